From an optimization exercise on the open Yosys and OpenROAD flow, aimed at small area, a short achievable clock period and few clock cycles; shortcuts taken in it are not production practice.
The RTL was checked by simulation tests, not by an equivalence proof against the original design.
Runs are listed by start time; runs that overlapped did not see each other's results, and the first one shown may already differ from the original design.
Some runs may be left out. An edit can pass the tests and still lose a function that they never use.
Power is estimated from default activity; no workload was simulated.

**flow/design.v**
```verilog
`timescale 1ns / 1ps
module Multiplier #(parameter BITS = 16) (
    input   [BITS-1:0]  A,
    input   [BITS-1:0]  B,
    output  [BITS-1:0]  AB
);
wire signed [(2*BITS)-1:0] mult;
assign mult = $signed(A) * $signed(B);
assign AB = mult[(2*BITS)-(BITS/2)-1:(BITS/2)];
endmodule  
`timescale 1ns / 1ps
module Adder #(parameter BITS = 16) (
	input	[BITS-1:0]	A,
	input	[BITS-1:0]	B,
	output	[BITS-1:0]	C
);
assign C = A + B;
endmodule  
`timescale 1ns / 1ps
module ReLU #(parameter BITS = 16) (
	input	[BITS-1:0]	x,
	output	[BITS-1:0]	z
);
assign z = x[BITS-1] ? 0 : x;
endmodule  
`timescale 1ns / 1ps
module Sigmoid_16(
	input	[15:0]	x,
	output	[15:0]	z
);
reg [3:0] addr;
reg [15:0] m, c;
wire [15:0]	xa, mx, y;
wire neg;
assign neg = x[15];
assign xa = neg ? (~x)+1 : x;
always @ (*)
begin
	casez(xa)
	16'b0000_0000_0???_???? : addr = 0;
	16'b0000_0000_1???_???? : addr = 1;
	16'b0000_0001_0???_???? : addr = 2;
	16'b0000_0001_1???_???? : addr = 3;
	16'b0000_0010_0???_???? : addr = 4;
	16'b0000_0010_1???_???? : addr = 5;
	16'b0000_0011_0???_???? : addr = 6;
	16'b0000_0011_1???_???? : addr = 7;
	16'b0000_0100_0???_???? : addr = 8;
	16'b0000_0100_1???_???? : addr = 9;
	16'b0000_0101_0???_???? : addr = 10;
	16'b0000_0101_1???_???? : addr = 11;
	default : addr = 12;
	endcase
end
always @ (*)
begin
	case (addr)
	4'd0:  begin m = 16'h003f; c = 16'h0080; end
	4'd1:  begin m = 16'h0038; c = 16'h0084; end
	4'd2:  begin m = 16'h002c; c = 16'h008f; end
	4'd3:  begin m = 16'h0020; c = 16'h00a1; end
	4'd4:  begin m = 16'h0016; c = 16'h00b5; end
	4'd5:  begin m = 16'h000f; c = 16'h00c8; end
	4'd6:  begin m = 16'h0009; c = 16'h00d8; end
	4'd7:  begin m = 16'h0006; c = 16'h00e4; end
	4'd8:  begin m = 16'h0004; c = 16'h00ed; end
	4'd9:  begin m = 16'h0002; c = 16'h00f3; end
	4'd10: begin m = 16'h0001; c = 16'h00f8; end
	4'd11: begin m = 16'h0001; c = 16'h00fa; end
	default: begin m = 16'h0000; c = 16'h0100; end
	endcase
end
Multiplier #(.BITS(16)) MX(
	.A(xa),
	.B(m),
	.AB(mx)
);
assign y = mx + c;
assign z = neg ? 16'h0100 - y : y;
endmodule  
`timescale 1ns / 1ps
module Neuron_ReLU #(parameter N = 6, parameter BITS = 16) (
	input						clk,		 
	input						FP,			 
	input						BP,			 
	input	[N-1:0][BITS-1:0]	x,			 
	input	[N-1:0][BITS-1:0]	w,			 
	input	[BITS-1:0]			b,			 
	input	[BITS-1:0]			dZ_in,		 
	input	[BITS-1:0]			W_in,		 
	input	[BITS-1:0]			lr,			 
	output	[BITS-1:0]			y,			 
	output	[N:0][BITS-1:0]		W_out		 
);
reg [4:0] itr1, itr2, itr3;		 
reg INC;						 
reg [4:0] itr1_n, itr2_n;		 
reg INC_n;
reg [BITS-1:0] ACT, OUT, dz;
reg [BITS-1:0] dz_n;
reg [N:0][BITS-1:0] WL;
wire [BITS-1:0] val;
wire [BITS-1:0] AB1, AB2, S1, S2;	 
reg [BITS-1:0] A1, B1, A2, B2;		 
reg [BITS-1:0] R1, R2, R3, R4;		 
Multiplier M1(
	.A(A1),
	.B(B1),
	.AB(AB1)
);
Multiplier M2(
	.A(A2),
	.B(B2),
	.AB(AB2)
);
Adder AD1(
	.A(R1),
	.B(R2),
	.C(S1)
);
Adder AD2(
	.A(R3),
	.B(R4),
	.C(S2)
);
ReLU reluActFunc(
	.x(S2),
	.z(val)
);
assign W_out = WL;	 
assign y = OUT;		 
always @ (*) begin
	itr1_n = (INC) ? itr1 + 5'b00010 : 5'b00000;
	itr2_n = (INC) ? itr1_n + 5'b00001 : 5'b00000;
	INC_n = (itr1_n == N) ? 1'b0 : INC;
	dz_n = (itr1 == 5'b00000) ? ((ACT[BITS-1]) ? {BITS{1'b0}} : AB2) : dz;
end
always @ (posedge clk) begin
	if ({FP,BP} == 2'b00) begin					 
		itr1 <= 5'b00000;
		itr2 <= 5'b00001;
		itr3 <= 5'b00000;
		INC <= 1'b1;
		A1 <= x[0];		 
		B1 <= w[0];
		A2 <= x[1];
		B2 <= w[1];
		R1 <= 16'h00_00;
		R2 <= 16'h00_00;
		R3 <= 16'h00_00;
		R4 <= b;
	end
	else if ({FP,BP} == 2'b10) begin			 
		itr1 <= itr1_n;
		itr2 <= itr2_n;
		INC <= INC_n;
		A1 <= INC_n ? x[itr1_n] : 0;		 
		B1 <= INC_n ? w[itr1_n] : 0;
		A2 <= INC_n ? x[itr2_n] : 0;
		B2 <= INC_n ? w[itr2_n] : 0;
		R1 <= AB1;						 
		R2 <= AB2;
		R3 <= S1;
		R4 <= S2;
		ACT <= S2;		 
		OUT <= val;		 
	end
	else if ({FP,BP} == 2'b01) begin			 
		dz <= dz_n;
		itr1 <= itr1 + 5'b00001;
		itr2 <= itr1;
		itr3 <= itr2;
		A1 <= (itr1 == 5'b00000) ? dz_n : AB2;	 
		B1 <= lr;
		A2 <= dz_n;			 
		B2 <= (itr1 < N) ? x[itr1] : 0;
		R1 <= (itr2 <= N) ? WL[itr2] : 0;		 
		R2 <= AB1;
		if (itr3 <= N)
			WL[itr3] <= S1;		 
	end
	else if ({FP,BP} == 2'b11) begin			 
		itr1 <= 5'b00000;
		itr2 <= 5'b00000;
		itr3 <= 5'b00000;
		INC <= 1'b1;
		A1 <= 16'h00_00;
		B1 <= 16'h00_00;
		A2 <= W_in;			 
		B2 <= dZ_in;
		R1 <= b;
		R2 <= 16'h00_00;
		R3 <= 16'h00_00;
		R4 <= 16'h00_00;
		WL <= {w, b};
	end
end
endmodule  
`timescale 1ns / 1ps
module Neuron_Sigmoid #(parameter N = 30, parameter BITS = 16) (
	input						clk,		 
	input						FP,			 
	input						BP,			 
	input	[N-1:0][BITS-1:0]	x,			 
	input	[N-1:0][BITS-1:0]	w,			 
	input	[BITS-1:0]			b,			 
	input	[BITS-1:0]			y_true,		 
	input	[BITS-1:0]			lr,			 
	output	[BITS-1:0]			y,			 
	output	[BITS-1:0]			yhat,		 
	output	[BITS-1:0]			dZ_out,		 
	output	[N:0][BITS-1:0]		W_out		 
);
reg [4:0] itr1, itr2, itr3;		 
reg INC;						 
reg [4:0] itr1_n, itr2_n;		 
reg INC_n;
reg [BITS-1:0] ACT, OUT, dz;
reg [BITS-1:0] dz_n;
reg [N:0][BITS-1:0] WL;
wire [BITS-1:0] val;
wire [BITS-1:0] AB1, AB2, S1, S2;	 
reg [BITS-1:0] A1, B1, A2, B2;		 
reg [BITS-1:0] R1, R2, R3, R4;		 
Multiplier M1(
	.A(A1),
	.B(B1),
	.AB(AB1)
);
Multiplier M2(
	.A(A2),
	.B(B2),
	.AB(AB2)
);
Adder AD1(
	.A(R1),
	.B(R2),
	.C(S1)
);
Adder AD2(
	.A(R3),
	.B(R4),
	.C(S2)
);
Sigmoid_16 sigmoidActFunc(
	.x(S2),
	.z(val)
);
assign dZ_out = dz;							 
assign W_out = WL;							 
assign yhat = ACT[15] ? 0 : 16'h0100;		 
assign y = OUT;								 
always @ (*) begin
	itr1_n = (INC) ? itr1 + 5'b00010 : 5'b00000;
	itr2_n = (INC) ? itr1_n + 5'b00001 : 5'b00000;
	INC_n = (itr1_n == N) ? 1'b0 : INC;
	dz_n = (itr1 == 5'b00000) ? S2 : dz;
end
always @ (posedge clk) begin
	if ({FP,BP} == 2'b00) begin						 
		itr1 <= 5'b00000;
		itr2 <= 5'b00001;
		INC <= 1'b1;
		A1 <= x[0];		 
		B1 <= w[0];
		A2 <= x[1];
		B2 <= w[1];
		R1 <= 16'h00_00;
		R2 <= 16'h00_00;
		R3 <= 16'h00_00;
		R4 <= b;
	end
	else if ({FP,BP} == 2'b10) begin				 
		itr1 <= itr1_n;
		itr2 <= itr2_n;
		INC <= INC_n;
		A1 <= INC_n ? x[itr1_n] : 0;			 
		B1 <= INC_n ? w[itr1_n] : 0;
		A2 <= INC_n ? x[itr2_n] : 0;
		B2 <= INC_n ? w[itr2_n] : 0;
		R1 <= AB1;							 
		R2 <= AB2;
		R3 <= S1;
		R4 <= S2;
		ACT <= S2;			 
		OUT <= val;			 
	end
	else if ({FP,BP} == 2'b01) begin				 
		dz <= dz_n;
		itr1 <= itr1 + 5'b00001;
		itr2 <= itr1;
		itr3 <= itr2;
		A1 <= (itr1 == 5'b00000) ? S2 : AB2;	 
		B1 <= lr;
		A2 <= dz_n;								 
		B2 <= (itr1 < N) ? x[itr1] : 0;
		R1 <= (itr2 <= N) ? WL[itr2] : 0;		 
		R2 <= AB1;
		if (itr3 <= N)
			WL[itr3] <= S1;		 
	end
	else if ({FP,BP} == 2'b11) begin				 
		itr1 <= 5'b00000;
		itr2 <= 5'b00000;
		itr3 <= 5'b00000;
		INC <= 1'b1;
		A1 <= 16'h00_00;
		B1 <= 16'h00_00;
		A2 <= 16'h00_00;
		B2 <= 16'h00_00;
		R1 <= b; 
		R2 <= 16'h00_00;
		R3 <= OUT;					 
		R4 <= (~y_true) + 1;
		WL <= {w, b};
	end
end
endmodule
`timescale 1ns / 1ps
module ArchCTRL #(parameter NX = 6, parameter NH = 30) (
	input	clk,
	input	rst,
	input	TR,
	input	VL,
	output	FPH,
	output	FPO,
	output	BPH,
	output	BPO,
	output	S_Train,
	output	S_Error
);
localparam [5:0] HF_END = NX/2 + 2;				 
localparam [5:0] OS     = HF_END + 1;			 
localparam [5:0] OF_END = OS + NH/2 + 2;		 
localparam [5:0] OBS    = OF_END + 1;			 
localparam [5:0] OB_END = OBS + NH + 3;			 
localparam [5:0] HBS    = OBS + 2;				 
localparam [5:0] HB_END = HBS + NX + 3;			 
localparam [5:0] T_DONE = ((OB_END > HB_END) ? OB_END : HB_END) + 1;
localparam [5:0] V_DONE = OF_END + 1;
reg [5:0] count;
reg [3:0] Signal;
reg [1:0] TV;
reg ST, SE;
reg [5:0] count_n;
reg [1:0] TV_n;
reg [3:0] Signal_n;
assign {FPH, FPO, BPH, BPO} = Signal;
assign S_Train = ST;
assign S_Error = SE;
always @ (*) begin
	if (TR) begin
		TV_n = 2'b10;
		count_n = 6'd1;
	end
	else if (VL) begin
		TV_n = 2'b01;
		count_n = 6'd1;
	end
	else if ((TV == 2'b10 && count == T_DONE) || (TV == 2'b01 && count == V_DONE) || TV == 2'b00) begin
		TV_n = 2'b00;
		count_n = 6'd0;
	end
	else begin
		TV_n = TV;
		count_n = count + 6'd1;
	end
	Signal_n = 4'b0000;
	if (TV_n != 2'b00) begin
		if (count_n <= HF_END)
			Signal_n[3] = 1'b1;
		if (count_n > OS && count_n <= OF_END)
			Signal_n[2] = 1'b1;
	end
	if (TV_n == 2'b10) begin
		if (count_n == OBS)
			Signal_n[2] = 1'b1;
		if (count_n >= OBS && count_n <= OB_END)
			Signal_n[0] = 1'b1;
		if (count_n == HBS)
			Signal_n[3] = 1'b1;
		if (count_n >= HBS && count_n <= HB_END)
			Signal_n[1] = 1'b1;
	end
end
always @ (posedge clk) begin
	if (rst) begin
		TV <= 2'b00;
		count <= 6'd0;
		Signal <= 4'b0000;
		ST <= 1'b0;
		SE <= 1'b0;
	end
	else begin
		TV <= TV_n;
		count <= count_n;
		Signal <= Signal_n;
		ST <= (TV_n == 2'b10) && (count_n == T_DONE);	 
		SE <= (TV_n == 2'b01) && (count_n == V_DONE);	 
	end
end
endmodule  
`timescale 1ns / 1ps
module Architecture #(parameter NX = 6, parameter NH = 4, parameter BITS = 16) (
	input								clk,		 
	input								rst,		 
	input								TR,			 
	input								VL,			 
	input	[NX-1:0][BITS-1:0]			x,			 
	input	[BITS-1:0]					y,			 
	input	[BITS-1:0]					lr,			 
	output	[BITS-1:0]					yhat,
	output	[BITS-1:0]					Error,
	output								S_Train,	 
	output								S_Error,	 
	output	[NH-1:0][NX:0][BITS-1:0]	WH,
	output	[NH:0][BITS-1:0]			WO
);
wire FPH, FPO, BPH, BPO;	 
wire [BITS-1:0] dz2;		 
reg [NH-1:0][NX:0][BITS-1:0] W1;
reg [NH:0][BITS-1:0] W2;
wire [NH-1:0][BITS-1:0] a1;		 
wire [BITS-1:0] a2;				 
ArchCTRL #(.NX(NX), .NH(NH)) archControl(
	.clk(clk),
	.rst(rst),
	.TR(TR),
	.VL(VL),
	.FPH(FPH),
	.FPO(FPO),
	.BPH(BPH),
	.BPO(BPO),
	.S_Train(S_Train),
	.S_Error(S_Error)
);
assign Error = (y == yhat) ? 0 : 1;
always @ (posedge clk) begin
	if (rst) begin
		W1 <= {
			112'h0072_fff0_0021_fff7_ff60_ffd8_ffb6,
			112'h000c_011c_ff4d_003a_0116_ffe9_ffc3,
			112'h00ae_0087_fed4_0011_ff5d_ffd9_002d,
			112'hffc9_ff96_001d_0037_00d5_ff7c_ff9a
		};
		W2 <= 80'hffca_006f_0047_0008__0000;
	end
	else if (S_Train) begin
		W2 <= WO;		 
		W1 <= WH;		 
	end
end
genvar i;
generate
	for (i = 0; i < NH; i = i+1) begin : hidden
		Neuron_ReLU #(.N(NX), .BITS(BITS)) HiddenUnit (
			.clk(clk),
			.FP(FPH),
			.BP(BPH),
			.x(x),
			.w(W1[i][NX:1]),
			.b(W1[i][0]),
			.dZ_in(dz2),
			.W_in(W2[i+1]),
			.lr(lr),
			.y(a1[i]),
			.W_out(WH[i])
		);
	end
endgenerate
Neuron_Sigmoid #(.N(NH), .BITS(BITS)) OutputUnit (
			.clk(clk),
			.FP(FPO),
			.BP(BPO),
			.x(a1),
			.w(W2[NH:1]),
			.b(W2[0]),
			.y_true(y),
			.lr(lr),
			.y(a2),
			.yhat(yhat),
			.dZ_out(dz2),
			.W_out(WO)
);
endmodule  
```
**flow/run.sh**
```bash
#!/bin/bash
# synth_recipe.tcl (not shown) runs the flow's synth.tcl, then flattens the netlist and writes it again
# the make line also repeats each setting of config.mk as NAME=value (left out here)
make -C /OpenROAD-flow-scripts/flow DESIGN_CONFIG=/design/flow/config.mk WORK_HOME=/design/flow/orfs CLKGATE_MAP_FILE= SYNTH_SCRIPT=/design/flow/synth_recipe.tcl finish
```
**flow/config.mk**
```make
export PLATFORM = sky130hd
export DESIGN_NAME = Architecture
export DESIGN_NICKNAME = Architecture
export VERILOG_FILES = /design/flow/design.v
export SDC_FILE = /design/flow/constraint.sdc
export NUM_CORES = 4
export LEC_CHECK = 0
export CAP_MARGIN = 20
export CELL_PAD_IN_SITES_DETAIL_PLACEMENT = 1
export CELL_PAD_IN_SITES_GLOBAL_PLACEMENT = 2
export CORE_MARGIN = 2
export CORE_UTILIZATION = 30
export PLACE_DENSITY = 0.5
export SLEW_MARGIN = 20
```
**flow/constraint.sdc**
```tcl
create_clock -name core_clock -period 12.0 [get_ports {clk}]
set_input_delay 2.4000 -clock core_clock [delete_from_list [all_inputs] [get_ports {clk}]]
set_output_delay 2.4000 -clock core_clock [all_outputs]
set_load 0.01 [all_outputs]
```
==> insert_results.sql, run 1 <==
INSERT INTO impl_metrics (metric_group, metric, value, unit) VALUES
('outcome', 'run_status', 'finished clean', ''),
('synth', 'synth_top_area_share', '20.55', '%'),
('critical_path', 'critical_path_peak_fanout', '6', ''),
('final_layout', 'final.fill_count', '71590', ''),
('placed_design', 'hpwlAfterDp', '766.7', 'mm'),
('detailed_routing', 'final_wl', '1013', 'mm'),
('global_route', 'grt_max_degree', '175', ''),
('flow_run', 'max-cap-violations', '0', ''),
('timing', 'finalHoldViolations', '0', ''),
('clock_network', 'clock_latency', '1010', 'ps'),
('timing', 'slew_at_the_pin_with_the_worst_max_slew_slack', '1431', 'ps'),
('synth', 'synthesis_stage_register_bit_count', '1951', ''),
('critical_path', 'timing.critical_path.from_type', 'flop', ''),
('synth', 'ys_async_sr_fraction', '0', '%'),
('detailed_routing', 'drc', '0', ''),
('timing', 'hold_ws', '472.0', 'ps'),
('critical_path', 'r2r_start', 'OutputUnit.R4[0]', ''),
('critical_path', 'timing.critical_path.slowest_cell_delay', '560', 'ps'),
('global_route', 'number_of_antenna_violations_at_the_first_check_in_global_routing', '205', ''),
('min_path', 'worst_hold_path_type', 'flop to flop', ''),
('synth', 'synth_area_per_cell', '9.194', 'um2'),
('synth', 'synth.yosys.warnings', '5', ''),
('synth', 'netlist.top_cell.by_area', 'sky130_fd_sc_hd__fa_1', ''),
('final_layout', 'final_layout_size_suffix_gt1_share', '7.373', '%'),
('detailed_routing', 'drtPass1Iterations', '8', ''),
('floorplanning', 'fp.dieW', '797.4', 'um'),
('clock_network', 'cts_made_buffers', '275', ''),
('timing', 'final-setup-viol-count', '0', ''),
('critical_path', 'timing.critical_path.required', '12730', 'ps'),
('critical_path', 'timing.critical_path.slowest_stage_cell', 'sky130_fd_sc_hd__or4_1', ''),
('critical_path', 'data_arrival_time_of_the_worst_path', '12170', 'ps'),
('floorplanning', 'start_util', '30.08', '%'),
('timing', 'rsz_0062_raised_after_global_routing', 'no', ''),
('synth', 'synth_seq_area_share', '26.48', '%'),
('global_route', 'grt_pass1_vias', '164300', ''),
('final_layout', 'finish.net_count', '24130', ''),
('timing', 'period_needed', '11440', 'ps'),
('synth', 'distinct_cell_type_count_of_the_synthesized_netlist', '105', ''),
('floorplanning', 'core_area', '0.6277', 'mm2'),
('synth', 'post_synth_inst_count', '20540', ''),
('synth', 'synth.top_cells.by_count', 'sky130_fd_sc_hd__nand2_1 (3123), sky130_fd_sc_hd__inv_1 (2499), sky130_fd_sc_hd__fa_1 (1938), sky130_fd_sc_hd__clkbuf_1 (1289), sky130_fd_sc_hd__o21ai_0 (1271)', ''),
('synth', 'synth_ff_type', 'sky130_fd_sc_hd__edfxtp_1', ''),
('min_path', 'hold_path_end', 'OutputUnit.R3[0]', ''),
('timing', 'final_min_period_over_clock_period', '95.33', '%'),
('detailed_routing', 'drt_iter0_drc', '12640', ''),
('final_layout', 'layout.area.seq', '0.05006', 'mm2'),
('global_route', 'sum_of_overflow_across_all_layers_after_global_routing', '0', ''),
('detailed_routing', 'dr_total_vias', '159500', ''),
('timing', 'final_max_slew_viol_count', '0', ''),
('placed_design', 'placement.io_buffers', '663', ''),
('synth', 'synthesis.area', '0.1888', 'mm2'),
('critical_path', 'crit_path_frequent_cell', 'sky130_fd_sc_hd__ha_1', ''),
('critical_path', 'worstRegToRegCells', '47', ''),
('detailed_routing', 'avgRoutedWirePerCell', '34.05', 'um'),
('floorplanning', 'chipHeight', '797.4', 'um'),
('final_layout', 'multi_input_logic_area', '0.1262', 'mm2'),
('placed_design', 'routability_driven_placement_congestion_ratio', '0.8987', ''),
('critical_path', 'setup.worst_path.end_class', 'flop', ''),
('detailed_routing', 'vias_per_cell', '5.361', ''),
('detailed_routing', 'antenna_violating_nets_post_route', '0', ''),
('floorplanning', 'io-pin-count', '694', ''),
('clock_network', 'clk_pin_slew_worst_paths', '60', 'ps'),
('global_route', 'overall_fraction_of_global_route_tracks_in_use', '31.21', '%'),
('floorplanning', 'die_area', '0.6358', 'mm2'),
('timing', 'fin_tns_setup', '0', 'ps'),
('final_layout', 'layout-area-overhead-vs-synth', '14.98', '%'),
('timing', 'final_skew', '94.48', 'ps'),
('critical_path', 'reg2reg_setup_slack', '560', 'ps'),
('clock_network', 'clock_tree.htree_level_count', '5', ''),
('min_path', 'worstHoldStart', 'OutputUnit.R3[0]', ''),
('clock_network', 'clock-root-buffer', 'sky130_fd_sc_hd__clkbuf_16', '');
[layout make-up]
| cell class | instances | area share [%] |
|---|---|---|
| diodes | 117 | 0.1349 |
| clock buffers | 396 | 3.653 |
| clock inverters | 107 | 0.5187 |
| inverters | 2512 | 4.353 |
| multi-input cells | 15020 | 58.11 |
| flip-flops and latches | 1951 | 23.06 |
| well taps | 8350 | 4.812 |
| repair buffers | 1311 | 5.356 |
[state kept, by name, summed over array words and instances, names as in the netlist, 64 cells and up]
| name | cells |
|---|---|
| OutputUnit.WL | 80 |
| hidden.HiddenUnit.dz | 64 |
| W1 | 448 |
| W2 | 80 |
| hidden.HiddenUnit.WL | 448 |
| hidden.HiddenUnit.R2 | 64 |
| hidden.HiddenUnit.B2 | 64 |
| hidden.HiddenUnit.A2 | 64 |
| hidden.HiddenUnit.R4 | 64 |
| hidden.HiddenUnit.R3 | 64 |
| hidden.HiddenUnit.A1 | 64 |
| hidden.HiddenUnit.R1 | 64 |
| hidden.HiddenUnit.B1 | 64 |
[cell usage in the layout (no fill, tap or decap), drive strengths merged, types with 126 or more instances in the layout]
cell | Yosys | layout
a211oi | 144 | 144
ha | 989 | 989
mux4 | 142 | 142
conb | 2 | 398
clkbuf | 1289 | 396
nand3 | 261 | 261
nor3 | 127 | 127
a21oi | 677 | 677
edfxtp | 1094 | 1094
o21bai | 126 | 126
xor2 | 154 | 154
nand2 | 3123 | 3123
o22ai | 240 | 240
inv | 2500 | 2519
buf | 165 | 656
and2 | 933 | 933
xnor2 | 448 | 448
o21ai | 1282 | 1282
fa | 1938 | 1938
clkdlybuf4s50 | 0 | 655
nor2b | 426 | 426
a22o | 170 | 170
dfxtp | 857 | 857
mux2i | 1250 | 1250
nor2 | 756 | 756
a211o | 262 | 262
[routing by layer]
layer	part of all wire [%]	GRT usage, %
met3	6.0	5.340
met2	46	50.56
met4	3.4	9.492
met1	45	42.56
met5	0.046	0
[critical path, delay by kind of cell, from the launching register on]
kind / cells / cell delay, ps
xor gates and xnor gates: 4 / 630
and+or+nand+nor: 15 / 3330
DFF: 1 / 380
adders and majority gates: 11 / 3640
buffers and inverters: 4 / 340
AOI/OAI and AO/OA: 13 / 2840
[logic make-up (layout without fill, tap and decap cells)]
| group | count (synthesis) | count (layout) | share of synthesized area [%] |
|---|---|---|---|
| fa+ha+maj | 2928 | 2928 | 27.11 |
| mux | 1506 | 1506 | 9.000 |
| other cells | 2 | 515 | 0.003977 |
| flops | 1951 | 1951 | 26.48 |
| simple gates | 5969 | 5969 | 14.46 |
| xor+xnor | 603 | 603 | 2.812 |
| compound gates | 3612 | 3612 | 12.18 |
| buf+inv | 3966 | 4326 | 7.950 |
[through the flow]
| step | instance area (um2) | utilization (%) | cells | setup WS [ps] |
|---|---|---|---|---|
| floorplan | 190300 | - | 20930 | 1158 |
| global placement | 207500 | 33.05 | 29130 | 120.8 |
| detailed placement | 207600 | 33.07 | 29140 | 201.3 |
| CTS | 216600 | 34.51 | 29640 | 130.2 |
| global route | 216900 | 34.55 | 29670 | 10.93 |
| finish | 217100 | 34.59 | 29760 | 559.8 |
[how the worst max path moves through the flow]
stage                startpoint                 end  slack, ps  cells after the start
2_1_floorplan  OutputUnit.R4[0]  OutputUnit.OUT[15]       1160                     50
3_3_place_gp   OutputUnit.R4[0]  OutputUnit.OUT[15]        120                     50
3_5_place_dp   OutputUnit.R4[0]  OutputUnit.OUT[15]        200                     50
4_1_cts        OutputUnit.R4[0]  OutputUnit.OUT[15]        130                     50
5_1_grt        OutputUnit.R4[0]  OutputUnit.OUT[14]         10                     47
6_report       OutputUnit.R4[0]  OutputUnit.OUT[14]        560                     47
[repair_timing]
item | 4_1_cts | 5_1_grt
resized for setup | 0 | 21
hold buffers | 0 | 0
setup endpoints to repair | 0 | 7
setup buffers | 0 | 2
Testbench counts, summed over its fixed seeds: cycles 32,328.
Power of run 1 is not shown: default switching activity piles up to over one toggle a cycle in this logic, so the estimate is an artifact.
==> inputs of run 2 (changes only) <==
--- a/flow/design.v
+++ b/flow/design.v
@@ -403,83 +403,213 @@
 `timescale 1ns / 1ps
 module Architecture #(parameter NX = 6, parameter NH = 4, parameter BITS = 16) (
-	input								clk,		 
-	input								rst,		 
-	input								TR,			 
-	input								VL,			 
-	input	[NX-1:0][BITS-1:0]			x,			 
-	input	[BITS-1:0]					y,			 
-	input	[BITS-1:0]					lr,			 
+	input								clk,
+	input								rst,
+	input								TR,
+	input								VL,
+	input	[NX-1:0][BITS-1:0]			x,
+	input	[BITS-1:0]					y,
+	input	[BITS-1:0]					lr,
 	output	[BITS-1:0]					yhat,
 	output	[BITS-1:0]					Error,
-	output								S_Train,	 
-	output								S_Error,	 
+	output								S_Train,
+	output								S_Error,
 	output	[NH-1:0][NX:0][BITS-1:0]	WH,
 	output	[NH:0][BITS-1:0]			WO
 );
-wire FPH, FPO, BPH, BPO;	 
-wire [BITS-1:0] dz2;		 
-reg [NH-1:0][NX:0][BITS-1:0] W1;
-reg [NH:0][BITS-1:0] W2;
-wire [NH-1:0][BITS-1:0] a1;		 
-wire [BITS-1:0] a2;				 
-ArchCTRL #(.NX(NX), .NH(NH)) archControl(
-	.clk(clk),
-	.rst(rst),
-	.TR(TR),
-	.VL(VL),
-	.FPH(FPH),
-	.FPO(FPO),
-	.BPH(BPH),
-	.BPO(BPO),
-	.S_Train(S_Train),
-	.S_Error(S_Error)
-);
-assign Error = (y == yhat) ? 0 : 1;
-always @ (posedge clk) begin
+localparam [NH*(NX+1)*BITS-1:0] WH_INIT = {
+	112'h0072_fff0_0021_fff7_ff60_ffd8_ffb6,
+	112'h000c_011c_ff4d_003a_0116_ffe9_ffc3,
+	112'h00ae_0087_fed4_0011_ff5d_ffd9_002d,
+	112'hffc9_ff96_001d_0037_00d5_ff7c_ff9a
+};
+localparam [(NH+1)*BITS-1:0] WO_INIT = 80'hffca_006f_0047_0008_0000;
+reg [3:0] cnt;			 
+reg       mode_tr;		 
+reg       ST, SE;
+wire start = TR | VL;
+always @(posedge clk) begin
 	if (rst) begin
-		W1 <= {
-			112'h0072_fff0_0021_fff7_ff60_ffd8_ffb6,
-			112'h000c_011c_ff4d_003a_0116_ffe9_ffc3,
-			112'h00ae_0087_fed4_0011_ff5d_ffd9_002d,
-			112'hffc9_ff96_001d_0037_00d5_ff7c_ff9a
-		};
-		W2 <= 80'hffca_006f_0047_0008__0000;
+		cnt <= 4'd0;
+		mode_tr <= 1'b0;
+		ST <= 1'b0;
+		SE <= 1'b0;
+	end
+	else begin
+		if (start) begin
+			cnt <= 4'd1;
+			mode_tr <= TR;
+		end
+		else if (cnt == 4'd5 && !mode_tr)
+			cnt <= 4'd0;
+		else if (cnt == 4'd14)
+			cnt <= 4'd0;
+		else if (cnt != 4'd0)
+			cnt <= cnt + 4'd1;
+		SE <= !start && cnt == 4'd4 && !mode_tr;
+		ST <= !start && cnt == 4'd13 && mode_tr;
 	end
-	else if (S_Train) begin
-		W2 <= WO;		 
-		W1 <= WH;		 
+end
+assign S_Train = ST;
+assign S_Error = SE;
+wire c1 = (cnt == 4'd1);
+wire c2 = (cnt == 4'd2);
+wire c3 = (cnt == 4'd3);
+wire c4 = (cnt == 4'd4);
+wire c5 = (cnt == 4'd5);
+wire c6 = (cnt == 4'd6);
+wire c13 = (cnt == 4'd13);
+wire fwd = c1 | c2 | c3;
+wire bwd = mode_tr && (cnt >= 4'd7) && (cnt <= 4'd13);
+reg [NX-1:0][BITS-1:0] xr;
+reg [BITS-1:0] yr, lrr;
+always @(posedge clk) begin
+	xr <= x;
+	yr <= y;
+	lrr <= lr;
+end
+reg [BITS-1:0] xa_bus, xb_bus;
+always @(*) begin
+	case (cnt)
+	4'd1:    xa_bus = xr[0];
+	4'd2:    xa_bus = xr[2];
+	4'd3:    xa_bus = xr[4];
+	4'd7:    xa_bus = xr[0];
+	4'd8:    xa_bus = xr[1];
+	4'd9:    xa_bus = xr[2];
+	4'd10:   xa_bus = xr[3];
+	4'd11:   xa_bus = xr[4];
+	default: xa_bus = xr[5];
+	endcase
+	case (cnt)
+	4'd1:    xb_bus = xr[1];
+	4'd2:    xb_bus = xr[3];
+	default: xb_bus = xr[5];
+	endcase
+end
+reg [BITS-1:0] WO0;
+reg [BITS-1:0] zo, d;
+reg            yneg;
+wire [NH-1:0][BITS-1:0] pa_all;
+wire [BITS-1:0] zsum = WO0 + pa_all[0] + pa_all[1] + pa_all[2] + pa_all[3];
+wire y_is0   = (yr == 16'h0000);
+wire y_is100 = (yr == 16'h0100);
+always @(posedge clk) begin
+	if (c4) begin
+		zo <= zsum;
+		yneg <= zsum[BITS-1];
 	end
 end
+assign yhat  = yneg ? 16'h0000 : 16'h0100;
+assign Error = {15'd0, yneg ? !y_is0 : !y_is100};
+wire        zneg = zo[BITS-1];
+wire [15:0] zabs = zneg ? (~zo + 16'd1) : zo;
+reg  [3:0]  seg;
+reg  [5:0]  sm;
+reg  [8:0]  sc;
+always @(*) begin
+	seg = (zabs < 16'h0600) ? zabs[10:7] : 4'd12;
+	case (seg)
+	4'd0:    begin sm = 6'h3f; sc = 9'h080; end
+	4'd1:    begin sm = 6'h38; sc = 9'h084; end
+	4'd2:    begin sm = 6'h2c; sc = 9'h08f; end
+	4'd3:    begin sm = 6'h20; sc = 9'h0a1; end
+	4'd4:    begin sm = 6'h16; sc = 9'h0b5; end
+	4'd5:    begin sm = 6'h0f; sc = 9'h0c8; end
+	4'd6:    begin sm = 6'h09; sc = 9'h0d8; end
+	4'd7:    begin sm = 6'h06; sc = 9'h0e4; end
+	4'd8:    begin sm = 6'h04; sc = 9'h0ed; end
+	4'd9:    begin sm = 6'h02; sc = 9'h0f3; end
+	4'd10:   begin sm = 6'h01; sc = 9'h0f8; end
+	4'd11:   begin sm = 6'h01; sc = 9'h0fa; end
+	default: begin sm = 6'h00; sc = 9'h100; end
+	endcase
+end
+wire [16:0] smx = zabs[10:0] * sm;				 
+wire [15:0] st  = {7'd0, sc} + {7'd0, smx[16:8]};
+wire [15:0] sv  = zneg ? (16'h0100 - st) : st;
+always @(posedge clk)
+	if (c5)
+		d <= sv - yr;
+wire [23:0] dlr = $signed(d) * $signed(lrr);
+always @(posedge clk) begin
+	if (rst)
+		WO0 <= WO_INIT[BITS-1:0];
+	else if (c6 && mode_tr)
+		WO0 <= WO0 + dlr[23:8];
+end
+assign WO[0] = WO0;
+reg [NH-1:0][NX:0][BITS-1:0] Wh;
+reg [NH-1:0][BITS-1:0] Vo, accr, dhr, m1r, pr;
 genvar i;
 generate
-	for (i = 0; i < NH; i = i+1) begin : hidden
-		Neuron_ReLU #(.N(NX), .BITS(BITS)) HiddenUnit (
-			.clk(clk),
-			.FP(FPH),
-			.BP(BPH),
-			.x(x),
-			.w(W1[i][NX:1]),
-			.b(W1[i][0]),
-			.dZ_in(dz2),
-			.W_in(W2[i+1]),
-			.lr(lr),
-			.y(a1[i]),
-			.W_out(WH[i])
-		);
+	for (i = 0; i < NH; i = i + 1) begin : lane
+		wire [BITS-1:0] a  = accr[i][BITS-1] ? 16'h0000 : accr[i];
+		reg [BITS-1:0] ma_a, ma_b;
+		always @(*) begin
+			if (c4 | c6)      ma_a = a;
+			else if (c13)     ma_a = m1r[i];
+			else              ma_a = xa_bus;
+			case (cnt)
+			4'd1:    ma_b = Wh[i][1];
+			4'd2:    ma_b = Wh[i][3];
+			4'd3:    ma_b = Wh[i][5];
+			4'd4:    ma_b = Vo[i];
+			4'd6:    ma_b = d;
+			4'd13:   ma_b = lrr;
+			default: ma_b = dhr[i];
+			endcase
+		end
+		reg [BITS-1:0] mb_a, mb_b;
+		always @(*) begin
+			if (fwd)          mb_a = xb_bus;
+			else if (c6)      mb_a = Vo[i];
+			else              mb_a = pr[i];
+			case (cnt)
+			4'd1:    mb_b = Wh[i][2];
+			4'd2:    mb_b = Wh[i][4];
+			4'd3:    mb_b = Wh[i][6];
+			4'd6:    mb_b = d;
+			default: mb_b = lrr;
+			endcase
+		end
+		wire [23:0] pa_full = $signed(ma_a) * $signed(ma_b);
+		wire [23:0] pb_full = $signed(mb_a) * $signed(mb_b);
+		wire [BITS-1:0] pa = pa_full[23:8];
+		wire [BITS-1:0] pb = pb_full[23:8];
+		assign pa_all[i] = pa;
+		wire [BITS-1:0] s_x = (c1 | bwd) ? Wh[i][0] : accr[i];
+		wire [BITS-1:0] s_a = fwd ? pa : 16'h0000;
+		wire [BITS-1:0] sum3 = s_x + s_a + pb;
+		always @(posedge clk) begin
+			if (fwd)
+				accr[i] <= sum3;
+			if (c6) begin
+				m1r[i] <= pa;
+				dhr[i] <= accr[i][BITS-1] ? 16'h0000 : pb;
+				pr[i]  <= accr[i][BITS-1] ? 16'h0000 : pb;
+			end
+			else if (bwd)
+				pr[i] <= pa;
+		end
+		integer k;
+		always @(posedge clk) begin
+			if (rst) begin
+				for (k = 0; k <= NX; k = k + 1)
+					Wh[i][k] <= WH_INIT[(i*(NX+1)+k)*BITS +: BITS];
+				Vo[i] <= WO_INIT[(i+1)*BITS +: BITS];
+			end
+			else begin
+				if (bwd) begin
+					for (k = 0; k < NX; k = k + 1)
+						Wh[i][k] <= Wh[i][k+1];
+					Wh[i][NX] <= sum3;
+				end
+				if (c13 && mode_tr)
+					Vo[i] <= Vo[i] + pa;
+			end
+		end
+		assign WH[i] = Wh[i];
+		assign WO[i+1] = Vo[i];
 	end
 endgenerate
-Neuron_Sigmoid #(.N(NH), .BITS(BITS)) OutputUnit (
-			.clk(clk),
-			.FP(FPO),
-			.BP(BPO),
-			.x(a1),
-			.w(W2[NH:1]),
-			.b(W2[0]),
-			.y_true(y),
-			.lr(lr),
-			.y(a2),
-			.yhat(yhat),
-			.dZ_out(dz2),
-			.W_out(WO)
-);
 endmodule  
==> insert_results.sql, run 2 <==
INSERT INTO impl_metrics (metric_group, metric, value, unit) VALUES
('timing', 'final_max_slew_viol_count', '0', ''),
('synth', 'synth.top_cells.by_count', 'sky130_fd_sc_hd__nand2_1 (2347), sky130_fd_sc_hd__inv_1 (1997), sky130_fd_sc_hd__fa_1 (1825), sky130_fd_sc_hd__nor2_1 (1023), sky130_fd_sc_hd__ha_1 (837)', ''),
('timing', 'achievable-frequency', '84.55', 'MHz'),
('global_route', 'grtUsageMet2', '51.12', '%'),
('critical_path', 'critical_path_peak_fanout', '14', ''),
('timing', 'finalHoldViolations', '0', ''),
('global_route', 'sum_of_overflow_across_all_layers_after_global_routing', '0', ''),
('placed_design', 'routability_driven_placement_congestion_ratio', '0.9460', ''),
('floorplanning', 'io-pin-count', '694', ''),
('critical_path', 'data_arrival_time_of_the_worst_path', '12400', 'ps'),
('global_route', 'grt_util_met1', '47.05', '%'),
('global_route', 'grt_pass1_vias', '106800', ''),
('critical_path', 'timing.critical_path.slowest_cell_delay', '690', 'ps'),
('critical_path', 'worst_path_dominant_cell_family', 'adder cells', ''),
('final_layout', 'layout-area-overhead-vs-synth', '22.73', '%'),
('clock_network', 'cts_tree', 'built', ''),
('critical_path', 'reg2reg_to', 'yneg', ''),
('critical_path', 'crit_path_frequent_cell', 'sky130_fd_sc_hd__fa_1', ''),
('detailed_routing', 'final_wl', '637.1', 'mm'),
('critical_path', 'crit_path_start', 'cnt[1]', ''),
('synth', 'synthesis.area', '0.1141', 'mm2'),
('clock_network', 'cts_made_buffers', '139', ''),
('synth', 'synthesis_stage_register_bit_count', '951', ''),
('critical_path', 'timing.critical_path.to', 'yneg', ''),
('clock_network', 'buffer_depth_of_the_longest_clock_path', '4', ''),
('clock_network', 'clock_latency', '890', 'ps'),
('final_layout', 'final_common_cell', 'sky130_fd_sc_hd__nand2_1', ''),
('flow_run', 'max-cap-violations', '0', ''),
('timing', 'slew_at_the_pin_with_the_worst_max_slew_slack', '1409', 'ps'),
('synth', 'synth_edf_count', '288', ''),
('detailed_routing', 'drt_iter0_drc', '9135', ''),
('critical_path', 'path_buf_inv', '16', ''),
('global_route', 'overall_fraction_of_global_route_tracks_in_use', '32.74', '%'),
('global_route', 'routing_layer_with_the_top_usage_in_global_route', 'met2', ''),
('clock_network', 'clock_tree.htree_level_count', '4', ''),
('synth', 'netlist.top_cell.by_area', 'sky130_fd_sc_hd__fa_1', ''),
('clock_network', 'clk_pin_slew_worst_paths', '70', 'ps'),
('synth', 'ys_async_sr_fraction', '0', '%'),
('timing', 'period_needed', '11830', 'ps'),
('synth', 'synth.yosys.warnings', '1', ''),
('floorplanning', 'floorplan.rows', '226', ''),
('synth', 'synth_top_area_share', '32.01', '%'),
('critical_path', 'setup.worst_path.end_class', 'flop', ''),
('placed_design', 'placement.io_buffers', '663', ''),
('final_layout', 'registers.top_by_ff_count', 'Wh', ''),
('clock_network', 'postCtsHoldBufs', '0', ''),
('critical_path', 'worstRegToRegCells', '43', ''),
('floorplanning', 'start_util', '30.12', '%'),
('detailed_routing', 'vias_per_cell', '5.188', ''),
('clock_network', 'clock-root-buffer', 'sky130_fd_sc_hd__clkbuf_16', ''),
('clock_network', 'clock_sinks', '951', ''),
('critical_path', 'path_class', 'flop to flop', ''),
('synth', 'count_leader_synth', 'sky130_fd_sc_hd__nand2_1', ''),
('critical_path', 'timing.critical_path.required', '12580', 'ps'),
('global_route', 'global_route.usage.met3', '3.514', '%'),
('critical_path', 'timing.critical_path.from_type', 'flop', ''),
('synth', 'synth_ff_type', 'sky130_fd_sc_hd__dfxtp_1', ''),
('critical_path', 'reg2reg_setup_slack', '170', 'ps'),
('final_layout', 'most-common-layout-cells', 'sky130_fd_sc_hd__nand2_1 (2344), sky130_fd_sc_hd__inv_1 (1991), sky130_fd_sc_hd__fa_1 (1825), sky130_fd_sc_hd__buf_4 (1142), sky130_fd_sc_hd__nor2_1 (1017)', ''),
('detailed_routing', 'avgRoutedWirePerCell', '32.87', 'um'),
('final_layout', 'largest_reg_flops', '448', ''),
('synth', 'post_synth_inst_count', '12780', ''),
('detailed_routing', 'drtPass1Iterations', '8', ''),
('global_route', 'number_of_antenna_violations_at_the_first_check_in_global_routing', '60', ''),
('final_layout', 'top_regs', 'Wh (448), xr (96)', ''),
('detailed_routing', 'antenna_violating_nets_post_route', '0', ''),
('placed_design', 'hpwlAfterDp', '537.7', 'mm'),
('timing', 'final-setup-viol-count', '0', ''),
('synth', 'distinct_cell_type_count_of_the_synthesized_netlist', '103', ''),
('floorplanning', 'fp.dieW', '620.8', 'um'),
('final_layout', 'finish.net_count', '17030', ''),
('floorplanning', 'core_area', '0.3789', 'mm2'),
('synth', 'synth.top_cells.by_area', 'sky130_fd_sc_hd__fa_1 (32%), sky130_fd_sc_hd__dfxtp_1 (12%), sky130_fd_sc_hd__ha_1 (9.2%)', ''),
('final_layout', 'final_layout_size_suffix_gt1_share', '12.18', '%'),
('timing', 'relSlewSlack', '6.045', '%'),
('critical_path', 'cp_num_cells', '43', ''),
('synth', 'synth_area_per_cell', '8.932', 'um2'),
('timing', 'final_skew', '50.44', 'ps'),
('floorplanning', 'die_area', '0.3854', 'mm2'),
('timing', 'fin_tns_setup', '0', 'ps'),
('synth', 'synth_seq_area_share', '19.21', '%'),
('global_route', 'grt_max_degree', '197', ''),
('timing', 'final_min_period_over_clock_period', '98.56', '%'),
('detailed_routing', 'drc', '0', ''),
('min_path', 'worst_hold_path_type', 'flop to flop', ''),
('critical_path', 'timing.critical_path.slowest_stage_cell', 'sky130_fd_sc_hd__a222oi_1', ''),
('detailed_routing', 'dr_total_vias', '100600', ''),
('floorplanning', 'chipHeight', '620.8', 'um'),
('critical_path', 'r2r_start', 'cnt[1]', ''),
('global_route', 'grt_first_pass_wirelength', '877.1', 'mm'),
('outcome', 'run_status', 'finished clean', '');
run 2: cell count changes in the layout (fill, tap and decap cells not counted), moves of 153 or more:
cell,change
sky130_fd_sc_hd__dfxtp_1,-175
sky130_fd_sc_hd__o21ai_0,-1114
sky130_fd_sc_hd__nor2_1,+276
sky130_fd_sc_hd__buf_4,+507
sky130_fd_sc_hd__o22ai_1,-230
sky130_fd_sc_hd__mux2i_1,-1192
sky130_fd_sc_hd__nor2b_1,-312
sky130_fd_sc_hd__and2_1,-695
sky130_fd_sc_hd__inv_1,-502
sky130_fd_sc_hd__conb_1,-364
sky130_fd_sc_hd__edfxtp_1,-806
sky130_fd_sc_hd__nand2_1,-761
sky130_fd_sc_hd__a211o_1,-255
sky130_fd_sc_hd__ha_1,-153
run 2: worst register-to-register path, delay by kind of cell, from the launching register on:
kind	cells	cell delay [ps]
xor gates and xnor gates	4	830
DFF	1	380
adders and majority gates	12	5380
and+or+nand+nor	3	670
AOI/OAI and AO/OA	8	1830
buffers and inverters	16	2430
run 2: layout make-up:
type | instances | area, um2
antenna | 26 | 65.06
clock buffer | 183 | 3841
clock inverter | 63 | 734.5
fill | 43660 | 238800
inverter | 1999 | 7525
multi-input combinational | 9268 | 83030
sequential | 951 | 21930
tap | 5016 | 6276
timing repair buffer | 1880 | 16670
run 2: repair_timing:
| action | 4_1_cts | 5_1_grt |
|---|---|---|
| pin swaps | 1 | 10 |
| gates resized for setup | 5 | 73 |
| buffers inserted | 0 | 12 |
| setup endpoints to repair | 1 | 22 |
run 2: per-layer routing:
metal  vias up  part of all wire [%]
li1      43220                     -
met1     53650                    46
met2      3088                    44
met3       618                   5.4
met4         2                   4.1
met5         -                0.0020
run 2: stage by stage:
step | util [%] | hold slack [ps] | area [um2] | setup WS [ps] | instances
2_1_floorplan | - | 490.2 | 114300 | 814.6 | 12810
3_3_place_gp | 35.60 | 455.8 | 134900 | -147.1 | 19100
3_5_place_dp | 35.62 | 480.0 | 135000 | -212.1 | 19100
4_1_cts | 36.84 | 488.3 | 139600 | 18.08 | 19350
5_1_grt | 36.95 | 513.1 | 140000 | -44.79 | 19370
6_report | 36.97 | 476.8 | 140100 | 173.0 | 19390
run 2: cells by family after synthesis:
group           Yosys count  synth area share (%)
buf+inv                2590                 8.820
fa+ha+maj              2662                 41.19
compound gates         1543                 9.048
flops                   951                 19.21
mux                     153                 1.449
other cells               2              0.006580
xor+xnor                517                 4.102
simple gates           4359                 16.18
run 2: worst min-delay path by stage:
stage	start	endpoint	slack, ps	cells after the start
finish	Wh[139]	Wh[139]	480	2
global route	Wh[90]	Wh[74]	510	2
CTS	Wh[139]	Wh[139]	490	2
detailed placement	Wh[139]	Wh[139]	480	2
global placement	Wh[139]	Wh[139]	460	2
floorplan	Wh[113]	Wh[113]	490	2
Testbench counts for the RTL of run 2, summed over its fixed seeds: cycles 19,446.
Power of run 2 is left out for the same reason.
==> inputs of run 3 (changes only) <==
--- a/flow/design.v
+++ b/flow/design.v
@@ -402,4 +402,229 @@
 endmodule  
 `timescale 1ns / 1ps
+module mul_cs (
+	input  [15:0] a,		 
+	input  [23:0] enc,	 
+	output [15:0] s,
+	output [15:0] c,
+	output        cy
+);
+wire [16:0] ax = {a[15], a};
+wire [16:0] r0 = (({17{enc[0]}} & ax) | ({17{enc[1]}} & {ax[15:0], 1'b0})) ^ {17{enc[2]}};
+wire [16:0] r1 = (({17{enc[3]}} & ax) | ({17{enc[4]}} & {ax[15:0], 1'b0})) ^ {17{enc[5]}};
+wire [16:0] r2 = (({17{enc[6]}} & ax) | ({17{enc[7]}} & {ax[15:0], 1'b0})) ^ {17{enc[8]}};
+wire [16:0] r3 = (({17{enc[9]}} & ax) | ({17{enc[10]}} & {ax[15:0], 1'b0})) ^ {17{enc[11]}};
+wire [16:0] r4 = (({17{enc[12]}} & ax) | ({17{enc[13]}} & {ax[15:0], 1'b0})) ^ {17{enc[14]}};
+wire [16:0] r5 = (({17{enc[15]}} & ax) | ({17{enc[16]}} & {ax[15:0], 1'b0})) ^ {17{enc[17]}};
+wire [16:0] r6 = (({17{enc[18]}} & ax) | ({17{enc[19]}} & {ax[15:0], 1'b0})) ^ {17{enc[20]}};
+wire [16:0] r7 = (({17{enc[21]}} & ax) | ({17{enc[22]}} & {ax[15:0], 1'b0})) ^ {17{enc[23]}};
+wire t_s0 = enc[17] ^ r0[10];
+wire t_c0 = enc[17] & r0[10];
+wire t_s1 = r0[11] ^ r1[9];
+wire t_c1 = r0[11] & r1[9];
+wire t_s2 = enc[20] ^ r0[12] ^ r1[10];
+wire t_c2 = (enc[20] & r0[12]) | (r1[10] & (enc[20] ^ r0[12]));
+wire t_s3 = r2[8] ^ r3[6];
+wire t_c3 = r2[8] & r3[6];
+wire t_s4 = r0[13] ^ r1[11] ^ r2[9];
+wire t_c4 = (r0[13] & r1[11]) | (r2[9] & (r0[13] ^ r1[11]));
+wire t_s5 = r3[7] ^ r4[5];
+wire t_c5 = r3[7] & r4[5];
+wire t_s6 = enc[23] ^ r0[14] ^ r1[12];
+wire t_c6 = (enc[23] & r0[14]) | (r1[12] & (enc[23] ^ r0[14]));
+wire t_s7 = r2[10] ^ r3[8] ^ r4[6];
+wire t_c7 = (r2[10] & r3[8]) | (r4[6] & (r2[10] ^ r3[8]));
+wire t_s8 = r5[4] ^ r6[2];
+wire t_c8 = r5[4] & r6[2];
+wire t_s9 = r0[15] ^ r1[13] ^ r2[11];
+wire t_c9 = (r0[15] & r1[13]) | (r2[11] & (r0[15] ^ r1[13]));
+wire t_s10 = r3[9] ^ r4[7] ^ r5[5];
+wire t_c10 = (r3[9] & r4[7]) | (r5[5] & (r3[9] ^ r4[7]));
+wire t_s11 = r6[3] ^ r7[1];
+wire t_c11 = r6[3] & r7[1];
+wire t_s12 = r0[16] ^ r1[14] ^ r2[12];
+wire t_c12 = (r0[16] & r1[14]) | (r2[12] & (r0[16] ^ r1[14]));
+wire t_s13 = r3[10] ^ r4[8] ^ r5[6];
+wire t_c13 = (r3[10] & r4[8]) | (r5[6] & (r3[10] ^ r4[8]));
+wire t_s14 = r6[4] ^ r7[2];
+wire t_c14 = r6[4] & r7[2];
+wire t_s15 = r0[16] ^ r1[15] ^ r2[13];
+wire t_c15 = (r0[16] & r1[15]) | (r2[13] & (r0[16] ^ r1[15]));
+wire t_s16 = r3[11] ^ r4[9] ^ r5[7];
+wire t_c16 = (r3[11] & r4[9]) | (r5[7] & (r3[11] ^ r4[9]));
+wire t_s17 = r6[5] ^ r7[3];
+wire t_c17 = r6[5] & r7[3];
+wire t_s18 = ~r0[16] ^ ~r1[16] ^ r2[14];
+wire t_c18 = (~r0[16] & ~r1[16]) | (r2[14] & (~r0[16] ^ ~r1[16]));
+wire t_s19 = r3[12] ^ r4[10] ^ r5[8];
+wire t_c19 = (r3[12] & r4[10]) | (r5[8] & (r3[12] ^ r4[10]));
+wire t_s20 = r6[6] ^ r7[4];
+wire t_c20 = r6[6] & r7[4];
+wire t_s21 = 1'b1 ^ r2[15] ^ r3[13];
+wire t_c21 = (1'b1 & r2[15]) | (r3[13] & (1'b1 ^ r2[15]));
+wire t_s22 = r4[11] ^ r5[9] ^ r6[7];
+wire t_c22 = (r4[11] & r5[9]) | (r6[7] & (r4[11] ^ r5[9]));
+wire t_s23 = ~r2[16] ^ r3[14] ^ r4[12];
+wire t_c23 = (~r2[16] & r3[14]) | (r4[12] & (~r2[16] ^ r3[14]));
+wire t_s24 = 1'b1 ^ r3[15];
+wire t_c24 = 1'b1 & r3[15];
+wire t_s25 = enc[11] ^ r0[6];
+wire t_c25 = enc[11] & r0[6];
+wire t_s26 = r0[7] ^ r1[5];
+wire t_c26 = r0[7] & r1[5];
+wire t_s27 = enc[14] ^ r0[8] ^ r1[6];
+wire t_c27 = (enc[14] & r0[8]) | (r1[6] & (enc[14] ^ r0[8]));
+wire t_s28 = r2[4] ^ r3[2];
+wire t_c28 = r2[4] & r3[2];
+wire t_s29 = r0[9] ^ r1[7] ^ r2[5];
+wire t_c29 = (r0[9] & r1[7]) | (r2[5] & (r0[9] ^ r1[7]));
+wire t_s30 = r3[3] ^ r4[1];
+wire t_c30 = r3[3] & r4[1];
+wire t_s31 = r1[8] ^ r2[6] ^ r3[4];
+wire t_c31 = (r1[8] & r2[6]) | (r3[4] & (r1[8] ^ r2[6]));
+wire t_s32 = r4[2] ^ r5[0] ^ t_s0;
+wire t_c32 = (r4[2] & r5[0]) | (t_s0 & (r4[2] ^ r5[0]));
+wire t_s33 = r2[7] ^ r3[5] ^ r4[3];
+wire t_c33 = (r2[7] & r3[5]) | (r4[3] & (r2[7] ^ r3[5]));
+wire t_s34 = r5[1] ^ t_c0 ^ t_s1;
+wire t_c34 = (r5[1] & t_c0) | (t_s1 & (r5[1] ^ t_c0));
+wire t_s35 = r4[4] ^ r5[2] ^ r6[0];
+wire t_c35 = (r4[4] & r5[2]) | (r6[0] & (r4[4] ^ r5[2]));
+wire t_s36 = t_c1 ^ t_s3 ^ t_s2;
+wire t_c36 = (t_c1 & t_s3) | (t_s2 & (t_c1 ^ t_s3));
+wire t_s37 = r5[3] ^ r6[1] ^ t_c3;
+wire t_c37 = (r5[3] & r6[1]) | (t_c3 & (r5[3] ^ r6[1]));
+wire t_s38 = t_s5 ^ t_c2 ^ t_s4;
+wire t_c38 = (t_s5 & t_c2) | (t_s4 & (t_s5 ^ t_c2));
+wire t_s39 = r7[0] ^ t_c5 ^ t_s8;
+wire t_c39 = (r7[0] & t_c5) | (t_s8 & (r7[0] ^ t_c5));
+wire t_s40 = t_c4 ^ t_s6 ^ t_s7;
+wire t_c40 = (t_c4 & t_s6) | (t_s7 & (t_c4 ^ t_s6));
+wire t_s41 = t_c8 ^ t_s11 ^ t_c6;
+wire t_c41 = (t_c8 & t_s11) | (t_c6 & (t_c8 ^ t_s11));
+wire t_s42 = t_c7 ^ t_s9 ^ t_s10;
+wire t_c42 = (t_c7 & t_s9) | (t_s10 & (t_c7 ^ t_s9));
+wire t_s43 = t_c11 ^ t_s14 ^ t_c9;
+wire t_c43 = (t_c11 & t_s14) | (t_c9 & (t_c11 ^ t_s14));
+wire t_s44 = t_c10 ^ t_s12 ^ t_s13;
+wire t_c44 = (t_c10 & t_s12) | (t_s13 & (t_c10 ^ t_s12));
+wire t_s45 = t_c14 ^ t_s17 ^ t_c12;
+wire t_c45 = (t_c14 & t_s17) | (t_c12 & (t_c14 ^ t_s17));
+wire t_s46 = t_c13 ^ t_s15 ^ t_s16;
+wire t_c46 = (t_c13 & t_s15) | (t_s16 & (t_c13 ^ t_s15));
+wire t_s47 = t_c17 ^ t_s20 ^ t_c15;
+wire t_c47 = (t_c17 & t_s20) | (t_c15 & (t_c17 ^ t_s20));
+wire t_s48 = t_c16 ^ t_s18 ^ t_s19;
+wire t_c48 = (t_c16 & t_s18) | (t_s19 & (t_c16 ^ t_s18));
+wire t_s49 = r7[5] ^ t_c20 ^ t_c18;
+wire t_c49 = (r7[5] & t_c20) | (t_c18 & (r7[5] ^ t_c20));
+wire t_s50 = t_c19 ^ t_s21 ^ t_s22;
+wire t_c50 = (t_c19 & t_s21) | (t_s22 & (t_c19 ^ t_s21));
+wire t_s51 = r5[10] ^ r6[8] ^ r7[6];
+wire t_c51 = (r5[10] & r6[8]) | (r7[6] & (r5[10] ^ r6[8]));
+wire t_s52 = t_c21 ^ t_c22 ^ t_s23;
+wire t_c52 = (t_c21 & t_c22) | (t_s23 & (t_c21 ^ t_c22));
+wire t_s53 = r4[13] ^ r5[11] ^ r6[9];
+wire t_c53 = (r4[13] & r5[11]) | (r6[9] & (r4[13] ^ r5[11]));
+wire t_s54 = r7[7] ^ t_s24 ^ t_c23;
+wire t_c54 = (r7[7] & t_s24) | (t_c23 & (r7[7] ^ t_s24));
+wire t_s55 = ~r3[16] ^ r4[14] ^ r5[12];
+wire t_c55 = (~r3[16] & r4[14]) | (r5[12] & (~r3[16] ^ r4[14]));
+wire t_s56 = r6[10] ^ r7[8] ^ t_c24;
+wire t_c56 = (r6[10] & r7[8]) | (t_c24 & (r6[10] ^ r7[8]));
+wire t_s57 = 1'b1 ^ r4[15] ^ r5[13];
+wire t_c57 = (1'b1 & r4[15]) | (r5[13] & (1'b1 ^ r4[15]));
+wire t_s58 = r6[11] ^ r7[9];
+wire t_c58 = r6[11] & r7[9];
+wire t_s59 = enc[8] ^ r0[4];
+wire t_c59 = enc[8] & r0[4];
+wire t_s60 = r0[5] ^ r1[3];
+wire t_c60 = r0[5] & r1[3];
+wire t_s61 = r1[4] ^ r2[2] ^ r3[0];
+wire t_c61 = (r1[4] & r2[2]) | (r3[0] & (r1[4] ^ r2[2]));
+wire t_s62 = r2[3] ^ r3[1] ^ t_c25;
+wire t_c62 = (r2[3] & r3[1]) | (t_c25 & (r2[3] ^ r3[1]));
+wire t_s63 = r4[0] ^ t_c26 ^ t_s28;
+wire t_c63 = (r4[0] & t_c26) | (t_s28 & (r4[0] ^ t_c26));
+wire t_s64 = t_c28 ^ t_s30 ^ t_c27;
+wire t_c64 = (t_c28 & t_s30) | (t_c27 & (t_c28 ^ t_s30));
+wire t_s65 = t_c30 ^ t_c29 ^ t_s31;
+wire t_c65 = (t_c30 & t_c29) | (t_s31 & (t_c30 ^ t_c29));
+wire t_s66 = t_c31 ^ t_s33 ^ t_c32;
+wire t_c66 = (t_c31 & t_s33) | (t_c32 & (t_c31 ^ t_s33));
+wire t_s67 = t_c33 ^ t_s35 ^ t_c34;
+wire t_c67 = (t_c33 & t_s35) | (t_c34 & (t_c33 ^ t_s35));
+wire t_s68 = t_c35 ^ t_s37 ^ t_c36;
+wire t_c68 = (t_c35 & t_s37) | (t_c36 & (t_c35 ^ t_s37));
+wire t_s69 = t_c37 ^ t_s39 ^ t_c38;
+wire t_c69 = (t_c37 & t_s39) | (t_c38 & (t_c37 ^ t_s39));
+wire t_s70 = t_c39 ^ t_s41 ^ t_c40;
+wire t_c70 = (t_c39 & t_s41) | (t_c40 & (t_c39 ^ t_s41));
+wire t_s71 = t_c41 ^ t_s43 ^ t_c42;
+wire t_c71 = (t_c41 & t_s43) | (t_c42 & (t_c41 ^ t_s43));
+wire t_s72 = t_c43 ^ t_s45 ^ t_c44;
+wire t_c72 = (t_c43 & t_s45) | (t_c44 & (t_c43 ^ t_s45));
+wire t_s73 = t_c45 ^ t_s47 ^ t_c46;
+wire t_c73 = (t_c45 & t_s47) | (t_c46 & (t_c45 ^ t_s47));
+wire t_s74 = t_c47 ^ t_s49 ^ t_c48;
+wire t_c74 = (t_c47 & t_s49) | (t_c48 & (t_c47 ^ t_s49));
+wire t_s75 = t_s51 ^ t_c49 ^ t_c50;
+wire t_c75 = (t_s51 & t_c49) | (t_c50 & (t_s51 ^ t_c49));
+wire t_s76 = t_c51 ^ t_s53 ^ t_s54;
+wire t_c76 = (t_c51 & t_s53) | (t_s54 & (t_c51 ^ t_s53));
+wire t_s77 = t_c53 ^ t_s55 ^ t_s56;
+wire t_c77 = (t_c53 & t_s55) | (t_s56 & (t_c53 ^ t_s55));
+wire t_s78 = t_s58 ^ t_c55 ^ t_s57;
+wire t_c78 = (t_s58 & t_c55) | (t_s57 & (t_s58 ^ t_c55));
+wire t_s79 = enc[5] ^ r0[2];
+wire t_c79 = enc[5] & r0[2];
+wire t_s80 = r0[3] ^ r1[1];
+wire t_c80 = r0[3] & r1[1];
+wire t_s81 = r1[2] ^ r2[0] ^ t_s59;
+wire t_c81 = (r1[2] & r2[0]) | (t_s59 & (r1[2] ^ r2[0]));
+wire t_s82 = r2[1] ^ t_c59 ^ t_s60;
+wire t_c82 = (r2[1] & t_c59) | (t_s60 & (r2[1] ^ t_c59));
+wire t_s83 = t_c60 ^ t_s25 ^ t_s61;
+wire t_c83 = (t_c60 & t_s25) | (t_s61 & (t_c60 ^ t_s25));
+wire t_s84 = t_s26 ^ t_c61 ^ t_s62;
+wire t_c84 = (t_s26 & t_c61) | (t_s62 & (t_s26 ^ t_c61));
+wire t_s85 = t_s27 ^ t_c62 ^ t_s63;
+wire t_c85 = (t_s27 & t_c62) | (t_s63 & (t_s27 ^ t_c62));
+wire t_s86 = t_s29 ^ t_c63 ^ t_s64;
+wire t_c86 = (t_s29 & t_c63) | (t_s64 & (t_s29 ^ t_c63));
+wire t_s87 = t_s32 ^ t_c64 ^ t_s65;
+wire t_c87 = (t_s32 & t_c64) | (t_s65 & (t_s32 ^ t_c64));
+wire t_s88 = t_s34 ^ t_c65 ^ t_s66;
+wire t_c88 = (t_s34 & t_c65) | (t_s66 & (t_s34 ^ t_c65));
+wire t_s89 = t_s36 ^ t_c66 ^ t_s67;
+wire t_c89 = (t_s36 & t_c66) | (t_s67 & (t_s36 ^ t_c66));
+wire t_s90 = t_s38 ^ t_c67 ^ t_s68;
+wire t_c90 = (t_s38 & t_c67) | (t_s68 & (t_s38 ^ t_c67));
+wire t_s91 = t_s40 ^ t_c68 ^ t_s69;
+wire t_c91 = (t_s40 & t_c68) | (t_s69 & (t_s40 ^ t_c68));
+wire t_s92 = t_s42 ^ t_c69 ^ t_s70;
+wire t_c92 = (t_s42 & t_c69) | (t_s70 & (t_s42 ^ t_c69));
+wire t_s93 = t_s44 ^ t_c70 ^ t_s71;
+wire t_c93 = (t_s44 & t_c70) | (t_s71 & (t_s44 ^ t_c70));
+wire t_s94 = t_s46 ^ t_c71 ^ t_s72;
+wire t_c94 = (t_s46 & t_c71) | (t_s72 & (t_s46 ^ t_c71));
+wire t_s95 = t_s48 ^ t_c72 ^ t_s73;
+wire t_c95 = (t_s48 & t_c72) | (t_s73 & (t_s48 ^ t_c72));
+wire t_s96 = t_s50 ^ t_c73 ^ t_s74;
+wire t_c96 = (t_s50 & t_c73) | (t_s74 & (t_s50 ^ t_c73));
+wire t_s97 = t_s52 ^ t_c74 ^ t_s75;
+wire t_c97 = (t_s52 & t_c74) | (t_s75 & (t_s52 ^ t_c74));
+wire t_s98 = t_c52 ^ t_c75 ^ t_s76;
+wire t_c98 = (t_c52 & t_c75) | (t_s76 & (t_c52 ^ t_c75));
+wire t_s99 = t_c54 ^ t_s77 ^ t_c76;
+wire t_c99 = (t_c54 & t_s77) | (t_c76 & (t_c54 ^ t_s77));
+wire t_s100 = t_c56 ^ t_s78 ^ t_c77;
+wire t_c100 = (t_c56 & t_s78) | (t_c77 & (t_c56 ^ t_s78));
+wire [23:0] q0 = {t_s100, t_s99, t_s98, t_s97, t_s96, t_s95, t_s94, t_s93, t_s92, t_s91, t_s90, t_s89, t_s88, t_s87, t_s86, t_s85, t_s84, t_s83, t_s82, t_s81, t_s80, r1[0], r0[1], enc[2]};
+wire [23:0] q1 = {t_c99, t_c98, t_c97, t_c96, t_c95, t_c94, t_c93, t_c92, t_c91, t_c90, t_c89, t_c88, t_c87, t_c86, t_c85, t_c84, t_c83, t_c82, t_c81, t_c80, t_c79, t_s79, 1'b0, r0[0]};
+wire [8:0] lo = {1'b0, q0[7:0]} + {1'b0, q1[7:0]};
+assign cy = lo[8];
+assign s = q0[23:8];
+assign c = q1[23:8];
+endmodule
 module Architecture #(parameter NX = 6, parameter NH = 4, parameter BITS = 16) (
 	input								clk,
@@ -424,82 +649,312 @@
 };
 localparam [(NH+1)*BITS-1:0] WO_INIT = 80'hffca_006f_0047_0008_0000;
-reg [3:0] cnt;			 
-reg       mode_tr;		 
-reg       ST, SE;
+function [23:0] benc;
+	input [15:0] b;
+	integer k;
+	reg b0, b1, b2;
+	begin
+		for (k = 0; k < 8; k = k + 1) begin
+			b0 = (k == 0) ? 1'b0 : b[2*k-1];
+			b1 = b[2*k];
+			b2 = b[2*k+1];
+			benc[3*k]   = b1 ^ b0;
+			benc[3*k+1] = (b2 & ~b1 & ~b0) | (~b2 & b1 & b0);
+			benc[3*k+2] = b2 & ~(b1 & b0);
+		end
+	end
+endfunction
+reg [14:0] s;			 
+reg        mode_tr;		 
+reg        fwd, bwd, bwdA;	 
 wire start = TR | VL;
 always @(posedge clk) begin
 	if (rst) begin
-		cnt <= 4'd0;
+		s <= 15'd1;
 		mode_tr <= 1'b0;
-		ST <= 1'b0;
-		SE <= 1'b0;
+		fwd <= 1'b0;
+		bwd <= 1'b0;
+		bwdA <= 1'b0;
 	end
 	else begin
-		if (start) begin
-			cnt <= 4'd1;
+		s[0]  <= !start && (s[0] || s[14] || (s[5] && !mode_tr));
+		s[1]  <= start;
+		s[2]  <= !start && s[1];
+		s[3]  <= !start && s[2];
+		s[4]  <= !start && s[3];
+		s[5]  <= !start && s[4];
+		s[6]  <= !start && s[5] && mode_tr;
+		s[7]  <= !start && s[6];
+		s[8]  <= !start && s[7];
+		s[9]  <= !start && s[8];
+		s[10] <= !start && s[9];
+		s[11] <= !start && s[10];
+		s[12] <= !start && s[11];
+		s[13] <= !start && s[12];
+		s[14] <= !start && s[13];
+		if (start)
 			mode_tr <= TR;
-		end
-		else if (cnt == 4'd5 && !mode_tr)
-			cnt <= 4'd0;
-		else if (cnt == 4'd14)
-			cnt <= 4'd0;
-		else if (cnt != 4'd0)
-			cnt <= cnt + 4'd1;
-		SE <= !start && cnt == 4'd4 && !mode_tr;
-		ST <= !start && cnt == 4'd13 && mode_tr;
+		fwd  <= start || (!start && (s[1] || s[2]));
+		bwd  <= !start && (s[6] || s[7] || s[8] || s[9] || s[10] || s[11] || s[12]);
+		bwdA <= !start && (s[6] || s[7] || s[8] || s[9] || s[10] || s[11]);
 	end
 end
-assign S_Train = ST;
-assign S_Error = SE;
-wire c1 = (cnt == 4'd1);
-wire c2 = (cnt == 4'd2);
-wire c3 = (cnt == 4'd3);
-wire c4 = (cnt == 4'd4);
-wire c5 = (cnt == 4'd5);
-wire c6 = (cnt == 4'd6);
-wire c13 = (cnt == 4'd13);
-wire fwd = c1 | c2 | c3;
-wire bwd = mode_tr && (cnt >= 4'd7) && (cnt <= 4'd13);
-reg [NX-1:0][BITS-1:0] xr;
-reg [BITS-1:0] yr, lrr;
-always @(posedge clk) begin
-	xr <= x;
-	yr <= y;
-	lrr <= lr;
-end
-reg [BITS-1:0] xa_bus, xb_bus;
-always @(*) begin
-	case (cnt)
-	4'd1:    xa_bus = xr[0];
-	4'd2:    xa_bus = xr[2];
-	4'd3:    xa_bus = xr[4];
-	4'd7:    xa_bus = xr[0];
-	4'd8:    xa_bus = xr[1];
-	4'd9:    xa_bus = xr[2];
-	4'd10:   xa_bus = xr[3];
-	4'd11:   xa_bus = xr[4];
-	default: xa_bus = xr[5];
-	endcase
-	case (cnt)
-	4'd1:    xb_bus = xr[1];
-	4'd2:    xb_bus = xr[3];
-	default: xb_bus = xr[5];
-	endcase
-end
+assign S_Train = s[14];
+assign S_Error = s[5] && !mode_tr;
+wire [BITS-1:0] x_ma_next =
+	({BITS{s[0] | s[6]}} & x[0]) |
+	({BITS{s[7]}}        & x[1]) |
+	({BITS{s[1] | s[8]}} & x[2]) |
+	({BITS{s[9]}}        & x[3]) |
+	({BITS{s[2] | s[10]}} & x[4]) |
+	({BITS{s[11]}}       & x[5]);
+wire x_ma_sel = s[0] | s[1] | s[2] | s[6] | s[7] | s[8] | s[9] | s[10] | s[11];
+wire [BITS-1:0] x_mb_next =
+	({BITS{s[0]}} & x[1]) |
+	({BITS{s[1]}} & x[3]) |
+	({BITS{s[2]}} & x[5]);
+wire x_mb_sel = s[0] | s[1] | s[2];
+wire [23:0] enc_xa = benc(x_ma_next);
+wire [23:0] enc_xb = benc(x_mb_next);
+wire [23:0] enc_lr = benc(lr);
 reg [BITS-1:0] WO0;
 reg [BITS-1:0] zo, d;
-reg            yneg;
-wire [NH-1:0][BITS-1:0] pa_all;
-wire [BITS-1:0] zsum = WO0 + pa_all[0] + pa_all[1] + pa_all[2] + pa_all[3];
-wire y_is0   = (yr == 16'h0000);
-wire y_is100 = (yr == 16'h0100);
+reg            yneg, err;
+reg [23:0]     enc_o;
+wire [NH-1:0][BITS-1:0] sa_all, ca_all;
+wire [NH-1:0]           cya_all;
+	wire fs_s0 = WO0[0] ^ sa_all[0][0] ^ ca_all[0][0];
+	wire fs_c0 = (WO0[0] & sa_all[0][0]) | (ca_all[0][0] & (WO0[0] ^ sa_all[0][0]));
+	wire fs_s1 = sa_all[1][0] ^ ca_all[1][0] ^ sa_all[2][0];
+	wire fs_c1 = (sa_all[1][0] & ca_all[1][0]) | (sa_all[2][0] & (sa_all[1][0] ^ ca_all[1][0]));
+	wire fs_s2 = ca_all[2][0] ^ sa_all[3][0] ^ ca_all[3][0];
+	wire fs_c2 = (ca_all[2][0] & sa_all[3][0]) | (ca_all[3][0] & (ca_all[2][0] ^ sa_all[3][0]));
+	wire fs_s3 = cya_all[0] ^ cya_all[1] ^ cya_all[2];
+	wire fs_c3 = (cya_all[0] & cya_all[1]) | (cya_all[2] & (cya_all[0] ^ cya_all[1]));
+	wire fs_s4 = cya_all[3] ^ fs_s0 ^ fs_s1;
+	wire fs_c4 = (cya_all[3] & fs_s0) | (fs_s1 & (cya_all[3] ^ fs_s0));
+	wire fs_s5 = fs_s2 ^ fs_s3 ^ fs_s4;
+	wire fs_c5 = (fs_s2 & fs_s3) | (fs_s4 & (fs_s2 ^ fs_s3));
+	wire fs_s6 = WO0[1] ^ sa_all[0][1] ^ ca_all[0][1];
+	wire fs_c6 = (WO0[1] & sa_all[0][1]) | (ca_all[0][1] & (WO0[1] ^ sa_all[0][1]));
+	wire fs_s7 = sa_all[1][1] ^ ca_all[1][1] ^ sa_all[2][1];
+	wire fs_c7 = (sa_all[1][1] & ca_all[1][1]) | (sa_all[2][1] & (sa_all[1][1] ^ ca_all[1][1]));
+	wire fs_s8 = ca_all[2][1] ^ sa_all[3][1] ^ ca_all[3][1];
+	wire fs_c8 = (ca_all[2][1] & sa_all[3][1]) | (ca_all[3][1] & (ca_all[2][1] ^ sa_all[3][1]));
+	wire fs_s9 = fs_c0 ^ fs_c1 ^ fs_c2;
+	wire fs_c9 = (fs_c0 & fs_c1) | (fs_c2 & (fs_c0 ^ fs_c1));
+	wire fs_s10 = fs_s6 ^ fs_s7 ^ fs_s8;
+	wire fs_c10 = (fs_s6 & fs_s7) | (fs_s8 & (fs_s6 ^ fs_s7));
+	wire fs_s11 = fs_c3 ^ fs_c4 ^ fs_s9;
+	wire fs_c11 = (fs_c3 & fs_c4) | (fs_s9 & (fs_c3 ^ fs_c4));
+	wire fs_s12 = fs_s10 ^ fs_c5 ^ fs_s11;
+	wire fs_c12 = (fs_s10 & fs_c5) | (fs_s11 & (fs_s10 ^ fs_c5));
+	wire fs_s13 = WO0[2] ^ sa_all[0][2] ^ ca_all[0][2];
+	wire fs_c13 = (WO0[2] & sa_all[0][2]) | (ca_all[0][2] & (WO0[2] ^ sa_all[0][2]));
+	wire fs_s14 = sa_all[1][2] ^ ca_all[1][2] ^ sa_all[2][2];
+	wire fs_c14 = (sa_all[1][2] & ca_all[1][2]) | (sa_all[2][2] & (sa_all[1][2] ^ ca_all[1][2]));
+	wire fs_s15 = ca_all[2][2] ^ sa_all[3][2] ^ ca_all[3][2];
+	wire fs_c15 = (ca_all[2][2] & sa_all[3][2]) | (ca_all[3][2] & (ca_all[2][2] ^ sa_all[3][2]));
+	wire fs_s16 = fs_c6 ^ fs_c7 ^ fs_c8;
+	wire fs_c16 = (fs_c6 & fs_c7) | (fs_c8 & (fs_c6 ^ fs_c7));
+	wire fs_s17 = fs_s13 ^ fs_s14 ^ fs_s15;
+	wire fs_c17 = (fs_s13 & fs_s14) | (fs_s15 & (fs_s13 ^ fs_s14));
+	wire fs_s18 = fs_c9 ^ fs_s16 ^ fs_c10;
+	wire fs_c18 = (fs_c9 & fs_s16) | (fs_c10 & (fs_c9 ^ fs_s16));
+	wire fs_s19 = fs_s17 ^ fs_c11 ^ fs_s18;
+	wire fs_c19 = (fs_s17 & fs_c11) | (fs_s18 & (fs_s17 ^ fs_c11));
+	wire fs_s20 = WO0[3] ^ sa_all[0][3] ^ ca_all[0][3];
+	wire fs_c20 = (WO0[3] & sa_all[0][3]) | (ca_all[0][3] & (WO0[3] ^ sa_all[0][3]));
+	wire fs_s21 = sa_all[1][3] ^ ca_all[1][3] ^ sa_all[2][3];
+	wire fs_c21 = (sa_all[1][3] & ca_all[1][3]) | (sa_all[2][3] & (sa_all[1][3] ^ ca_all[1][3]));
+	wire fs_s22 = ca_all[2][3] ^ sa_all[3][3] ^ ca_all[3][3];
+	wire fs_c22 = (ca_all[2][3] & sa_all[3][3]) | (ca_all[3][3] & (ca_all[2][3] ^ sa_all[3][3]));
+	wire fs_s23 = fs_c13 ^ fs_c14 ^ fs_c15;
+	wire fs_c23 = (fs_c13 & fs_c14) | (fs_c15 & (fs_c13 ^ fs_c14));
+	wire fs_s24 = fs_s20 ^ fs_s21 ^ fs_s22;
+	wire fs_c24 = (fs_s20 & fs_s21) | (fs_s22 & (fs_s20 ^ fs_s21));
+	wire fs_s25 = fs_c16 ^ fs_c17 ^ fs_s23;
+	wire fs_c25 = (fs_c16 & fs_c17) | (fs_s23 & (fs_c16 ^ fs_c17));
+	wire fs_s26 = fs_s24 ^ fs_c18 ^ fs_s25;
+	wire fs_c26 = (fs_s24 & fs_c18) | (fs_s25 & (fs_s24 ^ fs_c18));
+	wire fs_s27 = WO0[4] ^ sa_all[0][4] ^ ca_all[0][4];
+	wire fs_c27 = (WO0[4] & sa_all[0][4]) | (ca_all[0][4] & (WO0[4] ^ sa_all[0][4]));
+	wire fs_s28 = sa_all[1][4] ^ ca_all[1][4] ^ sa_all[2][4];
+	wire fs_c28 = (sa_all[1][4] & ca_all[1][4]) | (sa_all[2][4] & (sa_all[1][4] ^ ca_all[1][4]));
+	wire fs_s29 = ca_all[2][4] ^ sa_all[3][4] ^ ca_all[3][4];
+	wire fs_c29 = (ca_all[2][4] & sa_all[3][4]) | (ca_all[3][4] & (ca_all[2][4] ^ sa_all[3][4]));
+	wire fs_s30 = fs_c20 ^ fs_c21 ^ fs_c22;
+	wire fs_c30 = (fs_c20 & fs_c21) | (fs_c22 & (fs_c20 ^ fs_c21));
+	wire fs_s31 = fs_s27 ^ fs_s28 ^ fs_s29;
+	wire fs_c31 = (fs_s27 & fs_s28) | (fs_s29 & (fs_s27 ^ fs_s28));
+	wire fs_s32 = fs_c23 ^ fs_c24 ^ fs_s30;
+	wire fs_c32 = (fs_c23 & fs_c24) | (fs_s30 & (fs_c23 ^ fs_c24));
+	wire fs_s33 = fs_s31 ^ fs_c25 ^ fs_s32;
+	wire fs_c33 = (fs_s31 & fs_c25) | (fs_s32 & (fs_s31 ^ fs_c25));
+	wire fs_s34 = WO0[5] ^ sa_all[0][5] ^ ca_all[0][5];
+	wire fs_c34 = (WO0[5] & sa_all[0][5]) | (ca_all[0][5] & (WO0[5] ^ sa_all[0][5]));
+	wire fs_s35 = sa_all[1][5] ^ ca_all[1][5] ^ sa_all[2][5];
+	wire fs_c35 = (sa_all[1][5] & ca_all[1][5]) | (sa_all[2][5] & (sa_all[1][5] ^ ca_all[1][5]));
+	wire fs_s36 = ca_all[2][5] ^ sa_all[3][5] ^ ca_all[3][5];
+	wire fs_c36 = (ca_all[2][5] & sa_all[3][5]) | (ca_all[3][5] & (ca_all[2][5] ^ sa_all[3][5]));
+	wire fs_s37 = fs_c27 ^ fs_c28 ^ fs_c29;
+	wire fs_c37 = (fs_c27 & fs_c28) | (fs_c29 & (fs_c27 ^ fs_c28));
+	wire fs_s38 = fs_s34 ^ fs_s35 ^ fs_s36;
+	wire fs_c38 = (fs_s34 & fs_s35) | (fs_s36 & (fs_s34 ^ fs_s35));
+	wire fs_s39 = fs_c30 ^ fs_c31 ^ fs_s37;
+	wire fs_c39 = (fs_c30 & fs_c31) | (fs_s37 & (fs_c30 ^ fs_c31));
+	wire fs_s40 = fs_s38 ^ fs_c32 ^ fs_s39;
+	wire fs_c40 = (fs_s38 & fs_c32) | (fs_s39 & (fs_s38 ^ fs_c32));
+	wire fs_s41 = WO0[6] ^ sa_all[0][6] ^ ca_all[0][6];
+	wire fs_c41 = (WO0[6] & sa_all[0][6]) | (ca_all[0][6] & (WO0[6] ^ sa_all[0][6]));
+	wire fs_s42 = sa_all[1][6] ^ ca_all[1][6] ^ sa_all[2][6];
+	wire fs_c42 = (sa_all[1][6] & ca_all[1][6]) | (sa_all[2][6] & (sa_all[1][6] ^ ca_all[1][6]));
+	wire fs_s43 = ca_all[2][6] ^ sa_all[3][6] ^ ca_all[3][6];
+	wire fs_c43 = (ca_all[2][6] & sa_all[3][6]) | (ca_all[3][6] & (ca_all[2][6] ^ sa_all[3][6]));
+	wire fs_s44 = fs_c34 ^ fs_c35 ^ fs_c36;
+	wire fs_c44 = (fs_c34 & fs_c35) | (fs_c36 & (fs_c34 ^ fs_c35));
+	wire fs_s45 = fs_s41 ^ fs_s42 ^ fs_s43;
+	wire fs_c45 = (fs_s41 & fs_s42) | (fs_s43 & (fs_s41 ^ fs_s42));
+	wire fs_s46 = fs_c37 ^ fs_c38 ^ fs_s44;
+	wire fs_c46 = (fs_c37 & fs_c38) | (fs_s44 & (fs_c37 ^ fs_c38));
+	wire fs_s47 = fs_s45 ^ fs_c39 ^ fs_s46;
+	wire fs_c47 = (fs_s45 & fs_c39) | (fs_s46 & (fs_s45 ^ fs_c39));
+	wire fs_s48 = WO0[7] ^ sa_all[0][7] ^ ca_all[0][7];
+	wire fs_c48 = (WO0[7] & sa_all[0][7]) | (ca_all[0][7] & (WO0[7] ^ sa_all[0][7]));
+	wire fs_s49 = sa_all[1][7] ^ ca_all[1][7] ^ sa_all[2][7];
+	wire fs_c49 = (sa_all[1][7] & ca_all[1][7]) | (sa_all[2][7] & (sa_all[1][7] ^ ca_all[1][7]));
+	wire fs_s50 = ca_all[2][7] ^ sa_all[3][7] ^ ca_all[3][7];
+	wire fs_c50 = (ca_all[2][7] & sa_all[3][7]) | (ca_all[3][7] & (ca_all[2][7] ^ sa_all[3][7]));
+	wire fs_s51 = fs_c41 ^ fs_c42 ^ fs_c43;
+	wire fs_c51 = (fs_c41 & fs_c42) | (fs_c43 & (fs_c41 ^ fs_c42));
+	wire fs_s52 = fs_s48 ^ fs_s49 ^ fs_s50;
+	wire fs_c52 = (fs_s48 & fs_s49) | (fs_s50 & (fs_s48 ^ fs_s49));
+	wire fs_s53 = fs_c44 ^ fs_c45 ^ fs_s51;
+	wire fs_c53 = (fs_c44 & fs_c45) | (fs_s51 & (fs_c44 ^ fs_c45));
+	wire fs_s54 = fs_s52 ^ fs_c46 ^ fs_s53;
+	wire fs_c54 = (fs_s52 & fs_c46) | (fs_s53 & (fs_s52 ^ fs_c46));
+	wire fs_s55 = WO0[8] ^ sa_all[0][8] ^ ca_all[0][8];
+	wire fs_c55 = (WO0[8] & sa_all[0][8]) | (ca_all[0][8] & (WO0[8] ^ sa_all[0][8]));
+	wire fs_s56 = sa_all[1][8] ^ ca_all[1][8] ^ sa_all[2][8];
+	wire fs_c56 = (sa_all[1][8] & ca_all[1][8]) | (sa_all[2][8] & (sa_all[1][8] ^ ca_all[1][8]));
+	wire fs_s57 = ca_all[2][8] ^ sa_all[3][8] ^ ca_all[3][8];
+	wire fs_c57 = (ca_all[2][8] & sa_all[3][8]) | (ca_all[3][8] & (ca_all[2][8] ^ sa_all[3][8]));
+	wire fs_s58 = fs_c48 ^ fs_c49 ^ fs_c50;
+	wire fs_c58 = (fs_c48 & fs_c49) | (fs_c50 & (fs_c48 ^ fs_c49));
+	wire fs_s59 = fs_s55 ^ fs_s56 ^ fs_s57;
+	wire fs_c59 = (fs_s55 & fs_s56) | (fs_s57 & (fs_s55 ^ fs_s56));
+	wire fs_s60 = fs_c51 ^ fs_c52 ^ fs_s58;
+	wire fs_c60 = (fs_c51 & fs_c52) | (fs_s58 & (fs_c51 ^ fs_c52));
+	wire fs_s61 = fs_s59 ^ fs_c53 ^ fs_s60;
+	wire fs_c61 = (fs_s59 & fs_c53) | (fs_s60 & (fs_s59 ^ fs_c53));
+	wire fs_s62 = WO0[9] ^ sa_all[0][9] ^ ca_all[0][9];
+	wire fs_c62 = (WO0[9] & sa_all[0][9]) | (ca_all[0][9] & (WO0[9] ^ sa_all[0][9]));
+	wire fs_s63 = sa_all[1][9] ^ ca_all[1][9] ^ sa_all[2][9];
+	wire fs_c63 = (sa_all[1][9] & ca_all[1][9]) | (sa_all[2][9] & (sa_all[1][9] ^ ca_all[1][9]));
+	wire fs_s64 = ca_all[2][9] ^ sa_all[3][9] ^ ca_all[3][9];
+	wire fs_c64 = (ca_all[2][9] & sa_all[3][9]) | (ca_all[3][9] & (ca_all[2][9] ^ sa_all[3][9]));
+	wire fs_s65 = fs_c55 ^ fs_c56 ^ fs_c57;
+	wire fs_c65 = (fs_c55 & fs_c56) | (fs_c57 & (fs_c55 ^ fs_c56));
+	wire fs_s66 = fs_s62 ^ fs_s63 ^ fs_s64;
+	wire fs_c66 = (fs_s62 & fs_s63) | (fs_s64 & (fs_s62 ^ fs_s63));
+	wire fs_s67 = fs_c58 ^ fs_c59 ^ fs_s65;
+	wire fs_c67 = (fs_c58 & fs_c59) | (fs_s65 & (fs_c58 ^ fs_c59));
+	wire fs_s68 = fs_s66 ^ fs_c60 ^ fs_s67;
+	wire fs_c68 = (fs_s66 & fs_c60) | (fs_s67 & (fs_s66 ^ fs_c60));
+	wire fs_s69 = WO0[10] ^ sa_all[0][10] ^ ca_all[0][10];
+	wire fs_c69 = (WO0[10] & sa_all[0][10]) | (ca_all[0][10] & (WO0[10] ^ sa_all[0][10]));
+	wire fs_s70 = sa_all[1][10] ^ ca_all[1][10] ^ sa_all[2][10];
+	wire fs_c70 = (sa_all[1][10] & ca_all[1][10]) | (sa_all[2][10] & (sa_all[1][10] ^ ca_all[1][10]));
+	wire fs_s71 = ca_all[2][10] ^ sa_all[3][10] ^ ca_all[3][10];
+	wire fs_c71 = (ca_all[2][10] & sa_all[3][10]) | (ca_all[3][10] & (ca_all[2][10] ^ sa_all[3][10]));
+	wire fs_s72 = fs_c62 ^ fs_c63 ^ fs_c64;
+	wire fs_c72 = (fs_c62 & fs_c63) | (fs_c64 & (fs_c62 ^ fs_c63));
+	wire fs_s73 = fs_s69 ^ fs_s70 ^ fs_s71;
+	wire fs_c73 = (fs_s69 & fs_s70) | (fs_s71 & (fs_s69 ^ fs_s70));
+	wire fs_s74 = fs_c65 ^ fs_c66 ^ fs_s72;
+	wire fs_c74 = (fs_c65 & fs_c66) | (fs_s72 & (fs_c65 ^ fs_c66));
+	wire fs_s75 = fs_s73 ^ fs_c67 ^ fs_s74;
+	wire fs_c75 = (fs_s73 & fs_c67) | (fs_s74 & (fs_s73 ^ fs_c67));
+	wire fs_s76 = WO0[11] ^ sa_all[0][11] ^ ca_all[0][11];
+	wire fs_c76 = (WO0[11] & sa_all[0][11]) | (ca_all[0][11] & (WO0[11] ^ sa_all[0][11]));
+	wire fs_s77 = sa_all[1][11] ^ ca_all[1][11] ^ sa_all[2][11];
+	wire fs_c77 = (sa_all[1][11] & ca_all[1][11]) | (sa_all[2][11] & (sa_all[1][11] ^ ca_all[1][11]));
+	wire fs_s78 = ca_all[2][11] ^ sa_all[3][11] ^ ca_all[3][11];
+	wire fs_c78 = (ca_all[2][11] & sa_all[3][11]) | (ca_all[3][11] & (ca_all[2][11] ^ sa_all[3][11]));
+	wire fs_s79 = fs_c69 ^ fs_c70 ^ fs_c71;
+	wire fs_c79 = (fs_c69 & fs_c70) | (fs_c71 & (fs_c69 ^ fs_c70));
+	wire fs_s80 = fs_s76 ^ fs_s77 ^ fs_s78;
+	wire fs_c80 = (fs_s76 & fs_s77) | (fs_s78 & (fs_s76 ^ fs_s77));
+	wire fs_s81 = fs_c72 ^ fs_c73 ^ fs_s79;
+	wire fs_c81 = (fs_c72 & fs_c73) | (fs_s79 & (fs_c72 ^ fs_c73));
+	wire fs_s82 = fs_s80 ^ fs_c74 ^ fs_s81;
+	wire fs_c82 = (fs_s80 & fs_c74) | (fs_s81 & (fs_s80 ^ fs_c74));
+	wire fs_s83 = WO0[12] ^ sa_all[0][12] ^ ca_all[0][12];
+	wire fs_c83 = (WO0[12] & sa_all[0][12]) | (ca_all[0][12] & (WO0[12] ^ sa_all[0][12]));
+	wire fs_s84 = sa_all[1][12] ^ ca_all[1][12] ^ sa_all[2][12];
+	wire fs_c84 = (sa_all[1][12] & ca_all[1][12]) | (sa_all[2][12] & (sa_all[1][12] ^ ca_all[1][12]));
+	wire fs_s85 = ca_all[2][12] ^ sa_all[3][12] ^ ca_all[3][12];
+	wire fs_c85 = (ca_all[2][12] & sa_all[3][12]) | (ca_all[3][12] & (ca_all[2][12] ^ sa_all[3][12]));
+	wire fs_s86 = fs_c76 ^ fs_c77 ^ fs_c78;
+	wire fs_c86 = (fs_c76 & fs_c77) | (fs_c78 & (fs_c76 ^ fs_c77));
+	wire fs_s87 = fs_s83 ^ fs_s84 ^ fs_s85;
+	wire fs_c87 = (fs_s83 & fs_s84) | (fs_s85 & (fs_s83 ^ fs_s84));
+	wire fs_s88 = fs_c79 ^ fs_c80 ^ fs_s86;
+	wire fs_c88 = (fs_c79 & fs_c80) | (fs_s86 & (fs_c79 ^ fs_c80));
+	wire fs_s89 = fs_s87 ^ fs_c81 ^ fs_s88;
+	wire fs_c89 = (fs_s87 & fs_c81) | (fs_s88 & (fs_s87 ^ fs_c81));
+	wire fs_s90 = WO0[13] ^ sa_all[0][13] ^ ca_all[0][13];
+	wire fs_c90 = (WO0[13] & sa_all[0][13]) | (ca_all[0][13] & (WO0[13] ^ sa_all[0][13]));
+	wire fs_s91 = sa_all[1][13] ^ ca_all[1][13] ^ sa_all[2][13];
+	wire fs_c91 = (sa_all[1][13] & ca_all[1][13]) | (sa_all[2][13] & (sa_all[1][13] ^ ca_all[1][13]));
+	wire fs_s92 = ca_all[2][13] ^ sa_all[3][13] ^ ca_all[3][13];
+	wire fs_c92 = (ca_all[2][13] & sa_all[3][13]) | (ca_all[3][13] & (ca_all[2][13] ^ sa_all[3][13]));
+	wire fs_s93 = fs_c83 ^ fs_c84 ^ fs_c85;
+	wire fs_c93 = (fs_c83 & fs_c84) | (fs_c85 & (fs_c83 ^ fs_c84));
+	wire fs_s94 = fs_s90 ^ fs_s91 ^ fs_s92;
+	wire fs_c94 = (fs_s90 & fs_s91) | (fs_s92 & (fs_s90 ^ fs_s91));
+	wire fs_s95 = fs_c86 ^ fs_c87 ^ fs_s93;
+	wire fs_c95 = (fs_c86 & fs_c87) | (fs_s93 & (fs_c86 ^ fs_c87));
+	wire fs_s96 = fs_s94 ^ fs_c88 ^ fs_s95;
+	wire fs_c96 = (fs_s94 & fs_c88) | (fs_s95 & (fs_s94 ^ fs_c88));
+	wire fs_s97 = WO0[14] ^ sa_all[0][14] ^ ca_all[0][14];
+	wire fs_c97 = (WO0[14] & sa_all[0][14]) | (ca_all[0][14] & (WO0[14] ^ sa_all[0][14]));
+	wire fs_s98 = sa_all[1][14] ^ ca_all[1][14] ^ sa_all[2][14];
+	wire fs_c98 = (sa_all[1][14] & ca_all[1][14]) | (sa_all[2][14] & (sa_all[1][14] ^ ca_all[1][14]));
+	wire fs_s99 = ca_all[2][14] ^ sa_all[3][14] ^ ca_all[3][14];
+	wire fs_c99 = (ca_all[2][14] & sa_all[3][14]) | (ca_all[3][14] & (ca_all[2][14] ^ sa_all[3][14]));
+	wire fs_s100 = fs_s97 ^ fs_s98 ^ fs_s99;
+	wire fs_c100 = (fs_s97 & fs_s98) | (fs_s99 & (fs_s97 ^ fs_s98));
+	wire fs_s101 = fs_c90 ^ fs_c91 ^ fs_c92;
+	wire fs_c101 = (fs_c90 & fs_c91) | (fs_c92 & (fs_c90 ^ fs_c91));
+	wire fs_s102 = fs_c93 ^ fs_s100 ^ fs_c94;
+	wire fs_c102 = (fs_c93 & fs_s100) | (fs_c94 & (fs_c93 ^ fs_s100));
+	wire fs_s103 = fs_s101 ^ fs_c95 ^ fs_s102;
+	wire fs_c103 = (fs_s101 & fs_c95) | (fs_s102 & (fs_s101 ^ fs_c95));
+	wire fs_s104 = WO0[15] ^ sa_all[0][15] ^ ca_all[0][15];
+	wire fs_c104 = (WO0[15] & sa_all[0][15]) | (ca_all[0][15] & (WO0[15] ^ sa_all[0][15]));
+	wire fs_s105 = sa_all[1][15] ^ ca_all[1][15] ^ sa_all[2][15];
+	wire fs_c105 = (sa_all[1][15] & ca_all[1][15]) | (sa_all[2][15] & (sa_all[1][15] ^ ca_all[1][15]));
+	wire fs_s106 = ca_all[2][15] ^ sa_all[3][15] ^ ca_all[3][15];
+	wire fs_c106 = (ca_all[2][15] & sa_all[3][15]) | (ca_all[3][15] & (ca_all[2][15] ^ sa_all[3][15]));
+	wire fs_s107 = fs_c97 ^ fs_c98 ^ fs_c99;
+	wire fs_c107 = (fs_c97 & fs_c98) | (fs_c99 & (fs_c97 ^ fs_c98));
+	wire fs_s108 = fs_s104 ^ fs_s105 ^ fs_s106;
+	wire fs_c108 = (fs_s104 & fs_s105) | (fs_s106 & (fs_s104 ^ fs_s105));
+	wire fs_s109 = fs_c100 ^ fs_s107 ^ fs_s108;
+	wire fs_c109 = (fs_c100 & fs_s107) | (fs_s108 & (fs_c100 ^ fs_s107));
+	wire fs_s110 = fs_c101 ^ fs_s109 ^ fs_c102;
+	wire fs_c110 = (fs_c101 & fs_s109) | (fs_c102 & (fs_c101 ^ fs_s109));
+	wire [15:0] fs_r0 = {fs_c103, fs_c96, fs_c89, fs_c82, fs_c75, fs_c68, fs_c61, fs_c54, fs_c47, fs_c40, fs_c33, fs_c26, fs_c19, fs_c12, fs_s12, fs_s5};
+	wire [15:0] fs_r1 = {fs_s110, fs_s103, fs_s96, fs_s89, fs_s82, fs_s75, fs_s68, fs_s61, fs_s54, fs_s47, fs_s40, fs_s33, fs_s26, fs_s19, 1'b0, 1'b0};
+	wire [15:0] zsum = fs_r0 + fs_r1;
 always @(posedge clk) begin
-	if (c4) begin
+	if (s[4]) begin
 		zo <= zsum;
 		yneg <= zsum[BITS-1];
+		err <= zsum[BITS-1] ? (y != 16'h0000) : (y != 16'h0100);
 	end
 end
 assign yhat  = yneg ? 16'h0000 : 16'h0100;
-assign Error = {15'd0, yneg ? !y_is0 : !y_is100};
+assign Error = {15'd0, err};
 wire        zneg = zo[BITS-1];
 wire [15:0] zabs = zneg ? (~zo + 16'd1) : zo;
@@ -528,66 +983,239 @@
 wire [15:0] st  = {7'd0, sc} + {7'd0, smx[16:8]};
 wire [15:0] sv  = zneg ? (16'h0100 - st) : st;
-always @(posedge clk)
-	if (c5)
-		d <= sv - yr;
-wire [23:0] dlr = $signed(d) * $signed(lrr);
+always @(posedge clk) begin
+	if (s[5])
+		d <= sv - y;
+	enc_o <= enc_lr;
+end
+wire [15:0] so, co;
+wire        cyo;
+mul_cs mul_o (.a(d), .enc(enc_o), .s(so), .c(co), .cy(cyo));
+	wire ws_s0 = WO0[0] ^ so[0] ^ co[0];
+	wire ws_c0 = (WO0[0] & so[0]) | (co[0] & (WO0[0] ^ so[0]));
+	wire ws_s1 = WO0[1] ^ so[1] ^ co[1];
+	wire ws_c1 = (WO0[1] & so[1]) | (co[1] & (WO0[1] ^ so[1]));
+	wire ws_s2 = WO0[2] ^ so[2] ^ co[2];
+	wire ws_c2 = (WO0[2] & so[2]) | (co[2] & (WO0[2] ^ so[2]));
+	wire ws_s3 = WO0[3] ^ so[3] ^ co[3];
+	wire ws_c3 = (WO0[3] & so[3]) | (co[3] & (WO0[3] ^ so[3]));
+	wire ws_s4 = WO0[4] ^ so[4] ^ co[4];
+	wire ws_c4 = (WO0[4] & so[4]) | (co[4] & (WO0[4] ^ so[4]));
+	wire ws_s5 = WO0[5] ^ so[5] ^ co[5];
+	wire ws_c5 = (WO0[5] & so[5]) | (co[5] & (WO0[5] ^ so[5]));
+	wire ws_s6 = WO0[6] ^ so[6] ^ co[6];
+	wire ws_c6 = (WO0[6] & so[6]) | (co[6] & (WO0[6] ^ so[6]));
+	wire ws_s7 = WO0[7] ^ so[7] ^ co[7];
+	wire ws_c7 = (WO0[7] & so[7]) | (co[7] & (WO0[7] ^ so[7]));
+	wire ws_s8 = WO0[8] ^ so[8] ^ co[8];
+	wire ws_c8 = (WO0[8] & so[8]) | (co[8] & (WO0[8] ^ so[8]));
+	wire ws_s9 = WO0[9] ^ so[9] ^ co[9];
+	wire ws_c9 = (WO0[9] & so[9]) | (co[9] & (WO0[9] ^ so[9]));
+	wire ws_s10 = WO0[10] ^ so[10] ^ co[10];
+	wire ws_c10 = (WO0[10] & so[10]) | (co[10] & (WO0[10] ^ so[10]));
+	wire ws_s11 = WO0[11] ^ so[11] ^ co[11];
+	wire ws_c11 = (WO0[11] & so[11]) | (co[11] & (WO0[11] ^ so[11]));
+	wire ws_s12 = WO0[12] ^ so[12] ^ co[12];
+	wire ws_c12 = (WO0[12] & so[12]) | (co[12] & (WO0[12] ^ so[12]));
+	wire ws_s13 = WO0[13] ^ so[13] ^ co[13];
+	wire ws_c13 = (WO0[13] & so[13]) | (co[13] & (WO0[13] ^ so[13]));
+	wire ws_s14 = WO0[14] ^ so[14] ^ co[14];
+	wire ws_c14 = (WO0[14] & so[14]) | (co[14] & (WO0[14] ^ so[14]));
+	wire ws_s15 = WO0[15] ^ so[15] ^ co[15];
+	wire ws_c15 = (WO0[15] & so[15]) | (co[15] & (WO0[15] ^ so[15]));
+	wire [15:0] ws_r0 = {ws_c14, ws_c13, ws_c12, ws_c11, ws_c10, ws_c9, ws_c8, ws_c7, ws_c6, ws_c5, ws_c4, ws_c3, ws_c2, ws_c1, ws_c0, cyo};
+	wire [15:0] ws_r1 = {ws_s15, ws_s14, ws_s13, ws_s12, ws_s11, ws_s10, ws_s9, ws_s8, ws_s7, ws_s6, ws_s5, ws_s4, ws_s3, ws_s2, ws_s1, ws_s0};
+	wire [15:0] wo0_new = ws_r0 + ws_r1;
 always @(posedge clk) begin
 	if (rst)
 		WO0 <= WO_INIT[BITS-1:0];
-	else if (c6 && mode_tr)
-		WO0 <= WO0 + dlr[23:8];
+	else if (s[6])
+		WO0 <= wo0_new;
 end
 assign WO[0] = WO0;
 reg [NH-1:0][NX:0][BITS-1:0] Wh;
 reg [NH-1:0][BITS-1:0] Vo, accr, dhr, m1r, pr;
+reg [NH-1:0][23:0] enc_a, enc_b;
 genvar i;
 generate
 	for (i = 0; i < NH; i = i + 1) begin : lane
-		wire [BITS-1:0] a  = accr[i][BITS-1] ? 16'h0000 : accr[i];
-		reg [BITS-1:0] ma_a, ma_b;
-		always @(*) begin
-			if (c4 | c6)      ma_a = a;
-			else if (c13)     ma_a = m1r[i];
-			else              ma_a = xa_bus;
-			case (cnt)
-			4'd1:    ma_b = Wh[i][1];
-			4'd2:    ma_b = Wh[i][3];
-			4'd3:    ma_b = Wh[i][5];
-			4'd4:    ma_b = Vo[i];
-			4'd6:    ma_b = d;
-			4'd13:   ma_b = lrr;
-			default: ma_b = dhr[i];
-			endcase
-		end
-		reg [BITS-1:0] mb_a, mb_b;
-		always @(*) begin
-			if (fwd)          mb_a = xb_bus;
-			else if (c6)      mb_a = Vo[i];
-			else              mb_a = pr[i];
-			case (cnt)
-			4'd1:    mb_b = Wh[i][2];
-			4'd2:    mb_b = Wh[i][4];
-			4'd3:    mb_b = Wh[i][6];
-			4'd6:    mb_b = d;
-			default: mb_b = lrr;
-			endcase
+		wire [BITS-1:0] a = accr[i][BITS-1] ? 16'h0000 : accr[i];
+		always @(posedge clk) begin
+			enc_a[i] <= ({24{x_ma_sel}} & enc_xa) |
+			            ({24{s[3]}}     & benc(Vo[i])) |
+			            ({24{s[5]}}     & benc(a)) |
+			            ({24{s[12]}}    & enc_lr);
+			enc_b[i] <= ({24{x_mb_sel}} & enc_xb) |
+			            ({24{s[5]}}     & benc(Vo[i])) |
+			            ({24{s[6] | s[7] | s[8] | s[9] | s[10] | s[11] | s[12]}} & enc_lr);
 		end
-		wire [23:0] pa_full = $signed(ma_a) * $signed(ma_b);
-		wire [23:0] pb_full = $signed(mb_a) * $signed(mb_b);
-		wire [BITS-1:0] pa = pa_full[23:8];
-		wire [BITS-1:0] pb = pb_full[23:8];
-		assign pa_all[i] = pa;
-		wire [BITS-1:0] s_x = (c1 | bwd) ? Wh[i][0] : accr[i];
-		wire [BITS-1:0] s_a = fwd ? pa : 16'h0000;
-		wire [BITS-1:0] sum3 = s_x + s_a + pb;
+		wire [BITS-1:0] ma_a =
+			({BITS{s[1]}}  & Wh[i][1]) |
+			({BITS{s[2]}}  & Wh[i][3]) |
+			({BITS{s[3]}}  & Wh[i][5]) |
+			({BITS{s[4]}}  & a) |
+			({BITS{s[6]}}  & d) |
+			({BITS{bwdA}}  & dhr[i]) |
+			({BITS{s[13]}} & m1r[i]);
+		wire [BITS-1:0] mb_a =
+			({BITS{s[1]}}  & Wh[i][2]) |
+			({BITS{s[2]}}  & Wh[i][4]) |
+			({BITS{s[3]}}  & Wh[i][6]) |
+			({BITS{s[6]}}  & d) |
+			({BITS{bwd}}   & pr[i]);
+		wire [15:0] sa, ca, sb, cb;
+		wire        cya, cyb;
+		mul_cs mul_a (.a(ma_a), .enc(enc_a[i]), .s(sa), .c(ca), .cy(cya));
+		mul_cs mul_b (.a(mb_a), .enc(enc_b[i]), .s(sb), .c(cb), .cy(cyb));
+		assign sa_all[i] = sa;
+		assign ca_all[i] = ca;
+		assign cya_all[i] = cya;
+		wire [BITS-1:0] s_x = ({BITS{s[1] | bwd}} & Wh[i][0]) | ({BITS{s[2] | s[3]}} & accr[i]);
+		wire [BITS-1:0] sa_g = {BITS{fwd}} & sa;
+		wire [BITS-1:0] ca_g = {BITS{fwd}} & ca;
+		wire            cya_g = fwd & cya;
+		wire ls_s0 = s_x[0] ^ sa_g[0] ^ ca_g[0];
+		wire ls_c0 = (s_x[0] & sa_g[0]) | (ca_g[0] & (s_x[0] ^ sa_g[0]));
+		wire ls_s1 = sb[0] ^ cb[0] ^ cya_g;
+		wire ls_c1 = (sb[0] & cb[0]) | (cya_g & (sb[0] ^ cb[0]));
+		wire ls_s2 = cyb ^ ls_s0;
+		wire ls_c2 = cyb & ls_s0;
+		wire ls_s3 = s_x[1] ^ sa_g[1] ^ ca_g[1];
+		wire ls_c3 = (s_x[1] & sa_g[1]) | (ca_g[1] & (s_x[1] ^ sa_g[1]));
+		wire ls_s4 = sb[1] ^ cb[1] ^ ls_c0;
+		wire ls_c4 = (sb[1] & cb[1]) | (ls_c0 & (sb[1] ^ cb[1]));
+		wire ls_s5 = ls_s3 ^ ls_c2 ^ ls_c1;
+		wire ls_c5 = (ls_s3 & ls_c2) | (ls_c1 & (ls_s3 ^ ls_c2));
+		wire ls_s6 = s_x[2] ^ sa_g[2] ^ ca_g[2];
+		wire ls_c6 = (s_x[2] & sa_g[2]) | (ca_g[2] & (s_x[2] ^ sa_g[2]));
+		wire ls_s7 = sb[2] ^ cb[2] ^ ls_c3;
+		wire ls_c7 = (sb[2] & cb[2]) | (ls_c3 & (sb[2] ^ cb[2]));
+		wire ls_s8 = ls_s6 ^ ls_c4 ^ ls_s7;
+		wire ls_c8 = (ls_s6 & ls_c4) | (ls_s7 & (ls_s6 ^ ls_c4));
+		wire ls_s9 = s_x[3] ^ sa_g[3] ^ ca_g[3];
+		wire ls_c9 = (s_x[3] & sa_g[3]) | (ca_g[3] & (s_x[3] ^ sa_g[3]));
+		wire ls_s10 = sb[3] ^ cb[3] ^ ls_c6;
+		wire ls_c10 = (sb[3] & cb[3]) | (ls_c6 & (sb[3] ^ cb[3]));
+		wire ls_s11 = ls_s9 ^ ls_c7 ^ ls_s10;
+		wire ls_c11 = (ls_s9 & ls_c7) | (ls_s10 & (ls_s9 ^ ls_c7));
+		wire ls_s12 = s_x[4] ^ sa_g[4] ^ ca_g[4];
+		wire ls_c12 = (s_x[4] & sa_g[4]) | (ca_g[4] & (s_x[4] ^ sa_g[4]));
+		wire ls_s13 = sb[4] ^ cb[4] ^ ls_c9;
+		wire ls_c13 = (sb[4] & cb[4]) | (ls_c9 & (sb[4] ^ cb[4]));
+		wire ls_s14 = ls_s12 ^ ls_c10 ^ ls_s13;
+		wire ls_c14 = (ls_s12 & ls_c10) | (ls_s13 & (ls_s12 ^ ls_c10));
+		wire ls_s15 = s_x[5] ^ sa_g[5] ^ ca_g[5];
+		wire ls_c15 = (s_x[5] & sa_g[5]) | (ca_g[5] & (s_x[5] ^ sa_g[5]));
+		wire ls_s16 = sb[5] ^ cb[5] ^ ls_c12;
+		wire ls_c16 = (sb[5] & cb[5]) | (ls_c12 & (sb[5] ^ cb[5]));
+		wire ls_s17 = ls_s15 ^ ls_c13 ^ ls_s16;
+		wire ls_c17 = (ls_s15 & ls_c13) | (ls_s16 & (ls_s15 ^ ls_c13));
+		wire ls_s18 = s_x[6] ^ sa_g[6] ^ ca_g[6];
+		wire ls_c18 = (s_x[6] & sa_g[6]) | (ca_g[6] & (s_x[6] ^ sa_g[6]));
+		wire ls_s19 = sb[6] ^ cb[6] ^ ls_c15;
+		wire ls_c19 = (sb[6] & cb[6]) | (ls_c15 & (sb[6] ^ cb[6]));
+		wire ls_s20 = ls_s18 ^ ls_c16 ^ ls_s19;
+		wire ls_c20 = (ls_s18 & ls_c16) | (ls_s19 & (ls_s18 ^ ls_c16));
+		wire ls_s21 = s_x[7] ^ sa_g[7] ^ ca_g[7];
+		wire ls_c21 = (s_x[7] & sa_g[7]) | (ca_g[7] & (s_x[7] ^ sa_g[7]));
+		wire ls_s22 = sb[7] ^ cb[7] ^ ls_c18;
+		wire ls_c22 = (sb[7] & cb[7]) | (ls_c18 & (sb[7] ^ cb[7]));
+		wire ls_s23 = ls_s21 ^ ls_c19 ^ ls_s22;
+		wire ls_c23 = (ls_s21 & ls_c19) | (ls_s22 & (ls_s21 ^ ls_c19));
+		wire ls_s24 = s_x[8] ^ sa_g[8] ^ ca_g[8];
+		wire ls_c24 = (s_x[8] & sa_g[8]) | (ca_g[8] & (s_x[8] ^ sa_g[8]));
+		wire ls_s25 = sb[8] ^ cb[8] ^ ls_c21;
+		wire ls_c25 = (sb[8] & cb[8]) | (ls_c21 & (sb[8] ^ cb[8]));
+		wire ls_s26 = ls_s24 ^ ls_c22 ^ ls_s25;
+		wire ls_c26 = (ls_s24 & ls_c22) | (ls_s25 & (ls_s24 ^ ls_c22));
+		wire ls_s27 = s_x[9] ^ sa_g[9] ^ ca_g[9];
+		wire ls_c27 = (s_x[9] & sa_g[9]) | (ca_g[9] & (s_x[9] ^ sa_g[9]));
+		wire ls_s28 = sb[9] ^ cb[9] ^ ls_c24;
+		wire ls_c28 = (sb[9] & cb[9]) | (ls_c24 & (sb[9] ^ cb[9]));
+		wire ls_s29 = ls_s27 ^ ls_c25 ^ ls_s28;
+		wire ls_c29 = (ls_s27 & ls_c25) | (ls_s28 & (ls_s27 ^ ls_c25));
+		wire ls_s30 = s_x[10] ^ sa_g[10] ^ ca_g[10];
+		wire ls_c30 = (s_x[10] & sa_g[10]) | (ca_g[10] & (s_x[10] ^ sa_g[10]));
+		wire ls_s31 = sb[10] ^ cb[10] ^ ls_c27;
+		wire ls_c31 = (sb[10] & cb[10]) | (ls_c27 & (sb[10] ^ cb[10]));
+		wire ls_s32 = ls_s30 ^ ls_c28 ^ ls_s31;
+		wire ls_c32 = (ls_s30 & ls_c28) | (ls_s31 & (ls_s30 ^ ls_c28));
+		wire ls_s33 = s_x[11] ^ sa_g[11] ^ ca_g[11];
+		wire ls_c33 = (s_x[11] & sa_g[11]) | (ca_g[11] & (s_x[11] ^ sa_g[11]));
+		wire ls_s34 = sb[11] ^ cb[11] ^ ls_c30;
+		wire ls_c34 = (sb[11] & cb[11]) | (ls_c30 & (sb[11] ^ cb[11]));
+		wire ls_s35 = ls_s33 ^ ls_c31 ^ ls_s34;
+		wire ls_c35 = (ls_s33 & ls_c31) | (ls_s34 & (ls_s33 ^ ls_c31));
+		wire ls_s36 = s_x[12] ^ sa_g[12] ^ ca_g[12];
+		wire ls_c36 = (s_x[12] & sa_g[12]) | (ca_g[12] & (s_x[12] ^ sa_g[12]));
+		wire ls_s37 = sb[12] ^ cb[12] ^ ls_c33;
+		wire ls_c37 = (sb[12] & cb[12]) | (ls_c33 & (sb[12] ^ cb[12]));
+		wire ls_s38 = ls_s36 ^ ls_c34 ^ ls_s37;
+		wire ls_c38 = (ls_s36 & ls_c34) | (ls_s37 & (ls_s36 ^ ls_c34));
+		wire ls_s39 = s_x[13] ^ sa_g[13] ^ ca_g[13];
+		wire ls_c39 = (s_x[13] & sa_g[13]) | (ca_g[13] & (s_x[13] ^ sa_g[13]));
+		wire ls_s40 = sb[13] ^ cb[13] ^ ls_c36;
+		wire ls_c40 = (sb[13] & cb[13]) | (ls_c36 & (sb[13] ^ cb[13]));
+		wire ls_s41 = ls_s39 ^ ls_c37 ^ ls_s40;
+		wire ls_c41 = (ls_s39 & ls_c37) | (ls_s40 & (ls_s39 ^ ls_c37));
+		wire ls_s42 = s_x[14] ^ sa_g[14] ^ ca_g[14];
+		wire ls_c42 = (s_x[14] & sa_g[14]) | (ca_g[14] & (s_x[14] ^ sa_g[14]));
+		wire ls_s43 = sb[14] ^ cb[14] ^ ls_s42;
+		wire ls_c43 = (sb[14] & cb[14]) | (ls_s42 & (sb[14] ^ cb[14]));
+		wire ls_s44 = ls_c39 ^ ls_c40 ^ ls_s43;
+		wire ls_c44 = (ls_c39 & ls_c40) | (ls_s43 & (ls_c39 ^ ls_c40));
+		wire ls_s45 = s_x[15] ^ sa_g[15] ^ ca_g[15];
+		wire ls_c45 = (s_x[15] & sa_g[15]) | (ca_g[15] & (s_x[15] ^ sa_g[15]));
+		wire ls_s46 = sb[15] ^ cb[15] ^ ls_c42;
+		wire ls_c46 = (sb[15] & cb[15]) | (ls_c42 & (sb[15] ^ cb[15]));
+		wire ls_s47 = ls_s45 ^ ls_c43 ^ ls_s46;
+		wire ls_c47 = (ls_s45 & ls_c43) | (ls_s46 & (ls_s45 ^ ls_c43));
+		wire [15:0] ls_r0 = {ls_c44, ls_c41, ls_c38, ls_c35, ls_c32, ls_c29, ls_c26, ls_c23, ls_c20, ls_c17, ls_c14, ls_c11, ls_c8, ls_c5, ls_s4, ls_s1};
+		wire [15:0] ls_r1 = {ls_s47, ls_s44, ls_s41, ls_s38, ls_s35, ls_s32, ls_s29, ls_s26, ls_s23, ls_s20, ls_s17, ls_s14, ls_s11, ls_s8, ls_s5, ls_s2};
+		wire [15:0] sum3 = ls_r0 + ls_r1;
+		wire [BITS-1:0] v_g = {BITS{s[13]}} & Vo[i];
+		wire lp_s0 = v_g[0] ^ sa[0] ^ ca[0];
+		wire lp_c0 = (v_g[0] & sa[0]) | (ca[0] & (v_g[0] ^ sa[0]));
+		wire lp_s1 = v_g[1] ^ sa[1] ^ ca[1];
+		wire lp_c1 = (v_g[1] & sa[1]) | (ca[1] & (v_g[1] ^ sa[1]));
+		wire lp_s2 = v_g[2] ^ sa[2] ^ ca[2];
+		wire lp_c2 = (v_g[2] & sa[2]) | (ca[2] & (v_g[2] ^ sa[2]));
+		wire lp_s3 = v_g[3] ^ sa[3] ^ ca[3];
+		wire lp_c3 = (v_g[3] & sa[3]) | (ca[3] & (v_g[3] ^ sa[3]));
+		wire lp_s4 = v_g[4] ^ sa[4] ^ ca[4];
+		wire lp_c4 = (v_g[4] & sa[4]) | (ca[4] & (v_g[4] ^ sa[4]));
+		wire lp_s5 = v_g[5] ^ sa[5] ^ ca[5];
+		wire lp_c5 = (v_g[5] & sa[5]) | (ca[5] & (v_g[5] ^ sa[5]));
+		wire lp_s6 = v_g[6] ^ sa[6] ^ ca[6];
+		wire lp_c6 = (v_g[6] & sa[6]) | (ca[6] & (v_g[6] ^ sa[6]));
+		wire lp_s7 = v_g[7] ^ sa[7] ^ ca[7];
+		wire lp_c7 = (v_g[7] & sa[7]) | (ca[7] & (v_g[7] ^ sa[7]));
+		wire lp_s8 = v_g[8] ^ sa[8] ^ ca[8];
+		wire lp_c8 = (v_g[8] & sa[8]) | (ca[8] & (v_g[8] ^ sa[8]));
+		wire lp_s9 = v_g[9] ^ sa[9] ^ ca[9];
+		wire lp_c9 = (v_g[9] & sa[9]) | (ca[9] & (v_g[9] ^ sa[9]));
+		wire lp_s10 = v_g[10] ^ sa[10] ^ ca[10];
+		wire lp_c10 = (v_g[10] & sa[10]) | (ca[10] & (v_g[10] ^ sa[10]));
+		wire lp_s11 = v_g[11] ^ sa[11] ^ ca[11];
+		wire lp_c11 = (v_g[11] & sa[11]) | (ca[11] & (v_g[11] ^ sa[11]));
+		wire lp_s12 = v_g[12] ^ sa[12] ^ ca[12];
+		wire lp_c12 = (v_g[12] & sa[12]) | (ca[12] & (v_g[12] ^ sa[12]));
+		wire lp_s13 = v_g[13] ^ sa[13] ^ ca[13];
+		wire lp_c13 = (v_g[13] & sa[13]) | (ca[13] & (v_g[13] ^ sa[13]));
+		wire lp_s14 = v_g[14] ^ sa[14] ^ ca[14];
+		wire lp_c14 = (v_g[14] & sa[14]) | (ca[14] & (v_g[14] ^ sa[14]));
+		wire lp_s15 = v_g[15] ^ sa[15] ^ ca[15];
+		wire lp_c15 = (v_g[15] & sa[15]) | (ca[15] & (v_g[15] ^ sa[15]));
+		wire [15:0] lp_r0 = {lp_c14, lp_c13, lp_c12, lp_c11, lp_c10, lp_c9, lp_c8, lp_c7, lp_c6, lp_c5, lp_c4, lp_c3, lp_c2, lp_c1, lp_c0, cya};
+		wire [15:0] lp_r1 = {lp_s15, lp_s14, lp_s13, lp_s12, lp_s11, lp_s10, lp_s9, lp_s8, lp_s7, lp_s6, lp_s5, lp_s4, lp_s3, lp_s2, lp_s1, lp_s0};
+		wire [15:0] pa = lp_r0 + lp_r1;
 		always @(posedge clk) begin
 			if (fwd)
 				accr[i] <= sum3;
-			if (c6) begin
+			if (s[6]) begin
 				m1r[i] <= pa;
-				dhr[i] <= accr[i][BITS-1] ? 16'h0000 : pb;
-				pr[i]  <= accr[i][BITS-1] ? 16'h0000 : pb;
+				dhr[i] <= accr[i][BITS-1] ? 16'h0000 : sum3;
+				pr[i]  <= accr[i][BITS-1] ? 16'h0000 : sum3;
 			end
-			else if (bwd)
+			else if (bwdA)
 				pr[i] <= pa;
 		end
@@ -605,6 +1233,6 @@
 					Wh[i][NX] <= sum3;
 				end
-				if (c13 && mode_tr)
-					Vo[i] <= Vo[i] + pa;
+				if (s[13])
+					Vo[i] <= pa;
 			end
 		end
==> insert_results.sql, run 3 <==
INSERT INTO impl_metrics (metric_group, metric, value, unit) VALUES
('outcome', 'run_status', 'finished clean', ''),
('floorplanning', 'chipHeight', '587.6', 'um'),
('global_route', 'grt_pass1_vias', '90430', ''),
('synth', 'post_synth_inst_count', '10730', ''),
('critical_path', 'path_class', 'flop to flop', ''),
('timing', 'final_min_period_over_clock_period', '93.04', '%'),
('critical_path', 'data_arrival_time_of_the_worst_path', '11730', 'ps'),
('detailed_routing', 'dr_total_vias', '86180', ''),
('synth', 'netlist.top_cell.by_area', 'sky130_fd_sc_hd__fa_1', ''),
('clock_network', 'clock_latency', '910', 'ps'),
('detailed_routing', 'final_wl', '536.3', 'mm'),
('clock_network', 'clock-root-buffer', 'sky130_fd_sc_hd__clkbuf_16', ''),
('placed_design', 'hpwlAfterDp', '414.8', 'mm'),
('clock_network', 'clock_tree.htree_level_count', '4', ''),
('floorplanning', 'core_area', '0.3392', 'mm2'),
('detailed_routing', 'vias_per_cell', '5.446', ''),
('synth', 'synthesis.area', '0.1022', 'mm2'),
('global_route', 'number_of_antenna_violations_at_the_first_check_in_global_routing', '48', ''),
('synth', 'synth_top_family_by_area', 'adder cells', ''),
('detailed_routing', 'avgRoutedWirePerCell', '33.89', 'um'),
('synth', 'synth_top_area_share', '21.65', '%'),
('critical_path', 'timing.critical_path.slowest_cell_delay', '610', 'ps'),
('final_layout', 'top_regs', 'Wh (448), enc_a (96), enc_b (96)', ''),
('clock_network', 'clock_sinks', '1052', ''),
('flow_run', 'max-cap-violations', '0', ''),
('global_route', 'grt_first_pass_wirelength', '749.4', 'mm'),
('detailed_routing', 'drtPass1Iterations', '10', ''),
('timing', 'slew_at_the_pin_with_the_worst_max_slew_slack', '1265', 'ps'),
('floorplanning', 'start_util', '30.12', '%'),
('synth', 'synth.top_cells.by_count', 'sky130_fd_sc_hd__inv_1 (1264), sky130_fd_sc_hd__a22oi_1 (1236), sky130_fd_sc_hd__fa_1 (1105), sky130_fd_sc_hd__nand2_1 (844), sky130_fd_sc_hd__xnor2_1 (783)', ''),
('timing', 'finalHoldViolations', '0', ''),
('timing', 'final_max_slew_viol_count', '0', ''),
('synth', 'synth.top_cells.by_area', 'sky130_fd_sc_hd__fa_1 (22%), sky130_fd_sc_hd__dfxtp_1 (15%), sky130_fd_sc_hd__a22oi_1 (9.1%)', ''),
('placed_design', 'routability_driven_placement_congestion_ratio', '0.8974', ''),
('global_route', 'overall_fraction_of_global_route_tracks_in_use', '30.46', '%'),
('detailed_routing', 'antenna_violating_nets_post_route', '0', ''),
('synth', 'count_leader_synth', 'sky130_fd_sc_hd__inv_1', ''),
('timing', 'final-setup-viol-count', '0', ''),
('placed_design', 'placement.io_buffers', '663', ''),
('critical_path', 'timing.critical_path.required', '12560', 'ps'),
('timing', 'achievable-frequency', '89.57', 'MHz'),
('synth', 'synthesis_stage_register_bit_count', '1052', ''),
('placed_design', 'post_dp_cell_area', '0.1146', 'mm2'),
('final_layout', 'most-common-layout-cells', 'sky130_fd_sc_hd__inv_1 (1262), sky130_fd_sc_hd__a22oi_1 (1236), sky130_fd_sc_hd__fa_1 (1105), sky130_fd_sc_hd__nand2_1 (838), sky130_fd_sc_hd__xnor2_1 (781)', ''),
('synth', 'synth_edf_count', '289', ''),
('synth', 'synth_seq_area_share', '23.45', '%'),
('detailed_routing', 'drt_iter0_drc', '7408', ''),
('synth', 'synth-compound-area-share', '15.31', '%'),
('final_layout', 'largest_reg_flops', '448', ''),
('final_layout', 'finish.net_count', '12870', ''),
('synth', 'synth-simple-area-share', '8.792', '%'),
('clock_network', 'clk_pin_slew_worst_paths', '50', 'ps'),
('floorplanning', 'fp.dieW', '587.6', 'um'),
('floorplanning', 'io-pin-count', '694', ''),
('synth', 'synth.yosys.warnings', '1', ''),
('timing', 'period_needed', '11160', 'ps'),
('floorplanning', 'die_area', '0.3452', 'mm2'),
('critical_path', 'timing.critical_path.slowest_stage_cell', 'sky130_fd_sc_hd__or4_1', ''),
('final_layout', 'layout-area-overhead-vs-synth', '17.15', '%'),
('final_layout', 'final_common_cell', 'sky130_fd_sc_hd__inv_1', ''),
('timing', 'relSlewSlack', '15.04', '%'),
('min_path', 'worst_hold_path_type', 'flop to flop', ''),
('floorplanning', 'floorplan.rows', '214', ''),
('detailed_routing', 'drc', '0', ''),
('final_layout', 'registers.top_by_ff_count', 'Wh', ''),
('final_layout', 'post-route-cell-area', '0.1197', 'mm2'),
('synth', 'yosys.area_share.adder', '27.78', '%'),
('final_layout', 'final_layout_size_suffix_gt1_share', '6.744', '%'),
('critical_path', 'timing.critical_path.from_type', 'flop', ''),
('synth', 'synth_xor_area_share', '11.38', '%'),
('critical_path', 'setup.worst_path.end_class', 'flop', ''),
('synth', 'synth_ff_type', 'sky130_fd_sc_hd__dfxtp_1', ''),
('synth', 'synth_area_per_cell', '9.526', 'um2'),
('global_route', 'sum_of_overflow_across_all_layers_after_global_routing', '0', ''),
('global_route', 'grt_max_degree', '84', ''),
('clock_network', 'cts_made_buffers', '151', ''),
('synth', 'synth_mux_area_share', '5.490', '%'),
('critical_path', 'critical_path_peak_fanout', '5', ''),
('clock_network', 'buffer_depth_of_the_longest_clock_path', '4', ''),
('timing', 'final_skew', '119.0', 'ps'),
('synth', 'distinct_cell_type_count_of_the_synthesized_netlist', '75', ''),
('clock_network', 'cts_tree', 'built', ''),
('synth', 'ys_async_sr_fraction', '0', '%');
run 3: changes by cell type in the layout (fill, tap and decap cells not counted), moves of 523 or more:
cell | previous run | this run
sky130_fd_sc_hd__nand2_1 | 2344 | 838
sky130_fd_sc_hd__fa_1 | 1825 | 1105
sky130_fd_sc_hd__nor2_1 | 1017 | 494
sky130_fd_sc_hd__a22oi_1 | 104 | 1236
sky130_fd_sc_hd__inv_1 | 1991 | 1262
sky130_fd_sc_hd__buf_4 | 1142 | 367
run 3: stage by stage:
step	util, %	setup WS (ps)	instances	setup TNS, ps	hold WS [ps]
floorplan	-	764.0	10760	0	444.9
global placement	33.76	471.9	15510	0	497.9
detailed placement	33.79	500.0	15510	0	495.0
CTS	35.23	393.5	15790	0	502.4
global route	35.26	-1.916	15790	-1.916	515.3
finish	35.28	835.2	15820	0	495.4
run 3: worst max-delay path, delay by kind of cell, from the launching register on:
kind,cells,cell delay [ps]
AND/OR/NAND/NOR,10,3150
flip-flops,1,460
buffers and inverters,4,370
XOR/XNOR,3,310
AO/OA/AOI/OAI,20,3900
adder cells (fa/ha/maj),7,2720
run 3: routing by layer:
| metal | GRT usage, % | vias to the layer above | part of all wire [%] |
|---|---|---|---|
| met1 | 43.06 | 45580 | 46 |
| met5 | 0 | - | 0.057 |
| li1 | - | 37050 | - |
| met2 | 45.30 | 2978 | 43 |
| met3 | 5.913 | 560 | 6.7 |
| met4 | 12.31 | 14 | 4.6 |
run 3: layout make-up:
type                       count  area [um2]
antenna                       34       85.08
clock buffer                 230        4400
clock inverter                44       480.5
fill                       38200      219600
inverter                    1268        4767
multi-input combinational   7615       70600
sequential                  1052       24000
tap                         4536        5675
timing repair buffer        1045        9686
run 3: logic make-up after synthesis:
group / after synthesis
compound gates: 2113
other cells: 2
xor+xnor: 1315
mux: 554
simple gates: 1994
flops: 1052
buf+inv: 2090
fa+ha+maj: 1605
run 3: what timing repair did:
| action | in CTS | in global routing |
|---|---|---|
| buffers inserted | 0 | 3 |
| hold buffers | 0 | 0 |
| hold endpoints to repair | 0 | 0 |
| endpoints found under the setup margin | 0 | 8 |
| gates resized for setup | 0 | 11 |
run 3: worst paths after layout:
path | from | endpoint | slack [ps] | cells past startpoint
worst max-delay path | zo[3] | d[14] | 840 | 44
worst min-delay path | s[8] | s[9] | 500 | 1
worst max register to register | zo[3] | d[14] | 840 | 44
worst min register to register | s[8] | s[9] | 500 | 1
Testbench counts for the RTL of run 3, summed over its fixed seeds: cycles 19,446.
Power of run 3 is left out for the same reason.
==> inputs of run 4 (changes only) <==
--- a/flow/config.mk
+++ b/flow/config.mk
@@ -12,3 +12,4 @@
 export CORE_UTILIZATION = 30
 export PLACE_DENSITY = 0.5
+export SETUP_SLACK_MARGIN = 5
 export SLEW_MARGIN = 20
==> insert_results.sql, run 4 <==
INSERT INTO impl_metrics (metric_group, metric, value, unit) VALUES
('critical_path', 'r2r_start', 'zo[3]', ''),
('clock_network', 'postCtsHoldBufs', '0', ''),
('synth', 'synthesis_stage_register_bit_count', '1052', ''),
('timing', 'final_skew', '100.3', 'ps'),
('synth', 'synth.top_cells.by_area', 'sky130_fd_sc_hd__fa_1 (22%), sky130_fd_sc_hd__dfxtp_1 (15%), sky130_fd_sc_hd__a22oi_1 (9.1%)', ''),
('global_route', 'sum_of_overflow_across_all_layers_after_global_routing', '0', ''),
('placed_design', 'routability_driven_placement_congestion_ratio', '0.8787', ''),
('clock_network', 'clock_sinks', '1052', ''),
('floorplanning', 'die_area', '0.3452', 'mm2'),
('critical_path', 'reg2reg_setup_slack', '1520', 'ps'),
('detailed_routing', 'vias_per_cell', '5.436', ''),
('global_route', 'grt_max_degree', '77', ''),
('clock_network', 'clock_tree.htree_level_count', '4', ''),
('clock_network', 'cts_made_buffers', '148', ''),
('critical_path', 'crit_path_start', 'zo[3]', ''),
('timing', 'slew_at_the_pin_with_the_worst_max_slew_slack', '1238', 'ps'),
('floorplanning', 'fp.dieW', '587.6', 'um'),
('synth', 'synth_top_area_share', '21.65', '%'),
('detailed_routing', 'final_wl', '563.3', 'mm'),
('min_path', 'worst_hold_path_type', 'flop to flop', ''),
('synth', 'synth.top_cells.by_count', 'sky130_fd_sc_hd__inv_1 (1264), sky130_fd_sc_hd__a22oi_1 (1236), sky130_fd_sc_hd__fa_1 (1105), sky130_fd_sc_hd__nand2_1 (844), sky130_fd_sc_hd__xnor2_1 (783)', ''),
('timing', 'relSlewSlack', '17.33', '%'),
('outcome', 'run_status', 'finished clean', ''),
('floorplanning', 'chipHeight', '587.6', 'um'),
('placed_design', 'post_dp_cell_area', '0.1157', 'mm2'),
('synth', 'synth_area_per_cell', '9.526', 'um2'),
('timing', 'achievable-frequency', '95.45', 'MHz'),
('min_path', 'instance_count_along_the_most_critical_hold_path', '1', ''),
('min_path', 'hold_path_end', 's[9]', ''),
('detailed_routing', 'antenna_violating_nets_post_route', '0', ''),
('floorplanning', 'start_util', '30.12', '%'),
('floorplanning', 'io-pin-count', '694', ''),
('placed_design', 'placement.io_buffers', '663', ''),
('synth', 'synthesis.area', '0.1022', 'mm2'),
('final_layout', 'largest_reg_flops', '448', ''),
('synth', 'post_synth_inst_count', '10730', ''),
('synth', 'netlist.top_cell.by_area', 'sky130_fd_sc_hd__fa_1', ''),
('clock_network', 'clock_latency', '900', 'ps'),
('critical_path', 'critical_path_peak_fanout', '3', ''),
('final_layout', 'finish.net_count', '13540', ''),
('timing', 'final_min_period_over_clock_period', '87.30', '%'),
('final_layout', 'final_common_cell', 'sky130_fd_sc_hd__inv_1', ''),
('critical_path', 'crit_path_frequent_cell', 'sky130_fd_sc_hd__buf_4', ''),
('min_path', 'worstHoldStart', 's[8]', ''),
('timing', 'period_needed', '10480', 'ps'),
('global_route', 'overall_fraction_of_global_route_tracks_in_use', '31.79', '%'),
('final_layout', 'most-common-layout-cells', 'sky130_fd_sc_hd__inv_1 (1113), sky130_fd_sc_hd__a22oi_1 (1096), sky130_fd_sc_hd__fa_1 (899), sky130_fd_sc_hd__nand2_1 (759), sky130_fd_sc_hd__dfxtp_1 (751)', ''),
('critical_path', 'timing.critical_path.required', '12570', 'ps'),
('final_layout', 'final_layout_size_suffix_gt1_share', '21.52', '%'),
('critical_path', 'path_class', 'flop to flop', ''),
('critical_path', 'timing.critical_path.slowest_cell_delay', '590', 'ps'),
('synth', 'count_leader_synth', 'sky130_fd_sc_hd__inv_1', ''),
('synth', 'synth_ff_type', 'sky130_fd_sc_hd__dfxtp_1', ''),
('timing', 'final-setup-viol-count', '0', ''),
('synth', 'synth_seq_area_share', '23.45', '%'),
('final_layout', 'top_regs', 'Wh (448), enc_a (96), enc_b (96)', ''),
('clock_network', 'clk_pin_slew_worst_paths', '50', 'ps'),
('final_layout', 'layout-area-overhead-vs-synth', '31.08', '%'),
('timing', 'final_max_slew_viol_count', '0', ''),
('critical_path', 'worstRegToRegCells', '69', ''),
('critical_path', 'setup.worst_path.end_class', 'flop', ''),
('synth', 'distinct_cell_type_count_of_the_synthesized_netlist', '75', ''),
('timing', 'hold_ws', '476.0', 'ps'),
('synth', 'ys_async_sr_fraction', '0', '%'),
('clock_network', 'clock-root-buffer', 'sky130_fd_sc_hd__clkbuf_16', ''),
('clock_network', 'buffer_depth_of_the_longest_clock_path', '4', ''),
('critical_path', 'reg2reg_to', 'd[13]', ''),
('critical_path', 'timing.critical_path.from_type', 'flop', ''),
('floorplanning', 'floorplan.rows', '214', ''),
('synth', 'synth_edf_count', '289', ''),
('detailed_routing', 'dr_total_vias', '89590', ''),
('floorplanning', 'core_area', '0.3392', 'mm2'),
('critical_path', 'data_arrival_time_of_the_worst_path', '11040', 'ps'),
('global_route', 'grt_pass1_vias', '93790', ''),
('timing', 'fin_tns_setup', '0', 'ps'),
('detailed_routing', 'drt_iter0_drc', '7739', ''),
('clock_network', 'cts_tree', 'built', ''),
('final_layout', 'registers.top_by_ff_count', 'Wh', ''),
('critical_path', 'timing.critical_path.slowest_stage_cell', 'sky130_fd_sc_hd__or4_4', ''),
('flow_run', 'max-cap-violations', '0', ''),
('detailed_routing', 'drtPass1Iterations', '8', ''),
('synth', 'synth.yosys.warnings', '1', ''),
('detailed_routing', 'drc', '0', ''),
('final_layout', 'post-route-cell-area', '0.1339', 'mm2'),
('timing', 'finalHoldViolations', '0', ''),
('detailed_routing', 'avgRoutedWirePerCell', '34.18', 'um'),
('global_route', 'grt_first_pass_wirelength', '779.6', 'mm'),
('global_route', 'number_of_antenna_violations_at_the_first_check_in_global_routing', '35', ''),
('timing', 'rsz_0062_raised_after_global_routing', 'yes', ''),
('placed_design', 'hpwlAfterDp', '410.0', 'mm');
## run 4: cell counts after synthesis
Identical to the previous run, type by type.
## run 4: repair_timing
item | CTS | global route
buffers inserted | 538 | 183
pin swaps | 491 | 318
endpoints found under the setup margin | 355 | 279
gates resized for setup | 1068 | 429
cloned | 21 | 2
## run 4: worst max-delay path by stage
stage / end
CTS: d[15]
global placement: d[15]
floorplan: d[15]
global route: d[15]
finish: d[13]
detailed placement: d[15]
## run 4: metrics by stage
step	utilization, %	cells	worst slack (ps)
2_1_floorplan	-	10760	2023
3_3_place_gp	34.09	15440	675.9
3_5_place_dp	34.11	15440	713.8
4_1_cts	38.41	16260	1723
5_1_grt	39.46	16460	1232
6_report	39.47	16480	1524
## run 4: cells by family (layout without fill, tap and decap cells)
family / after synthesis / after routing / synth area share [%]
mux: 554 / 554 / 5.490
simple gates: 1994 / 1996 / 8.792
compound gates: 2113 / 2113 / 15.31
fa+ha+maj: 1605 / 1605 / 27.78
other cells: 2 / 67 / 0.007351
buf+inv: 2090 / 3243 / 7.800
flops: 1052 / 1052 / 23.45
xor+xnor: 1315 / 1315 / 11.38
## run 4: layer usage
metal | wire (um) | vias to the layer above | part of all wire [%] | GRT usage [%]
met2 | 240900 | 2987 | 43 | 47.06
met5 | 49 | - | 0.0087 | 0
li1 | - | 38350 | - | -
met4 | 24560 | 8 | 4.4 | 12.66
met1 | 259800 | 47690 | 46 | 45.04
met3 | 38060 | 555 | 6.8 | 6.441
## run 4: layout make-up
type / count / area, um2
diodes: 33 / 82.58
clock buffers: 213 / 4169
clock inverters: 51 / 623.1
fillers: 37320 / 205300
inverters: 1268 / 4951
multi-input cells: 7617 / 77250
flip-flops and latches: 1052 / 23990
well taps: 4536 / 5675
repair buffers: 1711 / 17170
## run 4: critical path, delay by kind of cell (launching register included)
family | cells | cell delay, ps
adder cells (fa/ha/maj) | 2 | 510
buffers and inverters | 53 | 6410
AND/OR/NAND/NOR | 6 | 1490
AO/OA/AOI/OAI | 5 | 930
flip-flops | 1 | 410
XOR/XNOR | 3 | 460
Power of run 4 is left out for the same reason.
==> inputs of run 5 (changes only) <==
--- a/flow/design.v
+++ b/flow/design.v
@@ -958,32 +958,220 @@
 assign Error = {15'd0, err};
 wire        zneg = zo[BITS-1];
-wire [15:0] zabs = zneg ? (~zo + 16'd1) : zo;
-reg  [3:0]  seg;
+wire [15:0] xo = zo ^ {16{zneg}};
+wire [8:0]  xh = xo[15:7] + {8'd0, zneg & (&xo[6:0])};	 
+wire        big = (|xh[8:4]) | (xh[3] & xh[2]);				 
 reg  [5:0]  sm;
 reg  [8:0]  sc;
 always @(*) begin
-	seg = (zabs < 16'h0600) ? zabs[10:7] : 4'd12;
-	case (seg)
-	4'd0:    begin sm = 6'h3f; sc = 9'h080; end
-	4'd1:    begin sm = 6'h38; sc = 9'h084; end
-	4'd2:    begin sm = 6'h2c; sc = 9'h08f; end
-	4'd3:    begin sm = 6'h20; sc = 9'h0a1; end
-	4'd4:    begin sm = 6'h16; sc = 9'h0b5; end
-	4'd5:    begin sm = 6'h0f; sc = 9'h0c8; end
-	4'd6:    begin sm = 6'h09; sc = 9'h0d8; end
-	4'd7:    begin sm = 6'h06; sc = 9'h0e4; end
-	4'd8:    begin sm = 6'h04; sc = 9'h0ed; end
-	4'd9:    begin sm = 6'h02; sc = 9'h0f3; end
-	4'd10:   begin sm = 6'h01; sc = 9'h0f8; end
-	4'd11:   begin sm = 6'h01; sc = 9'h0fa; end
-	default: begin sm = 6'h00; sc = 9'h100; end
-	endcase
+	if (big) begin
+		sm = 6'h00; sc = 9'h100;
+	end
+	else begin
+		case (xh[3:0])
+		4'd0:    begin sm = 6'h3f; sc = 9'h080; end
+		4'd1:    begin sm = 6'h38; sc = 9'h084; end
+		4'd2:    begin sm = 6'h2c; sc = 9'h08f; end
+		4'd3:    begin sm = 6'h20; sc = 9'h0a1; end
+		4'd4:    begin sm = 6'h16; sc = 9'h0b5; end
+		4'd5:    begin sm = 6'h0f; sc = 9'h0c8; end
+		4'd6:    begin sm = 6'h09; sc = 9'h0d8; end
+		4'd7:    begin sm = 6'h06; sc = 9'h0e4; end
+		4'd8:    begin sm = 6'h04; sc = 9'h0ed; end
+		4'd9:    begin sm = 6'h02; sc = 9'h0f3; end
+		4'd10:   begin sm = 6'h01; sc = 9'h0f8; end
+		default: begin sm = 6'h01; sc = 9'h0fa; end
+		endcase
+	end
 end
-wire [16:0] smx = zabs[10:0] * sm;				 
-wire [15:0] st  = {7'd0, sc} + {7'd0, smx[16:8]};
-wire [15:0] sv  = zneg ? (16'h0100 - st) : st;
+wire [10:0] xs = xo[10:0];
+wire [5:0]  smn = sm & {6{zneg}};
+wire sg_s0 = smn[5] ^ (xs[5] & sm[0]);
+wire sg_c0 = smn[5] & (xs[5] & sm[0]);
+wire sg_s1 = (xs[6] & sm[0]) ^ (xs[5] & sm[1]);
+wire sg_c1 = (xs[6] & sm[0]) & (xs[5] & sm[1]);
+wire sg_s2 = (xs[7] & sm[0]) ^ (xs[6] & sm[1]);
+wire sg_c2 = (xs[7] & sm[0]) & (xs[6] & sm[1]);
+wire sg_s3 = sc[0] ^ (xs[8] & sm[0]) ^ (xs[7] & sm[1]);
+wire sg_c3 = (sc[0] & (xs[8] & sm[0])) | ((xs[7] & sm[1]) & (sc[0] ^ (xs[8] & sm[0])));
+wire sg_s4 = sc[1] ^ (xs[9] & sm[0]) ^ (xs[8] & sm[1]);
+wire sg_c4 = (sc[1] & (xs[9] & sm[0])) | ((xs[8] & sm[1]) & (sc[1] ^ (xs[9] & sm[0])));
+wire sg_s5 = sc[2] ^ (xs[10] & sm[0]) ^ (xs[9] & sm[1]);
+wire sg_c5 = (sc[2] & (xs[10] & sm[0])) | ((xs[9] & sm[1]) & (sc[2] ^ (xs[10] & sm[0])));
+wire sg_s6 = sc[3] ^ (xs[10] & sm[1]);
+wire sg_c6 = sc[3] & (xs[10] & sm[1]);
+wire sg_s7 = smn[3] ^ (xs[3] & sm[0]);
+wire sg_c7 = smn[3] & (xs[3] & sm[0]);
+wire sg_s8 = smn[4] ^ (xs[4] & sm[0]) ^ (xs[3] & sm[1]);
+wire sg_c8 = (smn[4] & (xs[4] & sm[0])) | ((xs[3] & sm[1]) & (smn[4] ^ (xs[4] & sm[0])));
+wire sg_s9 = (xs[2] & sm[2]) ^ (xs[1] & sm[3]);
+wire sg_c9 = (xs[2] & sm[2]) & (xs[1] & sm[3]);
+wire sg_s10 = (xs[4] & sm[1]) ^ (xs[3] & sm[2]) ^ (xs[2] & sm[3]);
+wire sg_c10 = ((xs[4] & sm[1]) & (xs[3] & sm[2])) | ((xs[2] & sm[3]) & ((xs[4] & sm[1]) ^ (xs[3] & sm[2])));
+wire sg_s11 = (xs[1] & sm[4]) ^ (xs[0] & sm[5]) ^ sg_s0;
+wire sg_c11 = ((xs[1] & sm[4]) & (xs[0] & sm[5])) | (sg_s0 & ((xs[1] & sm[4]) ^ (xs[0] & sm[5])));
+wire sg_s12 = (xs[4] & sm[2]) ^ (xs[3] & sm[3]) ^ (xs[2] & sm[4]);
+wire sg_c12 = ((xs[4] & sm[2]) & (xs[3] & sm[3])) | ((xs[2] & sm[4]) & ((xs[4] & sm[2]) ^ (xs[3] & sm[3])));
+wire sg_s13 = (xs[1] & sm[5]) ^ sg_c0 ^ sg_s1;
+wire sg_c13 = ((xs[1] & sm[5]) & sg_c0) | (sg_s1 & ((xs[1] & sm[5]) ^ sg_c0));
+wire sg_s14 = (xs[5] & sm[2]) ^ (xs[4] & sm[3]) ^ (xs[3] & sm[4]);
+wire sg_c14 = ((xs[5] & sm[2]) & (xs[4] & sm[3])) | ((xs[3] & sm[4]) & ((xs[5] & sm[2]) ^ (xs[4] & sm[3])));
+wire sg_s15 = (xs[2] & sm[5]) ^ sg_c1 ^ sg_s2;
+wire sg_c15 = ((xs[2] & sm[5]) & sg_c1) | (sg_s2 & ((xs[2] & sm[5]) ^ sg_c1));
+wire sg_s16 = (xs[6] & sm[2]) ^ (xs[5] & sm[3]) ^ (xs[4] & sm[4]);
+wire sg_c16 = ((xs[6] & sm[2]) & (xs[5] & sm[3])) | ((xs[4] & sm[4]) & ((xs[6] & sm[2]) ^ (xs[5] & sm[3])));
+wire sg_s17 = (xs[3] & sm[5]) ^ sg_c2 ^ sg_s3;
+wire sg_c17 = ((xs[3] & sm[5]) & sg_c2) | (sg_s3 & ((xs[3] & sm[5]) ^ sg_c2));
+wire sg_s18 = (xs[7] & sm[2]) ^ (xs[6] & sm[3]) ^ (xs[5] & sm[4]);
+wire sg_c18 = ((xs[7] & sm[2]) & (xs[6] & sm[3])) | ((xs[5] & sm[4]) & ((xs[7] & sm[2]) ^ (xs[6] & sm[3])));
+wire sg_s19 = (xs[4] & sm[5]) ^ sg_c3 ^ sg_s4;
+wire sg_c19 = ((xs[4] & sm[5]) & sg_c3) | (sg_s4 & ((xs[4] & sm[5]) ^ sg_c3));
+wire sg_s20 = (xs[8] & sm[2]) ^ (xs[7] & sm[3]) ^ (xs[6] & sm[4]);
+wire sg_c20 = ((xs[8] & sm[2]) & (xs[7] & sm[3])) | ((xs[6] & sm[4]) & ((xs[8] & sm[2]) ^ (xs[7] & sm[3])));
+wire sg_s21 = (xs[5] & sm[5]) ^ sg_c4 ^ sg_s5;
+wire sg_c21 = ((xs[5] & sm[5]) & sg_c4) | (sg_s5 & ((xs[5] & sm[5]) ^ sg_c4));
+wire sg_s22 = (xs[9] & sm[2]) ^ (xs[8] & sm[3]) ^ (xs[7] & sm[4]);
+wire sg_c22 = ((xs[9] & sm[2]) & (xs[8] & sm[3])) | ((xs[7] & sm[4]) & ((xs[9] & sm[2]) ^ (xs[8] & sm[3])));
+wire sg_s23 = (xs[6] & sm[5]) ^ sg_s6 ^ sg_c5;
+wire sg_c23 = ((xs[6] & sm[5]) & sg_s6) | (sg_c5 & ((xs[6] & sm[5]) ^ sg_s6));
+wire sg_s24 = sc[4] ^ (xs[10] & sm[2]) ^ (xs[9] & sm[3]);
+wire sg_c24 = (sc[4] & (xs[10] & sm[2])) | ((xs[9] & sm[3]) & (sc[4] ^ (xs[10] & sm[2])));
+wire sg_s25 = (xs[8] & sm[4]) ^ (xs[7] & sm[5]) ^ sg_c6;
+wire sg_c25 = ((xs[8] & sm[4]) & (xs[7] & sm[5])) | (sg_c6 & ((xs[8] & sm[4]) ^ (xs[7] & sm[5])));
+wire sg_s26 = sc[5] ^ (xs[10] & sm[3]) ^ (xs[9] & sm[4]);
+wire sg_c26 = (sc[5] & (xs[10] & sm[3])) | ((xs[9] & sm[4]) & (sc[5] ^ (xs[10] & sm[3])));
+wire sg_s27 = smn[2] ^ (xs[2] & sm[0]);
+wire sg_c27 = smn[2] & (xs[2] & sm[0]);
+wire sg_s28 = (xs[2] & sm[1]) ^ (xs[1] & sm[2]) ^ (xs[0] & sm[3]);
+wire sg_c28 = ((xs[2] & sm[1]) & (xs[1] & sm[2])) | ((xs[0] & sm[3]) & ((xs[2] & sm[1]) ^ (xs[1] & sm[2])));
+wire sg_s29 = (xs[0] & sm[4]) ^ sg_c7 ^ sg_s9;
+wire sg_c29 = ((xs[0] & sm[4]) & sg_c7) | (sg_s9 & ((xs[0] & sm[4]) ^ sg_c7));
+wire sg_s30 = sg_c9 ^ sg_c8 ^ sg_s10;
+wire sg_c30 = (sg_c9 & sg_c8) | (sg_s10 & (sg_c9 ^ sg_c8));
+wire sg_s31 = sg_c10 ^ sg_s12 ^ sg_c11;
+wire sg_c31 = (sg_c10 & sg_s12) | (sg_c11 & (sg_c10 ^ sg_s12));
+wire sg_s32 = sg_c12 ^ sg_s14 ^ sg_c13;
+wire sg_c32 = (sg_c12 & sg_s14) | (sg_c13 & (sg_c12 ^ sg_s14));
+wire sg_s33 = sg_c14 ^ sg_s16 ^ sg_c15;
+wire sg_c33 = (sg_c14 & sg_s16) | (sg_c15 & (sg_c14 ^ sg_s16));
+wire sg_s34 = sg_c16 ^ sg_s18 ^ sg_c17;
+wire sg_c34 = (sg_c16 & sg_s18) | (sg_c17 & (sg_c16 ^ sg_s18));
+wire sg_s35 = sg_c18 ^ sg_s20 ^ sg_c19;
+wire sg_c35 = (sg_c18 & sg_s20) | (sg_c19 & (sg_c18 ^ sg_s20));
+wire sg_s36 = sg_c20 ^ sg_s22 ^ sg_s23;
+wire sg_c36 = (sg_c20 & sg_s22) | (sg_s23 & (sg_c20 ^ sg_s22));
+wire sg_s37 = sg_c22 ^ sg_s24 ^ sg_s25;
+wire sg_c37 = (sg_c22 & sg_s24) | (sg_s25 & (sg_c22 ^ sg_s24));
+wire sg_s38 = (xs[8] & sm[5]) ^ sg_c24 ^ sg_s26;
+wire sg_c38 = ((xs[8] & sm[5]) & sg_c24) | (sg_s26 & ((xs[8] & sm[5]) ^ sg_c24));
+wire sg_s39 = sc[6] ^ (xs[10] & sm[4]) ^ (xs[9] & sm[5]);
+wire sg_c39 = (sc[6] & (xs[10] & sm[4])) | ((xs[9] & sm[5]) & (sc[6] ^ (xs[10] & sm[4])));
+wire sg_s40 = smn[1] ^ (xs[1] & sm[0]);
+wire sg_c40 = smn[1] & (xs[1] & sm[0]);
+wire sg_s41 = (xs[1] & sm[1]) ^ (xs[0] & sm[2]) ^ sg_s27;
+wire sg_c41 = ((xs[1] & sm[1]) & (xs[0] & sm[2])) | (sg_s27 & ((xs[1] & sm[1]) ^ (xs[0] & sm[2])));
+wire sg_s42 = sg_c27 ^ sg_s7 ^ sg_s28;
+wire sg_c42 = (sg_c27 & sg_s7) | (sg_s28 & (sg_c27 ^ sg_s7));
+wire sg_s43 = sg_c28 ^ sg_s8 ^ sg_s29;
+wire sg_c43 = (sg_c28 & sg_s8) | (sg_s29 & (sg_c28 ^ sg_s8));
+wire sg_s44 = sg_c29 ^ sg_s11 ^ sg_s30;
+wire sg_c44 = (sg_c29 & sg_s11) | (sg_s30 & (sg_c29 ^ sg_s11));
+wire sg_s45 = sg_s13 ^ sg_c30 ^ sg_s31;
+wire sg_c45 = (sg_s13 & sg_c30) | (sg_s31 & (sg_s13 ^ sg_c30));
+wire sg_s46 = sg_s15 ^ sg_c31 ^ sg_s32;
+wire sg_c46 = (sg_s15 & sg_c31) | (sg_s32 & (sg_s15 ^ sg_c31));
+wire sg_s47 = sg_s17 ^ sg_c32 ^ sg_s33;
+wire sg_c47 = (sg_s17 & sg_c32) | (sg_s33 & (sg_s17 ^ sg_c32));
+wire sg_s48 = sg_s19 ^ sg_c33 ^ sg_s34;
+wire sg_c48 = (sg_s19 & sg_c33) | (sg_s34 & (sg_s19 ^ sg_c33));
+wire sg_s49 = sg_s21 ^ sg_c34 ^ sg_s35;
+wire sg_c49 = (sg_s21 & sg_c34) | (sg_s35 & (sg_s21 ^ sg_c34));
+wire sg_s50 = sg_c21 ^ sg_c35 ^ sg_s36;
+wire sg_c50 = (sg_c21 & sg_c35) | (sg_s36 & (sg_c21 ^ sg_c35));
+wire sg_s51 = sg_c23 ^ sg_s37 ^ sg_c36;
+wire sg_c51 = (sg_c23 & sg_s37) | (sg_c36 & (sg_c23 ^ sg_s37));
+wire sg_s52 = sg_c25 ^ sg_s38 ^ sg_c37;
+wire sg_c52 = (sg_c25 & sg_s38) | (sg_c37 & (sg_c25 ^ sg_s38));
+wire sg_s53 = sg_c26 ^ sg_s39 ^ sg_c38;
+wire sg_c53 = (sg_c26 & sg_s39) | (sg_c38 & (sg_c26 ^ sg_s39));
+wire sg_s54 = sc[7] ^ (xs[10] & sm[5]) ^ sg_c39;
+wire sg_c54 = (sc[7] & (xs[10] & sm[5])) | (sg_c39 & (sc[7] ^ (xs[10] & sm[5])));
+wire [16:0] sg_r0 = {sc[8], sg_s54, sg_s53, sg_s52, sg_s51, sg_s50, sg_s49, sg_s48, sg_s47, sg_s46, sg_s45, sg_s44, sg_s43, sg_s42, sg_s41, (xs[0] & sm[1]), smn[0]};
+wire [16:0] sg_r1 = {sg_c54, sg_c53, sg_c52, sg_c51, sg_c50, sg_c49, sg_c48, sg_c47, sg_c46, sg_c45, sg_c44, sg_c43, sg_c42, sg_c41, sg_c40, sg_s40, (xs[0] & sm[0])};
+wire [8:0] sg_lo = {1'b0, sg_r0[7:0]} + {1'b0, sg_r1[7:0]};
+wire [15:0] t0n = {16{zneg}} ^ {7'd0, sg_r0[16:8]};
+wire [15:0] t1n = {16{zneg}} ^ {7'd0, sg_r1[16:8]};
+wire        tcy = sg_lo[8] ^ zneg;
+wire [15:0] yn = ~y;
+wire [15:0] kd = zneg ? 16'h0102 : 16'h0001;
+wire sd_s0 = yn[0] ^ kd[0] ^ t0n[0];
+wire sd_c0 = (yn[0] & kd[0]) | (t0n[0] & (yn[0] ^ kd[0]));
+wire sd_s1 = t1n[0] ^ tcy ^ sd_s0;
+wire sd_c1 = (t1n[0] & tcy) | (sd_s0 & (t1n[0] ^ tcy));
+wire sd_s2 = yn[1] ^ kd[1] ^ t0n[1];
+wire sd_c2 = (yn[1] & kd[1]) | (t0n[1] & (yn[1] ^ kd[1]));
+wire sd_s3 = t1n[1] ^ sd_c0 ^ sd_s2;
+wire sd_c3 = (t1n[1] & sd_c0) | (sd_s2 & (t1n[1] ^ sd_c0));
+wire sd_s4 = yn[2] ^ kd[2] ^ t0n[2];
+wire sd_c4 = (yn[2] & kd[2]) | (t0n[2] & (yn[2] ^ kd[2]));
+wire sd_s5 = t1n[2] ^ sd_c2 ^ sd_s4;
+wire sd_c5 = (t1n[2] & sd_c2) | (sd_s4 & (t1n[2] ^ sd_c2));
+wire sd_s6 = yn[3] ^ kd[3] ^ t0n[3];
+wire sd_c6 = (yn[3] & kd[3]) | (t0n[3] & (yn[3] ^ kd[3]));
+wire sd_s7 = t1n[3] ^ sd_c4 ^ sd_s6;
+wire sd_c7 = (t1n[3] & sd_c4) | (sd_s6 & (t1n[3] ^ sd_c4));
+wire sd_s8 = yn[4] ^ kd[4] ^ t0n[4];
+wire sd_c8 = (yn[4] & kd[4]) | (t0n[4] & (yn[4] ^ kd[4]));
+wire sd_s9 = t1n[4] ^ sd_c6 ^ sd_s8;
+wire sd_c9 = (t1n[4] & sd_c6) | (sd_s8 & (t1n[4] ^ sd_c6));
+wire sd_s10 = yn[5] ^ kd[5] ^ t0n[5];
+wire sd_c10 = (yn[5] & kd[5]) | (t0n[5] & (yn[5] ^ kd[5]));
+wire sd_s11 = t1n[5] ^ sd_c8 ^ sd_s10;
+wire sd_c11 = (t1n[5] & sd_c8) | (sd_s10 & (t1n[5] ^ sd_c8));
+wire sd_s12 = yn[6] ^ kd[6] ^ t0n[6];
+wire sd_c12 = (yn[6] & kd[6]) | (t0n[6] & (yn[6] ^ kd[6]));
+wire sd_s13 = t1n[6] ^ sd_c10 ^ sd_s12;
+wire sd_c13 = (t1n[6] & sd_c10) | (sd_s12 & (t1n[6] ^ sd_c10));
+wire sd_s14 = yn[7] ^ kd[7] ^ t0n[7];
+wire sd_c14 = (yn[7] & kd[7]) | (t0n[7] & (yn[7] ^ kd[7]));
+wire sd_s15 = t1n[7] ^ sd_c12 ^ sd_s14;
+wire sd_c15 = (t1n[7] & sd_c12) | (sd_s14 & (t1n[7] ^ sd_c12));
+wire sd_s16 = yn[8] ^ kd[8] ^ t0n[8];
+wire sd_c16 = (yn[8] & kd[8]) | (t0n[8] & (yn[8] ^ kd[8]));
+wire sd_s17 = t1n[8] ^ sd_c14 ^ sd_s16;
+wire sd_c17 = (t1n[8] & sd_c14) | (sd_s16 & (t1n[8] ^ sd_c14));
+wire sd_s18 = yn[9] ^ kd[9] ^ t0n[9];
+wire sd_c18 = (yn[9] & kd[9]) | (t0n[9] & (yn[9] ^ kd[9]));
+wire sd_s19 = t1n[9] ^ sd_c16 ^ sd_s18;
+wire sd_c19 = (t1n[9] & sd_c16) | (sd_s18 & (t1n[9] ^ sd_c16));
+wire sd_s20 = yn[10] ^ kd[10] ^ t0n[10];
+wire sd_c20 = (yn[10] & kd[10]) | (t0n[10] & (yn[10] ^ kd[10]));
+wire sd_s21 = t1n[10] ^ sd_c18 ^ sd_s20;
+wire sd_c21 = (t1n[10] & sd_c18) | (sd_s20 & (t1n[10] ^ sd_c18));
+wire sd_s22 = yn[11] ^ kd[11] ^ t0n[11];
+wire sd_c22 = (yn[11] & kd[11]) | (t0n[11] & (yn[11] ^ kd[11]));
+wire sd_s23 = t1n[11] ^ sd_c20 ^ sd_s22;
+wire sd_c23 = (t1n[11] & sd_c20) | (sd_s22 & (t1n[11] ^ sd_c20));
+wire sd_s24 = yn[12] ^ kd[12] ^ t0n[12];
+wire sd_c24 = (yn[12] & kd[12]) | (t0n[12] & (yn[12] ^ kd[12]));
+wire sd_s25 = t1n[12] ^ sd_c22 ^ sd_s24;
+wire sd_c25 = (t1n[12] & sd_c22) | (sd_s24 & (t1n[12] ^ sd_c22));
+wire sd_s26 = yn[13] ^ kd[13] ^ t0n[13];
+wire sd_c26 = (yn[13] & kd[13]) | (t0n[13] & (yn[13] ^ kd[13]));
+wire sd_s27 = t1n[13] ^ sd_c24 ^ sd_s26;
+wire sd_c27 = (t1n[13] & sd_c24) | (sd_s26 & (t1n[13] ^ sd_c24));
+wire sd_s28 = yn[14] ^ kd[14] ^ t0n[14];
+wire sd_c28 = (yn[14] & kd[14]) | (t0n[14] & (yn[14] ^ kd[14]));
+wire sd_s29 = t1n[14] ^ sd_c26 ^ sd_s28;
+wire sd_c29 = (t1n[14] & sd_c26) | (sd_s28 & (t1n[14] ^ sd_c26));
+wire sd_s30 = yn[15] ^ kd[15] ^ t0n[15];
+wire sd_c30 = (yn[15] & kd[15]) | (t0n[15] & (yn[15] ^ kd[15]));
+wire sd_s31 = t1n[15] ^ sd_c28 ^ sd_s30;
+wire sd_c31 = (t1n[15] & sd_c28) | (sd_s30 & (t1n[15] ^ sd_c28));
+wire [15:0] sd_r0 = {sd_c29, sd_c27, sd_c25, sd_c23, sd_c21, sd_c19, sd_c17, sd_c15, sd_c13, sd_c11, sd_c9, sd_c7, sd_c5, sd_c3, sd_c1, sd_s1};
+wire [15:0] sd_r1 = {sd_s31, sd_s29, sd_s27, sd_s25, sd_s23, sd_s21, sd_s19, sd_s17, sd_s15, sd_s13, sd_s11, sd_s9, sd_s7, sd_s5, sd_s3, 1'b0};
+wire [15:0] dnew = sd_r0 + sd_r1;
 always @(posedge clk) begin
 	if (s[5])
-		d <= sv - y;
+		d <= dnew;
 	enc_o <= enc_lr;
 end
==> insert_results.sql, run 5 <==
INSERT INTO impl_metrics (metric_group, metric, value, unit) VALUES
('timing', 'period_needed', '8515', 'ps'),
('final_layout', 'layout-area-overhead-vs-synth', '29.88', '%'),
('final_layout', 'final.fill_count', '37230', ''),
('synth', 'count_leader_synth', 'sky130_fd_sc_hd__inv_1', ''),
('timing', 'relSlewSlack', '15.66', '%'),
('placed_design', 'routability_driven_placement_congestion_ratio', '0.9480', ''),
('synth', 'synth_top_area_share', '21.98', '%'),
('detailed_routing', 'avgRoutedWirePerCell', '37.52', 'um'),
('final_layout', 'final_layout_size_suffix_gt1_share', '20.24', '%'),
('critical_path', 'timing.critical_path.from_type', 'flop', ''),
('clock_network', 'clock_latency', '880', 'ps'),
('final_layout', 'finish.net_count', '13470', ''),
('synth', 'synth_seq_area_share', '23.40', '%'),
('detailed_routing', 'drt_iter0_drc', '9622', ''),
('critical_path', 'critical_path_peak_fanout', '8', ''),
('synth', 'synthesis_stage_register_bit_count', '1052', ''),
('detailed_routing', 'vias_per_cell', '5.617', ''),
('detailed_routing', 'final_wl', '615.7', 'mm'),
('placed_design', 'hpwlAfterDp', '448.8', 'mm'),
('timing', 'achievable-frequency', '117.4', 'MHz'),
('global_route', 'grt_max_degree', '137', ''),
('outcome', 'run_status', 'finished clean', ''),
('global_route', 'sum_of_overflow_across_all_layers_after_global_routing', '0', ''),
('critical_path', 'timing.critical_path.required', '12500', 'ps'),
('clock_network', 'cts_tree', 'built', ''),
('detailed_routing', 'dr_total_vias', '92170', ''),
('detailed_routing', 'drc', '0', ''),
('synth', 'synth.yosys.warnings', '1', ''),
('floorplanning', 'start_util', '30.13', '%'),
('clock_network', 'postCtsHoldBufs', '0', ''),
('global_route', 'overall_fraction_of_global_route_tracks_in_use', '34.76', '%'),
('final_layout', 'post-route-cell-area', '0.1330', 'mm2'),
('critical_path', 'timing.critical_path.slowest_stage_cell', 'sky130_fd_sc_hd__fa_1', ''),
('clock_network', 'clk_pin_slew_worst_paths', '70', 'ps'),
('global_route', 'grt_first_pass_wirelength', '835.7', 'mm'),
('timing', 'final_skew', '97.90', 'ps'),
('synth', 'distinct_cell_type_count_of_the_synthesized_netlist', '83', ''),
('synth', 'netlist.top_cell.by_area', 'sky130_fd_sc_hd__fa_1', ''),
('detailed_routing', 'drtPass1Iterations', '9', ''),
('final_layout', 'utilization', '39.13', '%'),
('timing', 'final-setup-viol-count', '0', ''),
('placed_design', 'dp_worst_setup_slack', '2095', 'ps'),
('final_layout', 'final_common_cell', 'sky130_fd_sc_hd__inv_1', ''),
('synth', 'ys_async_sr_fraction', '0', '%'),
('floorplanning', 'die_area', '0.3459', 'mm2'),
('synth', 'synth_area_per_cell', '9.600', 'um2'),
('timing', 'final_max_slew_viol_count', '0', ''),
('floorplanning', 'chipHeight', '588.2', 'um'),
('synth', 'post_synth_inst_count', '10660', ''),
('critical_path', 'path_class', 'flop to flop', ''),
('timing', 'finalHoldViolations', '0', ''),
('global_route', 'grt_pass1_vias', '95410', ''),
('timing', 'layout_setup_ws', '3485', 'ps'),
('synth', 'synth.top_cells.by_area', 'sky130_fd_sc_hd__fa_1 (22%), sky130_fd_sc_hd__dfxtp_1 (15%), sky130_fd_sc_hd__a22oi_1 (9.0%)', ''),
('clock_network', 'clock-root-buffer', 'sky130_fd_sc_hd__clkbuf_16', ''),
('synth', 'synthesis.area', '0.1024', 'mm2'),
('timing', 'fin_tns_setup', '0', 'ps'),
('placed_design', 'post_dp_cell_area', '0.1160', 'mm2'),
('detailed_routing', 'antenna_violating_nets_post_route', '0', ''),
('placed_design', 'placement.io_buffers', '663', ''),
('synth', 'synth_ff_type', 'sky130_fd_sc_hd__dfxtp_1', ''),
('timing', 'slew_at_the_pin_with_the_worst_max_slew_slack', '1256', 'ps'),
('critical_path', 'timing.critical_path.slowest_cell_delay', '540', 'ps'),
('final_layout', 'top_regs', 'Wh (448), enc_a (96), enc_b (96)', ''),
('final_layout', 'largest_reg_flops', '448', ''),
('final_layout', 'most-common-layout-cells', 'sky130_fd_sc_hd__inv_1 (1138), sky130_fd_sc_hd__a22oi_1 (1114), sky130_fd_sc_hd__fa_1 (936), sky130_fd_sc_hd__dfxtp_1 (752), sky130_fd_sc_hd__nand2_1 (735)', ''),
('flow_run', 'max-cap-violations', '0', ''),
('timing', 'rsz_0062_raised_after_global_routing', 'yes', ''),
('synth', 'synth_edf_count', '289', ''),
('min_path', 'worst_hold_path_type', 'flop to flop', ''),
('clock_network', 'clock_sinks', '1052', ''),
('floorplanning', 'core_area', '0.3398', 'mm2'),
('final_layout', 'layout.area.seq', '0.02399', 'mm2'),
('clock_network', 'buffer_depth_of_the_longest_clock_path', '4', ''),
('final_layout', 'multi_input_logic_area', '0.07651', 'mm2'),
('critical_path', 'setup.worst_path.end_class', 'flop', ''),
('final_layout', 'registers.top_by_ff_count', 'Wh', ''),
('synth', 'synth.top_cells.by_count', 'sky130_fd_sc_hd__inv_1 (1267), sky130_fd_sc_hd__a22oi_1 (1223), sky130_fd_sc_hd__fa_1 (1124), sky130_fd_sc_hd__xnor2_1 (800), sky130_fd_sc_hd__nand2_1 (786)', ''),
('floorplanning', 'io-pin-count', '694', ''),
('critical_path', 'crit_path_frequent_cell', 'sky130_fd_sc_hd__fa_1', ''),
('clock_network', 'clock_tree.htree_level_count', '4', ''),
('timing', 'final_min_period_over_clock_period', '70.96', '%'),
('floorplanning', 'fp.dieW', '588.2', 'um'),
('critical_path', 'data_arrival_time_of_the_worst_path', '9010', 'ps'),
('floorplanning', 'floorplan.rows', '214', ''),
('global_route', 'number_of_antenna_violations_at_the_first_check_in_global_routing', '92', ''),
('clock_network', 'cts_made_buffers', '148', '');
[run 5: cell count changes after synthesis, sizes merged, moves of 18 or more]
cell	delta
nand2	-58
and2	+52
clkbuf	-24
a21oi	-25
fa	+19
a22o	+25
xnor2	+18
[run 5: what timing repair did]
action / in CTS / in global routing
pin swaps: 357 / 218
cloned: 19 / 2
endpoints found under the setup margin: 384 / 276
setup buffers: 557 / 116
resized for setup: 950 / 340
[run 5: final cells by class]
type	count	share of cell area [%]
multi-input cells	7557	57.55
flip-flops and latches	1052	18.04
repair buffers	1687	12.75
well taps	4536	4.269
inverters	1270	3.636
clock buffers	208	3.254
clock inverters	61	0.4225
diodes	40	0.07528
[run 5: routing by layer]
layer  up-vias  track usage [%]  wire [um]
li1      38110                -          -
met1     49100            47.57     268500
met2      4111            53.00     269500
met3       817            8.508      53010
met4        38            12.48      24410
met5         -                0        274
[run 5: cell families (layout without fill, tap and decap cells)]
family                     count (synthesis)  count (layout)  share of synthesized area, %
AOI/OAI and AO/OA                       2114            2114                         15.36
adders and majority gates               1623            1623                         28.08
buffers and inverters                   2083            3226                         7.814
and+or+nand+nor                         1917            1917                         8.486
DFF                                     1052            1052                         23.40
xor gates and xnor gates                1329            1329                         11.47
other                                      2              71                      0.007336
muxes                                    543             543                         5.379
[run 5: per-stage QoR]
step | std cells | hold WS (ps)
2_1_floorplan | 10690 | 445.4
3_3_place_gp | 15400 | 462.2
3_5_place_dp | 15410 | 476.9
4_1_cts | 16250 | 491.5
5_1_grt | 16380 | 511.8
6_report | 16410 | 491.2
[run 5: path summary, 6_finish.rpt]
check | from | slack (ps) | to | depth (start not counted)
worst max-delay path | s[4] | 3490 | err | 28
worst min-delay path | s[8] | 490 | s[9] | 1
worst max register to register | s[4] | 3490 | err | 28
worst min register to register | s[8] | 490 | s[9] | 1
[run 5: worst max-delay path, delay by kind of cell, from the launching register on]
family	cells	cell delay [ps]
AND/OR/NAND/NOR	4	570
adder cells (fa/ha/maj)	9	4160
buffers and inverters	7	830
flip-flops	1	470
AO/OA/AOI/OAI	5	1240
XOR/XNOR	3	790
Testbench counts for the RTL of run 5, summed over its fixed seeds: cycles 19,446.
Power of run 5 is left out for the same reason.
==> inputs of run 6 (changes only) <==
--- a/flow/design.v
+++ b/flow/design.v
@@ -664,49 +664,50 @@
 	end
 endfunction
-reg [14:0] s;			 
+reg [20:0] s;			 
 reg        mode_tr;		 
-reg        fwd, bwd, bwdA;	 
+reg        fwd2;		 
+reg        dhA;			 
+reg        pB;			 
+reg        rot;			 
+reg        pW;			 
+reg        lrB;			 
 wire start = TR | VL;
+integer n;
 always @(posedge clk) begin
 	if (rst) begin
-		s <= 15'd1;
+		s <= 21'd1;
 		mode_tr <= 1'b0;
-		fwd <= 1'b0;
-		bwd <= 1'b0;
-		bwdA <= 1'b0;
+		fwd2 <= 1'b0;
+		dhA <= 1'b0;
+		pB <= 1'b0;
+		rot <= 1'b0;
+		pW <= 1'b0;
+		lrB <= 1'b0;
 	end
 	else begin
-		s[0]  <= !start && (s[0] || s[14] || (s[5] && !mode_tr));
-		s[1]  <= start;
-		s[2]  <= !start && s[1];
-		s[3]  <= !start && s[2];
-		s[4]  <= !start && s[3];
-		s[5]  <= !start && s[4];
-		s[6]  <= !start && s[5] && mode_tr;
-		s[7]  <= !start && s[6];
-		s[8]  <= !start && s[7];
-		s[9]  <= !start && s[8];
-		s[10] <= !start && s[9];
-		s[11] <= !start && s[10];
-		s[12] <= !start && s[11];
-		s[13] <= !start && s[12];
-		s[14] <= !start && s[13];
+		s[0] <= !start && (s[0] || s[20] || (s[7] && !mode_tr));
+		s[1] <= start;
+		for (n = 1; n < 20; n = n + 1)
+			s[n+1] <= !start && s[n] && (n != 7 || mode_tr);
 		if (start)
 			mode_tr <= TR;
-		fwd  <= start || (!start && (s[1] || s[2]));
-		bwd  <= !start && (s[6] || s[7] || s[8] || s[9] || s[10] || s[11] || s[12]);
-		bwdA <= !start && (s[6] || s[7] || s[8] || s[9] || s[10] || s[11]);
+		fwd2 <= !start && (s[1] || s[2] || s[3]);
+		dhA  <= !start && (s[10] || s[11] || s[12] || s[13] || s[14] || s[15]);
+		pB   <= !start && (s[10] || s[12] || s[13] || s[14] || s[15] || s[16] || s[17]);
+		rot  <= !start && (s[11] || s[13] || s[14] || s[15] || s[16] || s[17] || s[18]);
+		pW   <= !start && (s[11] || s[12] || s[13] || s[14] || s[15] || s[16]);
+		lrB  <= !start && (s[9] || s[11] || s[12] || s[13] || s[14] || s[15] || s[16]);
 	end
 end
-assign S_Train = s[14];
-assign S_Error = s[5] && !mode_tr;
+assign S_Train = s[20];
+assign S_Error = s[7] && !mode_tr;
 wire [BITS-1:0] x_ma_next =
-	({BITS{s[0] | s[6]}} & x[0]) |
-	({BITS{s[7]}}        & x[1]) |
-	({BITS{s[1] | s[8]}} & x[2]) |
-	({BITS{s[9]}}        & x[3]) |
-	({BITS{s[2] | s[10]}} & x[4]) |
-	({BITS{s[11]}}       & x[5]);
-wire x_ma_sel = s[0] | s[1] | s[2] | s[6] | s[7] | s[8] | s[9] | s[10] | s[11];
+	({BITS{s[0] | s[10]}} & x[0]) |
+	({BITS{s[11]}}        & x[1]) |
+	({BITS{s[1] | s[12]}} & x[2]) |
+	({BITS{s[13]}}        & x[3]) |
+	({BITS{s[2] | s[14]}} & x[4]) |
+	({BITS{s[15]}}        & x[5]);
+wire x_ma_sel = s[0] | s[1] | s[2] | s[10] | s[11] | s[12] | s[13] | s[14] | s[15];
 wire [BITS-1:0] x_mb_next =
 	({BITS{s[0]}} & x[1]) |
@@ -733,6 +734,6 @@
 	wire fs_s4 = cya_all[3] ^ fs_s0 ^ fs_s1;
 	wire fs_c4 = (cya_all[3] & fs_s0) | (fs_s1 & (cya_all[3] ^ fs_s0));
-	wire fs_s5 = fs_s2 ^ fs_s3 ^ fs_s4;
-	wire fs_c5 = (fs_s2 & fs_s3) | (fs_s4 & (fs_s2 ^ fs_s3));
+	wire fs_s5 = fs_s2 ^ fs_s3;
+	wire fs_c5 = fs_s2 & fs_s3;
 	wire fs_s6 = WO0[1] ^ sa_all[0][1] ^ ca_all[0][1];
 	wire fs_c6 = (WO0[1] & sa_all[0][1]) | (ca_all[0][1] & (WO0[1] ^ sa_all[0][1]));
@@ -743,10 +744,10 @@
 	wire fs_s9 = fs_c0 ^ fs_c1 ^ fs_c2;
 	wire fs_c9 = (fs_c0 & fs_c1) | (fs_c2 & (fs_c0 ^ fs_c1));
-	wire fs_s10 = fs_s6 ^ fs_s7 ^ fs_s8;
-	wire fs_c10 = (fs_s6 & fs_s7) | (fs_s8 & (fs_s6 ^ fs_s7));
-	wire fs_s11 = fs_c3 ^ fs_c4 ^ fs_s9;
-	wire fs_c11 = (fs_c3 & fs_c4) | (fs_s9 & (fs_c3 ^ fs_c4));
-	wire fs_s12 = fs_s10 ^ fs_c5 ^ fs_s11;
-	wire fs_c12 = (fs_s10 & fs_c5) | (fs_s11 & (fs_s10 ^ fs_c5));
+	wire fs_s10 = fs_c3 ^ fs_s6 ^ fs_s7;
+	wire fs_c10 = (fs_c3 & fs_s6) | (fs_s7 & (fs_c3 ^ fs_s6));
+	wire fs_s11 = fs_s8 ^ fs_c5 ^ fs_c4;
+	wire fs_c11 = (fs_s8 & fs_c5) | (fs_c4 & (fs_s8 ^ fs_c5));
+	wire fs_s12 = fs_s9 ^ fs_s10;
+	wire fs_c12 = fs_s9 & fs_s10;
 	wire fs_s13 = WO0[2] ^ sa_all[0][2] ^ ca_all[0][2];
 	wire fs_c13 = (WO0[2] & sa_all[0][2]) | (ca_all[0][2] & (WO0[2] ^ sa_all[0][2]));
@@ -759,8 +760,8 @@
 	wire fs_s17 = fs_s13 ^ fs_s14 ^ fs_s15;
 	wire fs_c17 = (fs_s13 & fs_s14) | (fs_s15 & (fs_s13 ^ fs_s14));
-	wire fs_s18 = fs_c9 ^ fs_s16 ^ fs_c10;
-	wire fs_c18 = (fs_c9 & fs_s16) | (fs_c10 & (fs_c9 ^ fs_s16));
-	wire fs_s19 = fs_s17 ^ fs_c11 ^ fs_s18;
-	wire fs_c19 = (fs_s17 & fs_c11) | (fs_s18 & (fs_s17 ^ fs_c11));
+	wire fs_s18 = fs_c9 ^ fs_c10 ^ fs_s16;
+	wire fs_c18 = (fs_c9 & fs_c10) | (fs_s16 & (fs_c9 ^ fs_c10));
+	wire fs_s19 = fs_s17 ^ fs_c12 ^ fs_c11;
+	wire fs_c19 = (fs_s17 & fs_c12) | (fs_c11 & (fs_s17 ^ fs_c12));
 	wire fs_s20 = WO0[3] ^ sa_all[0][3] ^ ca_all[0][3];
 	wire fs_c20 = (WO0[3] & sa_all[0][3]) | (ca_all[0][3] & (WO0[3] ^ sa_all[0][3]));
@@ -923,10 +924,10 @@
 	wire fs_s99 = ca_all[2][14] ^ sa_all[3][14] ^ ca_all[3][14];
 	wire fs_c99 = (ca_all[2][14] & sa_all[3][14]) | (ca_all[3][14] & (ca_all[2][14] ^ sa_all[3][14]));
-	wire fs_s100 = fs_s97 ^ fs_s98 ^ fs_s99;
-	wire fs_c100 = (fs_s97 & fs_s98) | (fs_s99 & (fs_s97 ^ fs_s98));
-	wire fs_s101 = fs_c90 ^ fs_c91 ^ fs_c92;
-	wire fs_c101 = (fs_c90 & fs_c91) | (fs_c92 & (fs_c90 ^ fs_c91));
-	wire fs_s102 = fs_c93 ^ fs_s100 ^ fs_c94;
-	wire fs_c102 = (fs_c93 & fs_s100) | (fs_c94 & (fs_c93 ^ fs_s100));
+	wire fs_s100 = fs_c90 ^ fs_c91 ^ fs_c92;
+	wire fs_c100 = (fs_c90 & fs_c91) | (fs_c92 & (fs_c90 ^ fs_c91));
+	wire fs_s101 = fs_s97 ^ fs_s98 ^ fs_s99;
+	wire fs_c101 = (fs_s97 & fs_s98) | (fs_s99 & (fs_s97 ^ fs_s98));
+	wire fs_s102 = fs_c93 ^ fs_c94 ^ fs_s100;
+	wire fs_c102 = (fs_c93 & fs_c94) | (fs_s100 & (fs_c93 ^ fs_c94));
 	wire fs_s103 = fs_s101 ^ fs_c95 ^ fs_s102;
 	wire fs_c103 = (fs_s101 & fs_c95) | (fs_s102 & (fs_s101 ^ fs_c95));
@@ -941,13 +942,13 @@
 	wire fs_s108 = fs_s104 ^ fs_s105 ^ fs_s106;
 	wire fs_c108 = (fs_s104 & fs_s105) | (fs_s106 & (fs_s104 ^ fs_s105));
-	wire fs_s109 = fs_c100 ^ fs_s107 ^ fs_s108;
-	wire fs_c109 = (fs_c100 & fs_s107) | (fs_s108 & (fs_c100 ^ fs_s107));
-	wire fs_s110 = fs_c101 ^ fs_s109 ^ fs_c102;
-	wire fs_c110 = (fs_c101 & fs_s109) | (fs_c102 & (fs_c101 ^ fs_s109));
-	wire [15:0] fs_r0 = {fs_c103, fs_c96, fs_c89, fs_c82, fs_c75, fs_c68, fs_c61, fs_c54, fs_c47, fs_c40, fs_c33, fs_c26, fs_c19, fs_c12, fs_s12, fs_s5};
-	wire [15:0] fs_r1 = {fs_s110, fs_s103, fs_s96, fs_s89, fs_s82, fs_s75, fs_s68, fs_s61, fs_s54, fs_s47, fs_s40, fs_s33, fs_s26, fs_s19, 1'b0, 1'b0};
+	wire fs_s109 = fs_c100 ^ fs_c101 ^ fs_s107;
+	wire fs_c109 = (fs_c100 & fs_c101) | (fs_s107 & (fs_c100 ^ fs_c101));
+	wire fs_s110 = fs_s108 ^ fs_c102 ^ fs_s109;
+	wire fs_c110 = (fs_s108 & fs_c102) | (fs_s109 & (fs_s108 ^ fs_c102));
+	wire [15:0] fs_r0 = {fs_c103, fs_c96, fs_c89, fs_c82, fs_c75, fs_c68, fs_c61, fs_c54, fs_c47, fs_c40, fs_c33, fs_c26, fs_c19, fs_s18, fs_s11, fs_s4};
+	wire [15:0] fs_r1 = {fs_s110, fs_s103, fs_s96, fs_s89, fs_s82, fs_s75, fs_s68, fs_s61, fs_s54, fs_s47, fs_s40, fs_s33, fs_s26, fs_s19, fs_s12, fs_s5};
 	wire [15:0] zsum = fs_r0 + fs_r1;
 always @(posedge clk) begin
-	if (s[4]) begin
+	if (s[6]) begin
 		zo <= zsum;
 		yneg <= zsum[BITS-1];
@@ -1098,7 +1099,8 @@
 wire [16:0] sg_r0 = {sc[8], sg_s54, sg_s53, sg_s52, sg_s51, sg_s50, sg_s49, sg_s48, sg_s47, sg_s46, sg_s45, sg_s44, sg_s43, sg_s42, sg_s41, (xs[0] & sm[1]), smn[0]};
 wire [16:0] sg_r1 = {sg_c54, sg_c53, sg_c52, sg_c51, sg_c50, sg_c49, sg_c48, sg_c47, sg_c46, sg_c45, sg_c44, sg_c43, sg_c42, sg_c41, sg_c40, sg_s40, (xs[0] & sm[0])};
-wire [8:0] sg_lo = {1'b0, sg_r0[7:0]} + {1'b0, sg_r1[7:0]};
-wire [15:0] t0n = {16{zneg}} ^ {7'd0, sg_r0[16:8]};
-wire [15:0] t1n = {16{zneg}} ^ {7'd0, sg_r1[16:8]};
+reg [16:0] sgr0, sgr1;
+wire [8:0] sg_lo = {1'b0, sgr0[7:0]} + {1'b0, sgr1[7:0]};
+wire [15:0] t0n = {16{zneg}} ^ {7'd0, sgr0[16:8]};
+wire [15:0] t1n = {16{zneg}} ^ {7'd0, sgr1[16:8]};
 wire        tcy = sg_lo[8] ^ zneg;
 wire [15:0] yn = ~y;
@@ -1172,11 +1174,22 @@
 wire [15:0] dnew = sd_r0 + sd_r1;
 always @(posedge clk) begin
-	if (s[5])
+	if (s[7]) begin
+		sgr0 <= sg_r0;
+		sgr1 <= sg_r1;
+	end
+	if (s[8])
 		d <= dnew;
 	enc_o <= enc_lr;
 end
-wire [15:0] so, co;
-wire        cyo;
-mul_cs mul_o (.a(d), .enc(enc_o), .s(so), .c(co), .cy(cyo));
+wire [15:0] so_c, co_c;
+wire        cyo_c;
+mul_cs mul_o (.a(d), .enc(enc_o), .s(so_c), .c(co_c), .cy(cyo_c));
+reg  [15:0] so, co;
+reg         cyo;
+always @(posedge clk) begin
+	so <= so_c;
+	co <= co_c;
+	cyo <= cyo_c;
+end
 	wire ws_s0 = WO0[0] ^ so[0] ^ co[0];
 	wire ws_c0 = (WO0[0] & so[0]) | (co[0] & (WO0[0] ^ so[0]));
@@ -1217,5 +1230,5 @@
 	if (rst)
 		WO0 <= WO_INIT[BITS-1:0];
-	else if (s[6])
+	else if (s[10])
 		WO0 <= wo0_new;
 end
@@ -1224,4 +1237,6 @@
 reg [NH-1:0][BITS-1:0] Vo, accr, dhr, m1r, pr;
 reg [NH-1:0][23:0] enc_a, enc_b;
+reg [NH-1:0][BITS-1:0] sar, car, sbr, cbr;		 
+reg [NH-1:0] cyar, cybr;
 genvar i;
 generate
@@ -1230,10 +1245,9 @@
 		always @(posedge clk) begin
 			enc_a[i] <= ({24{x_ma_sel}} & enc_xa) |
-			            ({24{s[3]}}     & benc(Vo[i])) |
-			            ({24{s[5]}}     & benc(a)) |
-			            ({24{s[12]}}    & enc_lr);
+			            ({24{s[4] | s[8]}} & benc(s[4] ? Vo[i] : a)) |
+			            ({24{s[16]}}    & enc_lr);
 			enc_b[i] <= ({24{x_mb_sel}} & enc_xb) |
-			            ({24{s[5]}}     & benc(Vo[i])) |
-			            ({24{s[6] | s[7] | s[8] | s[9] | s[10] | s[11] | s[12]}} & enc_lr);
+			            ({24{s[8]}}     & benc(Vo[i])) |
+			            ({24{lrB}}      & enc_lr);
 		end
 		wire [BITS-1:0] ma_a =
@@ -1241,169 +1255,179 @@
 			({BITS{s[2]}}  & Wh[i][3]) |
 			({BITS{s[3]}}  & Wh[i][5]) |
-			({BITS{s[4]}}  & a) |
-			({BITS{s[6]}}  & d) |
-			({BITS{bwdA}}  & dhr[i]) |
-			({BITS{s[13]}} & m1r[i]);
+			({BITS{s[5]}}  & a) |
+			({BITS{s[9]}}  & d) |
+			({BITS{dhA}}   & dhr[i]) |
+			({BITS{s[17]}} & m1r[i]);
 		wire [BITS-1:0] mb_a =
 			({BITS{s[1]}}  & Wh[i][2]) |
 			({BITS{s[2]}}  & Wh[i][4]) |
 			({BITS{s[3]}}  & Wh[i][6]) |
-			({BITS{s[6]}}  & d) |
-			({BITS{bwd}}   & pr[i]);
-		wire [15:0] sa, ca, sb, cb;
-		wire        cya, cyb;
-		mul_cs mul_a (.a(ma_a), .enc(enc_a[i]), .s(sa), .c(ca), .cy(cya));
-		mul_cs mul_b (.a(mb_a), .enc(enc_b[i]), .s(sb), .c(cb), .cy(cyb));
+			({BITS{s[9]}}  & d) |
+			({BITS{pB}}    & pr[i]);
+		wire [15:0] sa_c, ca_c, sb_c, cb_c;
+		wire        cya_c, cyb_c;
+		mul_cs mul_a (.a(ma_a), .enc(enc_a[i]), .s(sa_c), .c(ca_c), .cy(cya_c));
+		mul_cs mul_b (.a(mb_a), .enc(enc_b[i]), .s(sb_c), .c(cb_c), .cy(cyb_c));
+		always @(posedge clk) begin
+			sar[i] <= sa_c;
+			car[i] <= ca_c;
+			cyar[i] <= cya_c;
+			sbr[i] <= sb_c;
+			cbr[i] <= cb_c;
+			cybr[i] <= cyb_c;
+		end
+		wire [15:0] sa = sar[i], ca = car[i], sb = sbr[i], cb = cbr[i];
+		wire        cya = cyar[i], cyb = cybr[i];
 		assign sa_all[i] = sa;
 		assign ca_all[i] = ca;
 		assign cya_all[i] = cya;
-		wire [BITS-1:0] s_x = ({BITS{s[1] | bwd}} & Wh[i][0]) | ({BITS{s[2] | s[3]}} & accr[i]);
-		wire [BITS-1:0] sa_g = {BITS{fwd}} & sa;
-		wire [BITS-1:0] ca_g = {BITS{fwd}} & ca;
-		wire            cya_g = fwd & cya;
-		wire ls_s0 = s_x[0] ^ sa_g[0] ^ ca_g[0];
-		wire ls_c0 = (s_x[0] & sa_g[0]) | (ca_g[0] & (s_x[0] ^ sa_g[0]));
-		wire ls_s1 = sb[0] ^ cb[0] ^ cya_g;
-		wire ls_c1 = (sb[0] & cb[0]) | (cya_g & (sb[0] ^ cb[0]));
-		wire ls_s2 = cyb ^ ls_s0;
-		wire ls_c2 = cyb & ls_s0;
-		wire ls_s3 = s_x[1] ^ sa_g[1] ^ ca_g[1];
-		wire ls_c3 = (s_x[1] & sa_g[1]) | (ca_g[1] & (s_x[1] ^ sa_g[1]));
-		wire ls_s4 = sb[1] ^ cb[1] ^ ls_c0;
-		wire ls_c4 = (sb[1] & cb[1]) | (ls_c0 & (sb[1] ^ cb[1]));
-		wire ls_s5 = ls_s3 ^ ls_c2 ^ ls_c1;
-		wire ls_c5 = (ls_s3 & ls_c2) | (ls_c1 & (ls_s3 ^ ls_c2));
-		wire ls_s6 = s_x[2] ^ sa_g[2] ^ ca_g[2];
-		wire ls_c6 = (s_x[2] & sa_g[2]) | (ca_g[2] & (s_x[2] ^ sa_g[2]));
-		wire ls_s7 = sb[2] ^ cb[2] ^ ls_c3;
-		wire ls_c7 = (sb[2] & cb[2]) | (ls_c3 & (sb[2] ^ cb[2]));
+		wire [BITS-1:0] s_x = ({BITS{s[2] | rot}} & Wh[i][0]) | ({BITS{s[3] | s[4]}} & accr[i]);
+		wire [BITS-1:0] sa_g = {BITS{fwd2}} & sa;
+		wire [BITS-1:0] ca_g = {BITS{fwd2}} & ca;
+		wire            cya_g = fwd2 & cya;
+		wire ls_s0 = sa_g[0] ^ ca_g[0] ^ sb[0];
+		wire ls_c0 = (sa_g[0] & ca_g[0]) | (sb[0] & (sa_g[0] ^ ca_g[0]));
+		wire ls_s1 = cb[0] ^ cya_g ^ cyb;
+		wire ls_c1 = (cb[0] & cya_g) | (cyb & (cb[0] ^ cya_g));
+		wire ls_s2 = s_x[0] ^ ls_s0 ^ ls_s1;
+		wire ls_c2 = (s_x[0] & ls_s0) | (ls_s1 & (s_x[0] ^ ls_s0));
+		wire ls_s3 = sa_g[1] ^ ca_g[1] ^ sb[1];
+		wire ls_c3 = (sa_g[1] & ca_g[1]) | (sb[1] & (sa_g[1] ^ ca_g[1]));
+		wire ls_s4 = cb[1] ^ s_x[1] ^ ls_c0;
+		wire ls_c4 = (cb[1] & s_x[1]) | (ls_c0 & (cb[1] ^ s_x[1]));
+		wire ls_s5 = ls_c1 ^ ls_s3 ^ ls_c2;
+		wire ls_c5 = (ls_c1 & ls_s3) | (ls_c2 & (ls_c1 ^ ls_s3));
+		wire ls_s6 = sa_g[2] ^ ca_g[2] ^ sb[2];
+		wire ls_c6 = (sa_g[2] & ca_g[2]) | (sb[2] & (sa_g[2] ^ ca_g[2]));
+		wire ls_s7 = cb[2] ^ s_x[2] ^ ls_c3;
+		wire ls_c7 = (cb[2] & s_x[2]) | (ls_c3 & (cb[2] ^ s_x[2]));
 		wire ls_s8 = ls_s6 ^ ls_c4 ^ ls_s7;
 		wire ls_c8 = (ls_s6 & ls_c4) | (ls_s7 & (ls_s6 ^ ls_c4));
-		wire ls_s9 = s_x[3] ^ sa_g[3] ^ ca_g[3];
-		wire ls_c9 = (s_x[3] & sa_g[3]) | (ca_g[3] & (s_x[3] ^ sa_g[3]));
-		wire ls_s10 = sb[3] ^ cb[3] ^ ls_c6;
-		wire ls_c10 = (sb[3] & cb[3]) | (ls_c6 & (sb[3] ^ cb[3]));
+		wire ls_s9 = sa_g[3] ^ ca_g[3] ^ sb[3];
+		wire ls_c9 = (sa_g[3] & ca_g[3]) | (sb[3] & (sa_g[3] ^ ca_g[3]));
+		wire ls_s10 = cb[3] ^ s_x[3] ^ ls_c6;
+		wire ls_c10 = (cb[3] & s_x[3]) | (ls_c6 & (cb[3] ^ s_x[3]));
 		wire ls_s11 = ls_s9 ^ ls_c7 ^ ls_s10;
 		wire ls_c11 = (ls_s9 & ls_c7) | (ls_s10 & (ls_s9 ^ ls_c7));
-		wire ls_s12 = s_x[4] ^ sa_g[4] ^ ca_g[4];
-		wire ls_c12 = (s_x[4] & sa_g[4]) | (ca_g[4] & (s_x[4] ^ sa_g[4]));
-		wire ls_s13 = sb[4] ^ cb[4] ^ ls_c9;
-		wire ls_c13 = (sb[4] & cb[4]) | (ls_c9 & (sb[4] ^ cb[4]));
+		wire ls_s12 = sa_g[4] ^ ca_g[4] ^ sb[4];
+		wire ls_c12 = (sa_g[4] & ca_g[4]) | (sb[4] & (sa_g[4] ^ ca_g[4]));
+		wire ls_s13 = cb[4] ^ s_x[4] ^ ls_c9;
+		wire ls_c13 = (cb[4] & s_x[4]) | (ls_c9 & (cb[4] ^ s_x[4]));
 		wire ls_s14 = ls_s12 ^ ls_c10 ^ ls_s13;
 		wire ls_c14 = (ls_s12 & ls_c10) | (ls_s13 & (ls_s12 ^ ls_c10));
-		wire ls_s15 = s_x[5] ^ sa_g[5] ^ ca_g[5];
-		wire ls_c15 = (s_x[5] & sa_g[5]) | (ca_g[5] & (s_x[5] ^ sa_g[5]));
-		wire ls_s16 = sb[5] ^ cb[5] ^ ls_c12;
-		wire ls_c16 = (sb[5] & cb[5]) | (ls_c12 & (sb[5] ^ cb[5]));
+		wire ls_s15 = sa_g[5] ^ ca_g[5] ^ sb[5];
+		wire ls_c15 = (sa_g[5] & ca_g[5]) | (sb[5] & (sa_g[5] ^ ca_g[5]));
+		wire ls_s16 = cb[5] ^ s_x[5] ^ ls_c12;
+		wire ls_c16 = (cb[5] & s_x[5]) | (ls_c12 & (cb[5] ^ s_x[5]));
 		wire ls_s17 = ls_s15 ^ ls_c13 ^ ls_s16;
 		wire ls_c17 = (ls_s15 & ls_c13) | (ls_s16 & (ls_s15 ^ ls_c13));
-		wire ls_s18 = s_x[6] ^ sa_g[6] ^ ca_g[6];
-		wire ls_c18 = (s_x[6] & sa_g[6]) | (ca_g[6] & (s_x[6] ^ sa_g[6]));
-		wire ls_s19 = sb[6] ^ cb[6] ^ ls_c15;
-		wire ls_c19 = (sb[6] & cb[6]) | (ls_c15 & (sb[6] ^ cb[6]));
+		wire ls_s18 = sa_g[6] ^ ca_g[6] ^ sb[6];
+		wire ls_c18 = (sa_g[6] & ca_g[6]) | (sb[6] & (sa_g[6] ^ ca_g[6]));
+		wire ls_s19 = cb[6] ^ s_x[6] ^ ls_c15;
+		wire ls_c19 = (cb[6] & s_x[6]) | (ls_c15 & (cb[6] ^ s_x[6]));
 		wire ls_s20 = ls_s18 ^ ls_c16 ^ ls_s19;
 		wire ls_c20 = (ls_s18 & ls_c16) | (ls_s19 & (ls_s18 ^ ls_c16));
-		wire ls_s21 = s_x[7] ^ sa_g[7] ^ ca_g[7];
-		wire ls_c21 = (s_x[7] & sa_g[7]) | (ca_g[7] & (s_x[7] ^ sa_g[7]));
-		wire ls_s22 = sb[7] ^ cb[7] ^ ls_c18;
-		wire ls_c22 = (sb[7] & cb[7]) | (ls_c18 & (sb[7] ^ cb[7]));
+		wire ls_s21 = sa_g[7] ^ ca_g[7] ^ sb[7];
+		wire ls_c21 = (sa_g[7] & ca_g[7]) | (sb[7] & (sa_g[7] ^ ca_g[7]));
+		wire ls_s22 = cb[7] ^ s_x[7] ^ ls_c18;
+		wire ls_c22 = (cb[7] & s_x[7]) | (ls_c18 & (cb[7] ^ s_x[7]));
 		wire ls_s23 = ls_s21 ^ ls_c19 ^ ls_s22;
 		wire ls_c23 = (ls_s21 & ls_c19) | (ls_s22 & (ls_s21 ^ ls_c19));
-		wire ls_s24 = s_x[8] ^ sa_g[8] ^ ca_g[8];
-		wire ls_c24 = (s_x[8] & sa_g[8]) | (ca_g[8] & (s_x[8] ^ sa_g[8]));
-		wire ls_s25 = sb[8] ^ cb[8] ^ ls_c21;
-		wire ls_c25 = (sb[8] & cb[8]) | (ls_c21 & (sb[8] ^ cb[8]));
+		wire ls_s24 = sa_g[8] ^ ca_g[8] ^ sb[8];
+		wire ls_c24 = (sa_g[8] & ca_g[8]) | (sb[8] & (sa_g[8] ^ ca_g[8]));
+		wire ls_s25 = cb[8] ^ s_x[8] ^ ls_c21;
+		wire ls_c25 = (cb[8] & s_x[8]) | (ls_c21 & (cb[8] ^ s_x[8]));
 		wire ls_s26 = ls_s24 ^ ls_c22 ^ ls_s25;
 		wire ls_c26 = (ls_s24 & ls_c22) | (ls_s25 & (ls_s24 ^ ls_c22));
-		wire ls_s27 = s_x[9] ^ sa_g[9] ^ ca_g[9];
-		wire ls_c27 = (s_x[9] & sa_g[9]) | (ca_g[9] & (s_x[9] ^ sa_g[9]));
-		wire ls_s28 = sb[9] ^ cb[9] ^ ls_c24;
-		wire ls_c28 = (sb[9] & cb[9]) | (ls_c24 & (sb[9] ^ cb[9]));
+		wire ls_s27 = sa_g[9] ^ ca_g[9] ^ sb[9];
+		wire ls_c27 = (sa_g[9] & ca_g[9]) | (sb[9] & (sa_g[9] ^ ca_g[9]));
+		wire ls_s28 = cb[9] ^ s_x[9] ^ ls_c24;
+		wire ls_c28 = (cb[9] & s_x[9]) | (ls_c24 & (cb[9] ^ s_x[9]));
 		wire ls_s29 = ls_s27 ^ ls_c25 ^ ls_s28;
 		wire ls_c29 = (ls_s27 & ls_c25) | (ls_s28 & (ls_s27 ^ ls_c25));
-		wire ls_s30 = s_x[10] ^ sa_g[10] ^ ca_g[10];
-		wire ls_c30 = (s_x[10] & sa_g[10]) | (ca_g[10] & (s_x[10] ^ sa_g[10]));
-		wire ls_s31 = sb[10] ^ cb[10] ^ ls_c27;
-		wire ls_c31 = (sb[10] & cb[10]) | (ls_c27 & (sb[10] ^ cb[10]));
+		wire ls_s30 = sa_g[10] ^ ca_g[10] ^ sb[10];
+		wire ls_c30 = (sa_g[10] & ca_g[10]) | (sb[10] & (sa_g[10] ^ ca_g[10]));
+		wire ls_s31 = cb[10] ^ s_x[10] ^ ls_c27;
+		wire ls_c31 = (cb[10] & s_x[10]) | (ls_c27 & (cb[10] ^ s_x[10]));
 		wire ls_s32 = ls_s30 ^ ls_c28 ^ ls_s31;
 		wire ls_c32 = (ls_s30 & ls_c28) | (ls_s31 & (ls_s30 ^ ls_c28));
-		wire ls_s33 = s_x[11] ^ sa_g[11] ^ ca_g[11];
-		wire ls_c33 = (s_x[11] & sa_g[11]) | (ca_g[11] & (s_x[11] ^ sa_g[11]));
-		wire ls_s34 = sb[11] ^ cb[11] ^ ls_c30;
-		wire ls_c34 = (sb[11] & cb[11]) | (ls_c30 & (sb[11] ^ cb[11]));
+		wire ls_s33 = sa_g[11] ^ ca_g[11] ^ sb[11];
+		wire ls_c33 = (sa_g[11] & ca_g[11]) | (sb[11] & (sa_g[11] ^ ca_g[11]));
+		wire ls_s34 = cb[11] ^ s_x[11] ^ ls_c30;
+		wire ls_c34 = (cb[11] & s_x[11]) | (ls_c30 & (cb[11] ^ s_x[11]));
 		wire ls_s35 = ls_s33 ^ ls_c31 ^ ls_s34;
 		wire ls_c35 = (ls_s33 & ls_c31) | (ls_s34 & (ls_s33 ^ ls_c31));
-		wire ls_s36 = s_x[12] ^ sa_g[12] ^ ca_g[12];
-		wire ls_c36 = (s_x[12] & sa_g[12]) | (ca_g[12] & (s_x[12] ^ sa_g[12]));
-		wire ls_s37 = sb[12] ^ cb[12] ^ ls_c33;
-		wire ls_c37 = (sb[12] & cb[12]) | (ls_c33 & (sb[12] ^ cb[12]));
+		wire ls_s36 = sa_g[12] ^ ca_g[12] ^ sb[12];
+		wire ls_c36 = (sa_g[12] & ca_g[12]) | (sb[12] & (sa_g[12] ^ ca_g[12]));
+		wire ls_s37 = cb[12] ^ s_x[12] ^ ls_c33;
+		wire ls_c37 = (cb[12] & s_x[12]) | (ls_c33 & (cb[12] ^ s_x[12]));
 		wire ls_s38 = ls_s36 ^ ls_c34 ^ ls_s37;
 		wire ls_c38 = (ls_s36 & ls_c34) | (ls_s37 & (ls_s36 ^ ls_c34));
-		wire ls_s39 = s_x[13] ^ sa_g[13] ^ ca_g[13];
-		wire ls_c39 = (s_x[13] & sa_g[13]) | (ca_g[13] & (s_x[13] ^ sa_g[13]));
-		wire ls_s40 = sb[13] ^ cb[13] ^ ls_c36;
-		wire ls_c40 = (sb[13] & cb[13]) | (ls_c36 & (sb[13] ^ cb[13]));
+		wire ls_s39 = sa_g[13] ^ ca_g[13] ^ sb[13];
+		wire ls_c39 = (sa_g[13] & ca_g[13]) | (sb[13] & (sa_g[13] ^ ca_g[13]));
+		wire ls_s40 = cb[13] ^ s_x[13] ^ ls_c36;
+		wire ls_c40 = (cb[13] & s_x[13]) | (ls_c36 & (cb[13] ^ s_x[13]));
 		wire ls_s41 = ls_s39 ^ ls_c37 ^ ls_s40;
 		wire ls_c41 = (ls_s39 & ls_c37) | (ls_s40 & (ls_s39 ^ ls_c37));
-		wire ls_s42 = s_x[14] ^ sa_g[14] ^ ca_g[14];
-		wire ls_c42 = (s_x[14] & sa_g[14]) | (ca_g[14] & (s_x[14] ^ sa_g[14]));
-		wire ls_s43 = sb[14] ^ cb[14] ^ ls_s42;
-		wire ls_c43 = (sb[14] & cb[14]) | (ls_s42 & (sb[14] ^ cb[14]));
-		wire ls_s44 = ls_c39 ^ ls_c40 ^ ls_s43;
-		wire ls_c44 = (ls_c39 & ls_c40) | (ls_s43 & (ls_c39 ^ ls_c40));
-		wire ls_s45 = s_x[15] ^ sa_g[15] ^ ca_g[15];
-		wire ls_c45 = (s_x[15] & sa_g[15]) | (ca_g[15] & (s_x[15] ^ sa_g[15]));
-		wire ls_s46 = sb[15] ^ cb[15] ^ ls_c42;
-		wire ls_c46 = (sb[15] & cb[15]) | (ls_c42 & (sb[15] ^ cb[15]));
+		wire ls_s42 = sa_g[14] ^ ca_g[14] ^ sb[14];
+		wire ls_c42 = (sa_g[14] & ca_g[14]) | (sb[14] & (sa_g[14] ^ ca_g[14]));
+		wire ls_s43 = cb[14] ^ s_x[14] ^ ls_c39;
+		wire ls_c43 = (cb[14] & s_x[14]) | (ls_c39 & (cb[14] ^ s_x[14]));
+		wire ls_s44 = ls_s42 ^ ls_c40 ^ ls_s43;
+		wire ls_c44 = (ls_s42 & ls_c40) | (ls_s43 & (ls_s42 ^ ls_c40));
+		wire ls_s45 = sa_g[15] ^ ca_g[15] ^ sb[15];
+		wire ls_c45 = (sa_g[15] & ca_g[15]) | (sb[15] & (sa_g[15] ^ ca_g[15]));
+		wire ls_s46 = cb[15] ^ s_x[15] ^ ls_c42;
+		wire ls_c46 = (cb[15] & s_x[15]) | (ls_c42 & (cb[15] ^ s_x[15]));
 		wire ls_s47 = ls_s45 ^ ls_c43 ^ ls_s46;
 		wire ls_c47 = (ls_s45 & ls_c43) | (ls_s46 & (ls_s45 ^ ls_c43));
-		wire [15:0] ls_r0 = {ls_c44, ls_c41, ls_c38, ls_c35, ls_c32, ls_c29, ls_c26, ls_c23, ls_c20, ls_c17, ls_c14, ls_c11, ls_c8, ls_c5, ls_s4, ls_s1};
-		wire [15:0] ls_r1 = {ls_s47, ls_s44, ls_s41, ls_s38, ls_s35, ls_s32, ls_s29, ls_s26, ls_s23, ls_s20, ls_s17, ls_s14, ls_s11, ls_s8, ls_s5, ls_s2};
+		wire [15:0] ls_r0 = {ls_c44, ls_c41, ls_c38, ls_c35, ls_c32, ls_c29, ls_c26, ls_c23, ls_c20, ls_c17, ls_c14, ls_c11, ls_c8, ls_c5, ls_s4, ls_s2};
+		wire [15:0] ls_r1 = {ls_s47, ls_s44, ls_s41, ls_s38, ls_s35, ls_s32, ls_s29, ls_s26, ls_s23, ls_s20, ls_s17, ls_s14, ls_s11, ls_s8, ls_s5, 1'b0};
 		wire [15:0] sum3 = ls_r0 + ls_r1;
-		wire [BITS-1:0] v_g = {BITS{s[13]}} & Vo[i];
-		wire lp_s0 = v_g[0] ^ sa[0] ^ ca[0];
-		wire lp_c0 = (v_g[0] & sa[0]) | (ca[0] & (v_g[0] ^ sa[0]));
-		wire lp_s1 = v_g[1] ^ sa[1] ^ ca[1];
-		wire lp_c1 = (v_g[1] & sa[1]) | (ca[1] & (v_g[1] ^ sa[1]));
-		wire lp_s2 = v_g[2] ^ sa[2] ^ ca[2];
-		wire lp_c2 = (v_g[2] & sa[2]) | (ca[2] & (v_g[2] ^ sa[2]));
-		wire lp_s3 = v_g[3] ^ sa[3] ^ ca[3];
-		wire lp_c3 = (v_g[3] & sa[3]) | (ca[3] & (v_g[3] ^ sa[3]));
-		wire lp_s4 = v_g[4] ^ sa[4] ^ ca[4];
-		wire lp_c4 = (v_g[4] & sa[4]) | (ca[4] & (v_g[4] ^ sa[4]));
-		wire lp_s5 = v_g[5] ^ sa[5] ^ ca[5];
-		wire lp_c5 = (v_g[5] & sa[5]) | (ca[5] & (v_g[5] ^ sa[5]));
-		wire lp_s6 = v_g[6] ^ sa[6] ^ ca[6];
-		wire lp_c6 = (v_g[6] & sa[6]) | (ca[6] & (v_g[6] ^ sa[6]));
-		wire lp_s7 = v_g[7] ^ sa[7] ^ ca[7];
-		wire lp_c7 = (v_g[7] & sa[7]) | (ca[7] & (v_g[7] ^ sa[7]));
-		wire lp_s8 = v_g[8] ^ sa[8] ^ ca[8];
-		wire lp_c8 = (v_g[8] & sa[8]) | (ca[8] & (v_g[8] ^ sa[8]));
-		wire lp_s9 = v_g[9] ^ sa[9] ^ ca[9];
-		wire lp_c9 = (v_g[9] & sa[9]) | (ca[9] & (v_g[9] ^ sa[9]));
-		wire lp_s10 = v_g[10] ^ sa[10] ^ ca[10];
-		wire lp_c10 = (v_g[10] & sa[10]) | (ca[10] & (v_g[10] ^ sa[10]));
-		wire lp_s11 = v_g[11] ^ sa[11] ^ ca[11];
-		wire lp_c11 = (v_g[11] & sa[11]) | (ca[11] & (v_g[11] ^ sa[11]));
-		wire lp_s12 = v_g[12] ^ sa[12] ^ ca[12];
-		wire lp_c12 = (v_g[12] & sa[12]) | (ca[12] & (v_g[12] ^ sa[12]));
-		wire lp_s13 = v_g[13] ^ sa[13] ^ ca[13];
-		wire lp_c13 = (v_g[13] & sa[13]) | (ca[13] & (v_g[13] ^ sa[13]));
-		wire lp_s14 = v_g[14] ^ sa[14] ^ ca[14];
-		wire lp_c14 = (v_g[14] & sa[14]) | (ca[14] & (v_g[14] ^ sa[14]));
-		wire lp_s15 = v_g[15] ^ sa[15] ^ ca[15];
-		wire lp_c15 = (v_g[15] & sa[15]) | (ca[15] & (v_g[15] ^ sa[15]));
-		wire [15:0] lp_r0 = {lp_c14, lp_c13, lp_c12, lp_c11, lp_c10, lp_c9, lp_c8, lp_c7, lp_c6, lp_c5, lp_c4, lp_c3, lp_c2, lp_c1, lp_c0, cya};
+		wire [BITS-1:0] v_g = {BITS{s[18]}} & Vo[i];
+		wire lp_s0 = sa[0] ^ ca[0] ^ cya;
+		wire lp_c0 = (sa[0] & ca[0]) | (cya & (sa[0] ^ ca[0]));
+		wire lp_s1 = sa[1] ^ ca[1] ^ v_g[1];
+		wire lp_c1 = (sa[1] & ca[1]) | (v_g[1] & (sa[1] ^ ca[1]));
+		wire lp_s2 = sa[2] ^ ca[2] ^ v_g[2];
+		wire lp_c2 = (sa[2] & ca[2]) | (v_g[2] & (sa[2] ^ ca[2]));
+		wire lp_s3 = sa[3] ^ ca[3] ^ v_g[3];
+		wire lp_c3 = (sa[3] & ca[3]) | (v_g[3] & (sa[3] ^ ca[3]));
+		wire lp_s4 = sa[4] ^ ca[4] ^ v_g[4];
+		wire lp_c4 = (sa[4] & ca[4]) | (v_g[4] & (sa[4] ^ ca[4]));
+		wire lp_s5 = sa[5] ^ ca[5] ^ v_g[5];
+		wire lp_c5 = (sa[5] & ca[5]) | (v_g[5] & (sa[5] ^ ca[5]));
+		wire lp_s6 = sa[6] ^ ca[6] ^ v_g[6];
+		wire lp_c6 = (sa[6] & ca[6]) | (v_g[6] & (sa[6] ^ ca[6]));
+		wire lp_s7 = sa[7] ^ ca[7] ^ v_g[7];
+		wire lp_c7 = (sa[7] & ca[7]) | (v_g[7] & (sa[7] ^ ca[7]));
+		wire lp_s8 = sa[8] ^ ca[8] ^ v_g[8];
+		wire lp_c8 = (sa[8] & ca[8]) | (v_g[8] & (sa[8] ^ ca[8]));
+		wire lp_s9 = sa[9] ^ ca[9] ^ v_g[9];
+		wire lp_c9 = (sa[9] & ca[9]) | (v_g[9] & (sa[9] ^ ca[9]));
+		wire lp_s10 = sa[10] ^ ca[10] ^ v_g[10];
+		wire lp_c10 = (sa[10] & ca[10]) | (v_g[10] & (sa[10] ^ ca[10]));
+		wire lp_s11 = sa[11] ^ ca[11] ^ v_g[11];
+		wire lp_c11 = (sa[11] & ca[11]) | (v_g[11] & (sa[11] ^ ca[11]));
+		wire lp_s12 = sa[12] ^ ca[12] ^ v_g[12];
+		wire lp_c12 = (sa[12] & ca[12]) | (v_g[12] & (sa[12] ^ ca[12]));
+		wire lp_s13 = sa[13] ^ ca[13] ^ v_g[13];
+		wire lp_c13 = (sa[13] & ca[13]) | (v_g[13] & (sa[13] ^ ca[13]));
+		wire lp_s14 = sa[14] ^ ca[14] ^ v_g[14];
+		wire lp_c14 = (sa[14] & ca[14]) | (v_g[14] & (sa[14] ^ ca[14]));
+		wire lp_s15 = sa[15] ^ ca[15] ^ v_g[15];
+		wire lp_c15 = (sa[15] & ca[15]) | (v_g[15] & (sa[15] ^ ca[15]));
+		wire [15:0] lp_r0 = {lp_c14, lp_c13, lp_c12, lp_c11, lp_c10, lp_c9, lp_c8, lp_c7, lp_c6, lp_c5, lp_c4, lp_c3, lp_c2, lp_c1, lp_c0, v_g[0]};
 		wire [15:0] lp_r1 = {lp_s15, lp_s14, lp_s13, lp_s12, lp_s11, lp_s10, lp_s9, lp_s8, lp_s7, lp_s6, lp_s5, lp_s4, lp_s3, lp_s2, lp_s1, lp_s0};
 		wire [15:0] pa = lp_r0 + lp_r1;
 		always @(posedge clk) begin
-			if (fwd)
+			if (fwd2)
 				accr[i] <= sum3;
-			if (s[6]) begin
+			if (s[10]) begin
 				m1r[i] <= pa;
 				dhr[i] <= accr[i][BITS-1] ? 16'h0000 : sum3;
 				pr[i]  <= accr[i][BITS-1] ? 16'h0000 : sum3;
 			end
-			else if (bwdA)
+			else if (pW)
 				pr[i] <= pa;
 		end
@@ -1416,10 +1440,10 @@
 			end
 			else begin
-				if (bwd) begin
+				if (rot) begin
 					for (k = 0; k < NX; k = k + 1)
 						Wh[i][k] <= Wh[i][k+1];
 					Wh[i][NX] <= sum3;
 				end
-				if (s[13])
+				if (s[18])
 					Vo[i] <= pa;
 			end
==> insert_results.sql, run 6 <==
INSERT INTO impl_metrics (metric_group, metric, value, unit) VALUES
('critical_path', 'timing.critical_path.required', '12620', 'ps'),
('clock_network', 'cts_setup_buffers', '0', ''),
('clock_network', 'cts_tree', 'built', ''),
('min_path', 'worst_hold_path_type', 'flop to flop', ''),
('clock_network', 'cts_made_buffers', '190', ''),
('synth', 'distinct_cell_type_count_of_the_synthesized_netlist', '90', ''),
('floorplanning', 'core_area', '0.3689', 'mm2'),
('critical_path', 'reg2reg_setup_slack', '5590', 'ps'),
('final_layout', 'final.fill_count', '41220', ''),
('synth', 'synthesis.area', '0.1111', 'mm2'),
('timing', 'final_skew', '54.27', 'ps'),
('synth', 'count_leader_synth', 'sky130_fd_sc_hd__inv_1', ''),
('timing', 'final-setup-viol-count', '0', ''),
('synth', 'synth.top_cells.by_area', 'sky130_fd_sc_hd__fa_1 (20%), sky130_fd_sc_hd__dfxtp_1 (19%), sky130_fd_sc_hd__edfxtp_1 (8.7%)', ''),
('synth', 'synth_top_area_share', '20.28', '%'),
('power_and_ir_drop', 'pwr_density_cell', '322.8', 'mW/mm2'),
('clock_network', 'clk_pin_slew_worst_paths', '60', 'ps'),
('clock_network', 'clock_latency', '930', 'ps'),
('detailed_routing', 'drtPass1Iterations', '8', ''),
('timing', 'final_max_slew_viol_count', '0', ''),
('detailed_routing', 'drc', '0', ''),
('global_route', 'sum_of_overflow_across_all_layers_after_global_routing', '0', ''),
('global_route', 'overall_fraction_of_global_route_tracks_in_use', '30.77', '%'),
('final_layout', 'final_layout_size_suffix_gt1_share', '6.420', '%'),
('timing', 'fin_tns_setup', '0', 'ps'),
('final_layout', 'registers.top_by_ff_count', 'Wh', ''),
('detailed_routing', 'final_wl', '587.1', 'mm'),
('clock_network', 'postCtsHoldBufs', '0', ''),
('placed_design', 'routability_driven_placement_congestion_ratio', '0.8920', ''),
('detailed_routing', 'antenna_violating_nets_post_route', '0', ''),
('critical_path', 'timing.critical_path.from_type', 'flop', ''),
('timing', 'relSlewSlack', '18.10', '%'),
('timing', 'final_min_period_over_clock_period', '53.38', '%'),
('floorplanning', 'fp.dieW', '612.7', 'um'),
('final_layout', 'most-common-layout-cells', 'sky130_fd_sc_hd__inv_1 (1387), sky130_fd_sc_hd__a22oi_1 (1186), sky130_fd_sc_hd__fa_1 (1126), sky130_fd_sc_hd__dfxtp_1 (1053), sky130_fd_sc_hd__xnor2_1 (817)', ''),
('outcome', 'run_status', 'finished clean', ''),
('clock_network', 'number_of_gates_resized_after_cts', '0', ''),
('power_and_ir_drop', 'power_leakage', '51.74', 'nW'),
('timing', 'period_needed', '6406', 'ps'),
('timing', 'achievable-frequency', '156.1', 'MHz'),
('global_route', 'grt_first_pass_wirelength', '807.1', 'mm'),
('clock_network', 'clock_tree.htree_level_count', '4', ''),
('power_and_ir_drop', 'total_power', '41.86', 'mW'),
('final_layout', 'multi_input_logic_area', '0.07169', 'mm2'),
('final_layout', 'final_common_cell', 'sky130_fd_sc_hd__inv_1', ''),
('final_layout', 'layout-area-overhead-vs-synth', '16.71', '%'),
('synth', 'synth_ff_type', 'sky130_fd_sc_hd__dfxtp_1', ''),
('placed_design', 'hpwlAfterDp', '448.6', 'mm'),
('synth', 'ys_async_sr_fraction', '0', '%'),
('floorplanning', 'die_area', '0.3753', 'mm2'),
('critical_path', 'setup.worst_path.end_class', 'flop', ''),
('critical_path', 'data_arrival_time_of_the_worst_path', '7030', 'ps'),
('timing', 'finalHoldViolations', '0', ''),
('power_and_ir_drop', 'pwr-share-comb', '65.7', '%'),
('critical_path', 'critical_path_peak_fanout', '49', ''),
('detailed_routing', 'avgRoutedWirePerCell', '34.91', 'um'),
('placed_design', 'placement.io_buffers', '663', ''),
('floorplanning', 'start_util', '30.13', '%'),
('synth', 'synth_edf_count', '323', ''),
('synth', 'synth_area_per_cell', '9.813', 'um2'),
('power_and_ir_drop', 'intPower', '20.04', 'mW'),
('power_and_ir_drop', 'power.switching', '21.83', 'mW'),
('synth', 'synth.top_cells.by_count', 'sky130_fd_sc_hd__inv_1 (1387), sky130_fd_sc_hd__a22oi_1 (1186), sky130_fd_sc_hd__fa_1 (1126), sky130_fd_sc_hd__dfxtp_1 (1069), sky130_fd_sc_hd__xnor2_1 (818)', ''),
('synth', 'netlist.top_cell.by_area', 'sky130_fd_sc_hd__fa_1', ''),
('clock_network', 'clock-root-buffer', 'sky130_fd_sc_hd__clkbuf_16', ''),
('synth', 'synthesis_stage_register_bit_count', '1392', ''),
('clock_network', 'buffer_depth_of_the_longest_clock_path', '4', ''),
('synth', 'synth.yosys.warnings', '1', ''),
('critical_path', 'path_class', 'flop to flop', ''),
('floorplanning', 'chipHeight', '612.7', 'um'),
('detailed_routing', 'vias_per_cell', '5.394', ''),
('floorplanning', 'io-pin-count', '694', ''),
('clock_network', 'clock_sinks', '1392', ''),
('final_layout', 'finish.net_count', '13400', ''),
('power_and_ir_drop', 'power_frac_clock', '14.2', '%'),
('global_route', 'number_of_antenna_violations_at_the_first_check_in_global_routing', '72', ''),
('final_layout', 'top_regs', 'Wh (448), enc_a (96), enc_b (96)', ''),
('power_and_ir_drop', 'seq_power_share', '20.1', '%'),
('final_layout', 'layout.area.seq', '0.03115', 'mm2'),
('global_route', 'grt_pass1_vias', '95370', ''),
('timing', 'slew_at_the_pin_with_the_worst_max_slew_slack', '1229', 'ps'),
('floorplanning', 'floorplan.rows', '223', ''),
('synth', 'post_synth_inst_count', '11330', ''),
('timing', 'rsz_0062_raised_after_global_routing', 'no', ''),
('flow_run', 'max-cap-violations', '0', ''),
('detailed_routing', 'drt_iter0_drc', '8064', ''),
('power_and_ir_drop', 'swShare', '52.13', '%'),
('power_and_ir_drop', 'max-vdd-ir-drop', '857.8', 'uV'),
('detailed_routing', 'dr_total_vias', '90720', ''),
('final_layout', 'largest_reg_flops', '448', ''),
('synth', 'synth_seq_area_share', '27.98', '%'),
('global_route', 'grt_max_degree', '176', '');
==> run 6: cell types whose count changed in the layout (fill, tap and decap cells not counted), sizes merged, moves of 73 or more <==
cell	before	now
dfxtp	763	1069
inv	1273	1393
buf	1006	300
mux2i	486	246
a211o	4	261
nor2b	180	327
nand2	786	546
clkbuf	210	283
==> run 6: final cells by class <==
cell class / count / share of cell area (%)
clock buffers: 283 / 4.313
well taps: 4950 / 4.775
diodes: 62 / 0.1196
inverters: 1388 / 4.017
flip-flops and latches: 1392 / 24.02
repair buffers: 962 / 6.920
multi-input cells: 7714 / 55.27
clock inverters: 67 / 0.5672
==> run 6: logic make-up (layout without fill, tap and decap cells) <==
| kind of cell | Yosys count | in the layout | synth area share [%] |
|---|---|---|---|
| xor+xnor | 1337 | 1337 | 10.57 |
| other cells | 1 | 93 | 0.003374 |
| simple gates | 2023 | 2023 | 8.968 |
| compound gates | 2399 | 2399 | 16.00 |
| buf+inv | 2250 | 2700 | 7.829 |
| flops | 1392 | 1392 | 27.98 |
| mux | 303 | 303 | 2.793 |
| fa+ha+maj | 1621 | 1621 | 25.86 |
==> run 6: final timing paths <==
check,depth (start not counted),to,from
max,17,pr[31],fwd2
min,1,s[20],s[19]
max reg2reg,17,pr[31],fwd2
min reg2reg,1,s[20],s[19]
==> run 6: power groups by stage <==
stage / logic (mW) / clock network [mW] / registers, mW
detailed placement: 27.6 / 0 / 8.52
CTS: 27.8 / 6.09 / 8.43
floorplan: 16.9 / 0 / 7.27
global placement: 27.1 / 0 / 8.53
finish: 27.5 / 5.96 / 8.42
global route: 30.4 / 6.26 / 8.44
==> run 6: stage by stage <==
| stage | utilization (%) | hold slack [ps] | worst slack (ps) | cells | instance area (um2) |
|---|---|---|---|---|---|
| floorplan | - | 405.7 | 5343 | 11360 | 111200 |
| global placement | 33.39 | 472.8 | 5651 | 16400 | 123200 |
| detailed placement | 33.41 | 470.5 | 5597 | 16410 | 123200 |
| CTS | 35.12 | 484.1 | 5586 | 16760 | 129500 |
| global route | 35.14 | 520.4 | 5264 | 16780 | 129600 |
| finish | 35.16 | 486.1 | 5594 | 16820 | 129700 |
==> run 6: routing by layer <==
metal,global-route usage [%],wire length (um),vias up,part of all wire (%)
li1,-,-,38860,-
met1,40.13,253200,48390,43
met2,51.08,279300,2808,48
met3,4.837,31730,656,5.4
met4,11.59,22750,4,3.9
met5,0,21,-,0.0036
==> run 6: worst max-delay path, stage by stage (launching register included) <==
cell and delay [ps]:
sky130_fd_sc_hd__dfxtp_4 540, sky130_fd_sc_hd__buf_4 550, sky130_fd_sc_hd__buf_4 590, sky130_fd_sc_hd__nand2_1 160
sky130_fd_sc_hd__fa_1 520, sky130_fd_sc_hd__fa_1 430, sky130_fd_sc_hd__fa_1 550, sky130_fd_sc_hd__inv_1 40
sky130_fd_sc_hd__ha_1 220, sky130_fd_sc_hd__fa_1 480, sky130_fd_sc_hd__a211oi_1 240, sky130_fd_sc_hd__nor2_1 130
sky130_fd_sc_hd__o31ai_1 340, sky130_fd_sc_hd__a211oi_1 150, sky130_fd_sc_hd__or2_2 390, sky130_fd_sc_hd__o41a_1 440
sky130_fd_sc_hd__nand4b_1 100, sky130_fd_sc_hd__o21ai_0 100
Testbench counts for the RTL of run 6, summed over its fixed seeds: cycles 27,022.
==> inputs of run 7 (changes only) <==
--- a/flow/design.v
+++ b/flow/design.v
@@ -664,64 +664,57 @@
 	end
 endfunction
-reg [20:0] s;			 
+reg [19:0] s;			 
 reg        mode_tr;		 
+reg        frot;		 
 reg        fwd2;		 
-reg        dhA;			 
-reg        pB;			 
 reg        rot;			 
 reg        pW;			 
-reg        lrB;			 
 wire start = TR | VL;
 integer n;
 always @(posedge clk) begin
 	if (rst) begin
-		s <= 21'd1;
+		s <= 20'd1;
 		mode_tr <= 1'b0;
+		frot <= 1'b0;
 		fwd2 <= 1'b0;
-		dhA <= 1'b0;
-		pB <= 1'b0;
 		rot <= 1'b0;
 		pW <= 1'b0;
-		lrB <= 1'b0;
 	end
 	else begin
-		s[0] <= !start && (s[0] || s[20] || (s[7] && !mode_tr));
+		s[0] <= !start && (s[0] || s[19] || (s[7] && !mode_tr));
 		s[1] <= start;
-		for (n = 1; n < 20; n = n + 1)
+		for (n = 1; n < 19; n = n + 1)
 			s[n+1] <= !start && s[n] && (n != 7 || mode_tr);
 		if (start)
 			mode_tr <= TR;
+		frot <= start || (!start && (s[1] || s[2] || s[3]));
 		fwd2 <= !start && (s[1] || s[2] || s[3]);
-		dhA  <= !start && (s[10] || s[11] || s[12] || s[13] || s[14] || s[15]);
-		pB   <= !start && (s[10] || s[12] || s[13] || s[14] || s[15] || s[16] || s[17]);
-		rot  <= !start && (s[11] || s[13] || s[14] || s[15] || s[16] || s[17] || s[18]);
-		pW   <= !start && (s[11] || s[12] || s[13] || s[14] || s[15] || s[16]);
-		lrB  <= !start && (s[9] || s[11] || s[12] || s[13] || s[14] || s[15] || s[16]);
+		rot  <= !start && (s[13] || s[15] || s[16] || s[17]);
+		pW   <= !start && (s[11] || s[12] || s[14]);
 	end
 end
-assign S_Train = s[20];
+assign S_Train = s[19];
 assign S_Error = s[7] && !mode_tr;
 wire [BITS-1:0] x_ma_next =
 	({BITS{s[0] | s[10]}} & x[0]) |
-	({BITS{s[11]}}        & x[1]) |
-	({BITS{s[1] | s[12]}} & x[2]) |
-	({BITS{s[13]}}        & x[3]) |
-	({BITS{s[2] | s[14]}} & x[4]) |
-	({BITS{s[15]}}        & x[5]);
-wire x_ma_sel = s[0] | s[1] | s[2] | s[10] | s[11] | s[12] | s[13] | s[14] | s[15];
+	({BITS{s[1] | s[11]}} & x[2]) |
+	({BITS{s[2] | s[13]}} & x[4]);
 wire [BITS-1:0] x_mb_next =
-	({BITS{s[0]}} & x[1]) |
-	({BITS{s[1]}} & x[3]) |
-	({BITS{s[2]}} & x[5]);
-wire x_mb_sel = s[0] | s[1] | s[2];
+	({BITS{s[0] | s[10]}} & x[1]) |
+	({BITS{s[1] | s[11]}} & x[3]) |
+	({BITS{s[2] | s[13]}} & x[5]);
+wire x_sel = s[0] | s[1] | s[2] | s[10] | s[11] | s[13];
 wire [23:0] enc_xa = benc(x_ma_next);
 wire [23:0] enc_xb = benc(x_mb_next);
 wire [23:0] enc_lr = benc(lr);
+wire [23:0] enc_ga = x_sel ? enc_xa : enc_lr;
+wire [23:0] enc_gb = x_sel ? enc_xb : enc_lr;
 reg [BITS-1:0] WO0;
 reg [BITS-1:0] zo, d;
 reg            yneg, err;
-reg [23:0]     enc_o;
 wire [NH-1:0][BITS-1:0] sa_all, ca_all;
 wire [NH-1:0]           cya_all;
+wire [NH-1:0][BITS-1:0] sb_all, cb_all;
+wire [NH-1:0]           cyb_all;
 	wire fs_s0 = WO0[0] ^ sa_all[0][0] ^ ca_all[0][0];
 	wire fs_c0 = (WO0[0] & sa_all[0][0]) | (ca_all[0][0] & (WO0[0] ^ sa_all[0][0]));
@@ -949,9 +942,12 @@
 	wire [15:0] fs_r1 = {fs_s110, fs_s103, fs_s96, fs_s89, fs_s82, fs_s75, fs_s68, fs_s61, fs_s54, fs_s47, fs_s40, fs_s33, fs_s26, fs_s19, fs_s12, fs_s5};
 	wire [15:0] zsum = fs_r0 + fs_r1;
+reg [BITS-1:0] yr;
+always @(posedge clk)
+	yr <= y;
 always @(posedge clk) begin
 	if (s[6]) begin
 		zo <= zsum;
 		yneg <= zsum[BITS-1];
-		err <= zsum[BITS-1] ? (y != 16'h0000) : (y != 16'h0100);
+		err <= zsum[BITS-1] ? (yr != 16'h0000) : (yr != 16'h0100);
 	end
 end
@@ -960,27 +956,39 @@
 wire        zneg = zo[BITS-1];
 wire [15:0] xo = zo ^ {16{zneg}};
-wire [8:0]  xh = xo[15:7] + {8'd0, zneg & (&xo[6:0])};	 
-wire        big = (|xh[8:4]) | (xh[3] & xh[2]);				 
-reg  [5:0]  sm;
-reg  [8:0]  sc;
+wire        c7 = zneg & (&xo[6:0]);			 
+wire        hi_nz = |xo[15:11];
+reg  [5:0]  sm0, sm1, sm;
+reg  [8:0]  sc0, sc1, sc;
+function [14:0] segtab;
+	input [4:0] k;
+	begin
+		case (k)
+		5'd0:    segtab = {6'h3f, 9'h080};
+		5'd1:    segtab = {6'h38, 9'h084};
+		5'd2:    segtab = {6'h2c, 9'h08f};
+		5'd3:    segtab = {6'h20, 9'h0a1};
+		5'd4:    segtab = {6'h16, 9'h0b5};
+		5'd5:    segtab = {6'h0f, 9'h0c8};
+		5'd6:    segtab = {6'h09, 9'h0d8};
+		5'd7:    segtab = {6'h06, 9'h0e4};
+		5'd8:    segtab = {6'h04, 9'h0ed};
+		5'd9:    segtab = {6'h02, 9'h0f3};
+		5'd10:   segtab = {6'h01, 9'h0f8};
+		5'd11:   segtab = {6'h01, 9'h0fa};
+		default: segtab = {6'h00, 9'h100};
+		endcase
+	end
+endfunction
 always @(*) begin
-	if (big) begin
+	{sm0, sc0} = segtab({1'b0, xo[10:7]});
+	{sm1, sc1} = segtab({1'b0, xo[10:7]} + 5'd1);
+	if (hi_nz) begin
 		sm = 6'h00; sc = 9'h100;
 	end
+	else if (c7) begin
+		sm = sm1; sc = sc1;
+	end
 	else begin
-		case (xh[3:0])
-		4'd0:    begin sm = 6'h3f; sc = 9'h080; end
-		4'd1:    begin sm = 6'h38; sc = 9'h084; end
-		4'd2:    begin sm = 6'h2c; sc = 9'h08f; end
-		4'd3:    begin sm = 6'h20; sc = 9'h0a1; end
-		4'd4:    begin sm = 6'h16; sc = 9'h0b5; end
-		4'd5:    begin sm = 6'h0f; sc = 9'h0c8; end
-		4'd6:    begin sm = 6'h09; sc = 9'h0d8; end
-		4'd7:    begin sm = 6'h06; sc = 9'h0e4; end
-		4'd8:    begin sm = 6'h04; sc = 9'h0ed; end
-		4'd9:    begin sm = 6'h02; sc = 9'h0f3; end
-		4'd10:   begin sm = 6'h01; sc = 9'h0f8; end
-		default: begin sm = 6'h01; sc = 9'h0fa; end
-		endcase
+		sm = sm0; sc = sc0;
 	end
 end
@@ -1104,5 +1112,5 @@
 wire [15:0] t1n = {16{zneg}} ^ {7'd0, sgr1[16:8]};
 wire        tcy = sg_lo[8] ^ zneg;
-wire [15:0] yn = ~y;
+wire [15:0] yn = ~yr;
 wire [15:0] kd = zneg ? 16'h0102 : 16'h0001;
 wire sd_s0 = yn[0] ^ kd[0] ^ t0n[0];
@@ -1180,49 +1188,38 @@
 	if (s[8])
 		d <= dnew;
-	enc_o <= enc_lr;
 end
-wire [15:0] so_c, co_c;
-wire        cyo_c;
-mul_cs mul_o (.a(d), .enc(enc_o), .s(so_c), .c(co_c), .cy(cyo_c));
-reg  [15:0] so, co;
-reg         cyo;
-always @(posedge clk) begin
-	so <= so_c;
-	co <= co_c;
-	cyo <= cyo_c;
-end
-	wire ws_s0 = WO0[0] ^ so[0] ^ co[0];
-	wire ws_c0 = (WO0[0] & so[0]) | (co[0] & (WO0[0] ^ so[0]));
-	wire ws_s1 = WO0[1] ^ so[1] ^ co[1];
-	wire ws_c1 = (WO0[1] & so[1]) | (co[1] & (WO0[1] ^ so[1]));
-	wire ws_s2 = WO0[2] ^ so[2] ^ co[2];
-	wire ws_c2 = (WO0[2] & so[2]) | (co[2] & (WO0[2] ^ so[2]));
-	wire ws_s3 = WO0[3] ^ so[3] ^ co[3];
-	wire ws_c3 = (WO0[3] & so[3]) | (co[3] & (WO0[3] ^ so[3]));
-	wire ws_s4 = WO0[4] ^ so[4] ^ co[4];
-	wire ws_c4 = (WO0[4] & so[4]) | (co[4] & (WO0[4] ^ so[4]));
-	wire ws_s5 = WO0[5] ^ so[5] ^ co[5];
-	wire ws_c5 = (WO0[5] & so[5]) | (co[5] & (WO0[5] ^ so[5]));
-	wire ws_s6 = WO0[6] ^ so[6] ^ co[6];
-	wire ws_c6 = (WO0[6] & so[6]) | (co[6] & (WO0[6] ^ so[6]));
-	wire ws_s7 = WO0[7] ^ so[7] ^ co[7];
-	wire ws_c7 = (WO0[7] & so[7]) | (co[7] & (WO0[7] ^ so[7]));
-	wire ws_s8 = WO0[8] ^ so[8] ^ co[8];
-	wire ws_c8 = (WO0[8] & so[8]) | (co[8] & (WO0[8] ^ so[8]));
-	wire ws_s9 = WO0[9] ^ so[9] ^ co[9];
-	wire ws_c9 = (WO0[9] & so[9]) | (co[9] & (WO0[9] ^ so[9]));
-	wire ws_s10 = WO0[10] ^ so[10] ^ co[10];
-	wire ws_c10 = (WO0[10] & so[10]) | (co[10] & (WO0[10] ^ so[10]));
-	wire ws_s11 = WO0[11] ^ so[11] ^ co[11];
-	wire ws_c11 = (WO0[11] & so[11]) | (co[11] & (WO0[11] ^ so[11]));
-	wire ws_s12 = WO0[12] ^ so[12] ^ co[12];
-	wire ws_c12 = (WO0[12] & so[12]) | (co[12] & (WO0[12] ^ so[12]));
-	wire ws_s13 = WO0[13] ^ so[13] ^ co[13];
-	wire ws_c13 = (WO0[13] & so[13]) | (co[13] & (WO0[13] ^ so[13]));
-	wire ws_s14 = WO0[14] ^ so[14] ^ co[14];
-	wire ws_c14 = (WO0[14] & so[14]) | (co[14] & (WO0[14] ^ so[14]));
-	wire ws_s15 = WO0[15] ^ so[15] ^ co[15];
-	wire ws_c15 = (WO0[15] & so[15]) | (co[15] & (WO0[15] ^ so[15]));
-	wire [15:0] ws_r0 = {ws_c14, ws_c13, ws_c12, ws_c11, ws_c10, ws_c9, ws_c8, ws_c7, ws_c6, ws_c5, ws_c4, ws_c3, ws_c2, ws_c1, ws_c0, cyo};
+	wire ws_s0 = WO0[0] ^ sb_all[0][0] ^ cb_all[0][0];
+	wire ws_c0 = (WO0[0] & sb_all[0][0]) | (cb_all[0][0] & (WO0[0] ^ sb_all[0][0]));
+	wire ws_s1 = WO0[1] ^ sb_all[0][1] ^ cb_all[0][1];
+	wire ws_c1 = (WO0[1] & sb_all[0][1]) | (cb_all[0][1] & (WO0[1] ^ sb_all[0][1]));
+	wire ws_s2 = WO0[2] ^ sb_all[0][2] ^ cb_all[0][2];
+	wire ws_c2 = (WO0[2] & sb_all[0][2]) | (cb_all[0][2] & (WO0[2] ^ sb_all[0][2]));
+	wire ws_s3 = WO0[3] ^ sb_all[0][3] ^ cb_all[0][3];
+	wire ws_c3 = (WO0[3] & sb_all[0][3]) | (cb_all[0][3] & (WO0[3] ^ sb_all[0][3]));
+	wire ws_s4 = WO0[4] ^ sb_all[0][4] ^ cb_all[0][4];
+	wire ws_c4 = (WO0[4] & sb_all[0][4]) | (cb_all[0][4] & (WO0[4] ^ sb_all[0][4]));
+	wire ws_s5 = WO0[5] ^ sb_all[0][5] ^ cb_all[0][5];
+	wire ws_c5 = (WO0[5] & sb_all[0][5]) | (cb_all[0][5] & (WO0[5] ^ sb_all[0][5]));
+	wire ws_s6 = WO0[6] ^ sb_all[0][6] ^ cb_all[0][6];
+	wire ws_c6 = (WO0[6] & sb_all[0][6]) | (cb_all[0][6] & (WO0[6] ^ sb_all[0][6]));
+	wire ws_s7 = WO0[7] ^ sb_all[0][7] ^ cb_all[0][7];
+	wire ws_c7 = (WO0[7] & sb_all[0][7]) | (cb_all[0][7] & (WO0[7] ^ sb_all[0][7]));
+	wire ws_s8 = WO0[8] ^ sb_all[0][8] ^ cb_all[0][8];
+	wire ws_c8 = (WO0[8] & sb_all[0][8]) | (cb_all[0][8] & (WO0[8] ^ sb_all[0][8]));
+	wire ws_s9 = WO0[9] ^ sb_all[0][9] ^ cb_all[0][9];
+	wire ws_c9 = (WO0[9] & sb_all[0][9]) | (cb_all[0][9] & (WO0[9] ^ sb_all[0][9]));
+	wire ws_s10 = WO0[10] ^ sb_all[0][10] ^ cb_all[0][10];
+	wire ws_c10 = (WO0[10] & sb_all[0][10]) | (cb_all[0][10] & (WO0[10] ^ sb_all[0][10]));
+	wire ws_s11 = WO0[11] ^ sb_all[0][11] ^ cb_all[0][11];
+	wire ws_c11 = (WO0[11] & sb_all[0][11]) | (cb_all[0][11] & (WO0[11] ^ sb_all[0][11]));
+	wire ws_s12 = WO0[12] ^ sb_all[0][12] ^ cb_all[0][12];
+	wire ws_c12 = (WO0[12] & sb_all[0][12]) | (cb_all[0][12] & (WO0[12] ^ sb_all[0][12]));
+	wire ws_s13 = WO0[13] ^ sb_all[0][13] ^ cb_all[0][13];
+	wire ws_c13 = (WO0[13] & sb_all[0][13]) | (cb_all[0][13] & (WO0[13] ^ sb_all[0][13]));
+	wire ws_s14 = WO0[14] ^ sb_all[0][14] ^ cb_all[0][14];
+	wire ws_c14 = (WO0[14] & sb_all[0][14]) | (cb_all[0][14] & (WO0[14] ^ sb_all[0][14]));
+	wire ws_s15 = WO0[15] ^ sb_all[0][15] ^ cb_all[0][15];
+	wire ws_c15 = (WO0[15] & sb_all[0][15]) | (cb_all[0][15] & (WO0[15] ^ sb_all[0][15]));
+	wire [15:0] ws_r0 = {ws_c14, ws_c13, ws_c12, ws_c11, ws_c10, ws_c9, ws_c8, ws_c7, ws_c6, ws_c5, ws_c4, ws_c3, ws_c2, ws_c1, ws_c0, cyb_all[0]};
 	wire [15:0] ws_r1 = {ws_s15, ws_s14, ws_s13, ws_s12, ws_s11, ws_s10, ws_s9, ws_s8, ws_s7, ws_s6, ws_s5, ws_s4, ws_s3, ws_s2, ws_s1, ws_s0};
 	wire [15:0] wo0_new = ws_r0 + ws_r1;
@@ -1230,10 +1227,11 @@
 	if (rst)
 		WO0 <= WO_INIT[BITS-1:0];
-	else if (s[10])
+	else if (s[11])
 		WO0 <= wo0_new;
 end
 assign WO[0] = WO0;
-reg [NH-1:0][NX:0][BITS-1:0] Wh;
-reg [NH-1:0][BITS-1:0] Vo, accr, dhr, m1r, pr;
+reg [NH-1:0][7:0][BITS-1:0] R;
+reg [NH-1:0][BITS-1:0] accr, dhr, m1r, par, pbr;
+reg [NH-1:0][BITS-1:0] MAr, MBr;				 
 reg [NH-1:0][23:0] enc_a, enc_b;
 reg [NH-1:0][BITS-1:0] sar, car, sbr, cbr;		 
@@ -1244,25 +1242,9 @@
 		wire [BITS-1:0] a = accr[i][BITS-1] ? 16'h0000 : accr[i];
 		always @(posedge clk) begin
-			enc_a[i] <= ({24{x_ma_sel}} & enc_xa) |
-			            ({24{s[4] | s[8]}} & benc(s[4] ? Vo[i] : a)) |
-			            ({24{s[16]}}    & enc_lr);
-			enc_b[i] <= ({24{x_mb_sel}} & enc_xb) |
-			            ({24{s[8]}}     & benc(Vo[i])) |
-			            ({24{lrB}}      & enc_lr);
+			enc_a[i] <= (s[4] | s[8]) ? benc(s[4] ? R[i][1] : a) : enc_ga;
+			enc_b[i] <= s[8] ? benc(R[i][7]) : enc_gb;
 		end
-		wire [BITS-1:0] ma_a =
-			({BITS{s[1]}}  & Wh[i][1]) |
-			({BITS{s[2]}}  & Wh[i][3]) |
-			({BITS{s[3]}}  & Wh[i][5]) |
-			({BITS{s[5]}}  & a) |
-			({BITS{s[9]}}  & d) |
-			({BITS{dhA}}   & dhr[i]) |
-			({BITS{s[17]}} & m1r[i]);
-		wire [BITS-1:0] mb_a =
-			({BITS{s[1]}}  & Wh[i][2]) |
-			({BITS{s[2]}}  & Wh[i][4]) |
-			({BITS{s[3]}}  & Wh[i][6]) |
-			({BITS{s[9]}}  & d) |
-			({BITS{pB}}    & pr[i]);
+		wire [BITS-1:0] ma_a = MAr[i];
+		wire [BITS-1:0] mb_a = MBr[i];
 		wire [15:0] sa_c, ca_c, sb_c, cb_c;
 		wire        cya_c, cyb_c;
@@ -1282,108 +1264,144 @@
 		assign ca_all[i] = ca;
 		assign cya_all[i] = cya;
-		wire [BITS-1:0] s_x = ({BITS{s[2] | rot}} & Wh[i][0]) | ({BITS{s[3] | s[4]}} & accr[i]);
-		wire [BITS-1:0] sa_g = {BITS{fwd2}} & sa;
-		wire [BITS-1:0] ca_g = {BITS{fwd2}} & ca;
-		wire            cya_g = fwd2 & cya;
-		wire ls_s0 = sa_g[0] ^ ca_g[0] ^ sb[0];
-		wire ls_c0 = (sa_g[0] & ca_g[0]) | (sb[0] & (sa_g[0] ^ ca_g[0]));
-		wire ls_s1 = cb[0] ^ cya_g ^ cyb;
-		wire ls_c1 = (cb[0] & cya_g) | (cyb & (cb[0] ^ cya_g));
-		wire ls_s2 = s_x[0] ^ ls_s0 ^ ls_s1;
-		wire ls_c2 = (s_x[0] & ls_s0) | (ls_s1 & (s_x[0] ^ ls_s0));
-		wire ls_s3 = sa_g[1] ^ ca_g[1] ^ sb[1];
-		wire ls_c3 = (sa_g[1] & ca_g[1]) | (sb[1] & (sa_g[1] ^ ca_g[1]));
-		wire ls_s4 = cb[1] ^ s_x[1] ^ ls_c0;
-		wire ls_c4 = (cb[1] & s_x[1]) | (ls_c0 & (cb[1] ^ s_x[1]));
-		wire ls_s5 = ls_c1 ^ ls_s3 ^ ls_c2;
-		wire ls_c5 = (ls_c1 & ls_s3) | (ls_c2 & (ls_c1 ^ ls_s3));
-		wire ls_s6 = sa_g[2] ^ ca_g[2] ^ sb[2];
-		wire ls_c6 = (sa_g[2] & ca_g[2]) | (sb[2] & (sa_g[2] ^ ca_g[2]));
-		wire ls_s7 = cb[2] ^ s_x[2] ^ ls_c3;
-		wire ls_c7 = (cb[2] & s_x[2]) | (ls_c3 & (cb[2] ^ s_x[2]));
-		wire ls_s8 = ls_s6 ^ ls_c4 ^ ls_s7;
-		wire ls_c8 = (ls_s6 & ls_c4) | (ls_s7 & (ls_s6 ^ ls_c4));
-		wire ls_s9 = sa_g[3] ^ ca_g[3] ^ sb[3];
-		wire ls_c9 = (sa_g[3] & ca_g[3]) | (sb[3] & (sa_g[3] ^ ca_g[3]));
-		wire ls_s10 = cb[3] ^ s_x[3] ^ ls_c6;
-		wire ls_c10 = (cb[3] & s_x[3]) | (ls_c6 & (cb[3] ^ s_x[3]));
-		wire ls_s11 = ls_s9 ^ ls_c7 ^ ls_s10;
-		wire ls_c11 = (ls_s9 & ls_c7) | (ls_s10 & (ls_s9 ^ ls_c7));
-		wire ls_s12 = sa_g[4] ^ ca_g[4] ^ sb[4];
-		wire ls_c12 = (sa_g[4] & ca_g[4]) | (sb[4] & (sa_g[4] ^ ca_g[4]));
-		wire ls_s13 = cb[4] ^ s_x[4] ^ ls_c9;
-		wire ls_c13 = (cb[4] & s_x[4]) | (ls_c9 & (cb[4] ^ s_x[4]));
-		wire ls_s14 = ls_s12 ^ ls_c10 ^ ls_s13;
-		wire ls_c14 = (ls_s12 & ls_c10) | (ls_s13 & (ls_s12 ^ ls_c10));
-		wire ls_s15 = sa_g[5] ^ ca_g[5] ^ sb[5];
-		wire ls_c15 = (sa_g[5] & ca_g[5]) | (sb[5] & (sa_g[5] ^ ca_g[5]));
-		wire ls_s16 = cb[5] ^ s_x[5] ^ ls_c12;
-		wire ls_c16 = (cb[5] & s_x[5]) | (ls_c12 & (cb[5] ^ s_x[5]));
-		wire ls_s17 = ls_s15 ^ ls_c13 ^ ls_s16;
-		wire ls_c17 = (ls_s15 & ls_c13) | (ls_s16 & (ls_s15 ^ ls_c13));
-		wire ls_s18 = sa_g[6] ^ ca_g[6] ^ sb[6];
-		wire ls_c18 = (sa_g[6] & ca_g[6]) | (sb[6] & (sa_g[6] ^ ca_g[6]));
-		wire ls_s19 = cb[6] ^ s_x[6] ^ ls_c15;
-		wire ls_c19 = (cb[6] & s_x[6]) | (ls_c15 & (cb[6] ^ s_x[6]));
-		wire ls_s20 = ls_s18 ^ ls_c16 ^ ls_s19;
-		wire ls_c20 = (ls_s18 & ls_c16) | (ls_s19 & (ls_s18 ^ ls_c16));
-		wire ls_s21 = sa_g[7] ^ ca_g[7] ^ sb[7];
-		wire ls_c21 = (sa_g[7] & ca_g[7]) | (sb[7] & (sa_g[7] ^ ca_g[7]));
-		wire ls_s22 = cb[7] ^ s_x[7] ^ ls_c18;
-		wire ls_c22 = (cb[7] & s_x[7]) | (ls_c18 & (cb[7] ^ s_x[7]));
-		wire ls_s23 = ls_s21 ^ ls_c19 ^ ls_s22;
-		wire ls_c23 = (ls_s21 & ls_c19) | (ls_s22 & (ls_s21 ^ ls_c19));
-		wire ls_s24 = sa_g[8] ^ ca_g[8] ^ sb[8];
-		wire ls_c24 = (sa_g[8] & ca_g[8]) | (sb[8] & (sa_g[8] ^ ca_g[8]));
-		wire ls_s25 = cb[8] ^ s_x[8] ^ ls_c21;
-		wire ls_c25 = (cb[8] & s_x[8]) | (ls_c21 & (cb[8] ^ s_x[8]));
-		wire ls_s26 = ls_s24 ^ ls_c22 ^ ls_s25;
-		wire ls_c26 = (ls_s24 & ls_c22) | (ls_s25 & (ls_s24 ^ ls_c22));
-		wire ls_s27 = sa_g[9] ^ ca_g[9] ^ sb[9];
-		wire ls_c27 = (sa_g[9] & ca_g[9]) | (sb[9] & (sa_g[9] ^ ca_g[9]));
-		wire ls_s28 = cb[9] ^ s_x[9] ^ ls_c24;
-		wire ls_c28 = (cb[9] & s_x[9]) | (ls_c24 & (cb[9] ^ s_x[9]));
-		wire ls_s29 = ls_s27 ^ ls_c25 ^ ls_s28;
-		wire ls_c29 = (ls_s27 & ls_c25) | (ls_s28 & (ls_s27 ^ ls_c25));
-		wire ls_s30 = sa_g[10] ^ ca_g[10] ^ sb[10];
-		wire ls_c30 = (sa_g[10] & ca_g[10]) | (sb[10] & (sa_g[10] ^ ca_g[10]));
-		wire ls_s31 = cb[10] ^ s_x[10] ^ ls_c27;
-		wire ls_c31 = (cb[10] & s_x[10]) | (ls_c27 & (cb[10] ^ s_x[10]));
-		wire ls_s32 = ls_s30 ^ ls_c28 ^ ls_s31;
-		wire ls_c32 = (ls_s30 & ls_c28) | (ls_s31 & (ls_s30 ^ ls_c28));
-		wire ls_s33 = sa_g[11] ^ ca_g[11] ^ sb[11];
-		wire ls_c33 = (sa_g[11] & ca_g[11]) | (sb[11] & (sa_g[11] ^ ca_g[11]));
-		wire ls_s34 = cb[11] ^ s_x[11] ^ ls_c30;
-		wire ls_c34 = (cb[11] & s_x[11]) | (ls_c30 & (cb[11] ^ s_x[11]));
-		wire ls_s35 = ls_s33 ^ ls_c31 ^ ls_s34;
-		wire ls_c35 = (ls_s33 & ls_c31) | (ls_s34 & (ls_s33 ^ ls_c31));
-		wire ls_s36 = sa_g[12] ^ ca_g[12] ^ sb[12];
-		wire ls_c36 = (sa_g[12] & ca_g[12]) | (sb[12] & (sa_g[12] ^ ca_g[12]));
-		wire ls_s37 = cb[12] ^ s_x[12] ^ ls_c33;
-		wire ls_c37 = (cb[12] & s_x[12]) | (ls_c33 & (cb[12] ^ s_x[12]));
-		wire ls_s38 = ls_s36 ^ ls_c34 ^ ls_s37;
-		wire ls_c38 = (ls_s36 & ls_c34) | (ls_s37 & (ls_s36 ^ ls_c34));
-		wire ls_s39 = sa_g[13] ^ ca_g[13] ^ sb[13];
-		wire ls_c39 = (sa_g[13] & ca_g[13]) | (sb[13] & (sa_g[13] ^ ca_g[13]));
-		wire ls_s40 = cb[13] ^ s_x[13] ^ ls_c36;
-		wire ls_c40 = (cb[13] & s_x[13]) | (ls_c36 & (cb[13] ^ s_x[13]));
-		wire ls_s41 = ls_s39 ^ ls_c37 ^ ls_s40;
-		wire ls_c41 = (ls_s39 & ls_c37) | (ls_s40 & (ls_s39 ^ ls_c37));
-		wire ls_s42 = sa_g[14] ^ ca_g[14] ^ sb[14];
-		wire ls_c42 = (sa_g[14] & ca_g[14]) | (sb[14] & (sa_g[14] ^ ca_g[14]));
-		wire ls_s43 = cb[14] ^ s_x[14] ^ ls_c39;
-		wire ls_c43 = (cb[14] & s_x[14]) | (ls_c39 & (cb[14] ^ s_x[14]));
-		wire ls_s44 = ls_s42 ^ ls_c40 ^ ls_s43;
-		wire ls_c44 = (ls_s42 & ls_c40) | (ls_s43 & (ls_s42 ^ ls_c40));
-		wire ls_s45 = sa_g[15] ^ ca_g[15] ^ sb[15];
-		wire ls_c45 = (sa_g[15] & ca_g[15]) | (sb[15] & (sa_g[15] ^ ca_g[15]));
-		wire ls_s46 = cb[15] ^ s_x[15] ^ ls_c42;
-		wire ls_c46 = (cb[15] & s_x[15]) | (ls_c42 & (cb[15] ^ s_x[15]));
-		wire ls_s47 = ls_s45 ^ ls_c43 ^ ls_s46;
-		wire ls_c47 = (ls_s45 & ls_c43) | (ls_s46 & (ls_s45 ^ ls_c43));
-		wire [15:0] ls_r0 = {ls_c44, ls_c41, ls_c38, ls_c35, ls_c32, ls_c29, ls_c26, ls_c23, ls_c20, ls_c17, ls_c14, ls_c11, ls_c8, ls_c5, ls_s4, ls_s2};
-		wire [15:0] ls_r1 = {ls_s47, ls_s44, ls_s41, ls_s38, ls_s35, ls_s32, ls_s29, ls_s26, ls_s23, ls_s20, ls_s17, ls_s14, ls_s11, ls_s8, ls_s5, 1'b0};
+		assign sb_all[i] = sb;
+		assign cb_all[i] = cb;
+		assign cyb_all[i] = cyb;
+		wire [BITS-1:0] f_x = s[2] ? R[i][4] : accr[i];
+		wire lf_s0 = sa[0] ^ ca[0] ^ sb[0];
+		wire lf_c0 = (sa[0] & ca[0]) | (sb[0] & (sa[0] ^ ca[0]));
+		wire lf_s1 = cb[0] ^ cya ^ cyb;
+		wire lf_c1 = (cb[0] & cya) | (cyb & (cb[0] ^ cya));
+		wire lf_s2 = f_x[0] ^ lf_s0 ^ lf_s1;
+		wire lf_c2 = (f_x[0] & lf_s0) | (lf_s1 & (f_x[0] ^ lf_s0));
+		wire lf_s3 = sa[1] ^ ca[1] ^ sb[1];
+		wire lf_c3 = (sa[1] & ca[1]) | (sb[1] & (sa[1] ^ ca[1]));
+		wire lf_s4 = cb[1] ^ lf_c0 ^ lf_c1;
+		wire lf_c4 = (cb[1] & lf_c0) | (lf_c1 & (cb[1] ^ lf_c0));
+		wire lf_s5 = f_x[1] ^ lf_s3 ^ lf_c2;
+		wire lf_c5 = (f_x[1] & lf_s3) | (lf_c2 & (f_x[1] ^ lf_s3));
+		wire lf_s6 = sa[2] ^ ca[2] ^ sb[2];
+		wire lf_c6 = (sa[2] & ca[2]) | (sb[2] & (sa[2] ^ ca[2]));
+		wire lf_s7 = cb[2] ^ lf_c3 ^ f_x[2];
+		wire lf_c7 = (cb[2] & lf_c3) | (f_x[2] & (cb[2] ^ lf_c3));
+		wire lf_s8 = lf_s6 ^ lf_c4 ^ lf_s7;
+		wire lf_c8 = (lf_s6 & lf_c4) | (lf_s7 & (lf_s6 ^ lf_c4));
+		wire lf_s9 = sa[3] ^ ca[3] ^ sb[3];
+		wire lf_c9 = (sa[3] & ca[3]) | (sb[3] & (sa[3] ^ ca[3]));
+		wire lf_s10 = cb[3] ^ lf_c6 ^ f_x[3];
+		wire lf_c10 = (cb[3] & lf_c6) | (f_x[3] & (cb[3] ^ lf_c6));
+		wire lf_s11 = lf_s9 ^ lf_c7 ^ lf_s10;
+		wire lf_c11 = (lf_s9 & lf_c7) | (lf_s10 & (lf_s9 ^ lf_c7));
+		wire lf_s12 = sa[4] ^ ca[4] ^ sb[4];
+		wire lf_c12 = (sa[4] & ca[4]) | (sb[4] & (sa[4] ^ ca[4]));
+		wire lf_s13 = cb[4] ^ lf_c9 ^ f_x[4];
+		wire lf_c13 = (cb[4] & lf_c9) | (f_x[4] & (cb[4] ^ lf_c9));
+		wire lf_s14 = lf_s12 ^ lf_c10 ^ lf_s13;
+		wire lf_c14 = (lf_s12 & lf_c10) | (lf_s13 & (lf_s12 ^ lf_c10));
+		wire lf_s15 = sa[5] ^ ca[5] ^ sb[5];
+		wire lf_c15 = (sa[5] & ca[5]) | (sb[5] & (sa[5] ^ ca[5]));
+		wire lf_s16 = cb[5] ^ lf_c12 ^ f_x[5];
+		wire lf_c16 = (cb[5] & lf_c12) | (f_x[5] & (cb[5] ^ lf_c12));
+		wire lf_s17 = lf_s15 ^ lf_c13 ^ lf_s16;
+		wire lf_c17 = (lf_s15 & lf_c13) | (lf_s16 & (lf_s15 ^ lf_c13));
+		wire lf_s18 = sa[6] ^ ca[6] ^ sb[6];
+		wire lf_c18 = (sa[6] & ca[6]) | (sb[6] & (sa[6] ^ ca[6]));
+		wire lf_s19 = cb[6] ^ lf_c15 ^ f_x[6];
+		wire lf_c19 = (cb[6] & lf_c15) | (f_x[6] & (cb[6] ^ lf_c15));
+		wire lf_s20 = lf_s18 ^ lf_c16 ^ lf_s19;
+		wire lf_c20 = (lf_s18 & lf_c16) | (lf_s19 & (lf_s18 ^ lf_c16));
+		wire lf_s21 = sa[7] ^ ca[7] ^ sb[7];
+		wire lf_c21 = (sa[7] & ca[7]) | (sb[7] & (sa[7] ^ ca[7]));
+		wire lf_s22 = cb[7] ^ lf_c18 ^ f_x[7];
+		wire lf_c22 = (cb[7] & lf_c18) | (f_x[7] & (cb[7] ^ lf_c18));
+		wire lf_s23 = lf_s21 ^ lf_c19 ^ lf_s22;
+		wire lf_c23 = (lf_s21 & lf_c19) | (lf_s22 & (lf_s21 ^ lf_c19));
+		wire lf_s24 = sa[8] ^ ca[8] ^ sb[8];
+		wire lf_c24 = (sa[8] & ca[8]) | (sb[8] & (sa[8] ^ ca[8]));
+		wire lf_s25 = cb[8] ^ lf_c21 ^ f_x[8];
+		wire lf_c25 = (cb[8] & lf_c21) | (f_x[8] & (cb[8] ^ lf_c21));
+		wire lf_s26 = lf_s24 ^ lf_c22 ^ lf_s25;
+		wire lf_c26 = (lf_s24 & lf_c22) | (lf_s25 & (lf_s24 ^ lf_c22));
+		wire lf_s27 = sa[9] ^ ca[9] ^ sb[9];
+		wire lf_c27 = (sa[9] & ca[9]) | (sb[9] & (sa[9] ^ ca[9]));
+		wire lf_s28 = cb[9] ^ lf_c24 ^ f_x[9];
+		wire lf_c28 = (cb[9] & lf_c24) | (f_x[9] & (cb[9] ^ lf_c24));
+		wire lf_s29 = lf_s27 ^ lf_c25 ^ lf_s28;
+		wire lf_c29 = (lf_s27 & lf_c25) | (lf_s28 & (lf_s27 ^ lf_c25));
+		wire lf_s30 = sa[10] ^ ca[10] ^ sb[10];
+		wire lf_c30 = (sa[10] & ca[10]) | (sb[10] & (sa[10] ^ ca[10]));
+		wire lf_s31 = cb[10] ^ lf_c27 ^ f_x[10];
+		wire lf_c31 = (cb[10] & lf_c27) | (f_x[10] & (cb[10] ^ lf_c27));
+		wire lf_s32 = lf_s30 ^ lf_c28 ^ lf_s31;
+		wire lf_c32 = (lf_s30 & lf_c28) | (lf_s31 & (lf_s30 ^ lf_c28));
+		wire lf_s33 = sa[11] ^ ca[11] ^ sb[11];
+		wire lf_c33 = (sa[11] & ca[11]) | (sb[11] & (sa[11] ^ ca[11]));
+		wire lf_s34 = cb[11] ^ lf_c30 ^ f_x[11];
+		wire lf_c34 = (cb[11] & lf_c30) | (f_x[11] & (cb[11] ^ lf_c30));
+		wire lf_s35 = lf_s33 ^ lf_c31 ^ lf_s34;
+		wire lf_c35 = (lf_s33 & lf_c31) | (lf_s34 & (lf_s33 ^ lf_c31));
+		wire lf_s36 = sa[12] ^ ca[12] ^ sb[12];
+		wire lf_c36 = (sa[12] & ca[12]) | (sb[12] & (sa[12] ^ ca[12]));
+		wire lf_s37 = cb[12] ^ lf_c33 ^ f_x[12];
+		wire lf_c37 = (cb[12] & lf_c33) | (f_x[12] & (cb[12] ^ lf_c33));
+		wire lf_s38 = lf_s36 ^ lf_c34 ^ lf_s37;
+		wire lf_c38 = (lf_s36 & lf_c34) | (lf_s37 & (lf_s36 ^ lf_c34));
+		wire lf_s39 = sa[13] ^ ca[13] ^ sb[13];
+		wire lf_c39 = (sa[13] & ca[13]) | (sb[13] & (sa[13] ^ ca[13]));
+		wire lf_s40 = cb[13] ^ lf_c36 ^ f_x[13];
+		wire lf_c40 = (cb[13] & lf_c36) | (f_x[13] & (cb[13] ^ lf_c36));
+		wire lf_s41 = lf_s39 ^ lf_c37 ^ lf_s40;
+		wire lf_c41 = (lf_s39 & lf_c37) | (lf_s40 & (lf_s39 ^ lf_c37));
+		wire lf_s42 = sa[14] ^ ca[14] ^ sb[14];
+		wire lf_c42 = (sa[14] & ca[14]) | (sb[14] & (sa[14] ^ ca[14]));
+		wire lf_s43 = cb[14] ^ lf_c39 ^ f_x[14];
+		wire lf_c43 = (cb[14] & lf_c39) | (f_x[14] & (cb[14] ^ lf_c39));
+		wire lf_s44 = lf_s42 ^ lf_c40 ^ lf_s43;
+		wire lf_c44 = (lf_s42 & lf_c40) | (lf_s43 & (lf_s42 ^ lf_c40));
+		wire lf_s45 = sa[15] ^ ca[15] ^ sb[15];
+		wire lf_c45 = (sa[15] & ca[15]) | (sb[15] & (sa[15] ^ ca[15]));
+		wire lf_s46 = cb[15] ^ lf_c42 ^ f_x[15];
+		wire lf_c46 = (cb[15] & lf_c42) | (f_x[15] & (cb[15] ^ lf_c42));
+		wire lf_s47 = lf_s45 ^ lf_c43 ^ lf_s46;
+		wire lf_c47 = (lf_s45 & lf_c43) | (lf_s46 & (lf_s45 ^ lf_c43));
+		wire [15:0] lf_r0 = {lf_c44, lf_c41, lf_c38, lf_c35, lf_c32, lf_c29, lf_c26, lf_c23, lf_c20, lf_c17, lf_c14, lf_c11, lf_c8, lf_c5, lf_s4, lf_s2};
+		wire [15:0] lf_r1 = {lf_s47, lf_s44, lf_s41, lf_s38, lf_s35, lf_s32, lf_s29, lf_s26, lf_s23, lf_s20, lf_s17, lf_s14, lf_s11, lf_s8, lf_s5, 1'b0};
+		wire [15:0] sumf = lf_r0 + lf_r1;
+		wire [BITS-1:0] s_x = {BITS{rot}} & R[i][1];
+		wire ls_s0 = sb[0] ^ cb[0] ^ cyb;
+		wire ls_c0 = (sb[0] & cb[0]) | (cyb & (sb[0] ^ cb[0]));
+		wire ls_s1 = sb[1] ^ cb[1] ^ ls_c0;
+		wire ls_c1 = (sb[1] & cb[1]) | (ls_c0 & (sb[1] ^ cb[1]));
+		wire ls_s2 = sb[2] ^ cb[2] ^ s_x[2];
+		wire ls_c2 = (sb[2] & cb[2]) | (s_x[2] & (sb[2] ^ cb[2]));
+		wire ls_s3 = sb[3] ^ cb[3] ^ s_x[3];
+		wire ls_c3 = (sb[3] & cb[3]) | (s_x[3] & (sb[3] ^ cb[3]));
+		wire ls_s4 = sb[4] ^ cb[4] ^ s_x[4];
+		wire ls_c4 = (sb[4] & cb[4]) | (s_x[4] & (sb[4] ^ cb[4]));
+		wire ls_s5 = sb[5] ^ cb[5] ^ s_x[5];
+		wire ls_c5 = (sb[5] & cb[5]) | (s_x[5] & (sb[5] ^ cb[5]));
+		wire ls_s6 = sb[6] ^ cb[6] ^ s_x[6];
+		wire ls_c6 = (sb[6] & cb[6]) | (s_x[6] & (sb[6] ^ cb[6]));
+		wire ls_s7 = sb[7] ^ cb[7] ^ s_x[7];
+		wire ls_c7 = (sb[7] & cb[7]) | (s_x[7] & (sb[7] ^ cb[7]));
+		wire ls_s8 = sb[8] ^ cb[8] ^ s_x[8];
+		wire ls_c8 = (sb[8] & cb[8]) | (s_x[8] & (sb[8] ^ cb[8]));
+		wire ls_s9 = sb[9] ^ cb[9] ^ s_x[9];
+		wire ls_c9 = (sb[9] & cb[9]) | (s_x[9] & (sb[9] ^ cb[9]));
+		wire ls_s10 = sb[10] ^ cb[10] ^ s_x[10];
+		wire ls_c10 = (sb[10] & cb[10]) | (s_x[10] & (sb[10] ^ cb[10]));
+		wire ls_s11 = sb[11] ^ cb[11] ^ s_x[11];
+		wire ls_c11 = (sb[11] & cb[11]) | (s_x[11] & (sb[11] ^ cb[11]));
+		wire ls_s12 = sb[12] ^ cb[12] ^ s_x[12];
+		wire ls_c12 = (sb[12] & cb[12]) | (s_x[12] & (sb[12] ^ cb[12]));
+		wire ls_s13 = sb[13] ^ cb[13] ^ s_x[13];
+		wire ls_c13 = (sb[13] & cb[13]) | (s_x[13] & (sb[13] ^ cb[13]));
+		wire ls_s14 = sb[14] ^ cb[14] ^ s_x[14];
+		wire ls_c14 = (sb[14] & cb[14]) | (s_x[14] & (sb[14] ^ cb[14]));
+		wire ls_s15 = sb[15] ^ cb[15] ^ s_x[15];
+		wire ls_c15 = (sb[15] & cb[15]) | (s_x[15] & (sb[15] ^ cb[15]));
+		wire [15:0] ls_r0 = {ls_c14, ls_c13, ls_c12, ls_c11, ls_c10, ls_c9, ls_c8, ls_c7, ls_c6, ls_c5, ls_c4, ls_c3, ls_c2, ls_c1, s_x[1], s_x[0]};
+		wire [15:0] ls_r1 = {ls_s15, ls_s14, ls_s13, ls_s12, ls_s11, ls_s10, ls_s9, ls_s8, ls_s7, ls_s6, ls_s5, ls_s4, ls_s3, ls_s2, ls_s1, ls_s0};
 		wire [15:0] sum3 = ls_r0 + ls_r1;
-		wire [BITS-1:0] v_g = {BITS{s[18]}} & Vo[i];
+		wire [BITS-1:0] v_g = {BITS{rot}} & R[i][0];
 		wire lp_s0 = sa[0] ^ ca[0] ^ cya;
 		wire lp_c0 = (sa[0] & ca[0]) | (cya & (sa[0] ^ ca[0]));
@@ -1421,34 +1439,54 @@
 		wire [15:0] lp_r1 = {lp_s15, lp_s14, lp_s13, lp_s12, lp_s11, lp_s10, lp_s9, lp_s8, lp_s7, lp_s6, lp_s5, lp_s4, lp_s3, lp_s2, lp_s1, lp_s0};
 		wire [15:0] pa = lp_r0 + lp_r1;
+		wire [BITS-1:0] a_next  = sumf[BITS-1] ? 16'h0000 : sumf;
+		wire [BITS-1:0] dh_next = accr[i][BITS-1] ? 16'h0000 : sum3;
+		always @(posedge clk) begin
+			MAr[i] <= ({BITS{s[0]}}                & R[i][0]) |
+			          ({BITS{s[1] | s[2]}}         & R[i][2]) |
+			          ({BITS{s[4]}}                & a_next) |
+			          ({BITS{s[8]}}                & dnew) |
+			          ({BITS{s[10]}}               & dh_next) |
+			          ({BITS{s[11] | s[13] | s[16]}} & dhr[i]) |
+			          ({BITS{s[12] | s[15]}}       & pa) |
+			          ({BITS{s[14]}}               & par[i]);
+			MBr[i] <= ({BITS{s[0]}}                & R[i][1]) |
+			          ({BITS{s[1] | s[2]}}         & R[i][3]) |
+			          ({BITS{s[8]}}                & dnew) |
+			          ({BITS{(i == 0) && s[9]}}    & d) |
+			          ({BITS{s[10]}}               & dh_next) |
+			          ({BITS{s[11] | s[13]}}       & dhr[i]) |
+			          ({BITS{s[12] | s[15]}}       & sum3) |
+			          ({BITS{s[14]}}               & pbr[i]) |
+			          ({BITS{s[16]}}               & m1r[i]);
+		end
 		always @(posedge clk) begin
 			if (fwd2)
-				accr[i] <= sum3;
+				accr[i] <= sumf;
 			if (s[10]) begin
 				m1r[i] <= pa;
 				dhr[i] <= accr[i][BITS-1] ? 16'h0000 : sum3;
-				pr[i]  <= accr[i][BITS-1] ? 16'h0000 : sum3;
 			end
-			else if (pW)
-				pr[i] <= pa;
+			if (pW) begin
+				par[i] <= pa;
+				pbr[i] <= sum3;
+			end
 		end
 		integer k;
 		always @(posedge clk) begin
 			if (rst) begin
-				for (k = 0; k <= NX; k = k + 1)
-					Wh[i][k] <= WH_INIT[(i*(NX+1)+k)*BITS +: BITS];
-				Vo[i] <= WO_INIT[(i+1)*BITS +: BITS];
+				for (k = 0; k < NX; k = k + 1)
+					R[i][k] <= WH_INIT[(i*(NX+1)+k+1)*BITS +: BITS];
+				R[i][6] <= WH_INIT[(i*(NX+1))*BITS +: BITS];
+				R[i][7] <= WO_INIT[(i+1)*BITS +: BITS];
 			end
-			else begin
-				if (rot) begin
-					for (k = 0; k < NX; k = k + 1)
-						Wh[i][k] <= Wh[i][k+1];
-					Wh[i][NX] <= sum3;
-				end
-				if (s[18])
-					Vo[i] <= pa;
+			else if (rot | frot) begin
+				for (k = 0; k < 6; k = k + 1)
+					R[i][k] <= R[i][k+2];
+				R[i][6] <= frot ? R[i][0] : pa;
+				R[i][7] <= frot ? R[i][1] : sum3;
 			end
 		end
-		assign WH[i] = Wh[i];
-		assign WO[i+1] = Vo[i];
+		assign WH[i] = {R[i][5:0], R[i][6]};
+		assign WO[i+1] = R[i][7];
 	end
 endgenerate
--- a/flow/config.mk
+++ b/flow/config.mk
@@ -6,5 +6,5 @@
 export NUM_CORES = 4
 export LEC_CHECK = 0
-export CAP_MARGIN = 20
+export CAP_MARGIN = 40
 export CELL_PAD_IN_SITES_DETAIL_PLACEMENT = 1
 export CELL_PAD_IN_SITES_GLOBAL_PLACEMENT = 2
@@ -12,4 +12,3 @@
 export CORE_UTILIZATION = 30
 export PLACE_DENSITY = 0.5
-export SETUP_SLACK_MARGIN = 5
-export SLEW_MARGIN = 20
+export SLEW_MARGIN = 60
==> insert_results.sql, run 7 <==
INSERT INTO impl_metrics (metric_group, metric, value, unit) VALUES
('outcome', 'run_status', 'finished clean', ''),
('timing', 'achievable-frequency', '181.7', 'MHz'),
('final_layout', 'registers.top_by_ff_count', 'R', ''),
('final_layout', 'final_common_cell', 'sky130_fd_sc_hd__nand2_1', ''),
('synth', 'synth.yosys.warnings', '1', ''),
('floorplanning', 'chipHeight', '623', 'um'),
('global_route', 'grt_util_met1', '41.77', '%'),
('clock_network', 'cts_tree', 'built', ''),
('clock_network', 'clock_tree.htree_level_count', '4', ''),
('detailed_routing', 'final_wl', '655.9', 'mm'),
('critical_path', 'crit_path_start', 'sgr0[1]', ''),
('detailed_routing', 'drc', '0', ''),
('detailed_routing', 'vias_per_cell', '5.520', ''),
('synth', 'count_leader_synth', 'sky130_fd_sc_hd__nand2_1', ''),
('flow_run', 'max-cap-violations', '0', ''),
('timing', 'period_needed', '5504', 'ps'),
('synth', 'post_synth_inst_count', '12110', ''),
('floorplanning', 'core_area', '0.3820', 'mm2'),
('timing', 'fin_tns_setup', '0', 'ps'),
('timing', 'final_min_period_over_clock_period', '45.86', '%'),
('floorplanning', 'fp.dieW', '623', 'um'),
('timing', 'slew_at_the_pin_with_the_worst_max_slew_slack', '667.0', 'ps'),
('global_route', 'routing_layer_with_the_top_usage_in_global_route', 'met2', ''),
('synth', 'synth.top_cells.by_area', 'sky130_fd_sc_hd__dfxtp_1 (20%), sky130_fd_sc_hd__fa_1 (19%), sky130_fd_sc_hd__edfxtp_1 (10%)', ''),
('timing', 'layout_setup_ws', '6496', 'ps'),
('floorplanning', 'die_area', '0.3881', 'mm2'),
('clock_network', 'number_of_gates_resized_after_cts', '0', ''),
('final_layout', 'final_layout_size_suffix_gt1_share', '10.66', '%'),
('placed_design', 'hpwlAfterDp', '510.6', 'mm'),
('critical_path', 'timing.critical_path.required', '12820', 'ps'),
('clock_network', 'buffer_depth_of_the_longest_clock_path', '4', ''),
('synth', 'synth_edf_count', '387', ''),
('clock_network', 'clock_latency', '960', 'ps'),
('clock_network', 'cts_made_buffers', '203', ''),
('synth', 'netlist.top_cell.by_area', 'sky130_fd_sc_hd__dfxtp_1', ''),
('floorplanning', 'floorplan.rows', '227', ''),
('critical_path', 'timing.critical_path.from_type', 'flop', ''),
('placed_design', 'dp_worst_setup_slack', '6187', 'ps'),
('final_layout', 'layout-area-overhead-vs-synth', '19.41', '%'),
('final_layout', 'top_regs', 'R (512), enc_a (96), enc_b (96)', ''),
('critical_path', 'path_class', 'flop to flop', ''),
('placed_design', 'placement.io_buffers', '663', ''),
('critical_path', 'setup.worst_path.end_class', 'flop', ''),
('clock_network', 'cts_setup_buffers', '0', ''),
('final_layout', 'most-common-layout-cells', 'sky130_fd_sc_hd__nand2_1 (1380), sky130_fd_sc_hd__inv_1 (1247), sky130_fd_sc_hd__fa_1 (1112), sky130_fd_sc_hd__a22oi_1 (953), sky130_fd_sc_hd__dfxtp_1 (860)', ''),
('final_layout', 'final.fill_count', '42710', ''),
('timing', 'final-setup-viol-count', '0', ''),
('global_route', 'grtUsageMet2', '54.38', '%'),
('synth', 'ys_async_sr_fraction', '0', '%'),
('global_route', 'grt_max_degree', '74', ''),
('synth', 'synthesis_stage_register_bit_count', '1540', ''),
('clock_network', 'clk_pin_slew_worst_paths', '60', 'ps'),
('clock_network', 'postCtsHoldBufs', '0', ''),
('synth', 'synthesis.area', '0.1149', 'mm2'),
('clock_network', 'clock-root-buffer', 'sky130_fd_sc_hd__clkbuf_16', ''),
('critical_path', 'reg2reg_to', 'MAr[59]', ''),
('global_route', 'overall_fraction_of_global_route_tracks_in_use', '33.07', '%'),
('global_route', 'number_of_antenna_violations_at_the_first_check_in_global_routing', '75', ''),
('synth', 'synth_top_area_share', '20.08', '%'),
('placed_design', 'routability_driven_placement_congestion_ratio', '0.9177', ''),
('final_layout', 'finish.net_count', '14310', ''),
('critical_path', 'timing.critical_path.to', 'MAr[59]', ''),
('synth', 'synth_area_per_cell', '9.495', 'um2'),
('floorplanning', 'start_util', '30.09', '%'),
('timing', 'finalHoldViolations', '0', ''),
('synth', 'synth_ff_type', 'sky130_fd_sc_hd__dfxtp_1', ''),
('critical_path', 'r2r_start', 'sgr0[1]', ''),
('global_route', 'global_route.usage.met3', '5.246', '%'),
('timing', 'final_skew', '72.32', 'ps'),
('synth', 'distinct_cell_type_count_of_the_synthesized_netlist', '95', ''),
('timing', 'rsz_0062_raised_after_global_routing', 'no', ''),
('clock_network', 'clock_sinks', '1540', ''),
('global_route', 'grt_first_pass_wirelength', '891.6', 'mm'),
('detailed_routing', 'avgRoutedWirePerCell', '36.83', 'um'),
('timing', 'relSlewSlack', '55.53', '%'),
('critical_path', 'data_arrival_time_of_the_worst_path', '6330', 'ps'),
('global_route', 'grt_pass1_vias', '101700', ''),
('critical_path', 'reg2reg_setup_slack', '6500', 'ps'),
('floorplanning', 'io-pin-count', '694', ''),
('detailed_routing', 'antenna_violating_nets_post_route', '0', ''),
('synth', 'synth_seq_area_share', '30.19', '%'),
('synth', 'synth.top_cells.by_count', 'sky130_fd_sc_hd__nand2_1 (1402), sky130_fd_sc_hd__inv_1 (1257), sky130_fd_sc_hd__dfxtp_1 (1153), sky130_fd_sc_hd__fa_1 (1112), sky130_fd_sc_hd__a22oi_1 (953)', ''),
('timing', 'final_max_slew_viol_count', '0', ''),
('global_route', 'sum_of_overflow_across_all_layers_after_global_routing', '0', ''),
('final_layout', 'utilization', '35.93', '%'),
('critical_path', 'critical_path_peak_fanout', '3', ''),
('detailed_routing', 'drt_iter0_drc', '9061', ''),
('final_layout', 'largest_reg_flops', '512', ''),
('detailed_routing', 'drtPass1Iterations', '9', ''),
('critical_path', 'worstRegToRegCells', '22', ''),
('detailed_routing', 'dr_total_vias', '98310', ''),
('min_path', 'worst_hold_path_type', 'flop to flop', '');
run 7: cell types whose count changed after synthesis, moves of 59 or more:
cell                       before   now
sky130_fd_sc_hd__a211o_1      260    21
sky130_fd_sc_hd__inv_1       1387  1257
sky130_fd_sc_hd__clkbuf_1     619   764
sky130_fd_sc_hd__mux2i_1      246    89
sky130_fd_sc_hd__buf_2         96    16
sky130_fd_sc_hd__a21oi_1      150   485
sky130_fd_sc_hd__edfxtp_1     323   387
sky130_fd_sc_hd__and2_1       207   148
sky130_fd_sc_hd__a22oi_1     1186   953
sky130_fd_sc_hd__nand3_1      101   299
sky130_fd_sc_hd__dfxtp_1     1069  1153
sky130_fd_sc_hd__nand2_1      546  1402
sky130_fd_sc_hd__o21a_1        46   105
sky130_fd_sc_hd__nor2b_1      327    84
run 7: kinds of logic (layout without fill, tap and decap cells):
group / count (synthesis) / after routing / share of synthesized area (%)
other: 1 / 92 / 0.003262
muxes: 151 / 151 / 1.385
buffers and inverters: 2169 / 2743 / 7.221
adders and majority gates: 1645 / 1645 / 25.17
and+or+nand+nor: 2773 / 2773 / 10.72
DFF: 1540 / 1540 / 30.19
xor gates and xnor gates: 1248 / 1248 / 9.573
AOI/OAI and AO/OA: 2579 / 2579 / 15.74
run 7: per-stage QoR:
stage               cell area (um2)  std cells  hold slack [ps]
CTS                          136900      17740            427.8
global placement             127400      17270            408.3
detailed placement           130100      17360            413.6
global route                 137100      17770            452.9
finish                       137300      17810            423.9
floorplan                    115100      12140            405.7
run 7: cell type report:
cell class,count,area [um2],share of cell area [%]
antenna,62,155.1,0.1130
clock buffer,301,6045,4.404
clock inverter,78,753.2,0.5488
inverter,1263,4758,3.467
multi-input combinational,8426,73370,53.46
sequential,1540,35140,25.60
tap,5038,6304,4.592
timing repair buffer,1101,10730,7.819
run 7: critical path, cell delays in order, from the launching register on:
cell and delay (ps):
sky130_fd_sc_hd__edfxtp_1 370, sky130_fd_sc_hd__ha_1 300, sky130_fd_sc_hd__a31o_2 250, sky130_fd_sc_hd__a21oi_1 160, sky130_fd_sc_hd__nor2b_1 60, sky130_fd_sc_hd__o21ai_0 150
sky130_fd_sc_hd__nand2b_1 70, sky130_fd_sc_hd__a21oi_1 160, sky130_fd_sc_hd__o21ai_0 260, sky130_fd_sc_hd__xnor2_1 220, sky130_fd_sc_hd__fa_1 410, sky130_fd_sc_hd__inv_1 80
sky130_fd_sc_hd__ha_1 210, sky130_fd_sc_hd__inv_1 80, sky130_fd_sc_hd__fa_1 460, sky130_fd_sc_hd__nor2b_1 140, sky130_fd_sc_hd__o21a_1 200, sky130_fd_sc_hd__o21ai_1 120
sky130_fd_sc_hd__a21oi_2 350, sky130_fd_sc_hd__a31oi_2 240, sky130_fd_sc_hd__mux2_2 520, sky130_fd_sc_hd__a211o_1 340, sky130_fd_sc_hd__a221o_1 250
run 7: worst min-delay path by stage:
stage / from / end / cells past startpoint
after floorplan: s[18] / s[19] / 1
after global placement: s[5] / s[6] / 1
after detailed placement: s[5] / s[6] / 1
after CTS: s[5] / s[6] / 1
after global routing: s[5] / s[6] / 1
final: s[5] / s[6] / 1
run 7: per-layer routing:
| metal | share of wire (%) | up-vias |
|---|---|---|
| met4 | 6.0 | 30 |
| met1 | 41 | 52020 |
| met3 | 6.1 | 934 |
| met2 | 47 | 3542 |
| met5 | 0.028 | - |
| li1 | - | 41790 |
Testbench counts for the RTL of run 7, summed over its fixed seeds: cycles 25,928.
Power of run 7 is left out: the tool's default activity adds up to more than one toggle a clock period on the data nets, which glitch-free logic cannot reach.
==> inputs of run 8 (changes only) <==
--- a/flow/config.mk
+++ b/flow/config.mk
@@ -10,5 +10,5 @@
 export CELL_PAD_IN_SITES_GLOBAL_PLACEMENT = 2
 export CORE_MARGIN = 2
-export CORE_UTILIZATION = 30
-export PLACE_DENSITY = 0.5
+export CORE_UTILIZATION = 50
+export PLACE_DENSITY = 0.65
 export SLEW_MARGIN = 60
==> insert_results.sql, run 8 <==
INSERT INTO impl_metrics (metric_group, metric, value, unit) VALUES
('placed_design', 'dp_worst_setup_slack', '6456', 'ps'),
('critical_path', 'worstRegToRegCells', '14', ''),
('timing', 'final_skew', '39.00', 'ps'),
('critical_path', 'timing.critical_path.required', '12760', 'ps'),
('floorplanning', 'chipHeight', '483.5', 'um'),
('timing', 'relSlewSlack', '52.96', '%'),
('final_layout', 'post-route-cell-area', '0.1326', 'mm2'),
('synth', 'ys_async_sr_fraction', '0', '%'),
('floorplanning', 'start_util', '50.14', '%'),
('detailed_routing', 'drtPass1Iterations', '14', ''),
('final_layout', 'final_common_cell', 'sky130_fd_sc_hd__nand2_1', ''),
('detailed_routing', 'dr_total_vias', '103600', ''),
('final_layout', 'finish.net_count', '14150', ''),
('timing', 'layout_setup_ws', '6426', 'ps'),
('global_route', 'grt_first_pass_wirelength', '785.6', 'mm'),
('timing', 'rsz_0062_raised_after_global_routing', 'no', ''),
('min_path', 'worstHoldStart', 'R[346]', ''),
('final_layout', 'largest_reg_flops', '512', ''),
('global_route', 'grt_pass1_vias', '104700', ''),
('critical_path', 'r2r_start', 's[2]', ''),
('timing', 'final_max_slew_viol_count', '0', ''),
('timing', 'final_min_period_over_clock_period', '46.45', '%'),
('clock_network', 'number_of_gates_resized_after_cts', '0', ''),
('final_layout', 'registers.top_by_ff_count', 'R', ''),
('synth', 'synth_seq_area_share', '30.19', '%'),
('outcome', 'run_status', 'finished clean', ''),
('final_layout', 'top_regs', 'R (512), enc_a (96), enc_b (96)', ''),
('critical_path', 'crit_path_start', 's[2]', ''),
('detailed_routing', 'avgRoutedWirePerCell', '35.89', 'um'),
('synth', 'synth_area_per_cell', '9.495', 'um2'),
('placed_design', 'hpwlAfterDp', '422.2', 'mm'),
('global_route', 'number_of_antenna_violations_at_the_first_check_in_global_routing', '75', ''),
('synth', 'synth.top_cells.by_count', 'sky130_fd_sc_hd__nand2_1 (1402), sky130_fd_sc_hd__inv_1 (1257), sky130_fd_sc_hd__dfxtp_1 (1153), sky130_fd_sc_hd__fa_1 (1112), sky130_fd_sc_hd__a22oi_1 (953)', ''),
('clock_network', 'cts_tree', 'built', ''),
('placed_design', 'placement.io_buffers', '663', ''),
('final_layout', 'final_layout_size_suffix_gt1_share', '9.231', '%'),
('clock_network', 'buffer_depth_of_the_longest_clock_path', '3', ''),
('synth', 'synth.top_cells.by_area', 'sky130_fd_sc_hd__dfxtp_1 (20%), sky130_fd_sc_hd__fa_1 (19%), sky130_fd_sc_hd__edfxtp_1 (10%)', ''),
('timing', 'achievable-frequency', '179.4', 'MHz'),
('floorplanning', 'floorplan.rows', '176', ''),
('critical_path', 'reg2reg_setup_slack', '6430', 'ps'),
('detailed_routing', 'drt_iter0_drc', '13910', ''),
('critical_path', 'setup.worst_path.end_class', 'flop', ''),
('synth', 'distinct_cell_type_count_of_the_synthesized_netlist', '95', ''),
('clock_network', 'cts_made_buffers', '178', ''),
('min_path', 'instance_count_along_the_most_critical_hold_path', '2', ''),
('final_layout', 'layout-area-overhead-vs-synth', '15.34', '%'),
('global_route', 'overall_fraction_of_global_route_tracks_in_use', '46.88', '%'),
('timing', 'period_needed', '5574', 'ps'),
('floorplanning', 'core_area', '0.2292', 'mm2'),
('detailed_routing', 'antenna_violating_nets_post_route', '0', ''),
('critical_path', 'data_arrival_time_of_the_worst_path', '6340', 'ps'),
('synth', 'count_leader_synth', 'sky130_fd_sc_hd__nand2_1', ''),
('placed_design', 'routability_driven_placement_congestion_ratio', '1.036', ''),
('global_route', 'grt_max_degree', '83', ''),
('detailed_routing', 'final_wl', '561.0', 'mm'),
('synth', 'synth_top_area_share', '20.08', '%'),
('timing', 'slew_at_the_pin_with_the_worst_max_slew_slack', '705.7', 'ps'),
('detailed_routing', 'vias_per_cell', '6.631', ''),
('synth', 'synth_ff_type', 'sky130_fd_sc_hd__dfxtp_1', ''),
('placed_design', 'post_dp_cell_area', '0.1258', 'mm2'),
('min_path', 'worst_hold_path_type', 'flop to flop', ''),
('critical_path', 'critical_path_peak_fanout', '35', ''),
('final_layout', 'most-common-layout-cells', 'sky130_fd_sc_hd__nand2_1 (1383), sky130_fd_sc_hd__inv_1 (1246), sky130_fd_sc_hd__fa_1 (1111), sky130_fd_sc_hd__a22oi_1 (953), sky130_fd_sc_hd__dfxtp_1 (869)', ''),
('floorplanning', 'die_area', '0.2337', 'mm2'),
('flow_run', 'max-cap-violations', '0', ''),
('floorplanning', 'io-pin-count', '694', ''),
('floorplanning', 'fp.dieW', '483.5', 'um'),
('timing', 'finalHoldViolations', '0', ''),
('clock_network', 'clock_latency', '860', 'ps'),
('synth', 'netlist.top_cell.by_area', 'sky130_fd_sc_hd__dfxtp_1', ''),
('clock_network', 'postCtsHoldBufs', '0', ''),
('critical_path', 'timing.critical_path.from_type', 'flop', ''),
('synth', 'synthesis.area', '0.1149', 'mm2'),
('clock_network', 'clock-root-buffer', 'sky130_fd_sc_hd__clkbuf_16', ''),
('critical_path', 'path_class', 'flop to flop', ''),
('detailed_routing', 'drc', '0', ''),
('clock_network', 'cts_setup_buffers', '0', ''),
('synth', 'synth_edf_count', '387', ''),
('synth', 'synthesis_stage_register_bit_count', '1540', ''),
('synth', 'post_synth_inst_count', '12110', ''),
('timing', 'final-setup-viol-count', '0', ''),
('clock_network', 'clock_tree.htree_level_count', '4', ''),
('global_route', 'sum_of_overflow_across_all_layers_after_global_routing', '0', ''),
('synth', 'synth.yosys.warnings', '1', ''),
('timing', 'fin_tns_setup', '0', 'ps'),
('clock_network', 'clock_sinks', '1540', ''),
('clock_network', 'clk_pin_slew_worst_paths', '60', 'ps');
==> run 8: cell counts after synthesis <==
Identical to the previous run, type by type.
==> run 8: final timing paths <==
check | to
max | MAr[17]
min | R[346]
max reg2reg | MAr[17]
min reg2reg | R[346]
==> run 8: cell families (layout without fill, tap and decap cells) <==
group	Yosys count	count (layout)	synth area share (%)
AO/OA/AOI/OAI	2579	2579	15.74
XOR/XNOR	1248	1248	9.573
adder cells (fa/ha/maj)	1645	1645	25.17
buffers and inverters	2169	2557	7.221
flip-flops	1540	1540	30.19
multiplexers	151	151	1.385
other	1	111	0.003262
AND/OR/NAND/NOR	2773	2773	10.72
==> run 8: metal layers <==
metal	share of wire, %	wire (um)	GRT usage, %
met5	0.043	243	0
met2	43	240100	68.71
met1	36	200400	57.11
met3	11	64130	13.15
met4	10	56100	39.61
==> run 8: worst max-delay path, stage by stage, from the launching register on <==
cell and delay [ps]:
sky130_fd_sc_hd__dfxtp_4 530, sky130_fd_sc_hd__buf_12 240, sky130_fd_sc_hd__buf_6 380, sky130_fd_sc_hd__mux2_2 410, sky130_fd_sc_hd__fa_1 500, sky130_fd_sc_hd__fa_1 550, sky130_fd_sc_hd__fa_1 430, sky130_fd_sc_hd__a21o_1 220
sky130_fd_sc_hd__a221o_1 350, sky130_fd_sc_hd__o211ai_1 160, sky130_fd_sc_hd__and2_1 210, sky130_fd_sc_hd__o21ai_1 130, sky130_fd_sc_hd__a31oi_1 410, sky130_fd_sc_hd__mux2_2 560, sky130_fd_sc_hd__o2111ai_1 260
==> run 8: layout make-up <==
type | count | area, um2
well taps | 3026 | 3786
clock buffers | 246 | 5160
repair buffers | 962 | 9370
multi-input cells | 8426 | 73250
diodes | 81 | 202.7
inverters | 1263 | 4753
fillers | 25160 | 96650
clock inverters | 86 | 964.7
flip-flops and latches | 1540 | 35100
==> run 8: through the flow <==
stage,utilization (%),hold slack [ps],std cells
detailed placement,54.87,439.8,15210
global route,57.76,494.1,15560
CTS,57.54,469.2,15540
floorplan,-,405.7,12140
finish,57.84,469.6,15630
global placement,54.05,414.9,15160
Power of run 8 is left out for the same reason.
==> inputs of run 9 (changes only) <==
--- a/flow/design.v
+++ b/flow/design.v
@@ -696,13 +696,26 @@
 assign S_Train = s[19];
 assign S_Error = s[7] && !mode_tr;
+reg xs0, xs1, xs2;
+always @(posedge clk) begin
+	if (rst) begin
+		xs0 <= 1'b1;
+		xs1 <= 1'b0;
+		xs2 <= 1'b0;
+	end
+	else begin
+		xs0 <= (!start && (s[0] || s[19] || (s[7] && !mode_tr))) || (!start && s[9]);
+		xs1 <= start || (!start && s[10]);
+		xs2 <= !start && (s[1] || s[12]);
+	end
+end
 wire [BITS-1:0] x_ma_next =
-	({BITS{s[0] | s[10]}} & x[0]) |
-	({BITS{s[1] | s[11]}} & x[2]) |
-	({BITS{s[2] | s[13]}} & x[4]);
+	({BITS{xs0}} & x[0]) |
+	({BITS{xs1}} & x[2]) |
+	({BITS{xs2}} & x[4]);
 wire [BITS-1:0] x_mb_next =
-	({BITS{s[0] | s[10]}} & x[1]) |
-	({BITS{s[1] | s[11]}} & x[3]) |
-	({BITS{s[2] | s[13]}} & x[5]);
-wire x_sel = s[0] | s[1] | s[2] | s[10] | s[11] | s[13];
+	({BITS{xs0}} & x[1]) |
+	({BITS{xs1}} & x[3]) |
+	({BITS{xs2}} & x[5]);
+wire x_sel = xs0 | xs1 | xs2;
 wire [23:0] enc_xa = benc(x_ma_next);
 wire [23:0] enc_xb = benc(x_mb_next);
@@ -711,5 +724,5 @@
 wire [23:0] enc_gb = x_sel ? enc_xb : enc_lr;
 reg [BITS-1:0] WO0;
-reg [BITS-1:0] zo, d;
+reg [BITS-1:0] xor_z, d;		 
 reg            yneg, err;
 wire [NH-1:0][BITS-1:0] sa_all, ca_all;
@@ -947,5 +960,5 @@
 always @(posedge clk) begin
 	if (s[6]) begin
-		zo <= zsum;
+		xor_z <= zsum ^ {16{zsum[BITS-1]}};
 		yneg <= zsum[BITS-1];
 		err <= zsum[BITS-1] ? (yr != 16'h0000) : (yr != 16'h0100);
@@ -954,6 +967,6 @@
 assign yhat  = yneg ? 16'h0000 : 16'h0100;
 assign Error = {15'd0, err};
-wire        zneg = zo[BITS-1];
-wire [15:0] xo = zo ^ {16{zneg}};
+wire        zneg = yneg;
+wire [15:0] xo = xor_z;
 wire        c7 = zneg & (&xo[6:0]);			 
 wire        hi_nz = |xo[15:11];
@@ -963,19 +976,17 @@
 	input [4:0] k;
 	begin
-		case (k)
-		5'd0:    segtab = {6'h3f, 9'h080};
-		5'd1:    segtab = {6'h38, 9'h084};
-		5'd2:    segtab = {6'h2c, 9'h08f};
-		5'd3:    segtab = {6'h20, 9'h0a1};
-		5'd4:    segtab = {6'h16, 9'h0b5};
-		5'd5:    segtab = {6'h0f, 9'h0c8};
-		5'd6:    segtab = {6'h09, 9'h0d8};
-		5'd7:    segtab = {6'h06, 9'h0e4};
-		5'd8:    segtab = {6'h04, 9'h0ed};
-		5'd9:    segtab = {6'h02, 9'h0f3};
-		5'd10:   segtab = {6'h01, 9'h0f8};
-		5'd11:   segtab = {6'h01, 9'h0fa};
-		default: segtab = {6'h00, 9'h100};
-		endcase
+		if (k == 5'd0) segtab = {6'h3f, 9'h080};
+		else if (k == 5'd1) segtab = {6'h38, 9'h084};
+		else if (k == 5'd2) segtab = {6'h2c, 9'h08f};
+		else if (k == 5'd3) segtab = {6'h20, 9'h0a1};
+		else if (k == 5'd4) segtab = {6'h16, 9'h0b5};
+		else if (k == 5'd5) segtab = {6'h0f, 9'h0c8};
+		else if (k == 5'd6) segtab = {6'h09, 9'h0d8};
+		else if (k == 5'd7) segtab = {6'h06, 9'h0e4};
+		else if (k == 5'd8) segtab = {6'h04, 9'h0ed};
+		else if (k == 5'd9) segtab = {6'h02, 9'h0f3};
+		else if (k == 5'd10) segtab = {6'h01, 9'h0f8};
+		else if (k == 5'd11) segtab = {6'h01, 9'h0fa};
+		else         segtab = {6'h00, 9'h100};
 	end
 endfunction
@@ -1107,19 +1118,20 @@
 wire [16:0] sg_r0 = {sc[8], sg_s54, sg_s53, sg_s52, sg_s51, sg_s50, sg_s49, sg_s48, sg_s47, sg_s46, sg_s45, sg_s44, sg_s43, sg_s42, sg_s41, (xs[0] & sm[1]), smn[0]};
 wire [16:0] sg_r1 = {sg_c54, sg_c53, sg_c52, sg_c51, sg_c50, sg_c49, sg_c48, sg_c47, sg_c46, sg_c45, sg_c44, sg_c43, sg_c42, sg_c41, sg_c40, sg_s40, (xs[0] & sm[0])};
+wire [8:0] sg_lo = {1'b0, sg_r0[7:0]} + {1'b0, sg_r1[7:0]};
 reg [16:0] sgr0, sgr1;
-wire [8:0] sg_lo = {1'b0, sgr0[7:0]} + {1'b0, sgr1[7:0]};
+reg        sgc;			 
 wire [15:0] t0n = {16{zneg}} ^ {7'd0, sgr0[16:8]};
 wire [15:0] t1n = {16{zneg}} ^ {7'd0, sgr1[16:8]};
-wire        tcy = sg_lo[8] ^ zneg;
+wire        tcy = sgc ^ zneg;
 wire [15:0] yn = ~yr;
 wire [15:0] kd = zneg ? 16'h0102 : 16'h0001;
 wire sd_s0 = yn[0] ^ kd[0] ^ t0n[0];
 wire sd_c0 = (yn[0] & kd[0]) | (t0n[0] & (yn[0] ^ kd[0]));
-wire sd_s1 = t1n[0] ^ tcy ^ sd_s0;
-wire sd_c1 = (t1n[0] & tcy) | (sd_s0 & (t1n[0] ^ tcy));
+wire sd_s1 = t1n[0] ^ tcy;
+wire sd_c1 = t1n[0] & tcy;
 wire sd_s2 = yn[1] ^ kd[1] ^ t0n[1];
 wire sd_c2 = (yn[1] & kd[1]) | (t0n[1] & (yn[1] ^ kd[1]));
-wire sd_s3 = t1n[1] ^ sd_c0 ^ sd_s2;
-wire sd_c3 = (t1n[1] & sd_c0) | (sd_s2 & (t1n[1] ^ sd_c0));
+wire sd_s3 = t1n[1] ^ sd_c1 ^ sd_c0;
+wire sd_c3 = (t1n[1] & sd_c1) | (sd_c0 & (t1n[1] ^ sd_c1));
 wire sd_s4 = yn[2] ^ kd[2] ^ t0n[2];
 wire sd_c4 = (yn[2] & kd[2]) | (t0n[2] & (yn[2] ^ kd[2]));
@@ -1178,6 +1190,6 @@
 wire sd_s31 = t1n[15] ^ sd_c28 ^ sd_s30;
 wire sd_c31 = (t1n[15] & sd_c28) | (sd_s30 & (t1n[15] ^ sd_c28));
-wire [15:0] sd_r0 = {sd_c29, sd_c27, sd_c25, sd_c23, sd_c21, sd_c19, sd_c17, sd_c15, sd_c13, sd_c11, sd_c9, sd_c7, sd_c5, sd_c3, sd_c1, sd_s1};
-wire [15:0] sd_r1 = {sd_s31, sd_s29, sd_s27, sd_s25, sd_s23, sd_s21, sd_s19, sd_s17, sd_s15, sd_s13, sd_s11, sd_s9, sd_s7, sd_s5, sd_s3, 1'b0};
+wire [15:0] sd_r0 = {sd_c29, sd_c27, sd_c25, sd_c23, sd_c21, sd_c19, sd_c17, sd_c15, sd_c13, sd_c11, sd_c9, sd_c7, sd_c5, sd_c3, sd_s2, sd_s0};
+wire [15:0] sd_r1 = {sd_s31, sd_s29, sd_s27, sd_s25, sd_s23, sd_s21, sd_s19, sd_s17, sd_s15, sd_s13, sd_s11, sd_s9, sd_s7, sd_s5, sd_s3, sd_s1};
 wire [15:0] dnew = sd_r0 + sd_r1;
 always @(posedge clk) begin
@@ -1185,4 +1197,5 @@
 		sgr0 <= sg_r0;
 		sgr1 <= sg_r1;
+		sgc <= sg_lo[8];
 	end
 	if (s[8])
--- a/flow/config.mk
+++ b/flow/config.mk
@@ -10,5 +10,5 @@
 export CELL_PAD_IN_SITES_GLOBAL_PLACEMENT = 2
 export CORE_MARGIN = 2
-export CORE_UTILIZATION = 50
-export PLACE_DENSITY = 0.65
+export CORE_UTILIZATION = 30
+export PLACE_DENSITY = 0.5
 export SLEW_MARGIN = 60
==> insert_results.sql, run 9 <==
INSERT INTO impl_metrics (metric_group, metric, value, unit) VALUES
('global_route', 'number_of_antenna_violations_at_the_first_check_in_global_routing', '91', ''),
('floorplanning', 'start_util', '30.13', '%'),
('timing', 'final_min_period_over_clock_period', '49.00', '%'),
('final_layout', 'layout.area.seq', '0.03475', 'mm2'),
('floorplanning', 'floorplan.rows', '226', ''),
('critical_path', 'timing.critical_path.from_type', 'flop', ''),
('synth', 'synthesis_stage_register_bit_count', '1528', ''),
('global_route', 'routing_layer_with_the_top_usage_in_global_route', 'met2', ''),
('clock_network', 'clock_latency', '960', 'ps'),
('synth', 'post_synth_inst_count', '12150', ''),
('clock_network', 'clock-root-buffer', 'sky130_fd_sc_hd__clkbuf_16', ''),
('clock_network', 'cts_setup_buffers', '0', ''),
('synth', 'distinct_cell_type_count_of_the_synthesized_netlist', '76', ''),
('floorplanning', 'core_area', '0.3789', 'mm2'),
('timing', 'final-setup-viol-count', '0', ''),
('synth', 'synth_edf_count', '372', ''),
('synth', 'ys_async_sr_fraction', '0', '%'),
('critical_path', 'data_arrival_time_of_the_worst_path', '6550', 'ps'),
('final_layout', 'finish.net_count', '14320', ''),
('detailed_routing', 'final_wl', '643.7', 'mm'),
('placed_design', 'dp_worst_setup_slack', '6126', 'ps'),
('clock_network', 'cts_made_buffers', '203', ''),
('outcome', 'run_status', 'finished clean', ''),
('final_layout', 'largest_reg_flops', '512', ''),
('timing', 'relSlewSlack', '54.84', '%'),
('timing', 'period_needed', '5880', 'ps'),
('final_layout', 'final_common_cell', 'sky130_fd_sc_hd__nand2_1', ''),
('final_layout', 'most-common-layout-cells', 'sky130_fd_sc_hd__nand2_1 (1409), sky130_fd_sc_hd__inv_1 (1397), sky130_fd_sc_hd__fa_1 (1110), sky130_fd_sc_hd__a22oi_1 (961), sky130_fd_sc_hd__dfxtp_1 (842)', ''),
('floorplanning', 'io-pin-count', '694', ''),
('synth', 'netlist.top_cell.by_area', 'sky130_fd_sc_hd__dfxtp_1', ''),
('placed_design', 'placement.io_buffers', '663', ''),
('global_route', 'grt_pass1_vias', '100300', ''),
('synth', 'synth_area_per_cell', '9.394', 'um2'),
('timing', 'slew_at_the_pin_with_the_worst_max_slew_slack', '676.5', 'ps'),
('final_layout', 'final_layout_size_suffix_gt1_share', '9.994', '%'),
('final_layout', 'multi_input_logic_area', '0.07230', 'mm2'),
('clock_network', 'buffer_depth_of_the_longest_clock_path', '4', ''),
('critical_path', 'path_class', 'flop to flop', ''),
('global_route', 'grt_first_pass_wirelength', '875.0', 'mm'),
('synth', 'synth.top_cells.by_area', 'sky130_fd_sc_hd__dfxtp_1 (20%), sky130_fd_sc_hd__fa_1 (19%), sky130_fd_sc_hd__edfxtp_1 (9.8%)', ''),
('floorplanning', 'fp.dieW', '620.9', 'um'),
('clock_network', 'postCtsHoldBufs', '0', ''),
('global_route', 'overall_fraction_of_global_route_tracks_in_use', '32.84', '%'),
('detailed_routing', 'drtPass1Iterations', '9', ''),
('global_route', 'grtUsageMet2', '52.76', '%'),
('clock_network', 'cts_tree', 'built', ''),
('floorplanning', 'chipHeight', '620.9', 'um'),
('timing', 'layout_setup_ws', '6120', 'ps'),
('timing', 'rsz_0062_raised_after_global_routing', 'no', ''),
('min_path', 'worst_hold_path_type', 'flop to flop', ''),
('floorplanning', 'die_area', '0.3855', 'mm2'),
('global_route', 'grt_max_degree', '81', ''),
('global_route', 'global_route.usage.met3', '4.522', '%'),
('timing', 'fin_tns_setup', '0', 'ps'),
('detailed_routing', 'antenna_violating_nets_post_route', '0', ''),
('critical_path', 'timing.critical_path.required', '12670', 'ps'),
('timing', 'achievable-frequency', '170.1', 'MHz'),
('placed_design', 'placed_cell_count', '17360', ''),
('synth', 'synth.top_cells.by_count', 'sky130_fd_sc_hd__nand2_1 (1418), sky130_fd_sc_hd__inv_1 (1408), sky130_fd_sc_hd__dfxtp_1 (1156), sky130_fd_sc_hd__fa_1 (1111), sky130_fd_sc_hd__a22oi_1 (961)', ''),
('timing', 'hold_ws', '431.5', 'ps'),
('critical_path', 'crit_path_start', 'car[34]', ''),
('timing', 'final_max_slew_viol_count', '0', ''),
('detailed_routing', 'vias_per_cell', '5.442', ''),
('timing', 'final_skew', '74.06', 'ps'),
('critical_path', 'critical_path_peak_fanout', '10', ''),
('clock_network', 'clock_sinks', '1528', ''),
('placed_design', 'routability_driven_placement_congestion_ratio', '0.9132', ''),
('flow_run', 'max-cap-violations', '0', ''),
('detailed_routing', 'drc', '0', ''),
('placed_design', 'hpwlAfterDp', '496.1', 'mm'),
('global_route', 'grt_util_met1', '44.12', '%'),
('final_layout', 'registers.top_by_ff_count', 'R', ''),
('synth', 'synth_seq_area_share', '30.06', '%'),
('final_layout', 'top_regs', 'R (512), enc_a (96), enc_b (96)', ''),
('synth', 'synthesis.area', '0.1142', 'mm2'),
('final_layout', 'final.fill_count', '42570', ''),
('synth', 'synth_ff_type', 'sky130_fd_sc_hd__dfxtp_1', ''),
('critical_path', 'r2r_start', 'car[34]', ''),
('final_layout', 'finish.cell_count_without_fillers', '17790', ''),
('detailed_routing', 'avgRoutedWirePerCell', '36.18', 'um'),
('clock_network', 'clk_pin_slew_worst_paths', '60', 'ps'),
('synth', 'synth.yosys.warnings', '1', ''),
('final_layout', 'layout-area-overhead-vs-synth', '19.28', '%'),
('detailed_routing', 'dr_total_vias', '96830', ''),
('clock_network', 'number_of_gates_resized_after_cts', '0', ''),
('critical_path', 'setup.worst_path.end_class', 'flop', ''),
('synth', 'synth_top_area_share', '20.27', '%'),
('global_route', 'sum_of_overflow_across_all_layers_after_global_routing', '0', ''),
('detailed_routing', 'drt_iter0_drc', '9377', ''),
('clock_network', 'clock_tree.htree_level_count', '4', ''),
('timing', 'finalHoldViolations', '0', ''),
('synth', 'count_leader_synth', 'sky130_fd_sc_hd__nand2_1', ''),
('min_path', 'worstHoldStart', 'R[483]', '');
-- run 9: final timing paths --
path | slack (ps) | depth (start not counted) | to
min | 430 | 2 | R[451]
max reg2reg | 6120 | 18 | xor_z[1]
max | 6120 | 18 | xor_z[1]
min reg2reg | 430 | 2 | R[451]
-- run 9: stage by stage --
stage	area, um2	utilization [%]
2_1_floorplan	114300	-
3_3_place_gp	126200	33.31
3_5_place_dp	128900	34.01
4_1_cts	135800	35.84
5_1_grt	136100	35.91
6_report	136200	35.94
-- run 9: cell families after synthesis --
kind of cell | after synthesis | synth area share (%)
flops | 1528 | 30.06
xor+xnor | 1280 | 9.892
buf+inv | 2314 | 7.734
simple gates | 2747 | 10.72
compound gates | 2499 | 15.06
fa+ha+maj | 1636 | 25.24
mux | 147 | 1.303
other cells | 2 | 0.006578
-- run 9: layer usage --
layer  vias to the layer above  wire length [um]
met5                         -                82
met4                        12             30180
met3                       696             36860
met2                      3266            296200
met1                     51410            280400
li1                      41440                 -
-- run 9: layout make-up --
class,instances,share of cell area [%]
repair buffers,1069,7.690
clock buffers,290,4.289
flip-flops and latches,1528,25.52
inverters,1409,3.900
clock inverters,89,0.8086
diodes,49,0.09005
multi-input cells,8343,53.09
well taps,5016,4.609
-- run 9: critical path, stage by stage (launching register included) --
cell	delay [ps]
sky130_fd_sc_hd__dfxtp_1	420
sky130_fd_sc_hd__inv_1	130
sky130_fd_sc_hd__fa_1	490
sky130_fd_sc_hd__fa_1	560
sky130_fd_sc_hd__inv_1	60
sky130_fd_sc_hd__fa_1	500
sky130_fd_sc_hd__fa_1	500
sky130_fd_sc_hd__ha_1	370
sky130_fd_sc_hd__a21oi_1	180
sky130_fd_sc_hd__o22ai_1	150
sky130_fd_sc_hd__or4_4	460
sky130_fd_sc_hd__a31oi_2	340
sky130_fd_sc_hd__o21ai_2	140
sky130_fd_sc_hd__a211o_1	310
sky130_fd_sc_hd__a21oi_4	230
sky130_fd_sc_hd__xor2_4	230
sky130_fd_sc_hd__buf_6	190
sky130_fd_sc_hd__buf_4	220
sky130_fd_sc_hd__xnor2_1	100
Testbench counts for the RTL of run 9, summed over its fixed seeds: cycles 25,928.
Power of run 9 is left out for the same reason.
==> inputs of run 10 (changes only) <==
==> flow/flow/run.sh (new file) <==
#!/bin/bash
# The standard layout, with timing repair asked for 7 ns of setup slack
# (the clock and the constraints are the design's; only the repair effort differs).
set -euo pipefail
bash standard.sh SETUP_SLACK_MARGIN=7.0 finish > standard_flow.log 2>&1
==> flow/standard.sh (new file) <==
#!/bin/bash
# synth_recipe.tcl (not shown) runs the flow's synth.tcl, then flattens the netlist and writes it again
# the make line also repeats each setting of config.mk as NAME=value (left out here)
make -C /OpenROAD-flow-scripts/flow DESIGN_CONFIG=/design/flow/config.mk WORK_HOME=/design/flow/orfs CLKGATE_MAP_FILE= SYNTH_SCRIPT=/design/flow/synth_recipe.tcl "${@:-finish}"
removed: flow/run.sh
==> insert_results.sql, run 10 <==
INSERT INTO impl_metrics (metric_group, metric, value, unit) VALUES
('critical_path', 'reg2reg_setup_slack', '6820', 'ps'),
('global_route', 'grt_first_pass_wirelength', '867.8', 'mm'),
('detailed_routing', 'vias_per_cell', '5.442', ''),
('global_route', 'sum_of_overflow_across_all_layers_after_global_routing', '0', ''),
('critical_path', 'critical_path_peak_fanout', '4', ''),
('final_layout', 'most-common-layout-cells', 'sky130_fd_sc_hd__nand2_1 (1406), sky130_fd_sc_hd__inv_1 (1385), sky130_fd_sc_hd__fa_1 (1092), sky130_fd_sc_hd__a22oi_1 (961), sky130_fd_sc_hd__dfxtp_1 (829)', ''),
('floorplanning', 'chipHeight', '620.9', 'um'),
('critical_path', 'timing.critical_path.required', '12640', 'ps'),
('critical_path', 'path_class', 'flop to flop', ''),
('critical_path', 'r2r_start', 'sar[52]', ''),
('final_layout', 'top_regs', 'R (512), enc_a (96), enc_b (96)', ''),
('min_path', 'worstHoldStart', 's[18]', ''),
('critical_path', 'reg2reg_to', 'err', ''),
('clock_network', 'buffer_depth_of_the_longest_clock_path', '4', ''),
('floorplanning', 'core_area', '0.3789', 'mm2'),
('timing', 'final_skew', '62.82', 'ps'),
('synth', 'synth_edf_count', '372', ''),
('global_route', 'grt_max_degree', '83', ''),
('timing', 'rsz_0062_raised_after_global_routing', 'yes', ''),
('floorplanning', 'fp.dieW', '620.9', 'um'),
('final_layout', 'layout-area-overhead-vs-synth', '19.90', '%'),
('global_route', 'overall_fraction_of_global_route_tracks_in_use', '32.35', '%'),
('final_layout', 'finish.cell_count_without_fillers', '17840', ''),
('timing', 'period_needed', '5183', 'ps'),
('placed_design', 'placement.io_buffers', '663', ''),
('final_layout', 'largest_reg_flops', '512', ''),
('detailed_routing', 'drtPass1Iterations', '9', ''),
('synth', 'count_leader_synth', 'sky130_fd_sc_hd__nand2_1', ''),
('timing', 'fin_tns_setup', '0', 'ps'),
('critical_path', 'timing.critical_path.from_type', 'flop', ''),
('synth', 'netlist.top_cell.by_area', 'sky130_fd_sc_hd__dfxtp_1', ''),
('timing', 'achievable-frequency', '192.9', 'MHz'),
('synth', 'synthesis_stage_register_bit_count', '1528', ''),
('timing', 'layout_setup_ws', '6817', 'ps'),
('floorplanning', 'floorplan.rows', '226', ''),
('clock_network', 'postCtsHoldBufs', '0', ''),
('timing', 'relSlewSlack', '56.79', '%'),
('global_route', 'number_of_antenna_violations_at_the_first_check_in_global_routing', '67', ''),
('synth', 'synth_area_per_cell', '9.394', 'um2'),
('clock_network', 'clock_latency', '980', 'ps'),
('critical_path', 'setup.worst_path.end_class', 'flop', ''),
('placed_design', 'placed_cell_count', '17370', ''),
('clock_network', 'cts_made_buffers', '207', ''),
('timing', 'final-setup-viol-count', '0', ''),
('synth', 'synth.top_cells.by_count', 'sky130_fd_sc_hd__nand2_1 (1418), sky130_fd_sc_hd__inv_1 (1408), sky130_fd_sc_hd__dfxtp_1 (1156), sky130_fd_sc_hd__fa_1 (1111), sky130_fd_sc_hd__a22oi_1 (961)', ''),
('min_path', 'instance_count_along_the_most_critical_hold_path', '1', ''),
('clock_network', 'clk_pin_slew_worst_paths', '60', 'ps'),
('detailed_routing', 'antenna_violating_nets_post_route', '0', ''),
('placed_design', 'dp_worst_setup_slack', '6033', 'ps'),
('final_layout', 'final_common_cell', 'sky130_fd_sc_hd__nand2_1', ''),
('flow_run', 'max-cap-violations', '0', ''),
('detailed_routing', 'drt_iter0_drc', '9097', ''),
('detailed_routing', 'avgRoutedWirePerCell', '35.52', 'um'),
('timing', 'final_min_period_over_clock_period', '43.20', '%'),
('final_layout', 'registers.top_by_ff_count', 'R', ''),
('floorplanning', 'die_area', '0.3855', 'mm2'),
('synth', 'synth.top_cells.by_area', 'sky130_fd_sc_hd__dfxtp_1 (20%), sky130_fd_sc_hd__fa_1 (19%), sky130_fd_sc_hd__edfxtp_1 (9.8%)', ''),
('clock_network', 'clock_sinks', '1528', ''),
('floorplanning', 'start_util', '30.13', '%'),
('detailed_routing', 'dr_total_vias', '97070', ''),
('synth', 'synth_top_area_share', '20.27', '%'),
('synth', 'ys_async_sr_fraction', '0', '%'),
('clock_network', 'cts_tree', 'built', ''),
('synth', 'synth.yosys.warnings', '1', ''),
('clock_network', 'clock-root-buffer', 'sky130_fd_sc_hd__clkbuf_16', ''),
('outcome', 'run_status', 'finished clean', ''),
('critical_path', 'worstRegToRegCells', '14', ''),
('timing', 'finalHoldViolations', '0', ''),
('synth', 'post_synth_inst_count', '12150', ''),
('synth', 'synth_ff_type', 'sky130_fd_sc_hd__dfxtp_1', ''),
('min_path', 'worst_hold_path_type', 'flop to flop', ''),
('synth', 'synthesis.area', '0.1142', 'mm2'),
('critical_path', 'data_arrival_time_of_the_worst_path', '5820', 'ps'),
('global_route', 'grt_pass1_vias', '101200', ''),
('floorplanning', 'io-pin-count', '694', ''),
('timing', 'final_max_slew_viol_count', '0', ''),
('detailed_routing', 'final_wl', '633.5', 'mm'),
('final_layout', 'finish.net_count', '14370', ''),
('final_layout', 'final_layout_size_suffix_gt1_share', '10.90', '%'),
('synth', 'distinct_cell_type_count_of_the_synthesized_netlist', '76', ''),
('detailed_routing', 'drc', '0', ''),
('min_path', 'hold_path_end', 's[19]', ''),
('timing', 'slew_at_the_pin_with_the_worst_max_slew_slack', '641.3', 'ps'),
('placed_design', 'hpwlAfterDp', '488.0', 'mm'),
('placed_design', 'routability_driven_placement_congestion_ratio', '0.8973', ''),
('clock_network', 'clock_tree.htree_level_count', '4', ''),
('synth', 'synth_seq_area_share', '30.06', '%');
[run 10: routing by layer]
metal / share of wire, % / up-vias / global-route usage [%]
met5: 0.011 / - / 0
met3: 6.0 / 758 / 4.770
met1: 42 / 51400 / 42.44
met4: 4.9 / 10 / 13.97
li1: - / 41550 / -
met2: 47 / 3351 / 52.85
[run 10: what timing repair did]
action                                  CTS  global route
setup buffers                            21            17
endpoints found under the setup margin  105            85
gates resized for setup                 117            57
pin swaps                                32            25
cloned                                    1             1
[run 10: worst max-delay path by stage]
stage,end,startpoint,depth (start not counted)
after floorplan,xor_z[10],car[34],17
after global placement,MAr[13],s[2],16
after detailed placement,err,car[34],16
after CTS,err,car[34],16
after global routing,err,car[34],16
final,err,sar[52],14
[run 10: worst max-delay path, cell delays in order (launching register included)]
cell and delay [ps]:
sky130_fd_sc_hd__dfxtp_1 530, sky130_fd_sc_hd__fa_1 270, sky130_fd_sc_hd__inv_1 130, sky130_fd_sc_hd__fa_1 560
sky130_fd_sc_hd__inv_1 60, sky130_fd_sc_hd__fa_1 500, sky130_fd_sc_hd__fa_1 540, sky130_fd_sc_hd__ha_4 210
sky130_fd_sc_hd__or4_4 560, sky130_fd_sc_hd__a31oi_4 250, sky130_fd_sc_hd__o21ai_2 100, sky130_fd_sc_hd__a211o_1 300
sky130_fd_sc_hd__a21oi_4 250, sky130_fd_sc_hd__xnor3_2 360, sky130_fd_sc_hd__nand4_1 250
[run 10: area by class of cell]
cell class | count | area (um2)
Antenna cell | 37 | 92.59
Sequential cell | 1528 | 34790
Tap cell | 5016 | 6276
Timing Repair Buffer | 1116 | 10770
Fill cell | 42340 | 242000
Multi-Input combinational cell | 8343 | 72580
Clock inverter | 95 | 1117
Clock buffer | 292 | 5937
Inverter | 1409 | 5316
[run 10: cell families after synthesis]
family                   share of synthesized area [%]
adder cells (fa/ha/maj)                          25.24
multiplexers                                     1.303
buffers and inverters                            7.734
XOR/XNOR                                         9.892
AO/OA/AOI/OAI                                    15.06
flip-flops                                       30.06
other                                         0.006578
AND/OR/NAND/NOR                                  10.72
[run 10: per-stage QoR]
stage | hold WS [ps] | utilization, % | area [um2]
global placement | 417.8 | 33.37 | 126400
CTS | 453.1 | 35.96 | 136200
floorplan | 405.7 | - | 114300
finish | 454.4 | 36.13 | 136900
detailed placement | 438.9 | 33.94 | 128600
global route | 468.6 | 36.11 | 136800
Power of run 10 is left out for the same reason.
==> inputs of run 11 (changes only) <==
--- a/flow/design.v
+++ b/flow/design.v
@@ -669,5 +669,4 @@
 reg        fwd2;		 
 reg        rot;			 
-reg        pW;			 
 wire start = TR | VL;
 integer n;
@@ -679,5 +678,4 @@
 		fwd2 <= 1'b0;
 		rot <= 1'b0;
-		pW <= 1'b0;
 	end
 	else begin
@@ -690,6 +688,5 @@
 		frot <= start || (!start && (s[1] || s[2] || s[3]));
 		fwd2 <= !start && (s[1] || s[2] || s[3]);
-		rot  <= !start && (s[13] || s[15] || s[16] || s[17]);
-		pW   <= !start && (s[11] || s[12] || s[14]);
+		rot  <= !start && (s[13] || s[14] || s[16] || s[17]);
 	end
 end
@@ -706,5 +703,5 @@
 		xs0 <= (!start && (s[0] || s[19] || (s[7] && !mode_tr))) || (!start && s[9]);
 		xs1 <= start || (!start && s[10]);
-		xs2 <= !start && (s[1] || s[12]);
+		xs2 <= !start && (s[1] || s[13]);
 	end
 end
@@ -718,11 +715,8 @@
 	({BITS{xs2}} & x[5]);
 wire x_sel = xs0 | xs1 | xs2;
-wire [23:0] enc_xa = benc(x_ma_next);
-wire [23:0] enc_xb = benc(x_mb_next);
-wire [23:0] enc_lr = benc(lr);
-wire [23:0] enc_ga = x_sel ? enc_xa : enc_lr;
-wire [23:0] enc_gb = x_sel ? enc_xb : enc_lr;
+wire [BITS-1:0] b_ga = x_sel ? x_ma_next : lr;
+wire [BITS-1:0] b_gb = x_sel ? x_mb_next : lr;
 reg [BITS-1:0] WO0;
-reg [BITS-1:0] xor_z, d;		 
+reg [BITS-1:0] zo, d;
 reg            yneg, err;
 wire [NH-1:0][BITS-1:0] sa_all, ca_all;
@@ -960,5 +954,5 @@
 always @(posedge clk) begin
 	if (s[6]) begin
-		xor_z <= zsum ^ {16{zsum[BITS-1]}};
+		zo <= zsum;
 		yneg <= zsum[BITS-1];
 		err <= zsum[BITS-1] ? (yr != 16'h0000) : (yr != 16'h0100);
@@ -967,6 +961,6 @@
 assign yhat  = yneg ? 16'h0000 : 16'h0100;
 assign Error = {15'd0, err};
-wire        zneg = yneg;
-wire [15:0] xo = xor_z;
+wire        zneg = zo[BITS-1];
+wire [15:0] xo = zo ^ {16{zneg}};
 wire        c7 = zneg & (&xo[6:0]);			 
 wire        hi_nz = |xo[15:11];
@@ -1245,7 +1239,7 @@
 assign WO[0] = WO0;
 reg [NH-1:0][7:0][BITS-1:0] R;
-reg [NH-1:0][BITS-1:0] accr, dhr, m1r, par, pbr;
+reg [NH-1:0][BITS-1:0] accr, dhr, m1r;
 reg [NH-1:0][BITS-1:0] MAr, MBr;				 
-reg [NH-1:0][23:0] enc_a, enc_b;
+reg [NH-1:0][BITS-1:0] MAb, MBb;				 
 reg [NH-1:0][BITS-1:0] sar, car, sbr, cbr;		 
 reg [NH-1:0] cyar, cybr;
@@ -1255,6 +1249,6 @@
 		wire [BITS-1:0] a = accr[i][BITS-1] ? 16'h0000 : accr[i];
 		always @(posedge clk) begin
-			enc_a[i] <= (s[4] | s[8]) ? benc(s[4] ? R[i][1] : a) : enc_ga;
-			enc_b[i] <= s[8] ? benc(R[i][7]) : enc_gb;
+			MAb[i] <= s[4] ? R[i][7] : s[8] ? a : b_ga;
+			MBb[i] <= s[8] ? R[i][5] : b_gb;
 		end
 		wire [BITS-1:0] ma_a = MAr[i];
@@ -1262,6 +1256,8 @@
 		wire [15:0] sa_c, ca_c, sb_c, cb_c;
 		wire        cya_c, cyb_c;
-		mul_cs mul_a (.a(ma_a), .enc(enc_a[i]), .s(sa_c), .c(ca_c), .cy(cya_c));
-		mul_cs mul_b (.a(mb_a), .enc(enc_b[i]), .s(sb_c), .c(cb_c), .cy(cyb_c));
+		wire [23:0] enc_a = benc(MAb[i]);
+		wire [23:0] enc_b = benc(MBb[i]);
+		mul_cs mul_a (.a(ma_a), .enc(enc_a), .s(sa_c), .c(ca_c), .cy(cya_c));
+		mul_cs mul_b (.a(mb_a), .enc(enc_b), .s(sb_c), .c(cb_c), .cy(cyb_c));
 		always @(posedge clk) begin
 			sar[i] <= sa_c;
@@ -1280,99 +1276,99 @@
 		assign cb_all[i] = cb;
 		assign cyb_all[i] = cyb;
-		wire [BITS-1:0] f_x = s[2] ? R[i][4] : accr[i];
-		wire lf_s0 = sa[0] ^ ca[0] ^ sb[0];
-		wire lf_c0 = (sa[0] & ca[0]) | (sb[0] & (sa[0] ^ ca[0]));
-		wire lf_s1 = cb[0] ^ cya ^ cyb;
-		wire lf_c1 = (cb[0] & cya) | (cyb & (cb[0] ^ cya));
-		wire lf_s2 = f_x[0] ^ lf_s0 ^ lf_s1;
-		wire lf_c2 = (f_x[0] & lf_s0) | (lf_s1 & (f_x[0] ^ lf_s0));
-		wire lf_s3 = sa[1] ^ ca[1] ^ sb[1];
-		wire lf_c3 = (sa[1] & ca[1]) | (sb[1] & (sa[1] ^ ca[1]));
-		wire lf_s4 = cb[1] ^ lf_c0 ^ lf_c1;
-		wire lf_c4 = (cb[1] & lf_c0) | (lf_c1 & (cb[1] ^ lf_c0));
-		wire lf_s5 = f_x[1] ^ lf_s3 ^ lf_c2;
-		wire lf_c5 = (f_x[1] & lf_s3) | (lf_c2 & (f_x[1] ^ lf_s3));
-		wire lf_s6 = sa[2] ^ ca[2] ^ sb[2];
-		wire lf_c6 = (sa[2] & ca[2]) | (sb[2] & (sa[2] ^ ca[2]));
-		wire lf_s7 = cb[2] ^ lf_c3 ^ f_x[2];
-		wire lf_c7 = (cb[2] & lf_c3) | (f_x[2] & (cb[2] ^ lf_c3));
+		wire [BITS-1:0] f_x = accr[i];
+		wire lf_s0 = f_x[0] ^ sa[0] ^ ca[0];
+		wire lf_c0 = (f_x[0] & sa[0]) | (ca[0] & (f_x[0] ^ sa[0]));
+		wire lf_s1 = sb[0] ^ cb[0] ^ cya;
+		wire lf_c1 = (sb[0] & cb[0]) | (cya & (sb[0] ^ cb[0]));
+		wire lf_s2 = cyb ^ lf_s0 ^ lf_s1;
+		wire lf_c2 = (cyb & lf_s0) | (lf_s1 & (cyb ^ lf_s0));
+		wire lf_s3 = f_x[1] ^ sa[1] ^ ca[1];
+		wire lf_c3 = (f_x[1] & sa[1]) | (ca[1] & (f_x[1] ^ sa[1]));
+		wire lf_s4 = sb[1] ^ cb[1] ^ lf_c0;
+		wire lf_c4 = (sb[1] & cb[1]) | (lf_c0 & (sb[1] ^ cb[1]));
+		wire lf_s5 = lf_c1 ^ lf_s3 ^ lf_c2;
+		wire lf_c5 = (lf_c1 & lf_s3) | (lf_c2 & (lf_c1 ^ lf_s3));
+		wire lf_s6 = f_x[2] ^ sa[2] ^ ca[2];
+		wire lf_c6 = (f_x[2] & sa[2]) | (ca[2] & (f_x[2] ^ sa[2]));
+		wire lf_s7 = sb[2] ^ cb[2] ^ lf_c3;
+		wire lf_c7 = (sb[2] & cb[2]) | (lf_c3 & (sb[2] ^ cb[2]));
 		wire lf_s8 = lf_s6 ^ lf_c4 ^ lf_s7;
 		wire lf_c8 = (lf_s6 & lf_c4) | (lf_s7 & (lf_s6 ^ lf_c4));
-		wire lf_s9 = sa[3] ^ ca[3] ^ sb[3];
-		wire lf_c9 = (sa[3] & ca[3]) | (sb[3] & (sa[3] ^ ca[3]));
-		wire lf_s10 = cb[3] ^ lf_c6 ^ f_x[3];
-		wire lf_c10 = (cb[3] & lf_c6) | (f_x[3] & (cb[3] ^ lf_c6));
+		wire lf_s9 = f_x[3] ^ sa[3] ^ ca[3];
+		wire lf_c9 = (f_x[3] & sa[3]) | (ca[3] & (f_x[3] ^ sa[3]));
+		wire lf_s10 = sb[3] ^ cb[3] ^ lf_c6;
+		wire lf_c10 = (sb[3] & cb[3]) | (lf_c6 & (sb[3] ^ cb[3]));
 		wire lf_s11 = lf_s9 ^ lf_c7 ^ lf_s10;
 		wire lf_c11 = (lf_s9 & lf_c7) | (lf_s10 & (lf_s9 ^ lf_c7));
-		wire lf_s12 = sa[4] ^ ca[4] ^ sb[4];
-		wire lf_c12 = (sa[4] & ca[4]) | (sb[4] & (sa[4] ^ ca[4]));
-		wire lf_s13 = cb[4] ^ lf_c9 ^ f_x[4];
-		wire lf_c13 = (cb[4] & lf_c9) | (f_x[4] & (cb[4] ^ lf_c9));
+		wire lf_s12 = f_x[4] ^ sa[4] ^ ca[4];
+		wire lf_c12 = (f_x[4] & sa[4]) | (ca[4] & (f_x[4] ^ sa[4]));
+		wire lf_s13 = sb[4] ^ cb[4] ^ lf_c9;
+		wire lf_c13 = (sb[4] & cb[4]) | (lf_c9 & (sb[4] ^ cb[4]));
 		wire lf_s14 = lf_s12 ^ lf_c10 ^ lf_s13;
 		wire lf_c14 = (lf_s12 & lf_c10) | (lf_s13 & (lf_s12 ^ lf_c10));
-		wire lf_s15 = sa[5] ^ ca[5] ^ sb[5];
-		wire lf_c15 = (sa[5] & ca[5]) | (sb[5] & (sa[5] ^ ca[5]));
-		wire lf_s16 = cb[5] ^ lf_c12 ^ f_x[5];
-		wire lf_c16 = (cb[5] & lf_c12) | (f_x[5] & (cb[5] ^ lf_c12));
+		wire lf_s15 = f_x[5] ^ sa[5] ^ ca[5];
+		wire lf_c15 = (f_x[5] & sa[5]) | (ca[5] & (f_x[5] ^ sa[5]));
+		wire lf_s16 = sb[5] ^ cb[5] ^ lf_c12;
+		wire lf_c16 = (sb[5] & cb[5]) | (lf_c12 & (sb[5] ^ cb[5]));
 		wire lf_s17 = lf_s15 ^ lf_c13 ^ lf_s16;
 		wire lf_c17 = (lf_s15 & lf_c13) | (lf_s16 & (lf_s15 ^ lf_c13));
-		wire lf_s18 = sa[6] ^ ca[6] ^ sb[6];
-		wire lf_c18 = (sa[6] & ca[6]) | (sb[6] & (sa[6] ^ ca[6]));
-		wire lf_s19 = cb[6] ^ lf_c15 ^ f_x[6];
-		wire lf_c19 = (cb[6] & lf_c15) | (f_x[6] & (cb[6] ^ lf_c15));
+		wire lf_s18 = f_x[6] ^ sa[6] ^ ca[6];
+		wire lf_c18 = (f_x[6] & sa[6]) | (ca[6] & (f_x[6] ^ sa[6]));
+		wire lf_s19 = sb[6] ^ cb[6] ^ lf_c15;
+		wire lf_c19 = (sb[6] & cb[6]) | (lf_c15 & (sb[6] ^ cb[6]));
 		wire lf_s20 = lf_s18 ^ lf_c16 ^ lf_s19;
 		wire lf_c20 = (lf_s18 & lf_c16) | (lf_s19 & (lf_s18 ^ lf_c16));
-		wire lf_s21 = sa[7] ^ ca[7] ^ sb[7];
-		wire lf_c21 = (sa[7] & ca[7]) | (sb[7] & (sa[7] ^ ca[7]));
-		wire lf_s22 = cb[7] ^ lf_c18 ^ f_x[7];
-		wire lf_c22 = (cb[7] & lf_c18) | (f_x[7] & (cb[7] ^ lf_c18));
+		wire lf_s21 = f_x[7] ^ sa[7] ^ ca[7];
+		wire lf_c21 = (f_x[7] & sa[7]) | (ca[7] & (f_x[7] ^ sa[7]));
+		wire lf_s22 = sb[7] ^ cb[7] ^ lf_c18;
+		wire lf_c22 = (sb[7] & cb[7]) | (lf_c18 & (sb[7] ^ cb[7]));
 		wire lf_s23 = lf_s21 ^ lf_c19 ^ lf_s22;
 		wire lf_c23 = (lf_s21 & lf_c19) | (lf_s22 & (lf_s21 ^ lf_c19));
-		wire lf_s24 = sa[8] ^ ca[8] ^ sb[8];
-		wire lf_c24 = (sa[8] & ca[8]) | (sb[8] & (sa[8] ^ ca[8]));
-		wire lf_s25 = cb[8] ^ lf_c21 ^ f_x[8];
-		wire lf_c25 = (cb[8] & lf_c21) | (f_x[8] & (cb[8] ^ lf_c21));
+		wire lf_s24 = f_x[8] ^ sa[8] ^ ca[8];
+		wire lf_c24 = (f_x[8] & sa[8]) | (ca[8] & (f_x[8] ^ sa[8]));
+		wire lf_s25 = sb[8] ^ cb[8] ^ lf_c21;
+		wire lf_c25 = (sb[8] & cb[8]) | (lf_c21 & (sb[8] ^ cb[8]));
 		wire lf_s26 = lf_s24 ^ lf_c22 ^ lf_s25;
 		wire lf_c26 = (lf_s24 & lf_c22) | (lf_s25 & (lf_s24 ^ lf_c22));
-		wire lf_s27 = sa[9] ^ ca[9] ^ sb[9];
-		wire lf_c27 = (sa[9] & ca[9]) | (sb[9] & (sa[9] ^ ca[9]));
-		wire lf_s28 = cb[9] ^ lf_c24 ^ f_x[9];
-		wire lf_c28 = (cb[9] & lf_c24) | (f_x[9] & (cb[9] ^ lf_c24));
+		wire lf_s27 = f_x[9] ^ sa[9] ^ ca[9];
+		wire lf_c27 = (f_x[9] & sa[9]) | (ca[9] & (f_x[9] ^ sa[9]));
+		wire lf_s28 = sb[9] ^ cb[9] ^ lf_c24;
+		wire lf_c28 = (sb[9] & cb[9]) | (lf_c24 & (sb[9] ^ cb[9]));
 		wire lf_s29 = lf_s27 ^ lf_c25 ^ lf_s28;
 		wire lf_c29 = (lf_s27 & lf_c25) | (lf_s28 & (lf_s27 ^ lf_c25));
-		wire lf_s30 = sa[10] ^ ca[10] ^ sb[10];
-		wire lf_c30 = (sa[10] & ca[10]) | (sb[10] & (sa[10] ^ ca[10]));
-		wire lf_s31 = cb[10] ^ lf_c27 ^ f_x[10];
-		wire lf_c31 = (cb[10] & lf_c27) | (f_x[10] & (cb[10] ^ lf_c27));
+		wire lf_s30 = f_x[10] ^ sa[10] ^ ca[10];
+		wire lf_c30 = (f_x[10] & sa[10]) | (ca[10] & (f_x[10] ^ sa[10]));
+		wire lf_s31 = sb[10] ^ cb[10] ^ lf_c27;
+		wire lf_c31 = (sb[10] & cb[10]) | (lf_c27 & (sb[10] ^ cb[10]));
 		wire lf_s32 = lf_s30 ^ lf_c28 ^ lf_s31;
 		wire lf_c32 = (lf_s30 & lf_c28) | (lf_s31 & (lf_s30 ^ lf_c28));
-		wire lf_s33 = sa[11] ^ ca[11] ^ sb[11];
-		wire lf_c33 = (sa[11] & ca[11]) | (sb[11] & (sa[11] ^ ca[11]));
-		wire lf_s34 = cb[11] ^ lf_c30 ^ f_x[11];
-		wire lf_c34 = (cb[11] & lf_c30) | (f_x[11] & (cb[11] ^ lf_c30));
+		wire lf_s33 = f_x[11] ^ sa[11] ^ ca[11];
+		wire lf_c33 = (f_x[11] & sa[11]) | (ca[11] & (f_x[11] ^ sa[11]));
+		wire lf_s34 = sb[11] ^ cb[11] ^ lf_c30;
+		wire lf_c34 = (sb[11] & cb[11]) | (lf_c30 & (sb[11] ^ cb[11]));
 		wire lf_s35 = lf_s33 ^ lf_c31 ^ lf_s34;
 		wire lf_c35 = (lf_s33 & lf_c31) | (lf_s34 & (lf_s33 ^ lf_c31));
-		wire lf_s36 = sa[12] ^ ca[12] ^ sb[12];
-		wire lf_c36 = (sa[12] & ca[12]) | (sb[12] & (sa[12] ^ ca[12]));
-		wire lf_s37 = cb[12] ^ lf_c33 ^ f_x[12];
-		wire lf_c37 = (cb[12] & lf_c33) | (f_x[12] & (cb[12] ^ lf_c33));
+		wire lf_s36 = f_x[12] ^ sa[12] ^ ca[12];
+		wire lf_c36 = (f_x[12] & sa[12]) | (ca[12] & (f_x[12] ^ sa[12]));
+		wire lf_s37 = sb[12] ^ cb[12] ^ lf_c33;
+		wire lf_c37 = (sb[12] & cb[12]) | (lf_c33 & (sb[12] ^ cb[12]));
 		wire lf_s38 = lf_s36 ^ lf_c34 ^ lf_s37;
 		wire lf_c38 = (lf_s36 & lf_c34) | (lf_s37 & (lf_s36 ^ lf_c34));
-		wire lf_s39 = sa[13] ^ ca[13] ^ sb[13];
-		wire lf_c39 = (sa[13] & ca[13]) | (sb[13] & (sa[13] ^ ca[13]));
-		wire lf_s40 = cb[13] ^ lf_c36 ^ f_x[13];
-		wire lf_c40 = (cb[13] & lf_c36) | (f_x[13] & (cb[13] ^ lf_c36));
+		wire lf_s39 = f_x[13] ^ sa[13] ^ ca[13];
+		wire lf_c39 = (f_x[13] & sa[13]) | (ca[13] & (f_x[13] ^ sa[13]));
+		wire lf_s40 = sb[13] ^ cb[13] ^ lf_c36;
+		wire lf_c40 = (sb[13] & cb[13]) | (lf_c36 & (sb[13] ^ cb[13]));
 		wire lf_s41 = lf_s39 ^ lf_c37 ^ lf_s40;
 		wire lf_c41 = (lf_s39 & lf_c37) | (lf_s40 & (lf_s39 ^ lf_c37));
-		wire lf_s42 = sa[14] ^ ca[14] ^ sb[14];
-		wire lf_c42 = (sa[14] & ca[14]) | (sb[14] & (sa[14] ^ ca[14]));
-		wire lf_s43 = cb[14] ^ lf_c39 ^ f_x[14];
-		wire lf_c43 = (cb[14] & lf_c39) | (f_x[14] & (cb[14] ^ lf_c39));
+		wire lf_s42 = f_x[14] ^ sa[14] ^ ca[14];
+		wire lf_c42 = (f_x[14] & sa[14]) | (ca[14] & (f_x[14] ^ sa[14]));
+		wire lf_s43 = sb[14] ^ cb[14] ^ lf_c39;
+		wire lf_c43 = (sb[14] & cb[14]) | (lf_c39 & (sb[14] ^ cb[14]));
 		wire lf_s44 = lf_s42 ^ lf_c40 ^ lf_s43;
 		wire lf_c44 = (lf_s42 & lf_c40) | (lf_s43 & (lf_s42 ^ lf_c40));
-		wire lf_s45 = sa[15] ^ ca[15] ^ sb[15];
-		wire lf_c45 = (sa[15] & ca[15]) | (sb[15] & (sa[15] ^ ca[15]));
-		wire lf_s46 = cb[15] ^ lf_c42 ^ f_x[15];
-		wire lf_c46 = (cb[15] & lf_c42) | (f_x[15] & (cb[15] ^ lf_c42));
+		wire lf_s45 = f_x[15] ^ sa[15] ^ ca[15];
+		wire lf_c45 = (f_x[15] & sa[15]) | (ca[15] & (f_x[15] ^ sa[15]));
+		wire lf_s46 = sb[15] ^ cb[15] ^ lf_c42;
+		wire lf_c46 = (sb[15] & cb[15]) | (lf_c42 & (sb[15] ^ cb[15]));
 		wire lf_s47 = lf_s45 ^ lf_c43 ^ lf_s46;
 		wire lf_c47 = (lf_s45 & lf_c43) | (lf_s46 & (lf_s45 ^ lf_c43));
@@ -1456,23 +1452,25 @@
 		always @(posedge clk) begin
 			MAr[i] <= ({BITS{s[0]}}                & R[i][0]) |
-			          ({BITS{s[1] | s[2]}}         & R[i][2]) |
+			          ({BITS{s[1]}}                & R[i][2]) |
+			          ({BITS{s[2]}}                & R[i][4]) |
 			          ({BITS{s[4]}}                & a_next) |
 			          ({BITS{s[8]}}                & dnew) |
 			          ({BITS{s[10]}}               & dh_next) |
-			          ({BITS{s[11] | s[13] | s[16]}} & dhr[i]) |
-			          ({BITS{s[12] | s[15]}}       & pa) |
-			          ({BITS{s[14]}}               & par[i]);
+			          ({BITS{s[11] | s[14] | s[15]}} & dhr[i]) |
+			          ({BITS{s[12] | s[13] | s[16]}} & pa);
 			MBr[i] <= ({BITS{s[0]}}                & R[i][1]) |
-			          ({BITS{s[1] | s[2]}}         & R[i][3]) |
+			          ({BITS{s[1]}}                & R[i][3]) |
+			          ({BITS{s[2]}}                & R[i][5]) |
 			          ({BITS{s[8]}}                & dnew) |
 			          ({BITS{(i == 0) && s[9]}}    & d) |
 			          ({BITS{s[10]}}               & dh_next) |
-			          ({BITS{s[11] | s[13]}}       & dhr[i]) |
-			          ({BITS{s[12] | s[15]}}       & sum3) |
-			          ({BITS{s[14]}}               & pbr[i]) |
-			          ({BITS{s[16]}}               & m1r[i]);
+			          ({BITS{s[11] | s[14]}}       & dhr[i]) |
+			          ({BITS{s[12] | s[13] | s[16]}} & sum3) |
+			          ({BITS{s[15]}}               & m1r[i]);
 		end
 		always @(posedge clk) begin
-			if (fwd2)
+			if (s[1])
+				accr[i] <= R[i][4];
+			else if (fwd2)
 				accr[i] <= sumf;
 			if (s[10]) begin
@@ -1480,16 +1478,14 @@
 				dhr[i] <= accr[i][BITS-1] ? 16'h0000 : sum3;
 			end
-			if (pW) begin
-				par[i] <= pa;
-				pbr[i] <= sum3;
-			end
 		end
 		integer k;
 		always @(posedge clk) begin
 			if (rst) begin
-				for (k = 0; k < NX; k = k + 1)
+				for (k = 0; k < 4; k = k + 1)
 					R[i][k] <= WH_INIT[(i*(NX+1)+k+1)*BITS +: BITS];
-				R[i][6] <= WH_INIT[(i*(NX+1))*BITS +: BITS];
-				R[i][7] <= WO_INIT[(i+1)*BITS +: BITS];
+				R[i][4] <= WH_INIT[(i*(NX+1))*BITS +: BITS];
+				R[i][5] <= WO_INIT[(i+1)*BITS +: BITS];
+				R[i][6] <= WH_INIT[(i*(NX+1)+5)*BITS +: BITS];
+				R[i][7] <= WH_INIT[(i*(NX+1)+6)*BITS +: BITS];
 			end
 			else if (rot | frot) begin
@@ -1500,6 +1496,6 @@
 			end
 		end
-		assign WH[i] = {R[i][5:0], R[i][6]};
-		assign WO[i+1] = R[i][7];
+		assign WH[i] = {R[i][7], R[i][6], R[i][3], R[i][2], R[i][1], R[i][0], R[i][4]};
+		assign WO[i+1] = R[i][5];
 	end
 endgenerate
==> insert_results.sql, run 11 <==
INSERT INTO impl_metrics (metric_group, metric, value, unit) VALUES
('timing', 'finalHoldViolations', '0', ''),
('critical_path', 'timing.critical_path.required', '12670', 'ps'),
('timing', 'relSlewSlack', '48.25', '%'),
('floorplanning', 'floorplan.rows', '221', ''),
('synth', 'synth-compound-area-share', '16.32', '%'),
('synth', 'synthesis.area', '0.1090', 'mm2'),
('floorplanning', 'io-pin-count', '694', ''),
('critical_path', 'setup.worst_path.end_class', 'flop', ''),
('global_route', 'number_of_antenna_violations_at_the_first_check_in_global_routing', '79', ''),
('global_route', 'grt_first_pass_wirelength', '832.1', 'mm'),
('synth', 'synth_edf_count', '244', ''),
('synth', 'count_leader_synth', 'sky130_fd_sc_hd__inv_1', ''),
('clock_network', 'cts_tree', 'built', ''),
('timing', 'final_max_slew_viol_count', '0', ''),
('detailed_routing', 'antenna_violating_nets_post_route', '0', ''),
('clock_network', 'clk_pin_slew_worst_paths', '70', 'ps'),
('synth', 'synth.top_cells.by_count', 'sky130_fd_sc_hd__inv_1 (1413), sky130_fd_sc_hd__nand2_1 (1391), sky130_fd_sc_hd__fa_1 (1111), sky130_fd_sc_hd__dfxtp_1 (1091), sky130_fd_sc_hd__a22oi_1 (811)', ''),
('timing', 'final_min_period_over_clock_period', '41.66', '%'),
('synth', 'synth_top_family_by_area', 'adder cells', ''),
('global_route', 'overall_fraction_of_global_route_tracks_in_use', '32.38', '%'),
('detailed_routing', 'drc', '0', ''),
('synth', 'synth.yosys.warnings', '1', ''),
('clock_network', 'cts_made_buffers', '181', ''),
('floorplanning', 'core_area', '0.3620', 'mm2'),
('critical_path', 'timing.critical_path.from_type', 'flop', ''),
('synth', 'synth_area_per_cell', '9.081', 'um2'),
('final_layout', 'finish.net_count', '14180', ''),
('clock_network', 'clock-root-buffer', 'sky130_fd_sc_hd__clkbuf_16', ''),
('clock_network', 'buffer_depth_of_the_longest_clock_path', '4', ''),
('detailed_routing', 'dr_total_vias', '95110', ''),
('synth', 'ys_async_sr_fraction', '0', '%'),
('final_layout', 'most-common-layout-cells', 'sky130_fd_sc_hd__inv_1 (1398), sky130_fd_sc_hd__nand2_1 (1372), sky130_fd_sc_hd__fa_1 (1109), sky130_fd_sc_hd__dfxtp_1 (909), sky130_fd_sc_hd__a22oi_1 (809)', ''),
('timing', 'fin_tns_setup', '0', 'ps'),
('critical_path', 'data_arrival_time_of_the_worst_path', '5670', 'ps'),
('placed_design', 'hpwlAfterDp', '469.0', 'mm'),
('critical_path', 'path_class', 'flop to flop', ''),
('floorplanning', 'chipHeight', '606.7', 'um'),
('final_layout', 'registers.top_by_ff_count', 'R', ''),
('critical_path', 'reg2reg_setup_slack', '7000', 'ps'),
('flow_run', 'max-cap-violations', '0', ''),
('synth', 'post_synth_inst_count', '12000', ''),
('global_route', 'grt_pass1_vias', '98650', ''),
('clock_network', 'clock_tree.htree_level_count', '4', ''),
('synth', 'synth_xor_area_share', '10.05', '%'),
('global_route', 'grt_max_degree', '81', ''),
('detailed_routing', 'vias_per_cell', '5.454', ''),
('placed_design', 'routability_driven_placement_congestion_ratio', '0.9023', ''),
('final_layout', 'final.fill_count', '40950', ''),
('synth', 'netlist.top_cell.by_area', 'sky130_fd_sc_hd__fa_1', ''),
('detailed_routing', 'final_wl', '606.4', 'mm'),
('critical_path', 'r2r_start', 'yneg', ''),
('synth', 'synthesis_stage_register_bit_count', '1335', ''),
('timing', 'slew_at_the_pin_with_the_worst_max_slew_slack', '776.2', 'ps'),
('final_layout', 'final_common_cell', 'sky130_fd_sc_hd__inv_1', ''),
('timing', 'achievable-frequency', '200.1', 'MHz'),
('placed_design', 'placed_cell_count', '17000', ''),
('detailed_routing', 'drtPass1Iterations', '9', ''),
('global_route', 'sum_of_overflow_across_all_layers_after_global_routing', '0', ''),
('min_path', 'instance_count_along_the_most_critical_hold_path', '1', ''),
('synth', 'synth.top_cells.by_area', 'sky130_fd_sc_hd__fa_1 (20%), sky130_fd_sc_hd__dfxtp_1 (20%), sky130_fd_sc_hd__edfxtp_1 (6.7%)', ''),
('min_path', 'hold_path_end', 's[6]', ''),
('final_layout', 'final_layout_size_suffix_gt1_share', '10.30', '%'),
('floorplanning', 'die_area', '0.3680', 'mm2'),
('critical_path', 'critical_path_peak_fanout', '11', ''),
('timing', 'final_skew', '55.19', 'ps'),
('placed_design', 'placement.io_buffers', '663', ''),
('clock_network', 'clock_latency', '910', 'ps'),
('synth', 'synth_mux_area_share', '0.8727', '%'),
('placed_design', 'dp_worst_setup_slack', '5641', 'ps'),
('final_layout', 'finish.cell_count_without_fillers', '17440', ''),
('timing', 'rsz_0062_raised_after_global_routing', 'yes', ''),
('outcome', 'run_status', 'finished clean', ''),
('synth', 'synth_top_area_share', '20.41', '%'),
('detailed_routing', 'avgRoutedWirePerCell', '34.78', 'um'),
('detailed_routing', 'drt_iter0_drc', '8976', ''),
('floorplanning', 'start_util', '30.10', '%'),
('final_layout', 'utilization', '36.09', '%'),
('synth', 'synth_seq_area_share', '26.77', '%'),
('critical_path', 'reg2reg_to', 'sgc', ''),
('final_layout', 'largest_reg_flops', '512', ''),
('synth', 'yosys.area_share.adder', '26.20', '%'),
('synth', 'synth-simple-area-share', '11.66', '%'),
('synth', 'distinct_cell_type_count_of_the_synthesized_netlist', '94', ''),
('floorplanning', 'fp.dieW', '606.7', 'um'),
('synth', 'synth_ff_type', 'sky130_fd_sc_hd__dfxtp_1', ''),
('clock_network', 'clock_sinks', '1335', ''),
('min_path', 'worst_hold_path_type', 'flop to flop', ''),
('timing', 'period_needed', '4999', 'ps'),
('min_path', 'worstHoldStart', 's[5]', ''),
('critical_path', 'worstRegToRegCells', '19', ''),
('timing', 'final-setup-viol-count', '0', ''),
('timing', 'layout_setup_ws', '7001', 'ps'),
('clock_network', 'postCtsHoldBufs', '0', ''),
('final_layout', 'layout-area-overhead-vs-synth', '19.90', '%');
[run 11: worst max-delay path, cell delays in order, from the launching register on]
cell	delay [ps]
sky130_fd_sc_hd__edfxtp_1	400
sky130_fd_sc_hd__buf_12	130
sky130_fd_sc_hd__buf_16	140
sky130_fd_sc_hd__or4b_4	520
sky130_fd_sc_hd__nor2_4	160
sky130_fd_sc_hd__buf_4	230
sky130_fd_sc_hd__nand2_1	90
sky130_fd_sc_hd__a21oi_1	160
sky130_fd_sc_hd__o21ai_1	90
sky130_fd_sc_hd__buf_6	150
sky130_fd_sc_hd__buf_4	130
sky130_fd_sc_hd__or2_1	240
sky130_fd_sc_hd__fa_1	540
sky130_fd_sc_hd__inv_2	40
sky130_fd_sc_hd__fa_1	550
sky130_fd_sc_hd__fa_1	440
sky130_fd_sc_hd__ha_2	230
sky130_fd_sc_hd__a2111oi_4	270
sky130_fd_sc_hd__o21ai_1	100
sky130_fd_sc_hd__o21a_1	120
[run 11: cells by family after synthesis]
group	after synthesis
other	2
AO/OA/AOI/OAI	2588
XOR/XNOR	1247
flip-flops	1335
buffers and inverters	2317
adder cells (fa/ha/maj)	1615
multiplexers	92
AND/OR/NAND/NOR	2802
[run 11: repair_timing]
action                                  CTS  global route
pin swaps                                 8            16
gates cloned                              4             0
endpoints found under the setup margin   85            65
buffers inserted                         18             8
gates resized for setup                  50            54
[run 11: per-stage QoR]
stage	hold WS, ps	cell area (um2)
floorplan	405.7	109100
global placement	413.3	120900
detailed placement	416.7	123500
CTS	431.6	129900
global route	449.0	130500
finish	429.8	130600
[run 11: metal layers]
metal | part of all wire (%) | routed length, um | track usage (%) | vias up
met4 | 4.4 | 26910 | 13.20 | 20
met3 | 5.1 | 31180 | 4.145 | 687
met2 | 47 | 287000 | 53.61 | 3109
met1 | 43 | 261100 | 42.55 | 50400
met5 | 0.028 | 172 | 0 | -
li1 | - | - | - | 40890
[run 11: cell type report]
class	count	area [um2]	share of cell area [%]
multi-input combinational	8378	72950	55.84
sequential	1335	29440	22.54
timing repair buffer	1098	10760	8.235
tap	4794	5998	4.591
inverter	1434	5410	4.141
clock buffer	255	5090	3.896
clock inverter	76	825.8	0.6321
antenna	67	167.7	0.1283
[run 11: worst max-delay path by stage]
stage / start / end / cells after the start
after global routing: yneg / sgc / 20
after CTS: yneg / sgc / 20
after global placement: yneg / sgc / 20
after detailed placement: yneg / sgc / 20
after floorplan: yneg / sgc / 16
final: yneg / sgc / 19
Testbench counts for the RTL of run 11, summed over its fixed seeds: cycles 25,928.
Power of run 11 is left out for the same reason.
==> inputs of run 12 (changes only) <==
==> flow/flow/run.sh (replaced) <==
#!/bin/bash
# The standard layout, with timing repair asked for 7.5 ns of setup slack
# (the clock and the constraints are the design's; only the repair effort differs).
set -euo pipefail
bash standard.sh SETUP_SLACK_MARGIN=7.5 finish > standard_flow.log 2>&1
==> insert_results.sql, run 12 <==
INSERT INTO impl_metrics (metric_group, metric, value, unit) VALUES
('floorplanning', 'chipHeight', '606.7', 'um'),
('synth', 'ys_async_sr_fraction', '0', '%'),
('detailed_routing', 'dr_total_vias', '95410', ''),
('synth', 'distinct_cell_type_count_of_the_synthesized_netlist', '94', ''),
('floorplanning', 'fp.dieW', '606.7', 'um'),
('critical_path', 'path_class', 'flop to flop', ''),
('timing', 'final-setup-viol-count', '0', ''),
('global_route', 'grt_max_degree', '94', ''),
('final_layout', 'finish.net_count', '14250', ''),
('synth', 'count_leader_synth', 'sky130_fd_sc_hd__inv_1', ''),
('timing', 'final_min_period_over_clock_period', '39.51', '%'),
('min_path', 'worstHoldStart', 's[5]', ''),
('critical_path', 'crit_path_frequent_cell', 'sky130_fd_sc_hd__fa_1', ''),
('detailed_routing', 'antenna_violating_nets_post_route', '0', ''),
('placed_design', 'dp_worst_setup_slack', '6370', 'ps'),
('final_layout', 'most-common-layout-cells', 'sky130_fd_sc_hd__inv_1 (1384), sky130_fd_sc_hd__nand2_1 (1373), sky130_fd_sc_hd__fa_1 (1092), sky130_fd_sc_hd__a22oi_1 (810), sky130_fd_sc_hd__xnor2_1 (702)', ''),
('final_layout', 'post-route-cell-area', '0.1327', 'mm2'),
('final_layout', 'final.fill_count', '40730', ''),
('critical_path', 'path_buf_inv', '5', ''),
('final_layout', 'final_common_cell', 'sky130_fd_sc_hd__inv_1', ''),
('floorplanning', 'io-pin-count', '694', ''),
('critical_path', 'timing.critical_path.required', '12650', 'ps'),
('synth', 'synth.top_cells.by_area', 'sky130_fd_sc_hd__fa_1 (20%), sky130_fd_sc_hd__dfxtp_1 (20%), sky130_fd_sc_hd__edfxtp_1 (6.7%)', ''),
('timing', 'relSlewSlack', '56.14', '%'),
('critical_path', 'crit_path_start', 'yneg', ''),
('timing', 'finalHoldViolations', '0', ''),
('critical_path', 'timing.critical_path.from_type', 'flop', ''),
('timing', 'final_skew', '59.87', 'ps'),
('clock_network', 'buffer_depth_of_the_longest_clock_path', '4', ''),
('global_route', 'number_of_antenna_violations_at_the_first_check_in_global_routing', '80', ''),
('placed_design', 'routability_driven_placement_congestion_ratio', '0.9079', ''),
('flow_run', 'max-cap-violations', '0', ''),
('detailed_routing', 'drt_iter0_drc', '8879', ''),
('timing', 'period_needed', '4741', 'ps'),
('synth', 'synth.top_cells.by_count', 'sky130_fd_sc_hd__inv_1 (1413), sky130_fd_sc_hd__nand2_1 (1391), sky130_fd_sc_hd__fa_1 (1111), sky130_fd_sc_hd__dfxtp_1 (1091), sky130_fd_sc_hd__a22oi_1 (811)', ''),
('synth', 'synth_edf_count', '244', ''),
('detailed_routing', 'avgRoutedWirePerCell', '34.63', 'um'),
('critical_path', 'path_cells', 'buf_12, buf_16, or4b_4, nor2_4, buf_6, o311a_1, o21ai_0, nand3_4, nor2_1, fa_1, fa_1, inv_2, fa_1, inv_2, ha_4, a2111oi_2, o21ai_1, o21a_1', ''),
('synth', 'synthesis_stage_register_bit_count', '1335', ''),
('timing', 'fin_tns_setup', '0', 'ps'),
('global_route', 'grt_first_pass_wirelength', '831.8', 'mm'),
('critical_path', 'data_arrival_time_of_the_worst_path', '5390', 'ps'),
('synth', 'netlist.top_cell.by_area', 'sky130_fd_sc_hd__fa_1', ''),
('synth', 'synth_area_per_cell', '9.081', 'um2'),
('timing', 'final_max_slew_viol_count', '0', ''),
('timing', 'slew_at_the_pin_with_the_worst_max_slew_slack', '657.9', 'ps'),
('clock_network', 'clock_tree.htree_level_count', '4', ''),
('detailed_routing', 'drtPass1Iterations', '9', ''),
('synth', 'synthesis.area', '0.1090', 'mm2'),
('synth', 'synth_seq_area_share', '26.77', '%'),
('synth', 'synth.yosys.warnings', '1', ''),
('detailed_routing', 'final_wl', '607.2', 'mm'),
('global_route', 'grt_pass1_vias', '98690', ''),
('global_route', 'sum_of_overflow_across_all_layers_after_global_routing', '0', ''),
('final_layout', 'largest_reg_flops', '512', ''),
('synth', 'post_synth_inst_count', '12000', ''),
('clock_network', 'clk_pin_slew_worst_paths', '70', 'ps'),
('floorplanning', 'start_util', '30.10', '%'),
('floorplanning', 'core_area', '0.3620', 'mm2'),
('timing', 'achievable-frequency', '210.9', 'MHz'),
('clock_network', 'clock_sinks', '1335', ''),
('clock_network', 'cts_tree', 'built', ''),
('final_layout', 'layout.area.seq', '0.02990', 'mm2'),
('critical_path', 'timing.critical_path.slowest_cell_delay', '520', 'ps'),
('floorplanning', 'floorplan.rows', '221', ''),
('clock_network', 'clock-root-buffer', 'sky130_fd_sc_hd__clkbuf_16', ''),
('clock_network', 'cts_made_buffers', '184', ''),
('final_layout', 'registers.top_by_ff_count', 'R', ''),
('final_layout', 'final_layout_size_suffix_gt1_share', '13.62', '%'),
('final_layout', 'multi_input_logic_area', '0.07355', 'mm2'),
('final_layout', 'layout-area-overhead-vs-synth', '21.76', '%'),
('clock_network', 'clock_latency', '930', 'ps'),
('detailed_routing', 'vias_per_cell', '5.441', ''),
('critical_path', 'r2r_start', 'yneg', ''),
('timing', 'rsz_0062_raised_after_global_routing', 'yes', ''),
('detailed_routing', 'drc', '0', ''),
('critical_path', 'setup.worst_path.end_class', 'flop', ''),
('min_path', 'worst_hold_path_type', 'flop to flop', ''),
('placed_design', 'placement.io_buffers', '663', ''),
('placed_design', 'hpwlAfterDp', '468.0', 'mm'),
('synth', 'synth_ff_type', 'sky130_fd_sc_hd__dfxtp_1', ''),
('critical_path', 'timing.critical_path.slowest_stage_cell', 'sky130_fd_sc_hd__fa_1', ''),
('critical_path', 'critical_path_peak_fanout', '5', ''),
('placed_design', 'post_dp_cell_area', '0.1235', 'mm2'),
('synth', 'synth_top_area_share', '20.41', '%'),
('critical_path', 'worst_path_dominant_cell_family', 'adder cells', ''),
('outcome', 'run_status', 'finished clean', ''),
('floorplanning', 'die_area', '0.3680', 'mm2'),
('timing', 'layout_setup_ws', '7259', 'ps'),
('global_route', 'overall_fraction_of_global_route_tracks_in_use', '32.34', '%');
run 12: cell counts after synthesis:
No cell type changed its count.
run 12: metal layers:
metal	wire length, um	part of all wire (%)	vias up	global-route usage (%)
met5	75	0.012	-	0
met4	28070	4.6	10	13.74
met2	286300	47	3139	53.36
met1	262100	43	50530	42.64
li1	-	-	41040	-
met3	30670	5.1	687	3.811
run 12: layout make-up:
cell class              count  share of cell area [%]
multi-input cells        8379                   55.44
flip-flops and latches   1335                   22.54
repair buffers           1173                   8.603
well taps                4794                   4.521
clock buffers             274                   4.141
inverters                1434                   4.073
clock inverters            60                  0.5140
diodes                     86                  0.1622
run 12: cells by family (layout without fill, tap and decap cells):
group | count (synthesis) | in the layout | share of synthesized area (%)
xor gates and xnor gates | 1247 | 1247 | 10.05
AOI/OAI and AO/OA | 2588 | 2588 | 16.32
DFF | 1335 | 1335 | 26.77
and+or+nand+nor | 2802 | 2803 | 11.66
buffers and inverters | 2317 | 2941 | 8.119
adders and majority gates | 1615 | 1615 | 26.20
other | 2 | 120 | 0.006893
muxes | 92 | 92 | 0.8727
run 12: final timing paths:
kind | to | slack [ps] | depth (start not counted)
worst max register to register | sgc | 7260 | 18
worst min-delay path | s[6] | 440 | 1
worst min register to register | s[6] | 440 | 1
worst max-delay path | sgc | 7260 | 18
run 12: stage by stage:
step,util (%),hold WS (ps),instances
floorplan,-,405.7,12030
CTS,36.27,436.2,17400
global placement,33.37,411.8,16860
detailed placement,34.12,421.8,17000
finish,36.65,444.7,17540
global route,36.63,471.2,17510
run 12: timing repair:
action,4_1_cts,5_1_grt
gates cloned,3,3
endpoints found under the setup margin,408,121
setup buffers,60,45
pin swaps,49,67
resized for setup,444,144
hold buffers,0,0
Power of run 12 is left out for the same reason.
==> inputs of run 13 (changes only) <==
==> flow/flow/run.sh (replaced) <==
#!/bin/bash
# The standard layout, with timing repair asked for 8.0 ns of setup slack
# (the clock and the constraints are the design's; only the repair effort differs).
set -euo pipefail
bash standard.sh SETUP_SLACK_MARGIN=8.0 finish > standard_flow.log 2>&1
==> insert_results.sql, run 13 <==
INSERT INTO impl_metrics (metric_group, metric, value, unit) VALUES
('synth', 'ys_async_sr_fraction', '0', '%'),
('detailed_routing', 'drtPass1Iterations', '10', ''),
('synth', 'synth_top_area_share', '20.41', '%'),
('synth', 'synth.top_cells.by_count', 'sky130_fd_sc_hd__inv_1 (1413), sky130_fd_sc_hd__nand2_1 (1391), sky130_fd_sc_hd__fa_1 (1111), sky130_fd_sc_hd__dfxtp_1 (1091), sky130_fd_sc_hd__a22oi_1 (811)', ''),
('timing', 'fin_tns_setup', '0', 'ps'),
('critical_path', 'path_cells', 'buf_6, buf_16, or4_4, o21ai_4, buf_6, buf_6, buf_4, o311ai_4, buf_6, or2_2, fa_1, inv_1, fa_1, inv_1, fa_1, inv_1, ha_4, a2111oi_2, o21ai_1, o21a_1', ''),
('final_layout', 'most-common-layout-cells', 'sky130_fd_sc_hd__nand2_1 (1353), sky130_fd_sc_hd__inv_1 (1344), sky130_fd_sc_hd__fa_1 (1061), sky130_fd_sc_hd__a22oi_1 (810), sky130_fd_sc_hd__buf_4 (734)', ''),
('clock_network', 'clock_sinks', '1335', ''),
('timing', 'final_max_slew_viol_count', '0', ''),
('global_route', 'grt_max_degree', '94', ''),
('synth', 'netlist.top_cell.by_area', 'sky130_fd_sc_hd__fa_1', ''),
('final_layout', 'largest_reg_flops', '512', ''),
('critical_path', 'timing.critical_path.from_type', 'flop', ''),
('detailed_routing', 'antenna_violating_nets_post_route', '0', ''),
('detailed_routing', 'final_wl', '633.2', 'mm'),
('clock_network', 'clock_tree.htree_level_count', '4', ''),
('critical_path', 'timing.critical_path.required', '12670', 'ps'),
('global_route', 'grt_first_pass_wirelength', '863.5', 'mm'),
('clock_network', 'cts_made_buffers', '182', ''),
('synth', 'post_synth_inst_count', '12000', ''),
('floorplanning', 'floorplan.rows', '221', ''),
('clock_network', 'buffer_depth_of_the_longest_clock_path', '4', ''),
('placed_design', 'routability_driven_placement_congestion_ratio', '0.9208', ''),
('timing', 'relSlewSlack', '53.90', '%'),
('critical_path', 'path_class', 'flop to flop', ''),
('final_layout', 'finish.cell_count_without_fillers', '18040', ''),
('timing', 'final_skew', '65.72', 'ps'),
('clock_network', 'cts_tree', 'built', ''),
('detailed_routing', 'avgRoutedWirePerCell', '35.09', 'um'),
('timing', 'achievable-frequency', '209.7', 'MHz'),
('synth', 'synthesis.area', '0.1090', 'mm2'),
('critical_path', 'data_arrival_time_of_the_worst_path', '5440', 'ps'),
('min_path', 'worst_hold_path_type', 'flop to flop', ''),
('placed_design', 'placement.io_buffers', '663', ''),
('critical_path', 'timing.critical_path.slowest_cell_delay', '440', 'ps'),
('synth', 'synth_edf_count', '244', ''),
('floorplanning', 'core_area', '0.3620', 'mm2'),
('placed_design', 'hpwlAfterDp', '472.2', 'mm'),
('critical_path', 'path_buf_inv', '9', ''),
('final_layout', 'registers.top_by_ff_count', 'R', ''),
('floorplanning', 'io-pin-count', '694', ''),
('timing', 'finalHoldViolations', '0', ''),
('global_route', 'sum_of_overflow_across_all_layers_after_global_routing', '0', ''),
('timing', 'rsz_0062_raised_after_global_routing', 'yes', ''),
('critical_path', 'timing.critical_path.slowest_stage_cell', 'sky130_fd_sc_hd__edfxtp_1', ''),
('timing', 'final-setup-viol-count', '0', ''),
('timing', 'final_min_period_over_clock_period', '39.73', '%'),
('floorplanning', 'start_util', '30.10', '%'),
('timing', 'period_needed', '4768', 'ps'),
('detailed_routing', 'dr_total_vias', '98220', ''),
('outcome', 'run_status', 'finished clean', ''),
('critical_path', 'worst_path_dominant_cell_family', 'adder cells', ''),
('critical_path', 'critical_path_peak_fanout', '5', ''),
('clock_network', 'clk_pin_slew_worst_paths', '60', 'ps'),
('synth', 'synth_seq_area_share', '26.77', '%'),
('final_layout', 'final_layout_size_suffix_gt1_share', '25.82', '%'),
('detailed_routing', 'drt_iter0_drc', '9562', ''),
('clock_network', 'clock_latency', '960', 'ps'),
('critical_path', 'setup.worst_path.end_class', 'flop', ''),
('synth', 'distinct_cell_type_count_of_the_synthesized_netlist', '94', ''),
('synth', 'synth_area_per_cell', '9.081', 'um2'),
('critical_path', 'crit_path_frequent_cell', 'sky130_fd_sc_hd__buf_6', ''),
('synth', 'synthesis_stage_register_bit_count', '1335', ''),
('detailed_routing', 'drc', '0', ''),
('synth', 'count_leader_synth', 'sky130_fd_sc_hd__inv_1', ''),
('global_route', 'number_of_antenna_violations_at_the_first_check_in_global_routing', '89', ''),
('final_layout', 'layout-area-overhead-vs-synth', '29.21', '%'),
('timing', 'slew_at_the_pin_with_the_worst_max_slew_slack', '690.6', 'ps'),
('floorplanning', 'die_area', '0.3680', 'mm2'),
('placed_design', 'placed_cell_count', '17000', ''),
('global_route', 'grt_pass1_vias', '101900', ''),
('final_layout', 'finish.net_count', '14790', ''),
('synth', 'synth_ff_type', 'sky130_fd_sc_hd__dfxtp_1', ''),
('global_route', 'overall_fraction_of_global_route_tracks_in_use', '33.66', '%'),
('clock_network', 'clock-root-buffer', 'sky130_fd_sc_hd__clkbuf_16', ''),
('synth', 'synth.top_cells.by_area', 'sky130_fd_sc_hd__fa_1 (20%), sky130_fd_sc_hd__dfxtp_1 (20%), sky130_fd_sc_hd__edfxtp_1 (6.7%)', ''),
('final_layout', 'final_common_cell', 'sky130_fd_sc_hd__nand2_1', ''),
('flow_run', 'max-cap-violations', '0', ''),
('detailed_routing', 'vias_per_cell', '5.443', ''),
('floorplanning', 'chipHeight', '606.7', 'um'),
('floorplanning', 'fp.dieW', '606.7', 'um'),
('synth', 'synth.yosys.warnings', '1', '');
[run 13: cell counts after synthesis]
No cell type changed its count.
[run 13: worst register-to-register path, delay by kind of cell (launching register included)]
kind                       cells  cell delay [ps]
AOI/OAI and AO/OA              5              810
adders and majority gates      4             1450
buffers and inverters          9             1110
DFF                            1              440
and+or+nand+nor                2              740
[run 13: path summary, 6_finish.rpt]
path,start,end,slack (ps),depth (start not counted)
hold / removal,s[18],s[19],440,1
hold reg to reg,s[18],s[19],440,1
setup reg to reg,yneg,sgc,7230,20
setup / recovery,yneg,sgc,7230,20
[run 13: logic make-up after synthesis]
group / synth area share, %
and+or+nand+nor: 11.66
AOI/OAI and AO/OA: 16.32
buffers and inverters: 8.119
adders and majority gates: 26.20
DFF: 26.77
xor gates and xnor gates: 10.05
muxes: 0.8727
other: 0.006893
[run 13: cell type report]
class                      count  area (um2)
multi-input combinational   8379       76040
sequential                  1335       31220
timing repair buffer        1714       15710
clock inverter                85        1054
clock buffer                 246        5181
antenna                       56       140.1
inverter                    1434        5444
fill                       40450      221200
tap                         4794        5998
[run 13: metrics by stage]
step	hold WS, ps	util (%)	worst slack [ps]	area, um2
6_report	438.4	38.89	7232	140800
5_1_grt	445.6	38.88	7035	140700
4_1_cts	441.5	38.07	7228	137800
3_5_place_dp	428.1	34.18	6020	123700
3_3_place_gp	414.6	33.44	5649	121100
2_1_floorplan	405.7	-	7432	109500
[run 13: metal layers]
layer / share of wire, % / wire length [um] / vias to the layer above / global-route usage [%]
met3: 5.3 / 33630 / 769 / 3.923
met5: 0.015 / 93 / - / 0
met4: 5.4 / 34370 / 14 / 15.69
li1: - / - / 42150 / -
met2: 47 / 298200 / 3365 / 55.52
met1: 42 / 266900 / 51920 / 43.90
[run 13: timing repair]
action                                  4_1_cts  5_1_grt
resized for setup                          3433      334
gates cloned                                 11        4
endpoints found under the setup margin      825      271
setup buffers                               525      104
pin swaps                                   207      189
hold buffers                                  0        0
Power of run 13 is left out for the same reason.
==> inputs of run 14 (changes only) <==
==> flow/flow/run.sh (replaced) <==
#!/bin/bash
# The standard layout, with timing repair asked for 8.5 ns of setup slack
# (the clock and the constraints are the design's; only the repair effort differs).
set -euo pipefail
bash standard.sh SETUP_SLACK_MARGIN=8.5 finish > standard_flow.log 2>&1
==> insert_results.sql, run 14 <==
INSERT INTO impl_metrics (metric_group, metric, value, unit) VALUES
('final_layout', 'final_layout_size_suffix_gt1_share', '35.22', '%'),
('final_layout', 'most-common-layout-cells', 'sky130_fd_sc_hd__nand2_1 (1328), sky130_fd_sc_hd__inv_1 (1291), sky130_fd_sc_hd__buf_4 (1196), sky130_fd_sc_hd__fa_1 (991), sky130_fd_sc_hd__buf_6 (839)', ''),
('clock_network', 'clock_latency', '940', 'ps'),
('clock_network', 'cts_made_buffers', '184', ''),
('critical_path', 'path_cells', 'buf_6, buf_12, or4b_4, nor2_4, nor2_4, a21oi_2, nor2_2, nor4_2, o21ai_1, buf_6, buf_4, nor2_2, ha_1, fa_1, inv_1, fa_1, inv_1, ha_1, a2111oi_2, o21ai_1, o21a_1', ''),
('critical_path', 'setup.worst_path.end_class', 'flop', ''),
('synth', 'count_leader_synth', 'sky130_fd_sc_hd__inv_1', ''),
('placed_design', 'placed_cell_count', '16990', ''),
('synth', 'synth_edf_count', '244', ''),
('detailed_routing', 'dr_total_vias', '101800', ''),
('timing', 'fin_tns_setup', '0', 'ps'),
('global_route', 'sum_of_overflow_across_all_layers_after_global_routing', '0', ''),
('min_path', 'worst_hold_path_type', 'flop to flop', ''),
('placed_design', 'routability_driven_placement_congestion_ratio', '0.9110', ''),
('synth', 'synth.top_cells.by_area', 'sky130_fd_sc_hd__fa_1 (20%), sky130_fd_sc_hd__dfxtp_1 (20%), sky130_fd_sc_hd__edfxtp_1 (6.7%)', ''),
('clock_network', 'clock_tree.htree_level_count', '4', ''),
('detailed_routing', 'antenna_violating_nets_post_route', '0', ''),
('outcome', 'run_status', 'finished clean', ''),
('timing', 'rsz_0062_raised_after_global_routing', 'yes', ''),
('floorplanning', 'core_area', '0.3620', 'mm2'),
('critical_path', 'data_arrival_time_of_the_worst_path', '5530', 'ps'),
('timing', 'final_skew', '48.93', 'ps'),
('timing', 'relSlewSlack', '47.08', '%'),
('final_layout', 'finish.net_count', '15520', ''),
('detailed_routing', 'drtPass1Iterations', '10', ''),
('critical_path', 'r2r_start', 'yneg', ''),
('clock_network', 'postCtsHoldBufs', '0', ''),
('final_layout', 'registers.top_by_ff_count', 'R', ''),
('synth', 'synthesis.area', '0.1090', 'mm2'),
('floorplanning', 'floorplan.rows', '221', ''),
('detailed_routing', 'avgRoutedWirePerCell', '34.73', 'um'),
('synth', 'synthesis_stage_register_bit_count', '1335', ''),
('synth', 'synth_ff_type', 'sky130_fd_sc_hd__dfxtp_1', ''),
('timing', 'final_max_slew_viol_count', '0', ''),
('synth', 'post_synth_inst_count', '12000', ''),
('detailed_routing', 'final_wl', '650.9', 'mm'),
('global_route', 'grt_max_degree', '77', ''),
('synth', 'synth_top_area_share', '20.41', '%'),
('critical_path', 'path_buf_inv', '6', ''),
('critical_path', 'timing.critical_path.from_type', 'flop', ''),
('timing', 'final-setup-viol-count', '0', ''),
('global_route', 'number_of_antenna_violations_at_the_first_check_in_global_routing', '55', ''),
('critical_path', 'crit_path_start', 'yneg', ''),
('synth', 'synth_seq_area_share', '26.77', '%'),
('min_path', 'worstHoldStart', 's[5]', ''),
('floorplanning', 'io-pin-count', '694', ''),
('global_route', 'overall_fraction_of_global_route_tracks_in_use', '34.45', '%'),
('clock_network', 'buffer_depth_of_the_longest_clock_path', '4', ''),
('synth', 'distinct_cell_type_count_of_the_synthesized_netlist', '94', ''),
('final_layout', 'final.fill_count', '39870', ''),
('timing', 'achievable-frequency', '205.1', 'MHz'),
('final_layout', 'largest_reg_flops', '512', ''),
('synth', 'synth.top_cells.by_count', 'sky130_fd_sc_hd__inv_1 (1413), sky130_fd_sc_hd__nand2_1 (1391), sky130_fd_sc_hd__fa_1 (1111), sky130_fd_sc_hd__dfxtp_1 (1091), sky130_fd_sc_hd__a22oi_1 (811)', ''),
('clock_network', 'clk_pin_slew_worst_paths', '60', 'ps'),
('timing', 'finalHoldViolations', '0', ''),
('timing', 'hold_ws', '430.1', 'ps'),
('flow_run', 'max-cap-violations', '0', ''),
('final_layout', 'finish.cell_count_without_fillers', '18740', ''),
('critical_path', 'timing.critical_path.slowest_stage_cell', 'sky130_fd_sc_hd__fa_1', ''),
('timing', 'period_needed', '4877', 'ps'),
('clock_network', 'clock_sinks', '1335', ''),
('detailed_routing', 'drt_iter0_drc', '8563', ''),
('placed_design', 'hpwlAfterDp', '467.0', 'mm'),
('detailed_routing', 'vias_per_cell', '5.429', ''),
('critical_path', 'timing.critical_path.required', '12650', 'ps'),
('synth', 'synth.yosys.warnings', '1', ''),
('final_layout', 'layout-area-overhead-vs-synth', '41.79', '%'),
('placed_design', 'placement.io_buffers', '663', ''),
('clock_network', 'clock-root-buffer', 'sky130_fd_sc_hd__clkbuf_16', ''),
('synth', 'synth_area_per_cell', '9.081', 'um2'),
('floorplanning', 'die_area', '0.3680', 'mm2'),
('floorplanning', 'start_util', '30.10', '%'),
('timing', 'slew_at_the_pin_with_the_worst_max_slew_slack', '793.9', 'ps'),
('global_route', 'grt_first_pass_wirelength', '884.7', 'mm'),
('synth', 'netlist.top_cell.by_area', 'sky130_fd_sc_hd__fa_1', ''),
('clock_network', 'cts_tree', 'built', ''),
('final_layout', 'post-route-cell-area', '0.1545', 'mm2'),
('final_layout', 'final_common_cell', 'sky130_fd_sc_hd__nand2_1', ''),
('synth', 'ys_async_sr_fraction', '0', '%'),
('floorplanning', 'chipHeight', '606.7', 'um'),
('placed_design', 'post_dp_cell_area', '0.1242', 'mm2'),
('critical_path', 'path_class', 'flop to flop', ''),
('detailed_routing', 'drc', '0', ''),
('critical_path', 'timing.critical_path.slowest_cell_delay', '530', 'ps'),
('floorplanning', 'fp.dieW', '606.7', 'um'),
('global_route', 'grt_pass1_vias', '105400', ''),
('timing', 'final_min_period_over_clock_period', '40.64', '%'),
('critical_path', 'critical_path_peak_fanout', '5', ''),
('critical_path', 'worst_path_dominant_cell_family', 'adder cells', '');
run 14: cell counts after synthesis:
No cell type changed its count.
run 14: path summary, 6_finish.rpt:
path	end	slack, ps	cells past startpoint
max	sgc	7120	21
min	s[6]	430	1
max reg2reg	sgc	7120	21
min reg2reg	s[6]	430	1
run 14: layer usage:
layer  global-route usage (%)  share of wire [%]  vias to the layer above
met5                        0              0.017                        -
met2                    55.95                 46                     3452
met1                    45.11                 42                    53780
met3                    4.796                5.7                      977
met4                    16.27                5.7                       16
li1                         -                  -                    43530
run 14: what timing repair did:
action	in CTS	in global routing
resized for setup	5173	848
buffers inserted	992	342
pin swaps	416	570
cloned	27	12
endpoints found under the setup margin	1157	1088
run 14: logic make-up after synthesis:
| logic type | count (synthesis) | share of synthesized area (%) |
|---|---|---|
| and+or+nand+nor | 2802 | 11.66 |
| AOI/OAI and AO/OA | 2588 | 16.32 |
| buffers and inverters | 2317 | 8.119 |
| adders and majority gates | 1615 | 26.20 |
| DFF | 1335 | 26.77 |
| xor gates and xnor gates | 1247 | 10.05 |
| muxes | 92 | 0.8727 |
| other | 2 | 0.006893 |
run 14: worst register-to-register path: stages, from the launching register on:
cell and delay (ps):
sky130_fd_sc_hd__edfxtp_1 340, sky130_fd_sc_hd__buf_6 160, sky130_fd_sc_hd__buf_12 150, sky130_fd_sc_hd__or4b_4 520, sky130_fd_sc_hd__nor2_4 190, sky130_fd_sc_hd__nor2_4 60, sky130_fd_sc_hd__a21oi_2 160, sky130_fd_sc_hd__nor2_2 60
sky130_fd_sc_hd__nor4_2 290, sky130_fd_sc_hd__o21ai_1 140, sky130_fd_sc_hd__buf_6 160, sky130_fd_sc_hd__buf_4 150, sky130_fd_sc_hd__nor2_2 80, sky130_fd_sc_hd__ha_1 250, sky130_fd_sc_hd__fa_1 530, sky130_fd_sc_hd__inv_1 50
sky130_fd_sc_hd__fa_1 530, sky130_fd_sc_hd__inv_1 40, sky130_fd_sc_hd__ha_1 180, sky130_fd_sc_hd__a2111oi_2 340, sky130_fd_sc_hd__o21ai_1 110, sky130_fd_sc_hd__o21a_1 120
run 14: cell type report:
| type | instances | area, um2 | share of cell area (%) |
|---|---|---|---|
| timing repair buffer | 2440 | 24480 | 15.84 |
| inverter | 1434 | 5480 | 3.547 |
| tap | 4794 | 5998 | 3.883 |
| clock inverter | 69 | 790.8 | 0.5118 |
| antenna | 20 | 50.05 | 0.03239 |
| clock buffer | 270 | 5453 | 3.529 |
| sequential | 1335 | 31620 | 20.47 |
| multi-input combinational | 8380 | 80620 | 52.19 |
run 14: stage by stage:
| step | worst slack (ps) | util (%) |
|---|---|---|
| finish | 7123 | 42.68 |
| global route | 6859 | 42.67 |
| CTS | 7185 | 40.80 |
| detailed placement | 6544 | 34.32 |
| global placement | 6345 | 33.61 |
| floorplan | 7432 | - |
Power of run 14 is left out for the same reason.

port drivers added, routing unchanged:
The results above use ideal ports. As a check the final layouts listed here were re-extracted and re-timed, cells and wires unchanged.
Step 1 assumes that a clkbuf_16 drives the clock port and a buf_2 every other input.
Step 2 adds t to the input delays and takes it off the output delays; t is the mean of the earliest and latest rising clock arrival at the registers after step 1. Input paths then give back, and output paths get back, about the clock's delay inside the block.
Slacks: ideal / step 1 / step 2; pairs: ideal / step 1.
| run | t (ns) | slack for setup (ns) | worst setup path after step 2 | cell pins on the clock port's net |
|---|---|---|---|---|
| run 1 | 1.118 | 0.560 / 0.560 / 0.560 | register to register | 1 |
| run 2 | 0.956 | 0.173 / 0.173 / 0.173 | register to register | 1 |
| run 3 | 0.975 | 0.835 / 0.835 / 0.835 | register to register | 1 |
| run 4 | 0.974 | 1.524 / 1.524 / 1.524 | register to register | 1 |
| run 5 | 0.957 | 3.485 / 3.485 / 3.485 | register to register | 1 |
| run 6 | 1.019 | 5.594 / 5.594 / 5.594 | register to register | 1 |
| run 7 | 1.050 | 6.496 / 6.496 / 6.496 | register to register | 1 |
| run 8 | 0.954 | 6.426 / 6.426 / 6.426 | register to register | 1 |
| run 9 | 1.056 | 6.120 / 6.120 / 6.120 | register to register | 1 |
| run 10 | 1.074 | 6.817 / 6.817 / 6.817 | register to register | 1 |
| run 11 | 1.011 | 7.001 / 7.001 / 7.001 | register to register | 1 |
| run 12 | 1.010 | 7.259 / 7.259 / 7.259 | register to register | 1 |
| run 13 | 1.035 | 7.232 / 7.232 / 7.232 | register to register | 1 |
| run 14 | 1.026 | 7.123 / 7.123 / 7.123 | register to register | 1 |
After both steps every run listed still meets setup and hold.
